This design comes from an exercise in tuning for small area and a short achievable clock period on the open sky130 flow, not from production work. Function was checked by simulation only, so behaviour that the tests miss may differ from the original. Order is by start time. A run may have started before the one above it ended, and the first run may already hold edits. Some runs may be left out. An edit can pass the tests and still lose a function that they never use.

### flow/run.sh
#!/bin/bash
# synth_recipe.tcl (not shown) runs the flow's synth.tcl, then flattens the netlist and writes it again
# the make line also repeats each setting of config.mk as NAME=value (left out here)
make -C /OpenROAD-flow-scripts/flow DESIGN_CONFIG=/design/flow/config.mk WORK_HOME=/design/flow/orfs CLKGATE_MAP_FILE= SYNTH_SCRIPT=/design/flow/synth_recipe.tcl finish
### flow/config.mk
export PLATFORM = sky130hd
export DESIGN_NAME = mac_acc_sigmoid
export DESIGN_NICKNAME = mac_acc_sigmoid
export VERILOG_FILES = /design/flow/design.v
export SDC_FILE = /design/flow/constraint.sdc
export NUM_CORES = 4
export LEC_CHECK = 0
export CAP_MARGIN = 20
export CORE_MARGIN = 2
export CORE_UTILIZATION = 40
export SLEW_MARGIN = 20
### flow/constraint.sdc
create_clock -name core_clock -period 11.5 [get_ports {clk2}]
set_input_delay 2.3000 -clock core_clock [delete_from_list [all_inputs] [get_ports {clk2}]]
set_output_delay 2.3000 -clock core_clock [all_outputs]
set_load 0.01 [all_outputs]
### flow/design.v
`timescale 1ns / 1ps
module mult(
    input signed [7:0] a,
    input signed [7:0] b,
    output signed [15:0] p
);
    assign p=a*b;
endmodule
`timescale 1ns / 1ps
module adder #(
    parameter WIDTH=16,
    parameter A_WIDTH=WIDTH,
    parameter B_WIDTH=WIDTH)
    (
    input signed[A_WIDTH-1:0] a,
    input signed[B_WIDTH-1:0] b,
    output signed[WIDTH:0] s
    );
    assign s=a+b;
endmodule
`timescale 1ns / 1ps
module adder22(
    input signed[19:0] a,
    input signed[21:0] b,
    output signed[21:0] s
    );
    assign s=a+b;
endmodule
`timescale 1ns / 1ps
module mac1(
    input clk,
    input [127:0] pixels,
    input [127:0] weights,
    output [19:0] sum
    );
    wire [255:0] p;
    wire [135:0] s1;
    wire [71:0] s2;
    wire [37:0] s3;
    genvar i;
    generate
      for (i=0;i<=15;i=i+1)
        mult multName(pixels[(127-8*i):(127-8*i-7)],
                      weights[(127-8*i):(127-8*i-7)],
                      p[(255-16*i):(255-16*i-15)]);
    endgenerate
    genvar k;
    generate
      for (k=0;k<=7;k=k+1)
        adder #(16) adder16Name(p[(255-16*2*k):(255-16*2*k-15)],
                            p[(255-16*(2*k+1)):(255-16*(2*k+1)-15)],
                            s1[(135-17*k):(135-17*k-16)]);
    endgenerate
    adder #(17) adder17_1(s1[135:119],s1[118:102],s2[71:54]);
    adder #(17) adder17_2(s1[101:85],s1[84:68],s2[53:36]);
    adder #(17) adder17_3(s1[67:51],s1[50:34],s2[35:18]);
    adder #(17) adder17_4(s1[33:17],s1[16:0],s2[17:0]);
    adder #(18) adder18_1(s2[71:54],s2[53:36],s3[37:19]);
    adder #(18) adder18_2(s2[35:18],s2[17:0],s3[18:0]);
    adder #(19) adder19_1(s3[37:19],s3[18:0],sum);
endmodule
`timescale 1ns / 1ps
module acc_ctrl(
    input clk,
    input rst,
    output sel,
    output en
);
    reg[1:0] next_state, curr_state;
    parameter s1 = 2'b00;
    parameter s2 = 2'b01;
    parameter s3 = 2'b10;
    parameter s4 = 2'b11;
    always @(posedge clk) begin
        if(rst)
            curr_state <= s1;
        else
            curr_state <= next_state;
    end
    always @(curr_state) begin
        case(curr_state)
            s1: next_state = s2;
            s2: next_state = s3;
            s3: next_state = s4;
            s4: next_state = s1;
        endcase
    end
    assign sel = (curr_state ==s1) ? 1'b1 : 1'b0;
    assign en =  (curr_state ==s4) ? 1'b1 : 1'b0;
endmodule
`timescale 1ns / 1ps
module acc(
    input [19:0] din,
    input [7:0] b,
    input clk,
    input rst,
    output reg [21:0] dout);
    reg [21:0] accReg, muxout;
    wire sel,en;
    wire [21:0] b_est,sum;
    adder22 u1(din, muxout,sum);
    acc_ctrl u2(clk,rst,sel,en);
    assign b_est = {{14{b[7]}},b};  
    always @(posedge clk) begin
        if(en) begin
            dout <=sum;
        end
    end
    always @(posedge clk)
        accReg <=sum;
    always @(*) begin
        if(sel)
            muxout = b_est;
        else
            muxout = accReg;
    end
endmodule
`timescale 1ns / 1ps
module dist_mem_gen_0(
    input [8:0] a,
    output reg [5:0] spo
    );
    always @(*) begin
        case (a)
            9'd0: spo = 6'd0;
            9'd1: spo = 6'd0;
            9'd2: spo = 6'd0;
            9'd3: spo = 6'd0;
            9'd4: spo = 6'd0;
            9'd5: spo = 6'd1;
            9'd6: spo = 6'd1;
            9'd7: spo = 6'd1;
            9'd8: spo = 6'd1;
            9'd9: spo = 6'd2;
            9'd10: spo = 6'd2;
            9'd11: spo = 6'd2;
            9'd12: spo = 6'd2;
            9'd13: spo = 6'd3;
            9'd14: spo = 6'd3;
            9'd15: spo = 6'd3;
            9'd16: spo = 6'd3;
            9'd17: spo = 6'd4;
            9'd18: spo = 6'd4;
            9'd19: spo = 6'd4;
            9'd20: spo = 6'd4;
            9'd21: spo = 6'd5;
            9'd22: spo = 6'd5;
            9'd23: spo = 6'd5;
            9'd24: spo = 6'd5;
            9'd25: spo = 6'd6;
            9'd26: spo = 6'd6;
            9'd27: spo = 6'd6;
            9'd28: spo = 6'd6;
            9'd29: spo = 6'd7;
            9'd30: spo = 6'd7;
            9'd31: spo = 6'd7;
            9'd32: spo = 6'd7;
            9'd33: spo = 6'd8;
            9'd34: spo = 6'd8;
            9'd35: spo = 6'd8;
            9'd36: spo = 6'd8;
            9'd37: spo = 6'd9;
            9'd38: spo = 6'd9;
            9'd39: spo = 6'd9;
            9'd40: spo = 6'd9;
            9'd41: spo = 6'd10;
            9'd42: spo = 6'd10;
            9'd43: spo = 6'd10;
            9'd44: spo = 6'd10;
            9'd45: spo = 6'd11;
            9'd46: spo = 6'd11;
            9'd47: spo = 6'd11;
            9'd48: spo = 6'd11;
            9'd49: spo = 6'd12;
            9'd50: spo = 6'd12;
            9'd51: spo = 6'd12;
            9'd52: spo = 6'd12;
            9'd53: spo = 6'd13;
            9'd54: spo = 6'd13;
            9'd55: spo = 6'd13;
            9'd56: spo = 6'd13;
            9'd57: spo = 6'd14;
            9'd58: spo = 6'd14;
            9'd59: spo = 6'd14;
            9'd60: spo = 6'd14;
            9'd61: spo = 6'd14;
            9'd62: spo = 6'd15;
            9'd63: spo = 6'd15;
            9'd64: spo = 6'd15;
            9'd65: spo = 6'd15;
            9'd66: spo = 6'd16;
            9'd67: spo = 6'd16;
            9'd68: spo = 6'd16;
            9'd69: spo = 6'd16;
            9'd70: spo = 6'd17;
            9'd71: spo = 6'd17;
            9'd72: spo = 6'd17;
            9'd73: spo = 6'd17;
            9'd74: spo = 6'd18;
            9'd75: spo = 6'd18;
            9'd76: spo = 6'd18;
            9'd77: spo = 6'd18;
            9'd78: spo = 6'd18;
            9'd79: spo = 6'd19;
            9'd80: spo = 6'd19;
            9'd81: spo = 6'd19;
            9'd82: spo = 6'd19;
            9'd83: spo = 6'd20;
            9'd84: spo = 6'd20;
            9'd85: spo = 6'd20;
            9'd86: spo = 6'd20;
            9'd87: spo = 6'd20;
            9'd88: spo = 6'd21;
            9'd89: spo = 6'd21;
            9'd90: spo = 6'd21;
            9'd91: spo = 6'd21;
            9'd92: spo = 6'd22;
            9'd93: spo = 6'd22;
            9'd94: spo = 6'd22;
            9'd95: spo = 6'd22;
            9'd96: spo = 6'd22;
            9'd97: spo = 6'd23;
            9'd98: spo = 6'd23;
            9'd99: spo = 6'd23;
            9'd100: spo = 6'd23;
            9'd101: spo = 6'd24;
            9'd102: spo = 6'd24;
            9'd103: spo = 6'd24;
            9'd104: spo = 6'd24;
            9'd105: spo = 6'd24;
            9'd106: spo = 6'd25;
            9'd107: spo = 6'd25;
            9'd108: spo = 6'd25;
            9'd109: spo = 6'd25;
            9'd110: spo = 6'd25;
            9'd111: spo = 6'd26;
            9'd112: spo = 6'd26;
            9'd113: spo = 6'd26;
            9'd114: spo = 6'd26;
            9'd115: spo = 6'd26;
            9'd116: spo = 6'd27;
            9'd117: spo = 6'd27;
            9'd118: spo = 6'd27;
            9'd119: spo = 6'd27;
            9'd120: spo = 6'd27;
            9'd121: spo = 6'd28;
            9'd122: spo = 6'd28;
            9'd123: spo = 6'd28;
            9'd124: spo = 6'd28;
            9'd125: spo = 6'd28;
            9'd126: spo = 6'd29;
            9'd127: spo = 6'd29;
            9'd128: spo = 6'd29;
            9'd129: spo = 6'd29;
            9'd130: spo = 6'd29;
            9'd131: spo = 6'd30;
            9'd132: spo = 6'd30;
            9'd133: spo = 6'd30;
            9'd134: spo = 6'd30;
            9'd135: spo = 6'd30;
            9'd136: spo = 6'd31;
            9'd137: spo = 6'd31;
            9'd138: spo = 6'd31;
            9'd139: spo = 6'd31;
            9'd140: spo = 6'd31;
            9'd141: spo = 6'd32;
            9'd142: spo = 6'd32;
            9'd143: spo = 6'd32;
            9'd144: spo = 6'd32;
            9'd145: spo = 6'd32;
            9'd146: spo = 6'd32;
            9'd147: spo = 6'd33;
            9'd148: spo = 6'd33;
            9'd149: spo = 6'd33;
            9'd150: spo = 6'd33;
            9'd151: spo = 6'd33;
            9'd152: spo = 6'd34;
            9'd153: spo = 6'd34;
            9'd154: spo = 6'd34;
            9'd155: spo = 6'd34;
            9'd156: spo = 6'd34;
            9'd157: spo = 6'd34;
            9'd158: spo = 6'd35;
            9'd159: spo = 6'd35;
            9'd160: spo = 6'd35;
            9'd161: spo = 6'd35;
            9'd162: spo = 6'd35;
            9'd163: spo = 6'd36;
            9'd164: spo = 6'd36;
            9'd165: spo = 6'd36;
            9'd166: spo = 6'd36;
            9'd167: spo = 6'd36;
            9'd168: spo = 6'd36;
            9'd169: spo = 6'd37;
            9'd170: spo = 6'd37;
            9'd171: spo = 6'd37;
            9'd172: spo = 6'd37;
            9'd173: spo = 6'd37;
            9'd174: spo = 6'd37;
            9'd175: spo = 6'd38;
            9'd176: spo = 6'd38;
            9'd177: spo = 6'd38;
            9'd178: spo = 6'd38;
            9'd179: spo = 6'd38;
            9'd180: spo = 6'd38;
            9'd181: spo = 6'd38;
            9'd182: spo = 6'd39;
            9'd183: spo = 6'd39;
            9'd184: spo = 6'd39;
            9'd185: spo = 6'd39;
            9'd186: spo = 6'd39;
            9'd187: spo = 6'd39;
            9'd188: spo = 6'd40;
            9'd189: spo = 6'd40;
            9'd190: spo = 6'd40;
            9'd191: spo = 6'd40;
            9'd192: spo = 6'd40;
            9'd193: spo = 6'd40;
            9'd194: spo = 6'd40;
            9'd195: spo = 6'd41;
            9'd196: spo = 6'd41;
            9'd197: spo = 6'd41;
            9'd198: spo = 6'd41;
            9'd199: spo = 6'd41;
            9'd200: spo = 6'd41;
            9'd201: spo = 6'd41;
            9'd202: spo = 6'd42;
            9'd203: spo = 6'd42;
            9'd204: spo = 6'd42;
            9'd205: spo = 6'd42;
            9'd206: spo = 6'd42;
            9'd207: spo = 6'd42;
            9'd208: spo = 6'd42;
            9'd209: spo = 6'd43;
            9'd210: spo = 6'd43;
            9'd211: spo = 6'd43;
            9'd212: spo = 6'd43;
            9'd213: spo = 6'd43;
            9'd214: spo = 6'd43;
            9'd215: spo = 6'd43;
            9'd216: spo = 6'd44;
            9'd217: spo = 6'd44;
            9'd218: spo = 6'd44;
            9'd219: spo = 6'd44;
            9'd220: spo = 6'd44;
            9'd221: spo = 6'd44;
            9'd222: spo = 6'd44;
            9'd223: spo = 6'd44;
            9'd224: spo = 6'd45;
            9'd225: spo = 6'd45;
            9'd226: spo = 6'd45;
            9'd227: spo = 6'd45;
            9'd228: spo = 6'd45;
            9'd229: spo = 6'd45;
            9'd230: spo = 6'd45;
            9'd231: spo = 6'd45;
            9'd232: spo = 6'd46;
            9'd233: spo = 6'd46;
            9'd234: spo = 6'd46;
            9'd235: spo = 6'd46;
            9'd236: spo = 6'd46;
            9'd237: spo = 6'd46;
            9'd238: spo = 6'd46;
            9'd239: spo = 6'd46;
            9'd240: spo = 6'd46;
            9'd241: spo = 6'd47;
            9'd242: spo = 6'd47;
            9'd243: spo = 6'd47;
            9'd244: spo = 6'd47;
            9'd245: spo = 6'd47;
            9'd246: spo = 6'd47;
            9'd247: spo = 6'd47;
            9'd248: spo = 6'd47;
            9'd249: spo = 6'd47;
            9'd250: spo = 6'd48;
            9'd251: spo = 6'd48;
            9'd252: spo = 6'd48;
            9'd253: spo = 6'd48;
            9'd254: spo = 6'd48;
            9'd255: spo = 6'd48;
            9'd256: spo = 6'd48;
            9'd257: spo = 6'd48;
            9'd258: spo = 6'd48;
            9'd259: spo = 6'd49;
            9'd260: spo = 6'd49;
            9'd261: spo = 6'd49;
            9'd262: spo = 6'd49;
            9'd263: spo = 6'd49;
            9'd264: spo = 6'd49;
            9'd265: spo = 6'd49;
            9'd266: spo = 6'd49;
            9'd267: spo = 6'd49;
            9'd268: spo = 6'd49;
            9'd269: spo = 6'd50;
            9'd270: spo = 6'd50;
            9'd271: spo = 6'd50;
            9'd272: spo = 6'd50;
            9'd273: spo = 6'd50;
            9'd274: spo = 6'd50;
            9'd275: spo = 6'd50;
            9'd276: spo = 6'd50;
            9'd277: spo = 6'd50;
            9'd278: spo = 6'd50;
            9'd279: spo = 6'd50;
            9'd280: spo = 6'd51;
            9'd281: spo = 6'd51;
            9'd282: spo = 6'd51;
            9'd283: spo = 6'd51;
            9'd284: spo = 6'd51;
            9'd285: spo = 6'd51;
            9'd286: spo = 6'd51;
            9'd287: spo = 6'd51;
            9'd288: spo = 6'd51;
            9'd289: spo = 6'd51;
            9'd290: spo = 6'd51;
            9'd291: spo = 6'd52;
            9'd292: spo = 6'd52;
            9'd293: spo = 6'd52;
            9'd294: spo = 6'd52;
            9'd295: spo = 6'd52;
            9'd296: spo = 6'd52;
            9'd297: spo = 6'd52;
            9'd298: spo = 6'd52;
            9'd299: spo = 6'd52;
            9'd300: spo = 6'd52;
            9'd301: spo = 6'd52;
            9'd302: spo = 6'd52;
            9'd303: spo = 6'd53;
            9'd304: spo = 6'd53;
            9'd305: spo = 6'd53;
            9'd306: spo = 6'd53;
            9'd307: spo = 6'd53;
            9'd308: spo = 6'd53;
            9'd309: spo = 6'd53;
            9'd310: spo = 6'd53;
            9'd311: spo = 6'd53;
            9'd312: spo = 6'd53;
            9'd313: spo = 6'd53;
            9'd314: spo = 6'd53;
            9'd315: spo = 6'd53;
            9'd316: spo = 6'd54;
            9'd317: spo = 6'd54;
            9'd318: spo = 6'd54;
            9'd319: spo = 6'd54;
            9'd320: spo = 6'd54;
            9'd321: spo = 6'd54;
            9'd322: spo = 6'd54;
            9'd323: spo = 6'd54;
            9'd324: spo = 6'd54;
            9'd325: spo = 6'd54;
            9'd326: spo = 6'd54;
            9'd327: spo = 6'd54;
            9'd328: spo = 6'd54;
            9'd329: spo = 6'd54;
            9'd330: spo = 6'd54;
            9'd331: spo = 6'd55;
            9'd332: spo = 6'd55;
            9'd333: spo = 6'd55;
            9'd334: spo = 6'd55;
            9'd335: spo = 6'd55;
            9'd336: spo = 6'd55;
            9'd337: spo = 6'd55;
            9'd338: spo = 6'd55;
            9'd339: spo = 6'd55;
            9'd340: spo = 6'd55;
            9'd341: spo = 6'd55;
            9'd342: spo = 6'd55;
            9'd343: spo = 6'd55;
            9'd344: spo = 6'd55;
            9'd345: spo = 6'd55;
            9'd346: spo = 6'd55;
            9'd347: spo = 6'd56;
            9'd348: spo = 6'd56;
            9'd349: spo = 6'd56;
            9'd350: spo = 6'd56;
            9'd351: spo = 6'd56;
            9'd352: spo = 6'd56;
            9'd353: spo = 6'd56;
            9'd354: spo = 6'd56;
            9'd355: spo = 6'd56;
            9'd356: spo = 6'd56;
            9'd357: spo = 6'd56;
            9'd358: spo = 6'd56;
            9'd359: spo = 6'd56;
            9'd360: spo = 6'd56;
            9'd361: spo = 6'd56;
            9'd362: spo = 6'd56;
            9'd363: spo = 6'd56;
            9'd364: spo = 6'd56;
            9'd365: spo = 6'd57;
            9'd366: spo = 6'd57;
            9'd367: spo = 6'd57;
            9'd368: spo = 6'd57;
            9'd369: spo = 6'd57;
            9'd370: spo = 6'd57;
            9'd371: spo = 6'd57;
            9'd372: spo = 6'd57;
            9'd373: spo = 6'd57;
            9'd374: spo = 6'd57;
            9'd375: spo = 6'd57;
            9'd376: spo = 6'd57;
            9'd377: spo = 6'd57;
            9'd378: spo = 6'd57;
            9'd379: spo = 6'd57;
            9'd380: spo = 6'd57;
            9'd381: spo = 6'd57;
            9'd382: spo = 6'd57;
            9'd383: spo = 6'd57;
            9'd384: spo = 6'd57;
            9'd385: spo = 6'd57;
            9'd386: spo = 6'd58;
            9'd387: spo = 6'd58;
            9'd388: spo = 6'd58;
            9'd389: spo = 6'd58;
            9'd390: spo = 6'd58;
            9'd391: spo = 6'd58;
            9'd392: spo = 6'd58;
            9'd393: spo = 6'd58;
            9'd394: spo = 6'd58;
            9'd395: spo = 6'd58;
            9'd396: spo = 6'd58;
            9'd397: spo = 6'd58;
            9'd398: spo = 6'd58;
            9'd399: spo = 6'd58;
            9'd400: spo = 6'd58;
            9'd401: spo = 6'd58;
            9'd402: spo = 6'd58;
            9'd403: spo = 6'd58;
            9'd404: spo = 6'd58;
            9'd405: spo = 6'd58;
            9'd406: spo = 6'd58;
            9'd407: spo = 6'd58;
            9'd408: spo = 6'd58;
            9'd409: spo = 6'd58;
            9'd410: spo = 6'd59;
            9'd411: spo = 6'd59;
            9'd412: spo = 6'd59;
            9'd413: spo = 6'd59;
            9'd414: spo = 6'd59;
            9'd415: spo = 6'd59;
            9'd416: spo = 6'd59;
            9'd417: spo = 6'd59;
            9'd418: spo = 6'd59;
            9'd419: spo = 6'd59;
            9'd420: spo = 6'd59;
            9'd421: spo = 6'd59;
            9'd422: spo = 6'd59;
            9'd423: spo = 6'd59;
            9'd424: spo = 6'd59;
            9'd425: spo = 6'd59;
            9'd426: spo = 6'd59;
            9'd427: spo = 6'd59;
            9'd428: spo = 6'd59;
            9'd429: spo = 6'd59;
            9'd430: spo = 6'd59;
            9'd431: spo = 6'd59;
            9'd432: spo = 6'd59;
            9'd433: spo = 6'd59;
            9'd434: spo = 6'd59;
            9'd435: spo = 6'd59;
            9'd436: spo = 6'd59;
            9'd437: spo = 6'd59;
            9'd438: spo = 6'd59;
            9'd439: spo = 6'd59;
            9'd440: spo = 6'd60;
            9'd441: spo = 6'd60;
            9'd442: spo = 6'd60;
            9'd443: spo = 6'd60;
            9'd444: spo = 6'd60;
            9'd445: spo = 6'd60;
            9'd446: spo = 6'd60;
            9'd447: spo = 6'd60;
            9'd448: spo = 6'd60;
            9'd449: spo = 6'd60;
            9'd450: spo = 6'd60;
            9'd451: spo = 6'd60;
            9'd452: spo = 6'd60;
            9'd453: spo = 6'd60;
            9'd454: spo = 6'd60;
            9'd455: spo = 6'd60;
            9'd456: spo = 6'd60;
            9'd457: spo = 6'd60;
            9'd458: spo = 6'd60;
            9'd459: spo = 6'd60;
            9'd460: spo = 6'd60;
            9'd461: spo = 6'd60;
            9'd462: spo = 6'd60;
            9'd463: spo = 6'd60;
            9'd464: spo = 6'd60;
            9'd465: spo = 6'd60;
            9'd466: spo = 6'd60;
            9'd467: spo = 6'd60;
            9'd468: spo = 6'd60;
            9'd469: spo = 6'd60;
            9'd470: spo = 6'd60;
            9'd471: spo = 6'd60;
            9'd472: spo = 6'd60;
            9'd473: spo = 6'd60;
            9'd474: spo = 6'd60;
            9'd475: spo = 6'd60;
            9'd476: spo = 6'd60;
            9'd477: spo = 6'd60;
            9'd478: spo = 6'd61;
            9'd479: spo = 6'd61;
            9'd480: spo = 6'd61;
            9'd481: spo = 6'd61;
            9'd482: spo = 6'd61;
            9'd483: spo = 6'd61;
            9'd484: spo = 6'd61;
            9'd485: spo = 6'd61;
            9'd486: spo = 6'd61;
            9'd487: spo = 6'd61;
            9'd488: spo = 6'd61;
            9'd489: spo = 6'd61;
            9'd490: spo = 6'd61;
            9'd491: spo = 6'd61;
            9'd492: spo = 6'd61;
            9'd493: spo = 6'd61;
            9'd494: spo = 6'd61;
            9'd495: spo = 6'd61;
            9'd496: spo = 6'd61;
            9'd497: spo = 6'd61;
            9'd498: spo = 6'd61;
            9'd499: spo = 6'd61;
            9'd500: spo = 6'd61;
            9'd501: spo = 6'd61;
            9'd502: spo = 6'd61;
            9'd503: spo = 6'd61;
            9'd504: spo = 6'd61;
            9'd505: spo = 6'd61;
            9'd506: spo = 6'd61;
            9'd507: spo = 6'd61;
            9'd508: spo = 6'd61;
            9'd509: spo = 6'd61;
            9'd510: spo = 6'd61;
            9'd511: spo = 6'd61;
            default: spo = 6'd0;
        endcase
    end
endmodule
`timescale 1ns / 1ps
module addrConv(
    input [8:0] addrIN,
    input sign,
    output reg [8:0] addrOUT
    );
    always @(*) begin
       if (sign==0)
          addrOUT = addrIN;
       else
          addrOUT=~addrIN+1;
    end
endmodule
`timescale 1ns / 1ps
module dataConv(
    input [7:0] dataIN,
    input sign,
    output reg [7:0] dataOUT
    );
    always @(*) begin
       if (sign==0)
          dataOUT = dataIN;
       else
          dataOUT=~dataIN+1;
    end
endmodule
`timescale 1ns / 1ps
module saturationLogic(
    input [7:0] dataIN,
    input sign,
    input ovf,
    output reg [7:0] dataOUT
    );
    always @(*) begin
      if (ovf==0) 
        dataOUT = dataIN;
      else begin
        if (sign==0)
           dataOUT = 8'b01000000;
        else
           dataOUT = 8'b11000000;
       end
    end
endmodule
`timescale 1ns / 1ps
module sigmoid(
    input [8:0] addr,
    input sign,
    input ovf,
    output [7:0] data
    );
    wire [8:0] lutaddr;
    wire [5:0] lutdata;
    wire [7:0] dataext, datasigned;
    addrConv u1 (addr, sign, lutaddr);
    dist_mem_gen_0 u2 (lutaddr, lutdata);
    assign dataext = {2'b00, lutdata};
    dataConv u3 (dataext, sign, datasigned);
    saturationLogic u4 (datasigned, sign, ovf, data);
endmodule
module sigmoid_func(
    input[21:0] in,
    output[7:0] out
);
wire[16:0] y;
reg ovf;
wire sign;
wire out1,out2,out3,out4,out5,out6;
wire[8:0] data;
assign y=in[21:5];
assign sign=y[16];
assign data=y[8:0];
or u1(out1,y[15],y[14],y[13],y[12],y[11],y[10],y[9]);
and u2(out2,y[15],y[14],y[13],y[12],y[11],y[10],y[9]);
or u3(out3,y[8],y[7],y[6],y[5],y[4],y[3],y[2],y[1],y[0]);
not u4(out4,out2);
not u5(out5,out3);
or u6(out6,out4,out5);
always @(*) begin
  if (sign ==1'b0) begin
    ovf<=out1;
  end
  else begin
    ovf<=out6;
  end
end
sigmoid sig(data,sign,ovf,out);
endmodule
`timescale 1ns / 1ps
module mac_acc_sigmoid(
  input clk2,
  input rst2,
  input [127:0] pixelsIn,
  input [127:0] weightsIn,
  input [7:0] b,
  output [7:0] dout);
  wire [19:0] macOut;
  wire [21:0] dout_acc;
  mac1 MAC(clk2,pixelsIn,weightsIn,macOut);
  acc Accumulator(macOut,b,clk2,rst2,dout_acc);
  sigmoid_func sig(dout_acc,dout);
  endmodule
==> qor_table.md, run 1 <==
| Result | Value |
| --- | --- |
| Headroom to the max-slew limit | 25.4% |
| Clock buffers created by TritonCTS | 5 |
| Unique cell type count in the Yosys netlist | 81 |
| Hold Path Class | reg -> reg |
| Placed inst area | 0.0578 mm^2 |
| Number of failing setup endpoints in the final timing report | 0 |
| Share of synthesized area occupied by flip-flops and latches | 2.00% |
| DRT iter0 DRCs | 1,549 |
| Area share of the largest cell type after synthesis | 59.8% |
| Post-synthesis async set-or-reset flop share | 0% |
| Vias per cell | 4.63 |
| Share of the clock period used by the worst path | 98.3% |
| Synth Register Bits | 41 |
| Cell type contributing the most total cell area after synthesis | fa_1 |
| Per-cell routed wire length | 18.9 um |
| Total core area | 0.123 mm^2 |
| Starting utilization of the core area | 40.2% |
| CP most frequent cell | fa_1 |
| Stage delay of the slowest cell on the critical path | 0.64 ns |
| Non-filler cells in the finished layout | 7,356 |
| CTS H-tree depth | 2 |
| Post-synthesis instance area | 0.0496 mm^2 |
| Clock latency of the later-clocked register in the worst-skew pair | 0.28 ns |
| Number of pins with negative max-slew slack in the final report | 0 |
| Gate count of the mapped netlist | 5,001 |
| Outcome | complete, no violations |
| Total Neg Setup Slack | 0 ns |
| Setup repair after global routing missed its margin | true |
| Net count of the finished layout | 7,829 |
| Largest net degree at the start of global routing | 31 |
| Dominant register cell in the synthesized netlist | dfxtp_1 |
| # rows | 129 |
| Final instance area | 0.0584 mm^2 |
| Die Outline Area | 0.127 mm^2 |
| Clock slew at reported path FFs | 0.06 ns |
| Number of buffers inserted by port buffering | 273 |
| Clock period minus worst slack | 11.31 ns |
| Height of the die | 356 um |
| Synth warnings | 7 |
| Final weighted congestion of routability-driven global placement | 0.936 |
| Met2 Usage GRT | 39.2% |
| Remaining routing DRC violations | 0 |
| Leading cell type in the layout, fill and taps excluded | inv_1 |
| Hold buffer count at cts | 0 |
| Detailed-route via count | 34,000 |
| Global-route wire length before repair | 221 mm |
| Worst EP required | 11.53 ns |
| Overflow after GRT | 0 |
| Number of clock sinks seen by CTS | 41 |
| Post-DRT Antenna Nets | 0 |
| Via count of the first global-routing pass | 39,300 |
| Final hold violation count | 0 |
| Clock tree from TritonCTS | built |
| Worst setup path category | in -> reg |
| Antenna violations before repair | 5 |
| Area delta synth->final | 17.7% |
| Root buffer cell | clkbuf_16 |
| Maximum capacitance violations | 0 |
| Share of final-layout standard cells stronger than drive strength 1 | 10.2% |
| Achievable clock frequency | 88.5 MHz |
| Routed WL | 139 mm |
| Width of the die | 356 um |
| Clk buf depth | 2 |
| Arrival time at the worst endpoint | 11.33 ns |
| Worst-case clock skew | 0.00615 ns |
| Crit path max fanout | 4 |
| I/O pin count | 274 |
| Worst setup SP type | input port |
| Number of optimization iterations in the first detailed-route pass | 7 |
| Max stage delay cell, worst path | fa_2 |
| Global-route met3 utilization | 3.10% |
| DP HPWL | 131 mm |
| Most used routing layer | met2 |
| # fillers | 11,800 |
| Combined global-route utilization of all metal layers | 22.8% |
| Capturing element type of the critical path | flop |
| Highest-count cells in the layout ignoring fill and taps | inv_1, fa_1, and2_1 |
| Synth top area cells | fa_1, inv_1, ha_1 |
| Slew at the pin closest to its max-slew limit | 1.10 ns |
| Inst Count DP | 7,343 |
| Per-instance average area after synthesis | 9.92 um^2 |
| Number of synthesized flops with an enable pin | 17 |
| Grt met1 use | 30.6% |
synthesized netlist by cell type, types with 4 or more instances:
cell      number
inv_1       1679
fa_1        1483
and2_1       484
nand2_1      435
ha_1         363
nand2b_1      81
nor2_1        50
a21oi_1       40
nor2b_1       40
xnor2_1       40
clkbuf_1      31
o21ai_0       25
dfxtp_1       24
edfxtp_1      17
nor3_1        15
nand3_1       13
o211ai_1      12
buf_2         10
mux2i_1       10
a31oi_1        9
a211oi_1       8
a21o_1         8
xor2_1         8
and3_1         6
nor4_1         6
or2_2          5
a211o_1        4
o21a_1         4
or3_1          4
registers in the layout (all words and copies together), names as in the netlist:
signal                     count
Accumulator.accReg            22
Accumulator.u2.curr_state      2
Accumulator.dout              17
metal layers:
| layer | share of wire (%) | up-vias |
|---|---|---|
| met2 | 50 | 764 |
| li1 | - | 15500 |
| met3 | 5.2 | 124 |
| met5 | 0 | - |
| met1 | 43 | 17600 |
| met4 | 2.7 | 0 |
final timing paths:
kind | start | endpoint | slack (ns) | cells after the start
setup / recovery | pixelsIn[110] | Accumulator.dout[21]$_DFFE_PN_ | 0.19 | 31
hold / removal | Accumulator.u2.curr_state[1]$_SDFF_PP0_ | Accumulator.u2.curr_state[1]$_SDFF_PP0_ | 0.64 | 3
setup reg to reg | Accumulator.u2.curr_state[0]$_SDFF_PP0_ | Accumulator.dout[21]$_DFFE_PN_ | 1.78 | 30
hold reg to reg | Accumulator.u2.curr_state[1]$_SDFF_PP0_ | Accumulator.u2.curr_state[1]$_SDFF_PP0_ | 0.64 | 3
area by class of cell:
cell class,count,area (um^2),area share (%)
inverters,1682,6310,10.8
well taps,1637,2050,3.51
clock buffers,5,125,0.214
diodes,1,2.50,0.00429
multi-input cells,3233,42300,72.5
clock inverters,3,68.8,0.118
repair buffers,754,6530,11.2
flip-flops and latches,41,991,1.70
per-stage QoR:
| stage | setup slack [ns] | hold WS [ns] | util [%] |
|---|---|---|---|
| after floorplan | 0.215 | 0.585 | - |
| after global routing | -0.0461 | 0.692 | 47.3 |
| after CTS | 0.00289 | 0.650 | 47.0 |
| final | 0.194 | 0.641 | 47.3 |
| after global placement | -0.297 | 0.607 | 46.9 |
| after detailed placement | -0.351 | 0.628 | 46.9 |
critical path, delay by kind of cell:
family                     cells  cell delay [ns]
adders and majority gates     13             6.23
AOI/OAI and AO/OA              4             0.73
buffers and inverters         10             1.23
and+or+nand+nor                3             0.68
xor gates and xnor gates       1             0.14
what timing repair did:
item                       in CTS  in global routing
setup endpoints to repair       3                 13
resized for setup               8                110
setup buffers                   0                  4
pin swaps                       0                 39
cell families after synthesis:
| kind of cell | share of synthesized area (%) |
|---|---|
| and+or+nand+nor | 12.2 |
| DFF | 2.00 |
| buffers and inverters | 13.1 |
| xor gates and xnor gates | 0.946 |
| AOI/OAI and AO/OA | 2.47 |
| adders and majority gates | 69.0 |
| muxes | 0.270 |
Power of run 1 is left out: the tool's default activity adds up to more than one toggle a clock period on the data nets, which glitch-free logic cannot reach.
--- run 2: outline of the changes from run 1 ---
flow/design.v: 742 -> 5018 lines; modules unchanged: 11
  act10: new, 1038 lines, not shown
  mac_acc_sigmoid: edited, 13 -> 3278 lines, shown in part
  removed: sigmoid_func
  code outside the modules changed too, not shown
==> module mac_acc_sigmoid, changes in run 2, first 76 of 3281 lines <==
@@ -5,9 +5,3274 @@
   input [127:0] weightsIn,
   input [7:0] b,
   output [7:0] dout);
-  wire [19:0] macOut;
-  wire [21:0] dout_acc;
-  mac1 MAC(clk2,pixelsIn,weightsIn,macOut);
-  acc Accumulator(macOut,b,clk2,rst2,dout_acc);
-  sigmoid_func sig(dout_acc,dout);
-  endmodule
+  reg [1:0] ph;        
+  reg f;               
+  reg [7:0] dreg;      
+  wire ph0 = (ph == 2'd0);
+  always @(posedge clk2) begin
+    ph <= rst2 ? 2'd0 : ph + 2'd1;
+    f <= (ph == 2'd3);
+  end
+  reg acc0_0;
+  reg acc1_0;
+  reg acc0_1;
+  reg acc1_1;
+  reg acc0_2;
+  reg acc1_2;
+  reg acc0_3;
+  reg acc1_3;
+  reg acc0_4;
+  reg acc1_4;
+  reg acc0_5;
+  reg acc1_5;
+  reg acc0_6;
+  reg acc1_6;
+  reg acc0_7;
+  reg acc1_7;
+  reg acc0_8;
+  reg acc1_8;
+  reg acc0_9;
+  reg acc1_9;
+  reg acc0_10;
+  reg acc1_10;
+  reg acc0_11;
+  reg acc1_11;
+  reg acc0_12;
+  reg acc1_12;
+  reg acc0_13;
+  reg acc1_13;
+  reg acc0_14;
+  reg acc1_14;
+  reg acc0_15;
+  reg acc1_15;
+  reg acc0_16;
+  reg acc1_16;
+  reg acc0_17;
+  reg acc1_17;
+  reg acc0_18;
+  reg acc1_18;
+  reg acc0_19;
+  reg acc1_19;
+  reg acc0_20;
+  reg acc1_20;
+  reg acc0_21;
+  reg acc1_21;
+  wire pp1 = ~(pixelsIn[0] & weightsIn[0]);
+  wire pp2 = ~(pixelsIn[0] & weightsIn[1]);
+  wire pp3 = ~(pixelsIn[0] & weightsIn[2]);
+  wire pp4 = ~(pixelsIn[0] & weightsIn[3]);
+  wire pp5 = ~(pixelsIn[0] & weightsIn[4]);
+  wire pp6 = ~(pixelsIn[0] & weightsIn[5]);
+  wire pp7 = ~(pixelsIn[0] & weightsIn[6]);
+  wire pp8 = (pixelsIn[0] & weightsIn[7]);
+  wire pp9 = ~(pixelsIn[1] & weightsIn[0]);
+  wire pp10 = ~(pixelsIn[1] & weightsIn[1]);
+  wire pp11 = ~(pixelsIn[1] & weightsIn[2]);
+  wire pp12 = ~(pixelsIn[1] & weightsIn[3]);
+  wire pp13 = ~(pixelsIn[1] & weightsIn[4]);
+  wire pp14 = ~(pixelsIn[1] & weightsIn[5]);
==> run 2 against run 1 <==
Effect of this change: the run now fails in synthesis.
==> qor_table.md, run 2 <==
| Result | Value | Change |
| --- | --- | --- |
| First error | ERROR: TCL interpreter returned an error: Source files actually used in the design: |  |
| Exit stage | synthesis |  |
| Synth warnings | 2 | -5 |
| Outcome | aborted with a tool error |  |
==> run 3: changes to the inputs <==
--- a/flow/design.v
+++ b/flow/design.v
@@ -705,1036 +705,1042 @@
   wire [16:0] y = s[21:5];
   wire sign = y[16];
   wire ovf = sign ? (~&y[15:9] | ~|y[8:0]) : |y[15:9];
-  reg [7:0] r;
+  reg [5:0] rp, rn;
   always @(*) begin
-    case ({sign, y[8:0]})
-      10'd0: r = 8'd0;
-      10'd1: r = 8'd0;
-      10'd2: r = 8'd0;
-      10'd3: r = 8'd0;
-      10'd4: r = 8'd0;
-      10'd5: r = 8'd1;
-      10'd6: r = 8'd1;
-      10'd7: r = 8'd1;
-      10'd8: r = 8'd1;
-      10'd9: r = 8'd2;
-      10'd10: r = 8'd2;
-      10'd11: r = 8'd2;
-      10'd12: r = 8'd2;
-      10'd13: r = 8'd3;
-      10'd14: r = 8'd3;
-      10'd15: r = 8'd3;
-      10'd16: r = 8'd3;
-      10'd17: r = 8'd4;
-      10'd18: r = 8'd4;
-      10'd19: r = 8'd4;
-      10'd20: r = 8'd4;
-      10'd21: r = 8'd5;
-      10'd22: r = 8'd5;
-      10'd23: r = 8'd5;
-      10'd24: r = 8'd5;
-      10'd25: r = 8'd6;
-      10'd26: r = 8'd6;
-      10'd27: r = 8'd6;
-      10'd28: r = 8'd6;
-      10'd29: r = 8'd7;
-      10'd30: r = 8'd7;
-      10'd31: r = 8'd7;
-      10'd32: r = 8'd7;
-      10'd33: r = 8'd8;
-      10'd34: r = 8'd8;
-      10'd35: r = 8'd8;
-      10'd36: r = 8'd8;
-      10'd37: r = 8'd9;
-      10'd38: r = 8'd9;
-      10'd39: r = 8'd9;
-      10'd40: r = 8'd9;
-      10'd41: r = 8'd10;
-      10'd42: r = 8'd10;
-      10'd43: r = 8'd10;
-      10'd44: r = 8'd10;
-      10'd45: r = 8'd11;
-      10'd46: r = 8'd11;
-      10'd47: r = 8'd11;
-      10'd48: r = 8'd11;
-      10'd49: r = 8'd12;
-      10'd50: r = 8'd12;
-      10'd51: r = 8'd12;
-      10'd52: r = 8'd12;
-      10'd53: r = 8'd13;
-      10'd54: r = 8'd13;
-      10'd55: r = 8'd13;
-      10'd56: r = 8'd13;
-      10'd57: r = 8'd14;
-      10'd58: r = 8'd14;
-      10'd59: r = 8'd14;
-      10'd60: r = 8'd14;
-      10'd61: r = 8'd14;
-      10'd62: r = 8'd15;
-      10'd63: r = 8'd15;
-      10'd64: r = 8'd15;
-      10'd65: r = 8'd15;
-      10'd66: r = 8'd16;
-      10'd67: r = 8'd16;
-      10'd68: r = 8'd16;
-      10'd69: r = 8'd16;
-      10'd70: r = 8'd17;
-      10'd71: r = 8'd17;
-      10'd72: r = 8'd17;
-      10'd73: r = 8'd17;
-      10'd74: r = 8'd18;
-      10'd75: r = 8'd18;
-      10'd76: r = 8'd18;
-      10'd77: r = 8'd18;
-      10'd78: r = 8'd18;
-      10'd79: r = 8'd19;
-      10'd80: r = 8'd19;
-      10'd81: r = 8'd19;
-      10'd82: r = 8'd19;
-      10'd83: r = 8'd20;
-      10'd84: r = 8'd20;
-      10'd85: r = 8'd20;
-      10'd86: r = 8'd20;
-      10'd87: r = 8'd20;
-      10'd88: r = 8'd21;
-      10'd89: r = 8'd21;
-      10'd90: r = 8'd21;
-      10'd91: r = 8'd21;
-      10'd92: r = 8'd22;
-      10'd93: r = 8'd22;
-      10'd94: r = 8'd22;
-      10'd95: r = 8'd22;
-      10'd96: r = 8'd22;
-      10'd97: r = 8'd23;
-      10'd98: r = 8'd23;
-      10'd99: r = 8'd23;
-      10'd100: r = 8'd23;
-      10'd101: r = 8'd24;
-      10'd102: r = 8'd24;
-      10'd103: r = 8'd24;
-      10'd104: r = 8'd24;
-      10'd105: r = 8'd24;
-      10'd106: r = 8'd25;
-      10'd107: r = 8'd25;
-      10'd108: r = 8'd25;
-      10'd109: r = 8'd25;
-      10'd110: r = 8'd25;
-      10'd111: r = 8'd26;
-      10'd112: r = 8'd26;
-      10'd113: r = 8'd26;
-      10'd114: r = 8'd26;
-      10'd115: r = 8'd26;
-      10'd116: r = 8'd27;
-      10'd117: r = 8'd27;
-      10'd118: r = 8'd27;
-      10'd119: r = 8'd27;
-      10'd120: r = 8'd27;
-      10'd121: r = 8'd28;
-      10'd122: r = 8'd28;
-      10'd123: r = 8'd28;
-      10'd124: r = 8'd28;
-      10'd125: r = 8'd28;
-      10'd126: r = 8'd29;
-      10'd127: r = 8'd29;
-      10'd128: r = 8'd29;
-      10'd129: r = 8'd29;
-      10'd130: r = 8'd29;
-      10'd131: r = 8'd30;
-      10'd132: r = 8'd30;
-      10'd133: r = 8'd30;
-      10'd134: r = 8'd30;
-      10'd135: r = 8'd30;
-      10'd136: r = 8'd31;
-      10'd137: r = 8'd31;
-      10'd138: r = 8'd31;
-      10'd139: r = 8'd31;
-      10'd140: r = 8'd31;
-      10'd141: r = 8'd32;
-      10'd142: r = 8'd32;
-      10'd143: r = 8'd32;
-      10'd144: r = 8'd32;
-      10'd145: r = 8'd32;
-      10'd146: r = 8'd32;
-      10'd147: r = 8'd33;
-      10'd148: r = 8'd33;
-      10'd149: r = 8'd33;
-      10'd150: r = 8'd33;
-      10'd151: r = 8'd33;
-      10'd152: r = 8'd34;
-      10'd153: r = 8'd34;
-      10'd154: r = 8'd34;
-      10'd155: r = 8'd34;
-      10'd156: r = 8'd34;
-      10'd157: r = 8'd34;
-      10'd158: r = 8'd35;
-      10'd159: r = 8'd35;
-      10'd160: r = 8'd35;
-      10'd161: r = 8'd35;
-      10'd162: r = 8'd35;
-      10'd163: r = 8'd36;
-      10'd164: r = 8'd36;
-      10'd165: r = 8'd36;
-      10'd166: r = 8'd36;
-      10'd167: r = 8'd36;
-      10'd168: r = 8'd36;
-      10'd169: r = 8'd37;
-      10'd170: r = 8'd37;
-      10'd171: r = 8'd37;
-      10'd172: r = 8'd37;
-      10'd173: r = 8'd37;
-      10'd174: r = 8'd37;
-      10'd175: r = 8'd38;
-      10'd176: r = 8'd38;
-      10'd177: r = 8'd38;
-      10'd178: r = 8'd38;
-      10'd179: r = 8'd38;
-      10'd180: r = 8'd38;
-      10'd181: r = 8'd38;
-      10'd182: r = 8'd39;
-      10'd183: r = 8'd39;
-      10'd184: r = 8'd39;
-      10'd185: r = 8'd39;
-      10'd186: r = 8'd39;
-      10'd187: r = 8'd39;
-      10'd188: r = 8'd40;
-      10'd189: r = 8'd40;
-      10'd190: r = 8'd40;
-      10'd191: r = 8'd40;
-      10'd192: r = 8'd40;
-      10'd193: r = 8'd40;
-      10'd194: r = 8'd40;
-      10'd195: r = 8'd41;
-      10'd196: r = 8'd41;
-      10'd197: r = 8'd41;
-      10'd198: r = 8'd41;
-      10'd199: r = 8'd41;
-      10'd200: r = 8'd41;
-      10'd201: r = 8'd41;
-      10'd202: r = 8'd42;
-      10'd203: r = 8'd42;
-      10'd204: r = 8'd42;
-      10'd205: r = 8'd42;
-      10'd206: r = 8'd42;
-      10'd207: r = 8'd42;
-      10'd208: r = 8'd42;
-      10'd209: r = 8'd43;
-      10'd210: r = 8'd43;
-      10'd211: r = 8'd43;
-      10'd212: r = 8'd43;
-      10'd213: r = 8'd43;
-      10'd214: r = 8'd43;
-      10'd215: r = 8'd43;
-      10'd216: r = 8'd44;
-      10'd217: r = 8'd44;
-      10'd218: r = 8'd44;
-      10'd219: r = 8'd44;
-      10'd220: r = 8'd44;
-      10'd221: r = 8'd44;
-      10'd222: r = 8'd44;
-      10'd223: r = 8'd44;
-      10'd224: r = 8'd45;
-      10'd225: r = 8'd45;
-      10'd226: r = 8'd45;
-      10'd227: r = 8'd45;
-      10'd228: r = 8'd45;
-      10'd229: r = 8'd45;
-      10'd230: r = 8'd45;
-      10'd231: r = 8'd45;
-      10'd232: r = 8'd46;
-      10'd233: r = 8'd46;
-      10'd234: r = 8'd46;
-      10'd235: r = 8'd46;
-      10'd236: r = 8'd46;
-      10'd237: r = 8'd46;
-      10'd238: r = 8'd46;
-      10'd239: r = 8'd46;
-      10'd240: r = 8'd46;
-      10'd241: r = 8'd47;
-      10'd242: r = 8'd47;
-      10'd243: r = 8'd47;
-      10'd244: r = 8'd47;
-      10'd245: r = 8'd47;
-      10'd246: r = 8'd47;
-      10'd247: r = 8'd47;
-      10'd248: r = 8'd47;
-      10'd249: r = 8'd47;
-      10'd250: r = 8'd48;
-      10'd251: r = 8'd48;
-      10'd252: r = 8'd48;
-      10'd253: r = 8'd48;
-      10'd254: r = 8'd48;
-      10'd255: r = 8'd48;
-      10'd256: r = 8'd48;
-      10'd257: r = 8'd48;
-      10'd258: r = 8'd48;
-      10'd259: r = 8'd49;
-      10'd260: r = 8'd49;
-      10'd261: r = 8'd49;
-      10'd262: r = 8'd49;
-      10'd263: r = 8'd49;
-      10'd264: r = 8'd49;
-      10'd265: r = 8'd49;
-      10'd266: r = 8'd49;
-      10'd267: r = 8'd49;
-      10'd268: r = 8'd49;
-      10'd269: r = 8'd50;
-      10'd270: r = 8'd50;
-      10'd271: r = 8'd50;
-      10'd272: r = 8'd50;
-      10'd273: r = 8'd50;
-      10'd274: r = 8'd50;
-      10'd275: r = 8'd50;
-      10'd276: r = 8'd50;
-      10'd277: r = 8'd50;
-      10'd278: r = 8'd50;
-      10'd279: r = 8'd50;
-      10'd280: r = 8'd51;
-      10'd281: r = 8'd51;
-      10'd282: r = 8'd51;
-      10'd283: r = 8'd51;
-      10'd284: r = 8'd51;
-      10'd285: r = 8'd51;
-      10'd286: r = 8'd51;
-      10'd287: r = 8'd51;
-      10'd288: r = 8'd51;
-      10'd289: r = 8'd51;
-      10'd290: r = 8'd51;
-      10'd291: r = 8'd52;
-      10'd292: r = 8'd52;
-      10'd293: r = 8'd52;
-      10'd294: r = 8'd52;
-      10'd295: r = 8'd52;
-      10'd296: r = 8'd52;
-      10'd297: r = 8'd52;
-      10'd298: r = 8'd52;
-      10'd299: r = 8'd52;
-      10'd300: r = 8'd52;
-      10'd301: r = 8'd52;
-      10'd302: r = 8'd52;
-      10'd303: r = 8'd53;
-      10'd304: r = 8'd53;
-      10'd305: r = 8'd53;
-      10'd306: r = 8'd53;
-      10'd307: r = 8'd53;
-      10'd308: r = 8'd53;
-      10'd309: r = 8'd53;
-      10'd310: r = 8'd53;
-      10'd311: r = 8'd53;
-      10'd312: r = 8'd53;
-      10'd313: r = 8'd53;
-      10'd314: r = 8'd53;
-      10'd315: r = 8'd53;
-      10'd316: r = 8'd54;
-      10'd317: r = 8'd54;
-      10'd318: r = 8'd54;
-      10'd319: r = 8'd54;
-      10'd320: r = 8'd54;
-      10'd321: r = 8'd54;
-      10'd322: r = 8'd54;
-      10'd323: r = 8'd54;
-      10'd324: r = 8'd54;
-      10'd325: r = 8'd54;
-      10'd326: r = 8'd54;
-      10'd327: r = 8'd54;
-      10'd328: r = 8'd54;
-      10'd329: r = 8'd54;
-      10'd330: r = 8'd54;
-      10'd331: r = 8'd55;
-      10'd332: r = 8'd55;
-      10'd333: r = 8'd55;
-      10'd334: r = 8'd55;
-      10'd335: r = 8'd55;
-      10'd336: r = 8'd55;
-      10'd337: r = 8'd55;
-      10'd338: r = 8'd55;
-      10'd339: r = 8'd55;
-      10'd340: r = 8'd55;
-      10'd341: r = 8'd55;
-      10'd342: r = 8'd55;
-      10'd343: r = 8'd55;
-      10'd344: r = 8'd55;
-      10'd345: r = 8'd55;
-      10'd346: r = 8'd55;
-      10'd347: r = 8'd56;
-      10'd348: r = 8'd56;
-      10'd349: r = 8'd56;
-      10'd350: r = 8'd56;
-      10'd351: r = 8'd56;
-      10'd352: r = 8'd56;
-      10'd353: r = 8'd56;
-      10'd354: r = 8'd56;
-      10'd355: r = 8'd56;
-      10'd356: r = 8'd56;
-      10'd357: r = 8'd56;
-      10'd358: r = 8'd56;
-      10'd359: r = 8'd56;
-      10'd360: r = 8'd56;
-      10'd361: r = 8'd56;
-      10'd362: r = 8'd56;
-      10'd363: r = 8'd56;
-      10'd364: r = 8'd56;
-      10'd365: r = 8'd57;
-      10'd366: r = 8'd57;
-      10'd367: r = 8'd57;
-      10'd368: r = 8'd57;
-      10'd369: r = 8'd57;
-      10'd370: r = 8'd57;
-      10'd371: r = 8'd57;
-      10'd372: r = 8'd57;
-      10'd373: r = 8'd57;
-      10'd374: r = 8'd57;
-      10'd375: r = 8'd57;
-      10'd376: r = 8'd57;
-      10'd377: r = 8'd57;
-      10'd378: r = 8'd57;
-      10'd379: r = 8'd57;
-      10'd380: r = 8'd57;
-      10'd381: r = 8'd57;
-      10'd382: r = 8'd57;
-      10'd383: r = 8'd57;
-      10'd384: r = 8'd57;
-      10'd385: r = 8'd57;
-      10'd386: r = 8'd58;
-      10'd387: r = 8'd58;
-      10'd388: r = 8'd58;
-      10'd389: r = 8'd58;
-      10'd390: r = 8'd58;
-      10'd391: r = 8'd58;
-      10'd392: r = 8'd58;
-      10'd393: r = 8'd58;
-      10'd394: r = 8'd58;
-      10'd395: r = 8'd58;
-      10'd396: r = 8'd58;
-      10'd397: r = 8'd58;
-      10'd398: r = 8'd58;
-      10'd399: r = 8'd58;
-      10'd400: r = 8'd58;
-      10'd401: r = 8'd58;
-      10'd402: r = 8'd58;
-      10'd403: r = 8'd58;
-      10'd404: r = 8'd58;
-      10'd405: r = 8'd58;
-      10'd406: r = 8'd58;
-      10'd407: r = 8'd58;
-      10'd408: r = 8'd58;
-      10'd409: r = 8'd58;
-      10'd410: r = 8'd59;
-      10'd411: r = 8'd59;
-      10'd412: r = 8'd59;
-      10'd413: r = 8'd59;
-      10'd414: r = 8'd59;
-      10'd415: r = 8'd59;
-      10'd416: r = 8'd59;
-      10'd417: r = 8'd59;
-      10'd418: r = 8'd59;
-      10'd419: r = 8'd59;
-      10'd420: r = 8'd59;
-      10'd421: r = 8'd59;
-      10'd422: r = 8'd59;
-      10'd423: r = 8'd59;
-      10'd424: r = 8'd59;
-      10'd425: r = 8'd59;
-      10'd426: r = 8'd59;
-      10'd427: r = 8'd59;
-      10'd428: r = 8'd59;
-      10'd429: r = 8'd59;
-      10'd430: r = 8'd59;
-      10'd431: r = 8'd59;
-      10'd432: r = 8'd59;
-      10'd433: r = 8'd59;
-      10'd434: r = 8'd59;
-      10'd435: r = 8'd59;
-      10'd436: r = 8'd59;
-      10'd437: r = 8'd59;
-      10'd438: r = 8'd59;
-      10'd439: r = 8'd59;
-      10'd440: r = 8'd60;
-      10'd441: r = 8'd60;
-      10'd442: r = 8'd60;
-      10'd443: r = 8'd60;
-      10'd444: r = 8'd60;
-      10'd445: r = 8'd60;
-      10'd446: r = 8'd60;
-      10'd447: r = 8'd60;
-      10'd448: r = 8'd60;
-      10'd449: r = 8'd60;
-      10'd450: r = 8'd60;
-      10'd451: r = 8'd60;
-      10'd452: r = 8'd60;
-      10'd453: r = 8'd60;
-      10'd454: r = 8'd60;
-      10'd455: r = 8'd60;
-      10'd456: r = 8'd60;
-      10'd457: r = 8'd60;
-      10'd458: r = 8'd60;
-      10'd459: r = 8'd60;
-      10'd460: r = 8'd60;
-      10'd461: r = 8'd60;
-      10'd462: r = 8'd60;
-      10'd463: r = 8'd60;
-      10'd464: r = 8'd60;
-      10'd465: r = 8'd60;
-      10'd466: r = 8'd60;
-      10'd467: r = 8'd60;
-      10'd468: r = 8'd60;
-      10'd469: r = 8'd60;
-      10'd470: r = 8'd60;
-      10'd471: r = 8'd60;
-      10'd472: r = 8'd60;
-      10'd473: r = 8'd60;
-      10'd474: r = 8'd60;
-      10'd475: r = 8'd60;
-      10'd476: r = 8'd60;
-      10'd477: r = 8'd60;
-      10'd478: r = 8'd61;
-      10'd479: r = 8'd61;
-      10'd480: r = 8'd61;
-      10'd481: r = 8'd61;
-      10'd482: r = 8'd61;
-      10'd483: r = 8'd61;
-      10'd484: r = 8'd61;
-      10'd485: r = 8'd61;
-      10'd486: r = 8'd61;
-      10'd487: r = 8'd61;
-      10'd488: r = 8'd61;
-      10'd489: r = 8'd61;
-      10'd490: r = 8'd61;
-      10'd491: r = 8'd61;
-      10'd492: r = 8'd61;
-      10'd493: r = 8'd61;
-      10'd494: r = 8'd61;
-      10'd495: r = 8'd61;
-      10'd496: r = 8'd61;
-      10'd497: r = 8'd61;
-      10'd498: r = 8'd61;
-      10'd499: r = 8'd61;
-      10'd500: r = 8'd61;
-      10'd501: r = 8'd61;
-      10'd502: r = 8'd61;
-      10'd503: r = 8'd61;
-      10'd504: r = 8'd61;
-      10'd505: r = 8'd61;
-      10'd506: r = 8'd61;
-      10'd507: r = 8'd61;
-      10'd508: r = 8'd61;
-      10'd509: r = 8'd61;
-      10'd510: r = 8'd61;
-      10'd511: r = 8'd61;
-      10'd512: r = 8'd192;
-      10'd513: r = 8'd195;
-      10'd514: r = 8'd195;
-      10'd515: r = 8'd195;
-      10'd516: r = 8'd195;
-      10'd517: r = 8'd195;
-      10'd518: r = 8'd195;
-      10'd519: r = 8'd195;
-      10'd520: r = 8'd195;
-      10'd521: r = 8'd195;
-      10'd522: r = 8'd195;
-      10'd523: r = 8'd195;
-      10'd524: r = 8'd195;
-      10'd525: r = 8'd195;
-      10'd526: r = 8'd195;
-      10'd527: r = 8'd195;
-      10'd528: r = 8'd195;
-      10'd529: r = 8'd195;
-      10'd530: r = 8'd195;
-      10'd531: r = 8'd195;
-      10'd532: r = 8'd195;
-      10'd533: r = 8'd195;
-      10'd534: r = 8'd195;
-      10'd535: r = 8'd195;
-      10'd536: r = 8'd195;
-      10'd537: r = 8'd195;
-      10'd538: r = 8'd195;
-      10'd539: r = 8'd195;
-      10'd540: r = 8'd195;
-      10'd541: r = 8'd195;
-      10'd542: r = 8'd195;
-      10'd543: r = 8'd195;
-      10'd544: r = 8'd195;
-      10'd545: r = 8'd195;
-      10'd546: r = 8'd195;
-      10'd547: r = 8'd196;
-      10'd548: r = 8'd196;
-      10'd549: r = 8'd196;
-      10'd550: r = 8'd196;
-      10'd551: r = 8'd196;
-      10'd552: r = 8'd196;
-      10'd553: r = 8'd196;
-      10'd554: r = 8'd196;
-      10'd555: r = 8'd196;
-      10'd556: r = 8'd196;
-      10'd557: r = 8'd196;
-      10'd558: r = 8'd196;
-      10'd559: r = 8'd196;
-      10'd560: r = 8'd196;
-      10'd561: r = 8'd196;
-      10'd562: r = 8'd196;
-      10'd563: r = 8'd196;
-      10'd564: r = 8'd196;
-      10'd565: r = 8'd196;
-      10'd566: r = 8'd196;
-      10'd567: r = 8'd196;
-      10'd568: r = 8'd196;
-      10'd569: r = 8'd196;
-      10'd570: r = 8'd196;
-      10'd571: r = 8'd196;
-      10'd572: r = 8'd196;
-      10'd573: r = 8'd196;
-      10'd574: r = 8'd196;
-      10'd575: r = 8'd196;
-      10'd576: r = 8'd196;
-      10'd577: r = 8'd196;
-      10'd578: r = 8'd196;
-      10'd579: r = 8'd196;
-      10'd580: r = 8'd196;
-      10'd581: r = 8'd196;
-      10'd582: r = 8'd196;
-      10'd583: r = 8'd196;
-      10'd584: r = 8'd196;
-      10'd585: r = 8'd197;
-      10'd586: r = 8'd197;
-      10'd587: r = 8'd197;
-      10'd588: r = 8'd197;
-      10'd589: r = 8'd197;
-      10'd590: r = 8'd197;
-      10'd591: r = 8'd197;
-      10'd592: r = 8'd197;
-      10'd593: r = 8'd197;
-      10'd594: r = 8'd197;
-      10'd595: r = 8'd197;
-      10'd596: r = 8'd197;
-      10'd597: r = 8'd197;
-      10'd598: r = 8'd197;
-      10'd599: r = 8'd197;
-      10'd600: r = 8'd197;
-      10'd601: r = 8'd197;
-      10'd602: r = 8'd197;
-      10'd603: r = 8'd197;
-      10'd604: r = 8'd197;
-      10'd605: r = 8'd197;
-      10'd606: r = 8'd197;
-      10'd607: r = 8'd197;
-      10'd608: r = 8'd197;
-      10'd609: r = 8'd197;
-      10'd610: r = 8'd197;
-      10'd611: r = 8'd197;
-      10'd612: r = 8'd197;
-      10'd613: r = 8'd197;
-      10'd614: r = 8'd197;
-      10'd615: r = 8'd198;
-      10'd616: r = 8'd198;
-      10'd617: r = 8'd198;
-      10'd618: r = 8'd198;
-      10'd619: r = 8'd198;
-      10'd620: r = 8'd198;
-      10'd621: r = 8'd198;
-      10'd622: r = 8'd198;
-      10'd623: r = 8'd198;
-      10'd624: r = 8'd198;
-      10'd625: r = 8'd198;
-      10'd626: r = 8'd198;
-      10'd627: r = 8'd198;
-      10'd628: r = 8'd198;
-      10'd629: r = 8'd198;
-      10'd630: r = 8'd198;
-      10'd631: r = 8'd198;
-      10'd632: r = 8'd198;
-      10'd633: r = 8'd198;
-      10'd634: r = 8'd198;
-      10'd635: r = 8'd198;
-      10'd636: r = 8'd198;
-      10'd637: r = 8'd198;
-      10'd638: r = 8'd198;
-      10'd639: r = 8'd199;
-      10'd640: r = 8'd199;
-      10'd641: r = 8'd199;
-      10'd642: r = 8'd199;
-      10'd643: r = 8'd199;
-      10'd644: r = 8'd199;
-      10'd645: r = 8'd199;
-      10'd646: r = 8'd199;
-      10'd647: r = 8'd199;
-      10'd648: r = 8'd199;
-      10'd649: r = 8'd199;
-      10'd650: r = 8'd199;
-      10'd651: r = 8'd199;
-      10'd652: r = 8'd199;
-      10'd653: r = 8'd199;
-      10'd654: r = 8'd199;
-      10'd655: r = 8'd199;
-      10'd656: r = 8'd199;
-      10'd657: r = 8'd199;
-      10'd658: r = 8'd199;
-      10'd659: r = 8'd199;
-      10'd660: r = 8'd200;
-      10'd661: r = 8'd200;
-      10'd662: r = 8'd200;
-      10'd663: r = 8'd200;
-      10'd664: r = 8'd200;
-      10'd665: r = 8'd200;
-      10'd666: r = 8'd200;
-      10'd667: r = 8'd200;
-      10'd668: r = 8'd200;
-      10'd669: r = 8'd200;
-      10'd670: r = 8'd200;
-      10'd671: r = 8'd200;
-      10'd672: r = 8'd200;
-      10'd673: r = 8'd200;
-      10'd674: r = 8'd200;
-      10'd675: r = 8'd200;
-      10'd676: r = 8'd200;
-      10'd677: r = 8'd200;
-      10'd678: r = 8'd201;
-      10'd679: r = 8'd201;
-      10'd680: r = 8'd201;
-      10'd681: r = 8'd201;
-      10'd682: r = 8'd201;
-      10'd683: r = 8'd201;
-      10'd684: r = 8'd201;
-      10'd685: r = 8'd201;
-      10'd686: r = 8'd201;
-      10'd687: r = 8'd201;
-      10'd688: r = 8'd201;
-      10'd689: r = 8'd201;
-      10'd690: r = 8'd201;
-      10'd691: r = 8'd201;
-      10'd692: r = 8'd201;
-      10'd693: r = 8'd201;
-      10'd694: r = 8'd202;
-      10'd695: r = 8'd202;
-      10'd696: r = 8'd202;
-      10'd697: r = 8'd202;
-      10'd698: r = 8'd202;
-      10'd699: r = 8'd202;
-      10'd700: r = 8'd202;
-      10'd701: r = 8'd202;
-      10'd702: r = 8'd202;
-      10'd703: r = 8'd202;
-      10'd704: r = 8'd202;
-      10'd705: r = 8'd202;
-      10'd706: r = 8'd202;
-      10'd707: r = 8'd202;
-      10'd708: r = 8'd202;
-      10'd709: r = 8'd203;
-      10'd710: r = 8'd203;
-      10'd711: r = 8'd203;
-      10'd712: r = 8'd203;
-      10'd713: r = 8'd203;
-      10'd714: r = 8'd203;
-      10'd715: r = 8'd203;
-      10'd716: r = 8'd203;
-      10'd717: r = 8'd203;
-      10'd718: r = 8'd203;
-      10'd719: r = 8'd203;
-      10'd720: r = 8'd203;
-      10'd721: r = 8'd203;
-      10'd722: r = 8'd204;
-      10'd723: r = 8'd204;
-      10'd724: r = 8'd204;
-      10'd725: r = 8'd204;
-      10'd726: r = 8'd204;
-      10'd727: r = 8'd204;
-      10'd728: r = 8'd204;
-      10'd729: r = 8'd204;
-      10'd730: r = 8'd204;
-      10'd731: r = 8'd204;
-      10'd732: r = 8'd204;
-      10'd733: r = 8'd204;
-      10'd734: r = 8'd205;
-      10'd735: r = 8'd205;
-      10'd736: r = 8'd205;
-      10'd737: r = 8'd205;
-      10'd738: r = 8'd205;
-      10'd739: r = 8'd205;
-      10'd740: r = 8'd205;
-      10'd741: r = 8'd205;
-      10'd742: r = 8'd205;
-      10'd743: r = 8'd205;
-      10'd744: r = 8'd205;
-      10'd745: r = 8'd206;
-      10'd746: r = 8'd206;
-      10'd747: r = 8'd206;
-      10'd748: r = 8'd206;
-      10'd749: r = 8'd206;
-      10'd750: r = 8'd206;
-      10'd751: r = 8'd206;
-      10'd752: r = 8'd206;
-      10'd753: r = 8'd206;
-      10'd754: r = 8'd206;
-      10'd755: r = 8'd206;
-      10'd756: r = 8'd207;
-      10'd757: r = 8'd207;
-      10'd758: r = 8'd207;
-      10'd759: r = 8'd207;
-      10'd760: r = 8'd207;
-      10'd761: r = 8'd207;
-      10'd762: r = 8'd207;
-      10'd763: r = 8'd207;
-      10'd764: r = 8'd207;
-      10'd765: r = 8'd207;
-      10'd766: r = 8'd208;
-      10'd767: r = 8'd208;
-      10'd768: r = 8'd208;
-      10'd769: r = 8'd208;
-      10'd770: r = 8'd208;
-      10'd771: r = 8'd208;
-      10'd772: r = 8'd208;
-      10'd773: r = 8'd208;
-      10'd774: r = 8'd208;
-      10'd775: r = 8'd209;
-      10'd776: r = 8'd209;
-      10'd777: r = 8'd209;
-      10'd778: r = 8'd209;
-      10'd779: r = 8'd209;
-      10'd780: r = 8'd209;
-      10'd781: r = 8'd209;
-      10'd782: r = 8'd209;
-      10'd783: r = 8'd209;
-      10'd784: r = 8'd210;
-      10'd785: r = 8'd210;
-      10'd786: r = 8'd210;
-      10'd787: r = 8'd210;
-      10'd788: r = 8'd210;
-      10'd789: r = 8'd210;
-      10'd790: r = 8'd210;
-      10'd791: r = 8'd210;
-      10'd792: r = 8'd210;
-      10'd793: r = 8'd211;
-      10'd794: r = 8'd211;
-      10'd795: r = 8'd211;
-      10'd796: r = 8'd211;
-      10'd797: r = 8'd211;
-      10'd798: r = 8'd211;
-      10'd799: r = 8'd211;
-      10'd800: r = 8'd211;
-      10'd801: r = 8'd212;
-      10'd802: r = 8'd212;
-      10'd803: r = 8'd212;
-      10'd804: r = 8'd212;
-      10'd805: r = 8'd212;
-      10'd806: r = 8'd212;
-      10'd807: r = 8'd212;
-      10'd808: r = 8'd212;
-      10'd809: r = 8'd213;
-      10'd810: r = 8'd213;
-      10'd811: r = 8'd213;
-      10'd812: r = 8'd213;
-      10'd813: r = 8'd213;
-      10'd814: r = 8'd213;
-      10'd815: r = 8'd213;
-      10'd816: r = 8'd214;
-      10'd817: r = 8'd214;
-      10'd818: r = 8'd214;
-      10'd819: r = 8'd214;
-      10'd820: r = 8'd214;
-      10'd821: r = 8'd214;
-      10'd822: r = 8'd214;
-      10'd823: r = 8'd215;
-      10'd824: r = 8'd215;
-      10'd825: r = 8'd215;
-      10'd826: r = 8'd215;
-      10'd827: r = 8'd215;
-      10'd828: r = 8'd215;
-      10'd829: r = 8'd215;
-      10'd830: r = 8'd216;
-      10'd831: r = 8'd216;
-      10'd832: r = 8'd216;
-      10'd833: r = 8'd216;
-      10'd834: r = 8'd216;
-      10'd835: r = 8'd216;
-      10'd836: r = 8'd216;
-      10'd837: r = 8'd217;
-      10'd838: r = 8'd217;
-      10'd839: r = 8'd217;
-      10'd840: r = 8'd217;
-      10'd841: r = 8'd217;
-      10'd842: r = 8'd217;
-      10'd843: r = 8'd218;
-      10'd844: r = 8'd218;
-      10'd845: r = 8'd218;
-      10'd846: r = 8'd218;
-      10'd847: r = 8'd218;
-      10'd848: r = 8'd218;
-      10'd849: r = 8'd218;
-      10'd850: r = 8'd219;
-      10'd851: r = 8'd219;
-      10'd852: r = 8'd219;
-      10'd853: r = 8'd219;
-      10'd854: r = 8'd219;
-      10'd855: r = 8'd219;
-      10'd856: r = 8'd220;
-      10'd857: r = 8'd220;
-      10'd858: r = 8'd220;
-      10'd859: r = 8'd220;
-      10'd860: r = 8'd220;
-      10'd861: r = 8'd220;
-      10'd862: r = 8'd221;
-      10'd863: r = 8'd221;
-      10'd864: r = 8'd221;
-      10'd865: r = 8'd221;
-      10'd866: r = 8'd221;
-      10'd867: r = 8'd222;
-      10'd868: r = 8'd222;
-      10'd869: r = 8'd222;
-      10'd870: r = 8'd222;
-      10'd871: r = 8'd222;
-      10'd872: r = 8'd222;
-      10'd873: r = 8'd223;
-      10'd874: r = 8'd223;
-      10'd875: r = 8'd223;
-      10'd876: r = 8'd223;
-      10'd877: r = 8'd223;
-      10'd878: r = 8'd224;
-      10'd879: r = 8'd224;
-      10'd880: r = 8'd224;
-      10'd881: r = 8'd224;
-      10'd882: r = 8'd224;
-      10'd883: r = 8'd224;
-      10'd884: r = 8'd225;
-      10'd885: r = 8'd225;
-      10'd886: r = 8'd225;
-      10'd887: r = 8'd225;
-      10'd888: r = 8'd225;
-      10'd889: r = 8'd226;
-      10'd890: r = 8'd226;
-      10'd891: r = 8'd226;
-      10'd892: r = 8'd226;
-      10'd893: r = 8'd226;
-      10'd894: r = 8'd227;
-      10'd895: r = 8'd227;
-      10'd896: r = 8'd227;
-      10'd897: r = 8'd227;
-      10'd898: r = 8'd227;
-      10'd899: r = 8'd228;
-      10'd900: r = 8'd228;
-      10'd901: r = 8'd228;
-      10'd902: r = 8'd228;
-      10'd903: r = 8'd228;
-      10'd904: r = 8'd229;
-      10'd905: r = 8'd229;
-      10'd906: r = 8'd229;
-      10'd907: r = 8'd229;
-      10'd908: r = 8'd229;
-      10'd909: r = 8'd230;
-      10'd910: r = 8'd230;
-      10'd911: r = 8'd230;
-      10'd912: r = 8'd230;
-      10'd913: r = 8'd230;
-      10'd914: r = 8'd231;
-      10'd915: r = 8'd231;
-      10'd916: r = 8'd231;
-      10'd917: r = 8'd231;
-      10'd918: r = 8'd231;
-      10'd919: r = 8'd232;
-      10'd920: r = 8'd232;
-      10'd921: r = 8'd232;
-      10'd922: r = 8'd232;
-      10'd923: r = 8'd232;
-      10'd924: r = 8'd233;
-      10'd925: r = 8'd233;
-      10'd926: r = 8'd233;
-      10'd927: r = 8'd233;
-      10'd928: r = 8'd234;
-      10'd929: r = 8'd234;
-      10'd930: r = 8'd234;
-      10'd931: r = 8'd234;
-      10'd932: r = 8'd234;
-      10'd933: r = 8'd235;
-      10'd934: r = 8'd235;
-      10'd935: r = 8'd235;
-      10'd936: r = 8'd235;
-      10'd937: r = 8'd236;
-      10'd938: r = 8'd236;
-      10'd939: r = 8'd236;
-      10'd940: r = 8'd236;
-      10'd941: r = 8'd236;
-      10'd942: r = 8'd237;
-      10'd943: r = 8'd237;
-      10'd944: r = 8'd237;
-      10'd945: r = 8'd237;
-      10'd946: r = 8'd238;
-      10'd947: r = 8'd238;
-      10'd948: r = 8'd238;
-      10'd949: r = 8'd238;
-      10'd950: r = 8'd238;
-      10'd951: r = 8'd239;
-      10'd952: r = 8'd239;
-      10'd953: r = 8'd239;
-      10'd954: r = 8'd239;
-      10'd955: r = 8'd240;
-      10'd956: r = 8'd240;
-      10'd957: r = 8'd240;
-      10'd958: r = 8'd240;
-      10'd959: r = 8'd241;
-      10'd960: r = 8'd241;
-      10'd961: r = 8'd241;
-      10'd962: r = 8'd241;
-      10'd963: r = 8'd242;
-      10'd964: r = 8'd242;
-      10'd965: r = 8'd242;
-      10'd966: r = 8'd242;
-      10'd967: r = 8'd242;
-      10'd968: r = 8'd243;
-      10'd969: r = 8'd243;
-      10'd970: r = 8'd243;
-      10'd971: r = 8'd243;
-      10'd972: r = 8'd244;
-      10'd973: r = 8'd244;
-      10'd974: r = 8'd244;
-      10'd975: r = 8'd244;
-      10'd976: r = 8'd245;
-      10'd977: r = 8'd245;
-      10'd978: r = 8'd245;
-      10'd979: r = 8'd245;
-      10'd980: r = 8'd246;
-      10'd981: r = 8'd246;
-      10'd982: r = 8'd246;
-      10'd983: r = 8'd246;
-      10'd984: r = 8'd247;
-      10'd985: r = 8'd247;
-      10'd986: r = 8'd247;
-      10'd987: r = 8'd247;
-      10'd988: r = 8'd248;
-      10'd989: r = 8'd248;
-      10'd990: r = 8'd248;
-      10'd991: r = 8'd248;
-      10'd992: r = 8'd249;
-      10'd993: r = 8'd249;
-      10'd994: r = 8'd249;
-      10'd995: r = 8'd249;
-      10'd996: r = 8'd250;
-      10'd997: r = 8'd250;
-      10'd998: r = 8'd250;
-      10'd999: r = 8'd250;
-      10'd1000: r = 8'd251;
-      10'd1001: r = 8'd251;
-      10'd1002: r = 8'd251;
-      10'd1003: r = 8'd251;
-      10'd1004: r = 8'd252;
-      10'd1005: r = 8'd252;
-      10'd1006: r = 8'd252;
-      10'd1007: r = 8'd252;
-      10'd1008: r = 8'd253;
-      10'd1009: r = 8'd253;
-      10'd1010: r = 8'd253;
-      10'd1011: r = 8'd253;
-      10'd1012: r = 8'd254;
-      10'd1013: r = 8'd254;
-      10'd1014: r = 8'd254;
-      10'd1015: r = 8'd254;
-      10'd1016: r = 8'd255;
-      10'd1017: r = 8'd255;
-      10'd1018: r = 8'd255;
-      10'd1019: r = 8'd255;
-      10'd1020: r = 8'd0;
-      10'd1021: r = 8'd0;
-      10'd1022: r = 8'd0;
-      10'd1023: r = 8'd0;
-      default: r = 8'd0;
+    case (y[8:0])
+      9'd0: rp = 6'd0;
+      9'd1: rp = 6'd0;
+      9'd2: rp = 6'd0;
+      9'd3: rp = 6'd0;
+      9'd4: rp = 6'd0;
+      9'd5: rp = 6'd1;
+      9'd6: rp = 6'd1;
+      9'd7: rp = 6'd1;
+      9'd8: rp = 6'd1;
+      9'd9: rp = 6'd2;
+      9'd10: rp = 6'd2;
+      9'd11: rp = 6'd2;
+      9'd12: rp = 6'd2;
+      9'd13: rp = 6'd3;
+      9'd14: rp = 6'd3;
+      9'd15: rp = 6'd3;
+      9'd16: rp = 6'd3;
+      9'd17: rp = 6'd4;
+      9'd18: rp = 6'd4;
+      9'd19: rp = 6'd4;
+      9'd20: rp = 6'd4;
+      9'd21: rp = 6'd5;
+      9'd22: rp = 6'd5;
+      9'd23: rp = 6'd5;
+      9'd24: rp = 6'd5;
+      9'd25: rp = 6'd6;
+      9'd26: rp = 6'd6;
+      9'd27: rp = 6'd6;
+      9'd28: rp = 6'd6;
+      9'd29: rp = 6'd7;
+      9'd30: rp = 6'd7;
+      9'd31: rp = 6'd7;
+      9'd32: rp = 6'd7;
+      9'd33: rp = 6'd8;
+      9'd34: rp = 6'd8;
+      9'd35: rp = 6'd8;
+      9'd36: rp = 6'd8;
+      9'd37: rp = 6'd9;
+      9'd38: rp = 6'd9;
+      9'd39: rp = 6'd9;
+      9'd40: rp = 6'd9;
+      9'd41: rp = 6'd10;
+      9'd42: rp = 6'd10;
+      9'd43: rp = 6'd10;
+      9'd44: rp = 6'd10;
+      9'd45: rp = 6'd11;
+      9'd46: rp = 6'd11;
+      9'd47: rp = 6'd11;
+      9'd48: rp = 6'd11;
+      9'd49: rp = 6'd12;
+      9'd50: rp = 6'd12;
+      9'd51: rp = 6'd12;
+      9'd52: rp = 6'd12;
+      9'd53: rp = 6'd13;
+      9'd54: rp = 6'd13;
+      9'd55: rp = 6'd13;
+      9'd56: rp = 6'd13;
+      9'd57: rp = 6'd14;
+      9'd58: rp = 6'd14;
+      9'd59: rp = 6'd14;
+      9'd60: rp = 6'd14;
+      9'd61: rp = 6'd14;
+      9'd62: rp = 6'd15;
+      9'd63: rp = 6'd15;
+      9'd64: rp = 6'd15;
+      9'd65: rp = 6'd15;
+      9'd66: rp = 6'd16;
+      9'd67: rp = 6'd16;
+      9'd68: rp = 6'd16;
+      9'd69: rp = 6'd16;
+      9'd70: rp = 6'd17;
+      9'd71: rp = 6'd17;
+      9'd72: rp = 6'd17;
+      9'd73: rp = 6'd17;
+      9'd74: rp = 6'd18;
+      9'd75: rp = 6'd18;
+      9'd76: rp = 6'd18;
+      9'd77: rp = 6'd18;
+      9'd78: rp = 6'd18;
+      9'd79: rp = 6'd19;
+      9'd80: rp = 6'd19;
+      9'd81: rp = 6'd19;
+      9'd82: rp = 6'd19;
+      9'd83: rp = 6'd20;
+      9'd84: rp = 6'd20;
+      9'd85: rp = 6'd20;
+      9'd86: rp = 6'd20;
+      9'd87: rp = 6'd20;
+      9'd88: rp = 6'd21;
+      9'd89: rp = 6'd21;
+      9'd90: rp = 6'd21;
+      9'd91: rp = 6'd21;
+      9'd92: rp = 6'd22;
+      9'd93: rp = 6'd22;
+      9'd94: rp = 6'd22;
+      9'd95: rp = 6'd22;
+      9'd96: rp = 6'd22;
+      9'd97: rp = 6'd23;
+      9'd98: rp = 6'd23;
+      9'd99: rp = 6'd23;
+      9'd100: rp = 6'd23;
+      9'd101: rp = 6'd24;
+      9'd102: rp = 6'd24;
+      9'd103: rp = 6'd24;
+      9'd104: rp = 6'd24;
+      9'd105: rp = 6'd24;
+      9'd106: rp = 6'd25;
+      9'd107: rp = 6'd25;
+      9'd108: rp = 6'd25;
+      9'd109: rp = 6'd25;
+      9'd110: rp = 6'd25;
+      9'd111: rp = 6'd26;
+      9'd112: rp = 6'd26;
+      9'd113: rp = 6'd26;
+      9'd114: rp = 6'd26;
+      9'd115: rp = 6'd26;
+      9'd116: rp = 6'd27;
+      9'd117: rp = 6'd27;
+      9'd118: rp = 6'd27;
+      9'd119: rp = 6'd27;
+      9'd120: rp = 6'd27;
+      9'd121: rp = 6'd28;
+      9'd122: rp = 6'd28;
+      9'd123: rp = 6'd28;
+      9'd124: rp = 6'd28;
+      9'd125: rp = 6'd28;
+      9'd126: rp = 6'd29;
+      9'd127: rp = 6'd29;
+      9'd128: rp = 6'd29;
+      9'd129: rp = 6'd29;
+      9'd130: rp = 6'd29;
+      9'd131: rp = 6'd30;
+      9'd132: rp = 6'd30;
+      9'd133: rp = 6'd30;
+      9'd134: rp = 6'd30;
+      9'd135: rp = 6'd30;
+      9'd136: rp = 6'd31;
+      9'd137: rp = 6'd31;
+      9'd138: rp = 6'd31;
+      9'd139: rp = 6'd31;
+      9'd140: rp = 6'd31;
+      9'd141: rp = 6'd32;
+      9'd142: rp = 6'd32;
+      9'd143: rp = 6'd32;
+      9'd144: rp = 6'd32;
+      9'd145: rp = 6'd32;
+      9'd146: rp = 6'd32;
+      9'd147: rp = 6'd33;
+      9'd148: rp = 6'd33;
+      9'd149: rp = 6'd33;
+      9'd150: rp = 6'd33;
+      9'd151: rp = 6'd33;
+      9'd152: rp = 6'd34;
+      9'd153: rp = 6'd34;
+      9'd154: rp = 6'd34;
+      9'd155: rp = 6'd34;
+      9'd156: rp = 6'd34;
+      9'd157: rp = 6'd34;
+      9'd158: rp = 6'd35;
+      9'd159: rp = 6'd35;
+      9'd160: rp = 6'd35;
+      9'd161: rp = 6'd35;
+      9'd162: rp = 6'd35;
+      9'd163: rp = 6'd36;
+      9'd164: rp = 6'd36;
+      9'd165: rp = 6'd36;
+      9'd166: rp = 6'd36;
+      9'd167: rp = 6'd36;
+      9'd168: rp = 6'd36;
+      9'd169: rp = 6'd37;
+      9'd170: rp = 6'd37;
+      9'd171: rp = 6'd37;
+      9'd172: rp = 6'd37;
+      9'd173: rp = 6'd37;
+      9'd174: rp = 6'd37;
+      9'd175: rp = 6'd38;
+      9'd176: rp = 6'd38;
+      9'd177: rp = 6'd38;
+      9'd178: rp = 6'd38;
+      9'd179: rp = 6'd38;
+      9'd180: rp = 6'd38;
+      9'd181: rp = 6'd38;
+      9'd182: rp = 6'd39;
+      9'd183: rp = 6'd39;
+      9'd184: rp = 6'd39;
+      9'd185: rp = 6'd39;
+      9'd186: rp = 6'd39;
+      9'd187: rp = 6'd39;
+      9'd188: rp = 6'd40;
+      9'd189: rp = 6'd40;
+      9'd190: rp = 6'd40;
+      9'd191: rp = 6'd40;
+      9'd192: rp = 6'd40;
+      9'd193: rp = 6'd40;
+      9'd194: rp = 6'd40;
+      9'd195: rp = 6'd41;
+      9'd196: rp = 6'd41;
+      9'd197: rp = 6'd41;
+      9'd198: rp = 6'd41;
+      9'd199: rp = 6'd41;
+      9'd200: rp = 6'd41;
+      9'd201: rp = 6'd41;
+      9'd202: rp = 6'd42;
+      9'd203: rp = 6'd42;
+      9'd204: rp = 6'd42;
+      9'd205: rp = 6'd42;
+      9'd206: rp = 6'd42;
+      9'd207: rp = 6'd42;
+      9'd208: rp = 6'd42;
+      9'd209: rp = 6'd43;
+      9'd210: rp = 6'd43;
+      9'd211: rp = 6'd43;
+      9'd212: rp = 6'd43;
+      9'd213: rp = 6'd43;
+      9'd214: rp = 6'd43;
+      9'd215: rp = 6'd43;
+      9'd216: rp = 6'd44;
+      9'd217: rp = 6'd44;
+      9'd218: rp = 6'd44;
+      9'd219: rp = 6'd44;
+      9'd220: rp = 6'd44;
+      9'd221: rp = 6'd44;
+      9'd222: rp = 6'd44;
+      9'd223: rp = 6'd44;
+      9'd224: rp = 6'd45;
+      9'd225: rp = 6'd45;
+      9'd226: rp = 6'd45;
+      9'd227: rp = 6'd45;
+      9'd228: rp = 6'd45;
+      9'd229: rp = 6'd45;
+      9'd230: rp = 6'd45;
+      9'd231: rp = 6'd45;
+      9'd232: rp = 6'd46;
+      9'd233: rp = 6'd46;
+      9'd234: rp = 6'd46;
+      9'd235: rp = 6'd46;
+      9'd236: rp = 6'd46;
+      9'd237: rp = 6'd46;
+      9'd238: rp = 6'd46;
+      9'd239: rp = 6'd46;
+      9'd240: rp = 6'd46;
+      9'd241: rp = 6'd47;
+      9'd242: rp = 6'd47;
+      9'd243: rp = 6'd47;
+      9'd244: rp = 6'd47;
+      9'd245: rp = 6'd47;
+      9'd246: rp = 6'd47;
+      9'd247: rp = 6'd47;
+      9'd248: rp = 6'd47;
+      9'd249: rp = 6'd47;
+      9'd250: rp = 6'd48;
+      9'd251: rp = 6'd48;
+      9'd252: rp = 6'd48;
+      9'd253: rp = 6'd48;
+      9'd254: rp = 6'd48;
+      9'd255: rp = 6'd48;
+      9'd256: rp = 6'd48;
+      9'd257: rp = 6'd48;
+      9'd258: rp = 6'd48;
+      9'd259: rp = 6'd49;
+      9'd260: rp = 6'd49;
+      9'd261: rp = 6'd49;
+      9'd262: rp = 6'd49;
+      9'd263: rp = 6'd49;
+      9'd264: rp = 6'd49;
+      9'd265: rp = 6'd49;
+      9'd266: rp = 6'd49;
+      9'd267: rp = 6'd49;
+      9'd268: rp = 6'd49;
+      9'd269: rp = 6'd50;
+      9'd270: rp = 6'd50;
+      9'd271: rp = 6'd50;
+      9'd272: rp = 6'd50;
+      9'd273: rp = 6'd50;
+      9'd274: rp = 6'd50;
+      9'd275: rp = 6'd50;
+      9'd276: rp = 6'd50;
+      9'd277: rp = 6'd50;
+      9'd278: rp = 6'd50;
+      9'd279: rp = 6'd50;
+      9'd280: rp = 6'd51;
+      9'd281: rp = 6'd51;
+      9'd282: rp = 6'd51;
+      9'd283: rp = 6'd51;
+      9'd284: rp = 6'd51;
+      9'd285: rp = 6'd51;
+      9'd286: rp = 6'd51;
+      9'd287: rp = 6'd51;
+      9'd288: rp = 6'd51;
+      9'd289: rp = 6'd51;
+      9'd290: rp = 6'd51;
+      9'd291: rp = 6'd52;
+      9'd292: rp = 6'd52;
+      9'd293: rp = 6'd52;
+      9'd294: rp = 6'd52;
+      9'd295: rp = 6'd52;
+      9'd296: rp = 6'd52;
+      9'd297: rp = 6'd52;
+      9'd298: rp = 6'd52;
+      9'd299: rp = 6'd52;
+      9'd300: rp = 6'd52;
+      9'd301: rp = 6'd52;
+      9'd302: rp = 6'd52;
+      9'd303: rp = 6'd53;
+      9'd304: rp = 6'd53;
+      9'd305: rp = 6'd53;
+      9'd306: rp = 6'd53;
+      9'd307: rp = 6'd53;
+      9'd308: rp = 6'd53;
+      9'd309: rp = 6'd53;
+      9'd310: rp = 6'd53;
+      9'd311: rp = 6'd53;
+      9'd312: rp = 6'd53;
+      9'd313: rp = 6'd53;
+      9'd314: rp = 6'd53;
+      9'd315: rp = 6'd53;
+      9'd316: rp = 6'd54;
+      9'd317: rp = 6'd54;
+      9'd318: rp = 6'd54;
+      9'd319: rp = 6'd54;
+      9'd320: rp = 6'd54;
+      9'd321: rp = 6'd54;
+      9'd322: rp = 6'd54;
+      9'd323: rp = 6'd54;
+      9'd324: rp = 6'd54;
+      9'd325: rp = 6'd54;
+      9'd326: rp = 6'd54;
+      9'd327: rp = 6'd54;
+      9'd328: rp = 6'd54;
+      9'd329: rp = 6'd54;
+      9'd330: rp = 6'd54;
+      9'd331: rp = 6'd55;
+      9'd332: rp = 6'd55;
+      9'd333: rp = 6'd55;
+      9'd334: rp = 6'd55;
+      9'd335: rp = 6'd55;
+      9'd336: rp = 6'd55;
+      9'd337: rp = 6'd55;
+      9'd338: rp = 6'd55;
+      9'd339: rp = 6'd55;
+      9'd340: rp = 6'd55;
+      9'd341: rp = 6'd55;
+      9'd342: rp = 6'd55;
+      9'd343: rp = 6'd55;
+      9'd344: rp = 6'd55;
+      9'd345: rp = 6'd55;
+      9'd346: rp = 6'd55;
+      9'd347: rp = 6'd56;
+      9'd348: rp = 6'd56;
+      9'd349: rp = 6'd56;
+      9'd350: rp = 6'd56;
+      9'd351: rp = 6'd56;
+      9'd352: rp = 6'd56;
+      9'd353: rp = 6'd56;
+      9'd354: rp = 6'd56;
+      9'd355: rp = 6'd56;
+      9'd356: rp = 6'd56;
+      9'd357: rp = 6'd56;
+      9'd358: rp = 6'd56;
+      9'd359: rp = 6'd56;
+      9'd360: rp = 6'd56;
+      9'd361: rp = 6'd56;
+      9'd362: rp = 6'd56;
+      9'd363: rp = 6'd56;
+      9'd364: rp = 6'd56;
+      9'd365: rp = 6'd57;
+      9'd366: rp = 6'd57;
+      9'd367: rp = 6'd57;
+      9'd368: rp = 6'd57;
+      9'd369: rp = 6'd57;
+      9'd370: rp = 6'd57;
+      9'd371: rp = 6'd57;
+      9'd372: rp = 6'd57;
+      9'd373: rp = 6'd57;
+      9'd374: rp = 6'd57;
+      9'd375: rp = 6'd57;
+      9'd376: rp = 6'd57;
+      9'd377: rp = 6'd57;
+      9'd378: rp = 6'd57;
+      9'd379: rp = 6'd57;
+      9'd380: rp = 6'd57;
+      9'd381: rp = 6'd57;
+      9'd382: rp = 6'd57;
+      9'd383: rp = 6'd57;
+      9'd384: rp = 6'd57;
+      9'd385: rp = 6'd57;
+      9'd386: rp = 6'd58;
+      9'd387: rp = 6'd58;
+      9'd388: rp = 6'd58;
+      9'd389: rp = 6'd58;
+      9'd390: rp = 6'd58;
+      9'd391: rp = 6'd58;
+      9'd392: rp = 6'd58;
+      9'd393: rp = 6'd58;
+      9'd394: rp = 6'd58;
+      9'd395: rp = 6'd58;
+      9'd396: rp = 6'd58;
+      9'd397: rp = 6'd58;
+      9'd398: rp = 6'd58;
+      9'd399: rp = 6'd58;
+      9'd400: rp = 6'd58;
+      9'd401: rp = 6'd58;
+      9'd402: rp = 6'd58;
+      9'd403: rp = 6'd58;
+      9'd404: rp = 6'd58;
+      9'd405: rp = 6'd58;
+      9'd406: rp = 6'd58;
+      9'd407: rp = 6'd58;
+      9'd408: rp = 6'd58;
+      9'd409: rp = 6'd58;
+      9'd410: rp = 6'd59;
+      9'd411: rp = 6'd59;
+      9'd412: rp = 6'd59;
+      9'd413: rp = 6'd59;
+      9'd414: rp = 6'd59;
+      9'd415: rp = 6'd59;
+      9'd416: rp = 6'd59;
+      9'd417: rp = 6'd59;
+      9'd418: rp = 6'd59;
+      9'd419: rp = 6'd59;
+      9'd420: rp = 6'd59;
+      9'd421: rp = 6'd59;
+      9'd422: rp = 6'd59;
+      9'd423: rp = 6'd59;
+      9'd424: rp = 6'd59;
+      9'd425: rp = 6'd59;
+      9'd426: rp = 6'd59;
+      9'd427: rp = 6'd59;
+      9'd428: rp = 6'd59;
+      9'd429: rp = 6'd59;
+      9'd430: rp = 6'd59;
+      9'd431: rp = 6'd59;
+      9'd432: rp = 6'd59;
+      9'd433: rp = 6'd59;
+      9'd434: rp = 6'd59;
+      9'd435: rp = 6'd59;
+      9'd436: rp = 6'd59;
+      9'd437: rp = 6'd59;
+      9'd438: rp = 6'd59;
+      9'd439: rp = 6'd59;
+      9'd440: rp = 6'd60;
+      9'd441: rp = 6'd60;
+      9'd442: rp = 6'd60;
+      9'd443: rp = 6'd60;
+      9'd444: rp = 6'd60;
+      9'd445: rp = 6'd60;
+      9'd446: rp = 6'd60;
+      9'd447: rp = 6'd60;
+      9'd448: rp = 6'd60;
+      9'd449: rp = 6'd60;
+      9'd450: rp = 6'd60;
+      9'd451: rp = 6'd60;
+      9'd452: rp = 6'd60;
+      9'd453: rp = 6'd60;
+      9'd454: rp = 6'd60;
+      9'd455: rp = 6'd60;
+      9'd456: rp = 6'd60;
+      9'd457: rp = 6'd60;
+      9'd458: rp = 6'd60;
+      9'd459: rp = 6'd60;
+      9'd460: rp = 6'd60;
+      9'd461: rp = 6'd60;
+      9'd462: rp = 6'd60;
+      9'd463: rp = 6'd60;
+      9'd464: rp = 6'd60;
+      9'd465: rp = 6'd60;
+      9'd466: rp = 6'd60;
+      9'd467: rp = 6'd60;
+      9'd468: rp = 6'd60;
+      9'd469: rp = 6'd60;
+      9'd470: rp = 6'd60;
+      9'd471: rp = 6'd60;
+      9'd472: rp = 6'd60;
+      9'd473: rp = 6'd60;
+      9'd474: rp = 6'd60;
+      9'd475: rp = 6'd60;
+      9'd476: rp = 6'd60;
+      9'd477: rp = 6'd60;
+      9'd478: rp = 6'd61;
+      9'd479: rp = 6'd61;
+      9'd480: rp = 6'd61;
+      9'd481: rp = 6'd61;
+      9'd482: rp = 6'd61;
+      9'd483: rp = 6'd61;
+      9'd484: rp = 6'd61;
+      9'd485: rp = 6'd61;
+      9'd486: rp = 6'd61;
+      9'd487: rp = 6'd61;
+      9'd488: rp = 6'd61;
+      9'd489: rp = 6'd61;
+      9'd490: rp = 6'd61;
+      9'd491: rp = 6'd61;
+      9'd492: rp = 6'd61;
+      9'd493: rp = 6'd61;
+      9'd494: rp = 6'd61;
+      9'd495: rp = 6'd61;
+      9'd496: rp = 6'd61;
+      9'd497: rp = 6'd61;
+      9'd498: rp = 6'd61;
+      9'd499: rp = 6'd61;
+      9'd500: rp = 6'd61;
+      9'd501: rp = 6'd61;
+      9'd502: rp = 6'd61;
+      9'd503: rp = 6'd61;
+      9'd504: rp = 6'd61;
+      9'd505: rp = 6'd61;
+      9'd506: rp = 6'd61;
+      9'd507: rp = 6'd61;
+      9'd508: rp = 6'd61;
+      9'd509: rp = 6'd61;
+      9'd510: rp = 6'd61;
+      9'd511: rp = 6'd61;
+      default: rp = 6'd0;
     endcase
   end
+  always @(*) begin
+    case (y[8:0])
+      9'd0: rn = 6'd0;
+      9'd1: rn = 6'd3;
+      9'd2: rn = 6'd3;
+      9'd3: rn = 6'd3;
+      9'd4: rn = 6'd3;
+      9'd5: rn = 6'd3;
+      9'd6: rn = 6'd3;
+      9'd7: rn = 6'd3;
+      9'd8: rn = 6'd3;
+      9'd9: rn = 6'd3;
+      9'd10: rn = 6'd3;
+      9'd11: rn = 6'd3;
+      9'd12: rn = 6'd3;
+      9'd13: rn = 6'd3;
+      9'd14: rn = 6'd3;
+      9'd15: rn = 6'd3;
+      9'd16: rn = 6'd3;
+      9'd17: rn = 6'd3;
+      9'd18: rn = 6'd3;
+      9'd19: rn = 6'd3;
+      9'd20: rn = 6'd3;
+      9'd21: rn = 6'd3;
+      9'd22: rn = 6'd3;
+      9'd23: rn = 6'd3;
+      9'd24: rn = 6'd3;
+      9'd25: rn = 6'd3;
+      9'd26: rn = 6'd3;
+      9'd27: rn = 6'd3;
+      9'd28: rn = 6'd3;
+      9'd29: rn = 6'd3;
+      9'd30: rn = 6'd3;
+      9'd31: rn = 6'd3;
+      9'd32: rn = 6'd3;
+      9'd33: rn = 6'd3;
+      9'd34: rn = 6'd3;
+      9'd35: rn = 6'd4;
+      9'd36: rn = 6'd4;
+      9'd37: rn = 6'd4;
+      9'd38: rn = 6'd4;
+      9'd39: rn = 6'd4;
+      9'd40: rn = 6'd4;
+      9'd41: rn = 6'd4;
+      9'd42: rn = 6'd4;
+      9'd43: rn = 6'd4;
+      9'd44: rn = 6'd4;
+      9'd45: rn = 6'd4;
+      9'd46: rn = 6'd4;
+      9'd47: rn = 6'd4;
+      9'd48: rn = 6'd4;
+      9'd49: rn = 6'd4;
+      9'd50: rn = 6'd4;
+      9'd51: rn = 6'd4;
+      9'd52: rn = 6'd4;
+      9'd53: rn = 6'd4;
+      9'd54: rn = 6'd4;
+      9'd55: rn = 6'd4;
+      9'd56: rn = 6'd4;
+      9'd57: rn = 6'd4;
+      9'd58: rn = 6'd4;
+      9'd59: rn = 6'd4;
+      9'd60: rn = 6'd4;
+      9'd61: rn = 6'd4;
+      9'd62: rn = 6'd4;
+      9'd63: rn = 6'd4;
+      9'd64: rn = 6'd4;
+      9'd65: rn = 6'd4;
+      9'd66: rn = 6'd4;
+      9'd67: rn = 6'd4;
+      9'd68: rn = 6'd4;
+      9'd69: rn = 6'd4;
+      9'd70: rn = 6'd4;
+      9'd71: rn = 6'd4;
+      9'd72: rn = 6'd4;
+      9'd73: rn = 6'd5;
+      9'd74: rn = 6'd5;
+      9'd75: rn = 6'd5;
+      9'd76: rn = 6'd5;
+      9'd77: rn = 6'd5;
+      9'd78: rn = 6'd5;
+      9'd79: rn = 6'd5;
+      9'd80: rn = 6'd5;
+      9'd81: rn = 6'd5;
+      9'd82: rn = 6'd5;
+      9'd83: rn = 6'd5;
+      9'd84: rn = 6'd5;
+      9'd85: rn = 6'd5;
+      9'd86: rn = 6'd5;
+      9'd87: rn = 6'd5;
+      9'd88: rn = 6'd5;
+      9'd89: rn = 6'd5;
+      9'd90: rn = 6'd5;
+      9'd91: rn = 6'd5;
+      9'd92: rn = 6'd5;
+      9'd93: rn = 6'd5;
+      9'd94: rn = 6'd5;
+      9'd95: rn = 6'd5;
+      9'd96: rn = 6'd5;
+      9'd97: rn = 6'd5;
+      9'd98: rn = 6'd5;
+      9'd99: rn = 6'd5;
+      9'd100: rn = 6'd5;
+      9'd101: rn = 6'd5;
+      9'd102: rn = 6'd5;
+      9'd103: rn = 6'd6;
+      9'd104: rn = 6'd6;
+      9'd105: rn = 6'd6;
+      9'd106: rn = 6'd6;
+      9'd107: rn = 6'd6;
+      9'd108: rn = 6'd6;
+      9'd109: rn = 6'd6;
+      9'd110: rn = 6'd6;
+      9'd111: rn = 6'd6;
+      9'd112: rn = 6'd6;
+      9'd113: rn = 6'd6;
+      9'd114: rn = 6'd6;
+      9'd115: rn = 6'd6;
+      9'd116: rn = 6'd6;
+      9'd117: rn = 6'd6;
+      9'd118: rn = 6'd6;
+      9'd119: rn = 6'd6;
+      9'd120: rn = 6'd6;
+      9'd121: rn = 6'd6;
+      9'd122: rn = 6'd6;
+      9'd123: rn = 6'd6;
+      9'd124: rn = 6'd6;
+      9'd125: rn = 6'd6;
+      9'd126: rn = 6'd6;
+      9'd127: rn = 6'd7;
+      9'd128: rn = 6'd7;
+      9'd129: rn = 6'd7;
+      9'd130: rn = 6'd7;
+      9'd131: rn = 6'd7;
+      9'd132: rn = 6'd7;
+      9'd133: rn = 6'd7;
+      9'd134: rn = 6'd7;
+      9'd135: rn = 6'd7;
+      9'd136: rn = 6'd7;
+      9'd137: rn = 6'd7;
+      9'd138: rn = 6'd7;
+      9'd139: rn = 6'd7;
+      9'd140: rn = 6'd7;
+      9'd141: rn = 6'd7;
+      9'd142: rn = 6'd7;
+      9'd143: rn = 6'd7;
+      9'd144: rn = 6'd7;
+      9'd145: rn = 6'd7;
+      9'd146: rn = 6'd7;
+      9'd147: rn = 6'd7;
+      9'd148: rn = 6'd8;
+      9'd149: rn = 6'd8;
+      9'd150: rn = 6'd8;
+      9'd151: rn = 6'd8;
+      9'd152: rn = 6'd8;
+      9'd153: rn = 6'd8;
+      9'd154: rn = 6'd8;
+      9'd155: rn = 6'd8;
+      9'd156: rn = 6'd8;
+      9'd157: rn = 6'd8;
+      9'd158: rn = 6'd8;
+      9'd159: rn = 6'd8;
+      9'd160: rn = 6'd8;
+      9'd161: rn = 6'd8;
+      9'd162: rn = 6'd8;
+      9'd163: rn = 6'd8;
+      9'd164: rn = 6'd8;
+      9'd165: rn = 6'd8;
+      9'd166: rn = 6'd9;
+      9'd167: rn = 6'd9;
+      9'd168: rn = 6'd9;
+      9'd169: rn = 6'd9;
+      9'd170: rn = 6'd9;
+      9'd171: rn = 6'd9;
+      9'd172: rn = 6'd9;
+      9'd173: rn = 6'd9;
+      9'd174: rn = 6'd9;
+      9'd175: rn = 6'd9;
+      9'd176: rn = 6'd9;
+      9'd177: rn = 6'd9;
+      9'd178: rn = 6'd9;
+      9'd179: rn = 6'd9;
+      9'd180: rn = 6'd9;
+      9'd181: rn = 6'd9;
+      9'd182: rn = 6'd10;
+      9'd183: rn = 6'd10;
+      9'd184: rn = 6'd10;
+      9'd185: rn = 6'd10;
+      9'd186: rn = 6'd10;
+      9'd187: rn = 6'd10;
+      9'd188: rn = 6'd10;
+      9'd189: rn = 6'd10;
+      9'd190: rn = 6'd10;
+      9'd191: rn = 6'd10;
+      9'd192: rn = 6'd10;
+      9'd193: rn = 6'd10;
+      9'd194: rn = 6'd10;
+      9'd195: rn = 6'd10;
+      9'd196: rn = 6'd10;
+      9'd197: rn = 6'd11;
+      9'd198: rn = 6'd11;
+      9'd199: rn = 6'd11;
+      9'd200: rn = 6'd11;
+      9'd201: rn = 6'd11;
+      9'd202: rn = 6'd11;
+      9'd203: rn = 6'd11;
+      9'd204: rn = 6'd11;
+      9'd205: rn = 6'd11;
+      9'd206: rn = 6'd11;
+      9'd207: rn = 6'd11;
+      9'd208: rn = 6'd11;
+      9'd209: rn = 6'd11;
+      9'd210: rn = 6'd12;
+      9'd211: rn = 6'd12;
+      9'd212: rn = 6'd12;
+      9'd213: rn = 6'd12;
+      9'd214: rn = 6'd12;
+      9'd215: rn = 6'd12;
+      9'd216: rn = 6'd12;
+      9'd217: rn = 6'd12;
+      9'd218: rn = 6'd12;
+      9'd219: rn = 6'd12;
+      9'd220: rn = 6'd12;
+      9'd221: rn = 6'd12;
+      9'd222: rn = 6'd13;
+      9'd223: rn = 6'd13;
+      9'd224: rn = 6'd13;
+      9'd225: rn = 6'd13;
+      9'd226: rn = 6'd13;
+      9'd227: rn = 6'd13;
+      9'd228: rn = 6'd13;
+      9'd229: rn = 6'd13;
+      9'd230: rn = 6'd13;
+      9'd231: rn = 6'd13;
+      9'd232: rn = 6'd13;
+      9'd233: rn = 6'd14;
+      9'd234: rn = 6'd14;
+      9'd235: rn = 6'd14;
+      9'd236: rn = 6'd14;
+      9'd237: rn = 6'd14;
+      9'd238: rn = 6'd14;
+      9'd239: rn = 6'd14;
+      9'd240: rn = 6'd14;
+      9'd241: rn = 6'd14;
+      9'd242: rn = 6'd14;
+      9'd243: rn = 6'd14;
+      9'd244: rn = 6'd15;
+      9'd245: rn = 6'd15;
+      9'd246: rn = 6'd15;
+      9'd247: rn = 6'd15;
+      9'd248: rn = 6'd15;
+      9'd249: rn = 6'd15;
+      9'd250: rn = 6'd15;
+      9'd251: rn = 6'd15;
+      9'd252: rn = 6'd15;
+      9'd253: rn = 6'd15;
+      9'd254: rn = 6'd16;
+      9'd255: rn = 6'd16;
+      9'd256: rn = 6'd16;
+      9'd257: rn = 6'd16;
+      9'd258: rn = 6'd16;
+      9'd259: rn = 6'd16;
+      9'd260: rn = 6'd16;
+      9'd261: rn = 6'd16;
+      9'd262: rn = 6'd16;
+      9'd263: rn = 6'd17;
+      9'd264: rn = 6'd17;
+      9'd265: rn = 6'd17;
+      9'd266: rn = 6'd17;
+      9'd267: rn = 6'd17;
+      9'd268: rn = 6'd17;
+      9'd269: rn = 6'd17;
+      9'd270: rn = 6'd17;
+      9'd271: rn = 6'd17;
+      9'd272: rn = 6'd18;
+      9'd273: rn = 6'd18;
+      9'd274: rn = 6'd18;
+      9'd275: rn = 6'd18;
+      9'd276: rn = 6'd18;
+      9'd277: rn = 6'd18;
+      9'd278: rn = 6'd18;
+      9'd279: rn = 6'd18;
+      9'd280: rn = 6'd18;
+      9'd281: rn = 6'd19;
+      9'd282: rn = 6'd19;
+      9'd283: rn = 6'd19;
+      9'd284: rn = 6'd19;
+      9'd285: rn = 6'd19;
+      9'd286: rn = 6'd19;
+      9'd287: rn = 6'd19;
+      9'd288: rn = 6'd19;
+      9'd289: rn = 6'd20;
+      9'd290: rn = 6'd20;
+      9'd291: rn = 6'd20;
+      9'd292: rn = 6'd20;
+      9'd293: rn = 6'd20;
+      9'd294: rn = 6'd20;
+      9'd295: rn = 6'd20;
+      9'd296: rn = 6'd20;
+      9'd297: rn = 6'd21;
+      9'd298: rn = 6'd21;
+      9'd299: rn = 6'd21;
+      9'd300: rn = 6'd21;
+      9'd301: rn = 6'd21;
+      9'd302: rn = 6'd21;
+      9'd303: rn = 6'd21;
+      9'd304: rn = 6'd22;
+      9'd305: rn = 6'd22;
+      9'd306: rn = 6'd22;
+      9'd307: rn = 6'd22;
+      9'd308: rn = 6'd22;
+      9'd309: rn = 6'd22;
+      9'd310: rn = 6'd22;
+      9'd311: rn = 6'd23;
+      9'd312: rn = 6'd23;
+      9'd313: rn = 6'd23;
+      9'd314: rn = 6'd23;
+      9'd315: rn = 6'd23;
+      9'd316: rn = 6'd23;
+      9'd317: rn = 6'd23;
+      9'd318: rn = 6'd24;
+      9'd319: rn = 6'd24;
+      9'd320: rn = 6'd24;
+      9'd321: rn = 6'd24;
+      9'd322: rn = 6'd24;
+      9'd323: rn = 6'd24;
+      9'd324: rn = 6'd24;
+      9'd325: rn = 6'd25;
+      9'd326: rn = 6'd25;
+      9'd327: rn = 6'd25;
+      9'd328: rn = 6'd25;
+      9'd329: rn = 6'd25;
+      9'd330: rn = 6'd25;
+      9'd331: rn = 6'd26;
+      9'd332: rn = 6'd26;
+      9'd333: rn = 6'd26;
+      9'd334: rn = 6'd26;
+      9'd335: rn = 6'd26;
+      9'd336: rn = 6'd26;
+      9'd337: rn = 6'd26;
+      9'd338: rn = 6'd27;
+      9'd339: rn = 6'd27;
+      9'd340: rn = 6'd27;
+      9'd341: rn = 6'd27;
+      9'd342: rn = 6'd27;
+      9'd343: rn = 6'd27;
+      9'd344: rn = 6'd28;
+      9'd345: rn = 6'd28;
+      9'd346: rn = 6'd28;
+      9'd347: rn = 6'd28;
+      9'd348: rn = 6'd28;
+      9'd349: rn = 6'd28;
+      9'd350: rn = 6'd29;
+      9'd351: rn = 6'd29;
+      9'd352: rn = 6'd29;
+      9'd353: rn = 6'd29;
+      9'd354: rn = 6'd29;
+      9'd355: rn = 6'd30;
+      9'd356: rn = 6'd30;
+      9'd357: rn = 6'd30;
+      9'd358: rn = 6'd30;
+      9'd359: rn = 6'd30;
+      9'd360: rn = 6'd30;
+      9'd361: rn = 6'd31;
+      9'd362: rn = 6'd31;
+      9'd363: rn = 6'd31;
+      9'd364: rn = 6'd31;
+      9'd365: rn = 6'd31;
+      9'd366: rn = 6'd32;
+      9'd367: rn = 6'd32;
+      9'd368: rn = 6'd32;
+      9'd369: rn = 6'd32;
+      9'd370: rn = 6'd32;
+      9'd371: rn = 6'd32;
+      9'd372: rn = 6'd33;
+      9'd373: rn = 6'd33;
+      9'd374: rn = 6'd33;
+      9'd375: rn = 6'd33;
+      9'd376: rn = 6'd33;
+      9'd377: rn = 6'd34;
+      9'd378: rn = 6'd34;
+      9'd379: rn = 6'd34;
+      9'd380: rn = 6'd34;
+      9'd381: rn = 6'd34;
+      9'd382: rn = 6'd35;
+      9'd383: rn = 6'd35;
+      9'd384: rn = 6'd35;
+      9'd385: rn = 6'd35;
+      9'd386: rn = 6'd35;
+      9'd387: rn = 6'd36;
+      9'd388: rn = 6'd36;
+      9'd389: rn = 6'd36;
+      9'd390: rn = 6'd36;
+      9'd391: rn = 6'd36;
+      9'd392: rn = 6'd37;
+      9'd393: rn = 6'd37;
+      9'd394: rn = 6'd37;
+      9'd395: rn = 6'd37;
+      9'd396: rn = 6'd37;
+      9'd397: rn = 6'd38;
+      9'd398: rn = 6'd38;
+      9'd399: rn = 6'd38;
+      9'd400: rn = 6'd38;
+      9'd401: rn = 6'd38;
+      9'd402: rn = 6'd39;
+      9'd403: rn = 6'd39;
+      9'd404: rn = 6'd39;
+      9'd405: rn = 6'd39;
+      9'd406: rn = 6'd39;
+      9'd407: rn = 6'd40;
+      9'd408: rn = 6'd40;
+      9'd409: rn = 6'd40;
+      9'd410: rn = 6'd40;
+      9'd411: rn = 6'd40;
+      9'd412: rn = 6'd41;
+      9'd413: rn = 6'd41;
+      9'd414: rn = 6'd41;
+      9'd415: rn = 6'd41;
+      9'd416: rn = 6'd42;
+      9'd417: rn = 6'd42;
+      9'd418: rn = 6'd42;
+      9'd419: rn = 6'd42;
+      9'd420: rn = 6'd42;
+      9'd421: rn = 6'd43;
+      9'd422: rn = 6'd43;
+      9'd423: rn = 6'd43;
+      9'd424: rn = 6'd43;
+      9'd425: rn = 6'd44;
+      9'd426: rn = 6'd44;
+      9'd427: rn = 6'd44;
+      9'd428: rn = 6'd44;
+      9'd429: rn = 6'd44;
+      9'd430: rn = 6'd45;
+      9'd431: rn = 6'd45;
+      9'd432: rn = 6'd45;
+      9'd433: rn = 6'd45;
+      9'd434: rn = 6'd46;
+      9'd435: rn = 6'd46;
+      9'd436: rn = 6'd46;
+      9'd437: rn = 6'd46;
+      9'd438: rn = 6'd46;
+      9'd439: rn = 6'd47;
+      9'd440: rn = 6'd47;
+      9'd441: rn = 6'd47;
+      9'd442: rn = 6'd47;
+      9'd443: rn = 6'd48;
+      9'd444: rn = 6'd48;
+      9'd445: rn = 6'd48;
+      9'd446: rn = 6'd48;
+      9'd447: rn = 6'd49;
+      9'd448: rn = 6'd49;
+      9'd449: rn = 6'd49;
+      9'd450: rn = 6'd49;
+      9'd451: rn = 6'd50;
+      9'd452: rn = 6'd50;
+      9'd453: rn = 6'd50;
+      9'd454: rn = 6'd50;
+      9'd455: rn = 6'd50;
+      9'd456: rn = 6'd51;
+      9'd457: rn = 6'd51;
+      9'd458: rn = 6'd51;
+      9'd459: rn = 6'd51;
+      9'd460: rn = 6'd52;
+      9'd461: rn = 6'd52;
+      9'd462: rn = 6'd52;
+      9'd463: rn = 6'd52;
+      9'd464: rn = 6'd53;
+      9'd465: rn = 6'd53;
+      9'd466: rn = 6'd53;
+      9'd467: rn = 6'd53;
+      9'd468: rn = 6'd54;
+      9'd469: rn = 6'd54;
+      9'd470: rn = 6'd54;
+      9'd471: rn = 6'd54;
+      9'd472: rn = 6'd55;
+      9'd473: rn = 6'd55;
+      9'd474: rn = 6'd55;
+      9'd475: rn = 6'd55;
+      9'd476: rn = 6'd56;
+      9'd477: rn = 6'd56;
+      9'd478: rn = 6'd56;
+      9'd479: rn = 6'd56;
+      9'd480: rn = 6'd57;
+      9'd481: rn = 6'd57;
+      9'd482: rn = 6'd57;
+      9'd483: rn = 6'd57;
+      9'd484: rn = 6'd58;
+      9'd485: rn = 6'd58;
+      9'd486: rn = 6'd58;
+      9'd487: rn = 6'd58;
+      9'd488: rn = 6'd59;
+      9'd489: rn = 6'd59;
+      9'd490: rn = 6'd59;
+      9'd491: rn = 6'd59;
+      9'd492: rn = 6'd60;
+      9'd493: rn = 6'd60;
+      9'd494: rn = 6'd60;
+      9'd495: rn = 6'd60;
+      9'd496: rn = 6'd61;
+      9'd497: rn = 6'd61;
+      9'd498: rn = 6'd61;
+      9'd499: rn = 6'd61;
+      9'd500: rn = 6'd62;
+      9'd501: rn = 6'd62;
+      9'd502: rn = 6'd62;
+      9'd503: rn = 6'd62;
+      9'd504: rn = 6'd63;
+      9'd505: rn = 6'd63;
+      9'd506: rn = 6'd63;
+      9'd507: rn = 6'd63;
+      9'd508: rn = 6'd0;
+      9'd509: rn = 6'd0;
+      9'd510: rn = 6'd0;
+      9'd511: rn = 6'd0;
+      default: rn = 6'd0;
+    endcase
+  end
+  wire [7:0] r = sign ? {{2{|rn}}, rn} : {2'b00, rp};
   assign dout = ovf ? (sign ? 8'hC0 : 8'h40) : r;
 endmodule
 `timescale 1ns / 1ps
==> run 3 against run 2 <==
Effect of this change: now clean on timing, DRC and antenna.
==> qor_table.md, run 3 <==
| Result | Value | Change |
| --- | --- | --- |
| Remaining routing DRC violations | 0 |  |
| Destination of the worst hold path | ph[0]$_SDFF_PP0_ |  |
| Worst EP required | 11.72 ns |  |
| Height of the die | 300 um |  |
| Total Neg Setup Slack | 0 ns |  |
| Root buffer cell | clkbuf_16 |  |
| Detailed-route via count | 27,100 |  |
| Unique cell type count in the Yosys netlist | 80 |  |
| Launch instance of the worst register-to-register path | ph[0]$_SDFF_PP0_ |  |
| Hold wc startpoint | ph[0]$_SDFF_PP0_ |  |
| Number of buffers inserted by port buffering | 273 |  |
| Crit path max fanout | 8 |  |
| Total core area | 0.0868 mm^2 |  |
| Global-route wire length before repair | 206 mm |  |
| Area delta synth->final | 12.2% |  |
| Post-DRT Antenna Nets | 0 |  |
| Per-instance average area after synthesis | 9.54 um^2 |  |
| Vias per cell | 5.33 |  |
| Die Outline Area | 0.0899 mm^2 |  |
| Starting utilization of the core area | 40.3% |  |
| Post-synthesis instance area | 0.0350 mm^2 |  |
| # rows | 108 |  |
| Synth top area cells | fa_1, and2_1, inv_1 |  |
| CTS H-tree depth | 2 |  |
| Largest registers | dreg (8), ph (2) |  |
| Worst hold path cell count | 1 |  |
| Slew at the pin closest to its max-slew limit | 1.13 ns |  |
| Post-CTS resize count | 0 |  |
| Dominant register cell in the synthesized netlist | dfxtp_1 |  |
| Clk buf depth | 2 |  |
| CP Buf/Inv Count | 8 |  |
| Number of optimization iterations in the first detailed-route pass | 6 |  |
| Maximum capacitance violations | 0 |  |
| Max reg flops | 8 |  |
| Clock tree from TritonCTS | built |  |
| Number of synthesized flops with an enable pin | 0 |  |
| Hold buffer count at cts | 0 |  |
| # fillers | 8,631 |  |
| Number of setup buffers added after CTS | 0 |  |
| I/O pin count | 274 |  |
| Fraction of the core area covered by cells at the end of the flow | 45.3% |  |
| Register with the most flip-flops | dreg |  |
| Share of synthesized area occupied by flip-flops and latches | 3.15% |  |
| Number of clock sinks seen by CTS | 55 |  |
| Worst-case clock skew | 0.00835 ns |  |
| Share of final-layout standard cells stronger than drive strength 1 | 1.43% |  |
| Clock latency of the later-clocked register in the worst-skew pair | 0.33 ns |  |
| Combined global-route utilization of all metal layers | 32.4% |  |
| Max stage delay cell, worst path | clkdlybuf4s50_1 |  |
| DRT iter0 DRCs | 2,485 |  |
| Sequential cell area | 0.00110 mm^2 |  |
| Largest net degree at the start of global routing | 55 |  |
| Area of the multi-input gates | 0.0300 mm^2 |  |
| Setup repair after global routing missed its margin | false |  |
| Worst setup path category | in -> reg |  |
| First element of the critical path | pixelsIn[26] |  |
| Arrival time at the worst endpoint | 8.87 ns |  |
| Clock slew at reported path FFs | 0.09 ns |  |
| Routed WL | 141 mm |  |
| Area share of the largest cell type after synthesis | 58.5% |  |
| Number of logic stages on the critical path including buffering | 20 |  |
| CP most frequent cell | fa_1 |  |
| Post-synthesis async set-or-reset flop share | 0% |  |
| Net count of the finished layout | 5,265 |  |
| Hold Path Class | reg -> reg |  |
| Final weighted congestion of routability-driven global placement | 1.04 |  |
| Most frequent cell after synthesis | fa_1 |  |
| Outcome | complete, no violations |  |
| DP HPWL | 125 mm |  |
| Clock buffers created by TritonCTS | 5 |  |
| Achievable clock frequency | 116 MHz |  |
| Leading cell type in the layout, fill and taps excluded | fa_1 |  |
| Number of failing setup endpoints in the final timing report | 0 |  |
| Final hold violation count | 0 |  |
| Critical path's top delay family | adder cells |  |
| Crit Reg-Reg Endpoint | acc1_13$_DFF_P_ |  |
| Synth Register Bits | 55 |  |
| Overflow after GRT | 0 |  |
| Stage delay of the slowest cell on the critical path | 0.78 ns |  |
| Capturing element type of the critical path | flop |  |
| Worst setup SP type | input port |  |
| Highest-count cells in the layout ignoring fill and taps | fa_1, inv_1, and2_1 |  |
| Path depth of the worst reg2reg path | 20 |  |
| Cell type contributing the most total cell area after synthesis | fa_1 |  |
| Gate count of the mapped netlist | 3,669 |  |
| Number of pins with negative max-slew slack in the final report | 0 |  |
| Via count of the first global-routing pass | 30,500 |  |
| Per-cell routed wire length | 27.7 um |  |
| Share of the clock period used by the worst path | 75.2% |  |
| Ordered cell list for the critical path | clkdlybuf4s50_1 > and2_1 > fa_1 > inv_1 > fa_1 > inv_1 > ha_1 > fa_1 > fa_1 > inv_1 > fa_1 > inv_1 > fa_1 > fa_1 > inv_1 > fa_1 > inv_1 > fa_1 > inv_1 > fa_1 |  |
| Leading cell types by count after synthesis | fa_1, inv_1, and2_1, nand2_1, nor2_1 |  |
| Synth warnings | 2 | unchanged |
| Width of the die | 300 um |  |
| Worst R2R Setup Slack | 4.20 ns |  |
| Headroom to the max-slew limit | 24.1% |  |
| Clock period minus worst slack | 8.65 ns |  |
| Antenna violations before repair | 17 |  |
run 3: how the worst max path moves through the flow:
stage / end / slack, ns
6_report: acc1_10$_DFF_P_ / 2.85
5_1_grt: acc1_10$_DFF_P_ / 2.62
4_1_cts: acc1_10$_DFF_P_ / 2.86
3_5_place_dp: acc1_10$_DFF_P_ / 2.51
3_3_place_gp: acc1_10$_DFF_P_ / 2.57
2_1_floorplan: acc1_10$_DFF_P_ / 3.59
run 3: metrics by stage:
| step | instances | instance area, um^2 | setup WS (ns) | hold slack (ns) |
|---|---|---|---|---|
| final | 5085 | 39300 | 2.85 | 0.454 |
| after global placement | 5061 | 39100 | 2.57 | 0.436 |
| after CTS | 5069 | 39200 | 2.86 | 0.462 |
| after floorplan | 3669 | 35000 | 3.59 | 0.415 |
| after global routing | 5081 | 39300 | 2.62 | 0.489 |
| after detailed placement | 5061 | 39100 | 2.51 | 0.444 |
run 3: area by class of cell:
cell class              count  area share, %
diodes                     16          0.102
clock buffers               5          0.319
clock inverters             3         0.0860
inverters                 988           9.44
multi-input cells        2579           76.4
flip-flops and latches     55           2.80
well taps                1155           3.68
repair buffers            284           7.17
run 3: cells by family after synthesis:
family	after synthesis	share of synthesized area, %
adder cells (fa/ha/maj)	1086	60.8
buffers and inverters	1035	11.2
AND/OR/NAND/NOR	1226	19.4
multiplexers	13	0.390
flip-flops	55	3.15
XOR/XNOR	13	0.347
AO/OA/AOI/OAI	241	4.82
run 3: per-layer routing:
metal  routed length (um)  global-route usage, %  part of all wire (%)
met5                    9                      0                0.0064
met4                 9990                   19.0                   7.1
met3                11000                   5.00                   7.8
met2                66200                   52.5                    47
met1                53500                   41.4                    38
Power of run 3 is left out for the same reason.
==> run 4: too many edits to list; what changed since run 3 <==
flow/design.v: 5024 -> 5084 lines; modules unchanged: 12
  mac_acc_sigmoid: edited, 3278 -> 3338 lines, shown in part
==> module mac_acc_sigmoid, changes in run 4, first 86 of 4477 lines <==
@@ -15,48 +15,70 @@
   end
   reg acc0_0;
   reg acc1_0;
+  reg acc2_0;
   reg acc0_1;
   reg acc1_1;
+  reg acc2_1;
   reg acc0_2;
   reg acc1_2;
+  reg acc2_2;
   reg acc0_3;
   reg acc1_3;
+  reg acc2_3;
   reg acc0_4;
   reg acc1_4;
+  reg acc2_4;
   reg acc0_5;
   reg acc1_5;
+  reg acc2_5;
   reg acc0_6;
   reg acc1_6;
+  reg acc2_6;
   reg acc0_7;
   reg acc1_7;
+  reg acc2_7;
   reg acc0_8;
   reg acc1_8;
+  reg acc2_8;
   reg acc0_9;
   reg acc1_9;
+  reg acc2_9;
   reg acc0_10;
   reg acc1_10;
+  reg acc2_10;
   reg acc0_11;
   reg acc1_11;
+  reg acc2_11;
   reg acc0_12;
   reg acc1_12;
+  reg acc2_12;
   reg acc0_13;
   reg acc1_13;
+  reg acc2_13;
   reg acc0_14;
   reg acc1_14;
+  reg acc2_14;
   reg acc0_15;
   reg acc1_15;
+  reg acc2_15;
   reg acc0_16;
   reg acc1_16;
+  reg acc2_16;
   reg acc0_17;
   reg acc1_17;
+  reg acc2_17;
   reg acc0_18;
   reg acc1_18;
+  reg acc2_18;
   reg acc0_19;
   reg acc1_19;
+  reg acc2_19;
   reg acc0_20;
   reg acc1_20;
+  reg acc2_20;
   reg acc0_21;
   reg acc1_21;
+  reg acc2_21;
   wire pp1 = ~(pixelsIn[0] & weightsIn[0]);
   wire pp2 = ~(pixelsIn[0] & weightsIn[1]);
   wire pp3 = ~(pixelsIn[0] & weightsIn[2]);
@@ -1083,2193 +1105,2231 @@
   wire pp1024 = ~(pixelsIn[127] & weightsIn[127]);
   wire al1025 = ph0 ? ~(b[0]) : acc0_0;
   wire al1026 = ph0 ? 1'b1 : acc1_0;
-  wire al1027 = ph0 ? ~(b[1]) : acc0_1;
-  wire al1028 = ph0 ? 1'b1 : acc1_1;
-  wire al1029 = ph0 ? ~(b[2]) : acc0_2;
-  wire al1030 = ph0 ? 1'b1 : acc1_2;
-  wire al1031 = ph0 ? ~(b[3]) : acc0_3;
-  wire al1032 = ph0 ? 1'b1 : acc1_3;
-  wire al1033 = ph0 ? ~(b[4]) : acc0_4;
-  wire al1034 = ph0 ? 1'b1 : acc1_4;
-  wire al1035 = ph0 ? ~(b[5]) : acc0_5;
-  wire al1036 = ph0 ? 1'b1 : acc1_5;
-  wire al1037 = ph0 ? ~(b[6]) : acc0_6;
==> run 4 against run 3 <==
Effect of this change: still clean on timing, DRC and antenna; design area grew 3.0%; via count increased by 2.9%; clock skew increased by 0.021 ns; utilization is 0.12 points lower; register-to-register slack better by 0.40 ns; wire length grew 9.5%; worst setup slack improved by 0.079 ns; critical path type is now reg -> out.
==> qor_table.md, run 4 <==
| Result | Value | Change |
| --- | --- | --- |
| Outcome | complete, no violations |  |
| Combined global-route utilization of all metal layers | 34.2% | +1.8 points |
| Synth Register Bits | 77 | +40% |
| Per-cell routed wire length | 29.6 um | +6.9% |
| Area share of the largest cell type after synthesis | 58.0% | -0.55 points |
| Clock slew at reported path FFs | 0.09 ns | about the same |
| Hold Path Class | reg -> reg |  |
| Max reg flops | 8 | unchanged |
| Register with the most flip-flops | dreg |  |
| Height of the die | 304 um | +1.4% |
| Per-instance average area after synthesis | 9.55 um^2 | +0.11% |
| Most frequent cell after synthesis | fa_1 |  |
| CTS H-tree depth | 3 | +1 |
| Clock tree from TritonCTS | built |  |
| Crit path max fanout | 10 | +2 |
| Post-synthesis instance area | 0.0360 mm^2 | +2.9% |
| Capturing element type of the critical path | primary output |  |
| Gate count of the mapped netlist | 3,772 | +2.8% |
| Clock buffers created by TritonCTS | 9 | +4 |
| Starting utilization of the core area | 40.2% | -0.14 points |
| Post-DRT Antenna Nets | 0 | unchanged |
| Number of failing setup endpoints in the final timing report | 0 | unchanged |
| Compound-cell area share of the yosys netlist | 4.86% | +0.040 points |
| Share of the clock period used by the worst path | 74.6% | -0.69 points |
| Share of the synthesized netlist area taken by xor and xnor gates | 0.459% | +0.11 points |
| Synth warnings | 2 | unchanged |
| Arrival time at the worst endpoint | 6.27 ns | -2.60 ns |
| Number of optimization iterations in the first detailed-route pass | 8 | +2 |
| Detailed-route via count | 27,900 | +2.9% |
| Net count of the finished layout | 5,389 | +2.4% |
| Worst setup SP type | flop |  |
| Number of pins with negative max-slew slack in the final report | 0 | unchanged |
| Routed WL | 154 mm | +9.5% |
| Vias per cell | 5.36 | +0.50% |
| Clk buf depth | 2 | unchanged |
| Inst Count DP | 5,185 | +2.5% |
| Final worst hold slack | 0.448 ns | -0.00681 ns |
| Via count of the first global-routing pass | 30,400 | -0.16% |
| Final weighted congestion of routability-driven global placement | 1.05 | +1.3% |
| Number of clock sinks seen by CTS | 77 | +40% |
| Overflow after GRT | 0 | unchanged |
| Width of the die | 304 um | +1.4% |
| Multiplexer share of the synthesized area | 0.313% | -0.077 points |
| Die Outline Area | 0.0925 mm^2 | +2.9% |
| Antenna violations before repair | 13 | -4 |
| Setup repair after global routing missed its margin | false |  |
| Achievable clock frequency | 117 MHz | +0.93% |
| Non-filler cells in the finished layout | 5,208 | +2.4% |
| # rows | 110 | +1.9% |
| Worst-case clock skew | 0.0290 ns | +0.0206 ns |
| I/O pin count | 274 | unchanged |
| Number of buffers inserted by port buffering | 273 | unchanged |
| Post-synthesis async set-or-reset flop share | 0% | unchanged |
| Synth Area in Adders | 60.1% | -0.72 points |
| Total Neg Setup Slack | 0 ns | unchanged |
| Unique cell type count in the Yosys netlist | 84 | +5.0% |
| DP HPWL | 135 mm | +8.3% |
| Largest family of logic cells by synthesized area | adder cells |  |
| Share of final-layout standard cells stronger than drive strength 1 | 2.24% | +0.81 points |
| Global-route wire length before repair | 222 mm | +8.0% |
| Remaining routing DRC violations | 0 | unchanged |
| Cell type contributing the most total cell area after synthesis | fa_1 |  |
| Leading cell type in the layout, fill and taps excluded | fa_1 |  |
| Clock period minus worst slack | 8.57 ns | -0.0795 ns |
| Area delta synth->final | 12.3% | about the same |
| Leading cell types by count after synthesis | fa_1, inv_1, and2_1, nand2_1, dfxtp_1 |  |
| Slew at the pin closest to its max-slew limit | 1.25 ns | +0.117 ns |
| Share of synthesized area occupied by flip-flops and latches | 4.28% | +1.1 points |
| Maximum capacitance violations | 0 | unchanged |
| Hold buffer count at cts | 0 | unchanged |
| Largest registers | dreg (8), ph (2) |  |
| Clock latency of the later-clocked register in the worst-skew pair | 0.41 ns | +0.08 ns |
| Number of setup buffers added after CTS | 0 | unchanged |
| Highest-count cells in the layout ignoring fill and taps | fa_1, inv_1, and2_1 |  |
| Worst EP required | 9.20 ns | -2.52 ns |
| Total core area | 0.0896 mm^2 | +3.3% |
| Post-CTS resize count | 0 | unchanged |
| DRT iter0 DRCs | 3,165 | +27% |
| Synth Area in Simple Gates | 18.8% | -0.59 points |
| Final hold violation count | 0 | unchanged |
| Dominant register cell in the synthesized netlist | dfxtp_1 |  |
| Largest net degree at the start of global routing | 66 | +20% |
| Number of synthesized flops with an enable pin | 0 | unchanged |
| Root buffer cell | clkbuf_16 |  |
| Synth top area cells | fa_1, and2_1, inv_1 |  |
| Headroom to the max-slew limit | 16.4% | -7.7 points |
| Worst setup path category | reg -> out |  |
[run 4: cell types whose count changed after synthesis, sizes merged, moves of 13 or more]
| cell | delta |
|---|---|
| nand2 | +51 |
| and2 | -39 |
| inv | +38 |
| dfxtp | +22 |
| fa | +20 |
| or2 | +19 |
| nand3 | +13 |
[run 4: logic make-up after synthesis]
logic type / after synthesis
muxes: 11
AOI/OAI and AO/OA: 243
adders and majority gates: 1103
xor gates and xnor gates: 15
DFF: 77
buffers and inverters: 1074
and+or+nand+nor: 1249
[run 4: metrics by stage]
step / worst slack, ns / instance area [um^2] / utilization, %
detailed placement: 3.06 / 40100 / 44.8
floorplan: 4.17 / 36000 / -
global placement: 3.12 / 40100 / 44.8
finish: 2.93 / 40500 / 45.2
CTS: 2.96 / 40400 / 45.1
global route: 2.57 / 40500 / 45.1
[run 4: layout make-up]
type / count / area (um^2)
clock inverter: 7 / 105
fill: 8828 / 49100
inverter: 1026 / 3850
clock buffer: 9 / 225
multi-input combinational: 2621 / 30400
timing repair buffer: 285 / 2820
sequential: 77 / 1540
antenna: 7 / 17.5
tap: 1176 / 1470
[run 4: layer usage]
layer / global-route usage, % / vias to the layer above / part of all wire [%]
met5: 0 / - / 0.030
met4: 17.8 / 6 / 6.4
met3: 6.64 / 296 / 9.6
met2: 52.6 / 1610 / 45
met1: 46.2 / 14600 / 39
li1: - / 11300 / -
[run 4: path summary, 6_finish.rpt]
check | start | end | slack (ns) | cells past startpoint
max | acc0_5$_DFF_P_ | dout[7] | 2.93 | 18
min | ph[0]$_SDFF_PP0_ | ph[0]$_SDFF_PP0_ | 0.45 | 1
max reg2reg | ph[0]$_SDFF_PP0_ | acc2_12$_DFF_P_ | 4.60 | 19
min reg2reg | ph[0]$_SDFF_PP0_ | ph[0]$_SDFF_PP0_ | 0.45 | 1
[run 4: worst max-delay path: stages, from the launching register on]
cell,delay (ns)
dfxtp_1,0.36
fa_1,0.54
inv_1,0.04
ha_1,0.38
o211a_1,0.18
a211oi_2,0.44
a211o_1,0.31
and2_1,0.26
inv_1,0.12
nor2_1,0.45
ha_1,0.56
ha_1,0.32
a21oi_1,0.11
a31oi_1,0.17
o221ai_1,0.14
o211ai_1,0.41
nor4_2,0.14
a211oi_1,0.32
clkdlybuf4s50_1,0.61
Power of run 4 is left out for the same reason.
==> run 5: too many edits to list; what changed since run 4 <==
flow/design.v: 5084 -> 5032 lines; modules unchanged: 12
  mac_acc_sigmoid: edited, 3338 -> 3278 lines, shown in part
  fa3: new, 4 lines
  ha2: new, 4 lines
==> module mac_acc_sigmoid as of run 5, first 77 of 3278 lines <==
module mac_acc_sigmoid(
  input clk2,
  input rst2,
  input [127:0] pixelsIn,
  input [127:0] weightsIn,
  input [7:0] b,
  output [7:0] dout);
  reg [1:0] ph;        
  reg f;               
  reg [7:0] dreg;      
  wire ph0 = (ph == 2'd0);
  always @(posedge clk2) begin
    ph <= rst2 ? 2'd0 : ph + 2'd1;
    f <= (ph == 2'd3);
  end
  reg acc0_0;
  reg acc1_0;
  reg acc0_1;
  reg acc1_1;
  reg acc0_2;
  reg acc1_2;
  reg acc0_3;
  reg acc1_3;
  reg acc0_4;
  reg acc1_4;
  reg acc0_5;
  reg acc1_5;
  reg acc0_6;
  reg acc1_6;
  reg acc0_7;
  reg acc1_7;
  reg acc0_8;
  reg acc1_8;
  reg acc0_9;
  reg acc1_9;
  reg acc0_10;
  reg acc1_10;
  reg acc0_11;
  reg acc1_11;
  reg acc0_12;
  reg acc1_12;
  reg acc0_13;
  reg acc1_13;
  reg acc0_14;
  reg acc1_14;
  reg acc0_15;
  reg acc1_15;
  reg acc0_16;
  reg acc1_16;
  reg acc0_17;
  reg acc1_17;
  reg acc0_18;
  reg acc1_18;
  reg acc0_19;
  reg acc1_19;
  reg acc0_20;
  reg acc1_20;
  reg acc0_21;
  reg acc1_21;
  wire pp1 = ~(pixelsIn[0] & weightsIn[0]);
  wire pp2 = ~(pixelsIn[0] & weightsIn[1]);
  wire pp3 = ~(pixelsIn[0] & weightsIn[2]);
  wire pp4 = ~(pixelsIn[0] & weightsIn[3]);
  wire pp5 = ~(pixelsIn[0] & weightsIn[4]);
  wire pp6 = ~(pixelsIn[0] & weightsIn[5]);
  wire pp7 = ~(pixelsIn[0] & weightsIn[6]);
  wire pp8 = (pixelsIn[0] & weightsIn[7]);
  wire pp9 = ~(pixelsIn[1] & weightsIn[0]);
  wire pp10 = ~(pixelsIn[1] & weightsIn[1]);
  wire pp11 = ~(pixelsIn[1] & weightsIn[2]);
  wire pp12 = ~(pixelsIn[1] & weightsIn[3]);
  wire pp13 = ~(pixelsIn[1] & weightsIn[4]);
  wire pp14 = ~(pixelsIn[1] & weightsIn[5]);
  wire pp15 = ~(pixelsIn[1] & weightsIn[6]);
  wire pp16 = (pixelsIn[1] & weightsIn[7]);
  wire pp17 = ~(pixelsIn[2] & weightsIn[0]);
  wire pp18 = ~(pixelsIn[2] & weightsIn[1]);
==> module fa3 as of run 5 <==
module fa3(input a, input b, input c, output s, output co);
  assign s = a ^ b ^ c;
  assign co = (a & b) | (a & c) | (b & c);
endmodule
==> module ha2 as of run 5 <==
module ha2(input a, input b, output s, output co);
  assign s = a ^ b;
  assign co = a & b;
endmodule
--- a/flow/config.mk
+++ b/flow/config.mk
@@ -5,7 +5,10 @@
 export SDC_FILE = /design/flow/constraint.sdc
 export NUM_CORES = 4
 export LEC_CHECK = 0
+export ABC_CLOCK_PERIOD_IN_PS = 7000
 export CAP_MARGIN = 20
 export CORE_MARGIN = 2
 export CORE_UTILIZATION = 40
+export SETUP_SLACK_MARGIN = 4
 export SLEW_MARGIN = 20
+export SYNTH_HIERARCHICAL = 1
==> run 5 against run 4 <==
Effect of this change: clock skew is 0.0092 ns lower; critical path depth is 5 lower; sequential share of layout area is 0.64 points lower; sequential cell count is 22 lower; synthesized cell count is 25% lower; first-iteration DRC count is 1.8% lower; worst setup slack better by 1.1 ns; synthesized area is 14% lower; maximum frequency is 14% higher; critical path type is now in -> reg; largest cell class unchanged.
==> qor_table.md, run 5 <==
| Result | Value | Change |
| --- | --- | --- |
| Final hold violation count | 0 | unchanged |
| Inst Count DP | 4,011 | -23% |
| Routed WL | 148 mm | -4.0% |
| Height of the die | 281 um | -7.4% |
| Global-route wire length before repair | 206 mm | -7.5% |
| Total Neg Setup Slack | 0 ns | unchanged |
| Post-synthesis instance area | 0.0308 mm^2 | -14% |
| Root buffer cell | clkbuf_16 |  |
| Worst setup path category | in -> reg |  |
| Clock buffers created by TritonCTS | 5 | -4 |
| Largest registers | dreg (8), ph (2) |  |
| Combined global-route utilization of all metal layers | 38.2% | +4.0 points |
| Area delta synth->final | 12.9% |  |
| Share of final-layout standard cells stronger than drive strength 1 | 16.9% | +15 points |
| DP HPWL | 129 mm | -4.2% |
| Synth warnings | 8 | +6 |
| Final worst hold slack | 0.457 ns | +0.00934 ns |
| Area of the multi-input gates | 0.0294 mm^2 | -3.3% |
| Per-cell routed wire length | 36.6 um | +24% |
| Number of buffers inserted by port buffering | 273 | unchanged |
| Sequential cell area | 0.00110 mm^2 | -28% |
| Largest net degree at the start of global routing | 64 | -3.0% |
| Clk buf depth | 2 | unchanged |
| # fillers | 7,203 | -18% |
| Worst-case clock skew | 0.0198 ns | -0.00916 ns |
| Clock slew at reported path FFs | 0.10 ns | about the same |
| Headroom to the max-slew limit | 55.3% | +39 points |
| Via count of the first global-routing pass | 26,900 | -12% |
| Crit path max fanout | 8 | -2 |
| Per-instance average area after synthesis | 10.9 um^2 | +14% |
| Share of the clock period used by the worst path | 65.2% | -9.3 points |
| Worst EP required | 11.74 ns | +2.54 ns |
| Antenna violations before repair | 4 | -9 |
| Number of clock sinks seen by CTS | 55 | -29% |
| Achievable clock frequency | 133 MHz | +14% |
| Worst-case setup margin in the final layout | 4.00 ns | +1.07 ns |
| Clock tree from TritonCTS | built |  |
| Width of the die | 281 um | -7.4% |
| Setup repair after global routing missed its margin | true |  |
| Final weighted congestion of routability-driven global placement | 0.993 | -5.3% |
| Highest-count cells in the layout ignoring fill and taps | fa_1, nand2_1, and2_1 |  |
| DRT iter0 DRCs | 3,109 | -1.8% |
| Outcome | complete, no violations |  |
| CTS H-tree depth | 2 | -1 |
| Slew at the pin closest to its max-slew limit | 0.670 ns | -0.576 ns |
| I/O pin count | 274 | unchanged |
| Leading cell type in the layout, fill and taps excluded | fa_1 |  |
| Hold Path Class | reg -> reg |  |
| # rows | 101 | -8.2% |
| Overflow after GRT | 0 | unchanged |
| Number of failing setup endpoints in the final timing report | 0 | unchanged |
| Post-DRT Antenna Nets | 0 | unchanged |
| Detailed-route via count | 24,400 | -12% |
| Register with the most flip-flops | dreg |  |
| Starting utilization of the core area | 40.5% | +0.28 points |
| Capturing element type of the critical path | flop |  |
| Max reg flops | 8 | unchanged |
| Remaining routing DRC violations | 0 | unchanged |
| Total core area | 0.0761 mm^2 | -15% |
| Arrival time at the worst endpoint | 7.74 ns | +1.47 ns |
| Die Outline Area | 0.0792 mm^2 | -14% |
| Gate count of the mapped netlist | 2,830 | -25% |
| Maximum capacitance violations | 0 | unchanged |
| Number of pins with negative max-slew slack in the final report | 0 | unchanged |
| Vias per cell | 6.03 | +13% |
| Number of optimization iterations in the first detailed-route pass | 6 | -2 |
| Non-filler cells in the finished layout | 4,046 | -22% |
| Net count of the finished layout | 4,367 | -19% |
| Worst setup SP type | input port |  |
| Post-Place Setup Slack | 2.63 ns | -0.430 ns |
| Clock period minus worst slack | 7.50 ns | -1.07 ns |
| Clock latency of the later-clocked register in the worst-skew pair | 0.35 ns | -0.06 ns |
-- run 5: cell type report --
| cell class | instances | share of cell area (%) |
|---|---|---|
| diodes | 2 | 0.0144 |
| clock buffers | 5 | 0.360 |
| clock inverters | 3 | 0.0828 |
| inverters | 62 | 0.716 |
| multi-input cells | 2581 | 84.6 |
| flip-flops and latches | 55 | 3.18 |
| well taps | 1030 | 3.71 |
| repair buffers | 308 | 7.32 |
-- run 5: critical path, stage by stage --
cell and delay [ns]:
buf_12 0.12, nand2_2 0.07, fa_1 0.51, fa_2 0.63
fa_2 0.46, fa_2 0.55, fa_2 0.44, fa_2 0.37
fa_1 0.53, fa_2 0.45, fa_2 0.35, fa_2 0.54
fa_1 0.41
-- run 5: what timing repair did --
action                      CTS  global route
cloned                        0             1
gates resized for setup    1408           208
hold buffers                  0             0
buffers inserted             20             4
setup endpoints to repair    36            21
pin swaps                    15            20
-- run 5: final timing paths --
kind | start | to | slack [ns] | depth (start not counted)
setup / recovery | weightsIn[61] | acc1_11$_DFF_P_ | 4.00 | 13
hold / removal | ph[0]$_SDFF_PP0_ | ph[0]$_SDFF_PP0_ | 0.46 | 1
setup reg to reg | ph[0]$_SDFF_PP0_ | acc1_11$_DFF_P_ | 4.62 | 15
hold reg to reg | ph[0]$_SDFF_PP0_ | ph[0]$_SDFF_PP0_ | 0.46 | 1
-- run 5: per-stage QoR --
stage          util, %  instance area [um^2]
4_1_cts           45.4                 34600
5_1_grt           45.7                 34800
3_5_place_dp      45.3                 34500
3_3_place_gp      45.3                 34500
6_report          45.7                 34800
2_1_floorplan        -                 31100
-- run 5: routing by layer --
layer / wire length [um] / global-route usage (%)
met1: 57400 / 52.5
met2: 67000 / 59.0
met3: 14200 / 6.98
met4: 9240 / 18.1
met5: 0 / 0
Power of run 5 is left out for the same reason.
## Run 6: large edit since run 5, in outline
flow/design.v: 5032 -> 5092 lines; modules unchanged: 14
  mac_acc_sigmoid: edited, 3278 -> 3338 lines, shown in part
==> module mac_acc_sigmoid, changes in run 6, first 86 of 4141 lines <==
@@ -15,48 +15,70 @@
   end
   reg acc0_0;
   reg acc1_0;
+  reg acc2_0;
   reg acc0_1;
   reg acc1_1;
+  reg acc2_1;
   reg acc0_2;
   reg acc1_2;
+  reg acc2_2;
   reg acc0_3;
   reg acc1_3;
+  reg acc2_3;
   reg acc0_4;
   reg acc1_4;
+  reg acc2_4;
   reg acc0_5;
   reg acc1_5;
+  reg acc2_5;
   reg acc0_6;
   reg acc1_6;
+  reg acc2_6;
   reg acc0_7;
   reg acc1_7;
+  reg acc2_7;
   reg acc0_8;
   reg acc1_8;
+  reg acc2_8;
   reg acc0_9;
   reg acc1_9;
+  reg acc2_9;
   reg acc0_10;
   reg acc1_10;
+  reg acc2_10;
   reg acc0_11;
   reg acc1_11;
+  reg acc2_11;
   reg acc0_12;
   reg acc1_12;
+  reg acc2_12;
   reg acc0_13;
   reg acc1_13;
+  reg acc2_13;
   reg acc0_14;
   reg acc1_14;
+  reg acc2_14;
   reg acc0_15;
   reg acc1_15;
+  reg acc2_15;
   reg acc0_16;
   reg acc1_16;
+  reg acc2_16;
   reg acc0_17;
   reg acc1_17;
+  reg acc2_17;
   reg acc0_18;
   reg acc1_18;
+  reg acc2_18;
   reg acc0_19;
   reg acc1_19;
+  reg acc2_19;
   reg acc0_20;
   reg acc1_20;
+  reg acc2_20;
   reg acc0_21;
   reg acc1_21;
+  reg acc2_21;
   wire pp1 = ~(pixelsIn[0] & weightsIn[0]);
   wire pp2 = ~(pixelsIn[0] & weightsIn[1]);
   wire pp3 = ~(pixelsIn[0] & weightsIn[2]);
@@ -1083,2193 +1105,2231 @@
   wire pp1024 = ~(pixelsIn[127] & weightsIn[127]);
   wire al1025 = ph0 ? ~(b[0]) : acc0_0;
   wire al1026 = ph0 ? 1'b1 : acc1_0;
-  wire al1027 = ph0 ? ~(b[1]) : acc0_1;
-  wire al1028 = ph0 ? 1'b1 : acc1_1;
-  wire al1029 = ph0 ? ~(b[2]) : acc0_2;
-  wire al1030 = ph0 ? 1'b1 : acc1_2;
-  wire al1031 = ph0 ? ~(b[3]) : acc0_3;
-  wire al1032 = ph0 ? 1'b1 : acc1_3;
-  wire al1033 = ph0 ? ~(b[4]) : acc0_4;
-  wire al1034 = ph0 ? 1'b1 : acc1_4;
-  wire al1035 = ph0 ? ~(b[5]) : acc0_5;
-  wire al1036 = ph0 ? 1'b1 : acc1_5;
-  wire al1037 = ph0 ? ~(b[6]) : acc0_6;
==> run 6 against run 5 <==
Effect of this change: still clean on timing, DRC and antenna; synthesized area rose by 5.0%; clock skew fell by 0.0082 ns; synthesized cell count rose by 7.4%; sequential share of layout area rose by 1.1 points; register-to-register slack got worse by 0.02 ns; utilization fell by 0.50 points; worst setup slack improved by 0.030 ns; critical path type unchanged; critical endpoint is now acc2_10$_DFF_P_.
==> qor_table.md, run 6 <==
| Result | Value | Change |
| --- | --- | --- |
| Width of the die | 288 um | +2.4% |
| DRT iter0 DRCs | 2,871 | -7.7% |
| Largest net degree at the start of global routing | 47 | -27% |
| Fraction of the core area covered by cells at the end of the flow | 45.2% | -0.50 points |
| Synth warnings | 8 | unchanged |
| Clock buffers created by TritonCTS | 9 | +4 |
| Largest registers | dreg (8), ph (2) |  |
| Routed WL | 134 mm | -9.7% |
| Root buffer cell | clkbuf_16 |  |
| Die Outline Area | 0.0831 mm^2 | +4.9% |
| # fillers | 7,651 | +6.2% |
| Clock slew at reported path FFs | 0.07 ns | -0.03 ns |
| Worst-case clock skew | 0.0117 ns | -0.00815 ns |
| Register with the most flip-flops | dreg |  |
| Height of the die | 288 um | +2.4% |
| Total core area | 0.0803 mm^2 | +5.5% |
| Arrival time at the worst endpoint | 7.74 ns | about the same |
| Maximum capacitance violations | 0 | unchanged |
| Highest-count cells in the layout ignoring fill and taps | fa_1, nand2_1, and2_1 |  |
| Worst setup SP type | input port |  |
| Area delta synth->final | 12.2% |  |
| Post-synthesis instance area | 0.0323 mm^2 | +5.0% |
| Headroom to the max-slew limit | 46.8% | -8.6 points |
| # rows | 104 | +3.0% |
| Per-cell routed wire length | 31.9 um | -13% |
| Vias per cell | 5.93 | -1.8% |
| Share of the clock period used by the worst path | 65.0% | -0.26 points |
| Clock latency of the later-clocked register in the worst-skew pair | 0.39 ns | +0.04 ns |
| DP HPWL | 118 mm | -8.9% |
| Number of optimization iterations in the first detailed-route pass | 5 | -1 |
| Outcome | complete, no violations |  |
| Net count of the finished layout | 4,483 | +2.7% |
| Capturing element type of the critical path | flop |  |
| Detailed-route via count | 24,800 | +1.7% |
| Overflow after GRT | 0 | unchanged |
| Antenna violations before repair | 28 | +24 |
| Starting utilization of the core area | 40.3% | -0.21 points |
| Remaining routing DRC violations | 0 | unchanged |
| Via count of the first global-routing pass | 26,700 | -0.62% |
| Number of pins with negative max-slew slack in the final report | 0 | unchanged |
| Worst EP required | 11.76 ns | +0.02 ns |
| Global-route wire length before repair | 192 mm | -6.8% |
| Slew at the pin closest to its max-slew limit | 0.798 ns | +0.128 ns |
| Gate count of the mapped netlist | 3,039 | +7.4% |
| Hold Path Class | reg -> reg |  |
| Clock tree from TritonCTS | built |  |
| Post-DRT Antenna Nets | 0 | unchanged |
| Share of final-layout standard cells stronger than drive strength 1 | 11.0% | -5.8 points |
| Number of buffers inserted by port buffering | 273 | unchanged |
| Final hold violation count | 0 | unchanged |
| Combined global-route utilization of all metal layers | 33.1% | -5.1 points |
| Achievable clock frequency | 134 MHz | +0.41% |
| Clk buf depth | 2 | unchanged |
| Max reg flops | 8 | unchanged |
| Setup repair after global routing missed its margin | true |  |
| Number of failing setup endpoints in the final timing report | 0 | unchanged |
| CTS H-tree depth | 3 | +1 |
| Per-instance average area after synthesis | 10.6 um^2 | -2.2% |
| Worst setup path category | in -> reg |  |
| Final weighted congestion of routability-driven global placement | 1.01 | +1.8% |
| I/O pin count | 274 | unchanged |
| Clock period minus worst slack | 7.47 ns | -0.0304 ns |
| Leading cell type in the layout, fill and taps excluded | fa_1 |  |
| Total Neg Setup Slack | 0 ns | unchanged |
| Crit path max fanout | 8 | unchanged |
| Number of clock sinks seen by CTS | 77 | +40% |
run 6: changes by cell type in the layout (fill, tap and decap cells not counted), sizes merged, moves of 7 or more:
cell	delta
buf	-175
clkbuf	+36
clkdlybuf4s15	+32
clkdlybuf4s18	+7
clkdlybuf4s50	+18
dfxtp	+22
diode	+13
dlygate4sd2	+39
dlymetal6s2s	+54
fa	+18
inv	+22
or2	+21
run 6: area by class of cell:
type / instances / area (um^2) / share of cell area [%]
multi-input combinational: 2624 / 30000 / 82.6
clock buffer: 10 / 229 / 0.631
inverter: 84 / 338 / 0.931
tap: 1060 / 1330 / 3.66
sequential: 77 / 1550 / 4.26
antenna: 15 / 37.5 / 0.103
timing repair buffer: 316 / 2780 / 7.66
clock inverter: 6 / 71.3 / 0.197
run 6: per-stage QoR:
stage / std cells / setup WS [ns] / cell area, um^2 / hold slack [ns]
2_1_floorplan: 3061 / 4.13 / 32400 / 0.402
3_3_place_gp: 4128 / 3.03 / 35500 / 0.415
3_5_place_dp: 4128 / 2.98 / 35500 / 0.426
4_1_cts: 4168 / 3.90 / 36200 / 0.441
5_1_grt: 4190 / 3.90 / 36300 / 0.469
6_report: 4192 / 4.03 / 36300 / 0.439
run 6: metal layers:
layer | global-route usage (%) | up-vias | share of wire, % | wire length (um)
li1 | - | 9417 | - | -
met1 | 45.8 | 13200 | 38 | 50800
met2 | 48.9 | 1889 | 44 | 59300
met3 | 8.31 | 332 | 12 | 15600
met4 | 15.9 | 0 | 5.9 | 7850
met5 | 0 | - | 0 | 0
run 6: path summary, 6_finish.rpt:
kind                         start               end  slack, ns  depth (start not counted)
hold / removal    ph[0]$_SDFF_PP0_  ph[0]$_SDFF_PP0_       0.44                          1
setup reg to reg  ph[0]$_SDFF_PP0_   acc2_13$_DFF_P_       4.60                         14
hold reg to reg   ph[0]$_SDFF_PP0_  ph[0]$_SDFF_PP0_       0.44                          1
setup / recovery     weightsIn[40]   acc2_10$_DFF_P_       4.03                         11
run 6: worst max-delay path, cell delays in order:
cell and delay, ns:
clkdlybuf4s50_1 0.68, and2_1 0.32, fa_1 0.38, fa_1 0.66, fa_1 0.49, fa_1 0.53
fa_1 0.48, fa_1 0.54, fa_1 0.46, fa_1 0.41, fa_1 0.47
run 6: repair_timing:
action / CTS / global route
buffers inserted: 20 / 9
setup endpoints to repair: 26 / 22
gates cloned: 4 / 0
hold buffers: 0 / 0
gates resized for setup: 347 / 299
pin swaps: 18 / 27
Power of run 6 is left out for the same reason.
==> run 7: changes to the inputs <==
==> flow/design.v: back to that of run 5 <==
--- a/flow/config.mk
+++ b/flow/config.mk
@@ -9,6 +9,6 @@
 export CAP_MARGIN = 20
 export CORE_MARGIN = 2
 export CORE_UTILIZATION = 40
-export SETUP_SLACK_MARGIN = 4
+export SETUP_SLACK_MARGIN = 5
 export SLEW_MARGIN = 20
 export SYNTH_HIERARCHICAL = 1
==> run 7 against run 6 <==
Effect of this change: non-clock buffer count is 97 higher; still clean; maximum frequency decreased by 0.33%; clock-buffer cell count shrank 4; highest routed layer is now met5.
==> qor_table.md, run 7 <==
| Result | Value | Change |
| --- | --- | --- |
| Outcome | complete, no violations |  |
| Hold buffer count at cts | 0 | unchanged |
| Number of clock sinks seen by CTS | 55 | -29% |
| # rows | 101 | -2.9% |
| Worst-case clock skew | 0.0193 ns | +0.00765 ns |
| Clock tree from TritonCTS | built |  |
| Largest net degree at the start of global routing | 52 | +11% |
| Area delta synth->final | 26.8% |  |
| Post-synthesis instance area | 0.0308 mm^2 | -4.7% |
| Total core area | 0.0761 mm^2 | -5.2% |
| Final hold violation count | 0 | unchanged |
| Detailed-route via count | 25,300 | +1.8% |
| Final weighted congestion of routability-driven global placement | 1.01 | -0.58% |
| Largest registers | dreg (8), ph (2) |  |
| Leading cell type in the layout, fill and taps excluded | nand2_1 |  |
| Launch instance of the worst register-to-register path | ph[0]$_SDFF_PP0_ |  |
| Hold wc startpoint | ph[0]$_SDFF_PP0_ |  |
| Combined global-route utilization of all metal layers | 39.3% | +6.2 points |
| Worst setup SP type | input port |  |
| DRT iter0 DRCs | 2,712 | -5.5% |
| Worst hold path cell count | 1 | unchanged |
| Share of final-layout standard cells stronger than drive strength 1 | 36.5% | +25 points |
| Max stage delay cell, worst path | fa_2 |  |
| Routed WL | 153 mm | +15% |
| Setup repair after global routing missed its margin | true |  |
| Register with the most flip-flops | dreg |  |
| Non-filler cells in the finished layout | 4,152 | -0.95% |
| Clock buffers created by TritonCTS | 5 | -4 |
| Crit path max fanout | 7 | -1 |
| I/O pin count | 274 | unchanged |
| Inst Count DP | 4,012 | -2.8% |
| Via count of the first global-routing pass | 27,900 | +4.5% |
| Worst setup path category | in -> reg |  |
| Worst EP required | 11.71 ns | -0.05 ns |
| Ordered cell list for the critical path | buf_12 > nand2_4 > fa_1 > fa_2 > fa_2 > fa_2 > fa_2 > fa_2 > fa_2 > fa_2 > fa_2 > fa_2 > fa_2 |  |
| Worst R2R Setup Slack | 4.60 ns | about the same |
| # fillers | 6,833 | -11% |
| Number of failing setup endpoints in the final timing report | 0 | unchanged |
| Maximum capacitance violations | 0 | unchanged |
| Share of the clock period used by the worst path | 65.2% | +0.21 points |
| Slew at the pin closest to its max-slew limit | 0.756 ns | -0.0427 ns |
| CTS H-tree depth | 2 | -1 |
| DP HPWL | 129 mm | +9.7% |
| Total Neg Setup Slack | 0 ns | unchanged |
| Number of optimization iterations in the first detailed-route pass | 7 | +2 |
| Clock slew at reported path FFs | 0.10 ns | +0.03 ns |
| Headroom to the max-slew limit | 49.6% | +2.8 points |
| Synth warnings | 8 | unchanged |
| Remaining routing DRC violations | 0 | unchanged |
| Path depth of the worst reg2reg path | 15 | +1 |
| CP most frequent cell | fa_2 |  |
| Net count of the finished layout | 4,474 | -0.20% |
| Placed inst area | 0.0349 mm^2 | -1.6% |
| Vias per cell | 6.09 | +2.8% |
| Stage delay of the slowest cell on the critical path | 0.56 ns | -0.12 ns |
| Per-cell routed wire length | 37.0 um | +16% |
| Die Outline Area | 0.0792 mm^2 | -4.7% |
| Global-route wire length before repair | 212 mm | +10% |
| Antenna violations before repair | 8 | -71% |
| Root buffer cell | clkbuf_16 |  |
| Per-instance average area after synthesis | 10.9 um^2 | +2.3% |
| Destination of the worst hold path | ph[0]$_SDFF_PP0_ |  |
| Arrival time at the worst endpoint | 7.71 ns | -0.03 ns |
| Height of the die | 281 um | -2.4% |
| Clock period minus worst slack | 7.50 ns | +0.0245 ns |
| Achievable clock frequency | 133 MHz | -0.33% |
| Final instance area | 0.0390 mm^2 | +7.6% |
| Hold Path Class | reg -> reg |  |
| Clock latency of the later-clocked register in the worst-skew pair | 0.35 ns | -0.04 ns |
| Capturing element type of the critical path | flop |  |
| Crit Reg-Reg Endpoint | acc1_12$_DFF_P_ |  |
| Starting utilization of the core area | 40.5% | +0.21 points |
| Post-DRT Antenna Nets | 0 | unchanged |
| Overflow after GRT | 0 | unchanged |
| Number of pins with negative max-slew slack in the final report | 0 | unchanged |
| Number of buffers inserted by port buffering | 273 | unchanged |
| Clk buf depth | 2 | unchanged |
| Width of the die | 281 um | -2.4% |
| Gate count of the mapped netlist | 2,830 | -6.9% |
| Highest-count cells in the layout ignoring fill and taps | nand2_1, fa_1, fa_2 |  |
| Max reg flops | 8 | unchanged |
run 7: how the worst max path moves through the flow:
stage / start / endpoint / slack, ns
floorplan: weightsIn[60] / acc1_11$_DFF_P_ / 3.92
global placement: weightsIn[6] / acc1_12$_DFF_P_ / 2.67
detailed placement: weightsIn[6] / acc1_13$_DFF_P_ / 2.63
CTS: weightsIn[52] / acc1_11$_DFF_P_ / 4.04
global route: weightsIn[2] / acc1_11$_DFF_P_ / 3.96
finish: pixelsIn[54] / acc1_11$_DFF_P_ / 4.00
run 7: stage by stage:
stage | hold slack, ns | setup slack (ns) | utilization, %
floorplan | 0.415 | 3.92 | -
CTS | 0.461 | 4.04 | 49.6
detailed placement | 0.448 | 2.63 | 45.9
finish | 0.457 | 4.00 | 51.3
global placement | 0.424 | 2.67 | 45.9
global route | 0.480 | 3.96 | 51.3
run 7: what timing repair did:
| item | 4_1_cts | 5_1_grt |
|---|---|---|
| resized for setup | 2293 | 238 |
| endpoints found under the setup margin | 40 | 35 |
| pin swaps | 216 | 162 |
| gates cloned | 5 | 4 |
| setup buffers | 75 | 47 |
run 7: cell type report:
cell class                 instances  area, um^2  area share (%)
multi-input combinational       2583       31200            80.0
inverter                          62         255           0.654
tap                             1030        1290            3.30
clock inverter                     2        16.3          0.0417
sequential                        55        1110            2.86
antenna                            1        2.50         0.00641
clock buffer                       6         129           0.330
timing repair buffer             413        5000            12.8
run 7: critical path, delay by kind of cell:
kind,cells,cell delay [ns]
adder cells (fa/ha/maj),11,5.23
buffers and inverters,1,0.11
AND/OR/NAND/NOR,1,0.05
run 7: metal layers:
layer / part of all wire [%] / track usage, %
met1: 37 / 51.3
met2: 46 / 61.9
met3: 9.4 / 7.40
met4: 7.7 / 22.5
met5: 0.0072 / 0
Power of run 7 is left out for the same reason.
==> run 8: changes to the inputs <==
==> flow/design.v: back to that of run 6 <==
==> run 8 against run 7 <==
Effect of this change: die area increased by 4.9%; via count decreased by 0.66%; final cell count is 2.0% higher; wire length down 11%; global-route usage decreased by 5.7 points; utilization decreased by 2.7 points; synthesized area increased by 5.0%; first-iteration DRC count grew 6.7%; still clean on timing, DRC and antenna; register-to-register slack improved by 0.29 ns; critical endpoint is now dout[7]; design area hardly changed.
==> qor_table.md, run 8 <==
| Result | Value | Change |
| --- | --- | --- |
| Outcome | complete, no violations |  |
| Sequential cell area | 0.00155 mm^2 | +39% |
| Number of failing setup endpoints in the final timing report | 0 | unchanged |
| Number of optimization iterations in the first detailed-route pass | 5 | -2 |
| Via count of the first global-routing pass | 27,400 | -1.8% |
| Arrival time at the worst endpoint | 4.94 ns | -2.77 ns |
| Stage delay of the slowest cell on the critical path | 0.51 ns | -0.05 ns |
| Worst-case clock skew | 0.0173 ns | -0.00203 ns |
| Clock buffers created by TritonCTS | 9 | +4 |
| # rows | 104 | +3.0% |
| Gate count of the mapped netlist | 3,039 | +7.4% |
| Largest registers | dreg (8), ph (2) |  |
| Combined global-route utilization of all metal layers | 33.6% | -5.7 points |
| Setup repair after global routing missed its margin | true |  |
| CP most frequent cell | nor2_4 |  |
| Register with the most flip-flops | dreg |  |
| Die Outline Area | 0.0831 mm^2 | +4.9% |
| Vias per cell | 5.93 | -2.6% |
| Total Neg Setup Slack | 0 ns | unchanged |
| Starting utilization of the core area | 40.3% | -0.21 points |
| Maximum capacitance violations | 0 | unchanged |
| Crit path max fanout | 13 | +6 |
| Slew at the pin closest to its max-slew limit | 0.810 ns | +0.0538 ns |
| DRT iter0 DRCs | 2,894 | +6.7% |
| Per-instance average area after synthesis | 10.6 um^2 | -2.2% |
| Ordered cell list for the critical path | inv_2 > fa_1 > ha_4 > fa_2 > a211oi_4 > nor2_4 > o21a_1 > nor2_4 > buf_4 > xnor2_2 > a211oi_2 > nand2_1 > a211oi_1 > o32ai_2 > buf_4 > nor2_4 > a41oi_2 > mux2_4 > buf_6 |  |
| Net count of the finished layout | 4,539 | +1.5% |
| Max stage delay cell, worst path | fa_1 |  |
| Fraction of the core area covered by cells at the end of the flow | 48.6% | -2.7 points |
| Share of final-layout standard cells stronger than drive strength 1 | 31.4% | -5.1 points |
| Max reg flops | 8 | unchanged |
| Remaining routing DRC violations | 0 | unchanged |
| # fillers | 7,307 | +6.9% |
| Worst EP required | 9.20 ns | -2.51 ns |
| Root buffer cell | clkbuf_16 |  |
| Clock period minus worst slack | 7.24 ns | -0.257 ns |
| Capturing element type of the critical path | primary output |  |
| Number of buffers inserted by port buffering | 273 | unchanged |
| Width of the die | 288 um | +2.4% |
| Clk buf depth | 2 | unchanged |
| Post-DRT Antenna Nets | 0 | unchanged |
| Clock latency of the later-clocked register in the worst-skew pair | 0.39 ns | +0.04 ns |
| Area delta synth->final | 20.8% |  |
| Clock tree from TritonCTS | built |  |
| Share of the clock period used by the worst path | 63.0% | -2.2 points |
| Antenna violations before repair | 2 | -6 |
| Clock slew at reported path FFs | 0.07 ns | -0.03 ns |
| Worst setup path category | reg -> out |  |
| Routed WL | 136 mm | -11% |
| Final hold violation count | 0 | unchanged |
| Synth warnings | 8 | unchanged |
| Area of the multi-input gates | 0.0315 mm^2 | +0.76% |
| Hold Path Class | reg -> reg |  |
| Headroom to the max-slew limit | 46.0% | -3.5 points |
| Final weighted congestion of routability-driven global placement | 1.03 | +2.7% |
| Largest net degree at the start of global routing | 75 | +44% |
| Per-cell routed wire length | 32.1 um | -13% |
| Critical path's top delay family | compound AO/OA/AOI/OAI gates |  |
| Worst setup SP type | flop |  |
| Number of clock sinks seen by CTS | 77 | +40% |
| I/O pin count | 274 | unchanged |
| Height of the die | 288 um | +2.4% |
| Leading cell type in the layout, fill and taps excluded | nand2_1 |  |
| Post-synthesis instance area | 0.0323 mm^2 | +5.0% |
| Overflow after GRT | 0 | unchanged |
| CP Buf/Inv Count | 4 | +3 |
| Detailed-route via count | 25,100 | -0.66% |
| CTS H-tree depth | 3 | +1 |
| Number of pins with negative max-slew slack in the final report | 0 | unchanged |
| Global-route wire length before repair | 195 mm | -8.0% |
| DP HPWL | 118 mm | -8.7% |
| Total core area | 0.0803 mm^2 | +5.5% |
| Highest-count cells in the layout ignoring fill and taps | nand2_1, fa_1, fa_2 |  |
| Achievable clock frequency | 138 MHz | +3.6% |
## run 8: cell types whose count changed in the layout (fill, tap and decap cells not counted), sizes merged, moves of 6 or more
cell / change
fa: +18
xnor2: +6
buf: -43
xor2: -6
dfxtp: +22
or2: +21
inv: +23
## run 8: metal layers
layer / global-route usage, % / part of all wire [%] / vias up / wire length, um
li1: - / - / 9538 / -
met1: 44.6 / 37 / 13400 / 49800
met2: 52.7 / 47 / 1860 / 63400
met3: 8.17 / 11 / 307 / 15100
met4: 14.9 / 5.7 / 0 / 7720
met5: 0 / 0 / - / 0
## run 8: area by class of cell
| type | count | area share (%) |
|---|---|---|
| inverter | 84 | 0.855 |
| clock inverter | 5 | 0.330 |
| tap | 1060 | 3.40 |
| antenna | 2 | 0.0128 |
| multi-input combinational | 2625 | 80.6 |
| sequential | 77 | 3.96 |
| timing repair buffer | 371 | 10.2 |
| clock buffer | 11 | 0.647 |
## run 8: through the flow
stage / area (um^2) / std cells / hold slack [ns] / setup WS, ns
floorplan: 34100 / 3061 / 0.402 / 4.41
global placement: 36000 / 4126 / 0.418 / 3.27
detailed placement: 36000 / 4126 / 0.430 / 3.24
CTS: 38500 / 4214 / 0.444 / 4.28
global route: 39100 / 4234 / 0.456 / 4.05
finish: 39100 / 4235 / 0.439 / 4.26
## run 8: worst paths after layout
check	from	to	slack (ns)	depth (start not counted)
min	acc2_20$_DFF_P_	acc0_20$_SDFF_PP1_	0.44	1
max	acc0_1$_DFF_P_	dout[7]	4.26	19
max reg2reg	ph[0]$_SDFF_PP0_	acc2_11$_DFF_P_	4.89	14
min reg2reg	acc2_20$_DFF_P_	acc0_20$_SDFF_PP1_	0.44	1
## run 8: repair_timing
action,4_1_cts,5_1_grt
setup endpoints to repair,49,32
hold buffers,0,0
hold endpoints to repair,0,0
gates resized for setup,2104,125
cloned,5,0
buffers inserted,67,19
pin swaps,184,108
Power of run 8 is left out for the same reason.
==> run 9: changes to the inputs <==
==> flow/design.v: back to that of run 5 <==
--- a/flow/config.mk
+++ b/flow/config.mk
@@ -5,10 +5,10 @@
 export SDC_FILE = /design/flow/constraint.sdc
 export NUM_CORES = 4
 export LEC_CHECK = 0
-export ABC_CLOCK_PERIOD_IN_PS = 7000
+export ABC_AREA = 1
 export CAP_MARGIN = 20
 export CORE_MARGIN = 2
 export CORE_UTILIZATION = 40
-export SETUP_SLACK_MARGIN = 5
+export SETUP_SLACK_MARGIN = 4
 export SLEW_MARGIN = 20
 export SYNTH_HIERARCHICAL = 1
==> run 9 against run 8 <==
Effect of this change: still clean on timing, DRC and antenna; utilization is 4.4 points lower; wire length is 0.28% higher; register-to-register slack worse by 0.66 ns; worst hold slack better by 0.014 ns; critical path depth is 6 lower; global-route usage is 0.95 points higher; design area is 11% lower; sequential cell count is 22 lower; maximum frequency is 3.7% lower; critical endpoint is now acc1_10$_DFF_P_.
==> qor_table.md, run 9 <==
| Result | Value | Change |
| --- | --- | --- |
| I/O pin count | 274 | unchanged |
| Net count of the finished layout | 4,792 | +5.6% |
| Number of buffers inserted by port buffering | 273 | unchanged |
| Gate count of the mapped netlist | 3,399 | +12% |
| Clk buf depth | 2 | unchanged |
| Capturing element type of the critical path | flop |  |
| Area delta synth->final | 9.80% |  |
| Clock latency of the later-clocked register in the worst-skew pair | 0.34 ns | -0.05 ns |
| Clock buffers created by TritonCTS | 5 | -4 |
| Worst setup SP type | input port |  |
| Antenna violations before repair | 15 | +13 |
| Clock slew at reported path FFs | 0.09 ns | +0.02 ns |
| Detailed-route via count | 25,100 | -0.12% |
| Global-route wire length before repair | 197 mm | +1.0% |
| # fillers | 7,792 | +6.6% |
| Final weighted congestion of routability-driven global placement | 1.07 | +3.8% |
| CP most frequent cell | fa_1 |  |
| Number of clock sinks seen by CTS | 55 | -29% |
| Synth warnings | 8 | unchanged |
| Critical path's top delay family | adder cells |  |
| Per-instance average area after synthesis | 9.32 um^2 | -12% |
| CTS H-tree depth | 2 | -1 |
| Worst setup path category | in -> reg |  |
| Register with the most flip-flops | dreg |  |
| Outcome | complete, no violations |  |
| Highest-count cells in the layout ignoring fill and taps | nand2_1, fa_1, inv_1 |  |
| Overflow after GRT | 0 | unchanged |
| Slew at the pin closest to its max-slew limit | 0.748 ns | -0.0618 ns |
| Maximum capacitance violations | 0 | unchanged |
| Die Outline Area | 0.0815 mm^2 | -1.9% |
| Per-cell routed wire length | 30.3 um | -5.7% |
| Arrival time at the worst endpoint | 7.72 ns | +2.78 ns |
| DRT iter0 DRCs | 2,860 | -1.2% |
| Width of the die | 285 um | -0.97% |
| Root buffer cell | clkbuf_16 |  |
| Post-DRT Antenna Nets | 0 | unchanged |
| DP HPWL | 122 mm | +3.8% |
| CP Buf/Inv Count | 1 | -3 |
| Remaining routing DRC violations | 0 | unchanged |
| Post-synthesis instance area | 0.0317 mm^2 | -2.0% |
| Height of the die | 285 um | -0.97% |
| Largest net degree at the start of global routing | 42 | -44% |
| Leading cell type in the layout, fill and taps excluded | nand2_1 |  |
| Total Neg Setup Slack | 0 ns | unchanged |
| Worst-case clock skew | 0.0227 ns | +0.00538 ns |
| Share of the clock period used by the worst path | 65.4% | +2.4 points |
| Number of pins with negative max-slew slack in the final report | 0 | unchanged |
| Stage delay of the slowest cell on the critical path | 0.54 ns | +0.03 ns |
| Clock tree from TritonCTS | built |  |
| Final hold violation count | 0 | unchanged |
| Combined global-route utilization of all metal layers | 34.6% | +0.95 points |
| Via count of the first global-routing pass | 27,700 | +1.1% |
| Number of optimization iterations in the first detailed-route pass | 5 | unchanged |
| Setup repair after global routing missed its margin | true |  |
| # rows | 103 | -0.96% |
| Crit path max fanout | 8 | -5 |
| Largest registers | dreg (8), ph (2) |  |
| Max stage delay cell, worst path | fa_2 |  |
| Achievable clock frequency | 133 MHz | -3.7% |
| Ordered cell list for the critical path | buf_2 > nand2_1 > fa_1 > fa_2 > fa_2 > fa_2 > fa_1 > fa_2 > fa_1 > fa_1 > fa_2 > fa_1 > fa_1 |  |
| Share of final-layout standard cells stronger than drive strength 1 | 13.4% | -18 points |
| Total core area | 0.0787 mm^2 | -1.9% |
| Fraction of the core area covered by cells at the end of the flow | 44.2% | -4.4 points |
| Hold Path Class | reg -> reg |  |
| Number of failing setup endpoints in the final timing report | 0 | unchanged |
| Worst EP required | 11.70 ns | +2.50 ns |
| Vias per cell | 5.57 | -6.1% |
| Starting utilization of the core area | 40.3% | about the same |
| Headroom to the max-slew limit | 49.6% | +3.6 points |
| Max reg flops | 8 | unchanged |
| Routed WL | 136 mm | +0.28% |
| Clock period minus worst slack | 7.52 ns | +0.281 ns |
[run 9: changes by cell type in the layout (fill, tap and decap cells not counted), moves of 60 or more]
cell     delta
and2_1    -222
fa_1      +233
buf_6      -60
fa_2      -251
nand2_1   +512
inv_1     +278
[run 9: timing repair]
action	CTS	global route
hold buffers	0	0
gates resized for setup	1419	179
pin swaps	30	28
buffers inserted	4	1
endpoints found under the setup margin	31	21
gates cloned	0	1
[run 9: cell type report]
class	count	area, um^2	area share [%]
diodes	14	35.0	0.101
inverters	366	1380	3.97
well taps	1050	1310	3.78
repair buffers	286	2260	6.49
multi-input cells	2723	28600	82.1
clock inverters	3	25.0	0.0719
repair inverters	1	5.00	0.0144
clock buffers	5	125	0.360
flip-flops and latches	55	1100	3.16
[run 9: layer usage]
layer  vias up  track usage (%)  routed length [um]
li1       9903                -                   -
met1     13000             46.7               51800
met2      1866             50.8               58800
met3       325             9.59               16700
met4         2             18.5                9080
met5         -                0                   8
[run 9: final timing paths]
kind,start,to,slack (ns),cells past startpoint
min reg2reg,ph[0]$_SDFF_PP0_,ph[0]$_SDFF_PP0_,0.45,1
max reg2reg,ph[0]$_SDFF_PP0_,acc1_13$_DFF_P_,4.23,16
max,pixelsIn[8],acc1_10$_DFF_P_,3.98,13
min,ph[0]$_SDFF_PP0_,ph[0]$_SDFF_PP0_,0.45,1
[run 9: through the flow]
stage | std cells | instance area (um^2) | setup slack [ns] | hold WS, ns
2_1_floorplan | 3424 | 32100 | 3.91 | 0.415
3_3_place_gp | 4475 | 34900 | 2.82 | 0.425
3_5_place_dp | 4475 | 34900 | 2.81 | 0.435
4_1_cts | 4487 | 34500 | 3.98 | 0.454
5_1_grt | 4503 | 34800 | 3.92 | 0.493
6_report | 4503 | 34800 | 3.98 | 0.453
Power of run 9 is left out for the same reason.
## Run 10: large edit since run 9, in outline
flow/design.v: 5032 -> 5136 lines; modules unchanged: 14
  mac_acc_sigmoid: edited, 3278 -> 3382 lines, shown in part
==> module mac_acc_sigmoid, changes in run 10, first 86 of 4185 lines <==
@@ -15,48 +15,70 @@
   end
   reg acc0_0;
   reg acc1_0;
+  reg acc2_0;
   reg acc0_1;
   reg acc1_1;
+  reg acc2_1;
   reg acc0_2;
   reg acc1_2;
+  reg acc2_2;
   reg acc0_3;
   reg acc1_3;
+  reg acc2_3;
   reg acc0_4;
   reg acc1_4;
+  reg acc2_4;
   reg acc0_5;
   reg acc1_5;
+  reg acc2_5;
   reg acc0_6;
   reg acc1_6;
+  reg acc2_6;
   reg acc0_7;
   reg acc1_7;
+  reg acc2_7;
   reg acc0_8;
   reg acc1_8;
+  reg acc2_8;
   reg acc0_9;
   reg acc1_9;
+  reg acc2_9;
   reg acc0_10;
   reg acc1_10;
+  reg acc2_10;
   reg acc0_11;
   reg acc1_11;
+  reg acc2_11;
   reg acc0_12;
   reg acc1_12;
+  reg acc2_12;
   reg acc0_13;
   reg acc1_13;
+  reg acc2_13;
   reg acc0_14;
   reg acc1_14;
+  reg acc2_14;
   reg acc0_15;
   reg acc1_15;
+  reg acc2_15;
   reg acc0_16;
   reg acc1_16;
+  reg acc2_16;
   reg acc0_17;
   reg acc1_17;
+  reg acc2_17;
   reg acc0_18;
   reg acc1_18;
+  reg acc2_18;
   reg acc0_19;
   reg acc1_19;
+  reg acc2_19;
   reg acc0_20;
   reg acc1_20;
+  reg acc2_20;
   reg acc0_21;
   reg acc1_21;
+  reg acc2_21;
   wire pp1 = ~(pixelsIn[0] & weightsIn[0]);
   wire pp2 = ~(pixelsIn[0] & weightsIn[1]);
   wire pp3 = ~(pixelsIn[0] & weightsIn[2]);
@@ -1083,2193 +1105,2275 @@
   wire pp1024 = ~(pixelsIn[127] & weightsIn[127]);
   wire al1025 = ph0 ? ~(b[0]) : acc0_0;
   wire al1026 = ph0 ? 1'b1 : acc1_0;
-  wire al1027 = ph0 ? ~(b[1]) : acc0_1;
-  wire al1028 = ph0 ? 1'b1 : acc1_1;
-  wire al1029 = ph0 ? ~(b[2]) : acc0_2;
-  wire al1030 = ph0 ? 1'b1 : acc1_2;
-  wire al1031 = ph0 ? ~(b[3]) : acc0_3;
-  wire al1032 = ph0 ? 1'b1 : acc1_3;
-  wire al1033 = ph0 ? ~(b[4]) : acc0_4;
-  wire al1034 = ph0 ? 1'b1 : acc1_4;
-  wire al1035 = ph0 ? ~(b[5]) : acc0_5;
-  wire al1036 = ph0 ? 1'b1 : acc1_5;
-  wire al1037 = ph0 ? ~(b[6]) : acc0_6;
--- a/flow/config.mk
+++ b/flow/config.mk
@@ -9,6 +9,6 @@
 export CAP_MARGIN = 20
 export CORE_MARGIN = 2
 export CORE_UTILIZATION = 40
-export SETUP_SLACK_MARGIN = 4
+export SETUP_SLACK_MARGIN = 4.3
 export SLEW_MARGIN = 20
 export SYNTH_HIERARCHICAL = 1
==> run 10 against run 9 <==
Effect of this change: first-iteration DRC count up 3.3%; design area up 3.6%; clock-buffer cell count up 4; maximum frequency up 4.5%; final cell count up 1.6%; sequential share of layout area up 1.1 points; critical path depth down 2; non-clock buffer count up 23; critical path type unchanged.
==> qor_table.md, run 10 <==
| Result | Value | Change |
| --- | --- | --- |
| Outcome | complete, no violations |  |
| Starting utilization of the core area | 40.4% | +0.20 points |
| Headroom to the max-slew limit | 52.4% | +2.8 points |
| Height of the die | 290 um | +1.4% |
| Vias per cell | 5.66 | +1.6% |
| Area delta synth->final | 10.5% |  |
| Number of optimization iterations in the first detailed-route pass | 5 | unchanged |
| Per-cell routed wire length | 32.5 um | +7.2% |
| # fillers | 7,946 | +2.0% |
| Register with the most flip-flops | dreg |  |
| Clock buffers created by TritonCTS | 9 | +4 |
| Clock slew at reported path FFs | 0.08 ns | about the same |
| Detailed-route via count | 25,900 | +3.2% |
| Clock tree from TritonCTS | built |  |
| Worst setup path category | in -> reg |  |
| Hold Path Class | reg -> reg |  |
| Detailed-routed wire length on met2 | 65.0 mm | +11% |
| Clock period minus worst slack | 7.19 ns | -0.327 ns |
| Total core area | 0.0807 mm^2 | +2.5% |
| DRT iter0 DRCs | 2,955 | +3.3% |
| Per-instance average area after synthesis | 9.49 um^2 | +1.8% |
| Final weighted congestion of routability-driven global placement | 1.05 | -2.3% |
| Width of the die | 290 um | +1.4% |
| Maximum capacitance violations | 0 | unchanged |
| Number of buffers inserted by port buffering | 273 | unchanged |
| Highest-count cells in the layout ignoring fill and taps | nand2_1, fa_1, inv_1 |  |
| Remaining routing DRC violations | 0 | unchanged |
| I/O pin count | 274 | unchanged |
| Share of the clock period used by the worst path | 62.6% | -2.8 points |
| Gate count of the mapped netlist | 3,439 | +1.2% |
| Uppermost routed layer | met4 |  |
| CTS H-tree depth | 3 | +1 |
| Post-DRT Antenna Nets | 0 | unchanged |
| Synth warnings | 8 | unchanged |
| Die Outline Area | 0.0839 mm^2 | +2.9% |
| Clock latency of the later-clocked register in the worst-skew pair | 0.40 ns | +0.06 ns |
| Crit path max fanout | 8 | unchanged |
| Worst-case clock skew | 0.0184 ns | -0.00427 ns |
| Arrival time at the worst endpoint | 7.41 ns | -0.31 ns |
| Routed WL | 149 mm | +9.0% |
| Share of final-layout standard cells stronger than drive strength 1 | 14.8% | +1.5 points |
| Leading cell type in the layout, fill and taps excluded | nand2_1 |  |
| Worst setup SP type | input port |  |
| Number of failing setup endpoints in the final timing report | 0 | unchanged |
| Via count of the first global-routing pass | 27,900 | +0.89% |
| Post-synthesis instance area | 0.0326 mm^2 | +3.0% |
| Overflow after GRT | 0 | unchanged |
| Worst EP required | 11.71 ns | about the same |
| Antenna violations before repair | 10 | -5 |
| Hold buffer count at cts | 0 | unchanged |
| Global-route wire length before repair | 210 mm | +6.9% |
| Clk buf depth | 2 | unchanged |
| Routed metal-1 wirelength | 57.8 mm | +12% |
| Root buffer cell | clkbuf_16 |  |
| # rows | 104 | +0.97% |
| Total Neg Setup Slack | 0 ns | unchanged |
| Slew at the pin closest to its max-slew limit | 0.713 ns | -0.0344 ns |
| Placed inst area | 0.0357 mm^2 | +2.5% |
| Achievable clock frequency | 139 MHz | +4.5% |
| Net count of the finished layout | 4,873 | +1.7% |
| Worst R2R Setup Slack | 5.03 ns | +0.80 ns |
| Number of clock sinks seen by CTS | 77 | +40% |
| Final hold violation count | 0 | unchanged |
| Setup repair after global routing missed its margin | true |  |
| Combined global-route utilization of all metal layers | 36.8% | +2.2 points |
| Number of pins with negative max-slew slack in the final report | 0 | unchanged |
| Max reg flops | 8 | unchanged |
| DP HPWL | 130 mm | +6.1% |
| Largest registers | dreg (8), ph (2) |  |
| Capturing element type of the critical path | flop |  |
| Largest net degree at the start of global routing | 61 | +45% |
| Final instance area | 0.0361 mm^2 | +3.6% |
| Wire length on met3 | 16.8 mm | +0.55% |
run 10: cell type report:
class / instances / area (um^2) / share of cell area, %
sequential: 77 / 1550 / 4.30
multi-input combinational: 2746 / 29300 / 81.3
timing repair inverter: 2 / 12.5 / 0.0347
clock buffer: 9 / 225 / 0.625
clock inverter: 7 / 73.8 / 0.205
tap: 1060 / 1330 / 3.68
antenna: 10 / 25.0 / 0.0694
inverter: 356 / 1360 / 3.77
timing repair buffer: 309 / 2190 / 6.07
run 10: worst max-delay path, cell delays in order:
cell,delay (ns)
clkdlybuf4s15_1,0.46
nand2_1,0.15
fa_1,0.58
fa_1,0.45
fa_1,0.54
fa_1,0.53
fa_1,0.44
fa_1,0.42
fa_1,0.50
fa_1,0.44
fa_1,0.59
run 10: metrics by stage:
step           instances  hold WS, ns  worst slack [ns]  util (%)
2_1_floorplan       3461        0.415              4.29         -
3_3_place_gp        4519        0.432              3.12      44.3
3_5_place_dp        4519        0.444              3.06      44.3
4_1_cts             4544        0.455              4.21      44.8
5_1_grt             4575        0.478              4.26      44.7
6_report            4576        0.449              4.31      44.7
run 10: worst paths after layout:
kind / startpoint / to / cells after the start
setup / recovery: pixelsIn[40] / acc1_9$_DFF_P_ / 11
hold / removal: ph[0]$_SDFF_PP0_ / ph[0]$_SDFF_PP0_ / 1
setup reg to reg: ph[0]$_SDFF_PP0_ / acc2_12$_DFF_P_ / 14
hold reg to reg: ph[0]$_SDFF_PP0_ / ph[0]$_SDFF_PP0_ / 1
run 10: routing by layer:
metal	vias to the layer above	global-route usage, %
met5	-	0
met4	0	16.6
met3	354	9.91
met2	1854	55.2
met1	13600	50.3
li1	10100	-
run 10: timing repair:
action	CTS	global route
setup endpoints to repair	36	23
gates cloned	2	4
gates resized for setup	856	422
setup buffers	7	18
pin swaps	13	34
Power of run 10 is left out for the same reason.
==> run 11: too many edits to list; what changed since run 10 <==
flow/design.v: 5136 -> 4971 lines; modules unchanged: 14
  mac_acc_sigmoid: edited, 3382 -> 3217 lines, shown in part
==> module mac_acc_sigmoid as of run 11, first 77 of 3217 lines <==
module mac_acc_sigmoid(
  input clk2,
  input rst2,
  input [127:0] pixelsIn,
  input [127:0] weightsIn,
  input [7:0] b,
  output [7:0] dout);
  reg [1:0] ph;        
  reg f;               
  reg [7:0] dreg;      
  wire ph0 = (ph == 2'd0);
  wire [21:0] sum;     
  always @(posedge clk2) begin
    ph <= rst2 ? 2'd0 : ph + 2'd1;
    f <= (ph == 2'd3);
  end
  reg acc0_0;
  reg acc1_0;
  reg acc0_1;
  reg acc1_1;
  reg acc0_2;
  reg acc1_2;
  reg acc0_3;
  reg acc1_3;
  reg acc0_4;
  reg acc1_4;
  reg acc0_5;
  reg acc1_5;
  reg acc0_6;
  reg acc1_6;
  reg acc0_7;
  reg acc1_7;
  reg acc0_8;
  reg acc1_8;
  reg acc0_9;
  reg acc1_9;
  reg acc0_10;
  reg acc1_10;
  reg acc0_11;
  reg acc1_11;
  reg acc0_12;
  reg acc1_12;
  reg acc0_13;
  reg acc1_13;
  reg acc0_14;
  reg acc1_14;
  reg acc0_15;
  reg acc1_15;
  reg acc0_16;
  reg acc1_16;
  reg acc0_17;
  reg acc1_17;
  reg acc0_18;
  reg acc1_18;
  reg acc0_19;
  reg acc1_19;
  reg acc0_20;
  reg acc1_20;
  reg acc0_21;
  reg acc1_21;
  wire pp1 = ~(pixelsIn[0] & weightsIn[0]);
  wire pp2 = ~(pixelsIn[0] & weightsIn[1]);
  wire pp3 = ~(pixelsIn[0] & weightsIn[2]);
  wire pp4 = ~(pixelsIn[0] & weightsIn[3]);
  wire pp5 = ~(pixelsIn[0] & weightsIn[4]);
  wire pp6 = ~(pixelsIn[0] & weightsIn[5]);
  wire pp7 = ~(pixelsIn[0] & weightsIn[6]);
  wire pp8 = (pixelsIn[0] & weightsIn[7]);
  wire pp9 = ~(pixelsIn[1] & weightsIn[0]);
  wire pp10 = ~(pixelsIn[1] & weightsIn[1]);
  wire pp11 = ~(pixelsIn[1] & weightsIn[2]);
  wire pp12 = ~(pixelsIn[1] & weightsIn[3]);
  wire pp13 = ~(pixelsIn[1] & weightsIn[4]);
  wire pp14 = ~(pixelsIn[1] & weightsIn[5]);
  wire pp15 = ~(pixelsIn[1] & weightsIn[6]);
  wire pp16 = (pixelsIn[1] & weightsIn[7]);
  wire pp17 = ~(pixelsIn[2] & weightsIn[0]);
--- a/flow/config.mk
+++ b/flow/config.mk
@@ -9,6 +9,6 @@
 export CAP_MARGIN = 20
 export CORE_MARGIN = 2
 export CORE_UTILIZATION = 40
-export SETUP_SLACK_MARGIN = 4.3
+export SETUP_SLACK_MARGIN = 4
 export SLEW_MARGIN = 20
 export SYNTH_HIERARCHICAL = 1
==> run 11 against run 10 <==
Effect of this change: critical endpoint is now acc1_13$_DFF_P_; maximum frequency fell by 4.7%; still clean; non-clock buffer count fell by 20; clock skew grew 0.0083 ns; synthesized area down 4.3%; critical path type unchanged.
==> qor_table.md, run 11 <==
| Result | Value | Change |
| --- | --- | --- |
| CTS H-tree depth | 2 | -1 |
| Number of buffers inserted by port buffering | 273 | unchanged |
| Clock tree from TritonCTS | built |  |
| Global-route wire length before repair | 196 mm | -7.0% |
| Total Neg Setup Slack | 0 ns | unchanged |
| Via count of the first global-routing pass | 27,300 | -2.3% |
| Net count of the finished layout | 4,735 | -2.8% |
| Die Outline Area | 0.0804 mm^2 | -4.2% |
| Number of pins with negative max-slew slack in the final report | 0 | unchanged |
| Achievable clock frequency | 132 MHz | -4.7% |
| Gate count of the mapped netlist | 3,360 | -2.3% |
| Max reg flops | 8 | unchanged |
| Worst setup path category | in -> reg |  |
| Setup repair after global routing missed its margin | true |  |
| Final hold violation count | 0 | unchanged |
| Final weighted congestion of routability-driven global placement | 1.08 | +3.3% |
| Worst R2R Setup Slack | 4.71 ns | -0.32 ns |
| Starting utilization of the core area | 40.4% | -0.055 points |
| Share of the clock period used by the worst path | 65.6% | +3.1 points |
| Overflow after GRT | 0 | unchanged |
| Combined global-route utilization of all metal layers | 34.8% | -2.1 points |
| Post-DRT Antenna Nets | 0 | unchanged |
| Highest-count cells in the layout ignoring fill and taps | nand2_1, fa_1, inv_1 |  |
| Worst EP required | 11.72 ns | about the same |
| Clock latency of the later-clocked register in the worst-skew pair | 0.35 ns | -0.05 ns |
| Remaining routing DRC violations | 0 | unchanged |
| Detailed-route via count | 24,800 | -4.2% |
| Arrival time at the worst endpoint | 7.77 ns | +0.36 ns |
| Outcome | complete, no violations |  |
| Worst setup SP type | input port |  |
| DP HPWL | 120 mm | -7.6% |
| Clock period minus worst slack | 7.55 ns | +0.354 ns |
| Maximum capacitance violations | 0 | unchanged |
| Per-instance average area after synthesis | 9.30 um^2 | -2.0% |
| Area delta synth->final | 10.5% | about the same |
| Headroom to the max-slew limit | 39.1% | -13 points |
| I/O pin count | 274 | unchanged |
| Total core area | 0.0773 mm^2 | -4.1% |
| Share of final-layout standard cells stronger than drive strength 1 | 16.2% | +1.4 points |
| Hold buffer count at cts | 0 | unchanged |
| Leading cell type in the layout, fill and taps excluded | nand2_1 |  |
| Width of the die | 283 um | -2.1% |
| Per-cell routed wire length | 30.7 um | -5.6% |
| Synth warnings | 8 | unchanged |
| Vias per cell | 5.58 | -1.4% |
| Post-synthesis instance area | 0.0312 mm^2 | -4.3% |
| Hold Path Class | reg -> reg |  |
| Height of the die | 283 um | -2.1% |
| DRT iter0 DRCs | 2,525 | -15% |
| Routed WL | 136 mm | -8.2% |
| Capturing element type of the critical path | flop |  |
| Clock buffers created by TritonCTS | 5 | -4 |
| Largest registers | dreg (8), ph (2) |  |
| Number of clock sinks seen by CTS | 53 | -31% |
| Register with the most flip-flops | dreg |  |
| Root buffer cell | clkbuf_16 |  |
| Antenna violations before repair | 6 | -4 |
| Worst-case clock skew | 0.0267 ns | +0.00829 ns |
| Number of optimization iterations in the first detailed-route pass | 5 | unchanged |
| Clock slew at reported path FFs | 0.09 ns | about the same |
| Largest net degree at the start of global routing | 38 | -38% |
| # rows | 102 | -1.9% |
| Crit path max fanout | 7 | -1 |
| Number of failing setup endpoints in the final timing report | 0 | unchanged |
| Clk buf depth | 2 | unchanged |
| Slew at the pin closest to its max-slew limit | 0.903 ns | +0.190 ns |
==> run 11: path summary, 6_finish.rpt <==
| check | startpoint | to | depth (start not counted) |
|---|---|---|---|
| worst max-delay path | b[7] | acc1_13$_DFF_P_ | 12 |
| worst min register to register | ph[0]$_SDFF_PP0_ | ph[0]$_SDFF_PP0_ | 1 |
| worst min-delay path | ph[0]$_SDFF_PP0_ | ph[0]$_SDFF_PP0_ | 1 |
| worst max register to register | acc0_9$_DFF_P_ | acc1_13$_DFF_P_ | 19 |
==> run 11: area by class of cell <==
cell class	count	area (um^2)
Tap cell	1040	1300
Sequential cell	53	1060
Multi-Input combinational cell	2687	28300
Antenna cell	5	12.5
Clock inverter	3	28.8
Clock buffer	5	125
Inverter	366	1380
Fill cell	7734	42800
Timing Repair Buffer	289	2260
==> run 11: repair_timing <==
| item | in CTS | in global routing |
|---|---|---|
| pin swaps | 32 | 54 |
| buffers inserted | 7 | 0 |
| endpoints found under the hold margin | 0 | 0 |
| gates resized for setup | 1173 | 552 |
| endpoints found under the setup margin | 28 | 24 |
==> run 11: worst max-delay path, cell delays in order <==
cell and delay (ns):
clkdlybuf4s50_1 0.50, or2_2 0.39, o21ai_0 0.36, fa_1 0.57, fa_1 0.47, fa_1 0.40, fa_2 0.37, fa_1 0.52
fa_2 0.45, fa_2 0.36, fa_2 0.62, fa_2 0.46
==> run 11: metal layers <==
| layer | vias to the layer above | share of wire, % | GRT usage [%] |
|---|---|---|---|
| met5 | - | 0 | 0 |
| met4 | 0 | 8.5 | 22.1 |
| met2 | 1574 | 48 | 57.4 |
| met1 | 13100 | 35 | 42.6 |
| li1 | 9818 | - | - |
| met3 | 358 | 8.5 | 5.79 |
==> run 11: metrics by stage <==
step                hold slack, ns  cell area, um^2  utilization, %  cells  worst slack [ns]
CTS                          0.449            34200            44.3   4443              3.85
detailed placement           0.436            34400            44.5   4428              2.81
finish                       0.448            34500            44.6   4448              3.95
global route                 0.489            34500            44.6   4448              3.93
floorplan                    0.415            31700               -   3384              3.86
global placement             0.431            34400            44.5   4428              2.81
Power of run 11 is left out for the same reason.
==> run 12: changes to the inputs <==
--- a/flow/design.v
+++ b/flow/design.v
@@ -1762,48 +1762,70 @@
   end
   reg acc0_0;
   reg acc1_0;
+  reg acc2_0;
   reg acc0_1;
   reg acc1_1;
+  reg acc2_1;
   reg acc0_2;
   reg acc1_2;
+  reg acc2_2;
   reg acc0_3;
   reg acc1_3;
+  reg acc2_3;
   reg acc0_4;
   reg acc1_4;
+  reg acc2_4;
   reg acc0_5;
   reg acc1_5;
+  reg acc2_5;
   reg acc0_6;
   reg acc1_6;
+  reg acc2_6;
   reg acc0_7;
   reg acc1_7;
+  reg acc2_7;
   reg acc0_8;
   reg acc1_8;
+  reg acc2_8;
   reg acc0_9;
   reg acc1_9;
+  reg acc2_9;
   reg acc0_10;
   reg acc1_10;
+  reg acc2_10;
   reg acc0_11;
   reg acc1_11;
+  reg acc2_11;
   reg acc0_12;
   reg acc1_12;
+  reg acc2_12;
   reg acc0_13;
   reg acc1_13;
+  reg acc2_13;
   reg acc0_14;
   reg acc1_14;
+  reg acc2_14;
   reg acc0_15;
   reg acc1_15;
+  reg acc2_15;
   reg acc0_16;
   reg acc1_16;
+  reg acc2_16;
   reg acc0_17;
   reg acc1_17;
+  reg acc2_17;
   reg acc0_18;
   reg acc1_18;
+  reg acc2_18;
   reg acc0_19;
   reg acc1_19;
+  reg acc2_19;
   reg acc0_20;
   reg acc1_20;
+  reg acc2_20;
   reg acc0_21;
   reg acc1_21;
+  reg acc2_21;
   wire pp1 = ~(pixelsIn[0] & weightsIn[0]);
   wire pp2 = ~(pixelsIn[0] & weightsIn[1]);
   wire pp3 = ~(pixelsIn[0] & weightsIn[2]);
@@ -4870,91 +4892,119 @@
   fa3 u_s16_984(.a(s16_966), .b(c15_964), .c(s16_967), .s(s16_984), .co(c16_984));
   wire s17_985, c17_985;
   fa3 u_s17_985(.a(s17_968), .b(c16_935), .c(c16_966), .s(s17_985), .co(c17_985));
-  wire hs0_24, hc0_24;
-  fa3 u_hs0_24(.a(fb1025), .b(s0_936), .c(1'b1), .s(hs0_24), .co(hc0_24));
-  wire s1_986, c1_986;
-  fa3 u_s1_986(.a(hc0_23), .b(hs1_22), .c(s1_969), .s(s1_986), .co(c1_986));
-  wire s2_987, c2_987;
-  fa3 u_s2_987(.a(c1_969), .b(s2_970), .c(s2_939), .s(s2_987), .co(c2_987));
-  wire s3_988, c3_988;
-  fa3 u_s3_988(.a(c2_970), .b(s3_941), .c(s3_971), .s(s3_988), .co(c3_988));
-  wire s4_989, c4_989;
-  fa3 u_s4_989(.a(c3_971), .b(s4_972), .c(s4_943), .s(s4_989), .co(c4_989));
-  wire s5_990, c5_990;
-  fa3 u_s5_990(.a(c4_972), .b(s5_945), .c(s5_973), .s(s5_990), .co(c5_990));
-  wire s6_991, c6_991;
-  fa3 u_s6_991(.a(c5_973), .b(s6_974), .c(s6_947), .s(s6_991), .co(c6_991));
-  wire s7_992, c7_992;
-  fa3 u_s7_992(.a(c6_974), .b(s7_949), .c(s7_975), .s(s7_992), .co(c7_992));
-  wire s8_993, c8_993;
-  fa3 u_s8_993(.a(s8_951), .b(c7_975), .c(s8_976), .s(s8_993), .co(c8_993));
-  wire s9_994, c9_994;
-  fa3 u_s9_994(.a(s9_953), .b(c8_976), .c(s9_977), .s(s9_994), .co(c9_994));
-  wire s10_995, c10_995;
-  fa3 u_s10_995(.a(s10_955), .b(c9_977), .c(s10_978), .s(s10_995), .co(c10_995));
-  wire s11_996, c11_996;
-  fa3 u_s11_996(.a(s11_957), .b(c10_978), .c(s11_979), .s(s11_996), .co(c11_996));
-  wire s12_997, c12_997;
-  fa3 u_s12_997(.a(s12_959), .b(c11_979), .c(s12_980), .s(s12_997), .co(c12_997));
-  wire s13_998, c13_998;
-  fa3 u_s13_998(.a(s13_961), .b(c12_980), .c(s13_981), .s(s13_998), .co(c13_998));
-  wire s14_999, c14_999;
-  fa3 u_s14_999(.a(s14_963), .b(c13_981), .c(s14_982), .s(s14_999), .co(c14_999));
-  wire s15_1000, c15_1000;
-  fa3 u_s15_1000(.a(s15_965), .b(s15_983), .c(c14_982), .s(s15_1000), .co(c15_1000));
-  wire s16_1001, c16_1001;
-  fa3 u_s16_1001(.a(c15_965), .b(s16_984), .c(c15_983), .s(s16_1001), .co(c16_1001));
-  wire s17_1002, c17_1002;
-  fa3 u_s17_1002(.a(c16_967), .b(s17_985), .c(c16_984), .s(s17_1002), .co(c17_1002));
-  wire s18_1003, c18_1003;
-  fa3 u_s18_1003(.a(fb1043), .b(c17_968), .c(c17_985), .s(s18_1003), .co(c18_1003));
   always @(posedge clk2) begin
-    acc0_0 <= hs0_23;
-    acc1_0 <= hs0_24;
-    acc0_1 <= hc0_24;
-    acc1_1 <= s1_986;
-    acc0_2 <= c1_986;
-    acc1_2 <= s2_987;
-    acc0_3 <= c2_987;
-    acc1_3 <= s3_988;
-    acc0_4 <= c3_988;
-    acc1_4 <= s4_989;
-    acc0_5 <= c4_989;
-    acc1_5 <= s5_990;
-    acc0_6 <= c5_990;
-    acc1_6 <= s6_991;
-    acc0_7 <= c6_991;
-    acc1_7 <= s7_992;
-    acc0_8 <= c7_992;
-    acc1_8 <= s8_993;
-    acc0_9 <= c8_993;
-    acc1_9 <= s9_994;
-    acc0_10 <= c9_994;
-    acc1_10 <= s10_995;
-    acc0_11 <= c10_995;
-    acc1_11 <= s11_996;
-    acc0_12 <= c11_996;
-    acc1_12 <= s12_997;
-    acc0_13 <= c12_997;
-    acc1_13 <= s13_998;
-    acc0_14 <= c13_998;
-    acc1_14 <= s14_999;
-    acc0_15 <= c14_999;
-    acc1_15 <= s15_1000;
-    acc0_16 <= s16_1001;
-    acc1_16 <= c15_1000;
-    acc0_17 <= s17_1002;
-    acc1_17 <= c16_1001;
-    acc0_18 <= s18_1003;
-    acc1_18 <= c17_1002;
+    acc0_0 <= fb1025;
+    acc1_0 <= s0_936;
+    acc2_0 <= hs0_23;
+    acc0_1 <= hc0_23;
+    acc1_1 <= hs1_22;
+    acc2_1 <= s1_969;
+    acc0_2 <= c1_969;
+    acc1_2 <= s2_970;
+    acc2_2 <= s2_939;
+    acc0_3 <= c2_970;
+    acc1_3 <= s3_941;
+    acc2_3 <= s3_971;
+    acc0_4 <= c3_971;
+    acc1_4 <= s4_972;
+    acc2_4 <= s4_943;
+    acc0_5 <= c4_972;
+    acc1_5 <= s5_945;
+    acc2_5 <= s5_973;
+    acc0_6 <= c5_973;
+    acc1_6 <= s6_974;
+    acc2_6 <= s6_947;
+    acc0_7 <= c6_974;
+    acc1_7 <= s7_949;
+    acc2_7 <= s7_975;
+    acc0_8 <= s8_951;
+    acc1_8 <= c7_975;
+    acc2_8 <= s8_976;
+    acc0_9 <= s9_953;
+    acc1_9 <= c8_976;
+    acc2_9 <= s9_977;
+    acc0_10 <= s10_955;
+    acc1_10 <= c9_977;
+    acc2_10 <= s10_978;
+    acc0_11 <= s11_957;
+    acc1_11 <= c10_978;
+    acc2_11 <= s11_979;
+    acc0_12 <= s12_959;
+    acc1_12 <= c11_979;
+    acc2_12 <= s12_980;
+    acc0_13 <= s13_961;
+    acc1_13 <= c12_980;
+    acc2_13 <= s13_981;
+    acc0_14 <= s14_963;
+    acc1_14 <= c13_981;
+    acc2_14 <= s14_982;
+    acc0_15 <= s15_965;
+    acc1_15 <= s15_983;
+    acc2_15 <= c14_982;
+    acc0_16 <= c15_965;
+    acc1_16 <= s16_984;
+    acc2_16 <= c15_983;
+    acc0_17 <= c16_967;
+    acc1_17 <= s17_985;
+    acc2_17 <= c16_984;
+    acc0_18 <= fb1043;
+    acc1_18 <= c17_968;
+    acc2_18 <= c17_985;
     acc0_19 <= fb1044;
-    acc1_19 <= c18_1003;
+    acc1_19 <= 1'b1;
+    acc2_19 <= 1'b1;
     acc0_20 <= fb1045;
     acc1_20 <= 1'b1;
+    acc2_20 <= 1'b1;
     acc0_21 <= fb1046;
     acc1_21 <= 1'b1;
+    acc2_21 <= 1'b1;
   end
-  assign sum = {~acc0_21, ~acc0_20, ~acc0_19, ~acc0_18, ~acc0_17, ~acc0_16, ~acc0_15, ~acc0_14, ~acc0_13, ~acc0_12, ~acc0_11, ~acc0_10, ~acc0_9, ~acc0_8, ~acc0_7, ~acc0_6, ~acc0_5, ~acc0_4, ~acc0_3, ~acc0_2, ~acc0_1, ~acc0_0} + {~acc1_21, ~acc1_20, ~acc1_19, ~acc1_18, ~acc1_17, ~acc1_16, ~acc1_15, ~acc1_14, ~acc1_13, ~acc1_12, ~acc1_11, ~acc1_10, ~acc1_9, ~acc1_8, ~acc1_7, ~acc1_6, ~acc1_5, ~acc1_4, ~acc1_3, ~acc1_2, ~acc1_1, ~acc1_0};
+  wire os0, oc0;
+  fa3 u_os0(.a(acc0_0), .b(acc1_0), .c(acc2_0), .s(os0), .co(oc0));
+  wire os1, oc1;
+  fa3 u_os1(.a(acc0_1), .b(acc1_1), .c(acc2_1), .s(os1), .co(oc1));
+  wire os2, oc2;
+  fa3 u_os2(.a(acc0_2), .b(acc1_2), .c(acc2_2), .s(os2), .co(oc2));
+  wire os3, oc3;
+  fa3 u_os3(.a(acc0_3), .b(acc1_3), .c(acc2_3), .s(os3), .co(oc3));
+  wire os4, oc4;
+  fa3 u_os4(.a(acc0_4), .b(acc1_4), .c(acc2_4), .s(os4), .co(oc4));
+  wire os5, oc5;
+  fa3 u_os5(.a(acc0_5), .b(acc1_5), .c(acc2_5), .s(os5), .co(oc5));
+  wire os6, oc6;
+  fa3 u_os6(.a(acc0_6), .b(acc1_6), .c(acc2_6), .s(os6), .co(oc6));
+  wire os7, oc7;
+  fa3 u_os7(.a(acc0_7), .b(acc1_7), .c(acc2_7), .s(os7), .co(oc7));
+  wire os8, oc8;
+  fa3 u_os8(.a(acc0_8), .b(acc1_8), .c(acc2_8), .s(os8), .co(oc8));
+  wire os9, oc9;
+  fa3 u_os9(.a(acc0_9), .b(acc1_9), .c(acc2_9), .s(os9), .co(oc9));
+  wire os10, oc10;
+  fa3 u_os10(.a(acc0_10), .b(acc1_10), .c(acc2_10), .s(os10), .co(oc10));
+  wire os11, oc11;
+  fa3 u_os11(.a(acc0_11), .b(acc1_11), .c(acc2_11), .s(os11), .co(oc11));
+  wire os12, oc12;
+  fa3 u_os12(.a(acc0_12), .b(acc1_12), .c(acc2_12), .s(os12), .co(oc12));
+  wire os13, oc13;
+  fa3 u_os13(.a(acc0_13), .b(acc1_13), .c(acc2_13), .s(os13), .co(oc13));
+  wire os14, oc14;
+  fa3 u_os14(.a(acc0_14), .b(acc1_14), .c(acc2_14), .s(os14), .co(oc14));
+  wire os15, oc15;
+  fa3 u_os15(.a(acc0_15), .b(acc1_15), .c(acc2_15), .s(os15), .co(oc15));
+  wire os16, oc16;
+  fa3 u_os16(.a(acc0_16), .b(acc1_16), .c(acc2_16), .s(os16), .co(oc16));
+  wire os17, oc17;
+  fa3 u_os17(.a(acc0_17), .b(acc1_17), .c(acc2_17), .s(os17), .co(oc17));
+  wire os18, oc18;
+  fa3 u_os18(.a(acc0_18), .b(acc1_18), .c(acc2_18), .s(os18), .co(oc18));
+  wire os19, oc19;
+  fa3 u_os19(.a(acc0_19), .b(acc1_19), .c(acc2_19), .s(os19), .co(oc19));
+  wire os20, oc20;
+  fa3 u_os20(.a(acc0_20), .b(acc1_20), .c(acc2_20), .s(os20), .co(oc20));
+  wire os21, oc21;
+  fa3 u_os21(.a(acc0_21), .b(acc1_21), .c(acc2_21), .s(os21), .co(oc21));
+  assign sum = {~os21, ~os20, ~os19, ~os18, ~os17, ~os16, ~os15, ~os14, ~os13, ~os12, ~os11, ~os10, ~os9, ~os8, ~os7, ~os6, ~os5, ~os4, ~os3, ~os2, ~os1, ~os0} + {~oc20, ~oc19, ~oc18, ~oc17, ~oc16, ~oc15, ~oc14, ~oc13, ~oc12, ~oc11, ~oc10, ~oc9, ~oc8, ~oc7, ~oc6, ~oc5, ~oc4, ~oc3, ~oc2, ~oc1, ~oc0, ~1'b1};
   wire [7:0] fout;
   act10 sig(sum, fout);
   always @(posedge clk2)
--- a/flow/config.mk
+++ b/flow/config.mk
@@ -9,6 +9,6 @@
 export CAP_MARGIN = 20
 export CORE_MARGIN = 2
 export CORE_UTILIZATION = 40
-export SETUP_SLACK_MARGIN = 4
+export SETUP_SLACK_MARGIN = 4.3
 export SLEW_MARGIN = 20
 export SYNTH_HIERARCHICAL = 1
==> run 12 against run 11 <==
Effect of this change: still clean on timing, DRC and antenna; global-route usage grew 0.11 points; clock skew shrank 0.0055 ns; final cell count grew 0.85%; critical path depth shrank 1; synthesized cell count is 0.36% higher.
==> qor_table.md, run 12 <==
| Result | Value | Change |
| --- | --- | --- |
| Outcome | complete, no violations |  |
| Worst EP required | 11.75 ns | +0.03 ns |
| Number of failing setup endpoints in the final timing report | 0 | unchanged |
| Setup repair after global routing missed its margin | true |  |
| Largest registers | dreg (8), ph (2) |  |
| Vias per cell | 5.56 | -0.34% |
| Share of final-layout standard cells stronger than drive strength 1 | 12.6% | -3.6 points |
| Total Neg Setup Slack | 0 ns | unchanged |
| Number of pins with negative max-slew slack in the final report | 0 | unchanged |
| Capturing element type of the critical path | flop |  |
| Per-instance average area after synthesis | 9.38 um^2 | +0.84% |
| Combined global-route utilization of all metal layers | 34.9% | +0.11 points |
| Register with the most flip-flops | dreg |  |
| Detailed-route via count | 25,000 | +0.52% |
| Post-DRT Antenna Nets | 0 | unchanged |
| I/O pin count | 274 | unchanged |
| Sequential cell area | 0.00142 mm^2 | +34% |
| Ordered cell list for the critical path | clkdlybuf4s18_2 > nand2_1 > fa_1 > fa_1 > fa_1 > fa_1 > fa_1 > fa_1 > fa_1 > fa_1 > fa_1 |  |
| Maximum capacitance violations | 0 | unchanged |
| Clock buffers created by TritonCTS | 9 | +4 |
| Clock latency of the later-clocked register in the worst-skew pair | 0.39 ns | +0.04 ns |
| Worst-case clock skew | 0.0211 ns | -0.00554 ns |
| Clock tree from TritonCTS | built |  |
| CTS H-tree depth | 3 | +1 |
| Area delta synth->final | 9.53% |  |
| Per-cell routed wire length | 30.9 um | +0.72% |
| Final worst hold slack | 0.454 ns | +0.00592 ns |
| Crit path max fanout | 8 | +1 |
| Total core area | 0.0786 mm^2 | +1.6% |
| Worst setup SP type | input port |  |
| Headroom to the max-slew limit | 43.4% | +4.2 points |
| Via count of the first global-routing pass | 27,200 | -0.19% |
| Clk buf depth | 2 | unchanged |
| Number of optimization iterations in the first detailed-route pass | 5 | unchanged |
| Die Outline Area | 0.0813 mm^2 | +1.2% |
| Starting utilization of the core area | 40.2% | -0.18 points |
| Root buffer cell | clkbuf_16 |  |
| Height of the die | 285 um | +0.59% |
| Worst setup path category | in -> reg |  |
| Gate count of the mapped netlist | 3,372 | +0.36% |
| Remaining routing DRC violations | 0 | unchanged |
| Stage delay of the slowest cell on the critical path | 0.64 ns | +0.02 ns |
| Number of buffers inserted by port buffering | 273 | unchanged |
| Global-route wire length before repair | 196 mm | +0.39% |
| # fillers | 7,811 | +1.0% |
| Max reg flops | 8 | unchanged |
| Hold Path Class | reg -> reg |  |
| Post-synthesis instance area | 0.0316 mm^2 | +1.2% |
| Max stage delay cell, worst path | fa_1 |  |
| # rows | 103 | +0.98% |
| Overflow after GRT | 0 | unchanged |
| Clock period minus worst slack | 7.21 ns | -0.337 ns |
| Net count of the finished layout | 4,762 | +0.57% |
| Achievable clock frequency | 139 MHz | +4.7% |
| CP most frequent cell | fa_1 |  |
| Width of the die | 285 um | +0.59% |
| Final hold violation count | 0 | unchanged |
| Routed WL | 139 mm | +1.6% |
| Antenna violations before repair | 4 | -2 |
| Highest-count cells in the layout ignoring fill and taps | nand2_1, fa_1, inv_1 |  |
| Final weighted congestion of routability-driven global placement | 1.02 | -5.9% |
| Area of the multi-input gates | 0.0282 mm^2 | -0.61% |
| Synth warnings | 8 | unchanged |
| Clock slew at reported path FFs | 0.08 ns | about the same |
| DP HPWL | 120 mm | +0.43% |
| Largest net degree at the start of global routing | 38 | unchanged |
| Leading cell type in the layout, fill and taps excluded | nand2_1 |  |
| Slew at the pin closest to its max-slew limit | 0.848 ns | -0.0555 ns |
| Number of clock sinks seen by CTS | 71 | +34% |
| Arrival time at the worst endpoint | 7.46 ns | -0.31 ns |
| Share of the clock period used by the worst path | 62.7% | -2.9 points |
| DRT iter0 DRCs | 2,611 | +3.4% |
## run 12: layer usage
metal / vias to the layer above / wire length [um] / track usage [%]
met4: 0 / 11900 / 22.4
met3: 388 / 11800 / 5.90
met1: 13100 / 49600 / 43.4
li1: 9886 / - / -
met5: - / 0 / 0
met2: 1593 / 65200 / 56.7
## run 12: through the flow
step | cells | instance area, um^2 | utilization (%) | worst slack, ns
after floorplan | 3401 | 31900 | - | 4.30
after global placement | 4453 | 34800 | 44.2 | 3.20
after detailed placement | 4453 | 34800 | 44.2 | 3.17
after CTS | 4476 | 35200 | 44.7 | 4.29
after global routing | 4484 | 34600 | 44.0 | 4.19
final | 4486 | 34600 | 44.0 | 4.29
## run 12: path summary, 6_finish.rpt
kind                                        from          endpoint  slack (ns)  cells past startpoint
worst min-delay path            ph[0]$_SDFF_PP0_  ph[0]$_SDFF_PP0_        0.45                      1
worst max-delay path               pixelsIn[124]   acc2_10$_DFF_P_        4.29                     11
worst min register to register  ph[0]$_SDFF_PP0_  ph[0]$_SDFF_PP0_        0.45                      1
worst max register to register    acc0_1$_DFF_P_   acc2_10$_DFF_P_        4.74                     22
## run 12: critical path: cells and delay by family
family	cells	cell delay [ns]
and+or+nand+nor	1	0.17
buffers and inverters	1	0.45
adders and majority gates	9	4.53
## run 12: cell type report
| type | instances | share of cell area [%] |
|---|---|---|
| multi-input cells | 2690 | 81.3 |
| clock buffers | 9 | 0.650 |
| clock inverters | 7 | 0.177 |
| inverters | 362 | 4.00 |
| well taps | 1050 | 3.79 |
| diodes | 5 | 0.0361 |
| flip-flops and latches | 71 | 4.10 |
| repair buffers | 292 | 5.89 |
## run 12: what timing repair did
item | in CTS | in global routing
pin swaps | 5 | 23
gates cloned | 0 | 2
buffers inserted | 7 | 3
setup endpoints to repair | 38 | 24
hold endpoints to repair | 0 | 0
gates resized for setup | 828 | 512
hold buffers | 0 | 0
Power of run 12 is left out for the same reason.
==> run 13: changes to the inputs <==
--- a/flow/config.mk
+++ b/flow/config.mk
@@ -9,6 +9,6 @@
 export CAP_MARGIN = 20
 export CORE_MARGIN = 2
 export CORE_UTILIZATION = 40
-export SETUP_SLACK_MARGIN = 4.3
+export SETUP_SLACK_MARGIN = 4.6
 export SLEW_MARGIN = 20
 export SYNTH_HIERARCHICAL = 1
==> run 13 against run 12 <==
Effect of this change: synthesized area is the same; non-clock buffer count grew 24; largest cell class unchanged; die area is the same; global-route usage shrank 0.15 points; still clean; worst hold slack gained 0.012 ns; synthesized cell count is the same.
==> qor_table.md, run 13 <==
| Result | Value | Change |
| --- | --- | --- |
| Vias per cell | 5.54 | -0.35% |
| Stage delay of the slowest cell on the critical path | 0.62 ns | -0.02 ns |
| Inst Count DP | 4,457 | +0.090% |
| Detailed-route via count | 25,000 | +0.22% |
| Non-filler cells in the finished layout | 4,512 | +0.58% |
| Worst-case clock skew | 0.0263 ns | +0.00511 ns |
| Clock latency of the later-clocked register in the worst-skew pair | 0.39 ns | about the same |
| Worst setup path category | in -> reg |  |
| Largest net degree at the start of global routing | 38 | unchanged |
| Share of final-layout standard cells stronger than drive strength 1 | 18.6% | +5.9 points |
| Number of logic stages on the critical path including buffering | 12 | +1 |
| Capturing element type of the critical path | flop |  |
| Sequential cell area | 0.00142 mm^2 | about the same |
| Ordered cell list for the critical path | buf_8 > nand2_4 > fa_2 > fa_2 > fa_2 > fa_2 > fa_2 > fa_2 > fa_1 > fa_2 > fa_2 > fa_2 |  |
| Worst hold path cell count | 1 | unchanged |
| DRT iter0 DRCs | 2,581 | -1.1% |
| Height of the die | 285 um | unchanged |
| Hold Path Class | reg -> reg |  |
| Via count of the first global-routing pass | 27,500 | +1.0% |
| Overflow after GRT | 0 | unchanged |
| Worst setup SP type | input port |  |
| Global-route wire length before repair | 196 mm | -0.41% |
| Crit path max fanout | 8 | unchanged |
| # fillers | 7,746 | -0.83% |
| Headroom to the max-slew limit | 38.3% | -5.0 points |
| Maximum capacitance violations | 0 | unchanged |
| Total core area | 0.0786 mm^2 | unchanged |
| Gate count of the mapped netlist | 3,372 | unchanged |
| Area of the multi-input gates | 0.0288 mm^2 | +2.2% |
| # rows | 103 | unchanged |
| Final hold violation count | 0 | unchanged |
| Highest-count cells in the layout ignoring fill and taps | nand2_1, fa_1, inv_1 |  |
| Number of pins with negative max-slew slack in the final report | 0 | unchanged |
| Clock period minus worst slack | 6.98 ns | -0.231 ns |
| Per-cell routed wire length | 30.6 um | -0.88% |
| Worst EP required | 11.82 ns | +0.07 ns |
| I/O pin count | 274 | unchanged |
| Final weighted congestion of routability-driven global placement | 1.02 | about the same |
| Routed WL | 138 mm | -0.30% |
| Synth warnings | 8 | unchanged |
| CTS H-tree depth | 3 | unchanged |
| Clock buffers created by TritonCTS | 9 | unchanged |
| Clock slew at reported path FFs | 0.07 ns | about the same |
| Number of optimization iterations in the first detailed-route pass | 5 | unchanged |
| Final worst hold slack | 0.465 ns | +0.0115 ns |
| Number of clock sinks seen by CTS | 71 | unchanged |
| Outcome | complete, no violations |  |
| CP Buf/Inv Count | 1 | unchanged |
| Max stage delay cell, worst path | fa_2 |  |
| Setup repair after global routing missed its margin | true |  |
| Register with the most flip-flops | dreg |  |
| Leading cell type in the layout, fill and taps excluded | nand2_1 |  |
| Critical path's top delay family | adder cells |  |
| Clock tree from TritonCTS | built |  |
| Path depth of the worst reg2reg path | 22 | unchanged |
| Hold buffer count at cts | 0 | unchanged |
| Fraction of the core area covered by cells at the end of the flow | 45.6% | +1.6 points |
| Remaining routing DRC violations | 0 | unchanged |
| Area delta synth->final | 13.4% |  |
| Number of buffers inserted by port buffering | 273 | unchanged |
| Root buffer cell | clkbuf_16 |  |
| Clk buf depth | 2 | unchanged |
| Share of the clock period used by the worst path | 60.7% | -2.0 points |
| Achievable clock frequency | 143 MHz | +3.3% |
| Combined global-route utilization of all metal layers | 34.7% | -0.15 points |
| Die Outline Area | 0.0813 mm^2 | unchanged |
| Slew at the pin closest to its max-slew limit | 0.923 ns | +0.0753 ns |
| Antenna violations before repair | 8 | +4 |
| Post-DRT Antenna Nets | 0 | unchanged |
| Width of the die | 285 um | unchanged |
| Largest registers | dreg (8), ph (2) |  |
| DP HPWL | 120 mm | -0.15% |
| Per-instance average area after synthesis | 9.38 um^2 | unchanged |
| Total Neg Setup Slack | 0 ns | unchanged |
| CP most frequent cell | fa_2 |  |
| Max reg flops | 8 | unchanged |
| Post-synthesis instance area | 0.0316 mm^2 | unchanged |
| Arrival time at the worst endpoint | 7.30 ns | -0.16 ns |
| Net count of the finished layout | 4,786 | +0.50% |
| Starting utilization of the core area | 40.2% | unchanged |
| Number of failing setup endpoints in the final timing report | 0 | unchanged |
-- run 13: cell type report --
class | count | area share, %
clock inverter | 7 | 0.171
multi-input combinational | 2690 | 80.3
timing repair buffer | 316 | 7.33
clock buffer | 9 | 0.628
tap | 1050 | 3.66
sequential | 71 | 3.97
inverter | 362 | 3.88
antenna | 7 | 0.0488
-- run 13: timing repair --
item                       4_1_cts  5_1_grt
setup endpoints to repair       43       23
pin swaps                       68       58
gates resized for setup       1517      245
setup buffers                   15       17
cloned                           0        0
-- run 13: final timing paths --
kind | startpoint | end | slack, ns
worst max-delay path | weightsIn[70] | acc2_11$_DFF_P_ | 4.52
worst max register to register | acc2_1$_DFF_P_ | acc2_10$_DFF_P_ | 5.00
worst min register to register | ph[0]$_SDFF_PP0_ | ph[0]$_SDFF_PP0_ | 0.47
worst min-delay path | ph[0]$_SDFF_PP0_ | ph[0]$_SDFF_PP0_ | 0.47
-- run 13: worst register-to-register path: stages (launching register included) --
cell and delay (ns):
dfxtp_2 0.33, fa_1 0.48, inv_2 0.09, ha_4 0.16, inv_4 0.04, fa_2 0.36
inv_2 0.08, nand3_2 0.08, nand3_4 0.11, nand2_2 0.08, nand2_4 0.08, xor2_2 0.07
buf_6 0.14, buf_8 0.14, o21ai_0 0.53, fa_2 0.39, fa_2 0.46, fa_2 0.38
fa_1 0.50, fa_1 0.61, fa_1 0.45, fa_2 0.36, fa_2 0.52
-- run 13: per-stage QoR --
step / instance area [um^2] / setup slack, ns
6_report: 35900 / 4.52
5_1_grt: 35900 / 4.46
4_1_cts: 35300 / 4.47
3_5_place_dp: 35000 / 3.35
3_3_place_gp: 35000 / 3.38
2_1_floorplan: 32600 / 4.36
-- run 13: per-layer routing --
metal | track usage [%] | part of all wire (%) | vias up
li1 | - | - | 9915
met1 | 41.9 | 35 | 13100
met2 | 55.8 | 47 | 1644
met3 | 6.05 | 8.4 | 389
met4 | 26.5 | 9.7 | 0
met5 | 0 | 0 | -
Power of run 13 is left out for the same reason.
==> run 14: changes to the inputs <==
--- a/flow/config.mk
+++ b/flow/config.mk
@@ -8,7 +8,8 @@
 export ABC_AREA = 1
 export CAP_MARGIN = 20
 export CORE_MARGIN = 2
-export CORE_UTILIZATION = 40
+export CORE_UTILIZATION = 55
+export PLACE_DENSITY = 0.7
 export SETUP_SLACK_MARGIN = 4.6
 export SLEW_MARGIN = 20
 export SYNTH_HIERARCHICAL = 1
==> run 14 against run 13 <==
Effect of this change: utilization increased by 19 points; final cell count down 5.5%; highest routed layer is now met5; via count rose by 9.8%; synthesized cell count unchanged; worst setup slack worse by 0.087 ns; clock skew shrank 0.010 ns; wire length grew 3.6%; maximum frequency is 1.2% lower; still clean; critical endpoint is now acc2_10$_DFF_P_.
==> qor_table.md, run 14 <==
| Result | Value | Change |
| --- | --- | --- |
| Non-filler cells in the finished layout | 4,266 | -5.5% |
| CTS H-tree depth | 3 | unchanged |
| Via count of the first global-routing pass | 29,300 | +6.5% |
| Register with the most flip-flops | dreg |  |
| Leading cell type in the layout, fill and taps excluded | nand2_1 |  |
| Crit path max fanout | 8 | unchanged |
| Number of buffers inserted by port buffering | 273 | unchanged |
| Worst R2R Setup Slack | 4.70 ns | -0.30 ns |
| Final hold violation count | 0 | unchanged |
| Clk buf depth | 2 | unchanged |
| Inst Count DP | 4,161 | -6.6% |
| Die Outline Area | 0.0594 mm^2 | -27% |
| DP HPWL | 123 mm | +2.0% |
| Clock tree from TritonCTS | built |  |
| Max reg flops | 8 | unchanged |
| Achievable clock frequency | 141 MHz | -1.2% |
| Total Neg Setup Slack | 0 ns | unchanged |
| Placed inst area | 0.0346 mm^2 | -1.1% |
| Share of final-layout standard cells stronger than drive strength 1 | 22.2% | +3.6 points |
| Maximum capacitance violations | 0 | unchanged |
| Worst setup SP type | input port |  |
| # rows | 87 | -16% |
| Vias per cell | 6.44 | +16% |
| Clock buffers created by TritonCTS | 9 | unchanged |
| Height of the die | 244 um | -15% |
| Stage delay of the slowest cell on the critical path | 0.60 ns | -0.02 ns |
| Starting utilization of the core area | 55.9% | +16 points |
| Ordered cell list for the critical path | buf_6 > nand2_1 > fa_2 > fa_2 > fa_2 > fa_2 > fa_2 > fa_2 > fa_2 > fa_2 > fa_2 > fa_2 |  |
| Slew at the pin closest to its max-slew limit | 0.969 ns | +0.0456 ns |
| Net count of the finished layout | 4,840 | +1.1% |
| Detailed-route via count | 27,500 | +9.8% |
| Clock latency of the later-clocked register in the worst-skew pair | 0.38 ns | about the same |
| Routed WL | 143 mm | +3.6% |
| Share of the clock period used by the worst path | 61.5% | +0.76 points |
| Number of failing setup endpoints in the final timing report | 0 | unchanged |
| Combined global-route utilization of all metal layers | 49.6% | +15 points |
| Largest registers | dreg (8), ph (2) |  |
| Root buffer cell | clkbuf_16 |  |
| Post-DRT Antenna Nets | 0 | unchanged |
| Capturing element type of the critical path | flop |  |
| I/O pin count | 274 | unchanged |
| Number of pins with negative max-slew slack in the final report | 0 | unchanged |
| Remaining routing DRC violations | 0 | unchanged |
| Synth warnings | 8 | unchanged |
| Arrival time at the worst endpoint | 7.38 ns | +0.08 ns |
| Worst setup path category | in -> reg |  |
| Setup repair after global routing missed its margin | true |  |
| Post-synthesis instance area | 0.0316 mm^2 | unchanged |
| Highest-count cells in the layout ignoring fill and taps | nand2_1, fa_1, inv_1 |  |
| Headroom to the max-slew limit | 33.6% | -4.8 points |
| CP most frequent cell | fa_2 |  |
| Gate count of the mapped netlist | 3,372 | unchanged |
| Worst EP required | 11.82 ns | about the same |
| Per-cell routed wire length | 33.6 um | +9.6% |
| Overflow after GRT | 0 | unchanged |
| Outcome | complete, no violations |  |
| Clock period minus worst slack | 7.07 ns | +0.0869 ns |
| Area delta synth->final | 16.2% |  |
| DRT iter0 DRCs | 4,158 | +61% |
| Largest net degree at the start of global routing | 21 | -45% |
| Number of optimization iterations in the first detailed-route pass | 10 | +5 |
| Global-route wire length before repair | 203 mm | +3.6% |
| Antenna violations before repair | 0 | -8 |
| Final weighted congestion of routability-driven global placement | 1.09 | +7.1% |
| Hold Path Class | reg -> reg |  |
| Width of the die | 244 um | -15% |
| Worst-case clock skew | 0.0158 ns | -0.0104 ns |
| Number of clock sinks seen by CTS | 71 | unchanged |
| Total core area | 0.0566 mm^2 | -28% |
| Per-instance average area after synthesis | 9.38 um^2 | unchanged |
| Max stage delay cell, worst path | fa_2 |  |
| Final instance area | 0.0367 mm^2 | +2.4% |
| Clock slew at reported path FFs | 0.08 ns | about the same |
| Hold buffer count at cts | 0 | unchanged |
## run 14: final timing paths
check	start	endpoint	cells after the start
hold reg to reg	ph[0]$_SDFF_PP0_	ph[0]$_SDFF_PP0_	1
setup reg to reg	acc0_7$_DFF_P_	acc2_11$_DFF_P_	22
hold / removal	ph[0]$_SDFF_PP0_	ph[0]$_SDFF_PP0_	1
setup / recovery	pixelsIn[57]	acc2_10$_DFF_P_	12
## run 14: critical path: cells and delay by family
kind,cells,cell delay [ns]
adders and majority gates,10,4.83
and+or+nand+nor,1,0.10
buffers and inverters,1,0.15
## run 14: layout make-up
cell class	count	area [um^2]
Clock inverter	7	60.1
Sequential cell	71	1420
Fill cell	4535	19900
Tap cell	756	946
Multi-Input combinational cell	2690	29200
Inverter	362	1420
Timing Repair Buffer	370	3490
Antenna cell	1	2.50
Clock buffer	9	225
## run 14: timing repair
| item | in CTS | in global routing |
|---|---|---|
| endpoints found under the hold margin | 0 | 0 |
| setup buffers | 44 | 40 |
| cloned | 3 | 1 |
| pin swaps | 78 | 118 |
| resized for setup | 1585 | 436 |
| setup endpoints to repair | 44 | 25 |
## run 14: metal layers
| layer | wire length (um) | up-vias | global-route usage (%) |
|---|---|---|---|
| li1 | - | 10000 | - |
| met4 | 13400 | 5 | 33.3 |
| met2 | 56700 | 2967 | 66.6 |
| met5 | 118 | - | 1.06 |
| met1 | 48400 | 13800 | 63.6 |
| met3 | 24500 | 716 | 23.4 |
## run 14: per-stage QoR
stage / setup slack (ns) / util, % / hold WS [ns]
after floorplan: 4.36 / - / 0.415
after global placement: 3.29 / 61.2 / 0.430
after detailed placement: 3.28 / 61.2 / 0.446
after CTS: 4.38 / 63.0 / 0.456
after global routing: 4.43 / 64.9 / 0.478
final: 4.43 / 64.9 / 0.452
Power of run 14 is left out for the same reason.
==> run 15: changes to the inputs <==
--- a/flow/design.v
+++ b/flow/design.v
@@ -1763,69 +1763,91 @@
   reg acc0_0;
   reg acc1_0;
   reg acc2_0;
+  reg acc3_0;
   reg acc0_1;
   reg acc1_1;
   reg acc2_1;
+  reg acc3_1;
   reg acc0_2;
   reg acc1_2;
   reg acc2_2;
+  reg acc3_2;
   reg acc0_3;
   reg acc1_3;
   reg acc2_3;
+  reg acc3_3;
   reg acc0_4;
   reg acc1_4;
   reg acc2_4;
+  reg acc3_4;
   reg acc0_5;
   reg acc1_5;
   reg acc2_5;
+  reg acc3_5;
   reg acc0_6;
   reg acc1_6;
   reg acc2_6;
+  reg acc3_6;
   reg acc0_7;
   reg acc1_7;
   reg acc2_7;
+  reg acc3_7;
   reg acc0_8;
   reg acc1_8;
   reg acc2_8;
+  reg acc3_8;
   reg acc0_9;
   reg acc1_9;
   reg acc2_9;
+  reg acc3_9;
   reg acc0_10;
   reg acc1_10;
   reg acc2_10;
+  reg acc3_10;
   reg acc0_11;
   reg acc1_11;
   reg acc2_11;
+  reg acc3_11;
   reg acc0_12;
   reg acc1_12;
   reg acc2_12;
+  reg acc3_12;
   reg acc0_13;
   reg acc1_13;
   reg acc2_13;
+  reg acc3_13;
   reg acc0_14;
   reg acc1_14;
   reg acc2_14;
+  reg acc3_14;
   reg acc0_15;
   reg acc1_15;
   reg acc2_15;
+  reg acc3_15;
   reg acc0_16;
   reg acc1_16;
   reg acc2_16;
+  reg acc3_16;
   reg acc0_17;
   reg acc1_17;
   reg acc2_17;
+  reg acc3_17;
   reg acc0_18;
   reg acc1_18;
   reg acc2_18;
+  reg acc3_18;
   reg acc0_19;
   reg acc1_19;
   reg acc2_19;
+  reg acc3_19;
   reg acc0_20;
   reg acc1_20;
   reg acc2_20;
+  reg acc3_20;
   reg acc0_21;
   reg acc1_21;
   reg acc2_21;
+  reg acc3_21;
   wire pp1 = ~(pixelsIn[0] & weightsIn[0]);
   wire pp2 = ~(pixelsIn[0] & weightsIn[1]);
   wire pp3 = ~(pixelsIn[0] & weightsIn[2]);
@@ -4856,155 +4878,185 @@
   fa3 u_s16_967(.a(c15_931), .b(s16_935), .c(c15_932), .s(s16_967), .co(c16_967));
   wire s17_968, c17_968;
   fa3 u_s17_968(.a(fb1042), .b(c16_933), .c(c16_934), .s(s17_968), .co(c17_968));
+  always @(posedge clk2) begin
+    acc0_0 <= s0_888;
+    acc1_0 <= hs0_20;
+    acc2_0 <= fb1025;
+    acc3_0 <= s0_936;
+    acc0_1 <= c0_936;
+    acc1_1 <= s1_890;
+    acc2_1 <= s1_937;
+    acc3_1 <= hs1_22;
+    acc0_2 <= c1_937;
+    acc1_2 <= hc1_22;
+    acc2_2 <= s2_938;
+    acc3_2 <= s2_939;
+    acc0_3 <= c2_938;
+    acc1_3 <= s3_940;
+    acc2_3 <= c2_939;
+    acc3_3 <= s3_941;
+    acc0_4 <= c3_940;
+    acc1_4 <= s4_942;
+    acc2_4 <= c3_941;
+    acc3_4 <= s4_943;
+    acc0_5 <= c4_942;
+    acc1_5 <= s5_944;
+    acc2_5 <= c4_943;
+    acc3_5 <= s5_945;
+    acc0_6 <= c5_944;
+    acc1_6 <= c5_945;
+    acc2_6 <= s6_946;
+    acc3_6 <= s6_947;
+    acc0_7 <= c6_946;
+    acc1_7 <= s7_948;
+    acc2_7 <= c6_947;
+    acc3_7 <= s7_949;
+    acc0_8 <= c7_948;
+    acc1_8 <= s8_950;
+    acc2_8 <= c7_949;
+    acc3_8 <= s8_951;
+    acc0_9 <= c8_950;
+    acc1_9 <= s9_952;
+    acc2_9 <= c8_951;
+    acc3_9 <= s9_953;
+    acc0_10 <= c9_952;
+    acc1_10 <= s10_954;
+    acc2_10 <= c9_953;
+    acc3_10 <= s10_955;
+    acc0_11 <= c10_954;
+    acc1_11 <= s11_956;
+    acc2_11 <= c10_955;
+    acc3_11 <= s11_957;
+    acc0_12 <= c11_956;
+    acc1_12 <= s12_958;
+    acc2_12 <= c11_957;
+    acc3_12 <= s12_959;
+    acc0_13 <= c12_958;
+    acc1_13 <= s13_960;
+    acc2_13 <= c12_959;
+    acc3_13 <= s13_961;
+    acc0_14 <= c13_960;
+    acc1_14 <= s14_962;
+    acc2_14 <= c13_961;
+    acc3_14 <= s14_963;
+    acc0_15 <= s15_964;
+    acc1_15 <= c14_962;
+    acc2_15 <= c14_963;
+    acc3_15 <= s15_965;
+    acc0_16 <= s16_966;
+    acc1_16 <= c15_964;
+    acc2_16 <= s16_967;
+    acc3_16 <= c15_965;
+    acc0_17 <= s17_968;
+    acc1_17 <= c16_935;
+    acc2_17 <= c16_966;
+    acc3_17 <= c16_967;
+    acc0_18 <= fb1043;
+    acc1_18 <= c17_968;
+    acc2_18 <= 1'b1;
+    acc3_18 <= 1'b1;
+    acc0_19 <= fb1044;
+    acc1_19 <= 1'b1;
+    acc2_19 <= 1'b1;
+    acc3_19 <= 1'b1;
+    acc0_20 <= fb1045;
+    acc1_20 <= 1'b1;
+    acc2_20 <= 1'b1;
+    acc3_20 <= 1'b1;
+    acc0_21 <= fb1046;
+    acc1_21 <= 1'b1;
+    acc2_21 <= 1'b1;
+    acc3_21 <= 1'b1;
+  end
   wire hs0_23, hc0_23;
-  fa3 u_hs0_23(.a(s0_888), .b(hs0_20), .c(1'b1), .s(hs0_23), .co(hc0_23));
+  fa3 u_hs0_23(.a(acc0_0), .b(acc1_0), .c(1'b1), .s(hs0_23), .co(hc0_23));
   wire s1_969, c1_969;
-  fa3 u_s1_969(.a(c0_936), .b(s1_890), .c(s1_937), .s(s1_969), .co(c1_969));
+  fa3 u_s1_969(.a(acc0_1), .b(acc1_1), .c(acc2_1), .s(s1_969), .co(c1_969));
   wire s2_970, c2_970;
-  fa3 u_s2_970(.a(c1_937), .b(hc1_22), .c(s2_938), .s(s2_970), .co(c2_970));
+  fa3 u_s2_970(.a(acc0_2), .b(acc1_2), .c(acc2_2), .s(s2_970), .co(c2_970));
   wire s3_971, c3_971;
-  fa3 u_s3_971(.a(c2_938), .b(s3_940), .c(c2_939), .s(s3_971), .co(c3_971));
+  fa3 u_s3_971(.a(acc0_3), .b(acc1_3), .c(acc2_3), .s(s3_971), .co(c3_971));
   wire s4_972, c4_972;
-  fa3 u_s4_972(.a(c3_940), .b(s4_942), .c(c3_941), .s(s4_972), .co(c4_972));
+  fa3 u_s4_972(.a(acc0_4), .b(acc1_4), .c(acc2_4), .s(s4_972), .co(c4_972));
   wire s5_973, c5_973;
-  fa3 u_s5_973(.a(c4_942), .b(s5_944), .c(c4_943), .s(s5_973), .co(c5_973));
+  fa3 u_s5_973(.a(acc0_5), .b(acc1_5), .c(acc2_5), .s(s5_973), .co(c5_973));
   wire s6_974, c6_974;
-  fa3 u_s6_974(.a(c5_944), .b(c5_945), .c(s6_946), .s(s6_974), .co(c6_974));
+  fa3 u_s6_974(.a(acc0_6), .b(acc1_6), .c(acc2_6), .s(s6_974), .co(c6_974));
   wire s7_975, c7_975;
-  fa3 u_s7_975(.a(c6_946), .b(s7_948), .c(c6_947), .s(s7_975), .co(c7_975));
+  fa3 u_s7_975(.a(acc0_7), .b(acc1_7), .c(acc2_7), .s(s7_975), .co(c7_975));
   wire s8_976, c8_976;
-  fa3 u_s8_976(.a(c7_948), .b(s8_950), .c(c7_949), .s(s8_976), .co(c8_976));
+  fa3 u_s8_976(.a(acc0_8), .b(acc1_8), .c(acc2_8), .s(s8_976), .co(c8_976));
   wire s9_977, c9_977;
-  fa3 u_s9_977(.a(c8_950), .b(s9_952), .c(c8_951), .s(s9_977), .co(c9_977));
+  fa3 u_s9_977(.a(acc0_9), .b(acc1_9), .c(acc2_9), .s(s9_977), .co(c9_977));
   wire s10_978, c10_978;
-  fa3 u_s10_978(.a(c9_952), .b(s10_954), .c(c9_953), .s(s10_978), .co(c10_978));
+  fa3 u_s10_978(.a(acc0_10), .b(acc1_10), .c(acc2_10), .s(s10_978), .co(c10_978));
   wire s11_979, c11_979;
-  fa3 u_s11_979(.a(c10_954), .b(s11_956), .c(c10_955), .s(s11_979), .co(c11_979));
+  fa3 u_s11_979(.a(acc0_11), .b(acc1_11), .c(acc2_11), .s(s11_979), .co(c11_979));
   wire s12_980, c12_980;
-  fa3 u_s12_980(.a(c11_956), .b(s12_958), .c(c11_957), .s(s12_980), .co(c12_980));
+  fa3 u_s12_980(.a(acc0_12), .b(acc1_12), .c(acc2_12), .s(s12_980), .co(c12_980));
   wire s13_981, c13_981;
-  fa3 u_s13_981(.a(c12_958), .b(s13_960), .c(c12_959), .s(s13_981), .co(c13_981));
+  fa3 u_s13_981(.a(acc0_13), .b(acc1_13), .c(acc2_13), .s(s13_981), .co(c13_981));
   wire s14_982, c14_982;
-  fa3 u_s14_982(.a(c13_960), .b(s14_962), .c(c13_961), .s(s14_982), .co(c14_982));
+  fa3 u_s14_982(.a(acc0_14), .b(acc1_14), .c(acc2_14), .s(s14_982), .co(c14_982));
   wire s15_983, c15_983;
-  fa3 u_s15_983(.a(s15_964), .b(c14_962), .c(c14_963), .s(s15_983), .co(c15_983));
+  fa3 u_s15_983(.a(acc0_15), .b(acc1_15), .c(acc2_15), .s(s15_983), .co(c15_983));
   wire s16_984, c16_984;
-  fa3 u_s16_984(.a(s16_966), .b(c15_964), .c(s16_967), .s(s16_984), .co(c16_984));
+  fa3 u_s16_984(.a(acc0_16), .b(acc1_16), .c(acc2_16), .s(s16_984), .co(c16_984));
   wire s17_985, c17_985;
-  fa3 u_s17_985(.a(s17_968), .b(c16_935), .c(c16_966), .s(s17_985), .co(c17_985));
-  always @(posedge clk2) begin
-    acc0_0 <= fb1025;
-    acc1_0 <= s0_936;
-    acc2_0 <= hs0_23;
-    acc0_1 <= hc0_23;
-    acc1_1 <= hs1_22;
-    acc2_1 <= s1_969;
-    acc0_2 <= c1_969;
-    acc1_2 <= s2_970;
-    acc2_2 <= s2_939;
-    acc0_3 <= c2_970;
-    acc1_3 <= s3_941;
-    acc2_3 <= s3_971;
-    acc0_4 <= c3_971;
-    acc1_4 <= s4_972;
-    acc2_4 <= s4_943;
-    acc0_5 <= c4_972;
-    acc1_5 <= s5_945;
-    acc2_5 <= s5_973;
-    acc0_6 <= c5_973;
-    acc1_6 <= s6_974;
-    acc2_6 <= s6_947;
-    acc0_7 <= c6_974;
-    acc1_7 <= s7_949;
-    acc2_7 <= s7_975;
-    acc0_8 <= s8_951;
-    acc1_8 <= c7_975;
-    acc2_8 <= s8_976;
-    acc0_9 <= s9_953;
-    acc1_9 <= c8_976;
-    acc2_9 <= s9_977;
-    acc0_10 <= s10_955;
-    acc1_10 <= c9_977;
-    acc2_10 <= s10_978;
-    acc0_11 <= s11_957;
-    acc1_11 <= c10_978;
-    acc2_11 <= s11_979;
-    acc0_12 <= s12_959;
-    acc1_12 <= c11_979;
-    acc2_12 <= s12_980;
-    acc0_13 <= s13_961;
-    acc1_13 <= c12_980;
-    acc2_13 <= s13_981;
-    acc0_14 <= s14_963;
-    acc1_14 <= c13_981;
-    acc2_14 <= s14_982;
-    acc0_15 <= s15_965;
-    acc1_15 <= s15_983;
-    acc2_15 <= c14_982;
-    acc0_16 <= c15_965;
-    acc1_16 <= s16_984;
-    acc2_16 <= c15_983;
-    acc0_17 <= c16_967;
-    acc1_17 <= s17_985;
-    acc2_17 <= c16_984;
-    acc0_18 <= fb1043;
-    acc1_18 <= c17_968;
-    acc2_18 <= c17_985;
-    acc0_19 <= fb1044;
-    acc1_19 <= 1'b1;
-    acc2_19 <= 1'b1;
-    acc0_20 <= fb1045;
-    acc1_20 <= 1'b1;
-    acc2_20 <= 1'b1;
-    acc0_21 <= fb1046;
-    acc1_21 <= 1'b1;
-    acc2_21 <= 1'b1;
-  end
-  wire os0, oc0;
-  fa3 u_os0(.a(acc0_0), .b(acc1_0), .c(acc2_0), .s(os0), .co(oc0));
-  wire os1, oc1;
-  fa3 u_os1(.a(acc0_1), .b(acc1_1), .c(acc2_1), .s(os1), .co(oc1));
-  wire os2, oc2;
-  fa3 u_os2(.a(acc0_2), .b(acc1_2), .c(acc2_2), .s(os2), .co(oc2));
-  wire os3, oc3;
-  fa3 u_os3(.a(acc0_3), .b(acc1_3), .c(acc2_3), .s(os3), .co(oc3));
-  wire os4, oc4;
-  fa3 u_os4(.a(acc0_4), .b(acc1_4), .c(acc2_4), .s(os4), .co(oc4));
-  wire os5, oc5;
-  fa3 u_os5(.a(acc0_5), .b(acc1_5), .c(acc2_5), .s(os5), .co(oc5));
-  wire os6, oc6;
-  fa3 u_os6(.a(acc0_6), .b(acc1_6), .c(acc2_6), .s(os6), .co(oc6));
-  wire os7, oc7;
-  fa3 u_os7(.a(acc0_7), .b(acc1_7), .c(acc2_7), .s(os7), .co(oc7));
-  wire os8, oc8;
-  fa3 u_os8(.a(acc0_8), .b(acc1_8), .c(acc2_8), .s(os8), .co(oc8));
-  wire os9, oc9;
-  fa3 u_os9(.a(acc0_9), .b(acc1_9), .c(acc2_9), .s(os9), .co(oc9));
-  wire os10, oc10;
-  fa3 u_os10(.a(acc0_10), .b(acc1_10), .c(acc2_10), .s(os10), .co(oc10));
-  wire os11, oc11;
-  fa3 u_os11(.a(acc0_11), .b(acc1_11), .c(acc2_11), .s(os11), .co(oc11));
-  wire os12, oc12;
-  fa3 u_os12(.a(acc0_12), .b(acc1_12), .c(acc2_12), .s(os12), .co(oc12));
-  wire os13, oc13;
-  fa3 u_os13(.a(acc0_13), .b(acc1_13), .c(acc2_13), .s(os13), .co(oc13));
-  wire os14, oc14;
-  fa3 u_os14(.a(acc0_14), .b(acc1_14), .c(acc2_14), .s(os14), .co(oc14));
-  wire os15, oc15;
-  fa3 u_os15(.a(acc0_15), .b(acc1_15), .c(acc2_15), .s(os15), .co(oc15));
-  wire os16, oc16;
-  fa3 u_os16(.a(acc0_16), .b(acc1_16), .c(acc2_16), .s(os16), .co(oc16));
-  wire os17, oc17;
-  fa3 u_os17(.a(acc0_17), .b(acc1_17), .c(acc2_17), .s(os17), .co(oc17));
-  wire os18, oc18;
-  fa3 u_os18(.a(acc0_18), .b(acc1_18), .c(acc2_18), .s(os18), .co(oc18));
-  wire os19, oc19;
-  fa3 u_os19(.a(acc0_19), .b(acc1_19), .c(acc2_19), .s(os19), .co(oc19));
-  wire os20, oc20;
-  fa3 u_os20(.a(acc0_20), .b(acc1_20), .c(acc2_20), .s(os20), .co(oc20));
-  wire os21, oc21;
-  fa3 u_os21(.a(acc0_21), .b(acc1_21), .c(acc2_21), .s(os21), .co(oc21));
-  assign sum = {~os21, ~os20, ~os19, ~os18, ~os17, ~os16, ~os15, ~os14, ~os13, ~os12, ~os11, ~os10, ~os9, ~os8, ~os7, ~os6, ~os5, ~os4, ~os3, ~os2, ~os1, ~os0} + {~oc20, ~oc19, ~oc18, ~oc17, ~oc16, ~oc15, ~oc14, ~oc13, ~oc12, ~oc11, ~oc10, ~oc9, ~oc8, ~oc7, ~oc6, ~oc5, ~oc4, ~oc3, ~oc2, ~oc1, ~oc0, ~1'b1};
+  fa3 u_s17_985(.a(acc0_17), .b(acc1_17), .c(acc2_17), .s(s17_985), .co(c17_985));
+  wire s18_986, c18_986;
+  fa3 u_s18_986(.a(acc0_18), .b(acc1_18), .c(acc2_18), .s(s18_986), .co(c18_986));
+  wire s19_987, c19_987;
+  fa3 u_s19_987(.a(acc0_19), .b(acc1_19), .c(acc2_19), .s(s19_987), .co(c19_987));
+  wire s20_988, c20_988;
+  fa3 u_s20_988(.a(acc0_20), .b(acc1_20), .c(acc2_20), .s(s20_988), .co(c20_988));
+  wire s21_989, c21_989;
+  fa3 u_s21_989(.a(acc0_21), .b(acc1_21), .c(acc2_21), .s(s21_989), .co(c21_989));
+  wire hs0_24, hc0_24;
+  fa3 u_hs0_24(.a(acc2_0), .b(acc3_0), .c(1'b1), .s(hs0_24), .co(hc0_24));
+  wire s1_990, c1_990;
+  fa3 u_s1_990(.a(acc3_1), .b(hc0_23), .c(s1_969), .s(s1_990), .co(c1_990));
+  wire s2_991, c2_991;
+  fa3 u_s2_991(.a(acc3_2), .b(c1_969), .c(s2_970), .s(s2_991), .co(c2_991));
+  wire s3_992, c3_992;
+  fa3 u_s3_992(.a(acc3_3), .b(c2_970), .c(s3_971), .s(s3_992), .co(c3_992));
+  wire s4_993, c4_993;
+  fa3 u_s4_993(.a(acc3_4), .b(c3_971), .c(s4_972), .s(s4_993), .co(c4_993));
+  wire s5_994, c5_994;
+  fa3 u_s5_994(.a(acc3_5), .b(c4_972), .c(s5_973), .s(s5_994), .co(c5_994));
+  wire s6_995, c6_995;
+  fa3 u_s6_995(.a(acc3_6), .b(c5_973), .c(s6_974), .s(s6_995), .co(c6_995));
+  wire s7_996, c7_996;
+  fa3 u_s7_996(.a(acc3_7), .b(c6_974), .c(s7_975), .s(s7_996), .co(c7_996));
+  wire s8_997, c8_997;
+  fa3 u_s8_997(.a(acc3_8), .b(c7_975), .c(s8_976), .s(s8_997), .co(c8_997));
+  wire s9_998, c9_998;
+  fa3 u_s9_998(.a(acc3_9), .b(c8_976), .c(s9_977), .s(s9_998), .co(c9_998));
+  wire s10_999, c10_999;
+  fa3 u_s10_999(.a(acc3_10), .b(c9_977), .c(s10_978), .s(s10_999), .co(c10_999));
+  wire s11_1000, c11_1000;
+  fa3 u_s11_1000(.a(acc3_11), .b(c10_978), .c(s11_979), .s(s11_1000), .co(c11_1000));
+  wire s12_1001, c12_1001;
+  fa3 u_s12_1001(.a(acc3_12), .b(c11_979), .c(s12_980), .s(s12_1001), .co(c12_1001));
+  wire s13_1002, c13_1002;
+  fa3 u_s13_1002(.a(acc3_13), .b(c12_980), .c(s13_981), .s(s13_1002), .co(c13_1002));
+  wire s14_1003, c14_1003;
+  fa3 u_s14_1003(.a(acc3_14), .b(c13_981), .c(s14_982), .s(s14_1003), .co(c14_1003));
+  wire s15_1004, c15_1004;
+  fa3 u_s15_1004(.a(acc3_15), .b(c14_982), .c(s15_983), .s(s15_1004), .co(c15_1004));
+  wire s16_1005, c16_1005;
+  fa3 u_s16_1005(.a(acc3_16), .b(c15_983), .c(s16_984), .s(s16_1005), .co(c16_1005));
+  wire s17_1006, c17_1006;
+  fa3 u_s17_1006(.a(acc3_17), .b(c16_984), .c(s17_985), .s(s17_1006), .co(c17_1006));
+  wire s18_1007, c18_1007;
+  fa3 u_s18_1007(.a(acc3_18), .b(c17_985), .c(s18_986), .s(s18_1007), .co(c18_1007));
+  wire s19_1008, c19_1008;
+  fa3 u_s19_1008(.a(acc3_19), .b(c18_986), .c(s19_987), .s(s19_1008), .co(c19_1008));
+  wire s20_1009, c20_1009;
+  fa3 u_s20_1009(.a(acc3_20), .b(c19_987), .c(s20_988), .s(s20_1009), .co(c20_1009));
+  wire s21_1010, c21_1010;
+  fa3 u_s21_1010(.a(acc3_21), .b(c20_988), .c(s21_989), .s(s21_1010), .co(c21_1010));
+  assign sum = {~c20_1009, ~c19_1008, ~c18_1007, ~c17_1006, ~c16_1005, ~c15_1004, ~c14_1003, ~c13_1002, ~c12_1001, ~c11_1000, ~c10_999, ~c9_998, ~c8_997, ~c7_996, ~c6_995, ~c5_994, ~c4_993, ~c3_992, ~c2_991, ~c1_990, ~hc0_24, ~hs0_23} + {~s21_1010, ~s20_1009, ~s19_1008, ~s18_1007, ~s17_1006, ~s16_1005, ~s15_1004, ~s14_1003, ~s13_1002, ~s12_1001, ~s11_1000, ~s10_999, ~s9_998, ~s8_997, ~s7_996, ~s6_995, ~s5_994, ~s4_993, ~s3_992, ~s2_991, ~s1_990, ~hs0_24};
   wire [7:0] fout;
   act10 sig(sum, fout);
   always @(posedge clk2)
--- a/flow/config.mk
+++ b/flow/config.mk
@@ -8,8 +8,7 @@
 export ABC_AREA = 1
 export CAP_MARGIN = 20
 export CORE_MARGIN = 2
-export CORE_UTILIZATION = 55
-export PLACE_DENSITY = 0.7
+export CORE_UTILIZATION = 40
 export SETUP_SLACK_MARGIN = 4.6
 export SLEW_MARGIN = 20
 export SYNTH_HIERARCHICAL = 1
==> run 15 against run 14 <==
Effect of this change: register-to-register slack improved by 0.14 ns; wire length decreased by 3.2%; die area up 39%; non-clock buffer count down 17; worst hold slack improved by 0.0059 ns; critical path depth grew 12; global-route usage shrank 15 points; still clean on timing, DRC and antenna; design area down 0.61%; via count is 6.4% lower.
==> qor_table.md, run 15 <==
| Result | Value | Change |
| --- | --- | --- |
| Outcome | complete, no violations |  |
| CTS H-tree depth | 3 | unchanged |
| Largest registers | dreg (8), ph (2) |  |
| Total core area | 0.0802 mm^2 | +42% |
| Number of buffers inserted by port buffering | 273 | unchanged |
| Gate count of the mapped netlist | 3,414 | +1.2% |
| Clk buf depth | 2 | unchanged |
| Share of the clock period used by the worst path | 60.8% | -0.71 points |
| Final weighted congestion of routability-driven global placement | 1.00 | -7.8% |
| Number of synthesized flops with an enable pin | 0 |  |
| Remaining routing DRC violations | 0 | unchanged |
| Arrival time at the worst endpoint | 4.69 ns | -2.69 ns |
| Net count of the finished layout | 4,876 | +0.74% |
| Height of the die | 288 um | +18% |
| Largest net degree at the start of global routing | 26 | +24% |
| I/O pin count | 274 | unchanged |
| Most frequent cell after synthesis | nand2_1 |  |
| Final worst hold slack | 0.457 ns | +0.00587 ns |
| Overflow after GRT | 0 | unchanged |
| Setup repair after global routing missed its margin | true |  |
| Cell type contributing the most total cell area after synthesis | fa_1 |  |
| Combined global-route utilization of all metal layers | 34.5% | -15 points |
| Share of final-layout standard cells stronger than drive strength 1 | 15.0% | -7.2 points |
| Worst-case clock skew | 0.0219 ns | +0.00611 ns |
| Worst R2R Setup Slack | 4.84 ns | +0.14 ns |
| Clock buffers created by TritonCTS | 9 | unchanged |
| Maximum capacitance violations | 0 | unchanged |
| Hold Path Class | reg -> reg |  |
| Root buffer cell | clkbuf_16 |  |
| Vias per cell | 5.58 | -13% |
| Leading cell types by count after synthesis | nand2_1, fa_1, inv_1, clkbuf_1, dfxtp_1 |  |
| Per-instance average area after synthesis | 9.43 um^2 | +0.61% |
| Clock period minus worst slack | 6.99 ns | -0.0813 ns |
| Synth warnings | 8 | unchanged |
| Unique cell type count in the Yosys netlist | 50 |  |
| Highest-count cells in the layout ignoring fill and taps | nand2_1, fa_1, inv_1 |  |
| Worst hold path cell count | 1 | unchanged |
| Global-route wire length before repair | 198 mm | -2.2% |
| Achievable clock frequency | 143 MHz | +1.2% |
| Number of pins with negative max-slew slack in the final report | 0 | unchanged |
| Register with the most flip-flops | dreg |  |
| Final instance area | 0.0365 mm^2 | -0.61% |
| Per-cell routed wire length | 30.1 um | -10% |
| Starting utilization of the core area | 40.2% | -16 points |
| Total Neg Setup Slack | 0 ns | unchanged |
| Hold wc startpoint | ph[0]$_SDFF_PP0_ |  |
| DRT iter0 DRCs | 2,851 | -31% |
| Width of the die | 288 um | +18% |
| Slew at the pin closest to its max-slew limit | 0.804 ns | -0.165 ns |
| Launch instance of the worst register-to-register path | acc0_1$_DFF_P_ |  |
| Final hold violation count | 0 | unchanged |
| Post-synthesis async set-or-reset flop share | 0% |  |
| Number of clock sinks seen by CTS | 88 | +24% |
| Capturing element type of the critical path | primary output |  |
| Clock tree from TritonCTS | built |  |
| Synth top area cells | fa_1, nand2_1, dfxtp_1 |  |
| Antenna violations before repair | 8 | +8 |
| Dominant register cell in the synthesized netlist | dfxtp_1 |  |
| DP HPWL | 121 mm | -1.6% |
| Detailed-route via count | 25,700 | -6.4% |
| Worst setup SP type | flop |  |
| Post-synthesis instance area | 0.0322 mm^2 | +1.9% |
| Share of synthesized area occupied by flip-flops and latches | 5.47% |  |
| Clock slew at reported path FFs | 0.08 ns | about the same |
| Die Outline Area | 0.0828 mm^2 | +39% |
| Max reg flops | 8 | unchanged |
| Synth Register Bits | 88 |  |
| Post-DRT Antenna Nets | 0 | unchanged |
| Path depth of the worst reg2reg path | 19 | -14% |
| Number of optimization iterations in the first detailed-route pass | 6 | -4 |
| Hold buffer count at cts | 0 | unchanged |
| # rows | 104 | +20% |
| Area share of the largest cell type after synthesis | 64.5% |  |
| Number of failing setup endpoints in the final timing report | 0 | unchanged |
| Area delta synth->final | 13.4% |  |
| Leading cell type in the layout, fill and taps excluded | nand2_1 |  |
| Via count of the first global-routing pass | 27,900 | -4.8% |
| Crit path max fanout | 5 | -3 |
| Worst EP required | 9.20 ns | -2.62 ns |
| Routed WL | 138 mm | -3.2% |
| Headroom to the max-slew limit | 46.0% | +12 points |
| Worst setup path category | reg -> out |  |
| Clock latency of the later-clocked register in the worst-skew pair | 0.40 ns | +0.02 ns |
| Placed inst area | 0.0354 mm^2 | +2.1% |
| Destination of the worst hold path | ph[0]$_SDFF_PP0_ |  |
| Crit Reg-Reg Endpoint | acc3_10$_DFF_P_ |  |
run 15: modules after synthesis, one instance, submodules excluded:
module / cells / cell area [um^2] / times used / flops+latches
fa3: 1 / 20.0 / 1036 / 0
mac_acc_sigmoid: 1995 / 9540 / 1 / 88
act10: 383 / 1920 / 1 / 0
run 15: layout make-up:
cell class / instances / area (um^2)
well taps: 1060 / 1330
diodes: 7 / 17.5
multi-input cells: 2710 / 28900
fillers: 7779 / 43700
clock buffers: 9 / 225
flip-flops and latches: 88 / 1770
clock inverters: 7 / 75.1
inverters: 373 / 1440
repair buffers: 353 / 2780
run 15: worst max path at each step:
stage | start | to | slack (ns)
after floorplan | weightsIn[13] | acc3_10$_DFF_P_ | 4.59
after global placement | pixelsIn[34] | acc3_9$_DFF_P_ | 3.59
after detailed placement | pixelsIn[34] | acc3_9$_DFF_P_ | 3.57
after CTS | acc0_16$_DFF_P_ | dout[6] | 4.48
after global routing | acc2_4$_DFF_P_ | dout[6] | 4.29
final | acc0_1$_DFF_P_ | dout[6] | 4.51
run 15: logic make-up after synthesis:
family / Yosys count / synth area share [%]
AND/OR/NAND/NOR: 1472 / 18.2
adder cells (fa/ha/maj): 1075 / 65.9
buffers and inverters: 651 / 7.80
AO/OA/AOI/OAI: 106 / 1.94
flip-flops: 88 / 5.47
multiplexers: 13 / 0.435
XOR/XNOR: 8 / 0.218
other: 1 / 0.0116
run 15: repair_timing:
action                                 CTS  global route
pin swaps                               45            52
endpoints found under the hold margin    0             0
gates resized for setup                872           410
buffers inserted                        42            24
setup endpoints to repair               43            26
cloned                                   5             0
run 15: layer usage:
layer | track usage [%] | part of all wire (%) | vias to the layer above
li1 | - | - | 10100
met1 | 44.3 | 37 | 13500
met2 | 55.2 | 47 | 1768
met3 | 5.90 | 9.3 | 359
met4 | 20.2 | 7.5 | 4
met5 | 0 | 0.022 | -
run 15: critical path, stage by stage (launching register included):
cell and delay (ns):
dfxtp_2 0.33, fa_1 0.49, fa_1 0.51, inv_2 0.05, fa_2 0.38, nand3_1 0.11
nand3_2 0.09, nand3_2 0.10, nand2_4 0.08, xor2_4 0.16, buf_4 0.15, bufbuf_16 0.27
nor2_4 0.14, buf_4 0.14, nand2_1 0.10, a21oi_2 0.15, nand2_1 0.07, nand3_1 0.09
nand2_1 0.08, nor2_1 0.10, nand3_1 0.08, nor2_2 0.16, nor2_1 0.05, mux2_4 0.27
buf_6 0.12
run 15: metrics by stage:
step	utilization, %	setup WS (ns)	std cells
finish	45.5	4.51	4607
floorplan	-	4.59	3449
global route	45.5	4.29	4605
global placement	44.1	3.59	4513
CTS	45.6	4.48	4576
detailed placement	44.1	3.57	4513
Power of run 15 is left out for the same reason.
--- run 16: outline of the changes from run 15 ---
flow/design.v: 5073 -> 5002 lines; modules unchanged: 14
  mac_acc_sigmoid: edited, 3319 -> 3241 lines, shown in part
  ha2n: new, 4 lines
  and2m: new, 3 lines
==> module mac_acc_sigmoid as of run 16, first 92 of 3241 lines <==
module mac_acc_sigmoid(
  input clk2,
  input rst2,
  input [127:0] pixelsIn,
  input [127:0] weightsIn,
  input [7:0] b,
  output [7:0] dout);
  reg [1:0] ph;        
  reg f;               
  reg [7:0] dreg;      
  wire ph0 = (ph == 2'd0);
  wire [21:0] sum;     
  always @(posedge clk2) begin
    ph <= rst2 ? 2'd0 : ph + 2'd1;
    f <= (ph == 2'd3);
  end
  reg acc0_0;
  reg acc1_0;
  reg acc2_0;
  reg acc0_1;
  reg acc1_1;
  reg acc2_1;
  reg acc0_2;
  reg acc1_2;
  reg acc2_2;
  reg acc0_3;
  reg acc1_3;
  reg acc2_3;
  reg acc0_4;
  reg acc1_4;
  reg acc2_4;
  reg acc0_5;
  reg acc1_5;
  reg acc2_5;
  reg acc0_6;
  reg acc1_6;
  reg acc2_6;
  reg acc0_7;
  reg acc1_7;
  reg acc2_7;
  reg acc0_8;
  reg acc1_8;
  reg acc2_8;
  reg acc0_9;
  reg acc1_9;
  reg acc2_9;
  reg acc0_10;
  reg acc1_10;
  reg acc2_10;
  reg acc0_11;
  reg acc1_11;
  reg acc2_11;
  reg acc0_12;
  reg acc1_12;
  reg acc2_12;
  reg acc0_13;
  reg acc1_13;
  reg acc2_13;
  reg acc0_14;
  reg acc1_14;
  reg acc2_14;
  reg acc0_15;
  reg acc1_15;
  reg acc2_15;
  reg acc0_16;
  reg acc1_16;
  reg acc2_16;
  reg acc0_17;
  reg acc1_17;
  reg acc2_17;
  reg acc0_18;
  reg acc1_18;
  reg acc2_18;
  reg acc0_19;
  reg acc1_19;
  reg acc2_19;
  reg acc0_20;
  reg acc1_20;
  reg acc2_20;
  reg acc0_21;
  reg acc1_21;
  reg acc2_21;
  wire pp1 = ~(pixelsIn[0] & weightsIn[0]);
  wire pp2 = ~(pixelsIn[0] & weightsIn[1]);
  wire pp3 = ~(pixelsIn[0] & weightsIn[2]);
  wire pp4 = ~(pixelsIn[0] & weightsIn[3]);
  wire pp5 = ~(pixelsIn[0] & weightsIn[4]);
  wire pp6 = ~(pixelsIn[0] & weightsIn[5]);
  wire pp7 = ~(pixelsIn[0] & weightsIn[6]);
  wire pp8 = (pixelsIn[0] & weightsIn[7]);
  wire pp9 = ~(pixelsIn[1] & weightsIn[0]);
  wire pp10 = ~(pixelsIn[1] & weightsIn[1]);
==> module ha2n as of run 16 <==
module ha2n(input a, input b, output s, output co);
  assign s = ~(a ^ b);
  assign co = a | b;
endmodule
==> module and2m as of run 16 <==
module and2m(input a, input b, output y);
  assign y = a & b;
endmodule
--- a/flow/config.mk
+++ b/flow/config.mk
@@ -9,6 +9,6 @@
 export CAP_MARGIN = 20
 export CORE_MARGIN = 2
 export CORE_UTILIZATION = 40
-export SETUP_SLACK_MARGIN = 4.6
+export SETUP_SLACK_MARGIN = 4.3
 export SLEW_MARGIN = 20
 export SYNTH_HIERARCHICAL = 1
==> run 16 against run 15 <==
Effect of this change: synthesized area shrank 2.8%; worst setup slack lost 0.17 ns; non-clock buffer count shrank 39; critical path depth shrank 12; highest routed layer unchanged; via count shrank 1.2%; worst hold slack lost 0.0041 ns; clock-buffer cell count is the same; final cell count shrank 2.7%.
==> qor_table.md, run 16 <==
| Result | Value | Change |
| --- | --- | --- |
| Outcome | complete, no violations |  |
| Global-route wire length before repair | 198 mm | about the same |
| Clock buffers created by TritonCTS | 9 | unchanged |
| Worst setup SP type | input port |  |
| Post-Place Setup Slack | 3.26 ns | -0.311 ns |
| Vias per cell | 5.67 | +1.5% |
| Antenna violations before repair | 19 | +11 |
| Number of optimization iterations in the first detailed-route pass | 6 | unchanged |
| Maximum capacitance violations | 0 | unchanged |
| Largest net degree at the start of global routing | 33 | +27% |
| Number of buffers inserted by port buffering | 273 | unchanged |
| Remaining routing DRC violations | 0 | unchanged |
| Placed inst area | 0.0344 mm^2 | -2.7% |
| Synth warnings | 8 | unchanged |
| Total core area | 0.0775 mm^2 | -3.4% |
| Clk buf depth | 2 | unchanged |
| Most used routing layer | met2 |  |
| Post-synthesis instance area | 0.0313 mm^2 | -2.8% |
| Worst-case clock skew | 0.0188 ns | -0.00310 ns |
| DP HPWL | 123 mm | +2.2% |
| Total Neg Setup Slack | 0 ns | unchanged |
| Share of the clock period used by the worst path | 62.2% | +1.4 points |
| Per-instance average area after synthesis | 9.33 um^2 | -1.1% |
| Slew at the pin closest to its max-slew limit | 0.848 ns | +0.0434 ns |
| Hold Path Class | reg -> reg |  |
| Inst Count DP | 4,418 | -2.1% |
| Worst-case setup margin in the final layout | 4.35 ns | -0.167 ns |
| Max reg flops | 8 | unchanged |
| Clock latency of the later-clocked register in the worst-skew pair | 0.39 ns | about the same |
| Setup repair after global routing missed its margin | true |  |
| Starting utilization of the core area | 40.4% | +0.25 points |
| Post-DRT Antenna Nets | 0 | unchanged |
| Root buffer cell | clkbuf_16 |  |
| CTS H-tree depth | 3 | unchanged |
| Share of final-layout standard cells stronger than drive strength 1 | 13.7% | -1.3 points |
| Register with the most flip-flops | dreg |  |
| Final hold violation count | 0 | unchanged |
| Met2 Usage GRT | 51.3% | -3.9 points |
| # rows | 102 | -1.9% |
| Via count of the first global-routing pass | 27,300 | -2.0% |
| DRT iter0 DRCs | 3,323 | +17% |
| Leading cell type in the layout, fill and taps excluded | nand2_1 |  |
| Crit path max fanout | 8 | +3 |
| Worst EP required | 11.76 ns | +2.56 ns |
| Per-cell routed wire length | 31.2 um | +3.7% |
| Number of clock sinks seen by CTS | 69 | -22% |
| Overflow after GRT | 0 | unchanged |
| Detailed-route via count | 25,400 | -1.2% |
| Arrival time at the worst endpoint | 7.41 ns | +2.72 ns |
| Net count of the finished layout | 4,743 | -2.7% |
| Number of failing setup endpoints in the final timing report | 0 | unchanged |
| Width of the die | 284 um | -1.4% |
| Clock slew at reported path FFs | 0.07 ns | about the same |
| Worst setup path category | in -> reg |  |
| Capturing element type of the critical path | flop |  |
| Grt met1 use | 49.2% | +5.0 points |
| Clock tree from TritonCTS | built |  |
| Final weighted congestion of routability-driven global placement | 1.05 | +4.9% |
| Largest registers | dreg (8), ph (2) |  |
| Area delta synth->final | 11.1% |  |
| Combined global-route utilization of all metal layers | 35.3% | +0.87 points |
| Number of pins with negative max-slew slack in the final report | 0 | unchanged |
| Headroom to the max-slew limit | 43.4% | -2.6 points |
| Clock period minus worst slack | 7.15 ns | +0.167 ns |
| Die Outline Area | 0.0805 mm^2 | -2.7% |
| I/O pin count | 274 | unchanged |
| Gate count of the mapped netlist | 3,357 | -1.7% |
| Global-route met3 utilization | 9.86% | +4.0 points |
| Final instance area | 0.0348 mm^2 | -4.7% |
| Height of the die | 284 um | -1.4% |
| Highest-count cells in the layout ignoring fill and taps | nand2_1, fa_1, inv_1 |  |
| Non-filler cells in the finished layout | 4,484 | -2.7% |
| Achievable clock frequency | 140 MHz | -2.3% |
| Routed WL | 140 mm | +0.92% |
[run 16: final cells by class]
class / instances / area [um^2]
multi-input cells: 2664 / 28000
clock inverters: 7 / 62.6
inverters: 362 / 1390
repair buffers: 314 / 2380
well taps: 1040 / 1300
fillers: 7623 / 42700
diodes: 19 / 47.5
clock buffers: 9 / 225
flip-flops and latches: 69 / 1380
[run 16: metal layers]
metal | vias to the layer above | wire length (um) | part of all wire [%]
li1 | 9883 | - | -
met1 | 13300 | 54500 | 39
met2 | 1900 | 60000 | 43
met3 | 287 | 17600 | 13
met4 | 2 | 7570 | 5.4
met5 | - | 46 | 0.033
[run 16: stage by stage]
step | hold slack [ns] | util, %
floorplan | 0.415 | -
global placement | 0.435 | 44.4
detailed placement | 0.455 | 44.4
CTS | 0.466 | 44.6
global route | 0.490 | 44.9
finish | 0.453 | 44.9
[run 16: what timing repair did]
| action | in CTS | in global routing |
|---|---|---|
| pin swaps | 25 | 51 |
| buffers inserted | 11 | 18 |
| hold buffers | 0 | 0 |
| endpoints found under the setup margin | 37 | 25 |
| gates cloned | 0 | 2 |
| resized for setup | 887 | 415 |
[run 16: final timing paths]
kind / from / to / slack [ns] / cells after the start
max: weightsIn[95] / acc2_12$_DFF_P_ / 4.35 / 12
min: ph[0]$_SDFF_PP0_ / ph[0]$_SDFF_PP0_ / 0.45 / 1
max reg2reg: acc0_1$_DFF_P_ / acc2_12$_DFF_P_ / 4.63 / 22
min reg2reg: ph[0]$_SDFF_PP0_ / ph[0]$_SDFF_PP0_ / 0.45 / 1
[run 16: critical path, stage by stage]
cell and delay [ns]:
dlygate4sd2_1 0.52, nand2_1 0.10, inv_1 0.09, fa_1 0.48
fa_1 0.61, fa_1 0.51, fa_1 0.46, fa_1 0.51
fa_1 0.56, fa_2 0.45, fa_1 0.38, fa_1 0.44
Power of run 16 is left out for the same reason.
==> run 17: changes to the inputs <==
--- a/flow/config.mk
+++ b/flow/config.mk
@@ -9,6 +9,6 @@
 export CAP_MARGIN = 20
 export CORE_MARGIN = 2
 export CORE_UTILIZATION = 40
-export SETUP_SLACK_MARGIN = 4.3
+export SETUP_SLACK_MARGIN = 4.45
 export SLEW_MARGIN = 20
 export SYNTH_HIERARCHICAL = 1
==> run 17 against run 16 <==
Effect of this change: first-iteration DRC count fell by 8.8%; clock-buffer cell count rose by 1; synthesized area did not move; non-clock buffer count rose by 12; via count rose by 0.25%; worst hold slack improved by 0.0045 ns; still clean on timing, DRC and antenna; critical endpoint is now acc2_11$_DFF_P_; utilization rose by 0.78 points; maximum frequency rose by 1.4%; worst setup slack improved by 0.095 ns; global-route usage rose by 0.27 points; register-to-register slack improved by 0.15 ns; clock skew rose by 0.0025 ns.
==> qor_table.md, run 17 <==
| Result | Value | Change |
| --- | --- | --- |
| Slew at the pin closest to its max-slew limit | 0.898 ns | +0.0507 ns |
| Remaining routing DRC violations | 0 | unchanged |
| Capture point of the critical path | acc2_11$_DFF_P_ |  |
| Per-cell routed wire length | 31.4 um | +0.59% |
| Outcome | complete, no violations |  |
| Setup repair after global routing missed its margin | true |  |
| Path depth of the worst reg2reg path | 23 | +4.5% |
| Detailed-route via count | 25,500 | +0.25% |
| Number of optimization iterations in the first detailed-route pass | 7 | +1 |
| Clk buf depth | 2 | unchanged |
| Crit path max fanout | 8 | unchanged |
| Stage delay of the slowest cell on the critical path | 0.56 ns | -0.05 ns |
| # rows | 102 | unchanged |
| Achievable clock frequency | 142 MHz | +1.4% |
| Global-route wire length before repair | 199 mm | +0.52% |
| Hold buffer count at cts | 0 | unchanged |
| Total Neg Setup Slack | 0 ns | unchanged |
| Gate count of the mapped netlist | 3,357 | unchanged |
| Clock buffers created by TritonCTS | 9 | unchanged |
| Largest registers | dreg (8), ph (2) |  |
| Number of failing setup endpoints in the final timing report | 0 | unchanged |
| Max stage delay cell, worst path | fa_2 |  |
| Maximum capacitance violations | 0 | unchanged |
| Largest net degree at the start of global routing | 37 | +12% |
| # fillers | 7,695 | +0.94% |
| Via count of the first global-routing pass | 27,500 | +0.87% |
| Area delta synth->final | 13.0% |  |
| Share of the clock period used by the worst path | 61.4% | -0.83 points |
| Post-synthesis instance area | 0.0313 mm^2 | unchanged |
| Number of pins with negative max-slew slack in the final report | 0 | unchanged |
| Vias per cell | 5.68 | +0.16% |
| Antenna violations before repair | 9 | -10 |
| Critical path's top delay family | adder cells |  |
| Area of the multi-input gates | 0.0282 mm^2 | +0.68% |
| Clock latency of the later-clocked register in the worst-skew pair | 0.40 ns | about the same |
| Final hold violation count | 0 | unchanged |
| Crit Reg-Reg Endpoint | acc2_10$_DFF_P_ |  |
| Launch instance of the worst register-to-register path | acc0_1$_DFF_P_ |  |
| Worst R2R Setup Slack | 4.78 ns | +0.15 ns |
| Die Outline Area | 0.0805 mm^2 | unchanged |
| Hold Path Class | reg -> reg |  |
| Register with the most flip-flops | dreg |  |
| Height of the die | 284 um | unchanged |
| Sequential cell area | 0.00138 mm^2 | unchanged |
| Worst EP required | 11.78 ns | +0.02 ns |
| Arrival time at the worst endpoint | 7.33 ns | -0.08 ns |
| Number of buffers inserted by port buffering | 273 | unchanged |
| Root buffer cell | clkbuf_16 |  |
| Routed WL | 141 mm | +0.68% |
| Per-instance average area after synthesis | 9.33 um^2 | unchanged |
| Ordered cell list for the critical path | clkdlybuf4s15_2 > nand2_1 > fa_1 > fa_1 > fa_1 > fa_1 > fa_1 > fa_2 > fa_2 > fa_2 > fa_2 > fa_1 |  |
| Synth warnings | 8 | unchanged |
| Max reg flops | 8 | unchanged |
| First element of the critical path | weightsIn[16] |  |
| DP HPWL | 122 mm | -0.72% |
| Combined global-route utilization of all metal layers | 35.6% | +0.27 points |
| Final weighted congestion of routability-driven global placement | 1.01 | -4.2% |
| Worst-case clock skew | 0.0213 ns | +0.00252 ns |
| CP Buf/Inv Count | 1 | -1 |
| Worst setup path category | in -> reg |  |
| Width of the die | 284 um | unchanged |
| Clock period minus worst slack | 7.06 ns | -0.0953 ns |
| Net count of the finished layout | 4,758 | +0.32% |
| CTS H-tree depth | 3 | unchanged |
| Number of clock sinks seen by CTS | 69 | unchanged |
| Starting utilization of the core area | 40.4% | unchanged |
| DRT iter0 DRCs | 3,030 | -8.8% |
| I/O pin count | 274 | unchanged |
| Clock tree from TritonCTS | built |  |
| Leading cell type in the layout, fill and taps excluded | nand2_1 |  |
| Share of final-layout standard cells stronger than drive strength 1 | 15.8% | +2.0 points |
| Total core area | 0.0775 mm^2 | unchanged |
| Worst setup SP type | input port |  |
| CP most frequent cell | fa_1 |  |
| Clock slew at reported path FFs | 0.07 ns | about the same |
| Post-DRT Antenna Nets | 0 | unchanged |
| Highest-count cells in the layout ignoring fill and taps | nand2_1, fa_1, inv_1 |  |
| Overflow after GRT | 0 | unchanged |
| Headroom to the max-slew limit | 40.0% | -3.4 points |
| Number of logic stages on the critical path including buffering | 12 | unchanged |
| Capturing element type of the critical path | flop |  |
[run 17: layer usage]
metal / up-vias / global-route usage (%) / wire (um)
met1: 13300 / 45.6 / 50800
met5: - / 0 / 15
met4: 2 / 20.2 / 9750
li1: 9894 / - / -
met3: 359 / 10.9 / 17900
met2: 1890 / 53.7 / 62200
[run 17: worst min path at each step]
stage / from / to / cells past startpoint
floorplan: ph[0]$_SDFF_PP0_ / ph[0]$_SDFF_PP0_ / 1
global placement: ph[0]$_SDFF_PP0_ / ph[0]$_SDFF_PP0_ / 1
detailed placement: ph[0]$_SDFF_PP0_ / ph[0]$_SDFF_PP0_ / 1
CTS: ph[0]$_SDFF_PP0_ / ph[0]$_SDFF_PP0_ / 1
global route: dreg[0]$_DFF_P_ / dreg[0]$_DFF_P_ / 1
finish: ph[0]$_SDFF_PP0_ / ph[0]$_SDFF_PP0_ / 1
[run 17: area by class of cell]
type / count / share of cell area [%]
Timing Repair Buffer: 326 / 7.83
Clock buffer: 10 / 0.647
Antenna cell: 8 / 0.0566
Multi-Input combinational cell: 2665 / 79.7
Inverter: 362 / 3.91
Tap cell: 1040 / 3.68
Clock inverter: 6 / 0.269
Timing Repair inverter: 2 / 0.0424
Sequential cell: 69 / 3.90
[run 17: metrics by stage]
stage | cell area, um^2 | utilization [%] | hold slack [ns] | cells | setup slack [ns]
global route | 35400 | 45.7 | 0.482 | 4488 | 4.38
global placement | 34400 | 44.5 | 0.435 | 4420 | 3.26
floorplan | 31700 | - | 0.415 | 3373 | 4.32
CTS | 34800 | 44.9 | 0.454 | 4459 | 4.38
finish | 35400 | 45.7 | 0.458 | 4488 | 4.44
detailed placement | 34400 | 44.5 | 0.445 | 4420 | 3.23
[run 17: repair_timing]
action / 4_1_cts / 5_1_grt
gates cloned: 2 / 2
gates resized for setup: 1171 / 389
setup buffers: 21 / 19
endpoints found under the setup margin: 40 / 26
pin swaps: 51 / 30
Power of run 17 is left out for the same reason.
==> run 18: changes to the inputs <==
--- a/flow/config.mk
+++ b/flow/config.mk
@@ -12,3 +12,4 @@
 export SETUP_SLACK_MARGIN = 4.45
 export SLEW_MARGIN = 20
 export SYNTH_HIERARCHICAL = 1
+export TNS_END_PERCENT = 10
==> run 18 against run 17 <==
Effect of this change: wire length down 1.6%; synthesized cell count unchanged; worst hold slack worse by 0.0014 ns; synthesized area unchanged; non-clock buffer count unchanged; worst setup slack worse by 0.20 ns; utilization down 0.47 points; design area down 1.0%; register-to-register slack better by 0.08 ns; via count up 0.77%; die area unchanged; critical endpoint is now acc2_12$_DFF_P_; largest cell class unchanged.
==> qor_table.md, run 18 <==
| Result | Value | Change |
| --- | --- | --- |
| Outcome | complete, no violations |  |
| Vias per cell | 5.71 | +0.66% |
| Max reg flops | 8 | unchanged |
| Total core area | 0.0775 mm^2 | unchanged |
| Achievable clock frequency | 138 MHz | -2.7% |
| Area delta synth->final | 11.9% |  |
| Largest registers | dreg (8), ph (2) |  |
| Final weighted congestion of routability-driven global placement | 1.03 | +2.5% |
| Clock tree from TritonCTS | built |  |
| Headroom to the max-slew limit | 45.4% | +5.4 points |
| Clock period minus worst slack | 7.25 ns | +0.195 ns |
| Post-synthesis instance area | 0.0313 mm^2 | unchanged |
| CTS H-tree depth | 3 | unchanged |
| Non-filler cells in the finished layout | 4,493 | +0.11% |
| Combined global-route utilization of all metal layers | 35.0% | -0.65 points |
| Detailed-route via count | 25,700 | +0.77% |
| Starting utilization of the core area | 40.4% | unchanged |
| Highest-count cells in the layout ignoring fill and taps | nand2_1, fa_1, inv_1 |  |
| Total Neg Setup Slack | 0 ns | unchanged |
| Largest net degree at the start of global routing | 37 | unchanged |
| Capturing element type of the critical path | flop |  |
| Share of final-layout standard cells stronger than drive strength 1 | 12.9% | -2.9 points |
| Post-DRT Antenna Nets | 0 | unchanged |
| Gate count of the mapped netlist | 3,357 | unchanged |
| Global-route wire length before repair | 197 mm | -1.4% |
| Register with the most flip-flops | dreg |  |
| Die Outline Area | 0.0805 mm^2 | unchanged |
| Arrival time at the worst endpoint | 7.51 ns | +0.18 ns |
| Root buffer cell | clkbuf_16 |  |
| Worst setup path category | in -> reg |  |
| Leading cell type in the layout, fill and taps excluded | nand2_1 |  |
| Number of optimization iterations in the first detailed-route pass | 8 | +1 |
| Setup repair after global routing missed its margin | true |  |
| Antenna violations before repair | 14 | +5 |
| Clk buf depth | 2 | unchanged |
| Final hold violation count | 0 | unchanged |
| Remaining routing DRC violations | 0 | unchanged |
| Per-instance average area after synthesis | 9.33 um^2 | unchanged |
| Per-cell routed wire length | 30.8 um | -1.7% |
| Width of the die | 284 um | unchanged |
| Worst setup SP type | input port |  |
| Worst-case setup margin in the final layout | 4.25 ns | -0.195 ns |
| Worst-case clock skew | 0.0218 ns | +0.000491 ns |
| DRT iter0 DRCs | 3,350 | +11% |
| Number of clock sinks seen by CTS | 69 | unchanged |
| Number of failing setup endpoints in the final timing report | 0 | unchanged |
| Share of the clock period used by the worst path | 63.1% | +1.7 points |
| # rows | 102 | unchanged |
| Final worst hold slack | 0.456 ns | -0.00143 ns |
| Routed WL | 138 mm | -1.6% |
| I/O pin count | 274 | unchanged |
| Clock buffers created by TritonCTS | 9 | unchanged |
| Net count of the finished layout | 4,757 | -0.021% |
| DP HPWL | 121 mm | -0.72% |
| Synth warnings | 8 | unchanged |
| Overflow after GRT | 0 | unchanged |
| Inst Count DP | 4,420 | unchanged |
| Worst EP required | 11.76 ns | -0.02 ns |
| Height of the die | 284 um | unchanged |
| Maximum capacitance violations | 0 | unchanged |
| Crit path max fanout | 8 | unchanged |
| Slew at the pin closest to its max-slew limit | 0.817 ns | -0.0812 ns |
| Number of pins with negative max-slew slack in the final report | 0 | unchanged |
| Post-Place Setup Slack | 3.21 ns | -0.0209 ns |
| Via count of the first global-routing pass | 27,100 | -1.7% |
| Clock slew at reported path FFs | 0.07 ns | about the same |
| Number of buffers inserted by port buffering | 273 | unchanged |
| Clock latency of the later-clocked register in the worst-skew pair | 0.39 ns | about the same |
| Hold Path Class | reg -> reg |  |
| Hold buffer count at cts | 0 | unchanged |
-- run 18: cell count changes in the layout (fill, tap and decap cells not counted), moves of 11 or more --
cell             delta
buf_2              +14
buf_4              -30
buf_6              -25
clkbuf_4           -12
clkdlybuf4s15_1    +11
dlygate4sd2_1      +28
fa_1               +35
fa_2               -35
nand2_1            +11
nand2_2            -11
-- run 18: critical path, stage by stage --
cell	delay (ns)
clkdlybuf4s15_1	0.56
nand2_1	0.14
fa_1	0.53
fa_1	0.52
fa_1	0.54
fa_1	0.62
fa_2	0.46
fa_1	0.55
fa_2	0.45
fa_1	0.39
fa_1	0.43
-- run 18: repair_timing --
| item | 4_1_cts | 5_1_grt |
|---|---|---|
| endpoints found under the hold margin | 0 | 0 |
| resized for setup | 921 | 217 |
| gates cloned | 1 | 3 |
| buffers inserted | 19 | 20 |
| pin swaps | 27 | 43 |
| setup endpoints to repair | 41 | 29 |
-- run 18: layer usage --
metal	global-route usage [%]	routed length, um	vias to the layer above
li1	-	-	9895
met1	47.9	52000	13400
met2	52.1	60700	2049
met3	8.61	17500	309
met4	17.2	8320	0
met5	0	0	-
-- run 18: worst paths after layout --
kind | cells after the start | start | slack (ns) | to
min | 1 | ph[0]$_SDFF_PP0_ | 0.46 | ph[0]$_SDFF_PP0_
max | 11 | pixelsIn[118] | 4.25 | acc2_12$_DFF_P_
max reg2reg | 19 | acc0_6$_DFF_P_ | 4.86 | acc2_12$_DFF_P_
min reg2reg | 1 | ph[0]$_SDFF_PP0_ | 0.46 | ph[0]$_SDFF_PP0_
-- run 18: through the flow --
stage                     area (um^2)  util, %
after floorplan                 31700        -
after global placement          34400     44.4
after detailed placement        34400     44.4
after CTS                       34700     44.8
after global routing            35000     45.2
final                           35000     45.2
-- run 18: cell type report --
cell class	instances	area, um^2
well taps	1040	1300
clock inverters	7	63.8
repair buffers	326	2630
inverters	362	1380
diodes	14	35.0
repair inverters	1	7.51
fillers	7668	42400
clock buffers	9	225
multi-input cells	2665	28000
flip-flops and latches	69	1380
Power of run 18 is left out for the same reason.
==> run 19: changes to the inputs <==
--- a/flow/config.mk
+++ b/flow/config.mk
@@ -9,7 +9,7 @@
 export CAP_MARGIN = 20
 export CORE_MARGIN = 2
 export CORE_UTILIZATION = 40
-export SETUP_SLACK_MARGIN = 4.45
+export PLACE_DENSITY = 0.75
+export SETUP_SLACK_MARGIN = 4.3
 export SLEW_MARGIN = 20
 export SYNTH_HIERARCHICAL = 1
-export TNS_END_PERCENT = 10
==> run 19 against run 18 <==
Effect of this change: still clean; final cell count fell by 0.42%; first-iteration DRC count is 1.8% lower; die area is the same; synthesized cell count is the same; wire length up 0.64%; critical path depth up 1; via count increased by 0.78%; clock-buffer cell count unchanged; clock skew shrank 0.0040 ns; maximum frequency rose by 0.70%; sequential share of layout area hardly changed; synthesized area is the same; critical path type unchanged; critical endpoint is now acc2_11$_DFF_P_.
==> qor_table.md, run 19 <==
| Result | Value | Change |
| --- | --- | --- |
| Per-cell routed wire length | 31.1 um | +1.1% |
| CTS H-tree depth | 3 | unchanged |
| Critical path's top delay family | adder cells |  |
| Clock latency of the later-clocked register in the worst-skew pair | 0.39 ns | about the same |
| Headroom to the max-slew limit | 29.7% | -16 points |
| Largest net degree at the start of global routing | 38 | +2.7% |
| Combined global-route utilization of all metal layers | 35.2% | +0.18 points |
| Remaining routing DRC violations | 0 | unchanged |
| Detailed-route via count | 25,900 | +0.78% |
| Total Neg Setup Slack | 0 ns | unchanged |
| Root buffer cell | clkbuf_16 |  |
| Number of failing setup endpoints in the final timing report | 0 | unchanged |
| Clk buf depth | 2 | unchanged |
| Number of clock sinks seen by CTS | 69 | unchanged |
| Number of buffers inserted by port buffering | 273 | unchanged |
| Via count of the first global-routing pass | 28,200 | +4.0% |
| DRT iter0 DRCs | 3,290 | -1.8% |
| # rows | 102 | unchanged |
| Final weighted congestion of routability-driven global placement | 1.05 | +1.7% |
| Worst hold path cell count | 1 | unchanged |
| Routed WL | 139 mm | +0.64% |
| Hold Path Class | reg -> reg |  |
| Outcome | complete, no violations |  |
| Height of the die | 284 um | unchanged |
| Worst R2R Setup Slack | 5.03 ns | +0.17 ns |
| Capturing element type of the critical path | flop |  |
| Number of pins with negative max-slew slack in the final report | 0 | unchanged |
| Area delta synth->final | 12.3% |  |
| Per-instance average area after synthesis | 9.33 um^2 | unchanged |
| Overflow after GRT | 0 | unchanged |
| Number of optimization iterations in the first detailed-route pass | 5 | -3 |
| Setup repair after global routing missed its margin | true |  |
| I/O pin count | 274 | unchanged |
| Post-DRT Antenna Nets | 0 | unchanged |
| Share of the clock period used by the worst path | 62.6% | -0.44 points |
| Largest registers | dreg (8), ph (2) |  |
| Clock tree from TritonCTS | built |  |
| Vias per cell | 5.78 | +1.2% |
| Launch instance of the worst register-to-register path | acc0_9$_DFF_P_ |  |
| Gate count of the mapped netlist | 3,357 | unchanged |
| Max stage delay cell, worst path | fa_1 |  |
| Crit Reg-Reg Endpoint | acc2_11$_DFF_P_ |  |
| Die Outline Area | 0.0805 mm^2 | unchanged |
| Highest-count cells in the layout ignoring fill and taps | nand2_1, fa_1, inv_1 |  |
| Total core area | 0.0775 mm^2 | unchanged |
| DP HPWL | 120 mm | -1.0% |
| Ordered cell list for the critical path | dlygate4sd2_1 > nand2_1 > inv_1 > fa_1 > fa_1 > fa_1 > fa_2 > fa_2 > fa_2 > fa_1 > fa_2 > fa_1 |  |
| Antenna violations before repair | 11 | -3 |
| Starting utilization of the core area | 40.4% | unchanged |
| Register with the most flip-flops | dreg |  |
| Clock buffers created by TritonCTS | 9 | unchanged |
| Worst setup path category | in -> reg |  |
| CP Buf/Inv Count | 2 | +1 |
| Global-route wire length before repair | 197 mm | +0.47% |
| Slew at the pin closest to its max-slew limit | 1.05 ns | +0.236 ns |
| Synth warnings | 8 | unchanged |
| Worst EP required | 11.76 ns | about the same |
| # fillers | 7,537 | -1.7% |
| Arrival time at the worst endpoint | 7.46 ns | -0.05 ns |
| Max reg flops | 8 | unchanged |
| CP most frequent cell | fa_1 |  |
| Post-synthesis instance area | 0.0313 mm^2 | unchanged |
| Maximum capacitance violations | 0 | unchanged |
| Hold wc startpoint | ph[0]$_SDFF_PP0_ |  |
| Width of the die | 284 um | unchanged |
| Net count of the finished layout | 4,743 | -0.29% |
| Crit path max fanout | 8 | unchanged |
| Stage delay of the slowest cell on the critical path | 0.66 ns | +0.04 ns |
| Worst setup SP type | input port |  |
| Clock period minus worst slack | 7.20 ns | -0.0501 ns |
| Achievable clock frequency | 139 MHz | +0.70% |
| Clock slew at reported path FFs | 0.06 ns | about the same |
| Destination of the worst hold path | ph[0]$_SDFF_PP0_ |  |
| Share of final-layout standard cells stronger than drive strength 1 | 14.2% | +1.4 points |
| Final hold violation count | 0 | unchanged |
| Leading cell type in the layout, fill and taps excluded | nand2_1 |  |
| Path depth of the worst reg2reg path | 20 | +1 |
| Worst-case clock skew | 0.0178 ns | -0.00400 ns |
## run 19: worst max-delay path by stage
stage,start,to,slack (ns),cells after the start
2_1_floorplan,pixelsIn[12],acc2_11$_DFF_P_,4.29,12
3_3_place_gp,pixelsIn[85],acc2_11$_DFF_P_,3.27,12
3_5_place_dp,weightsIn[35],acc2_11$_DFF_P_,3.25,12
4_1_cts,weightsIn[51],acc2_11$_DFF_P_,4.23,12
5_1_grt,acc0_0$_DFF_P_,dout[6],4.25,31
6_report,pixelsIn[95],acc2_11$_DFF_P_,4.30,12
## run 19: per-stage QoR
stage	setup slack, ns	std cells	instance area (um^2)	utilization, %	hold WS (ns)
final	4.30	4474	35200	45.4	0.449
after global routing	4.25	4473	35200	45.4	0.486
after CTS	4.23	4453	34800	45.0	0.454
after detailed placement	3.25	4420	34400	44.4	0.442
after global placement	3.27	4420	34400	44.4	0.433
after floorplan	4.29	3373	31600	-	0.415
## run 19: what timing repair did
action / 4_1_cts / 5_1_grt
endpoints found under the hold margin: 0 / 0
buffers inserted: 16 / 12
resized for setup: 860 / 540
hold buffers: 0 / 0
setup endpoints to repair: 37 / 25
pin swaps: 41 / 84
gates cloned: 1 / 0
## run 19: metal layers
metal	vias to the layer above	global-route usage [%]	wire (um)
li1	9865	-	-
met1	13400	42.5	47300
met2	2138	53.9	62100
met3	495	11.0	17800
met4	6	24.0	12000
met5	-	0	46
## run 19: worst reg2reg max path: cells and delay by family, from the launching register on
family	cells	cell delay [ns]
DFF	1	0.31
AOI/OAI and AO/OA	1	0.20
and+or+nand+nor	6	0.83
buffers and inverters	3	0.17
adders and majority gates	10	4.84
## run 19: final cells by class
class	count	area, um^2	area share (%)
Antenna cell	9	22.5	0.0640
Tap cell	1040	1300	3.70
Timing Repair Buffer	313	2720	7.72
Multi-Input combinational cell	2664	28100	79.8
Sequential cell	69	1380	3.93
Clock inverter	7	80.1	0.228
Timing Repair inverter	1	7.51	0.0213
Clock buffer	9	225	0.640
Inverter	362	1380	3.92
Power of run 19 is left out for the same reason.
==> run 20: changes to the inputs <==
--- a/flow/design.v
+++ b/flow/design.v
@@ -699,1049 +699,723 @@
     saturationLogic u4 (datasigned, sign, ovf, data);
 endmodule
 `timescale 1ns / 1ps
-module act10(
-    input [21:0] s,
-    output [7:0] dout);
-  wire [16:0] y = s[21:5];
-  wire sign = y[16];
-  wire ovf = sign ? (~&y[15:9] | ~|y[8:0]) : |y[15:9];
-  reg [5:0] rp, rn;
-  always @(*) begin
-    case (y[8:0])
-      9'd0: rp = 6'd0;
-      9'd1: rp = 6'd0;
-      9'd2: rp = 6'd0;
-      9'd3: rp = 6'd0;
-      9'd4: rp = 6'd0;
-      9'd5: rp = 6'd1;
-      9'd6: rp = 6'd1;
-      9'd7: rp = 6'd1;
-      9'd8: rp = 6'd1;
-      9'd9: rp = 6'd2;
-      9'd10: rp = 6'd2;
-      9'd11: rp = 6'd2;
-      9'd12: rp = 6'd2;
-      9'd13: rp = 6'd3;
-      9'd14: rp = 6'd3;
-      9'd15: rp = 6'd3;
-      9'd16: rp = 6'd3;
-      9'd17: rp = 6'd4;
-      9'd18: rp = 6'd4;
-      9'd19: rp = 6'd4;
-      9'd20: rp = 6'd4;
-      9'd21: rp = 6'd5;
-      9'd22: rp = 6'd5;
-      9'd23: rp = 6'd5;
-      9'd24: rp = 6'd5;
-      9'd25: rp = 6'd6;
-      9'd26: rp = 6'd6;
-      9'd27: rp = 6'd6;
-      9'd28: rp = 6'd6;
-      9'd29: rp = 6'd7;
-      9'd30: rp = 6'd7;
-      9'd31: rp = 6'd7;
-      9'd32: rp = 6'd7;
-      9'd33: rp = 6'd8;
-      9'd34: rp = 6'd8;
-      9'd35: rp = 6'd8;
-      9'd36: rp = 6'd8;
-      9'd37: rp = 6'd9;
-      9'd38: rp = 6'd9;
-      9'd39: rp = 6'd9;
-      9'd40: rp = 6'd9;
-      9'd41: rp = 6'd10;
-      9'd42: rp = 6'd10;
-      9'd43: rp = 6'd10;
-      9'd44: rp = 6'd10;
-      9'd45: rp = 6'd11;
-      9'd46: rp = 6'd11;
-      9'd47: rp = 6'd11;
-      9'd48: rp = 6'd11;
-      9'd49: rp = 6'd12;
-      9'd50: rp = 6'd12;
-      9'd51: rp = 6'd12;
-      9'd52: rp = 6'd12;
-      9'd53: rp = 6'd13;
-      9'd54: rp = 6'd13;
-      9'd55: rp = 6'd13;
-      9'd56: rp = 6'd13;
-      9'd57: rp = 6'd14;
-      9'd58: rp = 6'd14;
-      9'd59: rp = 6'd14;
-      9'd60: rp = 6'd14;
-      9'd61: rp = 6'd14;
-      9'd62: rp = 6'd15;
-      9'd63: rp = 6'd15;
-      9'd64: rp = 6'd15;
-      9'd65: rp = 6'd15;
-      9'd66: rp = 6'd16;
-      9'd67: rp = 6'd16;
-      9'd68: rp = 6'd16;
-      9'd69: rp = 6'd16;
-      9'd70: rp = 6'd17;
-      9'd71: rp = 6'd17;
-      9'd72: rp = 6'd17;
-      9'd73: rp = 6'd17;
-      9'd74: rp = 6'd18;
-      9'd75: rp = 6'd18;
-      9'd76: rp = 6'd18;
-      9'd77: rp = 6'd18;
-      9'd78: rp = 6'd18;
-      9'd79: rp = 6'd19;
-      9'd80: rp = 6'd19;
-      9'd81: rp = 6'd19;
-      9'd82: rp = 6'd19;
-      9'd83: rp = 6'd20;
-      9'd84: rp = 6'd20;
-      9'd85: rp = 6'd20;
-      9'd86: rp = 6'd20;
-      9'd87: rp = 6'd20;
-      9'd88: rp = 6'd21;
-      9'd89: rp = 6'd21;
-      9'd90: rp = 6'd21;
-      9'd91: rp = 6'd21;
-      9'd92: rp = 6'd22;
-      9'd93: rp = 6'd22;
-      9'd94: rp = 6'd22;
-      9'd95: rp = 6'd22;
-      9'd96: rp = 6'd22;
-      9'd97: rp = 6'd23;
-      9'd98: rp = 6'd23;
-      9'd99: rp = 6'd23;
-      9'd100: rp = 6'd23;
-      9'd101: rp = 6'd24;
-      9'd102: rp = 6'd24;
-      9'd103: rp = 6'd24;
-      9'd104: rp = 6'd24;
-      9'd105: rp = 6'd24;
-      9'd106: rp = 6'd25;
-      9'd107: rp = 6'd25;
-      9'd108: rp = 6'd25;
-      9'd109: rp = 6'd25;
-      9'd110: rp = 6'd25;
-      9'd111: rp = 6'd26;
-      9'd112: rp = 6'd26;
-      9'd113: rp = 6'd26;
-      9'd114: rp = 6'd26;
-      9'd115: rp = 6'd26;
-      9'd116: rp = 6'd27;
-      9'd117: rp = 6'd27;
-      9'd118: rp = 6'd27;
-      9'd119: rp = 6'd27;
-      9'd120: rp = 6'd27;
-      9'd121: rp = 6'd28;
-      9'd122: rp = 6'd28;
-      9'd123: rp = 6'd28;
-      9'd124: rp = 6'd28;
-      9'd125: rp = 6'd28;
-      9'd126: rp = 6'd29;
-      9'd127: rp = 6'd29;
-      9'd128: rp = 6'd29;
-      9'd129: rp = 6'd29;
-      9'd130: rp = 6'd29;
-      9'd131: rp = 6'd30;
-      9'd132: rp = 6'd30;
-      9'd133: rp = 6'd30;
-      9'd134: rp = 6'd30;
-      9'd135: rp = 6'd30;
-      9'd136: rp = 6'd31;
-      9'd137: rp = 6'd31;
-      9'd138: rp = 6'd31;
-      9'd139: rp = 6'd31;
-      9'd140: rp = 6'd31;
-      9'd141: rp = 6'd32;
-      9'd142: rp = 6'd32;
-      9'd143: rp = 6'd32;
-      9'd144: rp = 6'd32;
-      9'd145: rp = 6'd32;
-      9'd146: rp = 6'd32;
-      9'd147: rp = 6'd33;
-      9'd148: rp = 6'd33;
-      9'd149: rp = 6'd33;
-      9'd150: rp = 6'd33;
-      9'd151: rp = 6'd33;
-      9'd152: rp = 6'd34;
-      9'd153: rp = 6'd34;
-      9'd154: rp = 6'd34;
-      9'd155: rp = 6'd34;
-      9'd156: rp = 6'd34;
-      9'd157: rp = 6'd34;
-      9'd158: rp = 6'd35;
-      9'd159: rp = 6'd35;
-      9'd160: rp = 6'd35;
-      9'd161: rp = 6'd35;
-      9'd162: rp = 6'd35;
-      9'd163: rp = 6'd36;
-      9'd164: rp = 6'd36;
-      9'd165: rp = 6'd36;
-      9'd166: rp = 6'd36;
-      9'd167: rp = 6'd36;
-      9'd168: rp = 6'd36;
-      9'd169: rp = 6'd37;
-      9'd170: rp = 6'd37;
-      9'd171: rp = 6'd37;
-      9'd172: rp = 6'd37;
-      9'd173: rp = 6'd37;
-      9'd174: rp = 6'd37;
-      9'd175: rp = 6'd38;
-      9'd176: rp = 6'd38;
-      9'd177: rp = 6'd38;
-      9'd178: rp = 6'd38;
-      9'd179: rp = 6'd38;
-      9'd180: rp = 6'd38;
-      9'd181: rp = 6'd38;
-      9'd182: rp = 6'd39;
-      9'd183: rp = 6'd39;
-      9'd184: rp = 6'd39;
-      9'd185: rp = 6'd39;
-      9'd186: rp = 6'd39;
-      9'd187: rp = 6'd39;
-      9'd188: rp = 6'd40;
-      9'd189: rp = 6'd40;
-      9'd190: rp = 6'd40;
-      9'd191: rp = 6'd40;
-      9'd192: rp = 6'd40;
-      9'd193: rp = 6'd40;
-      9'd194: rp = 6'd40;
-      9'd195: rp = 6'd41;
-      9'd196: rp = 6'd41;
-      9'd197: rp = 6'd41;
-      9'd198: rp = 6'd41;
-      9'd199: rp = 6'd41;
-      9'd200: rp = 6'd41;
-      9'd201: rp = 6'd41;
-      9'd202: rp = 6'd42;
-      9'd203: rp = 6'd42;
-      9'd204: rp = 6'd42;
-      9'd205: rp = 6'd42;
-      9'd206: rp = 6'd42;
-      9'd207: rp = 6'd42;
-      9'd208: rp = 6'd42;
-      9'd209: rp = 6'd43;
-      9'd210: rp = 6'd43;
-      9'd211: rp = 6'd43;
-      9'd212: rp = 6'd43;
-      9'd213: rp = 6'd43;
-      9'd214: rp = 6'd43;
-      9'd215: rp = 6'd43;
-      9'd216: rp = 6'd44;
-      9'd217: rp = 6'd44;
-      9'd218: rp = 6'd44;
-      9'd219: rp = 6'd44;
-      9'd220: rp = 6'd44;
-      9'd221: rp = 6'd44;
-      9'd222: rp = 6'd44;
-      9'd223: rp = 6'd44;
-      9'd224: rp = 6'd45;
-      9'd225: rp = 6'd45;
-      9'd226: rp = 6'd45;
-      9'd227: rp = 6'd45;
-      9'd228: rp = 6'd45;
-      9'd229: rp = 6'd45;
-      9'd230: rp = 6'd45;
-      9'd231: rp = 6'd45;
-      9'd232: rp = 6'd46;
-      9'd233: rp = 6'd46;
-      9'd234: rp = 6'd46;
-      9'd235: rp = 6'd46;
-      9'd236: rp = 6'd46;
-      9'd237: rp = 6'd46;
-      9'd238: rp = 6'd46;
-      9'd239: rp = 6'd46;
-      9'd240: rp = 6'd46;
-      9'd241: rp = 6'd47;
-      9'd242: rp = 6'd47;
-      9'd243: rp = 6'd47;
-      9'd244: rp = 6'd47;
-      9'd245: rp = 6'd47;
-      9'd246: rp = 6'd47;
-      9'd247: rp = 6'd47;
-      9'd248: rp = 6'd47;
-      9'd249: rp = 6'd47;
-      9'd250: rp = 6'd48;
-      9'd251: rp = 6'd48;
-      9'd252: rp = 6'd48;
-      9'd253: rp = 6'd48;
-      9'd254: rp = 6'd48;
-      9'd255: rp = 6'd48;
-      9'd256: rp = 6'd48;
-      9'd257: rp = 6'd48;
-      9'd258: rp = 6'd48;
-      9'd259: rp = 6'd49;
-      9'd260: rp = 6'd49;
-      9'd261: rp = 6'd49;
-      9'd262: rp = 6'd49;
-      9'd263: rp = 6'd49;
-      9'd264: rp = 6'd49;
-      9'd265: rp = 6'd49;
-      9'd266: rp = 6'd49;
-      9'd267: rp = 6'd49;
-      9'd268: rp = 6'd49;
-      9'd269: rp = 6'd50;
-      9'd270: rp = 6'd50;
-      9'd271: rp = 6'd50;
-      9'd272: rp = 6'd50;
-      9'd273: rp = 6'd50;
-      9'd274: rp = 6'd50;
-      9'd275: rp = 6'd50;
-      9'd276: rp = 6'd50;
-      9'd277: rp = 6'd50;
-      9'd278: rp = 6'd50;
-      9'd279: rp = 6'd50;
-      9'd280: rp = 6'd51;
-      9'd281: rp = 6'd51;
-      9'd282: rp = 6'd51;
-      9'd283: rp = 6'd51;
-      9'd284: rp = 6'd51;
-      9'd285: rp = 6'd51;
-      9'd286: rp = 6'd51;
-      9'd287: rp = 6'd51;
-      9'd288: rp = 6'd51;
-      9'd289: rp = 6'd51;
-      9'd290: rp = 6'd51;
-      9'd291: rp = 6'd52;
-      9'd292: rp = 6'd52;
-      9'd293: rp = 6'd52;
-      9'd294: rp = 6'd52;
-      9'd295: rp = 6'd52;
-      9'd296: rp = 6'd52;
-      9'd297: rp = 6'd52;
-      9'd298: rp = 6'd52;
-      9'd299: rp = 6'd52;
-      9'd300: rp = 6'd52;
-      9'd301: rp = 6'd52;
-      9'd302: rp = 6'd52;
-      9'd303: rp = 6'd53;
-      9'd304: rp = 6'd53;
-      9'd305: rp = 6'd53;
-      9'd306: rp = 6'd53;
-      9'd307: rp = 6'd53;
-      9'd308: rp = 6'd53;
-      9'd309: rp = 6'd53;
-      9'd310: rp = 6'd53;
-      9'd311: rp = 6'd53;
-      9'd312: rp = 6'd53;
-      9'd313: rp = 6'd53;
-      9'd314: rp = 6'd53;
-      9'd315: rp = 6'd53;
-      9'd316: rp = 6'd54;
-      9'd317: rp = 6'd54;
-      9'd318: rp = 6'd54;
-      9'd319: rp = 6'd54;
-      9'd320: rp = 6'd54;
-      9'd321: rp = 6'd54;
-      9'd322: rp = 6'd54;
-      9'd323: rp = 6'd54;
-      9'd324: rp = 6'd54;
-      9'd325: rp = 6'd54;
-      9'd326: rp = 6'd54;
-      9'd327: rp = 6'd54;
-      9'd328: rp = 6'd54;
-      9'd329: rp = 6'd54;
-      9'd330: rp = 6'd54;
-      9'd331: rp = 6'd55;
-      9'd332: rp = 6'd55;
-      9'd333: rp = 6'd55;
-      9'd334: rp = 6'd55;
-      9'd335: rp = 6'd55;
-      9'd336: rp = 6'd55;
-      9'd337: rp = 6'd55;
-      9'd338: rp = 6'd55;
-      9'd339: rp = 6'd55;
-      9'd340: rp = 6'd55;
-      9'd341: rp = 6'd55;
-      9'd342: rp = 6'd55;
-      9'd343: rp = 6'd55;
-      9'd344: rp = 6'd55;
-      9'd345: rp = 6'd55;
-      9'd346: rp = 6'd55;
-      9'd347: rp = 6'd56;
-      9'd348: rp = 6'd56;
-      9'd349: rp = 6'd56;
-      9'd350: rp = 6'd56;
-      9'd351: rp = 6'd56;
-      9'd352: rp = 6'd56;
-      9'd353: rp = 6'd56;
-      9'd354: rp = 6'd56;
-      9'd355: rp = 6'd56;
-      9'd356: rp = 6'd56;
-      9'd357: rp = 6'd56;
-      9'd358: rp = 6'd56;
-      9'd359: rp = 6'd56;
-      9'd360: rp = 6'd56;
-      9'd361: rp = 6'd56;
-      9'd362: rp = 6'd56;
-      9'd363: rp = 6'd56;
-      9'd364: rp = 6'd56;
-      9'd365: rp = 6'd57;
-      9'd366: rp = 6'd57;
-      9'd367: rp = 6'd57;
-      9'd368: rp = 6'd57;
-      9'd369: rp = 6'd57;
-      9'd370: rp = 6'd57;
-      9'd371: rp = 6'd57;
-      9'd372: rp = 6'd57;
-      9'd373: rp = 6'd57;
-      9'd374: rp = 6'd57;
-      9'd375: rp = 6'd57;
-      9'd376: rp = 6'd57;
-      9'd377: rp = 6'd57;
-      9'd378: rp = 6'd57;
-      9'd379: rp = 6'd57;
-      9'd380: rp = 6'd57;
-      9'd381: rp = 6'd57;
-      9'd382: rp = 6'd57;
-      9'd383: rp = 6'd57;
-      9'd384: rp = 6'd57;
-      9'd385: rp = 6'd57;
-      9'd386: rp = 6'd58;
-      9'd387: rp = 6'd58;
-      9'd388: rp = 6'd58;
-      9'd389: rp = 6'd58;
-      9'd390: rp = 6'd58;
-      9'd391: rp = 6'd58;
-      9'd392: rp = 6'd58;
-      9'd393: rp = 6'd58;
-      9'd394: rp = 6'd58;
-      9'd395: rp = 6'd58;
-      9'd396: rp = 6'd58;
-      9'd397: rp = 6'd58;
-      9'd398: rp = 6'd58;
-      9'd399: rp = 6'd58;
-      9'd400: rp = 6'd58;
-      9'd401: rp = 6'd58;
-      9'd402: rp = 6'd58;
-      9'd403: rp = 6'd58;
-      9'd404: rp = 6'd58;
-      9'd405: rp = 6'd58;
-      9'd406: rp = 6'd58;
-      9'd407: rp = 6'd58;
-      9'd408: rp = 6'd58;
-      9'd409: rp = 6'd58;
-      9'd410: rp = 6'd59;
-      9'd411: rp = 6'd59;
-      9'd412: rp = 6'd59;
-      9'd413: rp = 6'd59;
-      9'd414: rp = 6'd59;
-      9'd415: rp = 6'd59;
-      9'd416: rp = 6'd59;
-      9'd417: rp = 6'd59;
-      9'd418: rp = 6'd59;
-      9'd419: rp = 6'd59;
-      9'd420: rp = 6'd59;
-      9'd421: rp = 6'd59;
-      9'd422: rp = 6'd59;
-      9'd423: rp = 6'd59;
-      9'd424: rp = 6'd59;
-      9'd425: rp = 6'd59;
-      9'd426: rp = 6'd59;
-      9'd427: rp = 6'd59;
-      9'd428: rp = 6'd59;
-      9'd429: rp = 6'd59;
-      9'd430: rp = 6'd59;
-      9'd431: rp = 6'd59;
-      9'd432: rp = 6'd59;
-      9'd433: rp = 6'd59;
-      9'd434: rp = 6'd59;
-      9'd435: rp = 6'd59;
-      9'd436: rp = 6'd59;
-      9'd437: rp = 6'd59;
-      9'd438: rp = 6'd59;
-      9'd439: rp = 6'd59;
-      9'd440: rp = 6'd60;
-      9'd441: rp = 6'd60;
-      9'd442: rp = 6'd60;
-      9'd443: rp = 6'd60;
-      9'd444: rp = 6'd60;
-      9'd445: rp = 6'd60;
-      9'd446: rp = 6'd60;
-      9'd447: rp = 6'd60;
-      9'd448: rp = 6'd60;
-      9'd449: rp = 6'd60;
-      9'd450: rp = 6'd60;
-      9'd451: rp = 6'd60;
-      9'd452: rp = 6'd60;
-      9'd453: rp = 6'd60;
-      9'd454: rp = 6'd60;
-      9'd455: rp = 6'd60;
-      9'd456: rp = 6'd60;
-      9'd457: rp = 6'd60;
-      9'd458: rp = 6'd60;
-      9'd459: rp = 6'd60;
-      9'd460: rp = 6'd60;
-      9'd461: rp = 6'd60;
-      9'd462: rp = 6'd60;
-      9'd463: rp = 6'd60;
-      9'd464: rp = 6'd60;
-      9'd465: rp = 6'd60;
-      9'd466: rp = 6'd60;
-      9'd467: rp = 6'd60;
-      9'd468: rp = 6'd60;
-      9'd469: rp = 6'd60;
-      9'd470: rp = 6'd60;
-      9'd471: rp = 6'd60;
-      9'd472: rp = 6'd60;
-      9'd473: rp = 6'd60;
-      9'd474: rp = 6'd60;
-      9'd475: rp = 6'd60;
-      9'd476: rp = 6'd60;
-      9'd477: rp = 6'd60;
-      9'd478: rp = 6'd61;
-      9'd479: rp = 6'd61;
-      9'd480: rp = 6'd61;
-      9'd481: rp = 6'd61;
-      9'd482: rp = 6'd61;
-      9'd483: rp = 6'd61;
-      9'd484: rp = 6'd61;
-      9'd485: rp = 6'd61;
-      9'd486: rp = 6'd61;
-      9'd487: rp = 6'd61;
-      9'd488: rp = 6'd61;
-      9'd489: rp = 6'd61;
-      9'd490: rp = 6'd61;
-      9'd491: rp = 6'd61;
-      9'd492: rp = 6'd61;
-      9'd493: rp = 6'd61;
-      9'd494: rp = 6'd61;
-      9'd495: rp = 6'd61;
-      9'd496: rp = 6'd61;
-      9'd497: rp = 6'd61;
-      9'd498: rp = 6'd61;
-      9'd499: rp = 6'd61;
-      9'd500: rp = 6'd61;
-      9'd501: rp = 6'd61;
-      9'd502: rp = 6'd61;
-      9'd503: rp = 6'd61;
-      9'd504: rp = 6'd61;
-      9'd505: rp = 6'd61;
-      9'd506: rp = 6'd61;
-      9'd507: rp = 6'd61;
-      9'd508: rp = 6'd61;
-      9'd509: rp = 6'd61;
-      9'd510: rp = 6'd61;
-      9'd511: rp = 6'd61;
-      default: rp = 6'd0;
-    endcase
-  end
-  always @(*) begin
-    case (y[8:0])
-      9'd0: rn = 6'd0;
-      9'd1: rn = 6'd3;
-      9'd2: rn = 6'd3;
-      9'd3: rn = 6'd3;
-      9'd4: rn = 6'd3;
-      9'd5: rn = 6'd3;
-      9'd6: rn = 6'd3;
-      9'd7: rn = 6'd3;
-      9'd8: rn = 6'd3;
-      9'd9: rn = 6'd3;
-      9'd10: rn = 6'd3;
-      9'd11: rn = 6'd3;
-      9'd12: rn = 6'd3;
-      9'd13: rn = 6'd3;
-      9'd14: rn = 6'd3;
-      9'd15: rn = 6'd3;
-      9'd16: rn = 6'd3;
-      9'd17: rn = 6'd3;
-      9'd18: rn = 6'd3;
-      9'd19: rn = 6'd3;
-      9'd20: rn = 6'd3;
-      9'd21: rn = 6'd3;
-      9'd22: rn = 6'd3;
-      9'd23: rn = 6'd3;
-      9'd24: rn = 6'd3;
-      9'd25: rn = 6'd3;
-      9'd26: rn = 6'd3;
-      9'd27: rn = 6'd3;
-      9'd28: rn = 6'd3;
-      9'd29: rn = 6'd3;
-      9'd30: rn = 6'd3;
-      9'd31: rn = 6'd3;
-      9'd32: rn = 6'd3;
-      9'd33: rn = 6'd3;
-      9'd34: rn = 6'd3;
-      9'd35: rn = 6'd4;
-      9'd36: rn = 6'd4;
-      9'd37: rn = 6'd4;
-      9'd38: rn = 6'd4;
-      9'd39: rn = 6'd4;
-      9'd40: rn = 6'd4;
-      9'd41: rn = 6'd4;
-      9'd42: rn = 6'd4;
-      9'd43: rn = 6'd4;
-      9'd44: rn = 6'd4;
-      9'd45: rn = 6'd4;
-      9'd46: rn = 6'd4;
-      9'd47: rn = 6'd4;
-      9'd48: rn = 6'd4;
-      9'd49: rn = 6'd4;
-      9'd50: rn = 6'd4;
-      9'd51: rn = 6'd4;
-      9'd52: rn = 6'd4;
-      9'd53: rn = 6'd4;
-      9'd54: rn = 6'd4;
-      9'd55: rn = 6'd4;
-      9'd56: rn = 6'd4;
-      9'd57: rn = 6'd4;
-      9'd58: rn = 6'd4;
-      9'd59: rn = 6'd4;
-      9'd60: rn = 6'd4;
-      9'd61: rn = 6'd4;
-      9'd62: rn = 6'd4;
-      9'd63: rn = 6'd4;
-      9'd64: rn = 6'd4;
-      9'd65: rn = 6'd4;
-      9'd66: rn = 6'd4;
-      9'd67: rn = 6'd4;
-      9'd68: rn = 6'd4;
-      9'd69: rn = 6'd4;
-      9'd70: rn = 6'd4;
-      9'd71: rn = 6'd4;
-      9'd72: rn = 6'd4;
-      9'd73: rn = 6'd5;
-      9'd74: rn = 6'd5;
-      9'd75: rn = 6'd5;
-      9'd76: rn = 6'd5;
-      9'd77: rn = 6'd5;
-      9'd78: rn = 6'd5;
-      9'd79: rn = 6'd5;
-      9'd80: rn = 6'd5;
-      9'd81: rn = 6'd5;
-      9'd82: rn = 6'd5;
-      9'd83: rn = 6'd5;
-      9'd84: rn = 6'd5;
-      9'd85: rn = 6'd5;
-      9'd86: rn = 6'd5;
-      9'd87: rn = 6'd5;
-      9'd88: rn = 6'd5;
-      9'd89: rn = 6'd5;
-      9'd90: rn = 6'd5;
-      9'd91: rn = 6'd5;
-      9'd92: rn = 6'd5;
-      9'd93: rn = 6'd5;
-      9'd94: rn = 6'd5;
-      9'd95: rn = 6'd5;
-      9'd96: rn = 6'd5;
-      9'd97: rn = 6'd5;
-      9'd98: rn = 6'd5;
-      9'd99: rn = 6'd5;
-      9'd100: rn = 6'd5;
-      9'd101: rn = 6'd5;
-      9'd102: rn = 6'd5;
-      9'd103: rn = 6'd6;
-      9'd104: rn = 6'd6;
-      9'd105: rn = 6'd6;
-      9'd106: rn = 6'd6;
-      9'd107: rn = 6'd6;
-      9'd108: rn = 6'd6;
-      9'd109: rn = 6'd6;
-      9'd110: rn = 6'd6;
-      9'd111: rn = 6'd6;
-      9'd112: rn = 6'd6;
-      9'd113: rn = 6'd6;
-      9'd114: rn = 6'd6;
-      9'd115: rn = 6'd6;
-      9'd116: rn = 6'd6;
-      9'd117: rn = 6'd6;
-      9'd118: rn = 6'd6;
-      9'd119: rn = 6'd6;
-      9'd120: rn = 6'd6;
-      9'd121: rn = 6'd6;
-      9'd122: rn = 6'd6;
-      9'd123: rn = 6'd6;
-      9'd124: rn = 6'd6;
-      9'd125: rn = 6'd6;
-      9'd126: rn = 6'd6;
-      9'd127: rn = 6'd7;
-      9'd128: rn = 6'd7;
-      9'd129: rn = 6'd7;
-      9'd130: rn = 6'd7;
-      9'd131: rn = 6'd7;
-      9'd132: rn = 6'd7;
-      9'd133: rn = 6'd7;
-      9'd134: rn = 6'd7;
-      9'd135: rn = 6'd7;
-      9'd136: rn = 6'd7;
-      9'd137: rn = 6'd7;
-      9'd138: rn = 6'd7;
-      9'd139: rn = 6'd7;
-      9'd140: rn = 6'd7;
-      9'd141: rn = 6'd7;
-      9'd142: rn = 6'd7;
-      9'd143: rn = 6'd7;
-      9'd144: rn = 6'd7;
-      9'd145: rn = 6'd7;
-      9'd146: rn = 6'd7;
-      9'd147: rn = 6'd7;
-      9'd148: rn = 6'd8;
-      9'd149: rn = 6'd8;
-      9'd150: rn = 6'd8;
-      9'd151: rn = 6'd8;
-      9'd152: rn = 6'd8;
-      9'd153: rn = 6'd8;
-      9'd154: rn = 6'd8;
-      9'd155: rn = 6'd8;
-      9'd156: rn = 6'd8;
-      9'd157: rn = 6'd8;
-      9'd158: rn = 6'd8;
-      9'd159: rn = 6'd8;
-      9'd160: rn = 6'd8;
-      9'd161: rn = 6'd8;
-      9'd162: rn = 6'd8;
-      9'd163: rn = 6'd8;
-      9'd164: rn = 6'd8;
-      9'd165: rn = 6'd8;
-      9'd166: rn = 6'd9;
-      9'd167: rn = 6'd9;
-      9'd168: rn = 6'd9;
-      9'd169: rn = 6'd9;
-      9'd170: rn = 6'd9;
-      9'd171: rn = 6'd9;
-      9'd172: rn = 6'd9;
-      9'd173: rn = 6'd9;
-      9'd174: rn = 6'd9;
-      9'd175: rn = 6'd9;
-      9'd176: rn = 6'd9;
-      9'd177: rn = 6'd9;
-      9'd178: rn = 6'd9;
-      9'd179: rn = 6'd9;
-      9'd180: rn = 6'd9;
-      9'd181: rn = 6'd9;
-      9'd182: rn = 6'd10;
-      9'd183: rn = 6'd10;
-      9'd184: rn = 6'd10;
-      9'd185: rn = 6'd10;
-      9'd186: rn = 6'd10;
-      9'd187: rn = 6'd10;
-      9'd188: rn = 6'd10;
-      9'd189: rn = 6'd10;
-      9'd190: rn = 6'd10;
-      9'd191: rn = 6'd10;
-      9'd192: rn = 6'd10;
-      9'd193: rn = 6'd10;
-      9'd194: rn = 6'd10;
-      9'd195: rn = 6'd10;
-      9'd196: rn = 6'd10;
-      9'd197: rn = 6'd11;
-      9'd198: rn = 6'd11;
-      9'd199: rn = 6'd11;
-      9'd200: rn = 6'd11;
-      9'd201: rn = 6'd11;
-      9'd202: rn = 6'd11;
-      9'd203: rn = 6'd11;
-      9'd204: rn = 6'd11;
-      9'd205: rn = 6'd11;
-      9'd206: rn = 6'd11;
-      9'd207: rn = 6'd11;
-      9'd208: rn = 6'd11;
-      9'd209: rn = 6'd11;
-      9'd210: rn = 6'd12;
-      9'd211: rn = 6'd12;
-      9'd212: rn = 6'd12;
-      9'd213: rn = 6'd12;
-      9'd214: rn = 6'd12;
-      9'd215: rn = 6'd12;
-      9'd216: rn = 6'd12;
-      9'd217: rn = 6'd12;
-      9'd218: rn = 6'd12;
-      9'd219: rn = 6'd12;
-      9'd220: rn = 6'd12;
-      9'd221: rn = 6'd12;
-      9'd222: rn = 6'd13;
-      9'd223: rn = 6'd13;
-      9'd224: rn = 6'd13;
-      9'd225: rn = 6'd13;
-      9'd226: rn = 6'd13;
-      9'd227: rn = 6'd13;
-      9'd228: rn = 6'd13;
-      9'd229: rn = 6'd13;
-      9'd230: rn = 6'd13;
-      9'd231: rn = 6'd13;
-      9'd232: rn = 6'd13;
-      9'd233: rn = 6'd14;
-      9'd234: rn = 6'd14;
-      9'd235: rn = 6'd14;
-      9'd236: rn = 6'd14;
-      9'd237: rn = 6'd14;
-      9'd238: rn = 6'd14;
-      9'd239: rn = 6'd14;
-      9'd240: rn = 6'd14;
-      9'd241: rn = 6'd14;
-      9'd242: rn = 6'd14;
-      9'd243: rn = 6'd14;
-      9'd244: rn = 6'd15;
-      9'd245: rn = 6'd15;
-      9'd246: rn = 6'd15;
-      9'd247: rn = 6'd15;
-      9'd248: rn = 6'd15;
-      9'd249: rn = 6'd15;
-      9'd250: rn = 6'd15;
-      9'd251: rn = 6'd15;
-      9'd252: rn = 6'd15;
-      9'd253: rn = 6'd15;
-      9'd254: rn = 6'd16;
-      9'd255: rn = 6'd16;
-      9'd256: rn = 6'd16;
-      9'd257: rn = 6'd16;
-      9'd258: rn = 6'd16;
-      9'd259: rn = 6'd16;
-      9'd260: rn = 6'd16;
-      9'd261: rn = 6'd16;
-      9'd262: rn = 6'd16;
-      9'd263: rn = 6'd17;
-      9'd264: rn = 6'd17;
-      9'd265: rn = 6'd17;
-      9'd266: rn = 6'd17;
-      9'd267: rn = 6'd17;
-      9'd268: rn = 6'd17;
-      9'd269: rn = 6'd17;
-      9'd270: rn = 6'd17;
-      9'd271: rn = 6'd17;
-      9'd272: rn = 6'd18;
-      9'd273: rn = 6'd18;
-      9'd274: rn = 6'd18;
-      9'd275: rn = 6'd18;
-      9'd276: rn = 6'd18;
-      9'd277: rn = 6'd18;
-      9'd278: rn = 6'd18;
-      9'd279: rn = 6'd18;
-      9'd280: rn = 6'd18;
-      9'd281: rn = 6'd19;
-      9'd282: rn = 6'd19;
-      9'd283: rn = 6'd19;
-      9'd284: rn = 6'd19;
-      9'd285: rn = 6'd19;
-      9'd286: rn = 6'd19;
-      9'd287: rn = 6'd19;
-      9'd288: rn = 6'd19;
-      9'd289: rn = 6'd20;
-      9'd290: rn = 6'd20;
-      9'd291: rn = 6'd20;
-      9'd292: rn = 6'd20;
-      9'd293: rn = 6'd20;
-      9'd294: rn = 6'd20;
-      9'd295: rn = 6'd20;
-      9'd296: rn = 6'd20;
-      9'd297: rn = 6'd21;
-      9'd298: rn = 6'd21;
-      9'd299: rn = 6'd21;
-      9'd300: rn = 6'd21;
-      9'd301: rn = 6'd21;
-      9'd302: rn = 6'd21;
-      9'd303: rn = 6'd21;
-      9'd304: rn = 6'd22;
-      9'd305: rn = 6'd22;
-      9'd306: rn = 6'd22;
-      9'd307: rn = 6'd22;
-      9'd308: rn = 6'd22;
-      9'd309: rn = 6'd22;
-      9'd310: rn = 6'd22;
-      9'd311: rn = 6'd23;
-      9'd312: rn = 6'd23;
-      9'd313: rn = 6'd23;
-      9'd314: rn = 6'd23;
-      9'd315: rn = 6'd23;
-      9'd316: rn = 6'd23;
-      9'd317: rn = 6'd23;
-      9'd318: rn = 6'd24;
-      9'd319: rn = 6'd24;
-      9'd320: rn = 6'd24;
-      9'd321: rn = 6'd24;
-      9'd322: rn = 6'd24;
-      9'd323: rn = 6'd24;
-      9'd324: rn = 6'd24;
-      9'd325: rn = 6'd25;
-      9'd326: rn = 6'd25;
-      9'd327: rn = 6'd25;
-      9'd328: rn = 6'd25;
-      9'd329: rn = 6'd25;
-      9'd330: rn = 6'd25;
-      9'd331: rn = 6'd26;
-      9'd332: rn = 6'd26;
-      9'd333: rn = 6'd26;
-      9'd334: rn = 6'd26;
-      9'd335: rn = 6'd26;
-      9'd336: rn = 6'd26;
-      9'd337: rn = 6'd26;
-      9'd338: rn = 6'd27;
-      9'd339: rn = 6'd27;
-      9'd340: rn = 6'd27;
-      9'd341: rn = 6'd27;
-      9'd342: rn = 6'd27;
-      9'd343: rn = 6'd27;
-      9'd344: rn = 6'd28;
-      9'd345: rn = 6'd28;
-      9'd346: rn = 6'd28;
-      9'd347: rn = 6'd28;
-      9'd348: rn = 6'd28;
-      9'd349: rn = 6'd28;
-      9'd350: rn = 6'd29;
-      9'd351: rn = 6'd29;
-      9'd352: rn = 6'd29;
-      9'd353: rn = 6'd29;
-      9'd354: rn = 6'd29;
-      9'd355: rn = 6'd30;
-      9'd356: rn = 6'd30;
-      9'd357: rn = 6'd30;
-      9'd358: rn = 6'd30;
-      9'd359: rn = 6'd30;
-      9'd360: rn = 6'd30;
-      9'd361: rn = 6'd31;
-      9'd362: rn = 6'd31;
-      9'd363: rn = 6'd31;
-      9'd364: rn = 6'd31;
-      9'd365: rn = 6'd31;
-      9'd366: rn = 6'd32;
-      9'd367: rn = 6'd32;
-      9'd368: rn = 6'd32;
-      9'd369: rn = 6'd32;
-      9'd370: rn = 6'd32;
-      9'd371: rn = 6'd32;
-      9'd372: rn = 6'd33;
-      9'd373: rn = 6'd33;
-      9'd374: rn = 6'd33;
-      9'd375: rn = 6'd33;
-      9'd376: rn = 6'd33;
-      9'd377: rn = 6'd34;
-      9'd378: rn = 6'd34;
-      9'd379: rn = 6'd34;
-      9'd380: rn = 6'd34;
-      9'd381: rn = 6'd34;
-      9'd382: rn = 6'd35;
-      9'd383: rn = 6'd35;
-      9'd384: rn = 6'd35;
-      9'd385: rn = 6'd35;
-      9'd386: rn = 6'd35;
-      9'd387: rn = 6'd36;
-      9'd388: rn = 6'd36;
-      9'd389: rn = 6'd36;
-      9'd390: rn = 6'd36;
-      9'd391: rn = 6'd36;
-      9'd392: rn = 6'd37;
-      9'd393: rn = 6'd37;
-      9'd394: rn = 6'd37;
-      9'd395: rn = 6'd37;
-      9'd396: rn = 6'd37;
-      9'd397: rn = 6'd38;
-      9'd398: rn = 6'd38;
-      9'd399: rn = 6'd38;
-      9'd400: rn = 6'd38;
-      9'd401: rn = 6'd38;
-      9'd402: rn = 6'd39;
-      9'd403: rn = 6'd39;
-      9'd404: rn = 6'd39;
-      9'd405: rn = 6'd39;
-      9'd406: rn = 6'd39;
-      9'd407: rn = 6'd40;
-      9'd408: rn = 6'd40;
-      9'd409: rn = 6'd40;
-      9'd410: rn = 6'd40;
-      9'd411: rn = 6'd40;
-      9'd412: rn = 6'd41;
-      9'd413: rn = 6'd41;
-      9'd414: rn = 6'd41;
-      9'd415: rn = 6'd41;
-      9'd416: rn = 6'd42;
-      9'd417: rn = 6'd42;
-      9'd418: rn = 6'd42;
-      9'd419: rn = 6'd42;
-      9'd420: rn = 6'd42;
-      9'd421: rn = 6'd43;
-      9'd422: rn = 6'd43;
-      9'd423: rn = 6'd43;
-      9'd424: rn = 6'd43;
-      9'd425: rn = 6'd44;
-      9'd426: rn = 6'd44;
-      9'd427: rn = 6'd44;
-      9'd428: rn = 6'd44;
-      9'd429: rn = 6'd44;
-      9'd430: rn = 6'd45;
-      9'd431: rn = 6'd45;
-      9'd432: rn = 6'd45;
-      9'd433: rn = 6'd45;
-      9'd434: rn = 6'd46;
-      9'd435: rn = 6'd46;
-      9'd436: rn = 6'd46;
-      9'd437: rn = 6'd46;
-      9'd438: rn = 6'd46;
-      9'd439: rn = 6'd47;
-      9'd440: rn = 6'd47;
-      9'd441: rn = 6'd47;
-      9'd442: rn = 6'd47;
-      9'd443: rn = 6'd48;
-      9'd444: rn = 6'd48;
-      9'd445: rn = 6'd48;
-      9'd446: rn = 6'd48;
-      9'd447: rn = 6'd49;
-      9'd448: rn = 6'd49;
-      9'd449: rn = 6'd49;
-      9'd450: rn = 6'd49;
-      9'd451: rn = 6'd50;
-      9'd452: rn = 6'd50;
-      9'd453: rn = 6'd50;
-      9'd454: rn = 6'd50;
-      9'd455: rn = 6'd50;
-      9'd456: rn = 6'd51;
-      9'd457: rn = 6'd51;
-      9'd458: rn = 6'd51;
-      9'd459: rn = 6'd51;
-      9'd460: rn = 6'd52;
-      9'd461: rn = 6'd52;
-      9'd462: rn = 6'd52;
-      9'd463: rn = 6'd52;
-      9'd464: rn = 6'd53;
-      9'd465: rn = 6'd53;
-      9'd466: rn = 6'd53;
-      9'd467: rn = 6'd53;
-      9'd468: rn = 6'd54;
-      9'd469: rn = 6'd54;
-      9'd470: rn = 6'd54;
-      9'd471: rn = 6'd54;
-      9'd472: rn = 6'd55;
-      9'd473: rn = 6'd55;
-      9'd474: rn = 6'd55;
-      9'd475: rn = 6'd55;
-      9'd476: rn = 6'd56;
-      9'd477: rn = 6'd56;
-      9'd478: rn = 6'd56;
-      9'd479: rn = 6'd56;
-      9'd480: rn = 6'd57;
-      9'd481: rn = 6'd57;
-      9'd482: rn = 6'd57;
-      9'd483: rn = 6'd57;
-      9'd484: rn = 6'd58;
-      9'd485: rn = 6'd58;
-      9'd486: rn = 6'd58;
-      9'd487: rn = 6'd58;
-      9'd488: rn = 6'd59;
-      9'd489: rn = 6'd59;
-      9'd490: rn = 6'd59;
-      9'd491: rn = 6'd59;
-      9'd492: rn = 6'd60;
-      9'd493: rn = 6'd60;
-      9'd494: rn = 6'd60;
-      9'd495: rn = 6'd60;
-      9'd496: rn = 6'd61;
-      9'd497: rn = 6'd61;
-      9'd498: rn = 6'd61;
-      9'd499: rn = 6'd61;
-      9'd500: rn = 6'd62;
-      9'd501: rn = 6'd62;
-      9'd502: rn = 6'd62;
-      9'd503: rn = 6'd62;
-      9'd504: rn = 6'd63;
-      9'd505: rn = 6'd63;
-      9'd506: rn = 6'd63;
-      9'd507: rn = 6'd63;
-      9'd508: rn = 6'd0;
-      9'd509: rn = 6'd0;
-      9'd510: rn = 6'd0;
-      9'd511: rn = 6'd0;
-      default: rn = 6'd0;
-    endcase
-  end
-  wire [7:0] r = sign ? {{2{|rn}}, rn} : {2'b00, rp};
-  assign dout = ovf ? (sign ? 8'hC0 : 8'h40) : r;
+module act10(s, dout);
+  input [21:0] s;
+  wire [21:0] s;
+  output [7:0] dout;
+  wire [7:0] dout;
+  wire _000_;
+  wire _001_;
+  wire _002_;
+  wire _003_;
+  wire _004_;
+  wire _005_;
+  wire _006_;
+  wire _007_;
+  wire _008_;
+  wire _009_;
+  wire _010_;
+  wire _011_;
+  wire _012_;
+  wire _013_;
+  wire _014_;
+  wire _015_;
+  wire _016_;
+  wire _017_;
+  wire _018_;
+  wire _019_;
+  wire _020_;
+  wire _021_;
+  wire _022_;
+  wire _023_;
+  wire _024_;
+  wire _025_;
+  wire _026_;
+  wire _027_;
+  wire _028_;
+  wire _029_;
+  wire _030_;
+  wire _031_;
+  wire _032_;
+  wire _033_;
+  wire _034_;
+  wire _035_;
+  wire _036_;
+  wire _037_;
+  wire _038_;
+  wire _039_;
+  wire _040_;
+  wire _041_;
+  wire _042_;
+  wire _043_;
+  wire _044_;
+  wire _045_;
+  wire _046_;
+  wire _047_;
+  wire _048_;
+  wire _049_;
+  wire _050_;
+  wire _051_;
+  wire _052_;
+  wire _053_;
+  wire _054_;
+  wire _055_;
+  wire _056_;
+  wire _057_;
+  wire _058_;
+  wire _059_;
+  wire _060_;
+  wire _061_;
+  wire _062_;
+  wire _063_;
+  wire _064_;
+  wire _065_;
+  wire _066_;
+  wire _067_;
+  wire _068_;
+  wire _069_;
+  wire _070_;
+  wire _071_;
+  wire _072_;
+  wire _073_;
+  wire _074_;
+  wire _075_;
+  wire _076_;
+  wire _077_;
+  wire _078_;
+  wire _079_;
+  wire _080_;
+  wire _081_;
+  wire _082_;
+  wire _083_;
+  wire _084_;
+  wire _085_;
+  wire _086_;
+  wire _087_;
+  wire _088_;
+  wire _089_;
+  wire _090_;
+  wire _091_;
+  wire _092_;
+  wire _093_;
+  wire _094_;
+  wire _095_;
+  wire _096_;
+  wire _097_;
+  wire _098_;
+  wire _099_;
+  wire _100_;
+  wire _101_;
+  wire _102_;
+  wire _103_;
+  wire _104_;
+  wire _105_;
+  wire _106_;
+  wire _107_;
+  wire _108_;
+  wire _109_;
+  wire _110_;
+  wire _111_;
+  wire _112_;
+  wire _113_;
+  wire _114_;
+  wire _115_;
+  wire _116_;
+  wire _117_;
+  wire _118_;
+  wire _119_;
+  wire _120_;
+  wire _121_;
+  wire _122_;
+  wire _123_;
+  wire _124_;
+  wire _125_;
+  wire _126_;
+  wire _127_;
+  wire _128_;
+  wire _129_;
+  wire _130_;
+  wire _131_;
+  wire _132_;
+  wire _133_;
+  wire _134_;
+  wire _135_;
+  wire _136_;
+  wire _137_;
+  wire _138_;
+  wire _139_;
+  wire _140_;
+  wire _141_;
+  wire _142_;
+  wire _143_;
+  wire _144_;
+  wire _145_;
+  wire _146_;
+  wire _147_;
+  wire _148_;
+  wire _149_;
+  wire _150_;
+  wire _151_;
+  wire _152_;
+  wire _153_;
+  wire _154_;
+  wire _155_;
+  wire _156_;
+  wire _157_;
+  wire _158_;
+  wire _159_;
+  wire _160_;
+  wire _161_;
+  wire _162_;
+  wire _163_;
+  wire _164_;
+  wire _165_;
+  wire _166_;
+  wire _167_;
+  wire _168_;
+  wire _169_;
+  wire _170_;
+  wire _171_;
+  wire _172_;
+  wire _173_;
+  wire _174_;
+  wire _175_;
+  wire _176_;
+  wire _177_;
+  wire _178_;
+  wire _179_;
+  wire _180_;
+  wire _181_;
+  wire _182_;
+  wire _183_;
+  wire _184_;
+  wire _185_;
+  wire _186_;
+  wire _187_;
+  wire _188_;
+  wire _189_;
+  wire _190_;
+  wire _191_;
+  wire _192_;
+  wire _193_;
+  wire _194_;
+  wire _195_;
+  wire _196_;
+  wire _197_;
+  wire _198_;
+  wire _199_;
+  wire _200_;
+  wire _201_;
+  wire _202_;
+  wire _203_;
+  wire _204_;
+  wire _205_;
+  wire _206_;
+  wire _207_;
+  wire _208_;
+  wire _209_;
+  wire _210_;
+  wire _211_;
+  wire _212_;
+  wire _213_;
+  wire _214_;
+  wire _215_;
+  wire _216_;
+  wire _217_;
+  wire _218_;
+  wire _219_;
+  wire _220_;
+  wire _221_;
+  wire _222_;
+  wire _223_;
+  wire _224_;
+  wire _225_;
+  wire _226_;
+  wire _227_;
+  wire _228_;
+  wire _229_;
+  wire _230_;
+  wire _231_;
+  wire _232_;
+  wire _233_;
+  wire _234_;
+  wire _235_;
+  wire _236_;
+  wire _237_;
+  wire _238_;
+  wire _239_;
+  wire _240_;
+  wire _241_;
+  wire _242_;
+  wire _243_;
+  wire _244_;
+  wire _245_;
+  wire _246_;
+  wire _247_;
+  wire _248_;
+  wire _249_;
+  wire _250_;
+  wire _251_;
+  wire _252_;
+  wire _253_;
+  wire _254_;
+  wire _255_;
+  wire _256_;
+  wire _257_;
+  wire _258_;
+  wire _259_;
+  wire _260_;
+  wire _261_;
+  wire _262_;
+  wire _263_;
+  wire _264_;
+  wire _265_;
+  wire _266_;
+  wire _267_;
+  wire _268_;
+  wire _269_;
+  wire _270_;
+  wire _271_;
+  wire _272_;
+  wire _273_;
+  wire _274_;
+  wire _275_;
+  wire _276_;
+  wire _277_;
+  wire _278_;
+  wire _279_;
+  wire _280_;
+  wire _281_;
+  wire _282_;
+  wire _283_;
+  wire _284_;
+  wire _285_;
+  wire _286_;
+  wire _287_;
+  wire _288_;
+  wire _289_;
+  wire _290_;
+  wire _291_;
+  wire _292_;
+  wire _293_;
+  wire _294_;
+  wire _295_;
+  wire _296_;
+  wire _297_;
+  wire _298_;
+  wire _299_;
+  wire _300_;
+  wire _301_;
+  wire _302_;
+  wire _303_;
+  wire _304_;
+  wire _305_;
+  wire _306_;
+  wire _307_;
+  wire _308_;
+  wire _309_;
+  wire _310_;
+  wire _311_;
+  wire _312_;
+  wire _313_;
+  wire _314_;
+  wire _315_;
+  wire _316_;
+  wire _317_;
+  wire _318_;
+  wire _319_;
+  wire _320_;
+  wire _321_;
+  wire _322_;
+  wire _323_;
+  wire _324_;
+  wire _325_;
+  wire _326_;
+  wire _327_;
+  wire _328_;
+  wire _329_;
+  wire _330_;
+  wire _331_;
+  wire _332_;
+  wire _333_;
+  wire _334_;
+  wire _335_;
+  wire _336_;
+  wire _337_;
+  wire _338_;
+  wire _339_;
+  wire _340_;
+  wire _341_;
+  wire _342_;
+  wire _343_;
+  wire _344_;
+  wire _345_;
+  wire _346_;
+  wire _347_;
+  wire _348_;
+  wire [7:0] r;
+  wire sign;
+  wire [16:0] y;
+  assign _155_ = 4'h8 >> s[13:12];
+  assign _166_ = 4'h8 >> { s[8], s[9] };
+  assign _176_ = 4'h8 >> { _166_, s[10] };
+  assign _187_ = 4'h2 >> { _176_, s[12] };
+  assign _198_ = 4'h1 >> { s[6], s[7] };
+  assign _209_ = 4'h8 >> { s[8], s[11] };
+  assign _220_ = 4'h4 >> { _209_, _198_ };
+  assign _231_ = 4'h1 >> { s[9], s[10] };
+  assign _242_ = 4'h4 >> { _198_, s[5] };
+  assign _253_ = 4'h4 >> { _242_, s[8] };
+  assign _264_ = 4'h1 >> { _253_, s[11] };
+  assign _275_ = 4'h1 >> { _264_, _231_ };
+  assign _286_ = 4'h1 >> { _275_, _220_ };
+  assign _288_ = 4'h1 >> s[6:5];
+  assign _289_ = 4'h2 >> { _288_, s[7] };
+  assign _290_ = 4'h1 >> { _289_, s[9] };
+  assign _291_ = 4'h4 >> { _290_, s[8] };
+  assign _292_ = 4'h4 >> { _291_, _286_ };
+  assign _293_ = 4'h1 >> { s[10], s[11] };
+  assign _294_ = 4'h4 >> { _289_, s[9] };
+  assign _295_ = 4'h2 >> { _294_, s[8] };
+  assign _296_ = 4'h8 >> { s[7], s[8] };
+  assign _297_ = 4'h8 >> s[6:5];
+  assign _298_ = 4'h1 >> { _297_, s[7] };
+  assign _299_ = 4'h1 >> { _298_, s[9] };
+  assign _300_ = 4'h4 >> { _299_, _296_ };
+  assign _301_ = 4'h1 >> { _300_, _295_ };
+  assign _302_ = 4'h1 >> { _301_, _293_ };
+  assign _303_ = 4'h4 >> { _302_, _292_ };
+  assign _304_ = 4'h1 >> { s[8], s[9] };
+  assign _305_ = 4'h8 >> { _304_, s[5] };
+  assign _306_ = 4'h1 >> { _305_, _297_ };
+  assign _307_ = 4'h2 >> { s[7], s[9] };
+  assign _308_ = 4'h4 >> { s[6], s[8] };
+  assign _309_ = 4'h2 >> { _308_, _307_ };
+  assign _310_ = 4'h8 >> { _309_, _306_ };
+  assign _311_ = 4'h2 >> { s[7], s[11] };
+  assign _312_ = 4'h1 >> { _311_, _293_ };
+  assign _313_ = 4'h4 >> { _312_, _310_ };
+  assign _314_ = 4'h8 >> { _301_, _293_ };
+  assign _315_ = 4'h1 >> { _314_, _313_ };
+  assign _316_ = 4'h4 >> { _315_, _303_ };
+  assign _317_ = 4'h2 >> { _242_, s[8] };
+  assign _318_ = 4'h8 >> { _317_, _313_ };
+  assign _319_ = 4'h8 >> { _297_, s[7] };
+  assign _320_ = 4'h1 >> { _312_, s[8] };
+  assign _321_ = 4'h8 >> { _320_, _319_ };
+  assign _322_ = 4'h2 >> { _321_, _155_ };
+  assign _323_ = 4'h4 >> { _322_, _318_ };
+  assign _324_ = 4'h4 >> { _323_, _316_ };
+  assign _325_ = 4'h1 >> { _324_, _187_ };
+  assign _326_ = 4'h8 >> { _325_, s[11] };
+  assign _327_ = 4'h8 >> { _326_, _155_ };
+  assign _328_ = 4'h8 >> { s[9], s[10] };
+  assign _329_ = 4'h8 >> { _328_, _242_ };
+  assign _330_ = 4'h1 >> { s[8], s[10] };
+  assign _331_ = 4'h8 >> { _330_, s[9] };
+  assign _332_ = 4'h4 >> { _331_, _298_ };
+  assign _333_ = 4'h2 >> { _297_, _296_ };
+  assign _334_ = 4'h1 >> { _333_, _332_ };
+  assign _335_ = 4'h8 >> { _334_, _301_ };
+  assign _336_ = 4'h1 >> { _335_, _329_ };
+  assign _337_ = 4'h4 >> { _336_, _231_ };
+  assign _338_ = 4'h1 >> { _337_, _286_ };
+  assign _339_ = 4'h4 >> { _304_, s[10] };
+  assign _340_ = 4'h1 >> { _339_, s[12] };
+  assign _341_ = 4'h2 >> { _340_, _198_ };
+  assign _342_ = 4'h1 >> { _341_, _187_ };
+  assign _343_ = 4'h2 >> { _342_, s[11] };
+  assign _344_ = 4'h1 >> s[13:12];
+  assign _345_ = 4'h4 >> { _344_, _343_ };
+  assign _346_ = 4'h4 >> { _345_, _292_ };
+  assign _347_ = 4'h4 >> { _346_, _338_ };
+  assign _348_ = 4'h8 >> { _347_, _253_ };
+  assign _000_ = 4'h8 >> { s[19], s[16] };
+  assign _001_ = 4'h8 >> { s[20], s[18] };
+  assign _002_ = 4'h8 >> { _001_, _000_ };
+  assign _003_ = 4'h8 >> { s[15], s[21] };
+  assign _004_ = 4'h8 >> { s[17], s[14] };
+  assign _005_ = 4'h8 >> { _004_, _003_ };
+  assign _006_ = 4'h8 >> { _005_, _002_ };
+  assign _007_ = 4'h4 >> { _006_, _348_ };
+  assign _008_ = 4'h8 >> { _007_, _327_ };
+  assign _009_ = 4'h1 >> { s[19], s[16] };
+  assign _010_ = 4'h1 >> { s[20], s[18] };
+  assign _011_ = 4'h8 >> { _010_, _009_ };
+  assign _012_ = 4'h1 >> { s[15], s[21] };
+  assign _013_ = 4'h1 >> { s[17], s[14] };
+  assign _014_ = 4'h8 >> { _013_, _012_ };
+  assign _015_ = 4'h8 >> { _014_, _011_ };
+  assign dout[6] = 4'h1 >> { _015_, _008_ };
+  assign _016_ = 4'h1 >> { _304_, _290_ };
+  assign _017_ = 4'h2 >> { _016_, _293_ };
+  assign _018_ = 4'h2 >> s[13:12];
+  assign _019_ = 4'h4 >> { _018_, _017_ };
+  assign _020_ = 4'h1 >> { _019_, s[13] };
+  assign _021_ = 4'h2 >> { _020_, _015_ };
+  assign _022_ = 4'h4 >> s[13:12];
+  assign _023_ = 4'h8 >> { s[6], s[7] };
+  assign _024_ = 4'h1 >> { _023_, s[11] };
+  assign _025_ = 4'h2 >> { _024_, _328_ };
+  assign _026_ = 4'h2 >> { _023_, s[10] };
+  assign _027_ = 4'h2 >> { _026_, s[11] };
+  assign _028_ = 4'h1 >> { _027_, _025_ };
+  assign _029_ = 4'h2 >> { _304_, s[10] };
+  assign _030_ = 4'h8 >> { _029_, s[11] };
+  assign _031_ = 4'h4 >> { _030_, _028_ };
+  assign _032_ = 4'h2 >> { _031_, _022_ };
+  assign _033_ = 4'h2 >> { _032_, s[13] };
+  assign _034_ = 4'h8 >> { _033_, _007_ };
+  assign _035_ = 4'h4 >> { _034_, _327_ };
+  assign dout[5] = 4'he >> { _035_, _021_ };
+  assign _036_ = 4'h1 >> { _166_, s[10] };
+  assign _037_ = 4'h2 >> { _036_, s[11] };
+  assign _038_ = 4'h4 >> { _037_, _029_ };
+  assign _039_ = 4'h4 >> { _038_, _319_ };
+  assign _040_ = 4'h1 >> { _039_, s[13] };
+  assign _041_ = 4'h1 >> { _319_, s[8] };
+  assign _042_ = 4'h4 >> { _041_, _299_ };
+  assign _043_ = 4'h2 >> { _042_, _293_ };
+  assign _044_ = 4'h1 >> { _043_, _318_ };
+  assign _045_ = 4'h2 >> { _044_, s[9] };
+  assign _046_ = 4'h1 >> { _045_, s[10] };
+  assign _047_ = 4'h1 >> { _046_, _325_ };
+  assign _048_ = 4'h8 >> { _023_, _176_ };
+  assign _049_ = 4'h8 >> { _048_, s[11] };
+  assign _050_ = 4'h2 >> { _049_, _018_ };
+  assign _051_ = 4'h1 >> { _050_, _032_ };
+  assign _052_ = 4'h8 >> { s[6], s[11] };
+  assign _053_ = 4'h1 >> { _052_, s[7] };
+  assign _054_ = 4'h8 >> { _053_, _330_ };
+  assign _055_ = 4'h2 >> { _231_, s[12] };
+  assign _056_ = 4'h4 >> { _055_, _054_ };
+  assign _057_ = 4'h1 >> { _048_, s[11] };
+  assign _058_ = 4'h4 >> { _057_, _056_ };
+  assign _059_ = 4'h1 >> { _058_, _051_ };
+  assign _060_ = 4'h1 >> { _059_, _047_ };
+  assign _061_ = 4'h8 >> { _056_, s[11] };
+  assign _062_ = 4'h1 >> { _061_, _060_ };
+  assign _063_ = 4'h8 >> { _060_, _056_ };
+  assign _064_ = 4'h8 >> { _336_, s[10] };
+  assign _065_ = 4'h1 >> { _064_, _029_ };
+  assign _066_ = 4'h8 >> { s[7], s[9] };
+  assign _067_ = 4'h8 >> { _066_, s[8] };
+  assign _068_ = 4'h1 >> { _067_, _065_ };
+  assign _069_ = 4'h1 >> { _068_, s[12] };
+  assign _070_ = 4'h1 >> { _176_, s[11] };
+  assign _071_ = 4'h8 >> { _070_, _069_ };
+  assign _072_ = 4'h1 >> { _071_, _063_ };
+  assign _073_ = 4'h4 >> { _072_, _062_ };
+  assign _074_ = 4'h2 >> { _073_, _040_ };
+  assign _075_ = 4'h1 >> { _325_, s[11] };
+  assign _076_ = 4'h1 >> { _075_, _326_ };
+  assign _077_ = 4'h2 >> { _032_, s[21] };
+  assign _078_ = 4'h4 >> { _077_, _076_ };
+  assign _079_ = 4'h4 >> { _078_, _074_ };
+  assign _080_ = 4'h1 >> { _019_, _344_ };
+  assign _081_ = 4'h8 >> { _342_, s[11] };
+  assign _082_ = 4'h1 >> { _081_, _080_ };
+  assign _083_ = 4'h1 >> { _015_, _007_ };
+  assign _084_ = 4'h1 >> { _083_, _082_ };
+  assign dout[4] = 4'h4 >> { _084_, _079_ };
+  assign _085_ = 4'h2 >> { _060_, _007_ };
+  assign _086_ = 4'h4 >> { s[10], s[12] };
+  assign _087_ = 4'h4 >> { _086_, _292_ };
+  assign _088_ = 4'h4 >> { s[7], s[11] };
+  assign _089_ = 4'h8 >> { _088_, _176_ };
+  assign _090_ = 4'h1 >> { _089_, _343_ };
+  assign _091_ = 4'h4 >> { _090_, _080_ };
+  assign _092_ = 4'h4 >> { _091_, _087_ };
+  assign _093_ = 4'h8 >> { s[10], s[11] };
+  assign _094_ = 4'h4 >> { _038_, _298_ };
+  assign _095_ = 4'h2 >> { _094_, _022_ };
+  assign _096_ = 4'h4 >> { _095_, _093_ };
+  assign _097_ = 4'h2 >> { _096_, _015_ };
+  assign _098_ = 4'h4 >> { _097_, _092_ };
+  assign dout[3] = 4'he >> { _098_, _085_ };
+  assign _099_ = 4'h8 >> { dout[3], _022_ };
+  assign _100_ = 4'h2 >> { _099_, _015_ };
+  assign _101_ = 4'h2 >> { _338_, s[9] };
+  assign _102_ = 4'h2 >> { _101_, _346_ };
+  assign _103_ = 4'h8 >> { _220_, s[9] };
+  assign _104_ = 4'h2 >> { _103_, _068_ };
+  assign _105_ = 4'h1 >> { _104_, _038_ };
+  assign _106_ = 4'h1 >> { _105_, _155_ };
+  assign _107_ = 4'h1 >> { _070_, _019_ };
+  assign _108_ = 4'h1 >> { _107_, _020_ };
+  assign _109_ = 4'h4 >> { _108_, _106_ };
+  assign _110_ = 4'h1 >> { _109_, _102_ };
+  assign _111_ = 4'h8 >> { _110_, _100_ };
+  assign _112_ = 4'h4 >> { _026_, _292_ };
+  assign _113_ = 4'h2 >> { _112_, _105_ };
+  assign _114_ = 4'h2 >> { _113_, _032_ };
+  assign _115_ = 4'h4 >> { _044_, s[9] };
+  assign _116_ = 4'h2 >> { _045_, s[12] };
+  assign _117_ = 4'h4 >> { _116_, _115_ };
+  assign _118_ = 4'h2 >> { _117_, s[13] };
+  assign _119_ = 4'h4 >> { _118_, _114_ };
+  assign _120_ = 4'h2 >> { _119_, _007_ };
+  assign _121_ = 4'h4 >> { _120_, _074_ };
+  assign dout[2] = 4'he >> { _121_, _111_ };
+  assign _122_ = 4'h4 >> { _069_, _017_ };
+  assign _123_ = 4'h8 >> { _304_, s[11] };
+  assign _124_ = 4'h1 >> { _308_, _298_ };
+  assign _125_ = 4'h1 >> { _124_, _041_ };
+  assign _126_ = 4'h1 >> { _125_, _292_ };
+  assign _127_ = 4'h1 >> { _126_, _337_ };
+  assign _128_ = 4'h1 >> { _127_, _176_ };
+  assign _129_ = 4'h2 >> { _128_, _053_ };
+  assign _130_ = 4'h4 >> { _064_, s[11] };
+  assign _131_ = 4'h4 >> { _130_, _129_ };
+  assign _132_ = 4'h1 >> { _131_, _123_ };
+  assign _133_ = 4'h4 >> { _132_, _314_ };
+  assign _134_ = 4'h2 >> { _133_, _018_ };
+  assign _135_ = 4'h8 >> { _070_, s[12] };
+  assign _136_ = 4'h2 >> { _135_, s[13] };
+  assign _137_ = 4'h1 >> { _304_, _209_ };
+  assign _138_ = 4'h4 >> { _198_, s[10] };
+  assign _139_ = 4'h4 >> { _138_, _137_ };
+  assign _140_ = 4'h1 >> { _139_, _103_ };
+  assign _141_ = 4'h4 >> { _140_, _136_ };
+  assign _142_ = 4'h4 >> { _141_, _134_ };
+  assign _143_ = 4'h1 >> { _142_, _122_ };
+  assign _144_ = 4'h1 >> { _093_, _311_ };
+  assign _145_ = 4'h8 >> { _144_, _317_ };
+  assign _146_ = 4'h2 >> { _145_, _347_ };
+  assign _147_ = 4'h2 >> { _146_, _100_ };
+  assign _148_ = 4'h4 >> { _147_, _143_ };
+  assign _149_ = 4'h8 >> { _126_, _060_ };
+  assign _150_ = 4'h1 >> { _149_, _286_ };
+  assign _151_ = 4'h8 >> { _060_, s[9] };
+  assign _152_ = 4'h1 >> { _151_, _150_ };
+  assign _153_ = 4'h2 >> { _064_, _037_ };
+  assign _154_ = 4'h8 >> { _298_, _231_ };
+  assign _156_ = 4'h2 >> { _154_, _022_ };
+  assign _157_ = 4'h4 >> { _156_, _153_ };
+  assign _158_ = 4'h4 >> { _157_, _152_ };
+  assign _159_ = 4'h4 >> { _065_, s[11] };
+  assign _160_ = 4'h2 >> { _065_, s[11] };
+  assign _161_ = 4'h1 >> { _160_, s[12] };
+  assign _162_ = 4'h4 >> { _161_, _159_ };
+  assign _163_ = 4'h1 >> { _317_, _307_ };
+  assign _164_ = 4'h4 >> { _093_, _166_ };
+  assign _165_ = 4'h4 >> { _164_, _163_ };
+  assign _167_ = 4'h1 >> { _025_, _176_ };
+  assign _168_ = 4'h1 >> { _167_, _049_ };
+  assign _169_ = 4'h2 >> { _168_, _056_ };
+  assign _170_ = 4'h4 >> { _169_, _165_ };
+  assign _171_ = 4'h2 >> { _170_, _040_ };
+  assign _172_ = 4'h4 >> { _171_, _162_ };
+  assign _173_ = 4'h1 >> { _172_, _324_ };
+  assign _174_ = 4'h4 >> { _173_, _158_ };
+  assign _175_ = 4'h2 >> { _174_, _007_ };
+  assign dout[1] = 4'he >> { _175_, _148_ };
+  assign _177_ = 4'h8 >> { _242_, s[8] };
+  assign _178_ = 4'h1 >> { _177_, _029_ };
+  assign _179_ = 4'h8 >> { _067_, _297_ };
+  assign _180_ = 4'h1 >> { _179_, _178_ };
+  assign _181_ = 4'h2 >> { _180_, _132_ };
+  assign _182_ = 4'h4 >> { _040_, _293_ };
+  assign _183_ = 4'h4 >> { _182_, _181_ };
+  assign _184_ = 4'h1 >> { _066_, _331_ };
+  assign _185_ = 4'h2 >> { _184_, s[6] };
+  assign _186_ = 4'h4 >> { _163_, _290_ };
+  assign _188_ = 4'h4 >> { _186_, _064_ };
+  assign _189_ = 4'h1 >> { _188_, _185_ };
+  assign _190_ = 4'h2 >> { _189_, s[11] };
+  assign _191_ = 4'h8 >> { _028_, _317_ };
+  assign _192_ = 4'h2 >> { _191_, s[13] };
+  assign _193_ = 4'h4 >> { _192_, _127_ };
+  assign _194_ = 4'h4 >> { _193_, _190_ };
+  assign _195_ = 4'h1 >> { _194_, s[12] };
+  assign _196_ = 4'h4 >> { _195_, _183_ };
+  assign _197_ = 4'h2 >> { s[10], s[11] };
+  assign _199_ = 4'h4 >> { _197_, _023_ };
+  assign _200_ = 4'h1 >> { _056_, _291_ };
+  assign _201_ = 4'h2 >> { _200_, _199_ };
+  assign _202_ = 4'h8 >> { _026_, _304_ };
+  assign _203_ = 4'h8 >> { _023_, s[9] };
+  assign _204_ = 4'h1 >> { _203_, _166_ };
+  assign _205_ = 4'h4 >> { _204_, _202_ };
+  assign _206_ = 4'h1 >> { _205_, s[11] };
+  assign _207_ = 4'h8 >> { _066_, _330_ };
+  assign _208_ = 4'h2 >> { _207_, _018_ };
+  assign _210_ = 4'h4 >> { _208_, _048_ };
+  assign _211_ = 4'h4 >> { _210_, _165_ };
+  assign _212_ = 4'h4 >> { _211_, _206_ };
+  assign _213_ = 4'h4 >> { _212_, _201_ };
+  assign _214_ = 4'h8 >> { s[8], s[10] };
+  assign _215_ = 4'h4 >> { _198_, s[9] };
+  assign _216_ = 4'h4 >> { _215_, _214_ };
+  assign _217_ = 4'h1 >> { _297_, _288_ };
+  assign _218_ = 4'h8 >> { _217_, _214_ };
+  assign _219_ = 4'h1 >> { s[7], s[9] };
+  assign _221_ = 4'h8 >> { _219_, s[6] };
+  assign _222_ = 4'h4 >> { _221_, _305_ };
+  assign _223_ = 4'h1 >> { _222_, _218_ };
+  assign _224_ = 4'h4 >> { _223_, _216_ };
+  assign _225_ = 4'h8 >> { _296_, _290_ };
+  assign _226_ = 4'h1 >> { _203_, _332_ };
+  assign _227_ = 4'h4 >> { _226_, _225_ };
+  assign _228_ = 4'h8 >> { _227_, _224_ };
+  assign _229_ = 4'h8 >> { _228_, _231_ };
+  assign _230_ = 4'h4 >> { _028_, _026_ };
+  assign _232_ = 4'h4 >> { _088_, _306_ };
+  assign _233_ = 4'h1 >> { _232_, _177_ };
+  assign _234_ = 4'h8 >> { _233_, _313_ };
+  assign _235_ = 4'h4 >> { _234_, _230_ };
+  assign _236_ = 4'h8 >> { _309_, _293_ };
+  assign _237_ = 4'h2 >> { _236_, _322_ };
+  assign _238_ = 4'h4 >> { _237_, _235_ };
+  assign _239_ = 4'h4 >> { _238_, _229_ };
+  assign _240_ = 4'h1 >> { _239_, _213_ };
+  assign _241_ = 4'h4 >> { _240_, _196_ };
+  assign _243_ = 4'h2 >> { _241_, _007_ };
+  assign _244_ = 4'h4 >> { _199_, _298_ };
+  assign _245_ = 4'h2 >> { _144_, _290_ };
+  assign _246_ = 4'h4 >> { _245_, _244_ };
+  assign _247_ = 4'h2 >> { _246_, _095_ };
+  assign _248_ = 4'h8 >> { _247_, _133_ };
+  assign _249_ = 4'h2 >> { _228_, _070_ };
+  assign _250_ = 4'h2 >> { s[8], s[11] };
+  assign _251_ = 4'h4 >> { _250_, _242_ };
+  assign _252_ = 4'h4 >> { _251_, _154_ };
+  assign _254_ = 4'h1 >> { _252_, _249_ };
+  assign _255_ = 4'h4 >> { _254_, _129_ };
+  assign _256_ = 4'h2 >> { _255_, _018_ };
+  assign _257_ = 4'h2 >> { _294_, s[7] };
+  assign _258_ = 4'h1 >> { _221_, _333_ };
+  assign _259_ = 4'h4 >> { _258_, _257_ };
+  assign _260_ = 4'h1 >> { _259_, _197_ };
+  assign _261_ = 4'h1 >> { _244_, _093_ };
+  assign _262_ = 4'h8 >> { _261_, _259_ };
+  assign _263_ = 4'h4 >> { _166_, s[7] };
+  assign _265_ = 4'h8 >> { _305_, _198_ };
+  assign _266_ = 4'h1 >> { _265_, _263_ };
+  assign _267_ = 4'h4 >> { _266_, _262_ };
+  assign _268_ = 4'h4 >> { _267_, _260_ };
+  assign _269_ = 4'h2 >> { _339_, _242_ };
+  assign _270_ = 4'h1 >> { _289_, s[11] };
+  assign _271_ = 4'h8 >> { _026_, _166_ };
+  assign _272_ = 4'h1 >> { _271_, _270_ };
+  assign _273_ = 4'h1 >> { _272_, _269_ };
+  assign _274_ = 4'h2 >> { _273_, _344_ };
+  assign _276_ = 4'h4 >> { _274_, _268_ };
+  assign _277_ = 4'h1 >> { _036_, _176_ };
+  assign _278_ = 4'h4 >> { _277_, _138_ };
+  assign _279_ = 4'h4 >> { _140_, _093_ };
+  assign _280_ = 4'h4 >> { _279_, _278_ };
+  assign _281_ = 4'h2 >> { _199_, _155_ };
+  assign _282_ = 4'h4 >> { _281_, _280_ };
+  assign _283_ = 4'h1 >> { _282_, _276_ };
+  assign _284_ = 4'h4 >> { _283_, _256_ };
+  assign _285_ = 4'h4 >> { _284_, _248_ };
+  assign _287_ = 4'h2 >> { _285_, _015_ };
+  assign dout[0] = 4'he >> { _287_, _243_ };
+  assign dout[7] = 4'h2 >> { _008_, s[21] };
+  assign r[7] = r[6];
+  assign sign = s[21];
+  assign y = s[21:5];
 endmodule
 `timescale 1ns / 1ps
 module mac_acc_sigmoid(
--- a/flow/config.mk
+++ b/flow/config.mk
@@ -9,7 +9,6 @@
 export CAP_MARGIN = 20
 export CORE_MARGIN = 2
 export CORE_UTILIZATION = 40
-export PLACE_DENSITY = 0.75
 export SETUP_SLACK_MARGIN = 4.3
 export SLEW_MARGIN = 20
 export SYNTH_HIERARCHICAL = 1
==> run 20 against run 19 <==
Effect of this change: global-route usage grew 0.62 points; sequential cell count is the same; clock-buffer cell count is the same; first-iteration DRC count shrank 18%; still clean; wire length shrank 1.5%; non-clock buffer count grew 18.
==> qor_table.md, run 20 <==
| Result | Value | Change |
| --- | --- | --- |
| Headroom to the max-slew limit | 46.4% | +17 points |
| Worst setup path category | in -> reg |  |
| Final worst hold slack | 0.451 ns | +0.00241 ns |
| Remaining routing DRC violations | 0 | unchanged |
| Path depth of the worst reg2reg path | 22 | +10% |
| # fillers | 7,495 | -0.56% |
| Number of clock sinks seen by CTS | 69 | unchanged |
| Die Outline Area | 0.0793 mm^2 | -1.6% |
| Root buffer cell | clkbuf_16 |  |
| Number of failing setup endpoints in the final timing report | 0 | unchanged |
| Share of final-layout standard cells stronger than drive strength 1 | 14.7% | +0.45 points |
| Worst-case setup margin in the final layout | 4.32 ns | +0.0199 ns |
| Routed WL | 137 mm | -1.5% |
| Highest-count cells in the layout ignoring fill and taps | nand2_1, fa_1, inv_1 |  |
| I/O pin count | 274 | unchanged |
| Per-cell routed wire length | 31.2 um | +0.22% |
| Gate count of the mapped netlist | 3,273 | -2.5% |
| Number of buffers inserted by port buffering | 273 | unchanged |
| Final instance area | 0.0345 mm^2 | -1.9% |
| Slew at the pin closest to its max-slew limit | 0.796 ns | -0.257 ns |
| Worst hold path cell count | 1 | unchanged |
| Combined global-route utilization of all metal layers | 35.8% | +0.62 points |
| DP HPWL | 119 mm | -0.92% |
| Detailed-route via count | 24,600 | -4.9% |
| Arrival time at the worst endpoint | 7.44 ns | -0.02 ns |
| Launch instance of the worst register-to-register path | acc0_1$_DFF_P_ |  |
| Worst setup SP type | input port |  |
| CP most frequent cell | fa_2 |  |
| Hold buffer count at cts | 0 | unchanged |
| Share of the clock period used by the worst path | 62.5% | -0.17 points |
| Critical path's top delay family | adder cells |  |
| Clock tree from TritonCTS | built |  |
| Post-DRT Antenna Nets | 0 | unchanged |
| Net count of the finished layout | 4,675 | -1.4% |
| Height of the die | 282 um | -0.79% |
| Number of optimization iterations in the first detailed-route pass | 5 | unchanged |
| Max reg flops | 8 | unchanged |
| Width of the die | 282 um | -0.79% |
| Vias per cell | 5.60 | -3.2% |
| Crit path max fanout | 8 | unchanged |
| Clock buffers created by TritonCTS | 9 | unchanged |
| Worst R2R Setup Slack | 4.64 ns | -0.39 ns |
| Maximum capacitance violations | 0 | unchanged |
| Worst EP required | 11.75 ns | about the same |
| Setup repair after global routing missed its margin | true |  |
| CP Buf/Inv Count | 1 | -1 |
| Total core area | 0.0761 mm^2 | -1.8% |
| Clock period minus worst slack | 7.18 ns | -0.0199 ns |
| Post-Place Setup Slack | 3.20 ns | -0.0432 ns |
| Max stage delay cell, worst path | fa_2 |  |
| DRT iter0 DRCs | 2,692 | -18% |
| Placed inst area | 0.0340 mm^2 | -1.4% |
| Register with the most flip-flops | dreg |  |
| Worst-case clock skew | 0.0227 ns | +0.00485 ns |
| Synth warnings | 7 | -1 |
| Via count of the first global-routing pass | 26,800 | -5.0% |
| Clk buf depth | 2 | unchanged |
| Achievable clock frequency | 139 MHz | +0.28% |
| Clock slew at reported path FFs | 0.08 ns | +0.02 ns |
| Clock latency of the later-clocked register in the worst-skew pair | 0.39 ns | about the same |
| Antenna violations before repair | 2 | -9 |
| Global-route wire length before repair | 193 mm | -2.0% |
| Largest registers | dreg (8), ph (2) |  |
| Largest net degree at the start of global routing | 19 | -50% |
| # rows | 101 | -0.98% |
| Hold wc startpoint | ph[0]$_SDFF_PP0_ |  |
| Overflow after GRT | 0 | unchanged |
| Total Neg Setup Slack | 0 ns | unchanged |
| Crit Reg-Reg Endpoint | acc2_12$_DFF_P_ |  |
| Per-instance average area after synthesis | 9.41 um^2 | +0.93% |
| Ordered cell list for the critical path | buf_12 > nand2_2 > fa_1 > fa_2 > fa_2 > fa_2 > fa_2 > fa_2 > fa_1 > fa_2 > fa_2 > fa_1 |  |
| Destination of the worst hold path | ph[0]$_SDFF_PP0_ |  |
| Outcome | complete, no violations |  |
| Hold Path Class | reg -> reg |  |
| Stage delay of the slowest cell on the critical path | 0.67 ns | about the same |
| CTS H-tree depth | 3 | unchanged |
| Number of pins with negative max-slew slack in the final report | 0 | unchanged |
| Final hold violation count | 0 | unchanged |
| Area delta synth->final | 12.0% |  |
| Leading cell type in the layout, fill and taps excluded | nand2_1 |  |
| Post-synthesis instance area | 0.0308 mm^2 | -1.6% |
| Starting utilization of the core area | 40.5% | +0.083 points |
| Final weighted congestion of routability-driven global placement | 1.02 | -3.2% |
| Capturing element type of the critical path | flop |  |
-- run 20: worst max path at each step --
stage,slack (ns),endpoint,cells after the start,from
global route,4.16,dout[1],29,acc0_1$_DFF_P_
detailed placement,3.20,acc2_11$_DFF_P_,12,weightsIn[83]
global placement,3.21,acc2_11$_DFF_P_,12,weightsIn[83]
finish,4.32,acc2_11$_DFF_P_,12,weightsIn[51]
floorplan,4.29,acc2_11$_DFF_P_,12,pixelsIn[12]
CTS,4.23,acc2_11$_DFF_P_,13,weightsIn[57]
-- run 20: metal layers --
layer,routed length (um),up-vias,track usage [%]
met2,62600,1645,56.4
met5,0,-,0
met4,10900,0,21.7
li1,-,9603,-
met1,49700,13000,45.6
met3,14100,364,7.37
-- run 20: timing repair --
action                                  in CTS  in global routing
setup buffers                               18                 27
gates resized for setup                    801                549
gates cloned                                 0                  1
pin swaps                                   33                 71
hold endpoints to repair                     0                  0
endpoints found under the setup margin      39                 25
-- run 20: metrics by stage --
stage	util, %	std cells
3_5_place_dp	44.6	4335
3_3_place_gp	44.6	4335
4_1_cts	45.4	4369
2_1_floorplan	-	3289
5_1_grt	45.4	4398
6_report	45.4	4398
-- run 20: final cells by class --
cell class,instances,area (um^2),share of cell area (%)
Multi-Input combinational cell,2577,27600,80.0
Antenna cell,1,2.50,0.00725
Clock buffer,9,225,0.653
Clock inverter,7,57.6,0.167
Tap cell,1030,1290,3.73
Inverter,374,1420,4.12
Sequential cell,69,1380,4.01
Timing Repair Buffer,331,2540,7.35
Power of run 20 is left out for the same reason.
==> run 21: changes to the inputs <==
--- a/flow/config.mk
+++ b/flow/config.mk
@@ -9,6 +9,6 @@
 export CAP_MARGIN = 20
 export CORE_MARGIN = 2
 export CORE_UTILIZATION = 40
-export SETUP_SLACK_MARGIN = 4.3
+export SETUP_SLACK_MARGIN = 4.15
 export SLEW_MARGIN = 20
 export SYNTH_HIERARCHICAL = 1
==> run 21 against run 20 <==
Effect of this change: utilization rose by 0.17 points; die area did not move; synthesized area did not move; worst setup slack got worse by 0.15 ns; wire length rose by 1.4%; critical path depth fell by 1; sequential cell count did not move; non-clock buffer count fell by 2; critical endpoint is now acc2_12$_DFF_P_; register-to-register slack barely moved; clock-buffer cell count did not move; via count rose by 0.79%; global-route usage rose by 0.48 points.
==> qor_table.md, run 21 <==
| Result | Value | Change |
| --- | --- | --- |
| Outcome | complete, no violations |  |
| Root buffer cell | clkbuf_16 |  |
| Overflow after GRT | 0 | unchanged |
| Total Neg Setup Slack | 0 ns | unchanged |
| Max stage delay cell, worst path | fa_1 |  |
| Stage delay of the slowest cell on the critical path | 0.70 ns | +0.03 ns |
| Height of the die | 282 um | unchanged |
| Crit path max fanout | 8 | unchanged |
| Routed WL | 139 mm | +1.4% |
| Setup repair after global routing missed its margin | true |  |
| Inst Count DP | 4,338 | +0.069% |
| Per-cell routed wire length | 31.7 um | +1.5% |
| DP HPWL | 121 mm | +1.6% |
| Via count of the first global-routing pass | 27,000 | +0.84% |
| Clk buf depth | 2 | unchanged |
| Synth warnings | 7 | unchanged |
| Clock period minus worst slack | 7.34 ns | +0.154 ns |
| Worst-case clock skew | 0.0277 ns | +0.00501 ns |
| Starting utilization of the core area | 40.5% | unchanged |
| Area delta synth->final | 12.4% |  |
| Headroom to the max-slew limit | 47.1% | +0.70 points |
| Vias per cell | 5.64 | +0.83% |
| Global-route wire length before repair | 197 mm | +1.6% |
| # rows | 101 | unchanged |
| # fillers | 7,551 | +0.75% |
| Highest-count cells in the layout ignoring fill and taps | nand2_1, fa_1, inv_1 |  |
| Maximum capacitance violations | 0 | unchanged |
| Total core area | 0.0761 mm^2 | unchanged |
| Fraction of the core area covered by cells at the end of the flow | 45.5% | +0.17 points |
| Number of failing setup endpoints in the final timing report | 0 | unchanged |
| Largest net degree at the start of global routing | 19 | unchanged |
| CTS H-tree depth | 3 | unchanged |
| Antenna violations before repair | 6 | +4 |
| Combined global-route utilization of all metal layers | 36.3% | +0.48 points |
| CP most frequent cell | fa_1 |  |
| Remaining routing DRC violations | 0 | unchanged |
| Final hold violation count | 0 | unchanged |
| Register with the most flip-flops | dreg |  |
| Slew at the pin closest to its max-slew limit | 0.793 ns | -0.00331 ns |
| Worst setup SP type | input port |  |
| Achievable clock frequency | 136 MHz | -2.1% |
| Share of the clock period used by the worst path | 63.8% | +1.3 points |
| Hold Path Class | reg -> reg |  |
| Width of the die | 282 um | unchanged |
| Arrival time at the worst endpoint | 7.58 ns | +0.14 ns |
| Clock slew at reported path FFs | 0.09 ns | about the same |
| Placed inst area | 0.0340 mm^2 | unchanged |
| Number of buffers inserted by port buffering | 273 | unchanged |
| Clock tree from TritonCTS | built |  |
| Final instance area | 0.0346 mm^2 | +0.38% |
| I/O pin count | 274 | unchanged |
| Number of pins with negative max-slew slack in the final report | 0 | unchanged |
| Largest registers | dreg (8), ph (2) |  |
| Per-instance average area after synthesis | 9.41 um^2 | unchanged |
| Net count of the finished layout | 4,673 | -0.043% |
| Critical path's top delay family | adder cells |  |
| CP Buf/Inv Count | 1 | unchanged |
| Non-filler cells in the finished layout | 4,396 | -0.045% |
| Detailed-route via count | 24,800 | +0.79% |
| Number of clock sinks seen by CTS | 69 | unchanged |
| Clock buffers created by TritonCTS | 9 | unchanged |
| Ordered cell list for the critical path | dlygate4sd2_1 > nand2_1 > fa_1 > fa_1 > fa_1 > fa_1 > fa_2 > fa_1 > fa_1 > fa_1 > fa_1 |  |
| Gate count of the mapped netlist | 3,273 | unchanged |
| Clock latency of the later-clocked register in the worst-skew pair | 0.39 ns | about the same |
| Worst setup path category | in -> reg |  |
| Worst EP required | 11.75 ns | about the same |
| Number of optimization iterations in the first detailed-route pass | 8 | +3 |
| Max reg flops | 8 | unchanged |
| Post-DRT Antenna Nets | 0 | unchanged |
| Capturing element type of the critical path | flop |  |
| Post-synthesis instance area | 0.0308 mm^2 | unchanged |
| DRT iter0 DRCs | 2,781 | +3.3% |
| Share of final-layout standard cells stronger than drive strength 1 | 12.5% | -2.2 points |
| Hold buffer count at cts | 0 | unchanged |
| Die Outline Area | 0.0793 mm^2 | unchanged |
| Leading cell type in the layout, fill and taps excluded | nand2_1 |  |
| Final weighted congestion of routability-driven global placement | 1.02 | +0.30% |
==> run 21: cell type report <==
| class | instances | area (um^2) | share of cell area (%) |
|---|---|---|---|
| antenna | 1 | 2.50 | 0.00722 |
| inverter | 374 | 1410 | 4.08 |
| sequential | 69 | 1380 | 3.99 |
| multi-input combinational | 2577 | 27500 | 79.4 |
| clock inverter | 7 | 62.6 | 0.181 |
| tap | 1030 | 1290 | 3.72 |
| clock buffer | 9 | 225 | 0.650 |
| timing repair buffer | 329 | 2770 | 8.01 |
==> run 21: worst paths after layout <==
path	startpoint	endpoint	slack, ns	cells after the start
worst max-delay path	weightsIn[110]	acc2_12$_DFF_P_	4.16	11
worst min-delay path	ph[0]$_SDFF_PP0_	ph[0]$_SDFF_PP0_	0.46	1
worst min register to register	ph[0]$_SDFF_PP0_	ph[0]$_SDFF_PP0_	0.46	1
worst max register to register	acc0_3$_DFF_P_	acc2_11$_DFF_P_	4.64	19
==> run 21: routing by layer <==
metal / GRT usage (%) / vias to the layer above / share of wire, %
met3: 7.53 / 333 / 11
met5: 0 / - / 0.045
li1: - / 9598 / -
met4: 20.5 / 10 / 7.4
met1: 47.0 / 13100 / 37
met2: 56.9 / 1741 / 45
==> run 21: timing repair <==
item	in CTS	in global routing
setup endpoints to repair	35	25
resized for setup	564	326
pin swaps	23	40
buffers inserted	22	19
==> run 21: worst reg2reg max path: stages, from the launching register on <==
cell and delay (ns):
dfxtp_1 0.33, fa_1 0.53, inv_1 0.05, ha_2 0.37
nand2_1 0.10, nand3_2 0.13, nand2_1 0.06, nand2_1 0.15
nand2_1 0.09, nand3_1 0.13, nand2_4 0.19, o21ai_1 0.57
fa_1 0.55, fa_1 0.52, fa_1 0.58, fa_2 0.48
fa_1 0.62, fa_2 0.47, fa_2 0.35, fa_1 0.44
==> run 21: metrics by stage <==
step	hold WS, ns	setup slack (ns)
after floorplan	0.415	4.17
final	0.456	4.16
after detailed placement	0.440	3.10
after global placement	0.435	3.12
after global routing	0.488	3.97
after CTS	0.461	4.03
Power of run 21 is left out for the same reason.
==> run 22: changes to the inputs <==
--- a/flow/config.mk
+++ b/flow/config.mk
@@ -9,6 +9,7 @@
 export CAP_MARGIN = 20
 export CORE_MARGIN = 2
 export CORE_UTILIZATION = 40
-export SETUP_SLACK_MARGIN = 4.15
+export GPL_ROUTABILITY_DRIVEN = 0
+export SETUP_SLACK_MARGIN = 4.3
 export SLEW_MARGIN = 20
 export SYNTH_HIERARCHICAL = 1
==> run 22 against run 21 <==
Effect of this change: design area decreased by 1.7%; clock skew decreased by 0.0075 ns; final cell count decreased by 0.32%; synthesized area unchanged; die area unchanged; utilization decreased by 0.79 points; worst setup slack improved by 0.14 ns; critical path type unchanged.
==> qor_table.md, run 22 <==
| Result | Value | Change |
| --- | --- | --- |
| Share of the clock period used by the worst path | 62.6% | -1.2 points |
| Clock tree from TritonCTS | built |  |
| Via count of the first global-routing pass | 27,100 | +0.60% |
| Vias per cell | 5.61 | -0.68% |
| Root buffer cell | clkbuf_16 |  |
| I/O pin count | 274 | unchanged |
| Crit path max fanout | 8 | unchanged |
| Clk buf depth | 2 | unchanged |
| CTS H-tree depth | 3 | unchanged |
| Clock buffers created by TritonCTS | 9 | unchanged |
| Clock period minus worst slack | 7.20 ns | -0.138 ns |
| Inst Count DP | 4,330 | -0.18% |
| Worst hold path cell count | 1 | unchanged |
| Worst setup SP type | input port |  |
| Die Outline Area | 0.0793 mm^2 | unchanged |
| Per-cell routed wire length | 29.8 um | -5.9% |
| Largest registers | dreg (8), ph (2) |  |
| Achievable clock frequency | 139 MHz | +1.9% |
| Slew at the pin closest to its max-slew limit | 0.843 ns | +0.0501 ns |
| Largest net degree at the start of global routing | 19 | unchanged |
| Final hold violation count | 0 | unchanged |
| # fillers | 7,579 | +0.37% |
| Number of optimization iterations in the first detailed-route pass | 6 | -2 |
| Final instance area | 0.0340 mm^2 | -1.7% |
| Hold buffer count at cts | 0 | unchanged |
| Highest-count cells in the layout ignoring fill and taps | nand2_1, fa_1, inv_1 |  |
| Register with the most flip-flops | dreg |  |
| Height of the die | 282 um | unchanged |
| Non-filler cells in the finished layout | 4,382 | -0.32% |
| Headroom to the max-slew limit | 43.2% | -3.8 points |
| Hold Path Class | reg -> reg |  |
| Worst setup path category | in -> reg |  |
| Total core area | 0.0761 mm^2 | unchanged |
| Arrival time at the worst endpoint | 7.45 ns | -0.13 ns |
| DP HPWL | 114 mm | -5.8% |
| Leading cell type in the layout, fill and taps excluded | nand2_1 |  |
| Global-route wire length before repair | 188 mm | -4.5% |
| Number of buffers inserted by port buffering | 273 | unchanged |
| Placed inst area | 0.0339 mm^2 | -0.11% |
| Post-DRT Antenna Nets | 0 | unchanged |
| Capturing element type of the critical path | flop |  |
| Width of the die | 282 um | unchanged |
| Combined global-route utilization of all metal layers | 34.2% | -2.0 points |
| Overflow after GRT | 0 | unchanged |
| Routed WL | 131 mm | -6.2% |
| Worst-case clock skew | 0.0202 ns | -0.00746 ns |
| # rows | 101 | unchanged |
| Remaining routing DRC violations | 0 | unchanged |
| DRT iter0 DRCs | 2,782 | +0.036% |
| Number of clock sinks seen by CTS | 69 | unchanged |
| Antenna violations before repair | 9 | +3 |
| Total Neg Setup Slack | 0 ns | unchanged |
| Share of final-layout standard cells stronger than drive strength 1 | 12.2% | -0.23 points |
| Post-synthesis instance area | 0.0308 mm^2 | unchanged |
| Detailed-route via count | 24,600 | -1.0% |
| Gate count of the mapped netlist | 3,273 | unchanged |
| Path depth of the worst reg2reg path | 23 | +4 |
| Starting utilization of the core area | 40.5% | unchanged |
| Outcome | complete, no violations |  |
| Clock latency of the later-clocked register in the worst-skew pair | 0.39 ns | about the same |
| Clock slew at reported path FFs | 0.08 ns | about the same |
| Maximum capacitance violations | 0 | unchanged |
| Number of failing setup endpoints in the final timing report | 0 | unchanged |
| Worst EP required | 11.75 ns | about the same |
| Per-instance average area after synthesis | 9.41 um^2 | unchanged |
| Net count of the finished layout | 4,655 | -0.39% |
| Number of pins with negative max-slew slack in the final report | 0 | unchanged |
| Area delta synth->final | 10.5% |  |
| Max reg flops | 8 | unchanged |
| Setup repair after global routing missed its margin | true |  |
| Synth warnings | 7 | unchanged |
run 22: changes by cell type in the layout (fill, tap and decap cells not counted), sizes merged:
cell and change:
buf +64, clkbuf -1, clkdlybuf4s15 -25, clkdlybuf4s18 -3
clkdlybuf4s50 -8, diode +4, dlygate4sd2 -23, dlymetal6s2s -22
run 22: final cells by class:
cell class / count / area, um^2 / area share [%]
inverter: 374 / 1420 / 4.16
tap: 1030 / 1290 / 3.79
multi-input combinational: 2577 / 27400 / 80.5
antenna: 5 / 12.5 / 0.0368
clock inverter: 7 / 62.6 / 0.184
sequential: 69 / 1380 / 4.06
clock buffer: 9 / 225 / 0.662
timing repair buffer: 311 / 2250 / 6.61
run 22: path summary, 6_finish.rpt:
path / start / to / slack (ns)
setup / recovery: pixelsIn[9] / acc2_10$_DFF_P_ / 4.30
hold / removal: ph[0]$_SDFF_PP0_ / ph[0]$_SDFF_PP0_ / 0.45
setup reg to reg: acc0_1$_DFF_P_ / acc2_13$_DFF_P_ / 4.52
hold reg to reg: ph[0]$_SDFF_PP0_ / ph[0]$_SDFF_PP0_ / 0.45
run 22: metrics by stage:
stage | hold WS [ns] | utilization [%] | worst slack, ns
6_report | 0.454 | 44.7 | 4.30
5_1_grt | 0.493 | 44.7 | 4.21
4_1_cts | 0.458 | 45.0 | 4.29
3_5_place_dp | 0.442 | 44.6 | 3.31
3_3_place_gp | 0.432 | 44.6 | 3.34
2_1_floorplan | 0.415 | - | 4.29
run 22: per-layer routing:
layer	wire length [um]	vias up	part of all wire, %	global-route usage (%)
li1	-	9568	-	-
met1	44900	12700	34	41.6
met2	59000	1824	45	52.9
met3	15400	436	12	9.86
met4	11300	6	8.7	23.6
met5	37	-	0.028	0
run 22: timing repair:
action,in CTS,in global routing
gates resized for setup,817,378
setup buffers,14,16
cloned,0,1
endpoints found under the setup margin,38,25
pin swaps,10,23
run 22: critical path, cell delays in order:
cell,delay [ns]
buf_2,0.22
nand2_1,0.12
fa_1,0.51
fa_1,0.61
fa_1,0.50
fa_1,0.48
fa_2,0.49
fa_2,0.37
fa_1,0.59
fa_1,0.46
fa_2,0.36
fa_1,0.43
Power of run 22 is left out for the same reason.
==> run 23: changes to the inputs <==
--- a/flow/design.v
+++ b/flow/design.v
@@ -699,11 +699,16 @@
     saturationLogic u4 (datasigned, sign, ovf, data);
 endmodule
 `timescale 1ns / 1ps
-module act10(s, dout);
+module act10m(s, f, q, dout);
   input [21:0] s;
   wire [21:0] s;
+  input f;
+  wire f;
+  input [7:0] q;
+  wire [7:0] q;
   output [7:0] dout;
   wire [7:0] dout;
+  wire [7:0] fo;
   wire _000_;
   wire _001_;
   wire _002_;
@@ -1146,7 +1151,7 @@
   assign _013_ = 4'h1 >> { s[17], s[14] };
   assign _014_ = 4'h8 >> { _013_, _012_ };
   assign _015_ = 4'h8 >> { _014_, _011_ };
-  assign dout[6] = 4'h1 >> { _015_, _008_ };
+  assign fo[6] = 4'h1 >> { _015_, _008_ };
   assign _016_ = 4'h1 >> { _304_, _290_ };
   assign _017_ = 4'h2 >> { _016_, _293_ };
   assign _018_ = 4'h2 >> s[13:12];
@@ -1167,7 +1172,7 @@
   assign _033_ = 4'h2 >> { _032_, s[13] };
   assign _034_ = 4'h8 >> { _033_, _007_ };
   assign _035_ = 4'h4 >> { _034_, _327_ };
-  assign dout[5] = 4'he >> { _035_, _021_ };
+  assign fo[5] = 4'he >> { _035_, _021_ };
   assign _036_ = 4'h1 >> { _166_, s[10] };
   assign _037_ = 4'h2 >> { _036_, s[11] };
   assign _038_ = 4'h4 >> { _037_, _029_ };
@@ -1217,7 +1222,7 @@
   assign _082_ = 4'h1 >> { _081_, _080_ };
   assign _083_ = 4'h1 >> { _015_, _007_ };
   assign _084_ = 4'h1 >> { _083_, _082_ };
-  assign dout[4] = 4'h4 >> { _084_, _079_ };
+  assign fo[4] = 4'h4 >> { _084_, _079_ };
   assign _085_ = 4'h2 >> { _060_, _007_ };
   assign _086_ = 4'h4 >> { s[10], s[12] };
   assign _087_ = 4'h4 >> { _086_, _292_ };
@@ -1232,8 +1237,8 @@
   assign _096_ = 4'h4 >> { _095_, _093_ };
   assign _097_ = 4'h2 >> { _096_, _015_ };
   assign _098_ = 4'h4 >> { _097_, _092_ };
-  assign dout[3] = 4'he >> { _098_, _085_ };
-  assign _099_ = 4'h8 >> { dout[3], _022_ };
+  assign fo[3] = 4'he >> { _098_, _085_ };
+  assign _099_ = 4'h8 >> { fo[3], _022_ };
   assign _100_ = 4'h2 >> { _099_, _015_ };
   assign _101_ = 4'h2 >> { _338_, s[9] };
   assign _102_ = 4'h2 >> { _101_, _346_ };
@@ -1256,7 +1261,7 @@
   assign _119_ = 4'h4 >> { _118_, _114_ };
   assign _120_ = 4'h2 >> { _119_, _007_ };
   assign _121_ = 4'h4 >> { _120_, _074_ };
-  assign dout[2] = 4'he >> { _121_, _111_ };
+  assign fo[2] = 4'he >> { _121_, _111_ };
   assign _122_ = 4'h4 >> { _069_, _017_ };
   assign _123_ = 4'h8 >> { _304_, s[11] };
   assign _124_ = 4'h1 >> { _308_, _298_ };
@@ -1309,7 +1314,7 @@
   assign _173_ = 4'h1 >> { _172_, _324_ };
   assign _174_ = 4'h4 >> { _173_, _158_ };
   assign _175_ = 4'h2 >> { _174_, _007_ };
-  assign dout[1] = 4'he >> { _175_, _148_ };
+  assign fo[1] = 4'he >> { _175_, _148_ };
   assign _177_ = 4'h8 >> { _242_, s[8] };
   assign _178_ = 4'h1 >> { _177_, _029_ };
   assign _179_ = 4'h8 >> { _067_, _297_ };
@@ -1411,11 +1416,12 @@
   assign _284_ = 4'h4 >> { _283_, _256_ };
   assign _285_ = 4'h4 >> { _284_, _248_ };
   assign _287_ = 4'h2 >> { _285_, _015_ };
-  assign dout[0] = 4'he >> { _287_, _243_ };
-  assign dout[7] = 4'h2 >> { _008_, s[21] };
+  assign fo[0] = 4'he >> { _287_, _243_ };
+  assign fo[7] = 4'h2 >> { _008_, s[21] };
   assign r[7] = r[6];
   assign sign = s[21];
   assign y = s[21:5];
+  assign dout = f ? fo : q;
 endmodule
 `timescale 1ns / 1ps
 module mac_acc_sigmoid(
@@ -4653,11 +4659,9 @@
   wire os21, oc21;
   fa3 u_os21(.a(acc0_21), .b(acc1_21), .c(acc2_21), .s(os21), .co(oc21));
   assign sum = {~os21, ~os20, ~os19, ~os18, ~os17, ~os16, ~os15, ~os14, ~os13, ~os12, ~os11, ~os10, ~os9, ~os8, ~os7, ~os6, ~os5, ~os4, ~os3, ~os2, ~os1, ~os0} + {~oc20, ~oc19, ~oc18, ~oc17, ~oc16, ~oc15, ~oc14, ~oc13, ~oc12, ~oc11, ~oc10, ~oc9, ~oc8, ~oc7, ~oc6, ~oc5, ~oc4, ~oc3, ~oc2, ~oc1, ~oc0, ~1'b1};
-  wire [7:0] fout;
-  act10 sig(sum, fout);
+  act10m sig(.s(sum), .f(f), .q(dreg), .dout(dout));
   always @(posedge clk2)
-    if (f) dreg <= fout;
-  assign dout = f ? fout : dreg;
+    dreg <= dout;       
 endmodule
 module fa3(input a, input b, input c, output s, output co);
   assign s = a ^ b ^ c;
==> run 23 against run 22 <==
Effect of this change: still clean on timing, DRC and antenna; synthesized cell count increased by 0.43%; wire length fell by 0.56%; final cell count rose by 0.32%; first-iteration DRC count up 9.4%; clock-buffer cell count is the same; clock skew shrank 0.0039 ns; critical path type unchanged; largest cell class unchanged.
==> qor_table.md, run 23 <==
| Result | Value | Change |
| --- | --- | --- |
| I/O pin count | 274 | unchanged |
| CTS H-tree depth | 3 | unchanged |
| Total core area | 0.0761 mm^2 | unchanged |
| Routed WL | 130 mm | -0.56% |
| Clock buffers created by TritonCTS | 9 | unchanged |
| Number of buffers inserted by port buffering | 273 | unchanged |
| Setup repair after global routing missed its margin | true |  |
| Root buffer cell | clkbuf_16 |  |
| Maximum capacitance violations | 0 | unchanged |
| Net count of the finished layout | 4,667 | +0.26% |
| Launch instance of the worst register-to-register path | acc0_1$_DFF_P_ |  |
| Largest registers | dreg (8), ph (2) |  |
| Worst-case clock skew | 0.0163 ns | -0.00391 ns |
| Width of the die | 281 um | about the same |
| Crit Reg-Reg Endpoint | acc2_13$_DFF_P_ |  |
| Detailed-route via count | 24,700 | +0.74% |
| Number of clock sinks seen by CTS | 69 | unchanged |
| Path depth of the worst reg2reg path | 22 | -4.3% |
| Hold wc startpoint | dreg[2]$_DFF_P_ |  |
| Register with the most flip-flops | dreg |  |
| Achievable clock frequency | 138 MHz | -0.46% |
| Arrival time at the worst endpoint | 7.48 ns | +0.03 ns |
| Number of failing setup endpoints in the final timing report | 0 | unchanged |
| Headroom to the max-slew limit | 44.1% | +0.91 points |
| Outcome | complete, no violations |  |
| Antenna violations before repair | 7 | -2 |
| Die Outline Area | 0.0792 mm^2 | about the same |
| Worst R2R Setup Slack | 4.59 ns | +0.07 ns |
| Share of the clock period used by the worst path | 62.9% | +0.29 points |
| Largest net degree at the start of global routing | 18 | -1 |
| Clock latency of the later-clocked register in the worst-skew pair | 0.39 ns | about the same |
| Slew at the pin closest to its max-slew limit | 0.829 ns | -0.0135 ns |
| Post-synthesis instance area | 0.0308 mm^2 | about the same |
| Clk buf depth | 2 | unchanged |
| Capturing element type of the critical path | flop |  |
| Per-instance average area after synthesis | 9.37 um^2 | -0.49% |
| Most used routing layer | met2 |  |
| Number of optimization iterations in the first detailed-route pass | 6 | unchanged |
| Clock tree from TritonCTS | built |  |
| Height of the die | 281 um | about the same |
| Remaining routing DRC violations | 0 | unchanged |
| Starting utilization of the core area | 40.5% | about the same |
| Clock slew at reported path FFs | 0.06 ns | -0.02 ns |
| Vias per cell | 5.63 | +0.42% |
| Highest-count cells in the layout ignoring fill and taps | nand2_1, fa_1, inv_1 |  |
| Hold buffer count at cts | 0 | unchanged |
| Overflow after GRT | 0 | unchanged |
| Post-DRT Antenna Nets | 0 | unchanged |
| Destination of the worst hold path | dreg[2]$_DFF_P_ |  |
| Leading cell type in the layout, fill and taps excluded | nand2_1 |  |
| Share of final-layout standard cells stronger than drive strength 1 | 11.7% | -0.49 points |
| Per-cell routed wire length | 29.6 um | -0.88% |
| DP HPWL | 115 mm | +0.50% |
| Total Neg Setup Slack | 0 ns | unchanged |
| Via count of the first global-routing pass | 26,500 | -2.2% |
| Grt met1 use | 43.0% | +1.4 points |
| Global-route wire length before repair | 185 mm | -1.4% |
| # rows | 101 | unchanged |
| Worst EP required | 11.75 ns | about the same |
| DRT iter0 DRCs | 3,043 | +9.4% |
| Worst hold path cell count | 2 | +1 |
| Gate count of the mapped netlist | 3,287 | +0.43% |
| Hold Path Class | reg -> reg |  |
| Worst setup path category | in -> reg |  |
| Area delta synth->final | 10.4% | about the same |
| Number of pins with negative max-slew slack in the final report | 0 | unchanged |
| Met2 Usage GRT | 52.9% | about the same |
| Max reg flops | 8 | unchanged |
| Final hold violation count | 0 | unchanged |
| Worst setup SP type | input port |  |
| Combined global-route utilization of all metal layers | 33.9% | -0.35 points |
| Clock period minus worst slack | 7.23 ns | +0.0335 ns |
| Global-route met3 utilization | 6.75% | -3.1 points |
| Synth warnings | 7 | unchanged |
| Crit path max fanout | 8 | unchanged |
==> run 23: area by class of cell <==
cell class / count / area [um^2]
fill: 7565 / 42100
multi-input combinational: 2592 / 27300
timing repair buffer: 308 / 2260
inverter: 374 / 1400
sequential: 69 / 1380
tap: 1030 / 1290
clock buffer: 9 / 225
clock inverter: 7 / 62.6
antenna: 7 / 17.5
==> run 23: per-layer routing <==
metal,routed length [um],share of wire [%]
met5,0,0
met4,10900,8.4
met3,14600,11
met2,58700,45
met1,45700,35
==> run 23: worst max-delay path by stage <==
stage,start,endpoint,slack (ns),cells after the start
3_3_place_gp,weightsIn[13],acc2_12$_DFF_P_,3.30,12
4_1_cts,pixelsIn[28],acc2_12$_DFF_P_,4.30,12
5_1_grt,acc0_1$_DFF_P_,dout[2],4.13,32
3_5_place_dp,pixelsIn[6],acc2_12$_DFF_P_,3.25,12
6_report,weightsIn[106],acc2_10$_DFF_P_,4.27,11
2_1_floorplan,pixelsIn[12],acc2_11$_DFF_P_,4.29,12
==> run 23: metrics by stage <==
| stage | instance area, um^2 | hold slack [ns] | setup WS [ns] | util, % | instances |
|---|---|---|---|---|---|
| 2_1_floorplan | 31100 | 0.415 | 4.29 | - | 3303 |
| 3_3_place_gp | 33900 | 0.434 | 3.30 | 44.6 | 4347 |
| 3_5_place_dp | 33900 | 0.441 | 3.25 | 44.6 | 4347 |
| 4_1_cts | 34200 | 0.453 | 4.30 | 44.9 | 4367 |
| 5_1_grt | 34000 | 0.485 | 4.13 | 44.7 | 4394 |
| 6_report | 34000 | 0.461 | 4.27 | 44.7 | 4396 |
==> run 23: what timing repair did <==
item / CTS / global route
gates cloned: 0 / 0
buffers inserted: 4 / 22
setup endpoints to repair: 37 / 25
gates resized for setup: 751 / 403
pin swaps: 3 / 38
==> run 23: critical path, stage by stage <==
cell             delay, ns
clkdlybuf4s15_1       0.49
nand2_1               0.16
fa_1                  0.46
fa_1                  0.58
fa_1                  0.56
fa_1                  0.62
fa_2                  0.47
fa_1                  0.59
fa_1                  0.44
fa_2                  0.36
fa_1                  0.44
Power of run 23 is left out for the same reason.
==> run 24: changes to the inputs <==
--- a/flow/config.mk
+++ b/flow/config.mk
@@ -10,6 +10,6 @@
 export CORE_MARGIN = 2
 export CORE_UTILIZATION = 40
 export GPL_ROUTABILITY_DRIVEN = 0
-export SETUP_SLACK_MARGIN = 4.3
+export SETUP_SLACK_MARGIN = 4.45
 export SLEW_MARGIN = 20
 export SYNTH_HIERARCHICAL = 1
==> run 24 against run 23 <==
Effect of this change: final cell count grew 0.36%; global-route usage grew 0.11 points; sequential cell count is the same; critical path depth grew 1; maximum frequency grew 2.5%; critical endpoint unchanged; highest routed layer unchanged; via count grew 0.65%.
==> qor_table.md, run 24 <==
| Result | Value | Change |
| --- | --- | --- |
| Final worst hold slack | 0.453 ns | -0.00846 ns |
| Via count of the first global-routing pass | 26,700 | +0.46% |
| Number of pins with negative max-slew slack in the final report | 0 | unchanged |
| Routed WL | 130 mm | +0.40% |
| Destination of the worst hold path | ph[0]$_SDFF_PP0_ |  |
| Worst setup path category | in -> reg |  |
| Headroom to the max-slew limit | 47.2% | +3.1 points |
| Die Outline Area | 0.0792 mm^2 | unchanged |
| Crit Reg-Reg Endpoint | acc2_13$_DFF_P_ |  |
| Outcome | complete, no violations |  |
| Setup repair after global routing missed its margin | true |  |
| Worst-case clock skew | 0.0184 ns | +0.00210 ns |
| Gate count of the mapped netlist | 3,287 | unchanged |
| Vias per cell | 5.65 | +0.28% |
| Per-instance average area after synthesis | 9.37 um^2 | unchanged |
| Net count of the finished layout | 4,684 | +0.36% |
| Register with the most flip-flops | dreg |  |
| Leading cell type in the layout, fill and taps excluded | nand2_1 |  |
| Achievable clock frequency | 142 MHz | +2.5% |
| Clock slew at reported path FFs | 0.08 ns | +0.02 ns |
| Total Neg Setup Slack | 0 ns | unchanged |
| DRT iter0 DRCs | 2,830 | -7.0% |
| Clock buffers created by TritonCTS | 9 | unchanged |
| Maximum capacitance violations | 0 | unchanged |
| I/O pin count | 274 | unchanged |
| Number of buffers inserted by port buffering | 273 | unchanged |
| Launch instance of the worst register-to-register path | acc1_1$_DFF_P_ |  |
| Antenna violations before repair | 5 | -2 |
| Worst EP required | 11.83 ns | +0.08 ns |
| Share of the clock period used by the worst path | 61.3% | -1.6 points |
| Worst hold path cell count | 1 | -1 |
| DP HPWL | 115 mm | about the same |
| Hold wc startpoint | ph[0]$_SDFF_PP0_ |  |
| Detailed-route via count | 24,900 | +0.65% |
| Combined global-route utilization of all metal layers | 34.0% | +0.11 points |
| Crit path max fanout | 8 | unchanged |
| Post-DRT Antenna Nets | 0 | unchanged |
| Largest registers | dreg (8), ph (2) |  |
| Slew at the pin closest to its max-slew limit | 0.783 ns | -0.0463 ns |
| Capturing element type of the critical path | flop |  |
| Worst R2R Setup Slack | 4.55 ns | -0.04 ns |
| Max reg flops | 8 | unchanged |
| Worst setup SP type | input port |  |
| Root buffer cell | clkbuf_16 |  |
| Arrival time at the worst endpoint | 7.38 ns | -0.10 ns |
| Hold buffer count at cts | 0 | unchanged |
| Final hold violation count | 0 | unchanged |
| Number of failing setup endpoints in the final timing report | 0 | unchanged |
| # rows | 101 | unchanged |
| Highest-count cells in the layout ignoring fill and taps | nand2_1, fa_1, inv_1 |  |
| Remaining routing DRC violations | 0 | unchanged |
| Path depth of the worst reg2reg path | 23 | +4.5% |
| Total core area | 0.0761 mm^2 | unchanged |
| CTS H-tree depth | 3 | unchanged |
| Width of the die | 281 um | unchanged |
| Area delta synth->final | 12.0% |  |
| Synth warnings | 7 | unchanged |
| Hold Path Class | reg -> reg |  |
| Clk buf depth | 2 | unchanged |
| Clock tree from TritonCTS | built |  |
| Overflow after GRT | 0 | unchanged |
| Clock period minus worst slack | 7.05 ns | -0.179 ns |
| Post-synthesis instance area | 0.0308 mm^2 | unchanged |
| Height of the die | 281 um | unchanged |
| Number of clock sinks seen by CTS | 69 | unchanged |
| Largest net degree at the start of global routing | 18 | unchanged |
| Per-cell routed wire length | 29.6 um | about the same |
| Global-route wire length before repair | 186 mm | +0.37% |
| Number of optimization iterations in the first detailed-route pass | 6 | unchanged |
| Clock latency of the later-clocked register in the worst-skew pair | 0.40 ns | about the same |
| Share of final-layout standard cells stronger than drive strength 1 | 15.3% | +3.5 points |
| Starting utilization of the core area | 40.5% | unchanged |
run 24: worst max path at each step:
stage / start / to / slack [ns] / depth (start not counted)
global route: pixelsIn[93] / acc2_13$_DFF_P_ / 4.38 / 12
CTS: pixelsIn[9] / acc2_10$_DFF_P_ / 4.33 / 12
floorplan: pixelsIn[60] / acc2_12$_DFF_P_ / 4.32 / 12
detailed placement: weightsIn[13] / acc2_12$_DFF_P_ / 3.30 / 12
finish: weightsIn[85] / acc2_10$_DFF_P_ / 4.45 / 12
global placement: weightsIn[13] / acc2_12$_DFF_P_ / 3.32 / 12
run 24: cell type report:
class | count | area, um^2
Sequential cell | 69 | 1380
Antenna cell | 6 | 15.0
Clock buffer | 9 | 225
Multi-Input combinational cell | 2592 | 27600
Inverter | 374 | 1410
Fill cell | 7536 | 41600
Timing Repair Buffer | 325 | 2560
Clock inverter | 7 | 62.6
Tap cell | 1030 | 1290
run 24: per-stage QoR:
step	worst slack (ns)	cell area [um^2]	cells	util, %
final	4.45	34500	4412	45.4
after global routing	4.38	34500	4411	45.3
after CTS	4.33	34100	4368	44.8
after detailed placement	3.30	33900	4345	44.6
after global placement	3.32	33900	4345	44.6
after floorplan	4.32	31200	3303	-
run 24: critical path, stage by stage:
cell,delay (ns)
buf_4,0.15
nand2_1,0.08
fa_1,0.46
fa_2,0.62
fa_2,0.48
fa_1,0.56
fa_2,0.47
fa_2,0.37
fa_1,0.55
fa_1,0.45
fa_2,0.36
fa_2,0.52
run 24: routing by layer:
metal / share of wire, % / vias up / GRT usage (%) / routed length [um]
met5: 0 / - / 0 / 0
li1: - / 9637 / - / -
met3: 12 / 430 / 8.06 / 15300
met4: 8.8 / 0 / 23.2 / 11500
met2: 45 / 1901 / 52.3 / 58500
met1: 35 / 12900 / 42.7 / 45200
run 24: what timing repair did:
action,in CTS,in global routing
setup buffers,7,37
endpoints found under the setup margin,40,27
gates resized for setup,959,603
pin swaps,15,61
gates cloned,0,1
Power of run 24 is left out for the same reason.
==> run 25: changes to the inputs <==
--- a/flow/config.mk
+++ b/flow/config.mk
@@ -10,6 +10,6 @@
 export CORE_MARGIN = 2
 export CORE_UTILIZATION = 40
 export GPL_ROUTABILITY_DRIVEN = 0
-export SETUP_SLACK_MARGIN = 4.45
+export SETUP_SLACK_MARGIN = 4.6
 export SLEW_MARGIN = 20
 export SYNTH_HIERARCHICAL = 1
==> run 25 against run 24 <==
Effect of this change: non-clock buffer count grew 14; critical path type unchanged; worst hold slack worse by 0.0021 ns; global-route usage rose by 0.31 points; worst setup slack improved by 0.0022 ns.
==> qor_table.md, run 25 <==
| Result | Value | Change |
| --- | --- | --- |
| Outcome | complete, no violations |  |
| Arrival time at the worst endpoint | 7.37 ns | about the same |
| Sequential cell area | 0.00138 mm^2 | about the same |
| Combined global-route utilization of all metal layers | 34.3% | +0.31 points |
| Maximum capacitance violations | 0 | unchanged |
| Routed WL | 131 mm | +0.67% |
| Slew at the pin closest to its max-slew limit | 0.665 ns | -0.118 ns |
| Vias per cell | 5.65 | about the same |
| Crit path max fanout | 8 | unchanged |
| Leading cell type in the layout, fill and taps excluded | nand2_1 |  |
| Total core area | 0.0761 mm^2 | unchanged |
| Clk buf depth | 2 | unchanged |
| Clock buffers created by TritonCTS | 9 | unchanged |
| Clock slew at reported path FFs | 0.07 ns | about the same |
| Ordered cell list for the critical path | buf_6 > nand2_1 > fa_1 > fa_2 > fa_2 > fa_2 > fa_2 > fa_2 > fa_1 > fa_1 > fa_2 > fa_2 |  |
| Number of failing setup endpoints in the final timing report | 0 | unchanged |
| Capturing element type of the critical path | flop |  |
| Final hold violation count | 0 | unchanged |
| Gate count of the mapped netlist | 3,287 | unchanged |
| Post-synthesis instance area | 0.0308 mm^2 | unchanged |
| Per-cell routed wire length | 29.7 um | +0.40% |
| I/O pin count | 274 | unchanged |
| Per-instance average area after synthesis | 9.37 um^2 | unchanged |
| Clock tree from TritonCTS | built |  |
| Stage delay of the slowest cell on the critical path | 0.60 ns | -0.02 ns |
| Net count of the finished layout | 4,698 | +0.30% |
| Area delta synth->final | 14.9% |  |
| Number of optimization iterations in the first detailed-route pass | 6 | unchanged |
| Max stage delay cell, worst path | fa_2 |  |
| DRT iter0 DRCs | 3,022 | +6.8% |
| Detailed-route via count | 25,000 | +0.31% |
| Width of the die | 281 um | unchanged |
| Worst R2R Setup Slack | 4.98 ns | +0.43 ns |
| CTS H-tree depth | 3 | unchanged |
| Synth warnings | 7 | unchanged |
| Critical path's top delay family | adder cells |  |
| Antenna violations before repair | 5 | unchanged |
| Number of buffers inserted by port buffering | 273 | unchanged |
| Hold Path Class | reg -> reg |  |
| Overflow after GRT | 0 | unchanged |
| Max reg flops | 8 | unchanged |
| Worst-case clock skew | 0.0113 ns | -0.00714 ns |
| Headroom to the max-slew limit | 54.4% | +7.2 points |
| Setup repair after global routing missed its margin | true |  |
| Starting utilization of the core area | 40.5% | unchanged |
| Worst setup path category | in -> reg |  |
| Largest net degree at the start of global routing | 18 | unchanged |
| Register with the most flip-flops | dreg |  |
| Number of pins with negative max-slew slack in the final report | 0 | unchanged |
| Via count of the first global-routing pass | 27,100 | +1.7% |
| CP Buf/Inv Count | 1 | unchanged |
| # rows | 101 | unchanged |
| Total Neg Setup Slack | 0 ns | unchanged |
| Highest-count cells in the layout ignoring fill and taps | nand2_1, fa_1, inv_1 |  |
| Clock period minus worst slack | 7.05 ns | -0.00219 ns |
| Achievable clock frequency | 142 MHz | about the same |
| Height of the die | 281 um | unchanged |
| Number of clock sinks seen by CTS | 69 | unchanged |
| Clock latency of the later-clocked register in the worst-skew pair | 0.39 ns | about the same |
| Share of the clock period used by the worst path | 61.3% | about the same |
| Global-route wire length before repair | 188 mm | +1.4% |
| DP HPWL | 114 mm | -0.32% |
| Worst setup SP type | input port |  |
| Remaining routing DRC violations | 0 | unchanged |
| # fillers | 7,361 | -2.3% |
| Root buffer cell | clkbuf_16 |  |
| Post-DRT Antenna Nets | 0 | unchanged |
| Share of final-layout standard cells stronger than drive strength 1 | 19.5% | +4.3 points |
| Area of the multi-input gates | 0.0279 mm^2 | +1.4% |
| Largest registers | dreg (8), ph (2) |  |
| Worst EP required | 11.82 ns | about the same |
| Die Outline Area | 0.0792 mm^2 | unchanged |
| CP most frequent cell | fa_2 |  |
==> run 25: cell types whose count changed in the layout (fill, tap and decap cells not counted), moves of 9 or more <==
cell | before | now
nand2_2 | 39 | 50
clkbuf_2 | 37 | 5
buf_12 | 7 | 20
nand2_1 | 1217 | 1203
fa_2 | 72 | 185
fa_1 | 948 | 835
buf_6 | 29 | 50
buf_2 | 72 | 63
clkdlybuf4s15_2 | 19 | 4
clkbuf_4 | 59 | 48
buf_4 | 67 | 114
==> run 25: metal layers <==
layer	track usage, %	routed length, um	up-vias
met4	21.5	10800	2
met3	7.74	15500	413
met2	53.5	59400	1944
met5	0	14	-
li1	-	-	9668
met1	43.5	45600	13000
==> run 25: final timing paths <==
check | start | to | depth (start not counted)
hold reg to reg | dreg[2]$_DFF_P_ | dreg[2]$_DFF_P_ | 2
setup reg to reg | acc1_1$_DFF_P_ | acc2_12$_DFF_P_ | 22
setup / recovery | weightsIn[76] | acc2_10$_DFF_P_ | 12
hold / removal | dreg[2]$_DFF_P_ | dreg[2]$_DFF_P_ | 2
==> run 25: cell type report <==
| cell class | instances | share of cell area [%] |
|---|---|---|
| clock buffers | 9 | 0.637 |
| clock inverters | 7 | 0.361 |
| multi-input cells | 2592 | 79.0 |
| diodes | 4 | 0.0283 |
| well taps | 1030 | 3.64 |
| flip-flops and latches | 69 | 3.91 |
| repair buffers | 339 | 8.46 |
| inverters | 374 | 3.98 |
==> run 25: what timing repair did <==
item	4_1_cts	5_1_grt
setup endpoints to repair	41	27
resized for setup	1503	383
gates cloned	0	1
buffers inserted	27	31
pin swaps	63	106
hold buffers	0	0
==> run 25: tightest hold or removal path: cells and delay by family (launching register included) <==
| family | cells | cell delay [ns] |
|---|---|---|
| flops | 1 | 0.31 |
| simple gates | 2 | 0.11 |
==> run 25: metrics by stage <==
stage | instance area (um^2) | hold WS (ns) | worst slack (ns) | utilization [%] | cells
after CTS | 34700 | 0.458 | 4.47 | 45.6 | 4388
after detailed placement | 34000 | 0.441 | 3.23 | 44.6 | 4345
after floorplan | 31400 | 0.415 | 4.32 | - | 3303
after global routing | 35400 | 0.468 | 4.41 | 46.5 | 4423
after global placement | 34000 | 0.431 | 3.27 | 44.6 | 4345
final | 35400 | 0.451 | 4.45 | 46.5 | 4424
Power of run 25 is left out for the same reason.
==> run 26: changes to the inputs <==
--- a/flow/config.mk
+++ b/flow/config.mk
@@ -8,8 +8,8 @@
 export ABC_AREA = 1
 export CAP_MARGIN = 20
 export CORE_MARGIN = 2
-export CORE_UTILIZATION = 40
+export CORE_UTILIZATION = 35
 export GPL_ROUTABILITY_DRIVEN = 0
-export SETUP_SLACK_MARGIN = 4.6
+export SETUP_SLACK_MARGIN = 4.45
 export SLEW_MARGIN = 20
 export SYNTH_HIERARCHICAL = 1
==> run 26 against run 25 <==
Effect of this change: utilization fell by 6.7 points; clock skew is 0.010 ns higher; still clean on timing, DRC and antenna; global-route usage shrank 4.4 points; final cell count increased by 2.4%; register-to-register slack got worse by 0.37 ns; first-iteration DRC count is 10% lower; worst hold slack improved by 0.0049 ns.
==> qor_table.md, run 26 <==
| Result | Value | Change |
| --- | --- | --- |
| Outcome | complete, no violations |  |
| Height of the die | 301 um | +6.8% |
| Number of failing setup endpoints in the final timing report | 0 | unchanged |
| Clock buffers created by TritonCTS | 9 | unchanged |
| Max stage delay cell, worst path | fa_2 |  |
| Routed WL | 132 mm | +0.87% |
| # fillers | 8,796 | +19% |
| Overflow after GRT | 0 | unchanged |
| Largest net degree at the start of global routing | 18 | unchanged |
| Arrival time at the worst endpoint | 7.32 ns | -0.05 ns |
| Hold Path Class | reg -> reg |  |
| Worst-case setup margin in the final layout | 4.43 ns | -0.0164 ns |
| Ordered cell list for the critical path | clkdlybuf4s18_2 > nand2_1 > inv_1 > fa_1 > fa_1 > fa_1 > fa_2 > fa_2 > fa_2 > fa_1 > fa_2 > fa_1 |  |
| Clk buf depth | 2 | unchanged |
| Net count of the finished layout | 4,670 | -0.60% |
| Highest-count cells in the layout ignoring fill and taps | nand2_1, fa_1, inv_1 |  |
| Global-route wire length before repair | 188 mm | unchanged |
| Via count of the first global-routing pass | 27,000 | -0.43% |
| Leading cell type in the layout, fill and taps excluded | nand2_1 |  |
| Worst setup SP type | input port |  |
| Synth warnings | 7 | unchanged |
| CP most frequent cell | fa_1 |  |
| Headroom to the max-slew limit | 38.1% | -16 points |
| Clock latency of the later-clocked register in the worst-skew pair | 0.40 ns | about the same |
| Number of buffers inserted by port buffering | 273 | unchanged |
| Clock slew at reported path FFs | 0.08 ns | about the same |
| Max reg flops | 8 | unchanged |
| Slew at the pin closest to its max-slew limit | 0.919 ns | +0.254 ns |
| Remaining routing DRC violations | 0 | unchanged |
| Combined global-route utilization of all metal layers | 29.9% | -4.4 points |
| Area delta synth->final | 12.4% |  |
| Post-synthesis instance area | 0.0308 mm^2 | unchanged |
| Vias per cell | 5.42 | -4.0% |
| Capturing element type of the critical path | flop |  |
| Placed inst area | 0.0341 mm^2 | +0.33% |
| Area of the multi-input gates | 0.0275 mm^2 | -1.5% |
| Sequential cell area | 0.00138 mm^2 | about the same |
| Hold wc startpoint | ph[0]$_SDFF_PP0_ |  |
| Antenna violations before repair | 13 | +8 |
| Achievable clock frequency | 141 MHz | -0.23% |
| CTS H-tree depth | 3 | unchanged |
| Total core area | 0.0870 mm^2 | +14% |
| DRT iter0 DRCs | 2,706 | -10% |
| Launch instance of the worst register-to-register path | acc0_1$_DFF_P_ |  |
| Root buffer cell | clkbuf_16 |  |
| Share of the clock period used by the worst path | 61.5% | +0.14 points |
| Number of pins with negative max-slew slack in the final report | 0 | unchanged |
| Share of final-layout standard cells stronger than drive strength 1 | 14.7% | -4.9 points |
| Final worst hold slack | 0.456 ns | +0.00495 ns |
| Width of the die | 301 um | +6.8% |
| Post-Place Setup Slack | 3.20 ns | -0.0295 ns |
| Crit path max fanout | 8 | unchanged |
| Register with the most flip-flops | dreg |  |
| DP HPWL | 116 mm | +1.9% |
| Largest registers | dreg (8), ph (2) |  |
| # rows | 108 | +6.9% |
| Worst R2R Setup Slack | 4.61 ns | -0.37 ns |
| Gate count of the mapped netlist | 3,287 | unchanged |
| I/O pin count | 274 | unchanged |
| Per-cell routed wire length | 29.2 um | -1.5% |
| Number of optimization iterations in the first detailed-route pass | 6 | unchanged |
| Worst setup path category | in -> reg |  |
| Clock period minus worst slack | 7.07 ns | +0.0164 ns |
| First element of the critical path | weightsIn[32] |  |
| Clock tree from TritonCTS | built |  |
| Starting utilization of the core area | 35.4% | -5.1 points |
| Worst EP required | 11.76 ns | -0.06 ns |
| Stage delay of the slowest cell on the critical path | 0.63 ns | +0.03 ns |
| Maximum capacitance violations | 0 | unchanged |
| Detailed-route via count | 24,600 | -1.6% |
| Total Neg Setup Slack | 0 ns | unchanged |
| Setup repair after global routing missed its margin | true |  |
| Final instance area | 0.0346 mm^2 | -2.2% |
| Die Outline Area | 0.0904 mm^2 | +14% |
| Worst-case clock skew | 0.0214 ns | +0.0101 ns |
| Number of clock sinks seen by CTS | 69 | unchanged |
| Post-DRT Antenna Nets | 0 | unchanged |
| Per-instance average area after synthesis | 9.37 um^2 | unchanged |
| Final hold violation count | 0 | unchanged |
[run 26: worst max-delay path, delay by kind of cell]
| family | cells | cell delay, ns |
|---|---|---|
| fa+ha+maj | 9 | 4.49 |
| buf+inv | 2 | 0.39 |
| simple gates | 1 | 0.12 |
[run 26: routing by layer]
metal	GRT usage [%]	up-vias	part of all wire, %	routed length (um)
met5	0	-	0	0
met4	19.7	0	8.3	11000
met3	6.57	381	11	14300
met2	47.3	1764	46	60700
met1	37.1	12800	35	46400
li1	-	9608	-	-
[run 26: final timing paths]
check | endpoint | cells after the start
worst max register to register | acc2_13$_DFF_P_ | 22
worst min-delay path | ph[0]$_SDFF_PP0_ | 1
worst min register to register | ph[0]$_SDFF_PP0_ | 1
worst max-delay path | acc2_10$_DFF_P_ | 12
[run 26: area by class of cell]
cell class / count / area share, %
Antenna cell: 13 / 0.0940
Clock buffer: 9 / 0.651
Timing Repair Buffer: 311 / 7.27
Sequential cell: 69 / 3.99
Clock inverter: 7 / 0.181
Inverter: 374 / 4.06
Tap cell: 1155 / 4.18
Multi-Input combinational cell: 2592 / 79.6
[run 26: metrics by stage]
stage | util, % | std cells
5_1_grt | 39.8 | 4528
4_1_cts | 39.3 | 4496
3_3_place_gp | 39.1 | 4469
6_report | 39.8 | 4530
3_5_place_dp | 39.1 | 4469
2_1_floorplan | - | 3303
[run 26: repair_timing]
action                                   CTS  global route
setup buffers                             11            20
gates cloned                               0             1
pin swaps                                 38            63
gates resized for setup                 1102           479
hold buffers                               0             0
endpoints found under the setup margin    40            25
Power of run 26 is left out for the same reason.
==> run 27: changes to the inputs <==
--- a/flow/config.mk
+++ b/flow/config.mk
@@ -8,7 +8,7 @@
 export ABC_AREA = 1
 export CAP_MARGIN = 20
 export CORE_MARGIN = 2
-export CORE_UTILIZATION = 35
+export CORE_UTILIZATION = 47
 export GPL_ROUTABILITY_DRIVEN = 0
 export SETUP_SLACK_MARGIN = 4.45
 export SLEW_MARGIN = 20
==> run 27 against run 26 <==
Effect of this change: global-route usage increased by 9.5 points; sequential share of layout area increased by 0.061 points; wire length decreased by 3.1%; worst hold slack improved by 0.00053 ns; die area decreased by 25%; sequential cell count unchanged; clock skew decreased by 0.0046 ns; first-iteration DRC count increased by 31%; highest routed layer is now met5; maximum frequency decreased by 0.43%; critical path type unchanged; critical path depth unchanged.
==> qor_table.md, run 27 <==
| Result | Value | Change |
| --- | --- | --- |
| Crit path max fanout | 8 | unchanged |
| Vias per cell | 5.98 | +10% |
| Hold Path Class | reg -> reg |  |
| Height of the die | 260 um | -14% |
| Remaining routing DRC violations | 0 | unchanged |
| Register with the most flip-flops | dreg |  |
| Stage delay of the slowest cell on the critical path | 0.64 ns | about the same |
| Ordered cell list for the critical path | buf_4 > nand2_1 > fa_1 > fa_2 > fa_2 > fa_2 > fa_2 > fa_2 > fa_2 > fa_2 > fa_2 > fa_1 |  |
| Per-cell routed wire length | 30.3 um | +3.6% |
| Clock buffers created by TritonCTS | 9 | unchanged |
| Max stage delay cell, worst path | fa_2 |  |
| Max reg flops | 8 | unchanged |
| Number of pins with negative max-slew slack in the final report | 0 | unchanged |
| Largest net degree at the start of global routing | 18 | unchanged |
| Net count of the finished layout | 4,677 | +0.15% |
| CTS H-tree depth | 3 | unchanged |
| Width of the die | 260 um | -14% |
| CP Buf/Inv Count | 1 | -1 |
| Overflow after GRT | 0 | unchanged |
| Die Outline Area | 0.0676 mm^2 | -25% |
| Maximum capacitance violations | 0 | unchanged |
| Final instance area | 0.0341 mm^2 | -1.5% |
| Area delta synth->final | 10.7% |  |
| Capturing element type of the critical path | flop |  |
| Final hold violation count | 0 | unchanged |
| DRT iter0 DRCs | 3,546 | +31% |
| Critical path's top delay family | adder cells |  |
| Headroom to the max-slew limit | 51.3% | +13 points |
| Post-DRT Antenna Nets | 0 | unchanged |
| Clk buf depth | 2 | unchanged |
| Fraction of the core area covered by cells at the end of the flow | 52.8% | +13 points |
| Via count of the first global-routing pass | 27,400 | +1.6% |
| Outcome | complete, no violations |  |
| Gate count of the mapped netlist | 3,287 | unchanged |
| Combined global-route utilization of all metal layers | 39.4% | +9.5 points |
| I/O pin count | 274 | unchanged |
| Worst setup path category | in -> reg |  |
| Leading cell type in the layout, fill and taps excluded | nand2_1 |  |
| Per-instance average area after synthesis | 9.37 um^2 | unchanged |
| Clock tree from TritonCTS | built |  |
| Worst EP required | 11.77 ns | about the same |
| Synth warnings | 7 | unchanged |
| Largest registers | dreg (8), ph (2) |  |
| Placed inst area | 0.0337 mm^2 | -1.1% |
| Highest-count cells in the layout ignoring fill and taps | nand2_1, fa_1, inv_1 |  |
| Number of buffers inserted by port buffering | 273 | unchanged |
| # rows | 93 | -14% |
| Slew at the pin closest to its max-slew limit | 0.722 ns | -0.197 ns |
| Share of final-layout standard cells stronger than drive strength 1 | 14.2% | -0.51 points |
| Clock slew at reported path FFs | 0.08 ns | about the same |
| Hold buffer count at cts | 0 | unchanged |
| Total core area | 0.0646 mm^2 | -26% |
| Worst setup SP type | input port |  |
| Antenna violations before repair | 7 | -6 |
| Number of failing setup endpoints in the final timing report | 0 | unchanged |
| DP HPWL | 112 mm | -3.6% |
| Root buffer cell | clkbuf_16 |  |
| Number of optimization iterations in the first detailed-route pass | 8 | +2 |
| Starting utilization of the core area | 47.7% | +12 points |
| Achievable clock frequency | 141 MHz | -0.43% |
| Global-route wire length before repair | 185 mm | -1.8% |
| Number of clock sinks seen by CTS | 69 | unchanged |
| Share of the clock period used by the worst path | 61.7% | +0.27 points |
| Worst-case clock skew | 0.0167 ns | -0.00462 ns |
| Routed WL | 128 mm | -3.1% |
| Setup repair after global routing missed its margin | true |  |
| Detailed-route via count | 25,300 | +3.0% |
| Total Neg Setup Slack | 0 ns | unchanged |
| Clock latency of the later-clocked register in the worst-skew pair | 0.40 ns | about the same |
| Clock period minus worst slack | 7.10 ns | +0.0306 ns |
| Post-synthesis instance area | 0.0308 mm^2 | unchanged |
| Arrival time at the worst endpoint | 7.37 ns | +0.05 ns |
| CP most frequent cell | fa_2 |  |
-- run 27: what timing repair did --
item	4_1_cts	5_1_grt
resized for setup	1153	243
pin swaps	41	29
buffers inserted	19	18
gates cloned	1	0
endpoints found under the setup margin	41	27
-- run 27: path summary, 6_finish.rpt --
check                                      start  cells after the start  slack (ns)               end
worst max register to register    acc1_1$_DFF_P_                     22        4.64   acc2_12$_DFF_P_
worst min register to register  ph[0]$_SDFF_PP0_                      1        0.46  ph[0]$_SDFF_PP0_
worst max-delay path               weightsIn[85]                     12        4.40   acc2_10$_DFF_P_
worst min-delay path            ph[0]$_SDFF_PP0_                      1        0.46  ph[0]$_SDFF_PP0_
-- run 27: layout make-up --
class                           instances  area (um^2)
Clock inverter                          7         57.6
Clock buffer                            9          225
Timing Repair Buffer                  318         2450
Antenna cell                           11         27.5
Multi-Input combinational cell       2592        27500
Inverter                              374         1410
Sequential cell                        69         1380
Fill cell                            5911        30500
Tap cell                              855         1070
-- run 27: metrics by stage --
| stage | worst slack (ns) | hold WS, ns | cells |
|---|---|---|---|
| 2_1_floorplan | 4.32 | 0.415 | 3303 |
| 3_3_place_gp | 3.25 | 0.429 | 4170 |
| 3_5_place_dp | 3.23 | 0.442 | 4170 |
| 4_1_cts | 4.38 | 0.453 | 4206 |
| 5_1_grt | 4.36 | 0.482 | 4228 |
| 6_report | 4.40 | 0.456 | 4235 |
-- run 27: routing by layer --
metal	wire length (um)	GRT usage, %	share of wire [%]
met1	44200	50.1	34
met2	56800	59.6	44
met3	16300	10.9	13
met4	10900	25.3	8.5
met5	73	0.356	0.057
-- run 27: worst register-to-register path, delay by kind of cell (launching register included) --
kind,cells,cell delay [ns]
XOR/XNOR,1,0.18
AO/OA/AOI/OAI,1,0.57
AND/OR/NAND/NOR,5,0.45
flip-flops,1,0.32
adder cells (fa/ha/maj),11,4.77
buffers and inverters,4,0.46
Power of run 27 is left out for the same reason.
==> run 28: too many edits to list; what changed since run 27 <==
flow/design.v: 4680 -> 4834 lines; modules unchanged: 16
  mac_acc_sigmoid: edited, 3239 -> 3393 lines, shown in part
==> module mac_acc_sigmoid, changes in run 28, first 42 of 5424 lines <==
@@ -87,7 +87,7 @@
   wire pp5 = ~(pixelsIn[0] & weightsIn[4]);
   wire pp6 = ~(pixelsIn[0] & weightsIn[5]);
   wire pp7 = ~(pixelsIn[0] & weightsIn[6]);
-  wire pp8 = (pixelsIn[0] & weightsIn[7]);
+  wire pp8 = ~(pixelsIn[0] & weightsIn[7]);
   wire pp9 = ~(pixelsIn[1] & weightsIn[0]);
   wire pp10 = ~(pixelsIn[1] & weightsIn[1]);
   wire pp11 = ~(pixelsIn[1] & weightsIn[2]);
@@ -95,7 +95,7 @@
   wire pp13 = ~(pixelsIn[1] & weightsIn[4]);
   wire pp14 = ~(pixelsIn[1] & weightsIn[5]);
   wire pp15 = ~(pixelsIn[1] & weightsIn[6]);
-  wire pp16 = (pixelsIn[1] & weightsIn[7]);
+  wire pp16 = ~(pixelsIn[1] & weightsIn[7]);
   wire pp17 = ~(pixelsIn[2] & weightsIn[0]);
   wire pp18 = ~(pixelsIn[2] & weightsIn[1]);
   wire pp19 = ~(pixelsIn[2] & weightsIn[2]);
@@ -103,7 +103,7 @@
   wire pp21 = ~(pixelsIn[2] & weightsIn[4]);
   wire pp22 = ~(pixelsIn[2] & weightsIn[5]);
   wire pp23 = ~(pixelsIn[2] & weightsIn[6]);
-  wire pp24 = (pixelsIn[2] & weightsIn[7]);
+  wire pp24 = ~(pixelsIn[2] & weightsIn[7]);
   wire pp25 = ~(pixelsIn[3] & weightsIn[0]);
   wire pp26 = ~(pixelsIn[3] & weightsIn[1]);
   wire pp27 = ~(pixelsIn[3] & weightsIn[2]);
@@ -111,7 +111,7 @@
   wire pp29 = ~(pixelsIn[3] & weightsIn[4]);
   wire pp30 = ~(pixelsIn[3] & weightsIn[5]);
   wire pp31 = ~(pixelsIn[3] & weightsIn[6]);
-  wire pp32 = (pixelsIn[3] & weightsIn[7]);
+  wire pp32 = ~(pixelsIn[3] & weightsIn[7]);
   wire pp33 = ~(pixelsIn[4] & weightsIn[0]);
   wire pp34 = ~(pixelsIn[4] & weightsIn[1]);
   wire pp35 = ~(pixelsIn[4] & weightsIn[2]);
@@ -119,7 +119,7 @@
   wire pp37 = ~(pixelsIn[4] & weightsIn[4]);
   wire pp38 = ~(pixelsIn[4] & weightsIn[5]);
   wire pp39 = ~(pixelsIn[4] & weightsIn[6]);
-  wire pp40 = (pixelsIn[4] & weightsIn[7]);
+  wire pp40 = ~(pixelsIn[4] & weightsIn[7]);
==> run 28 against run 27 <==
Effect of this change: die area is 0.67% lower; sequential share of layout area is essentially flat; maximum frequency decreased by 0.74%; worst setup slack got worse by 0.053 ns; highest routed layer is now met4; design area fell by 1.2%; global-route usage shrank 1.5 points; non-clock buffer count decreased by 22; synthesized area is 0.68% lower; wire length is 4.6% lower; first-iteration DRC count decreased by 12%; utilization decreased by 0.45 points.
==> qor_table.md, run 28 <==
| Result | Value | Change |
| --- | --- | --- |
| Number of pins with negative max-slew slack in the final report | 0 | unchanged |
| Arrival time at the worst endpoint | 7.41 ns | +0.04 ns |
| Synth warnings | 7 | unchanged |
| Number of buffers inserted by port buffering | 273 | unchanged |
| Starting utilization of the core area | 47.5% | -0.15 points |
| Largest registers | dreg (8), ph (2) |  |
| Worst setup SP type | input port |  |
| Final hold violation count | 0 | unchanged |
| Height of the die | 259 um | -0.34% |
| Clock buffers created by TritonCTS | 9 | unchanged |
| Combined global-route utilization of all metal layers | 37.9% | -1.5 points |
| DRT iter0 DRCs | 3,117 | -12% |
| Total Neg Setup Slack | 0 ns | unchanged |
| Maximum capacitance violations | 0 | unchanged |
| I/O pin count | 274 | unchanged |
| CTS H-tree depth | 3 | unchanged |
| Detailed-route via count | 24,600 | -2.9% |
| Leading cell type in the layout, fill and taps excluded | nand2_1 |  |
| Remaining routing DRC violations | 0 | unchanged |
| Clk buf depth | 2 | unchanged |
| Global-route wire length before repair | 178 mm | -3.7% |
| Width of the die | 259 um | -0.34% |
| Vias per cell | 5.92 | -0.86% |
| Number of failing setup endpoints in the final timing report | 0 | unchanged |
| Outcome | complete, no violations |  |
| Post-DRT Antenna Nets | 0 | unchanged |
| Highest-count cells in the layout ignoring fill and taps | nand2_1, fa_1, inv_1 |  |
| Worst-case clock skew | 0.0184 ns | +0.00167 ns |
| Overflow after GRT | 0 | unchanged |
| Share of the clock period used by the worst path | 62.2% | +0.46 points |
| Worst setup path category | in -> reg |  |
| Clock slew at reported path FFs | 0.07 ns | about the same |
| Routed WL | 122 mm | -4.6% |
| DP HPWL | 108 mm | -3.7% |
| Setup repair after global routing missed its margin | true |  |
| Path depth of the worst reg2reg path | 22 | unchanged |
| Headroom to the max-slew limit | 43.2% | -8.1 points |
| Worst hold path cell count | 1 | unchanged |
| Net count of the finished layout | 4,593 | -1.8% |
| Post-synthesis instance area | 0.0306 mm^2 | -0.68% |
| Total core area | 0.0643 mm^2 | -0.36% |
| Number of optimization iterations in the first detailed-route pass | 6 | -2 |
| Gate count of the mapped netlist | 3,225 | -1.9% |
| Hold buffer count at cts | 0 | unchanged |
| Hold Path Class | reg -> reg |  |
| Largest net degree at the start of global routing | 18 | unchanged |
| Worst EP required | 11.76 ns | about the same |
| Capturing element type of the critical path | flop |  |
| Root buffer cell | clkbuf_16 |  |
| Via count of the first global-routing pass | 27,100 | -1.4% |
| Max reg flops | 8 | unchanged |
| Clock latency of the later-clocked register in the worst-skew pair | 0.39 ns | about the same |
| Slew at the pin closest to its max-slew limit | 0.843 ns | +0.121 ns |
| Per-instance average area after synthesis | 9.48 um^2 | +1.2% |
| Share of final-layout standard cells stronger than drive strength 1 | 14.6% | +0.48 points |
| Clock tree from TritonCTS | built |  |
| Per-cell routed wire length | 29.5 um | -2.6% |
| Crit path max fanout | 8 | unchanged |
| # rows | 93 | unchanged |
| Die Outline Area | 0.0671 mm^2 | -0.67% |
| Antenna violations before repair | 5 | -2 |
| Number of clock sinks seen by CTS | 69 | unchanged |
| Clock period minus worst slack | 7.15 ns | +0.0530 ns |
| Achievable clock frequency | 140 MHz | -0.74% |
| Register with the most flip-flops | dreg |  |
| Area delta synth->final | 10.1% |  |
## run 28: cell count changes in the layout (fill, tap and decap cells not counted), sizes merged, moves of 5 or more
cell,delta
buf,+6
clkbuf,-10
clkdlybuf4s15,-16
diode,-5
inv,-66
## run 28: layout make-up
class / count / area (um^2)
diodes: 6 / 15.0
repair buffers: 296 / 2230
clock buffers: 9 / 225
inverters: 306 / 1160
clock inverters: 7 / 62.6
flip-flops and latches: 69 / 1380
multi-input cells: 2598 / 27500
fillers: 5908 / 30700
well taps: 855 / 1070
## run 28: final timing paths
check | end | slack (ns) | startpoint
max | acc2_11$_DFF_P_ | 4.35 | pixelsIn[111]
min | ph[0]$_SDFF_PP0_ | 0.45 | ph[0]$_SDFF_PP0_
max reg2reg | acc2_11$_DFF_P_ | 4.67 | acc1_1$_DFF_P_
min reg2reg | ph[0]$_SDFF_PP0_ | 0.45 | ph[0]$_SDFF_PP0_
## run 28: metrics by stage
| stage | setup slack, ns | hold slack, ns | area (um^2) | instances | utilization, % |
|---|---|---|---|---|---|
| floorplan | 4.28 | 0.415 | 31200 | 3241 | - |
| global route | 4.30 | 0.489 | 33700 | 4145 | 52.3 |
| global placement | 3.33 | 0.430 | 33500 | 4104 | 52.1 |
| finish | 4.35 | 0.446 | 33700 | 4146 | 52.3 |
| CTS | 4.42 | 0.451 | 33600 | 4127 | 52.2 |
| detailed placement | 3.25 | 0.439 | 33500 | 4104 | 52.1 |
## run 28: per-layer routing
layer  wire, um  vias to the layer above  GRT usage, %
met5          0                        -             0
met4      11800                        0          26.8
met3      12200                      456          6.84
met2      57200                     2060          60.8
met1      41100                    12600          46.6
li1           -                     9452             -
## run 28: worst max-delay path: stages
cell     delay, ns
buf_6         0.12
nand2_2       0.07
fa_1          0.54
inv_1         0.07
fa_2          0.69
fa_2          0.48
fa_2          0.56
fa_2          0.44
fa_2          0.38
fa_2          0.54
fa_2          0.44
fa_2          0.35
fa_1          0.43
## run 28: timing repair
item	4_1_cts	5_1_grt
setup buffers	7	13
pin swaps	10	32
gates resized for setup	1137	400
setup endpoints to repair	40	23
Power of run 28 is left out for the same reason.
==> run 29: changes to the inputs <==
--- a/flow/config.mk
+++ b/flow/config.mk
@@ -8,7 +8,7 @@
 export ABC_AREA = 1
 export CAP_MARGIN = 20
 export CORE_MARGIN = 2
-export CORE_UTILIZATION = 47
+export CORE_UTILIZATION = 40
 export GPL_ROUTABILITY_DRIVEN = 0
 export SETUP_SLACK_MARGIN = 4.45
 export SLEW_MARGIN = 20
==> run 29 against run 28 <==
Effect of this change: maximum frequency rose by 0.69%; synthesized cell count did not move; die area rose by 17%; first-iteration DRC count fell by 24%; via count fell by 2.6%; synthesized area did not move; global-route usage fell by 5.7 points; design area rose by 1.6%; critical path type unchanged; critical endpoint unchanged.
==> qor_table.md, run 29 <==
| Result | Value | Change |
| --- | --- | --- |
| Overflow after GRT | 0 | unchanged |
| Net count of the finished layout | 4,607 | +0.30% |
| Worst setup SP type | input port |  |
| Detailed-route via count | 23,900 | -2.6% |
| Crit path max fanout | 8 | unchanged |
| Setup repair after global routing missed its margin | true |  |
| Clock tree from TritonCTS | built |  |
| Routed WL | 122 mm | about the same |
| Synth warnings | 7 | unchanged |
| Clk buf depth | 2 | unchanged |
| Number of pins with negative max-slew slack in the final report | 0 | unchanged |
| Per-cell routed wire length | 28.6 um | -3.3% |
| Final hold violation count | 0 | unchanged |
| Antenna violations before repair | 7 | +2 |
| Share of final-layout standard cells stronger than drive strength 1 | 15.2% | +0.60 points |
| Number of failing setup endpoints in the final timing report | 0 | unchanged |
| Arrival time at the worst endpoint | 7.35 ns | -0.06 ns |
| CTS H-tree depth | 3 | unchanged |
| Achievable clock frequency | 141 MHz | +0.69% |
| Remaining routing DRC violations | 0 | unchanged |
| Gate count of the mapped netlist | 3,225 | unchanged |
| Vias per cell | 5.58 | -5.8% |
| DRT iter0 DRCs | 2,382 | -24% |
| Global-route wire length before repair | 176 mm | -1.1% |
| Combined global-route utilization of all metal layers | 32.2% | -5.7 points |
| Highest-count cells in the layout ignoring fill and taps | nand2_1, fa_1, inv_1 |  |
| Worst-case clock skew | 0.0200 ns | +0.00163 ns |
| Area delta synth->final | 11.9% |  |
| Slew at the pin closest to its max-slew limit | 0.784 ns | -0.0594 ns |
| Clock slew at reported path FFs | 0.06 ns | about the same |
| Die Outline Area | 0.0787 mm^2 | +17% |
| Largest net degree at the start of global routing | 18 | unchanged |
| Area of the multi-input gates | 0.0275 mm^2 | about the same |
| Share of the clock period used by the worst path | 61.8% | -0.43 points |
| Per-instance average area after synthesis | 9.48 um^2 | unchanged |
| Number of optimization iterations in the first detailed-route pass | 5 | -1 |
| Via count of the first global-routing pass | 26,000 | -3.7% |
| Largest registers | dreg (8), ph (2) |  |
| Starting utilization of the core area | 40.3% | -7.2 points |
| Post-synthesis instance area | 0.0306 mm^2 | unchanged |
| Max reg flops | 8 | unchanged |
| Number of clock sinks seen by CTS | 69 | unchanged |
| Leading cell type in the layout, fill and taps excluded | nand2_1 |  |
| # rows | 101 | +8.6% |
| Worst setup path category | in -> reg |  |
| Clock period minus worst slack | 7.10 ns | -0.0492 ns |
| Max stage delay cell, worst path | fa_2 |  |
| Root buffer cell | clkbuf_16 |  |
| Sequential cell area | 0.00138 mm^2 | about the same |
| Register with the most flip-flops | dreg |  |
| Outcome | complete, no violations |  |
| Height of the die | 281 um | +8.3% |
| Headroom to the max-slew limit | 47.2% | +4.0 points |
| Capturing element type of the critical path | flop |  |
| Stage delay of the slowest cell on the critical path | 0.66 ns | -0.03 ns |
| CP most frequent cell | fa_2 |  |
| CP Buf/Inv Count | 2 | unchanged |
| Worst EP required | 11.75 ns | about the same |
| # fillers | 7,444 | +26% |
| Post-DRT Antenna Nets | 0 | unchanged |
| Number of buffers inserted by port buffering | 273 | unchanged |
| DP HPWL | 110 mm | +1.5% |
| Critical path's top delay family | adder cells |  |
| Maximum capacitance violations | 0 | unchanged |
| Clock buffers created by TritonCTS | 9 | unchanged |
| Ordered cell list for the critical path | buf_6 > nand2_1 > fa_1 > inv_1 > fa_2 > fa_2 > fa_2 > fa_2 > fa_2 > fa_2 > fa_2 > fa_2 > fa_1 |  |
| Total Neg Setup Slack | 0 ns | unchanged |
| Width of the die | 281 um | +8.3% |
| Hold Path Class | reg -> reg |  |
| I/O pin count | 274 | unchanged |
| Clock latency of the later-clocked register in the worst-skew pair | 0.38 ns | about the same |
| Total core area | 0.0758 mm^2 | +18% |
run 29: final timing paths:
kind | startpoint | to | slack, ns | depth (start not counted)
hold / removal | dreg[2]$_DFF_P_ | dreg[2]$_DFF_P_ | 0.45 | 2
hold reg to reg | dreg[2]$_DFF_P_ | dreg[2]$_DFF_P_ | 0.45 | 2
setup / recovery | pixelsIn[103] | acc2_11$_DFF_P_ | 4.40 | 13
setup reg to reg | acc0_1$_DFF_P_ | acc2_11$_DFF_P_ | 4.82 | 22
run 29: layout make-up:
type / count / area share, %
repair buffers: 310 / 7.67
multi-input cells: 2598 / 80.4
diodes: 7 / 0.0512
clock inverters: 7 / 0.183
inverters: 306 / 3.38
flip-flops and latches: 69 / 4.04
clock buffers: 9 / 0.658
well taps: 978 / 3.57
run 29: metrics by stage:
stage	std cells	hold slack [ns]	cell area, um^2	util (%)	worst slack [ns]
2_1_floorplan	3241	0.415	31200	-	4.28
5_1_grt	4284	0.466	34200	45.1	4.34
4_1_cts	4250	0.456	33900	44.7	4.42
6_report	4284	0.446	34200	45.1	4.40
3_5_place_dp	4227	0.439	33700	44.4	3.27
3_3_place_gp	4227	0.435	33700	44.4	3.28
run 29: timing repair:
| item | CTS | global route |
|---|---|---|
| pin swaps | 15 | 54 |
| buffers inserted | 7 | 26 |
| cloned | 0 | 1 |
| resized for setup | 1208 | 440 |
| endpoints found under the setup margin | 40 | 24 |
| hold buffers | 0 | 0 |
run 29: layer usage:
metal,vias up,part of all wire [%],global-route usage (%)
met2,1563,48,52.6
met5,-,0,0
met1,12500,35,38.6
li1,9498,-,-
met3,382,7.4,3.97
met4,0,10,25.6
run 29: tightest hold or removal path: stages (launching register included):
cell	delay [ns]
dfxtp_1	0.31
nand2_1	0.05
nand2_1	0.06
Power of run 29 is left out for the same reason.
==> run 30: changes to the inputs <==
--- a/flow/config.mk
+++ b/flow/config.mk
@@ -8,8 +8,8 @@
 export ABC_AREA = 1
 export CAP_MARGIN = 20
 export CORE_MARGIN = 2
-export CORE_UTILIZATION = 40
+export CORE_UTILIZATION = 47
 export GPL_ROUTABILITY_DRIVEN = 0
-export SETUP_SLACK_MARGIN = 4.45
+export SETUP_SLACK_MARGIN = 4.3
 export SLEW_MARGIN = 20
 export SYNTH_HIERARCHICAL = 1
==> run 30 against run 29 <==
Effect of this change: register-to-register slack got worse by 0.27 ns; synthesized area is the same; synthesized cell count unchanged; largest cell class unchanged; clock skew increased by 0.0052 ns; first-iteration DRC count increased by 11%; sequential share of layout area grew 0.12 points; still clean on timing, DRC and antenna; die area decreased by 15%; via count rose by 1.7%; design area down 3.0%; clock-buffer cell count is the same.
==> qor_table.md, run 30 <==
| Result | Value | Change |
| --- | --- | --- |
| Number of pins with negative max-slew slack in the final report | 0 | unchanged |
| Total core area | 0.0643 mm^2 | -15% |
| Crit path max fanout | 8 | unchanged |
| Launch instance of the worst register-to-register path | acc0_1$_DFF_P_ |  |
| Critical path's top delay family | adder cells |  |
| Overflow after GRT | 0 | unchanged |
| Clock period minus worst slack | 7.17 ns | +0.0691 ns |
| Clock slew at reported path FFs | 0.07 ns | about the same |
| CP Buf/Inv Count | 1 | -1 |
| Maximum capacitance violations | 0 | unchanged |
| # fillers | 5,922 | -20% |
| Number of failing setup endpoints in the final timing report | 0 | unchanged |
| Area delta synth->final | 8.60% |  |
| Per-cell routed wire length | 29.3 um | +2.6% |
| Share of final-layout standard cells stronger than drive strength 1 | 12.5% | -2.8 points |
| DRT iter0 DRCs | 2,646 | +11% |
| Remaining routing DRC violations | 0 | unchanged |
| Synth warnings | 7 | unchanged |
| I/O pin count | 274 | unchanged |
| Crit Reg-Reg Endpoint | acc2_11$_DFF_P_ |  |
| Achievable clock frequency | 139 MHz | -0.96% |
| Starting utilization of the core area | 47.5% | +7.2 points |
| Highest-count cells in the layout ignoring fill and taps | nand2_1, fa_1, inv_1 |  |
| Share of the clock period used by the worst path | 62.4% | +0.60 points |
| Setup repair after global routing missed its margin | true |  |
| Clk buf depth | 2 | unchanged |
| Clock tree from TritonCTS | built |  |
| # rows | 93 | -7.9% |
| Post-Place Setup Slack | 3.25 ns | -0.0192 ns |
| Width of the die | 259 um | -7.6% |
| Antenna violations before repair | 3 | -4 |
| CP most frequent cell | fa_1 |  |
| Detailed-route via count | 24,300 | +1.7% |
| Leading cell type in the layout, fill and taps excluded | nand2_1 |  |
| Clock latency of the later-clocked register in the worst-skew pair | 0.39 ns | about the same |
| Largest net degree at the start of global routing | 18 | unchanged |
| Headroom to the max-slew limit | 43.6% | -3.6 points |
| Number of clock sinks seen by CTS | 69 | unchanged |
| Capturing element type of the critical path | flop |  |
| Arrival time at the worst endpoint | 7.43 ns | +0.08 ns |
| Net count of the finished layout | 4,589 | -0.39% |
| Worst setup SP type | input port |  |
| Stage delay of the slowest cell on the critical path | 0.59 ns | -0.07 ns |
| Routed WL | 121 mm | -0.83% |
| Worst-case setup margin in the final layout | 4.33 ns | -0.0691 ns |
| Global-route wire length before repair | 178 mm | +0.85% |
| Via count of the first global-routing pass | 26,800 | +3.1% |
| Vias per cell | 5.88 | +5.2% |
| Register with the most flip-flops | dreg |  |
| Worst R2R Setup Slack | 4.55 ns | -0.27 ns |
| Outcome | complete, no violations |  |
| Capture point of the critical path | acc2_10$_DFF_P_ |  |
| Ordered cell list for the critical path | clkdlybuf4s15_1 > nand2_1 > fa_1 > fa_1 > fa_1 > fa_1 > fa_1 > fa_1 > fa_1 > fa_1 > fa_1 |  |
| Area of the multi-input gates | 0.0273 mm^2 | -0.69% |
| Clock buffers created by TritonCTS | 9 | unchanged |
| Per-instance average area after synthesis | 9.48 um^2 | unchanged |
| Total Neg Setup Slack | 0 ns | unchanged |
| Die Outline Area | 0.0671 mm^2 | -15% |
| Post-DRT Antenna Nets | 0 | unchanged |
| Final hold violation count | 0 | unchanged |
| Hold Path Class | reg -> reg |  |
| Sequential cell area | 0.00138 mm^2 | about the same |
| Root buffer cell | clkbuf_16 |  |
| Final worst hold slack | 0.456 ns | +0.00930 ns |
| First element of the critical path | weightsIn[126] |  |
| Height of the die | 259 um | -7.6% |
| Gate count of the mapped netlist | 3,225 | unchanged |
| Max reg flops | 8 | unchanged |
| CTS H-tree depth | 3 | unchanged |
| Number of logic stages on the critical path including buffering | 11 | -2 |
| Post-synthesis instance area | 0.0306 mm^2 | unchanged |
| Worst-case clock skew | 0.0252 ns | +0.00517 ns |
| Combined global-route utilization of all metal layers | 37.7% | +5.6 points |
| Worst EP required | 11.76 ns | about the same |
| Path depth of the worst reg2reg path | 22 | unchanged |
| Max stage delay cell, worst path | fa_1 |  |
| Worst setup path category | in -> reg |  |
| Slew at the pin closest to its max-slew limit | 0.837 ns | +0.0534 ns |
| Number of buffers inserted by port buffering | 273 | unchanged |
| DP HPWL | 109 mm | -0.83% |
| Number of optimization iterations in the first detailed-route pass | 9 | +4 |
| Largest registers | dreg (8), ph (2) |  |
run 30: cell count changes in the layout (fill, tap and decap cells not counted), moves of 26 or more:
cell	before	now
buf_4	81	26
buf_6	46	20
clkbuf_2	9	95
clkbuf_4	24	60
fa_1	943	988
fa_2	77	32
run 30: how the worst min path moves through the flow:
stage / from / end / depth (start not counted)
finish: ph[0]$_SDFF_PP0_ / ph[0]$_SDFF_PP0_ / 1
global route: ph[0]$_SDFF_PP0_ / ph[0]$_SDFF_PP0_ / 1
CTS: ph[0]$_SDFF_PP0_ / ph[0]$_SDFF_PP0_ / 1
detailed placement: ph[0]$_SDFF_PP0_ / ph[0]$_SDFF_PP0_ / 1
global placement: ph[0]$_SDFF_PP0_ / ph[0]$_SDFF_PP0_ / 1
floorplan: ph[0]$_SDFF_PP0_ / ph[0]$_SDFF_PP0_ / 1
run 30: area by class of cell:
type,count,share of cell area (%)
multi-input cells,2598,82.3
clock inverters,7,0.188
inverters,306,3.47
well taps,855,3.22
diodes,3,0.0226
flip-flops and latches,69,4.16
repair buffers,292,5.93
clock buffers,9,0.678
run 30: per-layer routing:
metal | vias up | wire (um) | global-route usage, %
met3 | 401 | 13300 | 8.47
met1 | 12600 | 41600 | 46.9
met2 | 1892 | 55100 | 59.0
met5 | - | 0 | 0
li1 | 9447 | - | -
met4 | 0 | 11300 | 26.2
run 30: per-stage QoR:
stage / cell area, um^2 / cells / utilization (%)
global route: 33200 / 4139 / 51.6
finish: 33200 / 4139 / 51.6
detailed placement: 33500 / 4104 / 52.0
floorplan: 30900 / 3241 / -
global placement: 33500 / 4104 / 52.0
CTS: 33700 / 4125 / 52.4
run 30: worst register-to-register path, delay by kind of cell, from the launching register on:
kind                       cells  cell delay, ns
and+or+nand+nor                5            0.40
DFF                            1            0.32
adders and majority gates     11            4.85
xor gates and xnor gates       1            0.16
buffers and inverters          4            0.41
AOI/OAI and AO/OA              1            0.66
run 30: timing repair:
| action | in CTS | in global routing |
|---|---|---|
| endpoints found under the setup margin | 38 | 25 |
| buffers inserted | 5 | 11 |
| pin swaps | 2 | 15 |
| hold buffers | 0 | 0 |
| gates resized for setup | 715 | 559 |
Power of run 30 is left out for the same reason.
==> run 31: changes to the inputs <==
--- a/flow/config.mk
+++ b/flow/config.mk
@@ -8,7 +8,7 @@
 export ABC_AREA = 1
 export CAP_MARGIN = 20
 export CORE_MARGIN = 2
-export CORE_UTILIZATION = 47
+export CORE_UTILIZATION = 52
 export GPL_ROUTABILITY_DRIVEN = 0
 export SETUP_SLACK_MARGIN = 4.3
 export SLEW_MARGIN = 20
==> run 31 against run 30 <==
Effect of this change: still clean; final cell count down 2.3%; sequential cell count unchanged; die area down 9.5%.
==> qor_table.md, run 31 <==
| Result | Value | Change |
| --- | --- | --- |
| Outcome | complete, no violations |  |
| Share of the clock period used by the worst path | 62.6% | +0.25 points |
| Antenna violations before repair | 3 | unchanged |
| Net count of the finished layout | 4,586 | -0.065% |
| Number of pins with negative max-slew slack in the final report | 0 | unchanged |
| Worst EP required | 11.77 ns | about the same |
| Worst hold path cell count | 1 | unchanged |
| Critical path's top delay family | adder cells |  |
| Worst R2R Setup Slack | 4.70 ns | +0.15 ns |
| Post-DRT Antenna Nets | 0 | unchanged |
| Via count of the first global-routing pass | 27,000 | +0.40% |
| Worst-case clock skew | 0.0160 ns | -0.00918 ns |
| Path depth of the worst reg2reg path | 22 | unchanged |
| Largest net degree at the start of global routing | 18 | unchanged |
| Fraction of the core area covered by cells at the end of the flow | 57.0% | +5.3 points |
| Hold buffer count at cts | 0 | unchanged |
| Launch instance of the worst register-to-register path | acc0_1$_DFF_P_ |  |
| Arrival time at the worst endpoint | 7.47 ns | +0.04 ns |
| Combined global-route utilization of all metal layers | 42.3% | +4.6 points |
| Vias per cell | 6.00 | +2.1% |
| Remaining routing DRC violations | 0 | unchanged |
| Largest registers | dreg (8), ph (2) |  |
| Detailed-route via count | 24,300 | -0.24% |
| CTS H-tree depth | 3 | unchanged |
| DP HPWL | 109 mm | about the same |
| Per-instance average area after synthesis | 9.48 um^2 | unchanged |
| Number of failing setup endpoints in the final timing report | 0 | unchanged |
| Headroom to the max-slew limit | 51.0% | +7.4 points |
| Clock buffers created by TritonCTS | 9 | unchanged |
| Crit Reg-Reg Endpoint | acc2_11$_DFF_P_ |  |
| Routed WL | 122 mm | +0.34% |
| # fillers | 5,344 | -9.8% |
| Highest-count cells in the layout ignoring fill and taps | nand2_1, fa_1, inv_1 |  |
| Overflow after GRT | 0 | unchanged |
| Width of the die | 247 um | -4.9% |
| Share of final-layout standard cells stronger than drive strength 1 | 12.0% | -0.51 points |
| CP Buf/Inv Count | 2 | +1 |
| Worst setup path category | in -> reg |  |
| Root buffer cell | clkbuf_16 |  |
| Clock slew at reported path FFs | 0.07 ns | about the same |
| Setup repair after global routing missed its margin | true |  |
| Number of optimization iterations in the first detailed-route pass | 8 | -1 |
| Ordered cell list for the critical path | buf_4 > nand2_2 > fa_2 > inv_1 > fa_2 > fa_2 > fa_2 > fa_2 > fa_2 > fa_2 > fa_2 > fa_2 > fa_1 |  |
| Number of buffers inserted by port buffering | 273 | unchanged |
| Slew at the pin closest to its max-slew limit | 0.727 ns | -0.110 ns |
| Leading cell type in the layout, fill and taps excluded | nand2_1 |  |
| DRT iter0 DRCs | 2,703 | +2.2% |
| Number of logic stages on the critical path including buffering | 13 | +2 |
| I/O pin count | 274 | unchanged |
| Max stage delay cell, worst path | fa_2 |  |
| Total core area | 0.0579 mm^2 | -10% |
| Capturing element type of the critical path | flop |  |
| Number of clock sinks seen by CTS | 69 | unchanged |
| Clk buf depth | 2 | unchanged |
| Height of the die | 247 um | -4.9% |
| Placed inst area | 0.0334 mm^2 | -0.31% |
| Final instance area | 0.0330 mm^2 | -0.67% |
| Worst setup SP type | input port |  |
| Starting utilization of the core area | 52.8% | +5.3 points |
| Stage delay of the slowest cell on the critical path | 0.67 ns | +0.08 ns |
| Area delta synth->final | 7.86% |  |
| Gate count of the mapped netlist | 3,225 | unchanged |
| Final hold violation count | 0 | unchanged |
| Destination of the worst hold path | ph[0]$_SDFF_PP0_ |  |
| Crit path max fanout | 8 | unchanged |
| Clock latency of the later-clocked register in the worst-skew pair | 0.39 ns | about the same |
| Maximum capacitance violations | 0 | unchanged |
| Per-cell routed wire length | 30.1 um | +2.7% |
| # rows | 88 | -5.4% |
| Hold wc startpoint | ph[0]$_SDFF_PP0_ |  |
| Clock tree from TritonCTS | built |  |
| Global-route wire length before repair | 178 mm | +0.27% |
| Total Neg Setup Slack | 0 ns | unchanged |
| Post-synthesis instance area | 0.0306 mm^2 | unchanged |
| Max reg flops | 8 | unchanged |
| Clock period minus worst slack | 7.20 ns | +0.0286 ns |
| Die Outline Area | 0.0608 mm^2 | -9.5% |
| Register with the most flip-flops | dreg |  |
| Synth warnings | 7 | unchanged |
| Hold Path Class | reg -> reg |  |
| Achievable clock frequency | 139 MHz | -0.40% |
| CP most frequent cell | fa_2 |  |
## run 31: per-stage QoR
step	std cells	setup slack, ns	hold slack (ns)
after floorplan	3241	4.26	0.415
after global placement	4014	3.27	0.427
after detailed placement	4014	3.27	0.440
after CTS	4038	4.30	0.451
after global routing	4045	4.29	0.484
final	4045	4.30	0.447
## run 31: repair_timing
item / CTS / global route
gates cloned: 0 / 1
buffers inserted: 8 / 4
pin swaps: 4 / 14
endpoints found under the setup margin: 36 / 25
resized for setup: 723 / 466
## run 31: area by class of cell
type / count / area [um^2] / area share, %
multi-input combinational: 2598 / 27300 / 82.9
antenna: 2 / 5.00 / 0.0152
clock buffer: 9 / 225 / 0.683
tap: 765 / 957 / 2.90
sequential: 69 / 1380 / 4.19
timing repair buffer: 289 / 1860 / 5.65
clock inverter: 7 / 65.1 / 0.197
inverter: 306 / 1150 / 3.49
## run 31: metal layers
metal | wire, um | global-route usage, % | vias to the layer above | share of wire, %
met4 | 11400 | 29.3 | 2 | 9.3
met3 | 14600 | 10.0 | 445 | 12
met1 | 41100 | 53.2 | 12500 | 34
li1 | - | - | 9437 | -
met5 | 11 | 0.408 | - | 0.0090
met2 | 54700 | 65.0 | 1903 | 45
## run 31: how the worst max path moves through the flow
stage | to | from
2_1_floorplan | acc2_11$_DFF_P_ | pixelsIn[87]
3_3_place_gp | acc2_11$_DFF_P_ | pixelsIn[87]
3_5_place_dp | acc2_11$_DFF_P_ | pixelsIn[87]
4_1_cts | acc2_11$_DFF_P_ | weightsIn[119]
5_1_grt | dout[1] | acc0_1$_DFF_P_
6_report | acc2_11$_DFF_P_ | weightsIn[106]
Power of run 31 is left out for the same reason.

## port drivers added, routing unchanged
How much do the figures lean on ideal ports? The routed layouts below were timed once more, with nothing changed but the port constraints.
Step 1: set_driving_cell puts a clkbuf_16 on clk2 and a buf_2 on each other input, an assumption about the parent block.
Step 2 times the ports against the registers' clock, not the clock port: input delays grow and output delays shrink by t, the midpoint of the rising clock arrivals with the driver on.
Slacks: ideal / step 1 / step 2; pairs: ideal / step 1.
run | shift t [ns] | setup slack, ns | latest minus earliest clock arrival (ns)
run 1 | 0.323 | 0.194 / 0.206 / -0.117 | 0.006 / 0.006
run 3 | 0.386 | 2.847 / 2.875 / 2.489 | 0.009 / 0.008
run 4 | 0.450 | 2.927 / 2.868 / 3.035 | 0.029 / 0.029
run 5 | 0.403 | 3.996 / 3.954 / 3.551 | 0.022 / 0.022
run 6 | 0.449 | 4.027 / 4.016 / 3.567 | 0.013 / 0.012
run 7 | 0.397 | 4.002 / 3.977 / 3.581 | 0.019 / 0.019
run 8 | 0.439 | 4.259 / 4.204 / 4.072 | 0.021 / 0.021
run 9 | 0.384 | 3.978 / 3.944 / 3.560 | 0.022 / 0.022
run 10 | 0.454 | 4.305 / 4.291 / 3.837 | 0.020 / 0.020
run 11 | 0.402 | 3.951 / 3.943 / 3.541 | 0.027 / 0.026
run 12 | 0.443 | 4.288 / 4.325 / 3.882 | 0.021 / 0.021
run 13 | 0.443 | 4.519 / 4.473 / 4.030 | 0.027 / 0.026
run 14 | 0.425 | 4.432 / 4.426 / 4.001 | 0.016 / 0.016
run 15 | 0.447 | 4.514 / 4.455 / 4.121 | 0.022 / 0.022
run 16 | 0.433 | 4.347 / 4.320 / 3.887 | 0.019 / 0.018
run 17 | 0.451 | 4.442 / 4.442 / 3.992 | 0.021 / 0.021
run 18 | 0.432 | 4.247 / 4.255 / 3.823 | 0.022 / 0.022
run 19 | 0.448 | 4.297 / 4.329 / 3.881 | 0.018 / 0.018
run 20 | 0.440 | 4.317 / 4.296 / 3.856 | 0.023 / 0.022
run 21 | 0.439 | 4.163 / 4.198 / 3.759 | 0.028 / 0.028
run 22 | 0.445 | 4.301 / 4.304 / 3.859 | 0.020 / 0.020
run 23 | 0.434 | 4.268 / 4.295 / 3.860 | 0.017 / 0.017
run 24 | 0.446 | 4.447 / 4.417 / 3.971 | 0.018 / 0.018
run 25 | 0.432 | 4.449 / 4.411 / 3.979 | 0.011 / 0.011
run 26 | 0.444 | 4.433 / 4.396 / 3.952 | 0.022 / 0.021
run 27 | 0.443 | 4.402 / 4.415 / 3.973 | 0.017 / 0.017
run 28 | 0.439 | 4.349 / 4.367 / 3.928 | 0.018 / 0.018
run 29 | 0.432 | 4.398 / 4.372 / 3.940 | 0.020 / 0.020
run 30 | 0.436 | 4.329 / 4.358 / 3.922 | 0.025 / 0.025
run 31 | 0.434 | 4.300 / 4.321 / 3.887 | 0.016 / 0.016
Met with ideal ports but missed after step 2: setup timing in run 1. For run 13, which loses most, drivers alone change the setup slack by -0.046 ns; drivers and shift together by -0.489 ns.
